What follows belongs to an exercise in optimizing a design on an open flow for small area, a short achievable clock period and few clock cycles; a production flow would make more cautious choices. At most, simulation tests tie the RTL to the original design; equivalence was not proved. The runs stand in the order in which they began. Some may have run side by side, so a run need not build on the results above it, and the first need not be the original design. Not every run is shown, and edits may drop behaviour that the tests do not exercise. No functional check of the RTL was part of runs 2 to 6, 8 to 11, 14 to 19, 26, 34 and 35. Power is estimated from default activity; no workload was simulated.

==> design/flow/config.mk <==
export PLATFORM = sky130hd
export DESIGN_NAME = matmul
export DESIGN_NICKNAME = matmul
export VERILOG_FILES = /design/flow/design.v
export SDC_FILE = /design/flow/constraint.sdc
export NUM_CORES = 4
export LEC_CHECK = 0
export CAP_MARGIN = 20
export CORE_MARGIN = 2
export CORE_UTILIZATION = 40
export PLACE_DENSITY = 0.6
export SLEW_MARGIN = 20
==> design/flow/constraint.sdc <==
create_clock -name core_clock -period 10.0 [get_ports {clk}]
set_input_delay 2.0000 -clock core_clock [delete_from_list [all_inputs] [get_ports {clk}]]
set_output_delay 2.0000 -clock core_clock [all_outputs]
set_load 0.01 [all_outputs]
==> design/flow/design.v <==
module matmul 
#(
    parameter DIM_BITS = 16,
    parameter MEM_AW = 16,
    parameter MEM_DW = 32,
    parameter PREC = 16)
(
    input [MEM_AW-1:0] aBASE,
    input [DIM_BITS-1:0] aCOLS,
    input [DIM_BITS-1:0] aROWS,
    input [DIM_BITS-1:0] aSTRIDE,
    input [MEM_AW-1:0] bBASE,
    input [DIM_BITS-1:0] bCOLS,
    input [DIM_BITS-1:0] bSTRIDE,
    input [MEM_AW-1:0] cBASE,
    input [DIM_BITS-1:0] cSTRIDE,
    input clk,
    input go,
    input [MEM_DW-1:0] mem_rdata,
    input rst_n,
    output reg [MEM_AW-1:0] mem_addr,
    output reg mem_req,
    output reg [MEM_DW-1:0] mem_wdata,
    output reg mem_write,
    output reg ret
);
localparam SM_MATMUL_FSM_S0=0;
localparam SM_MATMUL_FSM_S1=1;
localparam SM_MATMUL_FSM_S2=2;
localparam SM_MATMUL_FSM_S3=3;
localparam SM_MATMUL_FSM_S4=4;
localparam SM_MATMUL_FSM_S5=5;
localparam SM_MATMUL_FSM_S6=6;
localparam SM_MATMUL_FSM_S7=7;
localparam SM_MATMUL_FSM_S8=8;
localparam SM_MATMUL_FSM_S9=9;
localparam SM_MATMUL_FSM_S10=10;
localparam SM_MATMUL_FSM_S11=11;
reg [PREC-1:0] a;
reg [MEM_AW-1:0] a_i0;
reg [MEM_AW-1:0] a_ik;
reg [MEM_DW-1:0] acc;
reg [MEM_AW-1:0] b_0j;
reg [MEM_AW-1:0] b_kj;
reg [MEM_AW-1:0] c_i0;
reg [MEM_AW-1:0] c_ij;
reg [DIM_BITS-1:0] i;
reg [DIM_BITS-1:0] j;
reg [DIM_BITS-1:0] k;
reg [3:0] matmul_fsm_state;
always @(posedge clk or negedge rst_n) begin : matmul_fsm_clocked
    if (~rst_n) begin
        a <= 0;
        a_i0 <= 0;
        a_ik <= 0;
        acc <= 0;
        b_0j <= 0;
        b_kj <= 0;
        c_i0 <= 0;
        c_ij <= 0;
        i <= 0;
        j <= 0;
        k <= 0;
        matmul_fsm_state <= SM_MATMUL_FSM_S0;
        mem_addr <= 0;
        mem_req <= 0;
        mem_wdata <= 0;
        mem_write <= 0;
        ret <= 0;
    end
    else begin
        case (matmul_fsm_state)
            SM_MATMUL_FSM_S0 : begin
                ret <= 0;
                matmul_fsm_state <= SM_MATMUL_FSM_S1;
            end
            SM_MATMUL_FSM_S1 : begin
                if (~go) begin
                end
                else begin
                    a_i0 <= aBASE;
                    c_i0 <= cBASE;
                    i <= 0;
                    matmul_fsm_state <= SM_MATMUL_FSM_S2;
                end
            end
            SM_MATMUL_FSM_S2 : begin
                if (aROWS != i) begin
                    b_0j <= bBASE;
                    c_ij <= c_i0;
                    j <= 0;
                    matmul_fsm_state <= SM_MATMUL_FSM_S3;
                end
                else begin
                    ret <= 1;
                    matmul_fsm_state <= SM_MATMUL_FSM_S11;
                end
            end
            SM_MATMUL_FSM_S3 : begin
                if (bCOLS != j) begin
                    a_ik <= a_i0;
                    b_kj <= b_0j;
                    acc <= 0;
                    k <= 0;
                    matmul_fsm_state <= SM_MATMUL_FSM_S4;
                end
                else begin
                    a_i0 <= a_i0 + aSTRIDE;
                    c_i0 <= c_i0 + cSTRIDE;
                    i <= i + 1;
                    matmul_fsm_state <= SM_MATMUL_FSM_S2;
                end
            end
            SM_MATMUL_FSM_S4 : begin
                mem_addr <= a_ik;
                mem_write <= 0;
                mem_req <= 1;
                a_ik <= a_ik + 1;
                matmul_fsm_state <= SM_MATMUL_FSM_S5;
            end
            SM_MATMUL_FSM_S5 : begin
                mem_addr <= b_kj;
                mem_write <= 0;
                mem_req <= 1;
                b_kj <= b_kj + bSTRIDE;
                if (aCOLS != k) begin
                    matmul_fsm_state <= SM_MATMUL_FSM_S6;
                end
                else begin
                    mem_req <= 0;
                    matmul_fsm_state <= SM_MATMUL_FSM_S9;
                end
            end
            SM_MATMUL_FSM_S6 : begin
                k <= k + 1;
                matmul_fsm_state <= SM_MATMUL_FSM_S7;
            end
            SM_MATMUL_FSM_S7 : begin
                mem_addr <= a_ik;
                mem_write <= 0;
                mem_req <= 1;
                a_ik <= a_ik + 1;
                a <= mem_rdata[PREC-1:0];
                matmul_fsm_state <= SM_MATMUL_FSM_S8;
            end
            SM_MATMUL_FSM_S8 : begin
                mem_addr <= b_kj;
                mem_write <= 0;
                mem_req <= 1;
                b_kj <= b_kj + bSTRIDE;
                acc <= acc + a[PREC-1:0] * mem_rdata[PREC-1:0];
                if (aCOLS != k) begin
                    matmul_fsm_state <= SM_MATMUL_FSM_S6;
                end
                else begin
                    mem_req <= 0;
                    matmul_fsm_state <= SM_MATMUL_FSM_S9;
                end
            end
            SM_MATMUL_FSM_S9 : begin
                mem_wdata <= acc;
                mem_addr <= c_ij;
                mem_write <= 1;
                mem_req <= 1;
                b_0j <= b_0j + 1;
                c_ij <= c_ij + 1;
                j <= j + 1;
                matmul_fsm_state <= SM_MATMUL_FSM_S10;
            end
            SM_MATMUL_FSM_S10 : begin
                mem_req <= 0;
                if (bCOLS != j) begin
                    a_ik <= a_i0;
                    b_kj <= b_0j;
                    acc <= 0;
                    k <= 0;
                    matmul_fsm_state <= SM_MATMUL_FSM_S4;
                end
                else begin
                    a_i0 <= a_i0 + aSTRIDE;
                    c_i0 <= c_i0 + cSTRIDE;
                    i <= i + 1;
                    matmul_fsm_state <= SM_MATMUL_FSM_S2;
                end
            end
            SM_MATMUL_FSM_S11 : begin
                matmul_fsm_state <= SM_MATMUL_FSM_S0;
            end
        endcase
    end
end
endmodule
==> design/flow/run.sh <==
#!/bin/bash
# synth_recipe.tcl (not shown) runs the flow's synth.tcl, then flattens the netlist and writes it again
# the make line also repeats each setting of config.mk as NAME=value (left out here)
make -C /OpenROAD-flow-scripts/flow DESIGN_CONFIG=/design/flow/config.mk WORK_HOME=/design/flow/orfs CLKGATE_MAP_FILE= SYNTH_SCRIPT=/design/flow/synth_recipe.tcl finish
==> results of run 1 <==
[routing by layer]
layer,up-vias,part of all wire
met1,9675,0.44
li1,9253,-
met3,105,0.058
met5,-,0.00020
met4,2,0.031
met2,528,0.47
[registers in the layout, indices dropped and copies added (netlist names)]
register / cells
mem_wdata: 32
mem_addr: 16
i: 16
ret: 1
mem_req: 1
mem_write: 1
k: 16
a: 16
b_0j: 16
a_ik: 16
c_ij: 16
c_i0: 16
matmul_fsm_state: 4
b_kj: 16
a_i0: 16
j: 16
acc: 32
[worst max-delay path: stages]
cell and delay, ps:
clkdlybuf4s50_1 830, and2_1 400, fa_1 540, inv_1 50
fa_1 450, fa_1 520, inv_1 60, fa_1 460
fa_1 520, inv_1 50, fa_1 480, inv_1 40
ha_1 340, a21oi_1 360, o21ai_0 130, a31oi_1 240
o21ai_0 140, o41ai_1 730, o211ai_1 240, xnor2_1 200
o22ai_1 100
[cell type report]
class                   count  area (µm²)  area share
diodes                      5        12.5    0.000458
flip-flops and latches    247        6180       0.226
well taps                 765         957      0.0350
clock buffers              40         860      0.0314
inverters                 378        1420      0.0519
repair buffers            232        2280      0.0834
multi-input cells        1993       15400       0.565
clock inverters            13         189     0.00691
[cells by family (layout without fill, tap and decap cells)]
family	Yosys count	after routing	synth area share
simple gates	948	948	0.188
compound gates	512	512	0.134
buf+inv	492	663	0.0796
fa+ha+maj	378	378	0.274
flops	247	247	0.263
xor+xnor	129	129	0.0485
mux	26	26	0.0120
other cells	0	5	0
[metrics by stage]
stage	setup slack [ps]	std cells	area, µm²	hold slack, ps
2_1_floorplan	2420	2732	23500	449
3_3_place_gp	1090	3615	26300	462
4_1_cts	1690	3668	27300	477
6_report	1540	3673	27300	474
3_5_place_dp	1100	3615	26300	463
5_1_grt	1370	3672	27300	498
[worst max-delay path by stage]
stage / slack [ps] / to / start
3_3_place_gp: 1090 / acc[30] / mem_rdata[1]
5_1_grt: 1370 / acc[30] / mem_rdata[1]
2_1_floorplan: 2420 / acc[30] / mem_rdata[9]
4_1_cts: 1690 / acc[30] / mem_rdata[10]
3_5_place_dp: 1100 / acc[30] / mem_rdata[10]
6_report: 1540 / acc[30] / mem_rdata[4]
[Yosys cell counts (all sizes together) (57+ instances only)]
master,n
nand2,419
inv,378
dfrtp,247
fa,228
nor2,172
o21ai,162
ha,150
and2,130
a21oi,129
clkbuf,104
xor2,66
xnor2,63
nand3,57
==> results.json, run 1 <==
{
  "worst_ep_required_time_ps": 10450,
  "clockBufferDepth": 3,
  "synth_top_cell_area_share": 0.263,
  "gp_routability_congestion": 0.893,
  "postCtsHoldBufs": 0,
  "skew_ps": 14.6,
  "slew_violations": 0,
  "nFillCells": 5656,
  "drcViolationCount": 0,
  "crit_fanout": 17,
  "fin_util": 0.473,
  "worstPathArrival_ps": 8910,
  "chipHeight_um": 246,
  "hold_path.class": "reg -> reg",
  "nNetsFinal": 3440,
  "top_usage_layer": "met2",
  "r2r_cells": 21,
  "synth_seq_cells": 247,
  "worst_pin_slew_ps": 1110,
  "drt_iter0_drc": 1039,
  "rows": 88,
  "syn_inst": 2732,
  "synth_cell_types": 71,
  "postCtsSetupRepairBufs": 0,
  "holdCritStartpoint": "mem_wdata[16]",
  "dr_total_vias": 19600,
  "io_buffers": 213,
  "crit_type": "in -> reg",
  "setup_tns_ps": 0,
  "reg2reg_to": "acc[30]",
  "synthesis.area_mm2": 0.0235,
  "postRouteAntennaNets": 0,
  "gr-usage-met3": 0.0383,
  "ff2ff_setup_slack_ps": 3110,
  "hold_viol": 0,
  "slew_headroom": 0.253,
  "worstHoldPathCells": 2,
  "drive_above_1_share": 0.0382,
  "numCtsBuffers": 31,
  "fin_crit_ps": 8460,
  "antenna_found_initial": 6,
  "grt_first_pass_wirelength_um": 106000,
  "overflow": 0,
  "clock-sinks": 247,
  "syn_nets": 3289,
  "timing.fmax_mhz": 118,
  "dr.pass1.iters": 7,
  "die_w_um": 246,
  "synth_enable_flop_cells": 0,
  "rsz0062_at_grt": "no",
  "die-area_mm2": 0.0606,
  "wl_per_cell_um": 17.6,
  "fin_crit_sh": 0.846,
  "grt_start_max_net_pins": 84,
  "vias_per_cell": 5.33,
  "timing.rr.start": "a[6]",
  "min_to": "mem_wdata[16]",
  "netlist.top_cell.by_area": "dfrtp_1",
  "mostFrequentLayoutCell": "nand2_1",
  "syn_area_per_cell_um2": 8.59,
  "synthTopCellsByArea": "dfrtp_1 (26%), fa_1 (19%), ha_1 (8.0%), nand2_1 (6.7%), inv_1 (6.0%)",
  "cts_tree": "yes",
  "cts.htree.levels": 1,
  "io_pins": 230,
  "post_cts_resized": 0,
  "grt_use_met1": 0.290,
  "drt_wl_total_um": 64500,
  "grt_util_met2": 0.360,
  "finalSetupViolations": 0,
  "syn2layout_area_growth_pct": 16.5,
  "cp-end-kind": "flip-flop",
  "clk_pin_slew_ps": 60,
  "maxCapViolations": 0,
  "coreArea_mm2": 0.0578,
  "yosysSeqAreaShare": 0.263,
  "grt_pass1_vias": 20200,
  "clk_latency_ps": 600,
  "synthFlopType": "dfrtp_1",
  "status": "complete, no violations",
  "grt_use_total": 0.218,
  "start_util": 0.406,
  "async_reset_ff_frac": 1.00,
  "place_hpwl_um": 49200,
  "startpoint_type": "input port",
  "final_cell_mix": "nand2_1 (419), inv_1 (378), dfrtp_1 (247)",
  "cts-root-buf": "clkbuf_16",
  "ys.warnings.count": 1
}
Testbench counts, summed over its fixed seeds: cycles 149,008.
Power of run 1 is left out: the tool's default activity adds up to more than one toggle a clock period on the data nets, which glitch-free logic cannot reach.
==> run 2: changes to the inputs <==
==> design/flow/design.v (replaced) <==
module matmul
#(
    parameter DIM_BITS = 16,
    parameter MEM_AW = 16,
    parameter MEM_DW = 32,
    parameter PREC = 16)
(
    input [MEM_AW-1:0] aBASE,
    input [DIM_BITS-1:0] aCOLS,
    input [DIM_BITS-1:0] aROWS,
    input [DIM_BITS-1:0] aSTRIDE,
    input [MEM_AW-1:0] bBASE,
    input [DIM_BITS-1:0] bCOLS,
    input [DIM_BITS-1:0] bSTRIDE,
    input [MEM_AW-1:0] cBASE,
    input [DIM_BITS-1:0] cSTRIDE,
    input clk,
    input go,
    input [MEM_DW-1:0] mem_rdata,
    input rst_n,
    output reg [MEM_AW-1:0] mem_addr,
    output reg mem_req,
    output [MEM_DW-1:0] mem_wdata,
    output reg mem_write,
    output reg ret
);
localparam S_IDLE = 2'd0;
localparam S_RD   = 2'd1;
localparam S_GAP  = 2'd2;
localparam S_WR   = 2'd3;
localparam K_A0 = 2'd0;
localparam K_B0 = 2'd1;
localparam K_B1 = 2'd2;
localparam K_A1 = 2'd3;
reg [1:0] st;
reg [1:0] ph;           
reg       gcnt;         
reg       kfirst;       
reg       wpend;        
reg       zero;         
reg       shortk;       
reg       w_r1, w_c1;   
reg       w_nrow;       
reg       w_done;       
reg [15:0] krem, jrem, irem;
reg [15:0] a_row, a_ptr, b_col, b_ptr, c_row, c_ptr;
reg       q_v, d1_v, d2_v;
reg       q_f, d1_f, d2_f;
reg [1:0] q_k, d1_k, d2_k;
reg [15:0] ha0, ha1, hb0, hb1;
reg m_v, m_f, m_x, m_y, pend;
reg [31:0] prod;
reg p_v, p_f;
reg [31:0] acc0, acc1, acc2, acc3;
assign mem_wdata = acc3;
wire klast = (krem[15:1] == 15'd0);
wire jlast = (jrem[15:2] == 14'd0) && (jrem[1:0] != 2'd3);
wire ilast = (irem[15:2] == 14'd0) && (irem[1:0] != 2'd3);
wire [15:0] a_step2 = {aSTRIDE[14:0], 1'b0};
wire [15:0] c_step2 = {cSTRIDE[14:0], 1'b0};
always @(posedge clk or negedge rst_n) begin
    if (~rst_n) begin
        st <= S_IDLE;
        mem_req <= 1'b0;
        ret <= 1'b0;
        q_v <= 1'b0;
        d1_v <= 1'b0;
        d2_v <= 1'b0;
        m_v <= 1'b0;
        pend <= 1'b0;
        p_v <= 1'b0;
    end
    else begin
        q_v <= 1'b0;
        mem_req <= 1'b0;
        ret <= 1'b0;
        case (st)
            S_IDLE: begin
                if (go) begin
                    if (aROWS == 16'd0 || bCOLS == 16'd0) begin
                        st <= S_WR;
                        ph <= 2'd3;
                        w_r1 <= 1'b1;
                        w_c1 <= 1'b1;
                        w_done <= 1'b1;
                    end
                    else begin
                        st <= S_RD;
                        ph <= 2'd0;
                    end
                end
            end
            S_RD: begin
                mem_req <= 1'b1;
                mem_write <= 1'b0;
                q_v <= 1'b1;
                q_f <= kfirst;
                q_k <= ph;
                case (ph)
                    2'd0: begin
                        mem_addr <= a_ptr;
                        ph <= 2'd1;
                    end
                    2'd1: begin
                        mem_addr <= b_ptr;
                        ph <= 2'd2;
                        if (wpend) begin
                            st <= S_WR;
                            ph <= 2'd0;
                            wpend <= 1'b0;
                        end
                    end
                    2'd2: begin
                        mem_addr <= b_ptr + 16'd1;
                        ph <= 2'd3;
                    end
                    2'd3: begin
                        mem_addr <= a_ptr + aSTRIDE;
                        ph <= 2'd0;
                        if (!klast) begin
                            krem <= krem - 16'd1;
                            kfirst <= 1'b0;
                            a_ptr <= a_ptr + 16'd1;
                            b_ptr <= b_ptr + bSTRIDE;
                        end
                        else begin
                            kfirst <= 1'b1;
                            krem <= aCOLS;
                            w_r1 <= (irem[15:1] == 15'd0);
                            w_c1 <= (jrem[15:1] == 15'd0);
                            w_nrow <= jlast;
                            w_done <= jlast & ilast;
                            if (!jlast) begin
                                a_ptr <= a_row;
                                b_col <= b_col + 16'd2;
                                b_ptr <= b_col + 16'd2;
                                jrem <= jrem - 16'd2;
                            end
                            else begin
                                a_row <= a_row + a_step2;
                                a_ptr <= a_row + a_step2;
                                b_col <= bBASE;
                                b_ptr <= bBASE;
                                jrem <= bCOLS;
                                irem <= irem - 16'd2;
                            end
                            if ((jlast & ilast) | shortk) begin
                                st <= S_GAP;
                                gcnt <= 1'b0;
                            end
                            else begin
                                wpend <= 1'b1;
                            end
                        end
                    end
                endcase
            end
            S_GAP: begin
                gcnt <= 1'b1;
                if (gcnt) begin
                    st <= S_WR;
                    ph <= 2'd0;
                end
            end
            S_WR: begin
                mem_write <= 1'b1;
                case (ph)
                    2'd0: begin
                        mem_addr <= c_ptr;
                        mem_req <= 1'b1;
                        ph <= 2'd1;
                    end
                    2'd1: begin
                        mem_addr <= c_ptr + 16'd1;
                        mem_req <= ~w_c1;
                        ph <= 2'd2;
                    end
                    2'd2: begin
                        mem_addr <= c_ptr + cSTRIDE;
                        mem_req <= ~w_r1;
                        ph <= 2'd3;
                    end
                    2'd3: begin
                        mem_addr <= mem_addr + 16'd1;
                        mem_req <= ~w_r1 & ~w_c1;
                        if (w_nrow) begin
                            c_row <= c_row + c_step2;
                            c_ptr <= c_row + c_step2;
                        end
                        else begin
                            c_ptr <= c_ptr + 16'd2;
                        end
                        if (w_done) begin
                            st <= S_IDLE;
                            ret <= 1'b1;
                        end
                        else begin
                            st <= S_RD;
                            ph <= shortk ? 2'd0 : 2'd2;
                        end
                    end
                endcase
            end
        endcase
        d1_v <= q_v;
        d2_v <= d1_v;
        m_v <= 1'b0;
        pend <= 1'b0;
        if (pend) begin
            m_v <= 1'b1;
            m_x <= 1'b1;
            m_y <= 1'b1;
        end
        else if (d2_v && d2_k != K_A0) begin
            m_v <= 1'b1;
            m_f <= d2_f;
            m_x <= (d2_k == K_A1);
            m_y <= (d2_k == K_B1);
            pend <= (d2_k == K_A1);
        end
        p_v <= m_v;
    end
end
always @(posedge clk) begin
    if (st == S_IDLE && go) begin
        krem <= aCOLS;
        jrem <= bCOLS;
        irem <= aROWS;
        a_row <= aBASE;
        a_ptr <= aBASE;
        b_col <= bBASE;
        b_ptr <= bBASE;
        c_row <= cBASE;
        c_ptr <= cBASE;
        kfirst <= 1'b1;
        wpend <= 1'b0;
        zero <= (aCOLS == 16'd0);
        shortk <= (aCOLS[15:1] == 15'd0);
    end
end
always @(posedge clk) begin
    d1_f <= q_f;
    d1_k <= q_k;
    d2_f <= d1_f;
    d2_k <= d1_k;
    if (d2_v) begin
        case (d2_k)
            K_A0: ha0 <= mem_rdata[15:0];
            K_B0: hb0 <= mem_rdata[15:0];
            K_B1: hb1 <= mem_rdata[15:0];
            K_A1: ha1 <= mem_rdata[15:0];
        endcase
    end
    p_f <= m_f;
    if (m_v)
        prod <= (zero ? 16'd0 : (m_x ? ha1 : ha0)) * (m_y ? hb1 : hb0);
    if (p_v) begin
        acc3 <= (p_f ? 32'd0 : acc0) + prod;
        acc2 <= acc3;
        acc1 <= acc2;
        acc0 <= acc1;
    end
end
endmodule
==> run 2 against run 1 <==
The run now fails in synthesis (1_2_yosys).
==> results.json, run 2 <==
{
  "status": "aborted with a tool error",
  "ys.warnings.count": 1,
  "stop_error": "ERROR: Assert `count_id(cell->name) == 0' failed in kernel/rtlil.cc:2970.",
  "haltStage": "synthesis (1_2_yosys)"
}
==> run 3: changes to the inputs <==
==> design/flow/design.v (replaced) <==
module matmul
#(
    parameter DIM_BITS = 16,
    parameter MEM_AW = 16,
    parameter MEM_DW = 32,
    parameter PREC = 16)
(
    input [MEM_AW-1:0] aBASE,
    input [DIM_BITS-1:0] aCOLS,
    input [DIM_BITS-1:0] aROWS,
    input [DIM_BITS-1:0] aSTRIDE,
    input [MEM_AW-1:0] bBASE,
    input [DIM_BITS-1:0] bCOLS,
    input [DIM_BITS-1:0] bSTRIDE,
    input [MEM_AW-1:0] cBASE,
    input [DIM_BITS-1:0] cSTRIDE,
    input clk,
    input go,
    input [MEM_DW-1:0] mem_rdata,
    input rst_n,
    output reg [MEM_AW-1:0] mem_addr,
    output reg mem_req,
    output [MEM_DW-1:0] mem_wdata,
    output reg mem_write,
    output reg ret
);
localparam S_IDLE = 2'd0;
localparam S_RD   = 2'd1;
localparam S_GAP  = 2'd2;
localparam S_WR   = 2'd3;
localparam K_A0 = 2'd0;
localparam K_B0 = 2'd1;
localparam K_B1 = 2'd2;
localparam K_A1 = 2'd3;
reg [1:0] st;
reg [1:0] ph;           
reg       gcnt;         
reg       kfirst;       
reg       wpend;        
reg       zero;         
reg       shortk;       
reg       w_r1, w_c1;   
reg       w_nrow;       
reg       w_done;       
reg [15:0] krem, jrem, irem;
reg [15:0] a_row, a_ptr, b_col, b_ptr, c_row, c_ptr;
reg       q_v, d1_v, d2_v;
reg       q_f, d1_f, d2_f;
reg [1:0] q_k, d1_k, d2_k;
reg [15:0] ha0, ha1, hb0, hb1;
reg m_v, m_f, m_x, m_y, pend;
reg [31:0] prod;
reg p_v, p_f;
reg [31:0] acc0, acc1, acc2, acc3;
assign mem_wdata = acc3;
wire klast = (krem[15:1] == 15'd0);
wire jlast = (jrem[15:2] == 14'd0) && (jrem[1:0] != 2'd3);
wire ilast = (irem[15:2] == 14'd0) && (irem[1:0] != 2'd3);
wire [15:0] a_step2 = {aSTRIDE[14:0], 1'b0};
wire [15:0] c_step2 = {cSTRIDE[14:0], 1'b0};
reg [1:0]  st_n, ph_n, q_k_n;
reg        mem_req_n, ret_n, q_v_n, q_f_n, mem_write_n;
reg        gcnt_n, kfirst_n, wpend_n, zero_n, shortk_n;
reg        w_r1_n, w_c1_n, w_nrow_n, w_done_n;
reg [15:0] mem_addr_n, krem_n, jrem_n, irem_n;
reg [15:0] a_row_n, a_ptr_n, b_col_n, b_ptr_n, c_row_n, c_ptr_n;
always @* begin
    st_n = st;
    ph_n = ph;
    gcnt_n = gcnt;
    kfirst_n = kfirst;
    wpend_n = wpend;
    zero_n = zero;
    shortk_n = shortk;
    w_r1_n = w_r1;
    w_c1_n = w_c1;
    w_nrow_n = w_nrow;
    w_done_n = w_done;
    krem_n = krem;
    jrem_n = jrem;
    irem_n = irem;
    a_row_n = a_row;
    a_ptr_n = a_ptr;
    b_col_n = b_col;
    b_ptr_n = b_ptr;
    c_row_n = c_row;
    c_ptr_n = c_ptr;
    mem_addr_n = mem_addr;
    mem_write_n = mem_write;
    mem_req_n = 1'b0;
    ret_n = 1'b0;
    q_v_n = 1'b0;
    q_f_n = kfirst;
    q_k_n = ph;
    case (st)
        S_IDLE: begin
            if (go) begin
                krem_n = aCOLS;
                jrem_n = bCOLS;
                irem_n = aROWS;
                a_row_n = aBASE;
                a_ptr_n = aBASE;
                b_col_n = bBASE;
                b_ptr_n = bBASE;
                c_row_n = cBASE;
                c_ptr_n = cBASE;
                kfirst_n = 1'b1;
                wpend_n = 1'b0;
                zero_n = (aCOLS == 16'd0);
                shortk_n = (aCOLS[15:1] == 15'd0);
                if (aROWS == 16'd0 || bCOLS == 16'd0) begin
                    st_n = S_WR;
                    ph_n = 2'd3;
                    w_r1_n = 1'b1;
                    w_c1_n = 1'b1;
                    w_done_n = 1'b1;
                end
                else begin
                    st_n = S_RD;
                    ph_n = 2'd0;
                end
            end
        end
        S_RD: begin
            mem_req_n = 1'b1;
            mem_write_n = 1'b0;
            q_v_n = 1'b1;
            case (ph)
                2'd0: begin
                    mem_addr_n = a_ptr;
                    ph_n = 2'd1;
                end
                2'd1: begin
                    mem_addr_n = b_ptr;
                    ph_n = 2'd2;
                    if (wpend) begin
                        st_n = S_WR;
                        ph_n = 2'd0;
                        wpend_n = 1'b0;
                    end
                end
                2'd2: begin
                    mem_addr_n = b_ptr + 16'd1;
                    ph_n = 2'd3;
                end
                2'd3: begin
                    mem_addr_n = a_ptr + aSTRIDE;
                    ph_n = 2'd0;
                    if (!klast) begin
                        krem_n = krem - 16'd1;
                        kfirst_n = 1'b0;
                        a_ptr_n = a_ptr + 16'd1;
                        b_ptr_n = b_ptr + bSTRIDE;
                    end
                    else begin
                        kfirst_n = 1'b1;
                        krem_n = aCOLS;
                        w_r1_n = (irem[15:1] == 15'd0);
                        w_c1_n = (jrem[15:1] == 15'd0);
                        w_nrow_n = jlast;
                        w_done_n = jlast & ilast;
                        if (!jlast) begin
                            a_ptr_n = a_row;
                            b_col_n = b_col + 16'd2;
                            b_ptr_n = b_col + 16'd2;
                            jrem_n = jrem - 16'd2;
                        end
                        else begin
                            a_row_n = a_row + a_step2;
                            a_ptr_n = a_row + a_step2;
                            b_col_n = bBASE;
                            b_ptr_n = bBASE;
                            jrem_n = bCOLS;
                            irem_n = irem - 16'd2;
                        end
                        if ((jlast & ilast) | shortk) begin
                            st_n = S_GAP;
                            gcnt_n = 1'b0;
                        end
                        else begin
                            wpend_n = 1'b1;
                        end
                    end
                end
            endcase
        end
        S_GAP: begin
            gcnt_n = 1'b1;
            if (gcnt) begin
                st_n = S_WR;
                ph_n = 2'd0;
            end
        end
        S_WR: begin
            mem_write_n = 1'b1;
            case (ph)
                2'd0: begin
                    mem_addr_n = c_ptr;
                    mem_req_n = 1'b1;
                    ph_n = 2'd1;
                end
                2'd1: begin
                    mem_addr_n = c_ptr + 16'd1;
                    mem_req_n = ~w_c1;
                    ph_n = 2'd2;
                end
                2'd2: begin
                    mem_addr_n = c_ptr + cSTRIDE;
                    mem_req_n = ~w_r1;
                    ph_n = 2'd3;
                end
                2'd3: begin
                    mem_addr_n = mem_addr + 16'd1;
                    mem_req_n = ~w_r1 & ~w_c1;
                    if (w_nrow) begin
                        c_row_n = c_row + c_step2;
                        c_ptr_n = c_row + c_step2;
                    end
                    else begin
                        c_ptr_n = c_ptr + 16'd2;
                    end
                    if (w_done) begin
                        st_n = S_IDLE;
                        ret_n = 1'b1;
                    end
                    else begin
                        st_n = S_RD;
                        ph_n = shortk ? 2'd0 : 2'd2;
                    end
                end
            endcase
        end
    endcase
end
always @(posedge clk or negedge rst_n) begin
    if (~rst_n) begin
        st <= S_IDLE;
        mem_req <= 1'b0;
        ret <= 1'b0;
        q_v <= 1'b0;
        d1_v <= 1'b0;
        d2_v <= 1'b0;
        m_v <= 1'b0;
        pend <= 1'b0;
        p_v <= 1'b0;
    end
    else begin
        st <= st_n;
        mem_req <= mem_req_n;
        ret <= ret_n;
        q_v <= q_v_n;
        d1_v <= q_v;
        d2_v <= d1_v;
        m_v <= pend | (d2_v && d2_k != K_A0);
        pend <= ~pend & d2_v & (d2_k == K_A1);
        p_v <= m_v;
    end
end
always @(posedge clk) begin
    ph <= ph_n;
    gcnt <= gcnt_n;
    kfirst <= kfirst_n;
    wpend <= wpend_n;
    zero <= zero_n;
    shortk <= shortk_n;
    w_r1 <= w_r1_n;
    w_c1 <= w_c1_n;
    w_nrow <= w_nrow_n;
    w_done <= w_done_n;
    krem <= krem_n;
    jrem <= jrem_n;
    irem <= irem_n;
    a_row <= a_row_n;
    a_ptr <= a_ptr_n;
    b_col <= b_col_n;
    b_ptr <= b_ptr_n;
    c_row <= c_row_n;
    c_ptr <= c_ptr_n;
    mem_addr <= mem_addr_n;
    mem_write <= mem_write_n;
    q_f <= q_f_n;
    q_k <= q_k_n;
    if (!pend) begin
        m_f <= d2_f;
        m_x <= (d2_k == K_A1);
        m_y <= (d2_k == K_B1);
    end
    else begin
        m_x <= 1'b1;
        m_y <= 1'b1;
    end
end
always @(posedge clk) begin
    d1_f <= q_f;
    d1_k <= q_k;
    d2_f <= d1_f;
    d2_k <= d1_k;
    if (d2_v) begin
        case (d2_k)
            K_A0: ha0 <= mem_rdata[15:0];
            K_B0: hb0 <= mem_rdata[15:0];
            K_B1: hb1 <= mem_rdata[15:0];
            K_A1: ha1 <= mem_rdata[15:0];
        endcase
    end
    p_f <= m_f;
    if (m_v)
        prod <= (zero ? 16'd0 : (m_x ? ha1 : ha0)) * (m_y ? hb1 : hb0);
    if (p_v) begin
        acc3 <= (p_f ? 32'd0 : acc0) + prod;
        acc2 <= acc3;
        acc1 <= acc2;
        acc0 <= acc1;
    end
end
endmodule
==> run 3 against run 2 <==
Now clean on timing, DRC and antenna.
==> results.json, run 3 <==
{
  "status": "complete, no violations",
  "grt_start_max_net_pins": 77,
  "grt_first_pass_wirelength_um": 132000,
  "crit_buf_inv": 3,
  "startpoint_type": "flip-flop",
  "fin_crit_ps": 7970,
  "io_pins": 230,
  "crit_top_cell": "fa_1",
  "cp-end-kind": "flip-flop",
  "nFillCells": 7629,
  "synth_enable_flop_cells": 397,
  "netlist.top_cell.by_area": "edfxtp_1",
  "drt_iter0_drc": 1401,
  "mostFrequentLayoutCell": "edfxtp_1",
  "cp_top_family": "adder cells",
  "hold_path.class": "reg -> reg",
  "numCtsBuffers": 50,
  "overflow": 0,
  "yosysSeqAreaShare": 0.385,
  "skew_ps": 54.7,
  "r2r_cells": 21,
  "rows": 104,
  "syn_inst": 3149,
  "nNetsFinal": 3941,
  "synthFlopType": "edfxtp_1",
  "worstPathArrival_ps": 8310,
  "place_hpwl_um": 62900,
  "dr_total_vias": 23700,
  "crit_fanout": 16,
  "drt_wl_total_um": 82600,
  "drive_above_1_share": 0.0665,
  "start_util": 0.402,
  "die_w_um": 288,
  "cts.htree.levels": 2,
  "gp_routability_congestion": 0.884,
  "grt_pass1_vias": 24100,
  "antenna_found_initial": 5,
  "final_cell_mix": "edfxtp_1 (397), nand2_1 (350), nor2_1 (305)",
  "hold_viol": 0,
  "cts_tree": "yes",
  "post_cts_resized": 0,
  "finalSetupViolations": 0,
  "synthesis.area_mm2": 0.0322,
  "drcViolationCount": 0,
  "syn_nets": 3749,
  "slew_headroom": 0.239,
  "slew_violations": 0,
  "yosysMostFrequentCell": "edfxtp_1",
  "synth_cell_types": 94,
  "timing.fmax_mhz": 125,
  "coreArea_mm2": 0.0802,
  "netlist_top_cells_count": "edfxtp_1 (397), nand2_1 (350), nor2_1 (305)",
  "postCtsSetupRepairBufs": 0,
  "vias_per_cell": 5.33,
  "rsz0062_at_grt": "no",
  "syn_area_per_cell_um2": 10.2,
  "dr.pass1.iters": 5,
  "io_buffers": 213,
  "die-area_mm2": 0.0829,
  "syn2layout_area_growth_pct": 16.1,
  "chipHeight_um": 288,
  "worst_ep_required_time_ps": 10340,
  "setup_tns_ps": 0,
  "synth_top_cell_area_share": 0.370,
  "clk_latency_ps": 640,
  "postCtsHoldBufs": 0,
  "synthTopCellsByArea": "edfxtp_1 (37%), fa_1 (12%), ha_1 (8.6%), nand2_1 (4.1%), nor2_1 (3.6%)",
  "path_depth": 21,
  "fin_crit_sh": 0.797,
  "slowest_stage": "dfxtp_1",
  "crit_type": "reg -> reg",
  "ys.warnings.count": 1,
  "clk_pin_slew_ps": 60,
  "synth_seq_cells": 419,
  "maxCapViolations": 0,
  "postRouteAntennaNets": 0,
  "grt_use_total": 0.202,
  "max_stage_delay_ps": 1010,
  "clockBufferDepth": 3,
  "async_reset_ff_frac": 0.0239,
  "worstHoldPathCells": 0,
  "cts-root-buf": "clkbuf_16",
  "worst_pin_slew_ps": 1140,
  "wl_per_cell_um": 18.6,
  "clock-sinks": 419,
  "crit_chain": "mux2i_1 > nor2_1 > nand2_1 > fa_1 > fa_1 > fa_1 > inv_1 > fa_1 > fa_1 > inv_1 > fa_1 > inv_1 > ha_1 > a21oi_1 > nor3b_1 > o311ai_0 > o2111ai_1 > nand2_1 > o21ai_1 > a221oi_1 > xnor2_1"
}
-- run 3: through the flow --
step | cells | setup slack (ps) | utilization | area, µm² | hold slack, ps
final | 4446 | 2030 | 0.467 | 37400 | 325
after global routing | 4443 | 1270 | 0.467 | 37400 | 332
after CTS | 4443 | 1950 | 0.467 | 37400 | 326
after detailed placement | 4349 | 2030 | 0.443 | 35500 | 312
after global placement | 4349 | 2030 | 0.443 | 35500 | 310
after floorplan | 3149 | 3140 | - | 32200 | 310
-- run 3: metal layers --
metal  routed length [µm]  part of all wire  vias up  global-route usage
met4                 2480             0.030        4              0.0619
li1                     -                 -    11500                   -
met3                 5370             0.065      136              0.0397
met1                34700              0.42    11500               0.254
met5                   24           0.00029        -                   0
met2                40000              0.48      598               0.349
-- run 3: path summary, 6_finish.rpt --
kind | from | endpoint | slack (ps)
max in group asynchronous | rst_n | p_v | 7470
min | d1_k[1] | d2_k[1] | 330
min reg2reg | d1_k[1] | d2_k[1] | 330
min in group asynchronous | rst_n | q_v | 1860
max | m_x | prod[31] | 2030
max reg2reg | m_x | prod[31] | 2030
-- run 3: area by class of cell --
| cell class | instances | area [µm²] | area share |
|---|---|---|---|
| multi-input cells | 2336 | 18400 | 0.491 |
| repair buffers | 242 | 2350 | 0.0628 |
| clock buffers | 60 | 1380 | 0.0370 |
| clock inverters | 34 | 470 | 0.0126 |
| flip-flops and latches | 419 | 12400 | 0.332 |
| diodes | 3 | 7.51 | 0.000201 |
| well taps | 1060 | 1330 | 0.0355 |
| inverters | 292 | 1100 | 0.0294 |
-- run 3: logic make-up (layout without fill, tap and decap cells) --
group	after synthesis	count (layout)	share of synthesized area
compound gates	582	582	0.119
fa+ha+maj	421	421	0.210
buf+inv	394	628	0.0468
simple gates	1035	1035	0.149
mux	91	91	0.0342
xor+xnor	207	207	0.0563
flops	419	419	0.385
other cells	0	3	0
-- run 3: worst reg2reg max path, stage by stage, from the launching register on --
cell and delay [ps]:
dfxtp_1 1010, mux2i_1 330, nor2_1 810, nand2_1 180, fa_1 550, fa_1 520
fa_1 540, inv_1 70, fa_1 480, fa_1 490, inv_1 50, fa_1 470
inv_1 40, ha_1 330, a21oi_1 200, nor3b_1 100, o311ai_0 450, o2111ai_1 260
nand2_1 170, o21ai_1 170, a221oi_1 350, xnor2_1 110
Power of run 3 is left out for the same reason.
==> run 4: changes to the inputs <==
--- a/design/flow/design.v
+++ b/design/flow/design.v
@@ -51,5 +51,5 @@
 reg m_v, m_f, m_x, m_y, pend;
 reg [31:0] prod;
-reg p_v, p_f;
+reg p_f;
 reg [31:0] acc0, acc1, acc2, acc3;
 assign mem_wdata = acc3;
@@ -243,5 +243,4 @@
         m_v <= 1'b0;
         pend <= 1'b0;
-        p_v <= 1'b0;
     end
     else begin
@@ -254,5 +253,4 @@
         m_v <= pend | (d2_v && d2_k != K_A0);
         pend <= ~pend & d2_v & (d2_k == K_A1);
-        p_v <= m_v;
     end
 end
@@ -304,13 +302,10 @@
         endcase
     end
-    p_f <= m_f;
-    if (m_v)
-        prod <= (zero ? 16'd0 : (m_x ? ha1 : ha0)) * (m_y ? hb1 : hb0);
-    if (p_v) begin
-        acc3 <= (p_f ? 32'd0 : acc0) + prod;
-        acc2 <= acc3;
-        acc1 <= acc2;
-        acc0 <= acc1;
-    end
+    p_f <= m_v & m_f;
+    prod <= ((m_v & ~zero) ? (m_x ? ha1 : ha0) : 16'd0) * (m_y ? hb1 : hb0);
+    acc3 <= (p_f ? 32'd0 : acc0) + prod;
+    acc2 <= acc3;
+    acc1 <= acc2;
+    acc0 <= acc1;
 end
 endmodule
--- a/design/flow/config.mk
+++ b/design/flow/config.mk
@@ -6,7 +6,9 @@
 export NUM_CORES = 4
 export LEC_CHECK = 0
+export ABC_CLOCK_PERIOD_IN_PS = 3000
 export CAP_MARGIN = 20
 export CORE_MARGIN = 2
 export CORE_UTILIZATION = 40
 export PLACE_DENSITY = 0.6
+export SETUP_SLACK_MARGIN = 5
 export SLEW_MARGIN = 20
==> run 4 against run 3 <==
Hold slack worse by 3.2 ps. Non-clock buffer count increased by 117. Fmax up 31%. Worst setup slack improved by 1900 ps. Register-to-register slack better by 1900 ps. Cell count fell by 1.3%. Critical path type unchanged.
==> results.json, run 4 <==
{
  "status": "complete, no violations",
  "synth_seq_cells": 418,
  "ys.warnings.count": 1,
  "hold_path.class": "reg -> reg",
  "worst_ep_required_time_ps": 10510,
  "finalPower_mw": 12.5,
  "yosysSeqAreaShare": 0.358,
  "cp_top_family": "adder cells",
  "crit_type": "reg -> reg",
  "synth_cell_types": 84,
  "setup_tns_ps": 0,
  "postCtsHoldBufs": 0,
  "die-area_mm2": 0.0776,
  "power.density_mw_per_mm2": 336,
  "cts.htree.levels": 2,
  "slew_headroom": 0.325,
  "cts-root-buf": "clkbuf_16",
  "place_hpwl_um": 60500,
  "place_ws_ps": 2840,
  "crit_fanout": 5,
  "gr-usage-met3": 0.0347,
  "overflow": 0,
  "synthesis.area_mm2": 0.0302,
  "netlist.top_cell.by_area": "edfxtp_1",
  "slew_violations": 0,
  "syn2layout_area_growth_pct": 22.9,
  "start_util": 0.404,
  "fin_crit_sh": 0.610,
  "crit_chain": "buf_12 > mux2_4 > and2_4 > buf_4 > nand2_1 > fa_1 > inv_1 > fa_1 > fa_2 > fa_1 > fa_1 > inv_1 > fa_1 > inv_2 > ha_4 > a21oi_2 > o21ai_1 > a21o_1 > nor3_4 > nor3_4 > or3_4 > a31oi_4 > xnor2_1",
  "netlist_top_cells_count": "nand2_1 (346), nor2_1 (303), inv_1 (271)",
  "antenna_found_initial": 2,
  "max_stage_delay_ps": 590,
  "clk_pin_slew_ps": 60,
  "crit_top_cell": "fa_1",
  "finalNonFillerCells": 4390,
  "grt_use_met1": 0.254,
  "wl_per_cell_um": 18.8,
  "ff_latch_area_mm2": 0.0108,
  "worstPathArrival_ps": 6610,
  "synthTopCellsByArea": "edfxtp_1 (24%), fa_1 (13%), dfxtp_1 (11%), ha_1 (9.2%), nand2_1 (4.3%)",
  "placed_cells": 4179,
  "grt_first_pass_wirelength_um": 130000,
  "hold_viol": 0,
  "die_w_um": 279,
  "drcViolationCount": 0,
  "nNetsFinal": 3981,
  "cts_tree": "yes",
  "io_buffers": 213,
  "grt_pass1_vias": 24200,
  "grt_util_met2": 0.385,
  "synth_enable_flop_cells": 237,
  "final_cell_mix": "nand2_1 (321), nor2_1 (283), inv_1 (265)",
  "clk_latency_ps": 590,
  "ff2ff_setup_slack_ps": 3900,
  "postRouteAntennaNets": 0,
  "multiInputGateArea_mm2": 0.0189,
  "fin_ws_ps": 3900,
  "dr_total_vias": 23300,
  "drt_iter0_drc": 1457,
  "maxCapViolations": 0,
  "leakage_nw": 15.5,
  "syn_inst": 3077,
  "rows": 100,
  "clockBufferDepth": 3,
  "slowest_stage": "fa_2",
  "grt_start_max_net_pins": 65,
  "coreArea_mm2": 0.0746,
  "startpoint_type": "flip-flop",
  "clock-sinks": 418,
  "fin_crit_ps": 6100,
  "syn_area_per_cell_um2": 9.80,
  "io_pins": 230,
  "chipHeight_um": 279,
  "async_reset_ff_frac": 0.0215,
  "ir_drop_mv": 0.240,
  "drt_wl_total_um": 82500,
  "synthFlopType": "edfxtp_1",
  "synth_top_cell_area_share": 0.236,
  "dr.pass1.iters": 8,
  "nFillCells": 6857,
  "mostFrequentLayoutCell": "nand2_1",
  "timing.fmax_mhz": 164,
  "cp-end-kind": "flip-flop",
  "drive_above_1_share": 0.137,
  "top_usage_layer": "met2",
  "grt_use_total": 0.214,
  "rsz0062_at_grt": "yes",
  "finalSetupViolations": 0,
  "yosysMostFrequentCell": "nand2_1",
  "numCtsBuffers": 47,
  "worst_pin_slew_ps": 1010,
  "skew_ps": 17.8,
  "gp_routability_congestion": 0.890,
  "vias_per_cell": 5.31,
  "crit_buf_inv": 5,
  "syn_nets": 3677
}
[run 4: changes by cell type after synthesis, moves of 15 or more]
cell	before	now
or2_2	24	7
edfxtp_1	397	237
a21o_1	61	46
inv_1	288	271
xnor2_1	122	137
mux2i_1	47	32
a21oi_1	149	164
dfxtp_1	12	172
[run 4: area by class of cell]
type	instances	area share
multi-input cells	2281	0.510
clock inverters	24	0.00624
repair buffers	359	0.0958
clock buffers	63	0.0361
inverters	274	0.0281
diodes	2	0.000135
flip-flops and latches	418	0.291
well taps	969	0.0327
[run 4: power breakdown]
group / total (mW) / switching [mW] / internal [mW]
registers: 3.53 / 0.597 / 2.94
clock network: 1.76 / 0.739 / 1.02
logic: 7.18 / 3.99 / 3.20
total: 12.5 / 5.32 / 7.15
[run 4: logic make-up after synthesis]
kind of cell	count (synthesis)	share of synthesized area
xor gates and xnor gates	223	0.0648
adders and majority gates	421	0.224
muxes	94	0.0405
DFF	418	0.358
AOI/OAI and AO/OA	560	0.116
buffers and inverters	379	0.0490
and+or+nand+nor	982	0.148
[run 4: final timing paths]
check                      cells after the start       end     start
max                                           23  prod[25]       m_x
min                                            0  acc0[12]  acc1[12]
max reg2reg                                   23  prod[25]       m_x
min reg2reg                                    0  acc0[12]  acc1[12]
max in group asynchronous                      1   mem_req     rst_n
min in group asynchronous                      1      pend     rst_n
[run 4: through the flow]
step / hold WS, ps / utilization / area (µm²)
3_3_place_gp: 310 / 0.450 / 33500
6_report: 322 / 0.497 / 37100
5_1_grt: 326 / 0.497 / 37100
3_5_place_dp: 312 / 0.450 / 33500
2_1_floorplan: 310 / - / 30500
4_1_cts: 324 / 0.493 / 36800
[run 4: timing repair]
action / 4_1_cts / 5_1_grt
gates resized for setup: 167 / 36
setup buffers: 98 / 17
pin swaps: 54 / 27
cloned: 7 / 0
endpoints found under the setup margin: 26 / 24
[run 4: metal layers]
layer  share of wire  up-vias  routed length [µm]
li1                -    11200                   -
met1            0.40    11300               32900
met2            0.51      612               41900
met3           0.054      176                4470
met4           0.039        0                3230
met5               0        -                   0
==> run 5: changes to the inputs <==
--- a/design/flow/design.v
+++ b/design/flow/design.v
@@ -50,5 +50,12 @@
 reg [15:0] ha0, ha1, hb0, hb1;
 reg m_v, m_f, m_x, m_y, pend;
-reg [31:0] prod;
+reg [31:0] ps, pc;       
+wire [31:0] ms, mc;
+wire [15:0] mx = (m_v & ~zero) ? (m_x ? ha1 : ha0) : 16'd0;
+wire [15:0] my = m_y ? hb1 : hb0;
+matmul_csmul u_mul (.x(mx), .y(my), .s(ms), .c(mc));
+wire [31:0] acc_a = p_f ? 32'd0 : acc0;
+wire [31:0] acc_s = acc_a ^ ps ^ pc;
+wire [31:0] acc_c = ((acc_a & ps) | (acc_a & pc) | (ps & pc));
 reg p_f;
 reg [31:0] acc0, acc1, acc2, acc3;
@@ -303,6 +310,7 @@
     end
     p_f <= m_v & m_f;
-    prod <= ((m_v & ~zero) ? (m_x ? ha1 : ha0) : 16'd0) * (m_y ? hb1 : hb0);
-    acc3 <= (p_f ? 32'd0 : acc0) + prod;
+    ps <= ms;
+    pc <= mc;
+    acc3 <= acc_s + {acc_c[30:0], 1'b0};
     acc2 <= acc3;
     acc1 <= acc2;
@@ -310,2 +318,528 @@
 end
 endmodule
+module matmul_csmul (
+    input [15:0] x,
+    input [15:0] y,
+    output [31:0] s,
+    output [31:0] c
+);
+wire one0 = y[0] ^ 1'b0;
+wire two0 = (y[1] & ~y[0] & ~1'b0) | (~y[1] & y[0] & 1'b0);
+wire neg0 = y[1];
+wire pp0_0 = ((one0 & x[0]) | (two0 & 1'b0)) ^ neg0;
+wire pp0_1 = ((one0 & x[1]) | (two0 & x[0])) ^ neg0;
+wire pp0_2 = ((one0 & x[2]) | (two0 & x[1])) ^ neg0;
+wire pp0_3 = ((one0 & x[3]) | (two0 & x[2])) ^ neg0;
+wire pp0_4 = ((one0 & x[4]) | (two0 & x[3])) ^ neg0;
+wire pp0_5 = ((one0 & x[5]) | (two0 & x[4])) ^ neg0;
+wire pp0_6 = ((one0 & x[6]) | (two0 & x[5])) ^ neg0;
+wire pp0_7 = ((one0 & x[7]) | (two0 & x[6])) ^ neg0;
+wire pp0_8 = ((one0 & x[8]) | (two0 & x[7])) ^ neg0;
+wire pp0_9 = ((one0 & x[9]) | (two0 & x[8])) ^ neg0;
+wire pp0_10 = ((one0 & x[10]) | (two0 & x[9])) ^ neg0;
+wire pp0_11 = ((one0 & x[11]) | (two0 & x[10])) ^ neg0;
+wire pp0_12 = ((one0 & x[12]) | (two0 & x[11])) ^ neg0;
+wire pp0_13 = ((one0 & x[13]) | (two0 & x[12])) ^ neg0;
+wire pp0_14 = ((one0 & x[14]) | (two0 & x[13])) ^ neg0;
+wire pp0_15 = ((one0 & x[15]) | (two0 & x[14])) ^ neg0;
+wire pp0_16 = ((one0 & 1'b0) | (two0 & x[15])) ^ neg0;
+wire nn0 = ~neg0;
+wire one1 = y[2] ^ y[1];
+wire two1 = (y[3] & ~y[2] & ~y[1]) | (~y[3] & y[2] & y[1]);
+wire neg1 = y[3];
+wire pp1_0 = ((one1 & x[0]) | (two1 & 1'b0)) ^ neg1;
+wire pp1_1 = ((one1 & x[1]) | (two1 & x[0])) ^ neg1;
+wire pp1_2 = ((one1 & x[2]) | (two1 & x[1])) ^ neg1;
+wire pp1_3 = ((one1 & x[3]) | (two1 & x[2])) ^ neg1;
+wire pp1_4 = ((one1 & x[4]) | (two1 & x[3])) ^ neg1;
+wire pp1_5 = ((one1 & x[5]) | (two1 & x[4])) ^ neg1;
+wire pp1_6 = ((one1 & x[6]) | (two1 & x[5])) ^ neg1;
+wire pp1_7 = ((one1 & x[7]) | (two1 & x[6])) ^ neg1;
+wire pp1_8 = ((one1 & x[8]) | (two1 & x[7])) ^ neg1;
+wire pp1_9 = ((one1 & x[9]) | (two1 & x[8])) ^ neg1;
+wire pp1_10 = ((one1 & x[10]) | (two1 & x[9])) ^ neg1;
+wire pp1_11 = ((one1 & x[11]) | (two1 & x[10])) ^ neg1;
+wire pp1_12 = ((one1 & x[12]) | (two1 & x[11])) ^ neg1;
+wire pp1_13 = ((one1 & x[13]) | (two1 & x[12])) ^ neg1;
+wire pp1_14 = ((one1 & x[14]) | (two1 & x[13])) ^ neg1;
+wire pp1_15 = ((one1 & x[15]) | (two1 & x[14])) ^ neg1;
+wire pp1_16 = ((one1 & 1'b0) | (two1 & x[15])) ^ neg1;
+wire nn1 = ~neg1;
+wire one2 = y[4] ^ y[3];
+wire two2 = (y[5] & ~y[4] & ~y[3]) | (~y[5] & y[4] & y[3]);
+wire neg2 = y[5];
+wire pp2_0 = ((one2 & x[0]) | (two2 & 1'b0)) ^ neg2;
+wire pp2_1 = ((one2 & x[1]) | (two2 & x[0])) ^ neg2;
+wire pp2_2 = ((one2 & x[2]) | (two2 & x[1])) ^ neg2;
+wire pp2_3 = ((one2 & x[3]) | (two2 & x[2])) ^ neg2;
+wire pp2_4 = ((one2 & x[4]) | (two2 & x[3])) ^ neg2;
+wire pp2_5 = ((one2 & x[5]) | (two2 & x[4])) ^ neg2;
+wire pp2_6 = ((one2 & x[6]) | (two2 & x[5])) ^ neg2;
+wire pp2_7 = ((one2 & x[7]) | (two2 & x[6])) ^ neg2;
+wire pp2_8 = ((one2 & x[8]) | (two2 & x[7])) ^ neg2;
+wire pp2_9 = ((one2 & x[9]) | (two2 & x[8])) ^ neg2;
+wire pp2_10 = ((one2 & x[10]) | (two2 & x[9])) ^ neg2;
+wire pp2_11 = ((one2 & x[11]) | (two2 & x[10])) ^ neg2;
+wire pp2_12 = ((one2 & x[12]) | (two2 & x[11])) ^ neg2;
+wire pp2_13 = ((one2 & x[13]) | (two2 & x[12])) ^ neg2;
+wire pp2_14 = ((one2 & x[14]) | (two2 & x[13])) ^ neg2;
+wire pp2_15 = ((one2 & x[15]) | (two2 & x[14])) ^ neg2;
+wire pp2_16 = ((one2 & 1'b0) | (two2 & x[15])) ^ neg2;
+wire nn2 = ~neg2;
+wire one3 = y[6] ^ y[5];
+wire two3 = (y[7] & ~y[6] & ~y[5]) | (~y[7] & y[6] & y[5]);
+wire neg3 = y[7];
+wire pp3_0 = ((one3 & x[0]) | (two3 & 1'b0)) ^ neg3;
+wire pp3_1 = ((one3 & x[1]) | (two3 & x[0])) ^ neg3;
+wire pp3_2 = ((one3 & x[2]) | (two3 & x[1])) ^ neg3;
+wire pp3_3 = ((one3 & x[3]) | (two3 & x[2])) ^ neg3;
+wire pp3_4 = ((one3 & x[4]) | (two3 & x[3])) ^ neg3;
+wire pp3_5 = ((one3 & x[5]) | (two3 & x[4])) ^ neg3;
+wire pp3_6 = ((one3 & x[6]) | (two3 & x[5])) ^ neg3;
+wire pp3_7 = ((one3 & x[7]) | (two3 & x[6])) ^ neg3;
+wire pp3_8 = ((one3 & x[8]) | (two3 & x[7])) ^ neg3;
+wire pp3_9 = ((one3 & x[9]) | (two3 & x[8])) ^ neg3;
+wire pp3_10 = ((one3 & x[10]) | (two3 & x[9])) ^ neg3;
+wire pp3_11 = ((one3 & x[11]) | (two3 & x[10])) ^ neg3;
+wire pp3_12 = ((one3 & x[12]) | (two3 & x[11])) ^ neg3;
+wire pp3_13 = ((one3 & x[13]) | (two3 & x[12])) ^ neg3;
+wire pp3_14 = ((one3 & x[14]) | (two3 & x[13])) ^ neg3;
+wire pp3_15 = ((one3 & x[15]) | (two3 & x[14])) ^ neg3;
+wire pp3_16 = ((one3 & 1'b0) | (two3 & x[15])) ^ neg3;
+wire nn3 = ~neg3;
+wire one4 = y[8] ^ y[7];
+wire two4 = (y[9] & ~y[8] & ~y[7]) | (~y[9] & y[8] & y[7]);
+wire neg4 = y[9];
+wire pp4_0 = ((one4 & x[0]) | (two4 & 1'b0)) ^ neg4;
+wire pp4_1 = ((one4 & x[1]) | (two4 & x[0])) ^ neg4;
+wire pp4_2 = ((one4 & x[2]) | (two4 & x[1])) ^ neg4;
+wire pp4_3 = ((one4 & x[3]) | (two4 & x[2])) ^ neg4;
+wire pp4_4 = ((one4 & x[4]) | (two4 & x[3])) ^ neg4;
+wire pp4_5 = ((one4 & x[5]) | (two4 & x[4])) ^ neg4;
+wire pp4_6 = ((one4 & x[6]) | (two4 & x[5])) ^ neg4;
+wire pp4_7 = ((one4 & x[7]) | (two4 & x[6])) ^ neg4;
+wire pp4_8 = ((one4 & x[8]) | (two4 & x[7])) ^ neg4;
+wire pp4_9 = ((one4 & x[9]) | (two4 & x[8])) ^ neg4;
+wire pp4_10 = ((one4 & x[10]) | (two4 & x[9])) ^ neg4;
+wire pp4_11 = ((one4 & x[11]) | (two4 & x[10])) ^ neg4;
+wire pp4_12 = ((one4 & x[12]) | (two4 & x[11])) ^ neg4;
+wire pp4_13 = ((one4 & x[13]) | (two4 & x[12])) ^ neg4;
+wire pp4_14 = ((one4 & x[14]) | (two4 & x[13])) ^ neg4;
+wire pp4_15 = ((one4 & x[15]) | (two4 & x[14])) ^ neg4;
+wire pp4_16 = ((one4 & 1'b0) | (two4 & x[15])) ^ neg4;
+wire nn4 = ~neg4;
+wire one5 = y[10] ^ y[9];
+wire two5 = (y[11] & ~y[10] & ~y[9]) | (~y[11] & y[10] & y[9]);
+wire neg5 = y[11];
+wire pp5_0 = ((one5 & x[0]) | (two5 & 1'b0)) ^ neg5;
+wire pp5_1 = ((one5 & x[1]) | (two5 & x[0])) ^ neg5;
+wire pp5_2 = ((one5 & x[2]) | (two5 & x[1])) ^ neg5;
+wire pp5_3 = ((one5 & x[3]) | (two5 & x[2])) ^ neg5;
+wire pp5_4 = ((one5 & x[4]) | (two5 & x[3])) ^ neg5;
+wire pp5_5 = ((one5 & x[5]) | (two5 & x[4])) ^ neg5;
+wire pp5_6 = ((one5 & x[6]) | (two5 & x[5])) ^ neg5;
+wire pp5_7 = ((one5 & x[7]) | (two5 & x[6])) ^ neg5;
+wire pp5_8 = ((one5 & x[8]) | (two5 & x[7])) ^ neg5;
+wire pp5_9 = ((one5 & x[9]) | (two5 & x[8])) ^ neg5;
+wire pp5_10 = ((one5 & x[10]) | (two5 & x[9])) ^ neg5;
+wire pp5_11 = ((one5 & x[11]) | (two5 & x[10])) ^ neg5;
+wire pp5_12 = ((one5 & x[12]) | (two5 & x[11])) ^ neg5;
+wire pp5_13 = ((one5 & x[13]) | (two5 & x[12])) ^ neg5;
+wire pp5_14 = ((one5 & x[14]) | (two5 & x[13])) ^ neg5;
+wire pp5_15 = ((one5 & x[15]) | (two5 & x[14])) ^ neg5;
+wire pp5_16 = ((one5 & 1'b0) | (two5 & x[15])) ^ neg5;
+wire nn5 = ~neg5;
+wire one6 = y[12] ^ y[11];
+wire two6 = (y[13] & ~y[12] & ~y[11]) | (~y[13] & y[12] & y[11]);
+wire neg6 = y[13];
+wire pp6_0 = ((one6 & x[0]) | (two6 & 1'b0)) ^ neg6;
+wire pp6_1 = ((one6 & x[1]) | (two6 & x[0])) ^ neg6;
+wire pp6_2 = ((one6 & x[2]) | (two6 & x[1])) ^ neg6;
+wire pp6_3 = ((one6 & x[3]) | (two6 & x[2])) ^ neg6;
+wire pp6_4 = ((one6 & x[4]) | (two6 & x[3])) ^ neg6;
+wire pp6_5 = ((one6 & x[5]) | (two6 & x[4])) ^ neg6;
+wire pp6_6 = ((one6 & x[6]) | (two6 & x[5])) ^ neg6;
+wire pp6_7 = ((one6 & x[7]) | (two6 & x[6])) ^ neg6;
+wire pp6_8 = ((one6 & x[8]) | (two6 & x[7])) ^ neg6;
+wire pp6_9 = ((one6 & x[9]) | (two6 & x[8])) ^ neg6;
+wire pp6_10 = ((one6 & x[10]) | (two6 & x[9])) ^ neg6;
+wire pp6_11 = ((one6 & x[11]) | (two6 & x[10])) ^ neg6;
+wire pp6_12 = ((one6 & x[12]) | (two6 & x[11])) ^ neg6;
+wire pp6_13 = ((one6 & x[13]) | (two6 & x[12])) ^ neg6;
+wire pp6_14 = ((one6 & x[14]) | (two6 & x[13])) ^ neg6;
+wire pp6_15 = ((one6 & x[15]) | (two6 & x[14])) ^ neg6;
+wire pp6_16 = ((one6 & 1'b0) | (two6 & x[15])) ^ neg6;
+wire nn6 = ~neg6;
+wire one7 = y[14] ^ y[13];
+wire two7 = (y[15] & ~y[14] & ~y[13]) | (~y[15] & y[14] & y[13]);
+wire neg7 = y[15];
+wire pp7_0 = ((one7 & x[0]) | (two7 & 1'b0)) ^ neg7;
+wire pp7_1 = ((one7 & x[1]) | (two7 & x[0])) ^ neg7;
+wire pp7_2 = ((one7 & x[2]) | (two7 & x[1])) ^ neg7;
+wire pp7_3 = ((one7 & x[3]) | (two7 & x[2])) ^ neg7;
+wire pp7_4 = ((one7 & x[4]) | (two7 & x[3])) ^ neg7;
+wire pp7_5 = ((one7 & x[5]) | (two7 & x[4])) ^ neg7;
+wire pp7_6 = ((one7 & x[6]) | (two7 & x[5])) ^ neg7;
+wire pp7_7 = ((one7 & x[7]) | (two7 & x[6])) ^ neg7;
+wire pp7_8 = ((one7 & x[8]) | (two7 & x[7])) ^ neg7;
+wire pp7_9 = ((one7 & x[9]) | (two7 & x[8])) ^ neg7;
+wire pp7_10 = ((one7 & x[10]) | (two7 & x[9])) ^ neg7;
+wire pp7_11 = ((one7 & x[11]) | (two7 & x[10])) ^ neg7;
+wire pp7_12 = ((one7 & x[12]) | (two7 & x[11])) ^ neg7;
+wire pp7_13 = ((one7 & x[13]) | (two7 & x[12])) ^ neg7;
+wire pp7_14 = ((one7 & x[14]) | (two7 & x[13])) ^ neg7;
+wire pp7_15 = ((one7 & x[15]) | (two7 & x[14])) ^ neg7;
+wire pp7_16 = ((one7 & 1'b0) | (two7 & x[15])) ^ neg7;
+wire nn7 = ~neg7;
+wire one8 = 1'b0 ^ y[15];
+wire two8 = (1'b0 & ~1'b0 & ~y[15]) | (~1'b0 & 1'b0 & y[15]);
+wire neg8 = 1'b0;
+wire pp8_0 = ((one8 & x[0]) | (two8 & 1'b0)) ^ neg8;
+wire pp8_1 = ((one8 & x[1]) | (two8 & x[0])) ^ neg8;
+wire pp8_2 = ((one8 & x[2]) | (two8 & x[1])) ^ neg8;
+wire pp8_3 = ((one8 & x[3]) | (two8 & x[2])) ^ neg8;
+wire pp8_4 = ((one8 & x[4]) | (two8 & x[3])) ^ neg8;
+wire pp8_5 = ((one8 & x[5]) | (two8 & x[4])) ^ neg8;
+wire pp8_6 = ((one8 & x[6]) | (two8 & x[5])) ^ neg8;
+wire pp8_7 = ((one8 & x[7]) | (two8 & x[6])) ^ neg8;
+wire pp8_8 = ((one8 & x[8]) | (two8 & x[7])) ^ neg8;
+wire pp8_9 = ((one8 & x[9]) | (two8 & x[8])) ^ neg8;
+wire pp8_10 = ((one8 & x[10]) | (two8 & x[9])) ^ neg8;
+wire pp8_11 = ((one8 & x[11]) | (two8 & x[10])) ^ neg8;
+wire pp8_12 = ((one8 & x[12]) | (two8 & x[11])) ^ neg8;
+wire pp8_13 = ((one8 & x[13]) | (two8 & x[12])) ^ neg8;
+wire pp8_14 = ((one8 & x[14]) | (two8 & x[13])) ^ neg8;
+wire pp8_15 = ((one8 & x[15]) | (two8 & x[14])) ^ neg8;
+wire s1 = nn0 ^ pp1_15;
+wire c2 = nn0 & pp1_15;
+wire s3 = pp1_16 ^ pp2_14;
+wire c4 = pp1_16 & pp2_14;
+wire s5 = pp0_10 ^ pp1_8;
+wire c6 = pp0_10 & pp1_8;
+wire s7 = pp0_11 ^ pp1_9;
+wire c8 = pp0_11 & pp1_9;
+wire s9 = pp0_12 ^ pp1_10 ^ pp2_8;
+wire c10 = (pp0_12 & pp1_10) | (pp0_12 & pp2_8) | (pp1_10 & pp2_8);
+wire s11 = pp3_6 ^ pp4_4;
+wire c12 = pp3_6 & pp4_4;
+wire s13 = pp0_13 ^ pp1_11 ^ pp2_9;
+wire c14 = (pp0_13 & pp1_11) | (pp0_13 & pp2_9) | (pp1_11 & pp2_9);
+wire s15 = pp3_7 ^ pp4_5;
+wire c16 = pp3_7 & pp4_5;
+wire s17 = pp0_14 ^ pp1_12 ^ pp2_10;
+wire c18 = (pp0_14 & pp1_12) | (pp0_14 & pp2_10) | (pp1_12 & pp2_10);
+wire s19 = pp3_8 ^ pp4_6 ^ pp5_4;
+wire c20 = (pp3_8 & pp4_6) | (pp3_8 & pp5_4) | (pp4_6 & pp5_4);
+wire s21 = pp6_2 ^ pp7_0;
+wire c22 = pp6_2 & pp7_0;
+wire s23 = pp0_15 ^ pp1_13 ^ pp2_11;
+wire c24 = (pp0_15 & pp1_13) | (pp0_15 & pp2_11) | (pp1_13 & pp2_11);
+wire s25 = pp3_9 ^ pp4_7 ^ pp5_5;
+wire c26 = (pp3_9 & pp4_7) | (pp3_9 & pp5_5) | (pp4_7 & pp5_5);
+wire s27 = pp6_3 ^ pp7_1;
+wire c28 = pp6_3 & pp7_1;
+wire s29 = pp0_16 ^ pp1_14 ^ pp2_12;
+wire c30 = (pp0_16 & pp1_14) | (pp0_16 & pp2_12) | (pp1_14 & pp2_12);
+wire s31 = pp3_10 ^ pp4_8 ^ pp5_6;
+wire c32 = (pp3_10 & pp4_8) | (pp3_10 & pp5_6) | (pp4_8 & pp5_6);
+wire s33 = pp6_4 ^ pp7_2 ^ pp8_0;
+wire c34 = (pp6_4 & pp7_2) | (pp6_4 & pp8_0) | (pp7_2 & pp8_0);
+wire s35 = pp2_13 ^ pp3_11 ^ pp4_9;
+wire c36 = (pp2_13 & pp3_11) | (pp2_13 & pp4_9) | (pp3_11 & pp4_9);
+wire s37 = pp5_7 ^ pp6_5 ^ pp7_3;
+wire c38 = (pp5_7 & pp6_5) | (pp5_7 & pp7_3) | (pp6_5 & pp7_3);
+wire s39 = pp8_1 ^ 1'b1 ^ s1;
+wire c40 = (pp8_1 & 1'b1) | (pp8_1 & s1) | (1'b1 & s1);
+wire s41 = pp3_12 ^ pp4_10 ^ pp5_8;
+wire c42 = (pp3_12 & pp4_10) | (pp3_12 & pp5_8) | (pp4_10 & pp5_8);
+wire s43 = pp6_6 ^ pp7_4 ^ pp8_2;
+wire c44 = (pp6_6 & pp7_4) | (pp6_6 & pp8_2) | (pp7_4 & pp8_2);
+wire s45 = 1'b1 ^ s3 ^ c2;
+wire c46 = (1'b1 & s3) | (1'b1 & c2) | (s3 & c2);
+wire s47 = nn1 ^ pp2_15 ^ pp3_13;
+wire c48 = (nn1 & pp2_15) | (nn1 & pp3_13) | (pp2_15 & pp3_13);
+wire s49 = pp4_11 ^ pp5_9 ^ pp6_7;
+wire c50 = (pp4_11 & pp5_9) | (pp4_11 & pp6_7) | (pp5_9 & pp6_7);
+wire s51 = pp7_5 ^ pp8_3 ^ c4;
+wire c52 = (pp7_5 & pp8_3) | (pp7_5 & c4) | (pp8_3 & c4);
+wire s53 = pp2_16 ^ pp3_14 ^ pp4_12;
+wire c54 = (pp2_16 & pp3_14) | (pp2_16 & pp4_12) | (pp3_14 & pp4_12);
+wire s55 = pp5_10 ^ pp6_8 ^ pp7_6;
+wire c56 = (pp5_10 & pp6_8) | (pp5_10 & pp7_6) | (pp6_8 & pp7_6);
+wire s57 = pp8_4 ^ 1'b1;
+wire c58 = pp8_4 & 1'b1;
+wire s59 = nn2 ^ pp3_15 ^ pp4_13;
+wire c60 = (nn2 & pp3_15) | (nn2 & pp4_13) | (pp3_15 & pp4_13);
+wire s61 = pp5_11 ^ pp6_9 ^ pp7_7;
+wire c62 = (pp5_11 & pp6_9) | (pp5_11 & pp7_7) | (pp6_9 & pp7_7);
+wire s63 = pp3_16 ^ pp4_14 ^ pp5_12;
+wire c64 = (pp3_16 & pp4_14) | (pp3_16 & pp5_12) | (pp4_14 & pp5_12);
+wire s65 = pp6_10 ^ pp7_8;
+wire c66 = pp6_10 & pp7_8;
+wire s67 = nn3 ^ pp4_15 ^ pp5_13;
+wire c68 = (nn3 & pp4_15) | (nn3 & pp5_13) | (pp4_15 & pp5_13);
+wire s69 = pp4_16 ^ pp5_14;
+wire c70 = pp4_16 & pp5_14;
+wire s71 = pp0_6 ^ pp1_4;
+wire c72 = pp0_6 & pp1_4;
+wire s73 = pp0_7 ^ pp1_5;
+wire c74 = pp0_7 & pp1_5;
+wire s75 = pp0_8 ^ pp1_6 ^ pp2_4;
+wire c76 = (pp0_8 & pp1_6) | (pp0_8 & pp2_4) | (pp1_6 & pp2_4);
+wire s77 = pp3_2 ^ pp4_0;
+wire c78 = pp3_2 & pp4_0;
+wire s79 = pp0_9 ^ pp1_7 ^ pp2_5;
+wire c80 = (pp0_9 & pp1_7) | (pp0_9 & pp2_5) | (pp1_7 & pp2_5);
+wire s81 = pp3_3 ^ pp4_1;
+wire c82 = pp3_3 & pp4_1;
+wire s83 = pp2_6 ^ pp3_4 ^ pp4_2;
+wire c84 = (pp2_6 & pp3_4) | (pp2_6 & pp4_2) | (pp3_4 & pp4_2);
+wire s85 = pp5_0 ^ neg5 ^ s5;
+wire c86 = (pp5_0 & neg5) | (pp5_0 & s5) | (neg5 & s5);
+wire s87 = pp2_7 ^ pp3_5 ^ pp4_3;
+wire c88 = (pp2_7 & pp3_5) | (pp2_7 & pp4_3) | (pp3_5 & pp4_3);
+wire s89 = pp5_1 ^ s7 ^ c6;
+wire c90 = (pp5_1 & s7) | (pp5_1 & c6) | (s7 & c6);
+wire s91 = pp5_2 ^ pp6_0 ^ neg6;
+wire c92 = (pp5_2 & pp6_0) | (pp5_2 & neg6) | (pp6_0 & neg6);
+wire s93 = s9 ^ s11 ^ c8;
+wire c94 = (s9 & s11) | (s9 & c8) | (s11 & c8);
+wire s95 = pp5_3 ^ pp6_1 ^ s13;
+wire c96 = (pp5_3 & pp6_1) | (pp5_3 & s13) | (pp6_1 & s13);
+wire s97 = s15 ^ c10 ^ c12;
+wire c98 = (s15 & c10) | (s15 & c12) | (c10 & c12);
+wire s99 = neg7 ^ s17 ^ s19;
+wire c100 = (neg7 & s17) | (neg7 & s19) | (s17 & s19);
+wire s101 = s21 ^ c14 ^ c16;
+wire c102 = (s21 & c14) | (s21 & c16) | (c14 & c16);
+wire s103 = s23 ^ s25 ^ s27;
+wire c104 = (s23 & s25) | (s23 & s27) | (s25 & s27);
+wire s105 = c18 ^ c20 ^ c22;
+wire c106 = (c18 & c20) | (c18 & c22) | (c20 & c22);
+wire s107 = s29 ^ s31 ^ s33;
+wire c108 = (s29 & s31) | (s29 & s33) | (s31 & s33);
+wire s109 = c24 ^ c26 ^ c28;
+wire c110 = (c24 & c26) | (c24 & c28) | (c26 & c28);
+wire s111 = s35 ^ s37 ^ s39;
+wire c112 = (s35 & s37) | (s35 & s39) | (s37 & s39);
+wire s113 = c30 ^ c32 ^ c34;
+wire c114 = (c30 & c32) | (c30 & c34) | (c32 & c34);
+wire s115 = s41 ^ s43 ^ s45;
+wire c116 = (s41 & s43) | (s41 & s45) | (s43 & s45);
+wire s117 = c36 ^ c38 ^ c40;
+wire c118 = (c36 & c38) | (c36 & c40) | (c38 & c40);
+wire s119 = s47 ^ s49 ^ s51;
+wire c120 = (s47 & s49) | (s47 & s51) | (s49 & s51);
+wire s121 = c42 ^ c44 ^ c46;
+wire c122 = (c42 & c44) | (c42 & c46) | (c44 & c46);
+wire s123 = s53 ^ s55 ^ s57;
+wire c124 = (s53 & s55) | (s53 & s57) | (s55 & s57);
+wire s125 = c48 ^ c50 ^ c52;
+wire c126 = (c48 & c50) | (c48 & c52) | (c50 & c52);
+wire s127 = pp8_5 ^ s59 ^ s61;
+wire c128 = (pp8_5 & s59) | (pp8_5 & s61) | (s59 & s61);
+wire s129 = c54 ^ c56 ^ c58;
+wire c130 = (c54 & c56) | (c54 & c58) | (c56 & c58);
+wire s131 = pp8_6 ^ 1'b1 ^ s63;
+wire c132 = (pp8_6 & 1'b1) | (pp8_6 & s63) | (1'b1 & s63);
+wire s133 = s65 ^ c60 ^ c62;
+wire c134 = (s65 & c60) | (s65 & c62) | (c60 & c62);
+wire s135 = pp6_11 ^ pp7_9 ^ pp8_7;
+wire c136 = (pp6_11 & pp7_9) | (pp6_11 & pp8_7) | (pp7_9 & pp8_7);
+wire s137 = s67 ^ c64 ^ c66;
+wire c138 = (s67 & c64) | (s67 & c66) | (c64 & c66);
+wire s139 = pp6_12 ^ pp7_10 ^ pp8_8;
+wire c140 = (pp6_12 & pp7_10) | (pp6_12 & pp8_8) | (pp7_10 & pp8_8);
+wire s141 = 1'b1 ^ s69 ^ c68;
+wire c142 = (1'b1 & s69) | (1'b1 & c68) | (s69 & c68);
+wire s143 = nn4 ^ pp5_15 ^ pp6_13;
+wire c144 = (nn4 & pp5_15) | (nn4 & pp6_13) | (pp5_15 & pp6_13);
+wire s145 = pp7_11 ^ pp8_9 ^ c70;
+wire c146 = (pp7_11 & pp8_9) | (pp7_11 & c70) | (pp8_9 & c70);
+wire s147 = pp5_16 ^ pp6_14 ^ pp7_12;
+wire c148 = (pp5_16 & pp6_14) | (pp5_16 & pp7_12) | (pp6_14 & pp7_12);
+wire s149 = pp8_10 ^ 1'b1;
+wire c150 = pp8_10 & 1'b1;
+wire s151 = nn5 ^ pp6_15 ^ pp7_13;
+wire c152 = (nn5 & pp6_15) | (nn5 & pp7_13) | (pp6_15 & pp7_13);
+wire s153 = pp6_16 ^ pp7_14;
+wire c154 = pp6_16 & pp7_14;
+wire s155 = pp0_4 ^ pp1_2;
+wire c156 = pp0_4 & pp1_2;
+wire s157 = pp0_5 ^ pp1_3;
+wire c158 = pp0_5 & pp1_3;
+wire s159 = pp2_2 ^ pp3_0 ^ neg3;
+wire c160 = (pp2_2 & pp3_0) | (pp2_2 & neg3) | (pp3_0 & neg3);
+wire s161 = pp2_3 ^ pp3_1 ^ s73;
+wire c162 = (pp2_3 & pp3_1) | (pp2_3 & s73) | (pp3_1 & s73);
+wire s163 = neg4 ^ s75 ^ s77;
+wire c164 = (neg4 & s75) | (neg4 & s77) | (s75 & s77);
+wire s165 = s79 ^ s81 ^ c76;
+wire c166 = (s79 & s81) | (s79 & c76) | (s81 & c76);
+wire s167 = s83 ^ s85 ^ c80;
+wire c168 = (s83 & s85) | (s83 & c80) | (s85 & c80);
+wire s169 = s87 ^ s89 ^ c84;
+wire c170 = (s87 & s89) | (s87 & c84) | (s89 & c84);
+wire s171 = s91 ^ s93 ^ c88;
+wire c172 = (s91 & s93) | (s91 & c88) | (s93 & c88);
+wire s173 = s95 ^ s97 ^ c92;
+wire c174 = (s95 & s97) | (s95 & c92) | (s97 & c92);
+wire s175 = s99 ^ s101 ^ c96;
+wire c176 = (s99 & s101) | (s99 & c96) | (s101 & c96);
+wire s177 = s103 ^ s105 ^ c100;
+wire c178 = (s103 & s105) | (s103 & c100) | (s105 & c100);
+wire s179 = s107 ^ s109 ^ c104;
+wire c180 = (s107 & s109) | (s107 & c104) | (s109 & c104);
+wire s181 = s111 ^ s113 ^ c108;
+wire c182 = (s111 & s113) | (s111 & c108) | (s113 & c108);
+wire s183 = s115 ^ s117 ^ c112;
+wire c184 = (s115 & s117) | (s115 & c112) | (s117 & c112);
+wire s185 = s119 ^ s121 ^ c116;
+wire c186 = (s119 & s121) | (s119 & c116) | (s121 & c116);
+wire s187 = s123 ^ s125 ^ c120;
+wire c188 = (s123 & s125) | (s123 & c120) | (s125 & c120);
+wire s189 = s127 ^ s129 ^ c124;
+wire c190 = (s127 & s129) | (s127 & c124) | (s129 & c124);
+wire s191 = s131 ^ s133 ^ c128;
+wire c192 = (s131 & s133) | (s131 & c128) | (s133 & c128);
+wire s193 = s135 ^ s137 ^ c132;
+wire c194 = (s135 & s137) | (s135 & c132) | (s137 & c132);
+wire s195 = s139 ^ s141 ^ c136;
+wire c196 = (s139 & s141) | (s139 & c136) | (s141 & c136);
+wire s197 = s143 ^ s145 ^ c140;
+wire c198 = (s143 & s145) | (s143 & c140) | (s145 & c140);
+wire s199 = s147 ^ s149 ^ c144;
+wire c200 = (s147 & s149) | (s147 & c144) | (s149 & c144);
+wire s201 = pp8_11 ^ s151 ^ c148;
+wire c202 = (pp8_11 & s151) | (pp8_11 & c148) | (s151 & c148);
+wire s203 = pp8_12 ^ 1'b1 ^ s153;
+wire c204 = (pp8_12 & 1'b1) | (pp8_12 & s153) | (1'b1 & s153);
+wire s205 = nn6 ^ pp7_15 ^ pp8_13;
+wire c206 = (nn6 & pp7_15) | (nn6 & pp8_13) | (pp7_15 & pp8_13);
+wire s207 = pp7_16 ^ pp8_14;
+wire c208 = pp7_16 & pp8_14;
+wire s209 = pp0_2 ^ pp1_0;
+wire c210 = pp0_2 & pp1_0;
+wire s211 = pp0_3 ^ pp1_1;
+wire c212 = pp0_3 & pp1_1;
+wire s213 = pp2_0 ^ neg2 ^ s155;
+wire c214 = (pp2_0 & neg2) | (pp2_0 & s155) | (neg2 & s155);
+wire s215 = pp2_1 ^ s157 ^ c156;
+wire c216 = (pp2_1 & s157) | (pp2_1 & c156) | (s157 & c156);
+wire s217 = s71 ^ s159 ^ c158;
+wire c218 = (s71 & s159) | (s71 & c158) | (s159 & c158);
+wire s219 = c72 ^ s161 ^ c160;
+wire c220 = (c72 & s161) | (c72 & c160) | (s161 & c160);
+wire s221 = c74 ^ s163 ^ c162;
+wire c222 = (c74 & s163) | (c74 & c162) | (s163 & c162);
+wire s223 = c78 ^ s165 ^ c164;
+wire c224 = (c78 & s165) | (c78 & c164) | (s165 & c164);
+wire s225 = c82 ^ s167 ^ c166;
+wire c226 = (c82 & s167) | (c82 & c166) | (s167 & c166);
+wire s227 = c86 ^ s169 ^ c168;
+wire c228 = (c86 & s169) | (c86 & c168) | (s169 & c168);
+wire s229 = c90 ^ s171 ^ c170;
+wire c230 = (c90 & s171) | (c90 & c170) | (s171 & c170);
+wire s231 = c94 ^ s173 ^ c172;
+wire c232 = (c94 & s173) | (c94 & c172) | (s173 & c172);
+wire s233 = c98 ^ s175 ^ c174;
+wire c234 = (c98 & s175) | (c98 & c174) | (s175 & c174);
+wire s235 = c102 ^ s177 ^ c176;
+wire c236 = (c102 & s177) | (c102 & c176) | (s177 & c176);
+wire s237 = c106 ^ s179 ^ c178;
+wire c238 = (c106 & s179) | (c106 & c178) | (s179 & c178);
+wire s239 = c110 ^ s181 ^ c180;
+wire c240 = (c110 & s181) | (c110 & c180) | (s181 & c180);
+wire s241 = c114 ^ s183 ^ c182;
+wire c242 = (c114 & s183) | (c114 & c182) | (s183 & c182);
+wire s243 = c118 ^ s185 ^ c184;
+wire c244 = (c118 & s185) | (c118 & c184) | (s185 & c184);
+wire s245 = c122 ^ s187 ^ c186;
+wire c246 = (c122 & s187) | (c122 & c186) | (s187 & c186);
+wire s247 = c126 ^ s189 ^ c188;
+wire c248 = (c126 & s189) | (c126 & c188) | (s189 & c188);
+wire s249 = c130 ^ s191 ^ c190;
+wire c250 = (c130 & s191) | (c130 & c190) | (s191 & c190);
+wire s251 = c134 ^ s193 ^ c192;
+wire c252 = (c134 & s193) | (c134 & c192) | (s193 & c192);
+wire s253 = c138 ^ s195 ^ c194;
+wire c254 = (c138 & s195) | (c138 & c194) | (s195 & c194);
+wire s255 = c142 ^ s197 ^ c196;
+wire c256 = (c142 & s197) | (c142 & c196) | (s197 & c196);
+wire s257 = c146 ^ s199 ^ c198;
+wire c258 = (c146 & s199) | (c146 & c198) | (s199 & c198);
+wire s259 = c150 ^ s201 ^ c200;
+wire c260 = (c150 & s201) | (c150 & c200) | (s201 & c200);
+wire s261 = c152 ^ s203 ^ c202;
+wire c262 = (c152 & s203) | (c152 & c202) | (s203 & c202);
+wire s263 = c154 ^ s205 ^ c204;
+wire c264 = (c154 & s205) | (c154 & c204) | (s205 & c204);
+wire s265 = 1'b1 ^ s207 ^ c206;
+wire c266 = (1'b1 & s207) | (1'b1 & c206) | (s207 & c206);
+wire s267 = nn7 ^ pp8_15 ^ c208;
+wire c268 = (nn7 & pp8_15) | (nn7 & c208) | (pp8_15 & c208);
+assign s[0] = pp0_0;
+assign c[0] = neg0;
+assign s[1] = pp0_1;
+assign c[1] = 1'b0;
+assign s[2] = neg1;
+assign c[2] = s209;
+assign s[3] = s211;
+assign c[3] = c210;
+assign s[4] = s213;
+assign c[4] = c212;
+assign s[5] = s215;
+assign c[5] = c214;
+assign s[6] = s217;
+assign c[6] = c216;
+assign s[7] = s219;
+assign c[7] = c218;
+assign s[8] = s221;
+assign c[8] = c220;
+assign s[9] = s223;
+assign c[9] = c222;
+assign s[10] = s225;
+assign c[10] = c224;
+assign s[11] = s227;
+assign c[11] = c226;
+assign s[12] = s229;
+assign c[12] = c228;
+assign s[13] = s231;
+assign c[13] = c230;
+assign s[14] = s233;
+assign c[14] = c232;
+assign s[15] = s235;
+assign c[15] = c234;
+assign s[16] = s237;
+assign c[16] = c236;
+assign s[17] = s239;
+assign c[17] = c238;
+assign s[18] = s241;
+assign c[18] = c240;
+assign s[19] = s243;
+assign c[19] = c242;
+assign s[20] = s245;
+assign c[20] = c244;
+assign s[21] = s247;
+assign c[21] = c246;
+assign s[22] = s249;
+assign c[22] = c248;
+assign s[23] = s251;
+assign c[23] = c250;
+assign s[24] = s253;
+assign c[24] = c252;
+assign s[25] = s255;
+assign c[25] = c254;
+assign s[26] = s257;
+assign c[26] = c256;
+assign s[27] = s259;
+assign c[27] = c258;
+assign s[28] = s261;
+assign c[28] = c260;
+assign s[29] = s263;
+assign c[29] = c262;
+assign s[30] = s265;
+assign c[30] = c264;
+assign s[31] = s267;
+assign c[31] = c266;
+endmodule
==> run 5 against run 4 <==
Wire length rose by 4.8%. Critical path depth decreased by 8. Count of clock-buffer cells in the layout is 5 higher. First-iteration DRC count up 68%. Worst setup slack better by 1300 ps. Sequential share of layout area increased by 2.9 points. Critical path type unchanged. Still clean on timing, DRC and antenna. Fmax rose by 28%. Global-route usage is 0.30 points higher. Design area decreased by 3.8%. Hold slack got worse by 15 ps.
==> results.json, run 5 <==
{
  "postRouteAntennaNets": 0,
  "postCtsHoldBufs": 0,
  "worst_ep_required_time_ps": 10460,
  "crit_start": "m_y",
  "hold_viol": 0,
  "wl_per_cell_um": 19.1,
  "place_hpwl_um": 62300,
  "drt_wl_total_um": 86400,
  "gp_routability_congestion": 0.927,
  "status": "complete, no violations",
  "die_w_um": 282,
  "die-area_mm2": 0.0795,
  "netlist.top_cell.by_area": "edfxtp_1",
  "grt_pass1_vias": 24600,
  "final_cell_mix": "a21oi_1 (293), nand2_1 (265), inv_1 (265)",
  "grt_use_met1": 0.275,
  "nNetsFinal": 3914,
  "io_pins": 230,
  "chipHeight_um": 282,
  "synthesis.area_mm2": 0.0309,
  "slew_violations": 0,
  "max_stage_delay_ps": 550,
  "cts.htree.levels": 2,
  "synth_fa_ha_area_frac": 0.145,
  "crit_fanout": 23,
  "yosysSeqAreaShare": 0.369,
  "syn_inst": 3360,
  "clockBufferDepth": 3,
  "setup_tns_ps": 0,
  "slowest_stage": "fa_1",
  "grt_first_pass_wirelength_um": 137000,
  "netlist_top_cells_count": "a21oi_1 (294), nand2_1 (275), inv_1 (268)",
  "yosys-mux-area-fraction": 0.0345,
  "ys.warnings.count": 1,
  "synth_compound_area_frac": 0.202,
  "gr-usage-met3": 0.0472,
  "start_util": 0.405,
  "syn_nets": 3817,
  "timing.fmax_mhz": 209,
  "hold_path.class": "reg -> reg",
  "mostFrequentLayoutCell": "a21oi_1",
  "rsz0062_at_grt": "no",
  "io_buffers": 213,
  "coreArea_mm2": 0.0762,
  "yosysMostFrequentCell": "a21oi_1",
  "grt_use_total": 0.217,
  "fin_crit_ps": 4780,
  "synth-xor-area-share": 0.0567,
  "cts-root-buf": "clkbuf_16",
  "syn2layout_area_growth_pct": 15.4,
  "crit_top_cell": "fa_1",
  "dr_total_vias": 25600,
  "synth_enable_flop_cells": 237,
  "timing.rr.start": "m_y",
  "crit_chain": "buf_6 > mux2i_2 > buf_4 > nand2_1 > nand2_1 > nand2_1 > o22ai_1 > a21oi_1 > fa_1 > inv_1 > fa_1 > inv_1 > fa_1 > inv_1 > fa_1",
  "antenna_found_initial": 4,
  "cp-end-kind": "flip-flop",
  "cts_tree": "yes",
  "finalSetupViolations": 0,
  "worst_pin_slew_ps": 986,
  "ff_latch_area_mm2": 0.0114,
  "post_dp_cell_area_mm2": 0.0339,
  "crit_type": "reg -> reg",
  "nFillCells": 7276,
  "clk_pin_slew_ps": 60,
  "synth_seq_cells": 449,
  "fin_util": 0.468,
  "top_usage_layer": "met2",
  "holdCritStartpoint": "acc1[31]",
  "skew_ps": 32.9,
  "fin_crit_sh": 0.478,
  "worstPathArrival_ps": 5250,
  "syn_area_per_cell_um2": 9.19,
  "finalNonFillerCells": 4532,
  "async_reset_ff_frac": 0.0200,
  "grt_start_max_net_pins": 82,
  "maxCapViolations": 0,
  "grt_util_met2": 0.363,
  "numCtsBuffers": 51,
  "placed_cells": 4428,
  "overflow": 0,
  "synth_cell_types": 87,
  "drive_above_1_share": 0.0691,
  "synth_top_family_by_area": "compound AO/OA/AOI/OAI gates",
  "startpoint_type": "flip-flop",
  "slew_headroom": 0.340,
  "clk_latency_ps": 610,
  "dr.pass1.iters": 8,
  "vias_per_cell": 5.66,
  "synthTopCellsByArea": "edfxtp_1 (23%), dfxtp_1 (13%), fa_1 (8.7%), ha_1 (5.8%), a21oi_1 (4.8%)",
  "clock-sinks": 449,
  "multiInputGateArea_mm2": 0.0178,
  "drcViolationCount": 0,
  "drt_iter0_drc": 2443,
  "rows": 101,
  "synth_top_cell_area_share": 0.230,
  "synthFlopType": "edfxtp_1",
  "design_area_mm2": 0.0357,
  "synth-simple-area-share": 0.132
}
run 5: path summary, 6_finish.rpt:
| kind | end | depth (start not counted) | slack (ps) |
|---|---|---|---|
| setup reg to reg | ps[21] | 15 | 5220 |
| setup / recovery | ps[21] | 15 | 5220 |
| hold / removal | acc0[31] | 0 | 310 |
| hold reg to reg | acc0[31] | 0 | 310 |
| min in group asynchronous | ret | 1 | 1740 |
| max in group asynchronous | d1_v | 1 | 7890 |
run 5: per-layer routing:
layer  vias to the layer above  share of wire
met5                         -        0.00045
met4                         6          0.032
met2                       940           0.47
met1                     12200           0.41
li1                      12300              -
met3                       173          0.083
run 5: area by class of cell:
type	instances	area share
multi-input combinational	2420	0.498
sequential	449	0.320
timing repair buffer	260	0.0702
clock buffer	68	0.0395
tap	1030	0.0361
inverter	273	0.0292
clock inverter	28	0.00635
timing repair inverter	2	0.000281
antenna	2	0.000140
run 5: what timing repair did:
| action | in CTS | in global routing |
|---|---|---|
| setup endpoints to repair | 27 | 24 |
| gates cloned | 1 | 1 |
| setup buffers | 0 | 3 |
| gates resized for setup | 11 | 15 |
run 5: through the flow:
step                      setup slack, ps  hold slack (ps)
after detailed placement             4300              312
after CTS                            5010              318
final                                5220              307
after global routing                 5030              327
after global placement               4330              310
after floorplan                      4780              310
run 5: worst max-delay path, delay by kind of cell, from the launching register on:
family,cells,cell delay (ps)
fa+ha+maj,4,2000
buf+inv,5,710
simple gates,3,710
mux,1,500
compound gates,2,380
flops,1,320
run 5: logic make-up (layout without fill, tap and decap cells):
family                     after synthesis  count (layout)
xor gates and xnor gates               200             200
buffers and inverters                  491             631
and+or+nand+nor                        852             852
muxes                                   85              85
AOI/OAI and AO/OA                     1005            1005
other                                    0               2
adders and majority gates              278             278
DFF                                    449             449
Power of run 5 is not shown: the default activity estimate is doubtful for this run.
==> run 6: changes to the inputs <==
==> design/flow/flow/run.sh (new file) <==
#!/bin/bash
set -euo pipefail
bash standard.sh SETUP_SLACK_MARGIN=6.5 finish > standard_make.log 2>&1
==> design/flow/standard.sh (new file) <==
#!/bin/bash
# synth_recipe.tcl (not shown) runs the flow's synth.tcl, then flattens the netlist and writes it again
# the make line also repeats each setting of config.mk as NAME=value (left out here)
make -C /OpenROAD-flow-scripts/flow DESIGN_CONFIG=/design/flow/config.mk WORK_HOME=/design/flow/orfs CLKGATE_MAP_FILE= SYNTH_SCRIPT=/design/flow/synth_recipe.tcl "${@:-finish}"
--- a/design/flow/config.mk
+++ b/design/flow/config.mk
@@ -11,4 +11,3 @@
 export CORE_UTILIZATION = 40
 export PLACE_DENSITY = 0.6
-export SETUP_SLACK_MARGIN = 5
 export SLEW_MARGIN = 20
removed: design/flow/run.sh
==> run 6 against run 5 <==
Worst setup slack improved by 800 ps. Critical path depth increased by 2. Via count increased by 8.0%. Synthesized area unchanged. Wire length increased by 14%. Sequential share of layout area decreased by 4.2 points. Utilization increased by 7.1 points. First-iteration DRC count increased by 26%. Synthesized cell count unchanged. Fmax increased by 20%. Count of clock-buffer cells in the layout decreased by 2. Non-clock buffer count increased by 231. Largest cell class unchanged.
==> results.json, run 6 <==
{
  "cts_tree": "yes",
  "synthTopCellsByArea": "edfxtp_1 (23%), dfxtp_1 (13%), fa_1 (8.7%), ha_1 (5.8%), a21oi_1 (4.8%)",
  "maxCapViolations": 0,
  "worst_ep_required_time_ps": 10560,
  "crit_type": "reg -> reg",
  "setup_tns_ps": 0,
  "timing.fmax_mhz": 251,
  "grt_pass1_vias": 26400,
  "syn_inst": 3360,
  "grt_start_max_net_pins": 83,
  "final_cell_mix": "inv_1 (245), nand2_1 (243), a21oi_1 (242)",
  "async_reset_ff_frac": 0.0200,
  "worstPathArrival_ps": 4530,
  "hold_viol": 0,
  "gp_routability_congestion": 0.919,
  "skew_ps": 29.8,
  "place_hpwl_um": 63000,
  "start_util": 0.405,
  "postRouteAntennaNets": 0,
  "status": "complete, no violations",
  "wl_per_cell_um": 20.6,
  "startpoint_type": "flip-flop",
  "clock-sinks": 449,
  "postCtsHoldBufs": 0,
  "synth_cell_types": 87,
  "drt_iter0_drc": 3067,
  "max_stage_delay_ps": 500,
  "netlist_top_cells_count": "a21oi_1 (294), nand2_1 (275), inv_1 (268)",
  "clk_latency_ps": 610,
  "fin_crit_sh": 0.398,
  "synth_enable_flop_cells": 237,
  "nFillCells": 6762,
  "synthesis.area_mm2": 0.0309,
  "mostFrequentLayoutCell": "inv_1",
  "die_w_um": 282,
  "synth_top_cell_area_share": 0.230,
  "place_ws_ps": 4600,
  "rsz0062_at_grt": "yes",
  "cts-root-buf": "clkbuf_16",
  "drcViolationCount": 0,
  "clk_pin_slew_ps": 60,
  "crit_top_cell": "buf_6",
  "yosysMostFrequentCell": "a21oi_1",
  "io_pins": 230,
  "crit_fanout": 6,
  "drt_wl_total_um": 98500,
  "grt_use_total": 0.239,
  "chipHeight_um": 282,
  "die-area_mm2": 0.0795,
  "ff2ff_setup_slack_ps": 6020,
  "synth_seq_cells": 449,
  "worst_pin_slew_ps": 919,
  "syn2layout_area_growth_pct": 33.0,
  "ys.warnings.count": 1,
  "coreArea_mm2": 0.0762,
  "hold_path.class": "reg -> reg",
  "dr_total_vias": 27700,
  "grt_first_pass_wirelength_um": 150000,
  "overflow": 0,
  "nNetsFinal": 4164,
  "slew_violations": 0,
  "yosysSeqAreaShare": 0.369,
  "synthFlopType": "edfxtp_1",
  "syn_nets": 3817,
  "numCtsBuffers": 52,
  "syn_area_per_cell_um2": 9.19,
  "slowest_stage": "fa_2",
  "crit_chain": "buf_12 > mux2i_4 > buf_8 > clkinvlp_4 > buf_6 > nand2_8 > buf_4 > buf_6 > buf_6 > o221ai_2 > a21oi_2 > fa_2 > inv_2 > fa_1 > fa_1 > inv_1 > fa_2",
  "cp-end-kind": "flip-flop",
  "rows": 101,
  "fin_crit_ps": 3980,
  "slew_headroom": 0.387,
  "dr.pass1.iters": 8,
  "cts.htree.levels": 2,
  "netlist.top_cell.by_area": "edfxtp_1",
  "antenna_found_initial": 9,
  "clockBufferDepth": 3,
  "finalSetupViolations": 0,
  "vias_per_cell": 5.79,
  "fin_ws_ps": 6020,
  "drive_above_1_share": 0.232,
  "cp_top_family": "adder cells",
  "io_buffers": 213,
  "crit_buf_inv": 9
}
run 6: what timing repair did:
action                                  in CTS  in global routing
gates cloned                                26                  6
buffers inserted                           148                 81
pin swaps                                  130                101
resized for setup                          478                180
endpoints found under the setup margin     259                158
run 6: layout make-up:
cell class / instances / area (µm²) / area share
Clock inverter: 31 / 329 / 0.00801
Timing Repair Buffer: 491 / 4900 / 0.119
Antenna cell: 3 / 7.51 / 0.000183
Multi-Input combinational cell: 2433 / 20600 / 0.501
Inverter: 273 / 1130 / 0.0275
Timing Repair inverter: 7 / 68.8 / 0.00168
Sequential cell: 449 / 11400 / 0.278
Tap cell: 1030 / 1290 / 0.0314
Clock buffer: 66 / 1370 / 0.0335
run 6: worst paths after layout:
kind / start / cells past startpoint / end
max: m_y / 17 / ps[12]
max in group asynchronous: rst_n / 1 / m_v
max reg2reg: m_y / 17 / ps[12]
min in group asynchronous: rst_n / 1 / mem_req
min reg2reg: acc2[17] / 0 / acc1[17]
min: acc2[17] / 0 / acc1[17]
run 6: cell families (layout without fill, tap and decap cells):
logic type / after synthesis / count (layout) / synth area share
flip-flops: 449 / 449 / 0.369
XOR/XNOR: 200 / 200 / 0.0567
AND/OR/NAND/NOR: 852 / 857 / 0.132
adder cells (fa/ha/maj): 278 / 278 / 0.145
AO/OA/AOI/OAI: 1005 / 1005 / 0.202
buffers and inverters: 491 / 868 / 0.0606
other: 0 / 3 / 0
multiplexers: 85 / 93 / 0.0345
run 6: metrics by stage:
stage,cells,hold WS (ps),instance area [µm²],utilization
after floorplan,3360,310,32100,-
after global placement,4422,311,34700,0.455
after detailed placement,4422,312,34700,0.455
after CTS,4693,312,39600,0.520
after global routing,4781,318,41100,0.539
final,4783,309,41100,0.539
run 6: per-layer routing:
layer,GRT usage,vias to the layer above,share of wire
met4,0.0818,8,0.039
met2,0.401,1360,0.47
met3,0.0488,339,0.090
met5,0,-,0.00050
met1,0.307,13100,0.40
li1,-,12900,-
Power of run 6 is not shown: the default activity estimate is doubtful for this run.
==> run 7: changes to the inputs <==
--- a/design/flow/design.v
+++ b/design/flow/design.v
@@ -48,11 +48,10 @@
 reg       q_f, d1_f, d2_f;
 reg [1:0] q_k, d1_k, d2_k;
-reg [15:0] ha0, ha1, hb0, hb1;
-reg m_v, m_f, m_x, m_y, pend;
+reg [15:0] ha0, hb0, hb1;
+reg [15:0] xr, yr;
+reg m_v, m_f, pend;
 reg [31:0] ps, pc;       
 wire [31:0] ms, mc;
-wire [15:0] mx = (m_v & ~zero) ? (m_x ? ha1 : ha0) : 16'd0;
-wire [15:0] my = m_y ? hb1 : hb0;
-matmul_csmul u_mul (.x(mx), .y(my), .s(ms), .c(mc));
+matmul_csmul u_mul (.x(xr), .y(yr), .s(ms), .c(mc));
 wire [31:0] acc_a = p_f ? 32'd0 : acc0;
 wire [31:0] acc_s = acc_a ^ ps ^ pc;
@@ -61,4 +60,8 @@
 reg [31:0] acc0, acc1, acc2, acc3;
 assign mem_wdata = acc3;
+wire arr_a0 = d2_v & (d2_k == K_A0);
+wire arr_b0 = d2_v & (d2_k == K_B0);
+wire arr_b1 = d2_v & (d2_k == K_B1);
+wire arr_a1 = d2_v & (d2_k == K_A1);
 wire klast = (krem[15:1] == 15'd0);
 wire jlast = (jrem[15:2] == 14'd0) && (jrem[1:0] != 2'd3);
@@ -286,13 +289,6 @@
     q_f <= q_f_n;
     q_k <= q_k_n;
-    if (!pend) begin
+    if (!pend)
         m_f <= d2_f;
-        m_x <= (d2_k == K_A1);
-        m_y <= (d2_k == K_B1);
-    end
-    else begin
-        m_x <= 1'b1;
-        m_y <= 1'b1;
-    end
 end
 always @(posedge clk) begin
@@ -301,12 +297,21 @@
     d2_f <= d1_f;
     d2_k <= d1_k;
-    if (d2_v) begin
-        case (d2_k)
-            K_A0: ha0 <= mem_rdata[15:0];
-            K_B0: hb0 <= mem_rdata[15:0];
-            K_B1: hb1 <= mem_rdata[15:0];
-            K_A1: ha1 <= mem_rdata[15:0];
-        endcase
-    end
+    if (arr_a0) ha0 <= mem_rdata[15:0];
+    if (arr_b0) hb0 <= mem_rdata[15:0];
+    if (arr_b1) hb1 <= mem_rdata[15:0];
+    if (zero)
+        xr <= 16'd0;
+    else if (arr_b0 | arr_b1)
+        xr <= ha0;
+    else if (arr_a1)
+        xr <= mem_rdata[15:0];
+    else if (!pend)
+        xr <= 16'd0;
+    if (arr_a1)
+        yr <= hb0;
+    else if (pend)
+        yr <= hb1;
+    else
+        yr <= mem_rdata[15:0];
     p_f <= m_v & m_f;
     ps <= ms;
==> design/flow/run.sh (new file) <==
#!/bin/bash
# synth_recipe.tcl (not shown) runs the flow's synth.tcl, then flattens the netlist and writes it again
# the make line also repeats each setting of config.mk as NAME=value (left out here)
make -C /OpenROAD-flow-scripts/flow DESIGN_CONFIG=/design/flow/config.mk WORK_HOME=/design/flow/orfs CLKGATE_MAP_FILE= SYNTH_SCRIPT=/design/flow/synth_recipe.tcl finish
--- a/design/flow/config.mk
+++ b/design/flow/config.mk
@@ -11,3 +11,4 @@
 export CORE_UTILIZATION = 40
 export PLACE_DENSITY = 0.6
+export SETUP_SLACK_MARGIN = 5
 export SLEW_MARGIN = 20
removed: design/flow/flow/run.sh
removed: design/flow/standard.sh
==> run 7 against run 6 <==
Critical path type unchanged. Still clean. Cell count fell by 6.3%. Design area fell by 14%. Die area fell by 1.3%. Synthesized area fell by 1.3%. Via count fell by 12%. Flip-flop and latch count rose by 14. Synthesized cell count fell by 0.57%.
==> results.json, run 7 <==
{
  "syn2layout_area_growth_pct": 16.1,
  "mostFrequentLayoutCell": "nand2_1",
  "crit_type": "reg -> reg",
  "overflow": 0,
  "drt_iter0_drc": 1675,
  "chipHeight_um": 280,
  "ff_latch_area_mm2": 0.0115,
  "io_buffers": 213,
  "holdCritStartpoint": "acc1[31]",
  "grt_use_total": 0.208,
  "syn_nets": 3800,
  "crit_chain": "and2_0 > nand2_1 > a21oi_1 > nor2_1 > a221oi_1 > fa_1 > inv_1 > fa_1 > fa_1 > inv_1 > fa_1",
  "fin_crit_sh": 0.460,
  "io_pins": 230,
  "finalSetupViolations": 0,
  "maxCapViolations": 0,
  "slowest_stage": "dfxtp_1",
  "postCtsSetupRepairBufs": 0,
  "finalNonFillerCells": 4481,
  "cp-end-kind": "flip-flop",
  "fin_crit_ps": 4600,
  "hold_path.class": "reg -> reg",
  "cts_tree": "yes",
  "status": "complete, no violations",
  "clock-sinks": 463,
  "netlist_top_cells_count": "nand2_1 (439), inv_1 (274), a21oi_1 (261)",
  "worst_pin_slew_ps": 1000,
  "post_cts_resized": 0,
  "antenna_found_initial": 2,
  "ff2ff_setup_slack_ps": 5400,
  "skew_ps": 35.2,
  "crit_fanout": 25,
  "crit_top_cell": "fa_1",
  "final_cell_mix": "nand2_1 (438), inv_1 (273), a21oi_1 (260)",
  "dr.pass1.iters": 6,
  "drt_wl_total_um": 82000,
  "synth_cell_types": 92,
  "syn_inst": 3341,
  "placed_cells": 4378,
  "rows": 101,
  "reg2reg_to": "ps[17]",
  "dr_total_vias": 24300,
  "crit_start": "yr[5]",
  "wl_per_cell_um": 18.3,
  "crit_buf_inv": 2,
  "netlist.top_cell.by_area": "edfxtp_1",
  "postRouteAntennaNets": 0,
  "worstPathArrival_ps": 5090,
  "grt_first_pass_wirelength_um": 130000,
  "timing.rr.start": "yr[5]",
  "drive_above_1_share": 0.0625,
  "postCtsHoldBufs": 0,
  "rsz0062_at_grt": "no",
  "synth_top_cell_area_share": 0.218,
  "yosysSeqAreaShare": 0.378,
  "hold_viol": 0,
  "die_w_um": 280,
  "max_stage_delay_ps": 930,
  "ys.warnings.count": 1,
  "clk_latency_ps": 630,
  "antenna_cells": 0,
  "slew_headroom": 0.331,
  "syn_area_per_cell_um2": 9.12,
  "nNetsFinal": 3916,
  "min_to": "acc0[31]",
  "drcViolationCount": 0,
  "worst_ep_required_time_ps": 10490,
  "coreArea_mm2": 0.0757,
  "nFillCells": 7177,
  "synthFlopType": "dfxtp_1",
  "numCtsBuffers": 54,
  "worstHoldPathCells": 0,
  "grt_start_max_net_pins": 83,
  "timing.fmax_mhz": 217,
  "path_depth": 11,
  "synthesis.area_mm2": 0.0305,
  "setup_tns_ps": 0,
  "synthTopCellsByArea": "edfxtp_1 (22%), dfxtp_1 (15%), fa_1 (9.0%), ha_1 (5.9%), nand2_1 (5.4%)",
  "multiInputGateArea_mm2": 0.0172,
  "synth_enable_flop_cells": 221,
  "clk_pin_slew_ps": 60,
  "die-area_mm2": 0.0784,
  "r2r_cells": 11,
  "yosysMostFrequentCell": "nand2_1",
  "vias_per_cell": 5.42,
  "async_reset_ff_frac": 0.0194,
  "slew_violations": 0,
  "cp_top_family": "adder cells",
  "place_hpwl_um": 59400,
  "cts.htree.levels": 2,
  "gp_routability_congestion": 0.896,
  "synth_seq_cells": 463,
  "grt_pass1_vias": 23500,
  "start_util": 0.403,
  "cts-root-buf": "clkbuf_16",
  "startpoint_type": "flip-flop",
  "clockBufferDepth": 3
}
-- run 7: worst reg2reg max path: stages, from the launching register on --
cell	delay, ps
dfxtp_1	930
and2_0	810
nand2_1	120
a21oi_1	160
nor2_1	50
a221oi_1	350
fa_1	490
inv_1	100
fa_1	430
fa_1	550
inv_1	50
fa_1	430
-- run 7: layout make-up --
type	count	share of cell area
Multi-Input combinational cell	2399	0.486
Sequential cell	463	0.326
Timing Repair Buffer	262	0.0710
Clock buffer	66	0.0430
Tap cell	978	0.0346
Inverter	277	0.0295
Clock inverter	36	0.0109
-- run 7: metrics by stage --
stage          instance area (µm²)  setup slack (ps)  utilization  hold WS (ps)
3_5_place_dp                 33500              4820        0.442           312
6_report                     35400              5400        0.468           324
5_1_grt                      35400              5070        0.468           330
3_3_place_gp                 33500              4830        0.442           311
4_1_cts                      35400              5360        0.467           325
2_1_floorplan                30500              4670            -           310
-- run 7: worst max path at each step --
stage                         to
global route              ps[19]
floorplan              a_row[10]
finish                    ps[17]
global placement    mem_addr[14]
CTS                       ps[17]
detailed placement  mem_addr[12]
-- run 7: kinds of logic after synthesis --
logic type               Yosys count  synth area share
XOR/XNOR                         220            0.0632
adder cells (fa/ha/maj)          280             0.149
buffers and inverters            479            0.0597
AND/OR/NAND/NOR                 1007             0.152
AO/OA/AOI/OAI                    830             0.173
flip-flops                       463             0.378
multiplexers                      62            0.0257
-- run 7: layer usage --
metal / routed length (µm) / vias to the layer above / GRT usage
met5: 20 / - / 0
met4: 2250 / 4 / 0.0617
met1: 35300 / 11500 / 0.272
met2: 39300 / 776 / 0.354
met3: 5090 / 117 / 0.0322
li1: - / 11900 / -
Testbench counts for the RTL of run 7, summed over its fixed seeds: cycles 52,372.
Power of run 7 is not shown: the default activity estimate is doubtful for this run.
==> run 8: changes to the inputs <==
--- a/design/flow/design.v
+++ b/design/flow/design.v
@@ -48,10 +48,18 @@
 reg       q_f, d1_f, d2_f;
 reg [1:0] q_k, d1_k, d2_k;
+wire arr_a0 = d2_v & (d2_k == K_A0);
+wire arr_b0 = d2_v & (d2_k == K_B0);
+wire arr_b1 = d2_v & (d2_k == K_B1);
+wire arr_a1 = d2_v & (d2_k == K_A1);
 reg [15:0] ha0, hb0, hb1;
-reg [15:0] xr, yr;
+reg [15:0] xr;
+reg [8:0] y_one, y_two, y_neg;    
+wire [15:0] ysrc = arr_a1 ? hb0 : pend ? hb1 : mem_rdata[15:0];
+wire [8:0] ysrc_one, ysrc_two, ysrc_neg;
+matmul_booth_enc u_enc (.y(ysrc), .one(ysrc_one), .two(ysrc_two), .neg(ysrc_neg));
 reg m_v, m_f, pend;
 reg [31:0] ps, pc;       
 wire [31:0] ms, mc;
-matmul_csmul u_mul (.x(xr), .y(yr), .s(ms), .c(mc));
+matmul_csmul u_mul (.x(xr), .yone(y_one), .ytwo(y_two), .yneg(y_neg), .s(ms), .c(mc));
 wire [31:0] acc_a = p_f ? 32'd0 : acc0;
 wire [31:0] acc_s = acc_a ^ ps ^ pc;
@@ -60,8 +68,4 @@
 reg [31:0] acc0, acc1, acc2, acc3;
 assign mem_wdata = acc3;
-wire arr_a0 = d2_v & (d2_k == K_A0);
-wire arr_b0 = d2_v & (d2_k == K_B0);
-wire arr_b1 = d2_v & (d2_k == K_B1);
-wire arr_a1 = d2_v & (d2_k == K_A1);
 wire klast = (krem[15:1] == 15'd0);
 wire jlast = (jrem[15:2] == 14'd0) && (jrem[1:0] != 2'd3);
@@ -308,10 +312,7 @@
     else if (!pend)
         xr <= 16'd0;
-    if (arr_a1)
-        yr <= hb0;
-    else if (pend)
-        yr <= hb1;
-    else
-        yr <= mem_rdata[15:0];
+    y_one <= ysrc_one;
+    y_two <= ysrc_two;
+    y_neg <= ysrc_neg;
     p_f <= m_v & m_f;
     ps <= ms;
@@ -323,13 +324,49 @@
 end
 endmodule
+module matmul_booth_enc (
+    input [15:0] y,
+    output [8:0] one,
+    output [8:0] two,
+    output [8:0] neg
+);
+assign one[0] = y[0] ^ 1'b0;
+assign two[0] = (y[1] & ~y[0] & ~1'b0) | (~y[1] & y[0] & 1'b0);
+assign neg[0] = y[1];
+assign one[1] = y[2] ^ y[1];
+assign two[1] = (y[3] & ~y[2] & ~y[1]) | (~y[3] & y[2] & y[1]);
+assign neg[1] = y[3];
+assign one[2] = y[4] ^ y[3];
+assign two[2] = (y[5] & ~y[4] & ~y[3]) | (~y[5] & y[4] & y[3]);
+assign neg[2] = y[5];
+assign one[3] = y[6] ^ y[5];
+assign two[3] = (y[7] & ~y[6] & ~y[5]) | (~y[7] & y[6] & y[5]);
+assign neg[3] = y[7];
+assign one[4] = y[8] ^ y[7];
+assign two[4] = (y[9] & ~y[8] & ~y[7]) | (~y[9] & y[8] & y[7]);
+assign neg[4] = y[9];
+assign one[5] = y[10] ^ y[9];
+assign two[5] = (y[11] & ~y[10] & ~y[9]) | (~y[11] & y[10] & y[9]);
+assign neg[5] = y[11];
+assign one[6] = y[12] ^ y[11];
+assign two[6] = (y[13] & ~y[12] & ~y[11]) | (~y[13] & y[12] & y[11]);
+assign neg[6] = y[13];
+assign one[7] = y[14] ^ y[13];
+assign two[7] = (y[15] & ~y[14] & ~y[13]) | (~y[15] & y[14] & y[13]);
+assign neg[7] = y[15];
+assign one[8] = 1'b0 ^ y[15];
+assign two[8] = (1'b0 & ~1'b0 & ~y[15]) | (~1'b0 & 1'b0 & y[15]);
+assign neg[8] = 1'b0;
+endmodule
 module matmul_csmul (
     input [15:0] x,
-    input [15:0] y,
+    input [8:0] yone,
+    input [8:0] ytwo,
+    input [8:0] yneg,
     output [31:0] s,
     output [31:0] c
 );
-wire one0 = y[0] ^ 1'b0;
-wire two0 = (y[1] & ~y[0] & ~1'b0) | (~y[1] & y[0] & 1'b0);
-wire neg0 = y[1];
+wire one0 = yone[0];
+wire two0 = ytwo[0];
+wire neg0 = yneg[0];
 wire pp0_0 = ((one0 & x[0]) | (two0 & 1'b0)) ^ neg0;
 wire pp0_1 = ((one0 & x[1]) | (two0 & x[0])) ^ neg0;
@@ -350,7 +387,7 @@
 wire pp0_16 = ((one0 & 1'b0) | (two0 & x[15])) ^ neg0;
 wire nn0 = ~neg0;
-wire one1 = y[2] ^ y[1];
-wire two1 = (y[3] & ~y[2] & ~y[1]) | (~y[3] & y[2] & y[1]);
-wire neg1 = y[3];
+wire one1 = yone[1];
+wire two1 = ytwo[1];
+wire neg1 = yneg[1];
 wire pp1_0 = ((one1 & x[0]) | (two1 & 1'b0)) ^ neg1;
 wire pp1_1 = ((one1 & x[1]) | (two1 & x[0])) ^ neg1;
@@ -371,7 +408,7 @@
 wire pp1_16 = ((one1 & 1'b0) | (two1 & x[15])) ^ neg1;
 wire nn1 = ~neg1;
-wire one2 = y[4] ^ y[3];
-wire two2 = (y[5] & ~y[4] & ~y[3]) | (~y[5] & y[4] & y[3]);
-wire neg2 = y[5];
+wire one2 = yone[2];
+wire two2 = ytwo[2];
+wire neg2 = yneg[2];
 wire pp2_0 = ((one2 & x[0]) | (two2 & 1'b0)) ^ neg2;
 wire pp2_1 = ((one2 & x[1]) | (two2 & x[0])) ^ neg2;
@@ -392,7 +429,7 @@
 wire pp2_16 = ((one2 & 1'b0) | (two2 & x[15])) ^ neg2;
 wire nn2 = ~neg2;
-wire one3 = y[6] ^ y[5];
-wire two3 = (y[7] & ~y[6] & ~y[5]) | (~y[7] & y[6] & y[5]);
-wire neg3 = y[7];
+wire one3 = yone[3];
+wire two3 = ytwo[3];
+wire neg3 = yneg[3];
 wire pp3_0 = ((one3 & x[0]) | (two3 & 1'b0)) ^ neg3;
 wire pp3_1 = ((one3 & x[1]) | (two3 & x[0])) ^ neg3;
@@ -413,7 +450,7 @@
 wire pp3_16 = ((one3 & 1'b0) | (two3 & x[15])) ^ neg3;
 wire nn3 = ~neg3;
-wire one4 = y[8] ^ y[7];
-wire two4 = (y[9] & ~y[8] & ~y[7]) | (~y[9] & y[8] & y[7]);
-wire neg4 = y[9];
+wire one4 = yone[4];
+wire two4 = ytwo[4];
+wire neg4 = yneg[4];
 wire pp4_0 = ((one4 & x[0]) | (two4 & 1'b0)) ^ neg4;
 wire pp4_1 = ((one4 & x[1]) | (two4 & x[0])) ^ neg4;
@@ -434,7 +471,7 @@
 wire pp4_16 = ((one4 & 1'b0) | (two4 & x[15])) ^ neg4;
 wire nn4 = ~neg4;
-wire one5 = y[10] ^ y[9];
-wire two5 = (y[11] & ~y[10] & ~y[9]) | (~y[11] & y[10] & y[9]);
-wire neg5 = y[11];
+wire one5 = yone[5];
+wire two5 = ytwo[5];
+wire neg5 = yneg[5];
 wire pp5_0 = ((one5 & x[0]) | (two5 & 1'b0)) ^ neg5;
 wire pp5_1 = ((one5 & x[1]) | (two5 & x[0])) ^ neg5;
@@ -455,7 +492,7 @@
 wire pp5_16 = ((one5 & 1'b0) | (two5 & x[15])) ^ neg5;
 wire nn5 = ~neg5;
-wire one6 = y[12] ^ y[11];
-wire two6 = (y[13] & ~y[12] & ~y[11]) | (~y[13] & y[12] & y[11]);
-wire neg6 = y[13];
+wire one6 = yone[6];
+wire two6 = ytwo[6];
+wire neg6 = yneg[6];
 wire pp6_0 = ((one6 & x[0]) | (two6 & 1'b0)) ^ neg6;
 wire pp6_1 = ((one6 & x[1]) | (two6 & x[0])) ^ neg6;
@@ -476,7 +513,7 @@
 wire pp6_16 = ((one6 & 1'b0) | (two6 & x[15])) ^ neg6;
 wire nn6 = ~neg6;
-wire one7 = y[14] ^ y[13];
-wire two7 = (y[15] & ~y[14] & ~y[13]) | (~y[15] & y[14] & y[13]);
-wire neg7 = y[15];
+wire one7 = yone[7];
+wire two7 = ytwo[7];
+wire neg7 = yneg[7];
 wire pp7_0 = ((one7 & x[0]) | (two7 & 1'b0)) ^ neg7;
 wire pp7_1 = ((one7 & x[1]) | (two7 & x[0])) ^ neg7;
@@ -497,7 +534,7 @@
 wire pp7_16 = ((one7 & 1'b0) | (two7 & x[15])) ^ neg7;
 wire nn7 = ~neg7;
-wire one8 = 1'b0 ^ y[15];
-wire two8 = (1'b0 & ~1'b0 & ~y[15]) | (~1'b0 & 1'b0 & y[15]);
-wire neg8 = 1'b0;
+wire one8 = yone[8];
+wire two8 = ytwo[8];
+wire neg8 = yneg[8];
 wire pp8_0 = ((one8 & x[0]) | (two8 & 1'b0)) ^ neg8;
 wire pp8_1 = ((one8 & x[1]) | (two8 & x[0])) ^ neg8;
@@ -516,272 +553,268 @@
 wire pp8_14 = ((one8 & x[14]) | (two8 & x[13])) ^ neg8;
 wire pp8_15 = ((one8 & x[15]) | (two8 & x[14])) ^ neg8;
-wire s1 = nn0 ^ pp1_15;
-wire c2 = nn0 & pp1_15;
-wire s3 = pp1_16 ^ pp2_14;
-wire c4 = pp1_16 & pp2_14;
-wire s5 = pp0_10 ^ pp1_8;
-wire c6 = pp0_10 & pp1_8;
-wire s7 = pp0_11 ^ pp1_9;
-wire c8 = pp0_11 & pp1_9;
-wire s9 = pp0_12 ^ pp1_10 ^ pp2_8;
-wire c10 = (pp0_12 & pp1_10) | (pp0_12 & pp2_8) | (pp1_10 & pp2_8);
-wire s11 = pp3_6 ^ pp4_4;
-wire c12 = pp3_6 & pp4_4;
-wire s13 = pp0_13 ^ pp1_11 ^ pp2_9;
-wire c14 = (pp0_13 & pp1_11) | (pp0_13 & pp2_9) | (pp1_11 & pp2_9);
-wire s15 = pp3_7 ^ pp4_5;
-wire c16 = pp3_7 & pp4_5;
-wire s17 = pp0_14 ^ pp1_12 ^ pp2_10;
-wire c18 = (pp0_14 & pp1_12) | (pp0_14 & pp2_10) | (pp1_12 & pp2_10);
-wire s19 = pp3_8 ^ pp4_6 ^ pp5_4;
-wire c20 = (pp3_8 & pp4_6) | (pp3_8 & pp5_4) | (pp4_6 & pp5_4);
-wire s21 = pp6_2 ^ pp7_0;
-wire c22 = pp6_2 & pp7_0;
-wire s23 = pp0_15 ^ pp1_13 ^ pp2_11;
-wire c24 = (pp0_15 & pp1_13) | (pp0_15 & pp2_11) | (pp1_13 & pp2_11);
-wire s25 = pp3_9 ^ pp4_7 ^ pp5_5;
-wire c26 = (pp3_9 & pp4_7) | (pp3_9 & pp5_5) | (pp4_7 & pp5_5);
-wire s27 = pp6_3 ^ pp7_1;
-wire c28 = pp6_3 & pp7_1;
-wire s29 = pp0_16 ^ pp1_14 ^ pp2_12;
-wire c30 = (pp0_16 & pp1_14) | (pp0_16 & pp2_12) | (pp1_14 & pp2_12);
-wire s31 = pp3_10 ^ pp4_8 ^ pp5_6;
-wire c32 = (pp3_10 & pp4_8) | (pp3_10 & pp5_6) | (pp4_8 & pp5_6);
-wire s33 = pp6_4 ^ pp7_2 ^ pp8_0;
-wire c34 = (pp6_4 & pp7_2) | (pp6_4 & pp8_0) | (pp7_2 & pp8_0);
-wire s35 = pp2_13 ^ pp3_11 ^ pp4_9;
-wire c36 = (pp2_13 & pp3_11) | (pp2_13 & pp4_9) | (pp3_11 & pp4_9);
-wire s37 = pp5_7 ^ pp6_5 ^ pp7_3;
-wire c38 = (pp5_7 & pp6_5) | (pp5_7 & pp7_3) | (pp6_5 & pp7_3);
-wire s39 = pp8_1 ^ 1'b1 ^ s1;
-wire c40 = (pp8_1 & 1'b1) | (pp8_1 & s1) | (1'b1 & s1);
-wire s41 = pp3_12 ^ pp4_10 ^ pp5_8;
-wire c42 = (pp3_12 & pp4_10) | (pp3_12 & pp5_8) | (pp4_10 & pp5_8);
-wire s43 = pp6_6 ^ pp7_4 ^ pp8_2;
-wire c44 = (pp6_6 & pp7_4) | (pp6_6 & pp8_2) | (pp7_4 & pp8_2);
-wire s45 = 1'b1 ^ s3 ^ c2;
-wire c46 = (1'b1 & s3) | (1'b1 & c2) | (s3 & c2);
-wire s47 = nn1 ^ pp2_15 ^ pp3_13;
-wire c48 = (nn1 & pp2_15) | (nn1 & pp3_13) | (pp2_15 & pp3_13);
-wire s49 = pp4_11 ^ pp5_9 ^ pp6_7;
-wire c50 = (pp4_11 & pp5_9) | (pp4_11 & pp6_7) | (pp5_9 & pp6_7);
-wire s51 = pp7_5 ^ pp8_3 ^ c4;
-wire c52 = (pp7_5 & pp8_3) | (pp7_5 & c4) | (pp8_3 & c4);
-wire s53 = pp2_16 ^ pp3_14 ^ pp4_12;
-wire c54 = (pp2_16 & pp3_14) | (pp2_16 & pp4_12) | (pp3_14 & pp4_12);
-wire s55 = pp5_10 ^ pp6_8 ^ pp7_6;
-wire c56 = (pp5_10 & pp6_8) | (pp5_10 & pp7_6) | (pp6_8 & pp7_6);
-wire s57 = pp8_4 ^ 1'b1;
-wire c58 = pp8_4 & 1'b1;
-wire s59 = nn2 ^ pp3_15 ^ pp4_13;
-wire c60 = (nn2 & pp3_15) | (nn2 & pp4_13) | (pp3_15 & pp4_13);
-wire s61 = pp5_11 ^ pp6_9 ^ pp7_7;
-wire c62 = (pp5_11 & pp6_9) | (pp5_11 & pp7_7) | (pp6_9 & pp7_7);
-wire s63 = pp3_16 ^ pp4_14 ^ pp5_12;
-wire c64 = (pp3_16 & pp4_14) | (pp3_16 & pp5_12) | (pp4_14 & pp5_12);
-wire s65 = pp6_10 ^ pp7_8;
-wire c66 = pp6_10 & pp7_8;
-wire s67 = nn3 ^ pp4_15 ^ pp5_13;
-wire c68 = (nn3 & pp4_15) | (nn3 & pp5_13) | (pp4_15 & pp5_13);
-wire s69 = pp4_16 ^ pp5_14;
-wire c70 = pp4_16 & pp5_14;
-wire s71 = pp0_6 ^ pp1_4;
-wire c72 = pp0_6 & pp1_4;
-wire s73 = pp0_7 ^ pp1_5;
-wire c74 = pp0_7 & pp1_5;
-wire s75 = pp0_8 ^ pp1_6 ^ pp2_4;
-wire c76 = (pp0_8 & pp1_6) | (pp0_8 & pp2_4) | (pp1_6 & pp2_4);
-wire s77 = pp3_2 ^ pp4_0;
-wire c78 = pp3_2 & pp4_0;
-wire s79 = pp0_9 ^ pp1_7 ^ pp2_5;
-wire c80 = (pp0_9 & pp1_7) | (pp0_9 & pp2_5) | (pp1_7 & pp2_5);
-wire s81 = pp3_3 ^ pp4_1;
-wire c82 = pp3_3 & pp4_1;
-wire s83 = pp2_6 ^ pp3_4 ^ pp4_2;
-wire c84 = (pp2_6 & pp3_4) | (pp2_6 & pp4_2) | (pp3_4 & pp4_2);
-wire s85 = pp5_0 ^ neg5 ^ s5;
-wire c86 = (pp5_0 & neg5) | (pp5_0 & s5) | (neg5 & s5);
-wire s87 = pp2_7 ^ pp3_5 ^ pp4_3;
-wire c88 = (pp2_7 & pp3_5) | (pp2_7 & pp4_3) | (pp3_5 & pp4_3);
-wire s89 = pp5_1 ^ s7 ^ c6;
-wire c90 = (pp5_1 & s7) | (pp5_1 & c6) | (s7 & c6);
-wire s91 = pp5_2 ^ pp6_0 ^ neg6;
-wire c92 = (pp5_2 & pp6_0) | (pp5_2 & neg6) | (pp6_0 & neg6);
-wire s93 = s9 ^ s11 ^ c8;
-wire c94 = (s9 & s11) | (s9 & c8) | (s11 & c8);
-wire s95 = pp5_3 ^ pp6_1 ^ s13;
-wire c96 = (pp5_3 & pp6_1) | (pp5_3 & s13) | (pp6_1 & s13);
-wire s97 = s15 ^ c10 ^ c12;
-wire c98 = (s15 & c10) | (s15 & c12) | (c10 & c12);
-wire s99 = neg7 ^ s17 ^ s19;
-wire c100 = (neg7 & s17) | (neg7 & s19) | (s17 & s19);
-wire s101 = s21 ^ c14 ^ c16;
-wire c102 = (s21 & c14) | (s21 & c16) | (c14 & c16);
-wire s103 = s23 ^ s25 ^ s27;
-wire c104 = (s23 & s25) | (s23 & s27) | (s25 & s27);
-wire s105 = c18 ^ c20 ^ c22;
-wire c106 = (c18 & c20) | (c18 & c22) | (c20 & c22);
-wire s107 = s29 ^ s31 ^ s33;
-wire c108 = (s29 & s31) | (s29 & s33) | (s31 & s33);
-wire s109 = c24 ^ c26 ^ c28;
-wire c110 = (c24 & c26) | (c24 & c28) | (c26 & c28);
-wire s111 = s35 ^ s37 ^ s39;
-wire c112 = (s35 & s37) | (s35 & s39) | (s37 & s39);
-wire s113 = c30 ^ c32 ^ c34;
-wire c114 = (c30 & c32) | (c30 & c34) | (c32 & c34);
-wire s115 = s41 ^ s43 ^ s45;
-wire c116 = (s41 & s43) | (s41 & s45) | (s43 & s45);
-wire s117 = c36 ^ c38 ^ c40;
-wire c118 = (c36 & c38) | (c36 & c40) | (c38 & c40);
-wire s119 = s47 ^ s49 ^ s51;
-wire c120 = (s47 & s49) | (s47 & s51) | (s49 & s51);
-wire s121 = c42 ^ c44 ^ c46;
-wire c122 = (c42 & c44) | (c42 & c46) | (c44 & c46);
-wire s123 = s53 ^ s55 ^ s57;
-wire c124 = (s53 & s55) | (s53 & s57) | (s55 & s57);
-wire s125 = c48 ^ c50 ^ c52;
-wire c126 = (c48 & c50) | (c48 & c52) | (c50 & c52);
-wire s127 = pp8_5 ^ s59 ^ s61;
-wire c128 = (pp8_5 & s59) | (pp8_5 & s61) | (s59 & s61);
-wire s129 = c54 ^ c56 ^ c58;
-wire c130 = (c54 & c56) | (c54 & c58) | (c56 & c58);
-wire s131 = pp8_6 ^ 1'b1 ^ s63;
-wire c132 = (pp8_6 & 1'b1) | (pp8_6 & s63) | (1'b1 & s63);
-wire s133 = s65 ^ c60 ^ c62;
-wire c134 = (s65 & c60) | (s65 & c62) | (c60 & c62);
-wire s135 = pp6_11 ^ pp7_9 ^ pp8_7;
-wire c136 = (pp6_11 & pp7_9) | (pp6_11 & pp8_7) | (pp7_9 & pp8_7);
-wire s137 = s67 ^ c64 ^ c66;
-wire c138 = (s67 & c64) | (s67 & c66) | (c64 & c66);
-wire s139 = pp6_12 ^ pp7_10 ^ pp8_8;
-wire c140 = (pp6_12 & pp7_10) | (pp6_12 & pp8_8) | (pp7_10 & pp8_8);
-wire s141 = 1'b1 ^ s69 ^ c68;
-wire c142 = (1'b1 & s69) | (1'b1 & c68) | (s69 & c68);
-wire s143 = nn4 ^ pp5_15 ^ pp6_13;
-wire c144 = (nn4 & pp5_15) | (nn4 & pp6_13) | (pp5_15 & pp6_13);
-wire s145 = pp7_11 ^ pp8_9 ^ c70;
-wire c146 = (pp7_11 & pp8_9) | (pp7_11 & c70) | (pp8_9 & c70);
-wire s147 = pp5_16 ^ pp6_14 ^ pp7_12;
-wire c148 = (pp5_16 & pp6_14) | (pp5_16 & pp7_12) | (pp6_14 & pp7_12);
-wire s149 = pp8_10 ^ 1'b1;
-wire c150 = pp8_10 & 1'b1;
-wire s151 = nn5 ^ pp6_15 ^ pp7_13;
-wire c152 = (nn5 & pp6_15) | (nn5 & pp7_13) | (pp6_15 & pp7_13);
-wire s153 = pp6_16 ^ pp7_14;
-wire c154 = pp6_16 & pp7_14;
-wire s155 = pp0_4 ^ pp1_2;
-wire c156 = pp0_4 & pp1_2;
-wire s157 = pp0_5 ^ pp1_3;
-wire c158 = pp0_5 & pp1_3;
-wire s159 = pp2_2 ^ pp3_0 ^ neg3;
-wire c160 = (pp2_2 & pp3_0) | (pp2_2 & neg3) | (pp3_0 & neg3);
-wire s161 = pp2_3 ^ pp3_1 ^ s73;
-wire c162 = (pp2_3 & pp3_1) | (pp2_3 & s73) | (pp3_1 & s73);
-wire s163 = neg4 ^ s75 ^ s77;
-wire c164 = (neg4 & s75) | (neg4 & s77) | (s75 & s77);
-wire s165 = s79 ^ s81 ^ c76;
-wire c166 = (s79 & s81) | (s79 & c76) | (s81 & c76);
-wire s167 = s83 ^ s85 ^ c80;
-wire c168 = (s83 & s85) | (s83 & c80) | (s85 & c80);
-wire s169 = s87 ^ s89 ^ c84;
-wire c170 = (s87 & s89) | (s87 & c84) | (s89 & c84);
-wire s171 = s91 ^ s93 ^ c88;
-wire c172 = (s91 & s93) | (s91 & c88) | (s93 & c88);
-wire s173 = s95 ^ s97 ^ c92;
-wire c174 = (s95 & s97) | (s95 & c92) | (s97 & c92);
-wire s175 = s99 ^ s101 ^ c96;
-wire c176 = (s99 & s101) | (s99 & c96) | (s101 & c96);
-wire s177 = s103 ^ s105 ^ c100;
-wire c178 = (s103 & s105) | (s103 & c100) | (s105 & c100);
-wire s179 = s107 ^ s109 ^ c104;
-wire c180 = (s107 & s109) | (s107 & c104) | (s109 & c104);
-wire s181 = s111 ^ s113 ^ c108;
-wire c182 = (s111 & s113) | (s111 & c108) | (s113 & c108);
-wire s183 = s115 ^ s117 ^ c112;
-wire c184 = (s115 & s117) | (s115 & c112) | (s117 & c112);
-wire s185 = s119 ^ s121 ^ c116;
-wire c186 = (s119 & s121) | (s119 & c116) | (s121 & c116);
-wire s187 = s123 ^ s125 ^ c120;
-wire c188 = (s123 & s125) | (s123 & c120) | (s125 & c120);
-wire s189 = s127 ^ s129 ^ c124;
-wire c190 = (s127 & s129) | (s127 & c124) | (s129 & c124);
-wire s191 = s131 ^ s133 ^ c128;
-wire c192 = (s131 & s133) | (s131 & c128) | (s133 & c128);
-wire s193 = s135 ^ s137 ^ c132;
-wire c194 = (s135 & s137) | (s135 & c132) | (s137 & c132);
-wire s195 = s139 ^ s141 ^ c136;
-wire c196 = (s139 & s141) | (s139 & c136) | (s141 & c136);
-wire s197 = s143 ^ s145 ^ c140;
-wire c198 = (s143 & s145) | (s143 & c140) | (s145 & c140);
-wire s199 = s147 ^ s149 ^ c144;
-wire c200 = (s147 & s149) | (s147 & c144) | (s149 & c144);
-wire s201 = pp8_11 ^ s151 ^ c148;
-wire c202 = (pp8_11 & s151) | (pp8_11 & c148) | (s151 & c148);
-wire s203 = pp8_12 ^ 1'b1 ^ s153;
-wire c204 = (pp8_12 & 1'b1) | (pp8_12 & s153) | (1'b1 & s153);
-wire s205 = nn6 ^ pp7_15 ^ pp8_13;
-wire c206 = (nn6 & pp7_15) | (nn6 & pp8_13) | (pp7_15 & pp8_13);
-wire s207 = pp7_16 ^ pp8_14;
-wire c208 = pp7_16 & pp8_14;
-wire s209 = pp0_2 ^ pp1_0;
-wire c210 = pp0_2 & pp1_0;
-wire s211 = pp0_3 ^ pp1_1;
-wire c212 = pp0_3 & pp1_1;
-wire s213 = pp2_0 ^ neg2 ^ s155;
-wire c214 = (pp2_0 & neg2) | (pp2_0 & s155) | (neg2 & s155);
-wire s215 = pp2_1 ^ s157 ^ c156;
-wire c216 = (pp2_1 & s157) | (pp2_1 & c156) | (s157 & c156);
-wire s217 = s71 ^ s159 ^ c158;
-wire c218 = (s71 & s159) | (s71 & c158) | (s159 & c158);
-wire s219 = c72 ^ s161 ^ c160;
-wire c220 = (c72 & s161) | (c72 & c160) | (s161 & c160);
-wire s221 = c74 ^ s163 ^ c162;
-wire c222 = (c74 & s163) | (c74 & c162) | (s163 & c162);
-wire s223 = c78 ^ s165 ^ c164;
-wire c224 = (c78 & s165) | (c78 & c164) | (s165 & c164);
-wire s225 = c82 ^ s167 ^ c166;
-wire c226 = (c82 & s167) | (c82 & c166) | (s167 & c166);
-wire s227 = c86 ^ s169 ^ c168;
-wire c228 = (c86 & s169) | (c86 & c168) | (s169 & c168);
-wire s229 = c90 ^ s171 ^ c170;
-wire c230 = (c90 & s171) | (c90 & c170) | (s171 & c170);
-wire s231 = c94 ^ s173 ^ c172;
-wire c232 = (c94 & s173) | (c94 & c172) | (s173 & c172);
-wire s233 = c98 ^ s175 ^ c174;
-wire c234 = (c98 & s175) | (c98 & c174) | (s175 & c174);
-wire s235 = c102 ^ s177 ^ c176;
-wire c236 = (c102 & s177) | (c102 & c176) | (s177 & c176);
-wire s237 = c106 ^ s179 ^ c178;
-wire c238 = (c106 & s179) | (c106 & c178) | (s179 & c178);
-wire s239 = c110 ^ s181 ^ c180;
-wire c240 = (c110 & s181) | (c110 & c180) | (s181 & c180);
-wire s241 = c114 ^ s183 ^ c182;
-wire c242 = (c114 & s183) | (c114 & c182) | (s183 & c182);
-wire s243 = c118 ^ s185 ^ c184;
-wire c244 = (c118 & s185) | (c118 & c184) | (s185 & c184);
-wire s245 = c122 ^ s187 ^ c186;
-wire c246 = (c122 & s187) | (c122 & c186) | (s187 & c186);
-wire s247 = c126 ^ s189 ^ c188;
-wire c248 = (c126 & s189) | (c126 & c188) | (s189 & c188);
-wire s249 = c130 ^ s191 ^ c190;
-wire c250 = (c130 & s191) | (c130 & c190) | (s191 & c190);
-wire s251 = c134 ^ s193 ^ c192;
-wire c252 = (c134 & s193) | (c134 & c192) | (s193 & c192);
-wire s253 = c138 ^ s195 ^ c194;
-wire c254 = (c138 & s195) | (c138 & c194) | (s195 & c194);
-wire s255 = c142 ^ s197 ^ c196;
-wire c256 = (c142 & s197) | (c142 & c196) | (s197 & c196);
-wire s257 = c146 ^ s199 ^ c198;
-wire c258 = (c146 & s199) | (c146 & c198) | (s199 & c198);
+wire s1 = pp0_10 ^ pp1_8;
+wire c2 = pp0_10 & pp1_8;
+wire s3 = pp0_11 ^ pp1_9;
+wire c4 = pp0_11 & pp1_9;
+wire s5 = pp0_12 ^ pp1_10 ^ pp2_8;
+wire c6 = (pp0_12 & pp1_10) | (pp0_12 & pp2_8) | (pp1_10 & pp2_8);
+wire s7 = pp3_6 ^ pp4_4;
+wire c8 = pp3_6 & pp4_4;
+wire s9 = pp0_13 ^ pp1_11 ^ pp2_9;
+wire c10 = (pp0_13 & pp1_11) | (pp0_13 & pp2_9) | (pp1_11 & pp2_9);
+wire s11 = pp3_7 ^ pp4_5;
+wire c12 = pp3_7 & pp4_5;
+wire s13 = pp0_14 ^ pp1_12 ^ pp2_10;
+wire c14 = (pp0_14 & pp1_12) | (pp0_14 & pp2_10) | (pp1_12 & pp2_10);
+wire s15 = pp3_8 ^ pp4_6 ^ pp5_4;
+wire c16 = (pp3_8 & pp4_6) | (pp3_8 & pp5_4) | (pp4_6 & pp5_4);
+wire s17 = pp6_2 ^ pp7_0;
+wire c18 = pp6_2 & pp7_0;
+wire s19 = pp0_15 ^ pp1_13 ^ pp2_11;
+wire c20 = (pp0_15 & pp1_13) | (pp0_15 & pp2_11) | (pp1_13 & pp2_11);
+wire s21 = pp3_9 ^ pp4_7 ^ pp5_5;
+wire c22 = (pp3_9 & pp4_7) | (pp3_9 & pp5_5) | (pp4_7 & pp5_5);
+wire s23 = pp6_3 ^ pp7_1;
+wire c24 = pp6_3 & pp7_1;
+wire s25 = pp0_16 ^ pp1_14 ^ pp2_12;
+wire c26 = (pp0_16 & pp1_14) | (pp0_16 & pp2_12) | (pp1_14 & pp2_12);
+wire s27 = pp3_10 ^ pp4_8 ^ pp5_6;
+wire c28 = (pp3_10 & pp4_8) | (pp3_10 & pp5_6) | (pp4_8 & pp5_6);
+wire s29 = pp6_4 ^ pp7_2 ^ pp8_0;
+wire c30 = (pp6_4 & pp7_2) | (pp6_4 & pp8_0) | (pp7_2 & pp8_0);
+wire s31 = neg0 ^ pp1_15 ^ pp2_13;
+wire c32 = (neg0 & pp1_15) | (neg0 & pp2_13) | (pp1_15 & pp2_13);
+wire s33 = pp3_11 ^ pp4_9 ^ pp5_7;
+wire c34 = (pp3_11 & pp4_9) | (pp3_11 & pp5_7) | (pp4_9 & pp5_7);
+wire s35 = pp6_5 ^ pp7_3 ^ pp8_1;
+wire c36 = (pp6_5 & pp7_3) | (pp6_5 & pp8_1) | (pp7_3 & pp8_1);
+wire s37 = neg0 ^ pp1_16 ^ pp2_14;
+wire c38 = (neg0 & pp1_16) | (neg0 & pp2_14) | (pp1_16 & pp2_14);
+wire s39 = pp3_12 ^ pp4_10 ^ pp5_8;
+wire c40 = (pp3_12 & pp4_10) | (pp3_12 & pp5_8) | (pp4_10 & pp5_8);
+wire s41 = pp6_6 ^ pp7_4 ^ pp8_2;
+wire c42 = (pp6_6 & pp7_4) | (pp6_6 & pp8_2) | (pp7_4 & pp8_2);
+wire s43 = nn0 ^ nn1 ^ pp2_15;
+wire c44 = (nn0 & nn1) | (nn0 & pp2_15) | (nn1 & pp2_15);
+wire s45 = pp3_13 ^ pp4_11 ^ pp5_9;
+wire c46 = (pp3_13 & pp4_11) | (pp3_13 & pp5_9) | (pp4_11 & pp5_9);
+wire s47 = pp6_7 ^ pp7_5 ^ pp8_3;
+wire c48 = (pp6_7 & pp7_5) | (pp6_7 & pp8_3) | (pp7_5 & pp8_3);
+wire s49 = pp2_16 ^ pp3_14 ^ pp4_12;
+wire c50 = (pp2_16 & pp3_14) | (pp2_16 & pp4_12) | (pp3_14 & pp4_12);
+wire s51 = pp5_10 ^ pp6_8 ^ pp7_6;
+wire c52 = (pp5_10 & pp6_8) | (pp5_10 & pp7_6) | (pp6_8 & pp7_6);
+wire s53 = pp8_4 ^ 1'b1;
+wire c54 = pp8_4 & 1'b1;
+wire s55 = nn2 ^ pp3_15 ^ pp4_13;
+wire c56 = (nn2 & pp3_15) | (nn2 & pp4_13) | (pp3_15 & pp4_13);
+wire s57 = pp5_11 ^ pp6_9 ^ pp7_7;
+wire c58 = (pp5_11 & pp6_9) | (pp5_11 & pp7_7) | (pp6_9 & pp7_7);
+wire s59 = pp3_16 ^ pp4_14 ^ pp5_12;
+wire c60 = (pp3_16 & pp4_14) | (pp3_16 & pp5_12) | (pp4_14 & pp5_12);
+wire s61 = pp6_10 ^ pp7_8;
+wire c62 = pp6_10 & pp7_8;
+wire s63 = nn3 ^ pp4_15 ^ pp5_13;
+wire c64 = (nn3 & pp4_15) | (nn3 & pp5_13) | (pp4_15 & pp5_13);
+wire s65 = pp4_16 ^ pp5_14;
+wire c66 = pp4_16 & pp5_14;
+wire s67 = pp0_6 ^ pp1_4;
+wire c68 = pp0_6 & pp1_4;
+wire s69 = pp0_7 ^ pp1_5;
+wire c70 = pp0_7 & pp1_5;
+wire s71 = pp0_8 ^ pp1_6 ^ pp2_4;
+wire c72 = (pp0_8 & pp1_6) | (pp0_8 & pp2_4) | (pp1_6 & pp2_4);
+wire s73 = pp3_2 ^ pp4_0;
+wire c74 = pp3_2 & pp4_0;
+wire s75 = pp0_9 ^ pp1_7 ^ pp2_5;
+wire c76 = (pp0_9 & pp1_7) | (pp0_9 & pp2_5) | (pp1_7 & pp2_5);
+wire s77 = pp3_3 ^ pp4_1;
+wire c78 = pp3_3 & pp4_1;
+wire s79 = pp2_6 ^ pp3_4 ^ pp4_2;
+wire c80 = (pp2_6 & pp3_4) | (pp2_6 & pp4_2) | (pp3_4 & pp4_2);
+wire s81 = pp5_0 ^ neg5 ^ s1;
+wire c82 = (pp5_0 & neg5) | (pp5_0 & s1) | (neg5 & s1);
+wire s83 = pp2_7 ^ pp3_5 ^ pp4_3;
+wire c84 = (pp2_7 & pp3_5) | (pp2_7 & pp4_3) | (pp3_5 & pp4_3);
+wire s85 = pp5_1 ^ s3 ^ c2;
+wire c86 = (pp5_1 & s3) | (pp5_1 & c2) | (s3 & c2);
+wire s87 = pp5_2 ^ pp6_0 ^ neg6;
+wire c88 = (pp5_2 & pp6_0) | (pp5_2 & neg6) | (pp6_0 & neg6);
+wire s89 = s5 ^ s7 ^ c4;
+wire c90 = (s5 & s7) | (s5 & c4) | (s7 & c4);
+wire s91 = pp5_3 ^ pp6_1 ^ s9;
+wire c92 = (pp5_3 & pp6_1) | (pp5_3 & s9) | (pp6_1 & s9);
+wire s93 = s11 ^ c6 ^ c8;
+wire c94 = (s11 & c6) | (s11 & c8) | (c6 & c8);
+wire s95 = neg7 ^ s13 ^ s15;
+wire c96 = (neg7 & s13) | (neg7 & s15) | (s13 & s15);
+wire s97 = s17 ^ c10 ^ c12;
+wire c98 = (s17 & c10) | (s17 & c12) | (c10 & c12);
+wire s99 = s19 ^ s21 ^ s23;
+wire c100 = (s19 & s21) | (s19 & s23) | (s21 & s23);
+wire s101 = c14 ^ c16 ^ c18;
+wire c102 = (c14 & c16) | (c14 & c18) | (c16 & c18);
+wire s103 = s25 ^ s27 ^ s29;
+wire c104 = (s25 & s27) | (s25 & s29) | (s27 & s29);
+wire s105 = c20 ^ c22 ^ c24;
+wire c106 = (c20 & c22) | (c20 & c24) | (c22 & c24);
+wire s107 = s31 ^ s33 ^ s35;
+wire c108 = (s31 & s33) | (s31 & s35) | (s33 & s35);
+wire s109 = c26 ^ c28 ^ c30;
+wire c110 = (c26 & c28) | (c26 & c30) | (c28 & c30);
+wire s111 = s37 ^ s39 ^ s41;
+wire c112 = (s37 & s39) | (s37 & s41) | (s39 & s41);
+wire s113 = c32 ^ c34 ^ c36;
+wire c114 = (c32 & c34) | (c32 & c36) | (c34 & c36);
+wire s115 = s43 ^ s45 ^ s47;
+wire c116 = (s43 & s45) | (s43 & s47) | (s45 & s47);
+wire s117 = c38 ^ c40 ^ c42;
+wire c118 = (c38 & c40) | (c38 & c42) | (c40 & c42);
+wire s119 = s49 ^ s51 ^ s53;
+wire c120 = (s49 & s51) | (s49 & s53) | (s51 & s53);
+wire s121 = c44 ^ c46 ^ c48;
+wire c122 = (c44 & c46) | (c44 & c48) | (c46 & c48);
+wire s123 = pp8_5 ^ s55 ^ s57;
+wire c124 = (pp8_5 & s55) | (pp8_5 & s57) | (s55 & s57);
+wire s125 = c50 ^ c52 ^ c54;
+wire c126 = (c50 & c52) | (c50 & c54) | (c52 & c54);
+wire s127 = pp8_6 ^ 1'b1 ^ s59;
+wire c128 = (pp8_6 & 1'b1) | (pp8_6 & s59) | (1'b1 & s59);
+wire s129 = s61 ^ c56 ^ c58;
+wire c130 = (s61 & c56) | (s61 & c58) | (c56 & c58);
+wire s131 = pp6_11 ^ pp7_9 ^ pp8_7;
+wire c132 = (pp6_11 & pp7_9) | (pp6_11 & pp8_7) | (pp7_9 & pp8_7);
+wire s133 = s63 ^ c60 ^ c62;
+wire c134 = (s63 & c60) | (s63 & c62) | (c60 & c62);
+wire s135 = pp6_12 ^ pp7_10 ^ pp8_8;
+wire c136 = (pp6_12 & pp7_10) | (pp6_12 & pp8_8) | (pp7_10 & pp8_8);
+wire s137 = 1'b1 ^ s65 ^ c64;
+wire c138 = (1'b1 & s65) | (1'b1 & c64) | (s65 & c64);
+wire s139 = nn4 ^ pp5_15 ^ pp6_13;
+wire c140 = (nn4 & pp5_15) | (nn4 & pp6_13) | (pp5_15 & pp6_13);
+wire s141 = pp7_11 ^ pp8_9 ^ c66;
+wire c142 = (pp7_11 & pp8_9) | (pp7_11 & c66) | (pp8_9 & c66);
+wire s143 = pp5_16 ^ pp6_14 ^ pp7_12;
+wire c144 = (pp5_16 & pp6_14) | (pp5_16 & pp7_12) | (pp6_14 & pp7_12);
+wire s145 = pp8_10 ^ 1'b1;
+wire c146 = pp8_10 & 1'b1;
+wire s147 = nn5 ^ pp6_15 ^ pp7_13;
+wire c148 = (nn5 & pp6_15) | (nn5 & pp7_13) | (pp6_15 & pp7_13);
+wire s149 = pp6_16 ^ pp7_14;
+wire c150 = pp6_16 & pp7_14;
+wire s151 = pp0_4 ^ pp1_2;
+wire c152 = pp0_4 & pp1_2;
+wire s153 = pp0_5 ^ pp1_3;
+wire c154 = pp0_5 & pp1_3;
+wire s155 = pp2_2 ^ pp3_0 ^ neg3;
+wire c156 = (pp2_2 & pp3_0) | (pp2_2 & neg3) | (pp3_0 & neg3);
+wire s157 = pp2_3 ^ pp3_1 ^ s69;
+wire c158 = (pp2_3 & pp3_1) | (pp2_3 & s69) | (pp3_1 & s69);
+wire s159 = neg4 ^ s71 ^ s73;
+wire c160 = (neg4 & s71) | (neg4 & s73) | (s71 & s73);
+wire s161 = s75 ^ s77 ^ c72;
+wire c162 = (s75 & s77) | (s75 & c72) | (s77 & c72);
+wire s163 = s79 ^ s81 ^ c76;
+wire c164 = (s79 & s81) | (s79 & c76) | (s81 & c76);
+wire s165 = s83 ^ s85 ^ c80;
+wire c166 = (s83 & s85) | (s83 & c80) | (s85 & c80);
+wire s167 = s87 ^ s89 ^ c84;
+wire c168 = (s87 & s89) | (s87 & c84) | (s89 & c84);
+wire s169 = s91 ^ s93 ^ c88;
+wire c170 = (s91 & s93) | (s91 & c88) | (s93 & c88);
+wire s171 = s95 ^ s97 ^ c92;
+wire c172 = (s95 & s97) | (s95 & c92) | (s97 & c92);
+wire s173 = s99 ^ s101 ^ c96;
+wire c174 = (s99 & s101) | (s99 & c96) | (s101 & c96);
+wire s175 = s103 ^ s105 ^ c100;
+wire c176 = (s103 & s105) | (s103 & c100) | (s105 & c100);
+wire s177 = s107 ^ s109 ^ c104;
+wire c178 = (s107 & s109) | (s107 & c104) | (s109 & c104);
+wire s179 = s111 ^ s113 ^ c108;
+wire c180 = (s111 & s113) | (s111 & c108) | (s113 & c108);
+wire s181 = s115 ^ s117 ^ c112;
+wire c182 = (s115 & s117) | (s115 & c112) | (s117 & c112);
+wire s183 = s119 ^ s121 ^ c116;
+wire c184 = (s119 & s121) | (s119 & c116) | (s121 & c116);
+wire s185 = s123 ^ s125 ^ c120;
+wire c186 = (s123 & s125) | (s123 & c120) | (s125 & c120);
+wire s187 = s127 ^ s129 ^ c124;
+wire c188 = (s127 & s129) | (s127 & c124) | (s129 & c124);
+wire s189 = s131 ^ s133 ^ c128;
+wire c190 = (s131 & s133) | (s131 & c128) | (s133 & c128);
+wire s191 = s135 ^ s137 ^ c132;
+wire c192 = (s135 & s137) | (s135 & c132) | (s137 & c132);
+wire s193 = s139 ^ s141 ^ c136;
+wire c194 = (s139 & s141) | (s139 & c136) | (s141 & c136);
+wire s195 = s143 ^ s145 ^ c140;
+wire c196 = (s143 & s145) | (s143 & c140) | (s145 & c140);
+wire s197 = pp8_11 ^ s147 ^ c144;
+wire c198 = (pp8_11 & s147) | (pp8_11 & c144) | (s147 & c144);
+wire s199 = pp8_12 ^ 1'b1 ^ s149;
+wire c200 = (pp8_12 & 1'b1) | (pp8_12 & s149) | (1'b1 & s149);
+wire s201 = nn6 ^ pp7_15 ^ pp8_13;
+wire c202 = (nn6 & pp7_15) | (nn6 & pp8_13) | (pp7_15 & pp8_13);
+wire s203 = pp7_16 ^ pp8_14;
+wire c204 = pp7_16 & pp8_14;
+wire s205 = pp0_2 ^ pp1_0;
+wire c206 = pp0_2 & pp1_0;
+wire s207 = pp0_3 ^ pp1_1;
+wire c208 = pp0_3 & pp1_1;
+wire s209 = pp2_0 ^ neg2 ^ s151;
+wire c210 = (pp2_0 & neg2) | (pp2_0 & s151) | (neg2 & s151);
+wire s211 = pp2_1 ^ s153 ^ c152;
+wire c212 = (pp2_1 & s153) | (pp2_1 & c152) | (s153 & c152);
+wire s213 = s67 ^ s155 ^ c154;
+wire c214 = (s67 & s155) | (s67 & c154) | (s155 & c154);
+wire s215 = c68 ^ s157 ^ c156;
+wire c216 = (c68 & s157) | (c68 & c156) | (s157 & c156);
+wire s217 = c70 ^ s159 ^ c158;
+wire c218 = (c70 & s159) | (c70 & c158) | (s159 & c158);
+wire s219 = c74 ^ s161 ^ c160;
+wire c220 = (c74 & s161) | (c74 & c160) | (s161 & c160);
+wire s221 = c78 ^ s163 ^ c162;
+wire c222 = (c78 & s163) | (c78 & c162) | (s163 & c162);
+wire s223 = c82 ^ s165 ^ c164;
+wire c224 = (c82 & s165) | (c82 & c164) | (s165 & c164);
+wire s225 = c86 ^ s167 ^ c166;
+wire c226 = (c86 & s167) | (c86 & c166) | (s167 & c166);
+wire s227 = c90 ^ s169 ^ c168;
+wire c228 = (c90 & s169) | (c90 & c168) | (s169 & c168);
+wire s229 = c94 ^ s171 ^ c170;
+wire c230 = (c94 & s171) | (c94 & c170) | (s171 & c170);
+wire s231 = c98 ^ s173 ^ c172;
+wire c232 = (c98 & s173) | (c98 & c172) | (s173 & c172);
+wire s233 = c102 ^ s175 ^ c174;
+wire c234 = (c102 & s175) | (c102 & c174) | (s175 & c174);
+wire s235 = c106 ^ s177 ^ c176;
+wire c236 = (c106 & s177) | (c106 & c176) | (s177 & c176);
+wire s237 = c110 ^ s179 ^ c178;
+wire c238 = (c110 & s179) | (c110 & c178) | (s179 & c178);
+wire s239 = c114 ^ s181 ^ c180;
+wire c240 = (c114 & s181) | (c114 & c180) | (s181 & c180);
+wire s241 = c118 ^ s183 ^ c182;
+wire c242 = (c118 & s183) | (c118 & c182) | (s183 & c182);
+wire s243 = c122 ^ s185 ^ c184;
+wire c244 = (c122 & s185) | (c122 & c184) | (s185 & c184);
+wire s245 = c126 ^ s187 ^ c186;
+wire c246 = (c126 & s187) | (c126 & c186) | (s187 & c186);
+wire s247 = c130 ^ s189 ^ c188;
+wire c248 = (c130 & s189) | (c130 & c188) | (s189 & c188);
+wire s249 = c134 ^ s191 ^ c190;
+wire c250 = (c134 & s191) | (c134 & c190) | (s191 & c190);
+wire s251 = c138 ^ s193 ^ c192;
+wire c252 = (c138 & s193) | (c138 & c192) | (s193 & c192);
+wire s253 = c142 ^ s195 ^ c194;
+wire c254 = (c142 & s195) | (c142 & c194) | (s195 & c194);
+wire s255 = c146 ^ s197 ^ c196;
+wire c256 = (c146 & s197) | (c146 & c196) | (s197 & c196);
+wire s257 = c148 ^ s199 ^ c198;
+wire c258 = (c148 & s199) | (c148 & c198) | (s199 & c198);
 wire s259 = c150 ^ s201 ^ c200;
 wire c260 = (c150 & s201) | (c150 & c200) | (s201 & c200);
-wire s261 = c152 ^ s203 ^ c202;
-wire c262 = (c152 & s203) | (c152 & c202) | (s203 & c202);
-wire s263 = c154 ^ s205 ^ c204;
-wire c264 = (c154 & s205) | (c154 & c204) | (s205 & c204);
-wire s265 = 1'b1 ^ s207 ^ c206;
-wire c266 = (1'b1 & s207) | (1'b1 & c206) | (s207 & c206);
-wire s267 = nn7 ^ pp8_15 ^ c208;
-wire c268 = (nn7 & pp8_15) | (nn7 & c208) | (pp8_15 & c208);
+wire s261 = 1'b1 ^ s203 ^ c202;
+wire c262 = (1'b1 & s203) | (1'b1 & c202) | (s203 & c202);
+wire s263 = nn7 ^ pp8_15 ^ c204;
+wire c264 = (nn7 & pp8_15) | (nn7 & c204) | (pp8_15 & c204);
 assign s[0] = pp0_0;
 assign c[0] = neg0;
@@ -789,62 +822,62 @@
 assign c[1] = 1'b0;
 assign s[2] = neg1;
-assign c[2] = s209;
-assign s[3] = s211;
-assign c[3] = c210;
-assign s[4] = s213;
-assign c[4] = c212;
-assign s[5] = s215;
-assign c[5] = c214;
-assign s[6] = s217;
-assign c[6] = c216;
-assign s[7] = s219;
-assign c[7] = c218;
-assign s[8] = s221;
-assign c[8] = c220;
-assign s[9] = s223;
-assign c[9] = c222;
-assign s[10] = s225;
-assign c[10] = c224;
-assign s[11] = s227;
-assign c[11] = c226;
-assign s[12] = s229;
-assign c[12] = c228;
-assign s[13] = s231;
-assign c[13] = c230;
-assign s[14] = s233;
-assign c[14] = c232;
-assign s[15] = s235;
-assign c[15] = c234;
-assign s[16] = s237;
-assign c[16] = c236;
-assign s[17] = s239;
-assign c[17] = c238;
-assign s[18] = s241;
-assign c[18] = c240;
-assign s[19] = s243;
-assign c[19] = c242;
-assign s[20] = s245;
-assign c[20] = c244;
-assign s[21] = s247;
-assign c[21] = c246;
-assign s[22] = s249;
-assign c[22] = c248;
-assign s[23] = s251;
-assign c[23] = c250;
-assign s[24] = s253;
-assign c[24] = c252;
-assign s[25] = s255;
-assign c[25] = c254;
-assign s[26] = s257;
-assign c[26] = c256;
-assign s[27] = s259;
-assign c[27] = c258;
-assign s[28] = s261;
-assign c[28] = c260;
-assign s[29] = s263;
-assign c[29] = c262;
-assign s[30] = s265;
-assign c[30] = c264;
-assign s[31] = s267;
-assign c[31] = c266;
+assign c[2] = s205;
+assign s[3] = s207;
+assign c[3] = c206;
+assign s[4] = s209;
+assign c[4] = c208;
+assign s[5] = s211;
+assign c[5] = c210;
+assign s[6] = s213;
+assign c[6] = c212;
+assign s[7] = s215;
+assign c[7] = c214;
+assign s[8] = s217;
+assign c[8] = c216;
+assign s[9] = s219;
+assign c[9] = c218;
+assign s[10] = s221;
+assign c[10] = c220;
+assign s[11] = s223;
+assign c[11] = c222;
+assign s[12] = s225;
+assign c[12] = c224;
+assign s[13] = s227;
+assign c[13] = c226;
+assign s[14] = s229;
+assign c[14] = c228;
+assign s[15] = s231;
+assign c[15] = c230;
+assign s[16] = s233;
+assign c[16] = c232;
+assign s[17] = s235;
+assign c[17] = c234;
+assign s[18] = s237;
+assign c[18] = c236;
+assign s[19] = s239;
+assign c[19] = c238;
+assign s[20] = s241;
+assign c[20] = c240;
+assign s[21] = s243;
+assign c[21] = c242;
+assign s[22] = s245;
+assign c[22] = c244;
+assign s[23] = s247;
+assign c[23] = c246;
+assign s[24] = s249;
+assign c[24] = c248;
+assign s[25] = s251;
+assign c[25] = c250;
+assign s[26] = s253;
+assign c[26] = c252;
+assign s[27] = s255;
+assign c[27] = c254;
+assign s[28] = s257;
+assign c[28] = c256;
+assign s[29] = s259;
+assign c[29] = c258;
+assign s[30] = s261;
+assign c[30] = c260;
+assign s[31] = s263;
+assign c[31] = c262;
 endmodule
==> run 8 against run 7 <==
Still clean on timing, DRC and antenna. Via count is 10% lower. Design area shrank 4.1%. Non-clock buffer count fell by 21. Die area decreased by 4.6%. Flip-flop and latch count is 8 higher. Synthesized area shrank 4.7%. Sequential share of layout area rose by 1.9 points. Wire length is 8.2% lower. Worst setup slack lost 100 ps. Hold slack lost 9.7 ps. Cell count is 9.7% lower. Largest cell class unchanged. Highest routed layer unchanged.
==> results.json, run 8 <==
{
  "fin_ws_ps": 5300,
  "drcViolationCount": 0,
  "synth_top_cell_area_share": 0.228,
  "grt_util_met2": 0.350,
  "mostFrequentLayoutCell": "inv_1",
  "grt_use_total": 0.200,
  "hold_path.class": "reg -> reg",
  "io_pins": 230,
  "skew_ps": 31.8,
  "gp_routability_congestion": 0.875,
  "postCtsSetupRepairBufs": 0,
  "finalSetupViolations": 0,
  "hold_ws_ps": 314,
  "syn_area_per_cell_um2": 9.99,
  "fin_crit_sh": 0.470,
  "grt_first_pass_wirelength_um": 120000,
  "start_util": 0.405,
  "overflow": 0,
  "io_buffers": 213,
  "hold_viol": 0,
  "yosysSeqAreaShare": 0.402,
  "synth_enable_flop_cells": 221,
  "synth_seq_cells": 471,
  "synthTopCellsByArea": "edfxtp_1 (23%), dfxtp_1 (17%), fa_1 (9.6%), xnor2_1 (7.4%), ha_1 (5.9%)",
  "postCtsHoldBufs": 0,
  "cts-root-buf": "clkbuf_16",
  "cp-end-kind": "flip-flop",
  "slew_headroom": 0.253,
  "worst_pin_slew_ps": 1110,
  "slew_violations": 0,
  "drive_above_1_share": 0.0566,
  "min_to": "acc0[28]",
  "gr-usage-met3": 0.0316,
  "worst_ep_required_time_ps": 10360,
  "grt_pass1_vias": 22100,
  "drt_wl_total_um": 75300,
  "synthFlopType": "dfxtp_1",
  "drt_iter0_drc": 1551,
  "timing.fmax_mhz": 213,
  "top_usage_layer": "met2",
  "timing.rr.start": "p_f",
  "crit_fanout": 4,
  "crit_type": "in -> reg",
  "dr_total_vias": 21800,
  "clk_pin_slew_ps": 60,
  "worstPathArrival_ps": 5060,
  "place_hpwl_um": 55800,
  "cts_tree": "yes",
  "netlist.top_cell.by_area": "edfxtp_1",
  "grt_use_met1": 0.252,
  "die-area_mm2": 0.0748,
  "wl_per_cell_um": 18.6,
  "cts.htree.levels": 2,
  "maxCapViolations": 0,
  "antenna_found_initial": 9,
  "postRouteAntennaNets": 0,
  "worstHoldPathCells": 0,
  "numCtsBuffers": 53,
  "startpoint_type": "input port",
  "synthesis.area_mm2": 0.0291,
  "r2r_cells": 15,
  "grt_start_max_net_pins": 86,
  "place_ws_ps": 4680,
  "reg2reg_to": "acc3[29]",
  "coreArea_mm2": 0.0717,
  "rows": 98,
  "yosysMostFrequentCell": "inv_1",
  "synth_cell_types": 87,
  "holdCritStartpoint": "acc1[28]",
  "chipHeight_um": 274,
  "rsz0062_at_grt": "no",
  "finalNonFillerCells": 4045,
  "clock-sinks": 471,
  "die_w_um": 274,
  "syn_nets": 3366,
  "vias_per_cell": 5.39,
  "ys.warnings.count": 1,
  "netlist_top_cells_count": "inv_1 (249), xnor2_1 (244), dfxtp_1 (241)",
  "nNetsFinal": 3503,
  "placed_cells": 3942,
  "post_cts_resized": 0,
  "async_reset_ff_frac": 0.0191,
  "setup_tns_ps": 0,
  "clockBufferDepth": 3,
  "final_cell_mix": "inv_1 (248), xnor2_1 (244), dfxtp_1 (241)",
  "status": "complete, no violations",
  "dr.pass1.iters": 5,
  "syn2layout_area_growth_pct": 16.9,
  "ff2ff_setup_slack_ps": 5930,
  "syn_inst": 2910,
  "fin_crit_ps": 4700,
  "clk_latency_ps": 640
}
## run 8: layout make-up
class | count | area [µm²]
inverters | 254 | 953
clock buffers | 79 | 1610
fillers | 6637 | 37800
multi-input cells | 2026 | 15900
diodes | 4 | 10.0
flip-flops and latches | 471 | 11700
well taps | 950 | 1190
repair buffers | 241 | 2340
clock inverters | 20 | 314
## run 8: critical path: stages
cell and delay, ps:
clkdlybuf4s50_1 650, ha_1 240, inv_1 60, fa_1 410
nor2b_1 270, o31a_1 280, o2111ai_1 180, nand3_1 170
a41oi_1 180, xnor2_1 200, a21boi_1 110, nor3_1 190
o22ai_1 110
## run 8: how the worst max path moves through the flow
stage | from | endpoint | slack [ps] | depth (start not counted)
floorplan | go | a_row[10] | 5120 | 5
global placement | aSTRIDE[1] | mem_addr[11] | 4700 | 11
detailed placement | aSTRIDE[1] | mem_addr[11] | 4680 | 11
CTS | aSTRIDE[1] | mem_addr[11] | 5350 | 11
global route | aSTRIDE[1] | a_row[15] | 5140 | 12
finish | aSTRIDE[0] | a_ptr[15] | 5300 | 13
## run 8: through the flow
step | utilization | area (µm²)
floorplan | - | 29100
global placement | 0.446 | 32000
detailed placement | 0.446 | 32000
CTS | 0.473 | 33900
global route | 0.473 | 33900
finish | 0.473 | 34000
## run 8: layer usage
| metal | vias to the layer above | routed length, µm | part of all wire |
|---|---|---|---|
| met1 | 10700 | 31500 | 0.42 |
| met3 | 135 | 4410 | 0.059 |
| met2 | 629 | 37300 | 0.50 |
| li1 | 10400 | - | - |
| met5 | - | 76 | 0.0010 |
| met4 | 12 | 1980 | 0.026 |
## run 8: cell families after synthesis
family,Yosys count,share of synthesized area
XOR/XNOR,335,0.101
AND/OR/NAND/NOR,700,0.115
AO/OA/AOI/OAI,664,0.151
flip-flops,471,0.402
buffers and inverters,413,0.0537
multiplexers,50,0.0222
adder cells (fa/ha/maj),277,0.155
Power of run 8 is not shown: the default activity estimate is doubtful for this run.
==> run 9: changes to the inputs <==
--- a/design/flow/design.v
+++ b/design/flow/design.v
@@ -25,13 +25,14 @@
     output reg ret
 );
-localparam S_IDLE = 2'd0;
-localparam S_RD   = 2'd1;
-localparam S_GAP  = 2'd2;
-localparam S_WR   = 2'd3;
+localparam S_IDLE = 3'd0;
+localparam S_RD   = 3'd1;
+localparam S_GAP  = 3'd2;
+localparam S_WR   = 3'd3;
+localparam S_INIT = 3'd4;
 localparam K_A0 = 2'd0;
 localparam K_B0 = 2'd1;
 localparam K_B1 = 2'd2;
 localparam K_A1 = 2'd3;
-reg [1:0] st;
+reg [2:0] st;
 reg [1:0] ph;           
 reg       gcnt;         
@@ -45,4 +46,6 @@
 reg [15:0] krem, jrem, irem;
 reg [15:0] a_row, a_ptr, b_col, b_ptr, c_row, c_ptr;
+reg [15:0] a_s, b_s, c_s;   
+reg        klast, jlast, ilast, r1, c1;   
 reg       q_v, d1_v, d2_v;
 reg       q_f, d1_f, d2_f;
@@ -68,10 +71,8 @@
 reg [31:0] acc0, acc1, acc2, acc3;
 assign mem_wdata = acc3;
-wire klast = (krem[15:1] == 15'd0);
-wire jlast = (jrem[15:2] == 14'd0) && (jrem[1:0] != 2'd3);
-wire ilast = (irem[15:2] == 14'd0) && (irem[1:0] != 2'd3);
-wire [15:0] a_step2 = {aSTRIDE[14:0], 1'b0};
-wire [15:0] c_step2 = {cSTRIDE[14:0], 1'b0};
-reg [1:0]  st_n, ph_n, q_k_n;
+wire [15:0] a_step2 = {a_s[14:0], 1'b0};
+wire [15:0] c_step2 = {c_s[14:0], 1'b0};
+reg [2:0]  st_n;
+reg [1:0]  ph_n, q_k_n;
 reg        mem_req_n, ret_n, q_v_n, q_f_n, mem_write_n;
 reg        gcnt_n, kfirst_n, wpend_n, zero_n, shortk_n;
@@ -109,29 +110,37 @@
     case (st)
         S_IDLE: begin
-            if (go) begin
-                krem_n = aCOLS;
-                jrem_n = bCOLS;
-                irem_n = aROWS;
-                a_row_n = aBASE;
-                a_ptr_n = aBASE;
-                b_col_n = bBASE;
-                b_ptr_n = bBASE;
-                c_row_n = cBASE;
-                c_ptr_n = cBASE;
-                kfirst_n = 1'b1;
-                wpend_n = 1'b0;
-                zero_n = (aCOLS == 16'd0);
-                shortk_n = (aCOLS[15:1] == 15'd0);
-                if (aROWS == 16'd0 || bCOLS == 16'd0) begin
-                    st_n = S_WR;
-                    ph_n = 2'd3;
-                    w_r1_n = 1'b1;
-                    w_c1_n = 1'b1;
-                    w_done_n = 1'b1;
-                end
-                else begin
-                    st_n = S_RD;
-                    ph_n = 2'd0;
-                end
+            if (go)
+                st_n = S_INIT;
+        end
+        S_INIT: begin
+            krem_n = aCOLS;
+            jrem_n = bCOLS;
+            irem_n = aROWS;
+            a_row_n = aBASE;
+            a_ptr_n = aBASE;
+            b_col_n = bBASE;
+            b_ptr_n = bBASE;
+            c_row_n = cBASE;
+            c_ptr_n = cBASE;
+            kfirst_n = 1'b1;
+            wpend_n = 1'b0;
+            zero_n = (aCOLS == 16'd0);
+            shortk_n = (aCOLS[15:1] == 15'd0);
+            if (aROWS == 16'd0 || bCOLS == 16'd0) begin
+                st_n = S_WR;
+                ph_n = 2'd3;
+                w_r1_n = 1'b1;
+                w_c1_n = 1'b1;
+                w_done_n = 1'b1;
+            end
+            else begin
+                st_n = S_RD;
+                ph_n = 2'd1;
+                mem_addr_n = aBASE;
+                mem_req_n = 1'b1;
+                mem_write_n = 1'b0;
+                q_v_n = 1'b1;
+                q_f_n = 1'b1;
+                q_k_n = K_A0;
             end
         end
@@ -159,5 +168,5 @@
                 end
                 2'd3: begin
-                    mem_addr_n = a_ptr + aSTRIDE;
+                    mem_addr_n = a_ptr + a_s;
                     ph_n = 2'd0;
                     if (!klast) begin
@@ -165,11 +174,11 @@
                         kfirst_n = 1'b0;
                         a_ptr_n = a_ptr + 16'd1;
-                        b_ptr_n = b_ptr + bSTRIDE;
+                        b_ptr_n = b_ptr + b_s;
                     end
                     else begin
                         kfirst_n = 1'b1;
                         krem_n = aCOLS;
-                        w_r1_n = (irem[15:1] == 15'd0);
-                        w_c1_n = (jrem[15:1] == 15'd0);
+                        w_r1_n = r1;
+                        w_c1_n = c1;
                         w_nrow_n = jlast;
                         w_done_n = jlast & ilast;
@@ -220,5 +229,5 @@
                 end
                 2'd2: begin
-                    mem_addr_n = c_ptr + cSTRIDE;
+                    mem_addr_n = c_ptr + c_s;
                     mem_req_n = ~w_r1;
                     ph_n = 2'd3;
@@ -270,4 +279,14 @@
 end
 always @(posedge clk) begin
+    if (st == S_INIT) begin
+        a_s <= aSTRIDE;
+        b_s <= bSTRIDE;
+        c_s <= cSTRIDE;
+    end
+    klast <= (krem[15:1] == 15'd0);
+    jlast <= (jrem[15:2] == 14'd0) && (jrem[1:0] != 2'd3);
+    ilast <= (irem[15:2] == 14'd0) && (irem[1:0] != 2'd3);
+    r1 <= (irem[15:1] == 15'd0);
+    c1 <= (jrem[15:1] == 15'd0);
     ph <= ph_n;
     gcnt <= gcnt_n;
==> run 9 against run 8 <==
Critical endpoint is now acc3[31]. Sequential share of layout area rose by 2.2 points. Synthesized cell count increased by 6.9%. Hold slack improved by 1.2 ps. Worst setup slack better by 340 ps. Cell count grew 7.1%. Global-route usage down 0.081 points. Still clean on timing, DRC and antenna. Critical path type is now reg -> reg. Register-to-register slack lost 290 ps. Synthesized area increased by 7.5%.
==> results.json, run 9 <==
{
  "synth_compound_area_frac": 0.144,
  "syn_area_per_cell_um2": 10.0,
  "io_pins": 230,
  "drcViolationCount": 0,
  "synth-simple-area-share": 0.122,
  "post_cts_resized": 0,
  "fin_crit_sh": 0.436,
  "crit_type": "reg -> reg",
  "netlist.top_cell.by_area": "edfxtp_1",
  "hold_ws_ps": 315,
  "yosys-mux-area-fraction": 0.0230,
  "slew_violations": 0,
  "coreArea_mm2": 0.0773,
  "synth_top_cell_area_share": 0.259,
  "vias_per_cell": 5.35,
  "syn_nets": 3563,
  "antenna_found_initial": 6,
  "synthFlopType": "edfxtp_1",
  "worst_pin_slew_ps": 1120,
  "crit_fanout": 21,
  "maxCapViolations": 0,
  "multiInputGateArea_mm2": 0.0163,
  "hold_viol": 0,
  "drt_iter0_drc": 1679,
  "synth_fa_ha_area_frac": 0.143,
  "dr.pass1.iters": 9,
  "cp-end-kind": "flip-flop",
  "gp_routability_congestion": 0.876,
  "cts-root-buf": "clkbuf_16",
  "leakage_nw": 14.2,
  "hold_path.class": "reg -> reg",
  "synth_top_family_by_area": "compound AO/OA/AOI/OAI gates",
  "die_w_um": 283,
  "timing.fmax_mhz": 229,
  "setup_tns_ps": 0,
  "numCtsBuffers": 59,
  "netlist_top_cells_count": "inv_1 (275), edfxtp_1 (269), nand2_1 (251)",
  "cts_tree": "yes",
  "postRouteAntennaNets": 0,
  "power.density_mw_per_mm2": 220,
  "nFillCells": 7361,
  "wl_per_cell_um": 18.6,
  "grt_pass1_vias": 23200,
  "ff_latch_area_mm2": 0.0133,
  "clockBufferDepth": 3,
  "synthesis.area_mm2": 0.0312,
  "ff2ff_setup_slack_ps": 5640,
  "synth_enable_flop_cells": 269,
  "drt_wl_total_um": 80500,
  "postCtsHoldBufs": 0,
  "syn2layout_area_growth_pct": 16.0,
  "synthTopCellsByArea": "edfxtp_1 (26%), dfxtp_1 (16%), fa_1 (8.9%), xnor2_1 (6.5%), ha_1 (5.4%)",
  "syn_inst": 3111,
  "ys.warnings.count": 1,
  "place_hpwl_um": 57900,
  "io_buffers": 213,
  "drive_above_1_share": 0.0550,
  "final_cell_mix": "inv_1 (273), edfxtp_1 (269), nand2_1 (250)",
  "fin_crit_ps": 4360,
  "skew_ps": 25.3,
  "ir_drop_mv": 0.163,
  "synth_seq_cells": 525,
  "dr_total_vias": 23200,
  "yosysSeqAreaShare": 0.424,
  "grt_use_total": 0.199,
  "grt_start_max_net_pins": 60,
  "grt_first_pass_wirelength_um": 128000,
  "worst_ep_required_time_ps": 10570,
  "rows": 102,
  "fin_util": 0.468,
  "async_reset_ff_frac": 0.0190,
  "startpoint_type": "flip-flop",
  "postCtsSetupRepairBufs": 0,
  "synth_cell_types": 91,
  "start_util": 0.404,
  "overflow": 0,
  "clock-sinks": 525,
  "nNetsFinal": 3691,
  "clk_pin_slew_ps": 60,
  "finalPower_mw": 7.97,
  "mostFrequentLayoutCell": "inv_1",
  "slew_headroom": 0.252,
  "clk_latency_ps": 640,
  "rsz0062_at_grt": "no",
  "finalSetupViolations": 0,
  "synth-xor-area-share": 0.0886,
  "cts.htree.levels": 2,
  "status": "complete, no violations",
  "die-area_mm2": 0.0803,
  "yosysMostFrequentCell": "inv_1",
  "chipHeight_um": 283,
  "worstPathArrival_ps": 4930
}
==> run 9: changes by cell type after synthesis, sizes merged, moves of 12 or more <==
cell / previous run / this run
a21o: 58 / 41
nor2b: 33 / 17
edfxtp: 221 / 269
nand2: 219 / 251
mux2i: 24 / 39
nor3: 34 / 55
xnor2: 244 / 232
nand4: 10 / 25
o21ai: 152 / 169
nand3: 49 / 76
inv: 251 / 278
==> run 9: metrics by stage <==
stage | std cells | cell area, µm² | worst slack (ps)
4_1_cts | 4330 | 36200 | 5610
2_1_floorplan | 3111 | 31200 | 6070
3_3_place_gp | 4218 | 34200 | 5400
3_5_place_dp | 4218 | 34200 | 5340
6_report | 4333 | 36200 | 5640
5_1_grt | 4331 | 36200 | 5420
==> run 9: final cells by class <==
type | count | share of cell area
Sequential cell | 525 | 0.366
Clock buffer | 93 | 0.0501
Inverter | 280 | 0.0290
Timing Repair Buffer | 244 | 0.0653
Antenna cell | 3 | 0.000207
Clock inverter | 19 | 0.00456
Tap cell | 1040 | 0.0359
Multi-Input combinational cell | 2129 | 0.449
==> run 9: metal layers <==
layer,GRT usage,vias up,routed length (µm)
met3,0.0339,129,4790
met2,0.344,655,39200
met4,0.0620,6,2310
li1,-,11200,-
met5,0,-,32
met1,0.254,11200,34100
==> run 9: worst paths after layout <==
check | depth (start not counted) | startpoint | endpoint
max in group asynchronous | 1 | rst_n | m_v
max | 13 | p_f | acc3[31]
min | 0 | acc1[1] | acc0[1]
min reg2reg | 0 | acc1[1] | acc0[1]
min in group asynchronous | 1 | rst_n | ret
max reg2reg | 13 | p_f | acc3[31]
==> run 9: kinds of logic after synthesis <==
logic type      count (synthesis)
flops                         525
simple gates                  793
compound gates                684
buf+inv                       457
fa+ha+maj                     273
mux                            63
xor+xnor                      316
==> run 9: critical path, cell delays in order, from the launching register on <==
cell     delay, ps
dfxtp_1        720
buf_4          370
nor2b_1         90
fa_1           370
ha_1           230
fa_1           480
a21o_1         210
a31oi_1        250
o21ai_1        160
a21o_1         280
a21oi_2        300
a41oi_2        250
or4_1          460
nand3_1        120
==> run 9: report_power, final <==
part	leakage (nW)	internal, mW	switching, mW
combinational	8.53	1.34	1.62
sequential	4.66	2.66	0.142
clock	0.986	1.30	0.906
==> run 10: changes to the inputs <==
==> design/flow/flow/run.sh (new file) <==
#!/bin/bash
# The standard layout, with two changes to how it is made (the SDC and its
# 10 ns clock are unchanged): port buffers use the small buf_1 cell instead of
# the default delay buffer, and repair_timing aims for a larger setup margin.
set -euo pipefail
bash standard.sh 'BUFFER_PORTS_ARGS=-buffer_cell sky130_fd_sc_hd__buf_1' SETUP_SLACK_MARGIN=5 finish > standard_make.log 2>&1
==> design/flow/standard.sh (new file) <==
#!/bin/bash
# synth_recipe.tcl (not shown) runs the flow's synth.tcl, then flattens the netlist and writes it again
# the make line also repeats each setting of config.mk as NAME=value (left out here)
make -C /OpenROAD-flow-scripts/flow DESIGN_CONFIG=/design/flow/config.mk WORK_HOME=/design/flow/orfs CLKGATE_MAP_FILE= SYNTH_SCRIPT=/design/flow/synth_recipe.tcl "${@:-finish}"
--- a/design/flow/config.mk
+++ b/design/flow/config.mk
@@ -11,4 +11,3 @@
 export CORE_UTILIZATION = 40
 export PLACE_DENSITY = 0.6
-export SETUP_SLACK_MARGIN = 5
 export SLEW_MARGIN = 20
removed: design/flow/run.sh
==> run 10 against run 9 <==
Count of clock-buffer cells in the layout fell by 21. Critical path depth is the same. Design area fell by 3.6%. Critical endpoint is now acc3[24]. Clock power up 3%. Combinational power decreased by 4%. Sequential share of layout area grew 1.4 points. Power is 0.68% lower. Synthesized cell count unchanged. Still clean on timing, DRC and antenna.
==> results.json, run 10 <==
{
  "status": "complete, no violations",
  "vias_per_cell": 5.36,
  "timing.rr.start": "p_f",
  "netlist_top_cells_count": "inv_1 (275), edfxtp_1 (269), nand2_1 (251)",
  "final_cell_mix": "inv_1 (273), edfxtp_1 (269), nand2_1 (250)",
  "synthesis.area_mm2": 0.0312,
  "crit_type": "reg -> reg",
  "grt_use_met1": 0.248,
  "hold_viol": 0,
  "maxCapViolations": 0,
  "clock-sinks": 525,
  "place_hpwl_um": 57000,
  "drcViolationCount": 0,
  "worstPathArrival_ps": 4790,
  "fin_crit_sh": 0.428,
  "slew_headroom": 0.269,
  "ff_latch_area_mm2": 0.0133,
  "drive_above_1_share": 0.0542,
  "dr.pass1.iters": 6,
  "cts.htree.levels": 2,
  "synth_enable_flop_cells": 269,
  "clk_latency_ps": 620,
  "finalSetupViolations": 0,
  "syn_nets": 3563,
  "slew_violations": 0,
  "cts-root-buf": "clkbuf_16",
  "rsz0062_at_grt": "no",
  "crit_fanout": 21,
  "synth_cell_types": 91,
  "startpoint_type": "flip-flop",
  "syn_inst": 3111,
  "antenna_found_initial": 7,
  "start_util": 0.404,
  "synthFlopType": "edfxtp_1",
  "yosysMostFrequentCell": "inv_1",
  "io_buffers": 213,
  "nNetsFinal": 3687,
  "ir_drop_mv": 0.157,
  "async_reset_ff_frac": 0.0190,
  "setup_tns_ps": 0,
  "mostFrequentLayoutCell": "inv_1",
  "worst_ep_required_time_ps": 10510,
  "fin_crit_ps": 4280,
  "grt_first_pass_wirelength_um": 125000,
  "drt_wl_total_um": 79100,
  "grt_use_total": 0.194,
  "gp_routability_congestion": 0.893,
  "timing.fmax_mhz": 234,
  "leakage_nw": 13.6,
  "postRouteAntennaNets": 0,
  "hold_path.class": "reg -> reg",
  "grt_start_max_net_pins": 82,
  "wl_per_cell_um": 18.3,
  "fin_util": 0.452,
  "coreArea_mm2": 0.0773,
  "synthTopCellsByArea": "edfxtp_1 (26%), dfxtp_1 (16%), fa_1 (8.9%), xnor2_1 (6.5%), ha_1 (5.4%)",
  "rows": 102,
  "numCtsBuffers": 58,
  "synth_top_cell_area_share": 0.259,
  "synth_seq_cells": 525,
  "multiInputGateArea_mm2": 0.0163,
  "ys.warnings.count": 1,
  "yosysSeqAreaShare": 0.424,
  "die_w_um": 283,
  "clk_pin_slew_ps": 60,
  "reg2reg_to": "acc3[24]",
  "holdCritStartpoint": "d1_f",
  "grt_pass1_vias": 22800,
  "ff2ff_setup_slack_ps": 5720,
  "clockBufferDepth": 3,
  "netlist.top_cell.by_area": "edfxtp_1",
  "power.density_mw_per_mm2": 227,
  "die-area_mm2": 0.0803,
  "worstHoldPathCells": 0,
  "overflow": 0,
  "syn2layout_area_growth_pct": 11.8,
  "cp-end-kind": "flip-flop",
  "postCtsHoldBufs": 0,
  "min_to": "d2_f",
  "io_pins": 230,
  "skew_ps": 13.3,
  "top_usage_layer": "met2",
  "postCtsSetupRepairBufs": 0,
  "syn_area_per_cell_um2": 10.0,
  "r2r_cells": 13,
  "worst_pin_slew_ps": 1100,
  "gr-usage-met3": 0.0301,
  "cts_tree": "yes",
  "chipHeight_um": 283,
  "post_cts_resized": 0,
  "dr_total_vias": 23200,
  "grt_util_met2": 0.336,
  "drt_iter0_drc": 1429,
  "nFillCells": 7592
}
## run 10: cell count changes in the layout (fill, tap and decap cells not counted), sizes merged
cell           before  now
diode               3    1
clkdlybuf4s50     213    0
buf                31  241
clkinvlp            1    2
clkbuf             93   72
inv               282  285
clkinv             14   23
bufinv              2    8
## run 10: layout make-up
class,count,share of cell area
Clock buffer,72,0.0459
Clock inverter,38,0.0124
Inverter,280,0.0301
Antenna cell,1,0.0000716
Tap cell,1040,0.0373
Multi-Input combinational cell,2129,0.466
Timing Repair Buffer,241,0.0289
Sequential cell,525,0.379
## run 10: cell families after synthesis
family,Yosys count,share of synthesized area
adder cells (fa/ha/maj),273,0.143
XOR/XNOR,316,0.0886
multiplexers,63,0.0230
AND/OR/NAND/NOR,793,0.122
AO/OA/AOI/OAI,684,0.144
buffers and inverters,457,0.0559
flip-flops,525,0.424
## run 10: through the flow
stage	std cells	setup slack, ps	total power, mW	cell area, µm²	hold WS [ps]
after floorplan	3111	6070	5.04	31200	310
after global placement	4215	5700	5.69	32900	310
after detailed placement	4215	5700	5.73	32900	312
after CTS	4325	5660	8.03	34900	320
after global routing	4326	5390	8.57	34900	322
final	4326	5720	7.92	34900	319
## run 10: critical path, cell delays in order, from the launching register on
cell,delay (ps)
dfxtp_1,700
buf_4,360
nand2b_1,150
fa_1,410
inv_1,70
ha_1,250
nand3_1,100
o211ai_1,320
a22oi_1,230
o32ai_2,580
a21boi_1,270
o311ai_1,430
a21oi_1,140
xnor2_1,130
## run 10: worst max-delay path by stage
stage | start | end | slack [ps] | cells after the start
floorplan | st[0] | a_ptr[0] | 6070 | 6
global placement | p_f | acc3[31] | 5700 | 13
detailed placement | p_f | acc3[31] | 5700 | 13
CTS | p_f | acc3[31] | 5660 | 13
global route | p_f | acc3[30] | 5390 | 13
finish | p_f | acc3[24] | 5720 | 13
## run 10: power breakdown
| part | total, mW | switching, mW | leakage (nW) | internal, mW |
|---|---|---|---|---|
| logic | 2.85 | 1.61 | 7.94 | 1.24 |
| registers | 2.81 | 0.147 | 4.66 | 2.66 |
| clock network | 2.26 | 0.910 | 1.00 | 1.35 |
| total | 7.92 | 2.67 | 13.6 | 5.25 |
## run 10: per-layer routing
metal / vias to the layer above / part of all wire
met4: 10 / 0.029
met2: 655 / 0.48
li1: 11200 / -
met5: - / 0.00069
met3: 129 / 0.059
met1: 11200 / 0.43
==> run 11: changes to the inputs <==
==> design/flow/flow/run.sh (replaced) <==
#!/bin/bash
# The standard layout, with two changes to how it is made (the SDC and its
# 10 ns clock are unchanged): port buffers use the small buf_1 cell instead of
# the default delay buffer, and repair_timing aims for a larger setup margin.
set -euo pipefail
bash standard.sh 'BUFFER_PORTS_ARGS=-buffer_cell sky130_fd_sc_hd__buf_1' SETUP_SLACK_MARGIN=6 finish > standard_make.log 2>&1
==> run 11 against run 10 <==
Still clean on timing, DRC and antenna. Combinational power rose by 1%. Sequential share of layout area about the same. Global-route usage is the same. Non-clock buffer count unchanged. Clock power about the same. Synthesized area stayed put. Largest cell class unchanged. Largest power group unchanged.
==> results.json, run 11 <==
{
  "crit_fanout": 69,
  "synthFlopType": "edfxtp_1",
  "cp-end-kind": "flip-flop",
  "synth-xor-area-share": 0.0886,
  "crit_type": "reg -> reg",
  "yosys-mux-area-fraction": 0.0230,
  "dr.pass1.iters": 5,
  "place_hpwl_um": 57000,
  "synthesis.area_mm2": 0.0312,
  "ff_latch_area_mm2": 0.0133,
  "grt_use_total": 0.194,
  "hold_ws_ps": 320,
  "netlist_top_cells_count": "inv_1 (275), edfxtp_1 (269), nand2_1 (251)",
  "startpoint_type": "flip-flop",
  "worst_pin_slew_ps": 1100,
  "maxCapViolations": 0,
  "io_pins": 230,
  "worst_ep_required_time_ps": 10330,
  "drt_wl_total_um": 79200,
  "gp_routability_congestion": 0.893,
  "clk_pin_slew_ps": 60,
  "mostFrequentLayoutCell": "inv_1",
  "status": "complete, no violations",
  "postCtsHoldBufs": 0,
  "synth_enable_flop_cells": 269,
  "syn_area_per_cell_um2": 10.0,
  "clock-sinks": 525,
  "grt_pass1_vias": 22800,
  "synth_top_cell_area_share": 0.259,
  "slew_violations": 0,
  "antenna_found_initial": 7,
  "grt_start_max_net_pins": 82,
  "nNetsFinal": 3687,
  "ys.warnings.count": 1,
  "wl_per_cell_um": 18.3,
  "synth_cell_types": 91,
  "power.density_mw_per_mm2": 227,
  "holdCritStartpoint": "d1_f",
  "syn_inst": 3111,
  "nFillCells": 7587,
  "die-area_mm2": 0.0803,
  "worstPathArrival_ps": 4110,
  "synth-simple-area-share": 0.122,
  "ir_drop_mv": 0.155,
  "yosysMostFrequentCell": "inv_1",
  "vias_per_cell": 5.34,
  "syn2layout_area_growth_pct": 11.9,
  "dr_total_vias": 23100,
  "fin_crit_sh": 0.378,
  "fin_crit_ps": 3780,
  "overflow": 0,
  "synth_fa_ha_area_frac": 0.143,
  "skew_ps": 13.0,
  "coreArea_mm2": 0.0773,
  "slowest_stage": "nand2_1",
  "chipHeight_um": 283,
  "finalSetupViolations": 0,
  "synthTopCellsByArea": "edfxtp_1 (26%), dfxtp_1 (16%), fa_1 (8.9%), xnor2_1 (6.5%), ha_1 (5.4%)",
  "rsz0062_at_grt": "no",
  "slew_headroom": 0.265,
  "numCtsBuffers": 58,
  "die_w_um": 283,
  "cts-root-buf": "clkbuf_16",
  "netlist.top_cell.by_area": "edfxtp_1",
  "multiInputGateArea_mm2": 0.0163,
  "drive_above_1_share": 0.0554,
  "setup_tns_ps": 0,
  "synth_seq_cells": 525,
  "leakage_nw": 13.6,
  "crit_start": "ph[1]",
  "synth_compound_area_frac": 0.144,
  "syn_nets": 3563,
  "drt_iter0_drc": 1368,
  "io_buffers": 213,
  "max_stage_delay_ps": 670,
  "cp_top_family": "simple AND/OR/NAND/NOR gates",
  "yosysSeqAreaShare": 0.424,
  "crit_buf_inv": 1,
  "clockBufferDepth": 3,
  "hold_path.class": "reg -> reg",
  "fin_util": 0.452,
  "async_reset_ff_frac": 0.0190,
  "cts.htree.levels": 2,
  "grt_first_pass_wirelength_um": 125000,
  "timing.rr.start": "ph[1]",
  "postRouteAntennaNets": 0,
  "hold_viol": 0,
  "crit_chain": "buf_4 > nand2_1 > and3_4 > o21a_1 > and2_4 > xor2_1 > mux4_2 > o311ai_1 > o211ai_1",
  "final_cell_mix": "inv_1 (273), edfxtp_1 (269), nand2_1 (250)",
  "timing.fmax_mhz": 265,
  "drcViolationCount": 0,
  "start_util": 0.404,
  "rows": 102,
  "synth_top_family_by_area": "compound AO/OA/AOI/OAI gates",
  "cts_tree": "yes",
  "clk_latency_ps": 620
}
-- run 11: layer usage --
layer  track usage  part of all wire
met4        0.0631             0.029
met5             0           0.00069
met2         0.336              0.49
met1         0.248              0.43
met3        0.0301             0.056
-- run 11: worst paths after layout --
| check | to | slack [ps] | cells after the start |
|---|---|---|---|
| worst min-delay path | d2_f | 320 | 0 |
| worst max register to register | mem_addr[9] | 6220 | 9 |
| min in group asynchronous | ret | 1420 | 1 |
| worst min register to register | d2_f | 320 | 0 |
| max in group asynchronous | st[1] | 8090 | 1 |
| worst max-delay path | mem_addr[9] | 6220 | 9 |
-- run 11: repair_timing --
| action | CTS | global route |
|---|---|---|
| resized for setup | 3 | 6 |
| setup endpoints to repair | 8 | 9 |
| setup buffers | 0 | 0 |
| hold endpoints to repair | 0 | 0 |
-- run 11: final cells by class --
type	count	share of cell area
multi-input cells	2129	0.466
flip-flops and latches	525	0.379
clock buffers	72	0.0458
well taps	1040	0.0372
inverters	280	0.0302
repair buffers	241	0.0291
clock inverters	38	0.0124
diodes	1	0.0000716
-- run 11: logic make-up after synthesis --
kind of cell	after synthesis
flops	525
fa+ha+maj	273
compound gates	684
simple gates	793
xor+xnor	316
mux	63
buf+inv	457
-- run 11: power by group --
group	leakage (nW)	switching [mW]	internal (mW)
sequential	4.66	0.147	2.66
clock	1.00	0.911	1.35
combinational	7.94	1.64	1.25
total	13.6	2.69	5.26
-- run 11: metrics by stage --
stage               instance area [µm²]  power [mW]  setup WS (ps)  cells
floorplan                         31200        5.04           6070   3111
global placement                  32900        5.69           5700   4215
detailed placement                32900        5.73           5700   4215
CTS                               34900        8.06           5910   4325
global route                      35000        8.60           6010   4326
finish                            35000        7.95           6220   4326
==> run 12: changes to the inputs <==
--- a/design/flow/design.v
+++ b/design/flow/design.v
@@ -65,8 +65,6 @@
 wire [31:0] ms, mc;
 matmul_csmul u_mul (.x(xr), .yone(y_one), .ytwo(y_two), .yneg(y_neg), .s(ms), .c(mc));
-wire [31:0] acc_a = p_f ? 32'd0 : acc0;
-wire [31:0] acc_s = acc_a ^ ps ^ pc;
-wire [31:0] acc_c = ((acc_a & ps) | (acc_a & pc) | (ps & pc));
-reg p_f;
+wire [31:0] acc_s = acc0 ^ ps ^ pc;
+wire [31:0] acc_c = ((acc0 & ps) | (acc0 & pc) | (ps & pc));
 reg [31:0] acc0, acc1, acc2, acc3;
 assign mem_wdata = acc3;
@@ -101,6 +99,6 @@
     c_row_n = c_row;
     c_ptr_n = c_ptr;
-    mem_addr_n = mem_addr;
-    mem_write_n = mem_write;
+    mem_addr_n = a_ptr;
+    mem_write_n = 1'b1;
     mem_req_n = 1'b0;
     ret_n = 1'b0;
@@ -334,5 +332,4 @@
     y_two <= ysrc_two;
     y_neg <= ysrc_neg;
-    p_f <= m_v & m_f;
     ps <= ms;
     pc <= mc;
@@ -340,5 +337,5 @@
     acc2 <= acc3;
     acc1 <= acc2;
-    acc0 <= acc1;
+    acc0 <= (m_v & m_f) ? 32'd0 : acc1;
 end
 endmodule
==> design/flow/flow/run.sh (replaced) <==
#!/bin/bash
# The standard layout, with two changes to how it is made (the SDC and its
# 10 ns clock are unchanged): port buffers use the small buf_1 cell instead of
# the default delay buffer, and repair_timing aims for a larger setup margin.
set -euo pipefail
bash standard.sh 'BUFFER_PORTS_ARGS=-buffer_cell sky130_fd_sc_hd__buf_1' SETUP_SLACK_MARGIN=6.5 finish > standard_make.log 2>&1
==> run 12 against run 11 <==
Still clean on timing, DRC and antenna. Worst setup slack improved by 250 ps. Fmax grew 7.0%. Design area shrank 1.5%. Flip-flop and latch count decreased by 1. Sequential share of layout area increased by 0.14 points. Via count fell by 4.5%.
==> results.json, run 12 <==
{
  "maxCapViolations": 0,
  "postRouteAntennaNets": 0,
  "hold_viol": 0,
  "yosysSeqAreaShare": 0.430,
  "finalSetupViolations": 0,
  "crit_fanout": 5,
  "cts-root-buf": "clkbuf_16",
  "worst_ep_required_time_ps": 10570,
  "gp_routability_congestion": 0.862,
  "startpoint_type": "flip-flop",
  "clk_latency_ps": 660,
  "overflow": 0,
  "dr_total_vias": 22100,
  "syn_nets": 3410,
  "synthTopCellsByArea": "edfxtp_1 (25%), dfxtp_1 (17%), fa_1 (9.2%), xnor2_1 (6.6%), ha_1 (5.5%)",
  "yosysMostFrequentCell": "dfxtp_1",
  "netlist.top_cell.by_area": "edfxtp_1",
  "rsz0062_at_grt": "yes",
  "skew_ps": 28.6,
  "place_hpwl_um": 55300,
  "crit_type": "reg -> reg",
  "wl_per_cell_um": 18.5,
  "cts.htree.levels": 2,
  "cp-end-kind": "flip-flop",
  "synth_seq_cells": 524,
  "clock-sinks": 524,
  "start_util": 0.402,
  "drcViolationCount": 0,
  "final_cell_mix": "nand2_1 (252), edfxtp_1 (252), dfxtp_1 (230)",
  "clockBufferDepth": 3,
  "setup_tns_ps": 0,
  "rows": 101,
  "drt_wl_total_um": 76500,
  "slew_violations": 0,
  "grt_use_total": 0.193,
  "grt_pass1_vias": 21400,
  "worstPathArrival_ps": 4100,
  "drt_iter0_drc": 1518,
  "clk_pin_slew_ps": 70,
  "grt_start_max_net_pins": 84,
  "synth_enable_flop_cells": 252,
  "synthFlopType": "dfxtp_1",
  "grt_first_pass_wirelength_um": 120000,
  "timing.fmax_mhz": 283,
  "io_buffers": 213,
  "status": "complete, no violations",
  "fin_crit_ps": 3530,
  "die_w_um": 280,
  "io_pins": 230,
  "die-area_mm2": 0.0781,
  "async_reset_ff_frac": 0.0191,
  "chipHeight_um": 280,
  "cts_tree": "yes",
  "slew_headroom": 0.296,
  "vias_per_cell": 5.33,
  "drive_above_1_share": 0.0814,
  "synthesis.area_mm2": 0.0304,
  "worst_pin_slew_ps": 1050,
  "netlist_top_cells_count": "dfxtp_1 (262), nand2_1 (257), edfxtp_1 (252)",
  "dr.pass1.iters": 7,
  "nNetsFinal": 3556,
  "hold_path.class": "reg -> reg",
  "syn2layout_area_growth_pct": 13.4,
  "coreArea_mm2": 0.0756,
  "syn_inst": 2958,
  "fin_crit_sh": 0.353,
  "synth_cell_types": 91,
  "numCtsBuffers": 61,
  "antenna_found_initial": 14,
  "syn_area_per_cell_um2": 10.3,
  "synth_top_cell_area_share": 0.249,
  "ys.warnings.count": 1
}
run 12: cell types whose count changed after synthesis, moves of 16 or more:
cell      change
inv_1       -105
nand2b_1     -27
o21ai_0      +26
and2_1       +24
o21ai_1      -23
a21o_1       -19
edfxtp_1     -17
nor2_1       +17
dfxtp_1      +16
nand3_1      -16
run 12: final cells by class:
cell class,instances,area (µm²)
clock buffers,71,1630
well taps,978,1220
multi-input cells,2093,16100
diodes,6,15.0
flip-flops and latches,524,13100
repair buffers,250,1080
inverters,174,663
fillers,7190,41100
clock inverters,45,597
run 12: kinds of logic (layout without fill, tap and decap cells):
group           count (synthesis)  in the layout  share of synthesized area
compound gates                663            663                      0.143
xor+xnor                      325            325                     0.0937
fa+ha+maj                     273            273                      0.147
buf+inv                       342            540                     0.0429
flops                         524            524                      0.430
mux                            63             63                     0.0237
other cells                     0              6                          0
simple gates                  768            769                      0.120
run 12: final timing paths:
check                      startpoint        to  slack, ps  cells past startpoint
max                             ps[4]  acc3[19]       6470                     17
min                           acc2[5]   acc1[5]        320                      0
max reg2reg                     ps[4]  acc3[19]       6470                     17
min reg2reg                   acc2[5]   acc1[5]        320                      0
max in group asynchronous       rst_n      d2_v       7900                      1
min in group asynchronous       rst_n     st[0]       1480                      1
run 12: metal layers:
layer	part of all wire	up-vias	GRT usage
li1	-	10700	-
met1	0.43	10600	0.245
met2	0.49	592	0.332
met3	0.056	136	0.0330
met4	0.030	14	0.0627
met5	0.0013	-	0
run 12: what timing repair did:
| item | CTS | global route |
|---|---|---|
| buffers inserted | 13 | 1 |
| hold buffers | 0 | 0 |
| gates cloned | 0 | 1 |
| hold endpoints to repair | 0 | 0 |
| setup endpoints to repair | 38 | 34 |
| resized for setup | 23 | 31 |
| pin swaps | 3 | 6 |
run 12: worst max-delay path, cell delays in order (launching register included):
cell,delay [ps]
dfxtp_1,310
fa_1,600
ha_4,240
o211ai_1,280
a21oi_4,60
a211oi_4,360
o211ai_1,220
buf_4,180
buf_4,120
buf_4,120
buf_4,120
buf_4,120
buf_4,120
buf_4,120
buf_4,120
buf_4,130
a21oi_2,120
xnor2_1,130
run 12: metrics by stage:
stage          cell area [µm²]  setup WS [ps]  cells  utilization  hold slack, ps
6_report                 34400           6470   4141        0.456             318
5_1_grt                  34400           6340   4139        0.456             324
4_1_cts                  34300           6470   4133        0.454             317
3_5_place_dp             31900           5880   4004        0.423             312
3_3_place_gp             31900           5900   4004        0.423             311
2_1_floorplan            30400           6510   2958            -             310
Testbench counts for the RTL of run 12, summed over its fixed seeds: cycles 52,372.
Power of run 12 is not shown: the default activity estimate is doubtful for this run.
==> run 13: changes to the inputs <==
==> design/flow/flow/run.sh (replaced) <==
#!/bin/bash
# The standard layout, with two changes to how it is made (the SDC and its
# 10 ns clock are unchanged): port buffers use the small buf_1 cell instead of
# the default delay buffer, and repair_timing aims for a larger setup margin.
set -euo pipefail
bash standard.sh 'BUFFER_PORTS_ARGS=-buffer_cell sky130_fd_sc_hd__buf_1' SETUP_SLACK_MARGIN=7 finish > standard_make.log 2>&1
==> run 13 against run 12 <==
Die area unchanged. First-iteration DRC count increased by 15%. Count of clock-buffer cells in the layout increased by 7. Hold slack got worse by 33 ps. Utilization increased by 3.5 points. Critical path depth decreased by 16. Design area increased by 7.6%. Clock skew increased by 32 ps. Flip-flop and latch count unchanged. Register-to-register slack improved by 450 ps. Highest routed layer unchanged.
==> results.json, run 13 <==
{
  "start_util": 0.402,
  "synth_cell_types": 91,
  "rsz0062_at_grt": "yes",
  "coreArea_mm2": 0.0756,
  "synth_top_cell_area_share": 0.249,
  "slew_headroom": 0.278,
  "netlist.top_cell.by_area": "edfxtp_1",
  "synth-xor-area-share": 0.0937,
  "synth_top_family_by_area": "adder cells",
  "clockBufferDepth": 3,
  "hold_viol": 0,
  "netlist_top_cells_count": "dfxtp_1 (262), nand2_1 (257), edfxtp_1 (252)",
  "ff2ff_setup_slack_ps": 6920,
  "die_w_um": 280,
  "crit_chain": "clkbuf_2",
  "async_reset_ff_frac": 0.0191,
  "worstHoldPathCells": 0,
  "startpoint_type": "flip-flop",
  "grt_first_pass_wirelength_um": 124000,
  "timing.fmax_mhz": 311,
  "clk_pin_slew_ps": 60,
  "cp_top_family": "flip-flops",
  "syn_nets": 3410,
  "finalSetupViolations": 0,
  "crit_fanout": 1,
  "worstPathArrival_ps": 1220,
  "place_hpwl_um": 54800,
  "grt_use_total": 0.199,
  "drt_wl_total_um": 79500,
  "synthesis.area_mm2": 0.0304,
  "slew_violations": 0,
  "r2r_cells": 10,
  "setup_tns_ps": 0,
  "synth_fa_ha_area_frac": 0.147,
  "max_stage_delay_ps": 410,
  "synth_enable_flop_cells": 252,
  "clk_latency_ps": 670,
  "numCtsBuffers": 59,
  "ys.warnings.count": 1,
  "yosys-mux-area-fraction": 0.0237,
  "yosysSeqAreaShare": 0.430,
  "synth-simple-area-share": 0.120,
  "drive_above_1_share": 0.201,
  "syn_inst": 2958,
  "postCtsHoldBufs": 0,
  "hold_ws_ps": 285,
  "io_pins": 230,
  "cts_tree": "yes",
  "dr.pass1.iters": 10,
  "fin_crit_ps": 3220,
  "fin_crit_sh": 0.322,
  "path_depth": 1,
  "mostFrequentLayoutCell": "edfxtp_1",
  "status": "complete, no violations",
  "slowest_stage": "dfrtp_1",
  "gp_routability_congestion": 0.845,
  "cts.htree.levels": 2,
  "vias_per_cell": 5.32,
  "hold_path.class": "reg -> reg",
  "die-area_mm2": 0.0781,
  "grt_pass1_vias": 22200,
  "synth_compound_area_frac": 0.143,
  "nNetsFinal": 3668,
  "worst_pin_slew_ps": 1080,
  "drt_iter0_drc": 1746,
  "syn_area_per_cell_um2": 10.3,
  "fin_util": 0.490,
  "syn2layout_area_growth_pct": 22.0,
  "io_buffers": 213,
  "chipHeight_um": 280,
  "cp-end-kind": "output port",
  "cts-root-buf": "clkbuf_16",
  "clock-sinks": 524,
  "synthFlopType": "dfxtp_1",
  "wl_per_cell_um": 18.7,
  "maxCapViolations": 0,
  "drcViolationCount": 0,
  "postRouteAntennaNets": 0,
  "worst_ep_required_time_ps": 8000,
  "skew_ps": 60.9,
  "antenna_found_initial": 9,
  "overflow": 0,
  "crit_type": "reg -> out",
  "dr_total_vias": 22600,
  "final_cell_mix": "edfxtp_1 (252), nand2_1 (250), xnor2_1 (208)",
  "synth_seq_cells": 524,
  "synthTopCellsByArea": "edfxtp_1 (25%), dfxtp_1 (17%), fa_1 (9.2%), xnor2_1 (6.6%), ha_1 (5.5%)",
  "grt_start_max_net_pins": 84,
  "rows": 101,
  "yosysMostFrequentCell": "dfxtp_1",
  "crit_buf_inv": 1
}
## run 13: logic make-up after synthesis
kind of cell	after synthesis
flip-flops	524
adder cells (fa/ha/maj)	273
multiplexers	63
AND/OR/NAND/NOR	768
buffers and inverters	342
AO/OA/AOI/OAI	663
XOR/XNOR	325
## run 13: path summary, 6_finish.rpt
| path | startpoint | endpoint |
|---|---|---|
| max in group asynchronous | rst_n | m_v |
| min in group asynchronous | rst_n | mem_req |
| min | q_k[1] | d1_k[1] |
| max | ret | ret |
| max reg2reg | xr[11] | ps[21] |
| min reg2reg | q_k[1] | d1_k[1] |
## run 13: what timing repair did
action | CTS | global route
gates resized for setup | 341 | 136
setup buffers | 83 | 43
pin swaps | 51 | 98
endpoints found under the setup margin | 158 | 140
cloned | 1 | 1
## run 13: metrics by stage
step,cells,setup slack (ps),area (µm²)
after global placement,4005,5880,32300
after global routing,4249,6760,37100
after CTS,4201,6760,36200
after floorplan,2958,6640,31300
after detailed placement,4005,5890,32300
final,4250,6780,37100
## run 13: cell type report
| cell class | instances | area [µm²] |
|---|---|---|
| Timing Repair Buffer | 363 | 2560 |
| Antenna cell | 5 | 12.5 |
| Sequential cell | 524 | 13300 |
| Tap cell | 978 | 1220 |
| Inverter | 174 | 684 |
| Clock buffer | 78 | 1740 |
| Clock inverter | 34 | 400 |
| Multi-Input combinational cell | 2093 | 17100 |
| Timing Repair inverter | 1 | 5.00 |
| Fill cell | 6936 | 38500 |
## run 13: per-layer routing
layer	GRT usage	wire, µm
met1	0.265	34800
met2	0.336	38200
met3	0.0289	4340
met4	0.0609	2140
met5	0	28
Power of run 13 is not shown: the default activity estimate is doubtful for this run.
==> run 14: changes to the inputs <==
--- a/design/flow/design.v
+++ b/design/flow/design.v
@@ -48,4 +48,5 @@
 reg [15:0] a_s, b_s, c_s;   
 reg        klast, jlast, ilast, r1, c1;   
+reg        bend;         
 reg       q_v, d1_v, d2_v;
 reg       q_f, d1_f, d2_f;
@@ -168,5 +169,5 @@
                     mem_addr_n = a_ptr + a_s;
                     ph_n = 2'd0;
-                    if (!klast) begin
+                    if (!bend) begin
                         krem_n = krem - 16'd1;
                         kfirst_n = 1'b0;
@@ -283,4 +284,5 @@
     end
     klast <= (krem[15:1] == 15'd0);
+    bend <= (st == S_RD) && (ph == 2'd2) && klast;
     jlast <= (jrem[15:2] == 14'd0) && (jrem[1:0] != 2'd3);
     ilast <= (irem[15:2] == 14'd0) && (irem[1:0] != 2'd3);
==> run 14 against run 13 <==
Clock skew shrank 15 ps. Hold slack gained 32 ps. Fmax shrank 4.4%. Register-to-register slack lost 100 ps. Die area grew 1.2%. Highest routed layer unchanged.
==> results.json, run 14 <==
{
  "drcViolationCount": 0,
  "ys.warnings.count": 1,
  "place_ws_ps": 5700,
  "worstHoldPathCells": 0,
  "fin_crit_sh": 0.336,
  "status": "complete, no violations",
  "drt_iter0_drc": 1670,
  "clockBufferDepth": 3,
  "chipHeight_um": 281,
  "netlist_top_cells_count": "dfxtp_1 (263), edfxtp_1 (252), nand2_1 (248)",
  "hold_path.class": "reg -> reg",
  "drt_wl_total_um": 85700,
  "final_cell_mix": "edfxtp_1 (252), nand2_1 (242), xnor2_1 (195)",
  "slew_violations": 0,
  "cp-end-kind": "flip-flop",
  "maxCapViolations": 0,
  "mostFrequentLayoutCell": "edfxtp_1",
  "fin_ws_ps": 6640,
  "nNetsFinal": 3729,
  "cts.htree.levels": 2,
  "syn_nets": 3462,
  "reg2reg_to": "mem_addr[15]",
  "netlist.top_cell.by_area": "edfxtp_1",
  "wl_per_cell_um": 19.7,
  "clk_latency_ps": 660,
  "synth_enable_flop_cells": 252,
  "numCtsBuffers": 59,
  "skew_ps": 46.3,
  "drive_above_1_share": 0.192,
  "synthesis.area_mm2": 0.0307,
  "dr.pass1.iters": 6,
  "min_to": "acc1[16]",
  "vias_per_cell": 5.44,
  "synthTopCellsByArea": "edfxtp_1 (25%), dfxtp_1 (17%), fa_1 (9.0%), xnor2_1 (6.1%), ha_1 (5.5%)",
  "async_reset_ff_frac": 0.0190,
  "overflow": 0,
  "yosysMostFrequentCell": "dfxtp_1",
  "timing.rr.start": "st[1]",
  "gp_routability_congestion": 0.914,
  "synth_seq_cells": 525,
  "antenna_found_initial": 11,
  "slew_headroom": 0.271,
  "worst_ep_required_time_ps": 10490,
  "coreArea_mm2": 0.0761,
  "syn2layout_area_growth_pct": 21.8,
  "grt_pass1_vias": 23900,
  "post_dp_cell_area_mm2": 0.0327,
  "postRouteAntennaNets": 0,
  "worst_pin_slew_ps": 1090,
  "grt_first_pass_wirelength_um": 133000,
  "setup_tns_ps": 0,
  "io_pins": 230,
  "rows": 101,
  "io_buffers": 213,
  "dr_total_vias": 23700,
  "grt_start_max_net_pins": 78,
  "crit_type": "in -> reg",
  "grt_use_total": 0.214,
  "worstPathArrival_ps": 3850,
  "syn_inst": 3010,
  "cts-root-buf": "clkbuf_16",
  "die_w_um": 281,
  "clk_pin_slew_ps": 60,
  "place_hpwl_um": 57600,
  "synth_top_cell_area_share": 0.246,
  "clock-sinks": 525,
  "r2r_cells": 10,
  "holdCritStartpoint": "acc2[16]",
  "timing.fmax_mhz": 297,
  "ff2ff_setup_slack_ps": 6820,
  "synth_cell_types": 86,
  "fin_util": 0.492,
  "rsz0062_at_grt": "yes",
  "syn_area_per_cell_um2": 10.2,
  "fin_crit_ps": 3360,
  "startpoint_type": "input port",
  "cts_tree": "yes",
  "start_util": 0.404,
  "yosysSeqAreaShare": 0.425,
  "crit_fanout": 4,
  "die-area_mm2": 0.0791,
  "design_area_mm2": 0.0375,
  "finalSetupViolations": 0,
  "synthFlopType": "dfxtp_1",
  "hold_viol": 0
}
## run 14: cell type report
type                       instances  area, µm²
timing repair inverter             1       5.00
antenna                            4       10.0
clock buffer                      82       1660
multi-input combinational       2136      17400
sequential                       525      13300
fill                            6958      38600
tap                             1030       1290
inverter                         174        686
clock inverter                    30        383
timing repair buffer             380       2720
## run 14: repair_timing
item,4_1_cts,5_1_grt
pin swaps,75,83
hold buffers,0,0
buffers inserted,96,41
setup endpoints to repair,118,116
gates resized for setup,369,101
gates cloned,0,2
## run 14: through the flow
| stage | instances | hold WS [ps] |
|---|---|---|
| final | 4362 | 317 |
| after global routing | 4358 | 324 |
| after CTS | 4315 | 318 |
| after detailed placement | 4107 | 312 |
| after global placement | 4107 | 310 |
| after floorplan | 3010 | 310 |
## run 14: worst max-delay path by stage
stage	end	slack, ps	cells past startpoint	start
floorplan	mem_addr[15]	6370	8	bCOLS[6]
global placement	mem_addr[15]	5730	9	bCOLS[14]
detailed placement	mem_addr[15]	5700	9	bCOLS[5]
CTS	mem_addr[15]	6650	9	bCOLS[6]
global route	mem_addr[15]	6570	9	bCOLS[6]
finish	mem_addr[15]	6640	9	bCOLS[6]
## run 14: critical path: stages
cell and delay (ps):
buf_6 100, nor4_4 260, nand4_1 240, nand2_4 200, nor2_4 70, a32o_2 270, or4_1 470, o21ai_1 140
o22ai_1 100
## run 14: cell families after synthesis
kind of cell               count (synthesis)  synth area share
DFF                                      525             0.425
muxes                                     61            0.0223
and+or+nand+nor                          802             0.127
adders and majority gates                273             0.145
AOI/OAI and AO/OA                        690             0.148
buffers and inverters                    350            0.0437
xor gates and xnor gates                 309            0.0880
## run 14: metal layers
layer	wire [µm]	GRT usage	vias up
met3	5230	0.0370	219
met2	42500	0.378	703
met5	88	0	-
li1	-	-	11300
met1	34400	0.256	11500
met4	3550	0.0873	14
Power of run 14 is not shown: the default activity estimate is doubtful for this run.
==> run 15: changes to the inputs <==
--- a/design/flow/design.v
+++ b/design/flow/design.v
@@ -46,5 +46,4 @@
 reg [15:0] krem, jrem, irem;
 reg [15:0] a_row, a_ptr, b_col, b_ptr, c_row, c_ptr;
-reg [15:0] a_s, b_s, c_s;   
 reg        klast, jlast, ilast, r1, c1;   
 reg        bend;         
@@ -70,6 +69,6 @@
 reg [31:0] acc0, acc1, acc2, acc3;
 assign mem_wdata = acc3;
-wire [15:0] a_step2 = {a_s[14:0], 1'b0};
-wire [15:0] c_step2 = {c_s[14:0], 1'b0};
+wire [15:0] a_step2 = {aSTRIDE[14:0], 1'b0};
+wire [15:0] c_step2 = {cSTRIDE[14:0], 1'b0};
 reg [2:0]  st_n;
 reg [1:0]  ph_n, q_k_n;
@@ -167,5 +166,5 @@
                 end
                 2'd3: begin
-                    mem_addr_n = a_ptr + a_s;
+                    mem_addr_n = a_ptr + aSTRIDE;
                     ph_n = 2'd0;
                     if (!bend) begin
@@ -173,5 +172,5 @@
                         kfirst_n = 1'b0;
                         a_ptr_n = a_ptr + 16'd1;
-                        b_ptr_n = b_ptr + b_s;
+                        b_ptr_n = b_ptr + bSTRIDE;
                     end
                     else begin
@@ -228,5 +227,5 @@
                 end
                 2'd2: begin
-                    mem_addr_n = c_ptr + c_s;
+                    mem_addr_n = c_ptr + cSTRIDE;
                     mem_req_n = ~w_r1;
                     ph_n = 2'd3;
@@ -278,9 +277,4 @@
 end
 always @(posedge clk) begin
-    if (st == S_INIT) begin
-        a_s <= aSTRIDE;
-        b_s <= bSTRIDE;
-        c_s <= cSTRIDE;
-    end
     klast <= (krem[15:1] == 15'd0);
     bend <= (st == S_RD) && (ph == 2'd2) && klast;
==> run 15 against run 14 <==
Synthesized area down 5.7%. Register-to-register slack worse by 390 ps. Hold slack worse by 31 ps. First-iteration DRC count down 0.42%. Wire length down 1.4%. Non-clock buffer count up 77. Sequential share of layout area down 3.7 points. Critical endpoint is now a_ptr[15]. Utilization up 2.8 points. Fmax down 11%. Count of clock-buffer cells in the layout down 5. Via count down 0.94%. Clock skew up 27 ps.
==> results.json, run 15 <==
{
  "cts_tree": "yes",
  "ir_drop_mv": 0.227,
  "drcViolationCount": 0,
  "clk_pin_slew_ps": 60,
  "final_cell_mix": "nand2_1 (280), edfxtp_1 (204), xnor2_1 (202)",
  "synth_cell_types": 79,
  "syn_area_per_cell_um2": 9.82,
  "io_pins": 230,
  "clk_latency_ps": 660,
  "wl_per_cell_um": 19.7,
  "synthesis.area_mm2": 0.0290,
  "power.density_mw_per_mm2": 223,
  "setup_tns_ps": 0,
  "yosysMostFrequentCell": "nand2_1",
  "dr.pass1.iters": 9,
  "ff2ff_setup_slack_ps": 6430,
  "cts-root-buf": "clkbuf_16",
  "io_buffers": 213,
  "synth_seq_cells": 477,
  "post_dp_cell_area_mm2": 0.0314,
  "synthFlopType": "dfxtp_1",
  "maxCapViolations": 0,
  "worstHoldPathCells": 0,
  "drive_above_1_share": 0.258,
  "crit_start": "aSTRIDE[5]",
  "grt_start_max_net_pins": 63,
  "syn2layout_area_growth_pct": 28.4,
  "drt_wl_total_um": 84500,
  "chipHeight_um": 273,
  "r2r_cells": 11,
  "worst_pin_slew_ps": 1050,
  "syn_nets": 3405,
  "numCtsBuffers": 55,
  "synth_enable_flop_cells": 204,
  "postRouteAntennaNets": 0,
  "die_w_um": 273,
  "slew_headroom": 0.302,
  "timing.rr.start": "ps[3]",
  "coreArea_mm2": 0.0716,
  "overflow": 0,
  "crit_fanout": 5,
  "async_reset_ff_frac": 0.0210,
  "grt_pass1_vias": 24000,
  "finalSetupViolations": 0,
  "rows": 98,
  "nFillCells": 6338,
  "drt_iter0_drc": 1663,
  "antenna_found_initial": 4,
  "leakage_nw": 14.2,
  "worstPathArrival_ps": 4160,
  "netlist_top_cells_count": "nand2_1 (294), dfxtp_1 (263), xnor2_1 (230)",
  "ys.warnings.count": 1,
  "worst_ep_required_time_ps": 10390,
  "synthTopCellsByArea": "edfxtp_1 (21%), dfxtp_1 (18%), fa_1 (9.6%), xnor2_1 (6.9%), ha_1 (5.8%)",
  "dr_total_vias": 23500,
  "finalPower_mw": 8.31,
  "nNetsFinal": 3751,
  "hold_viol": 0,
  "reg2reg_to": "acc3[29]",
  "yosysSeqAreaShare": 0.401,
  "design_area_mm2": 0.0373,
  "holdCritStartpoint": "acc2[31]",
  "die-area_mm2": 0.0747,
  "syn_inst": 2953,
  "clock-sinks": 477,
  "slew_violations": 0,
  "crit_type": "in -> reg",
  "timing.fmax_mhz": 265,
  "synth_top_cell_area_share": 0.211,
  "grt_use_total": 0.220,
  "cp-end-kind": "flip-flop",
  "cts.htree.levels": 2,
  "skew_ps": 73.4,
  "hold_ws_ps": 286,
  "netlist.top_cell.by_area": "edfxtp_1",
  "rsz0062_at_grt": "yes",
  "gp_routability_congestion": 0.902,
  "fin_crit_ps": 3780,
  "vias_per_cell": 5.46,
  "clockBufferDepth": 3,
  "place_hpwl_um": 58100,
  "grt_first_pass_wirelength_um": 131000,
  "start_util": 0.405,
  "mostFrequentLayoutCell": "nand2_1",
  "fin_crit_sh": 0.378,
  "min_to": "acc1[31]",
  "startpoint_type": "input port",
  "hold_path.class": "reg -> reg",
  "status": "complete, no violations"
}
[run 15: cell count changes in the layout (fill, tap and decap cells not counted), sizes merged, moves of 13 or more]
cell and delta:
xnor2 +15, nor2 +13, buf +74, nand2 +46, edfxtp -48, o21ai +35, nand4 -15, a31oi -13
[run 15: repair_timing]
action / 4_1_cts / 5_1_grt
resized for setup: 481 / 140
setup buffers: 167 / 50
endpoints found under the setup margin: 205 / 226
hold buffers: 0 / 0
pin swaps: 192 / 144
[run 15: final cells by class]
cell class / instances / area, µm² / area share
clock inverters: 27 / 427 / 0.0115
repair buffers: 457 / 3460 / 0.0929
diodes: 3 / 7.51 / 0.000202
inverters: 170 / 662 / 0.0178
well taps: 950 / 1190 / 0.0319
clock buffers: 77 / 1600 / 0.0430
multi-input cells: 2138 / 18100 / 0.485
flip-flops and latches: 477 / 11800 / 0.318
[run 15: cell families (layout without fill, tap and decap cells)]
group,after synthesis,in the layout,synth area share
DFF,477,477,0.401
muxes,55,55,0.0206
and+or+nand+nor,799,799,0.127
AOI/OAI and AO/OA,689,689,0.156
buffers and inverters,338,731,0.0438
other,0,3,0
adders and majority gates,273,273,0.154
xor gates and xnor gates,322,322,0.0972
[run 15: worst max-delay path by stage]
stage	endpoint	slack, ps	cells past startpoint
after floorplan	a_ptr[12]	5840	10
after global placement	a_ptr[12]	5240	11
after detailed placement	a_ptr[14]	5120	10
after CTS	mem_addr[10]	6180	12
after global routing	a_ptr[15]	6170	13
final	a_ptr[15]	6220	10
[run 15: power by group]
part	internal (mW)	switching [mW]	total, mW
clock network	1.34	0.869	2.21
registers	2.46	0.187	2.65
logic	1.67	1.79	3.46
[run 15: layer usage]
metal | part of all wire | GRT usage
met1 | 0.42 | 0.274
met2 | 0.49 | 0.383
met3 | 0.057 | 0.0367
met4 | 0.033 | 0.0810
met5 | 0 | 0
[run 15: per-stage QoR]
| stage | std cells | worst slack, ps | utilization |
|---|---|---|---|
| final | 4299 | 6220 | 0.520 |
| after global placement | 3975 | 5240 | 0.439 |
| after floorplan | 2953 | 5840 | - |
| after CTS | 4246 | 6180 | 0.507 |
| after detailed placement | 3975 | 5120 | 0.439 |
| after global routing | 4299 | 6170 | 0.520 |
[run 15: critical path: stages]
cell      delay [ps]
buf_1            140
ha_1             320
or3_1            360
o211ai_1         310
nand3_2          150
a31o_4           250
a21oi_4          140
xnor2_2          160
mux2i_1          230
o22ai_1           90
==> run 16: changes to the inputs <==
--- a/design/flow/design.v
+++ b/design/flow/design.v
@@ -40,4 +40,5 @@
 reg       wpend;        
 reg       zero;         
+reg       empty;        
 reg       shortk;       
 reg       w_r1, w_c1;   
@@ -74,7 +75,9 @@
 reg [1:0]  ph_n, q_k_n;
 reg        mem_req_n, ret_n, q_v_n, q_f_n, mem_write_n;
-reg        gcnt_n, kfirst_n, wpend_n, zero_n, shortk_n;
+reg        gcnt_n, kfirst_n, wpend_n, zero_n, shortk_n, empty_n;
 reg        w_r1_n, w_c1_n, w_nrow_n, w_done_n;
 reg [15:0] mem_addr_n, krem_n, jrem_n, irem_n;
+reg [15:0] abase, aoff;
+reg        acin, ajunk;
 reg [15:0] a_row_n, a_ptr_n, b_col_n, b_ptr_n, c_row_n, c_ptr_n;
 always @* begin
@@ -86,4 +89,5 @@
     zero_n = zero;
     shortk_n = shortk;
+    empty_n = empty;
     w_r1_n = w_r1;
     w_c1_n = w_c1;
@@ -99,5 +103,7 @@
     c_row_n = c_row;
     c_ptr_n = c_ptr;
-    mem_addr_n = a_ptr;
+    abase = a_ptr;
+    aoff = 16'd0;
+    acin = 1'b0;
     mem_write_n = 1'b1;
     mem_req_n = 1'b0;
@@ -108,4 +114,7 @@
     case (st)
         S_IDLE: begin
+            zero_n = (aCOLS == 16'd0);
+            shortk_n = (aCOLS[15:1] == 15'd0);
+            empty_n = (aROWS == 16'd0) || (bCOLS == 16'd0);
             if (go)
                 st_n = S_INIT;
@@ -123,7 +132,9 @@
             kfirst_n = 1'b1;
             wpend_n = 1'b0;
-            zero_n = (aCOLS == 16'd0);
-            shortk_n = (aCOLS[15:1] == 15'd0);
-            if (aROWS == 16'd0 || bCOLS == 16'd0) begin
+            abase = aBASE;
+            mem_write_n = 1'b0;
+            q_f_n = 1'b1;
+            q_k_n = K_A0;
+            if (empty) begin
                 st_n = S_WR;
                 ph_n = 2'd3;
@@ -135,10 +146,6 @@
                 st_n = S_RD;
                 ph_n = 2'd1;
-                mem_addr_n = aBASE;
                 mem_req_n = 1'b1;
-                mem_write_n = 1'b0;
                 q_v_n = 1'b1;
-                q_f_n = 1'b1;
-                q_k_n = K_A0;
             end
         end
@@ -149,9 +156,9 @@
             case (ph)
                 2'd0: begin
-                    mem_addr_n = a_ptr;
+                    abase = a_ptr;
                     ph_n = 2'd1;
                 end
                 2'd1: begin
-                    mem_addr_n = b_ptr;
+                    abase = b_ptr;
                     ph_n = 2'd2;
                     if (wpend) begin
@@ -162,9 +169,11 @@
                 end
                 2'd2: begin
-                    mem_addr_n = b_ptr + 16'd1;
+                    abase = b_ptr;
+                    acin = 1'b1;
                     ph_n = 2'd3;
                 end
                 2'd3: begin
-                    mem_addr_n = a_ptr + aSTRIDE;
+                    abase = a_ptr;
+                    aoff = aSTRIDE;
                     ph_n = 2'd0;
                     if (!bend) begin
@@ -217,20 +226,23 @@
             case (ph)
                 2'd0: begin
-                    mem_addr_n = c_ptr;
+                    abase = c_ptr;
                     mem_req_n = 1'b1;
                     ph_n = 2'd1;
                 end
                 2'd1: begin
-                    mem_addr_n = c_ptr + 16'd1;
+                    abase = c_ptr;
+                    acin = 1'b1;
                     mem_req_n = ~w_c1;
                     ph_n = 2'd2;
                 end
                 2'd2: begin
-                    mem_addr_n = c_ptr + cSTRIDE;
+                    abase = c_ptr;
+                    aoff = cSTRIDE;
                     mem_req_n = ~w_r1;
                     ph_n = 2'd3;
                 end
                 2'd3: begin
-                    mem_addr_n = mem_addr + 16'd1;
+                    abase = mem_addr;
+                    acin = 1'b1;
                     mem_req_n = ~w_r1 & ~w_c1;
                     if (w_nrow) begin
@@ -253,4 +265,5 @@
         end
     endcase
+    {mem_addr_n, ajunk} = {abase, 1'b1} + {aoff, acin};
 end
 always @(posedge clk or negedge rst_n) begin
@@ -289,4 +302,5 @@
     zero <= zero_n;
     shortk <= shortk_n;
+    empty <= empty_n;
     w_r1 <= w_r1_n;
     w_c1 <= w_c1_n;
==> run 16 against run 15 <==
Hold slack better by 27 ps. Worst setup slack worse by 120 ps. Cell count is 8.9% lower. Utilization barely moved. Fmax shrank 3.1%. Critical path depth grew 4. Count of clock-buffer cells in the layout is 4 higher. Flip-flop and latch count increased by 1.
==> results.json, run 16 <==
{
  "status": "complete, no violations",
  "crit_fanout": 2,
  "maxCapViolations": 0,
  "hold_path.class": "reg -> reg",
  "startpoint_type": "input port",
  "rsz0062_at_grt": "yes",
  "clockBufferDepth": 3,
  "grt_start_max_net_pins": 55,
  "coreArea_mm2": 0.0674,
  "crit_type": "in -> reg",
  "multiInputGateArea_mm2": 0.0161,
  "vias_per_cell": 5.42,
  "nFillCells": 5922,
  "syn_inst": 2647,
  "skew_ps": 22.1,
  "finalSetupViolations": 0,
  "dr_total_vias": 21200,
  "slew_violations": 0,
  "grt_first_pass_wirelength_um": 119000,
  "worst_pin_slew_ps": 1090,
  "ff_latch_area_mm2": 0.0119,
  "clk_latency_ps": 630,
  "cts.htree.levels": 2,
  "worst_ep_required_time_ps": 10550,
  "clk_pin_slew_ps": 60,
  "synthFlopType": "dfxtp_1",
  "drcViolationCount": 0,
  "syn2layout_area_growth_pct": 28.4,
  "hold_viol": 0,
  "postRouteAntennaNets": 0,
  "antenna_found_initial": 9,
  "die_w_um": 265,
  "netlist.top_cell.by_area": "edfxtp_1",
  "holdCritStartpoint": "q_k[1]",
  "synth_enable_flop_cells": 205,
  "overflow": 0,
  "wl_per_cell_um": 19.5,
  "worstPathArrival_ps": 4450,
  "mostFrequentLayoutCell": "nand2_1",
  "nNetsFinal": 3437,
  "fin_crit_sh": 0.390,
  "fin_crit_ps": 3900,
  "synthTopCellsByArea": "edfxtp_1 (23%), dfxtp_1 (19%), fa_1 (10%), xnor2_1 (7.1%), ha_1 (5.7%)",
  "synth_seq_cells": 478,
  "io_buffers": 213,
  "timing.fmax_mhz": 257,
  "clock-sinks": 478,
  "chipHeight_um": 265,
  "drt_wl_total_um": 76500,
  "io_pins": 230,
  "yosysMostFrequentCell": "dfxtp_1",
  "synth_top_cell_area_share": 0.225,
  "rows": 95,
  "setup_tns_ps": 0,
  "syn_area_per_cell_um2": 10.3,
  "drive_above_1_share": 0.263,
  "numCtsBuffers": 54,
  "place_hpwl_um": 51000,
  "synth_cell_types": 85,
  "final_cell_mix": "nand2_1 (222), edfxtp_1 (205), xnor2_1 (197)",
  "die-area_mm2": 0.0704,
  "start_util": 0.405,
  "gp_routability_congestion": 0.902,
  "drt_iter0_drc": 1580,
  "async_reset_ff_frac": 0.0209,
  "crit_start": "aBASE[0]",
  "yosysSeqAreaShare": 0.427,
  "syn_nets": 3088,
  "grt_use_total": 0.213,
  "cp-end-kind": "flip-flop",
  "timing.rr.start": "st[1]",
  "synthesis.area_mm2": 0.0273,
  "cts_tree": "yes",
  "ys.warnings.count": 1,
  "grt_pass1_vias": 21900,
  "netlist_top_cells_count": "dfxtp_1 (263), nand2_1 (234), xnor2_1 (221)",
  "cts-root-buf": "clkbuf_16",
  "dr.pass1.iters": 5,
  "slew_headroom": 0.272
}
==> run 16: routing by layer <==
layer	wire, µm	GRT usage	share of wire	up-vias
met1	30000	0.251	0.39	10400
met2	38600	0.375	0.50	674
met5	81	0	0.0011	-
met4	3320	0.102	0.043	14
met3	4480	0.0375	0.059	200
li1	-	-	-	9942
==> run 16: cell families (layout without fill, tap and decap cells) <==
| group | after synthesis | count (layout) | synth area share |
|---|---|---|---|
| compound gates | 591 | 591 | 0.144 |
| xor+xnor | 298 | 298 | 0.0955 |
| fa+ha+maj | 262 | 262 | 0.158 |
| buf+inv | 310 | 703 | 0.0437 |
| flops | 478 | 478 | 0.427 |
| mux | 51 | 51 | 0.0192 |
| other cells | 0 | 2 | 0 |
| simple gates | 657 | 658 | 0.112 |
==> run 16: final timing paths <==
| path | end | slack, ps | cells past startpoint |
|---|---|---|---|
| worst max-delay path | mem_addr[15] | 6100 | 14 |
| worst min-delay path | d1_k[1] | 310 | 0 |
| worst max register to register | mem_addr[15] | 6210 | 17 |
| worst min register to register | d1_k[1] | 310 | 0 |
| max in group asynchronous | st[2] | 8220 | 1 |
| min in group asynchronous | m_v | 1350 | 1 |
==> run 16: per-stage QoR <==
stage | utilization | instances | hold WS (ps) | cell area [µm²] | setup WS, ps
floorplan | - | 2647 | 310 | 28500 | 5680
global placement | 0.436 | 3601 | 312 | 29400 | 5250
detailed placement | 0.436 | 3601 | 312 | 29400 | 5240
CTS | 0.504 | 3856 | 303 | 34000 | 6120
global route | 0.520 | 3915 | 324 | 35100 | 6000
finish | 0.520 | 3916 | 313 | 35100 | 6100
==> run 16: what timing repair did <==
item	in CTS	in global routing
endpoints found under the setup margin	301	163
buffers inserted	153	57
pin swaps	141	139
endpoints found under the hold margin	0	0
gates cloned	1	0
hold buffers	0	0
gates resized for setup	410	155
==> run 16: final cells by class <==
type,instances,area share
Timing Repair Buffer,447,0.0994
Multi-Input combinational cell,1860,0.459
Inverter,155,0.0175
Clock inverter,20,0.00742
Clock buffer,81,0.0476
Tap cell,873,0.0311
Antenna cell,2,0.000143
Sequential cell,478,0.338
==> run 16: critical path: stages <==
cell	delay, ps
buf_6	100
nand2_4	40
o21ai_2	40
a221o_1	340
fa_2	380
a21o_1	200
a21oi_2	160
nor2b_1	60
o21a_1	210
o41ai_4	280
o211ai_1	160
a31o_1	220
a21oi_2	130
xnor2_1	120
Power of run 16 is not shown: the default activity estimate is doubtful for this run.
==> run 17: changes to the inputs <==
--- a/design/flow/design.v
+++ b/design/flow/design.v
@@ -47,4 +47,5 @@
 reg [15:0] krem, jrem, irem;
 reg [15:0] a_row, a_ptr, b_col, b_ptr, c_row, c_ptr;
+reg [15:0] a_s, b_s, c_s;   
 reg        klast, jlast, ilast, r1, c1;   
 reg        bend;         
@@ -70,6 +71,6 @@
 reg [31:0] acc0, acc1, acc2, acc3;
 assign mem_wdata = acc3;
-wire [15:0] a_step2 = {aSTRIDE[14:0], 1'b0};
-wire [15:0] c_step2 = {cSTRIDE[14:0], 1'b0};
+wire [15:0] a_step2 = {a_s[14:0], 1'b0};
+wire [15:0] c_step2 = {c_s[14:0], 1'b0};
 reg [2:0]  st_n;
 reg [1:0]  ph_n, q_k_n;
@@ -175,5 +176,5 @@
                 2'd3: begin
                     abase = a_ptr;
-                    aoff = aSTRIDE;
+                    aoff = a_s;
                     ph_n = 2'd0;
                     if (!bend) begin
@@ -181,5 +182,5 @@
                         kfirst_n = 1'b0;
                         a_ptr_n = a_ptr + 16'd1;
-                        b_ptr_n = b_ptr + bSTRIDE;
+                        b_ptr_n = b_ptr + b_s;
                     end
                     else begin
@@ -238,5 +239,5 @@
                 2'd2: begin
                     abase = c_ptr;
-                    aoff = cSTRIDE;
+                    aoff = c_s;
                     mem_req_n = ~w_r1;
                     ph_n = 2'd3;
@@ -290,4 +291,9 @@
 end
 always @(posedge clk) begin
+    if (st == S_INIT) begin
+        a_s <= aSTRIDE;
+        b_s <= bSTRIDE;
+        c_s <= cSTRIDE;
+    end
     klast <= (krem[15:1] == 15'd0);
     bend <= (st == S_RD) && (ph == 2'd2) && klast;
==> run 17 against run 16 <==
Critical path depth shrank 3. Highest routed layer unchanged. Cell count increased by 5.1%. Global-route usage up 0.63 points. Still clean. Critical path type unchanged. Register-to-register slack gained 390 ps. Fmax is 12% higher. Count of clock-buffer cells in the layout increased by 2.
==> results.json, run 17 <==
{
  "drt_wl_total_um": 84700,
  "die_w_um": 275,
  "netlist.top_cell.by_area": "edfxtp_1",
  "synth_top_cell_area_share": 0.258,
  "numCtsBuffers": 60,
  "vias_per_cell": 5.49,
  "dr.pass1.iters": 10,
  "r2r_cells": 13,
  "grt_start_max_net_pins": 71,
  "max_stage_delay_ps": 390,
  "clock-sinks": 526,
  "leakage_nw": 13.9,
  "crit_chain": "buf_8 > a222oi_1 > nand2_2 > fa_2 > a21o_1 > a21oi_4 > o21ai_4 > nand3_2 > o21a_1 > o21bai_1 > xor2_1",
  "drt_iter0_drc": 2082,
  "rows": 99,
  "clockBufferDepth": 3,
  "yosysMostFrequentCell": "nand2_1",
  "setup_tns_ps": 0,
  "swShare": 0.360,
  "worst_pin_slew_ps": 1090,
  "clk_latency_ps": 650,
  "cts_tree": "yes",
  "synthesis.area_mm2": 0.0294,
  "overflow": 0,
  "syn_inst": 2807,
  "gp_routability_congestion": 0.908,
  "worstPathArrival_ps": 4030,
  "ir_drop_mv": 0.262,
  "ff2ff_setup_slack_ps": 6600,
  "grt_first_pass_wirelength_um": 129000,
  "fin_crit_ps": 3490,
  "die-area_mm2": 0.0757,
  "start_util": 0.404,
  "ys.warnings.count": 1,
  "drive_above_1_share": 0.219,
  "place_hpwl_um": 57300,
  "drcViolationCount": 0,
  "grt_pass1_vias": 22900,
  "holdCritStartpoint": "acc2[31]",
  "synthFlopType": "dfxtp_1",
  "postRouteAntennaNets": 0,
  "fin_crit_sh": 0.349,
  "syn_nets": 3248,
  "p_seq_frac": 0.322,
  "cts.htree.levels": 2,
  "chipHeight_um": 275,
  "wl_per_cell_um": 20.6,
  "nNetsFinal": 3543,
  "min_to": "acc1[31]",
  "p_int_mw": 5.65,
  "crit_fanout": 3,
  "coreArea_mm2": 0.0728,
  "hold_path.class": "reg -> reg",
  "crit_type": "in -> reg",
  "worst_ep_required_time_ps": 10530,
  "netlist_top_cells_count": "nand2_1 (282), dfxtp_1 (263), edfxtp_1 (253)",
  "io_buffers": 213,
  "finalSetupViolations": 0,
  "syn_area_per_cell_um2": 10.5,
  "slew_headroom": 0.270,
  "clk_pin_slew_ps": 70,
  "wl_met2_um": 42800,
  "yosysSeqAreaShare": 0.446,
  "cp-end-kind": "flip-flop",
  "timing.rr.start": "st[2]",
  "async_reset_ff_frac": 0.0190,
  "power.density_mw_per_mm2": 242,
  "slowest_stage": "fa_2",
  "startpoint_type": "input port",
  "maxCapViolations": 0,
  "synth_seq_cells": 526,
  "switching_power_mw": 3.18,
  "synth_cell_types": 81,
  "rsz0062_at_grt": "yes",
  "synthTopCellsByArea": "edfxtp_1 (26%), dfxtp_1 (18%), fa_1 (9.4%), xnor2_1 (6.2%), ha_1 (5.3%)",
  "syn2layout_area_growth_pct": 23.8,
  "cts-root-buf": "clkbuf_16",
  "wl_met3_um": 5050,
  "reg2reg_to": "mem_addr[11]",
  "dr_total_vias": 22600,
  "io_pins": 230,
  "drt-met1-wl_um": 32900,
  "place_ws_ps": 5490,
  "synth_enable_flop_cells": 253,
  "timing.fmax_mhz": 286,
  "worstHoldPathCells": 0,
  "pwr-share-comb": 0.416,
  "antenna_found_initial": 7,
  "final_cell_mix": "nand2_1 (277), edfxtp_1 (253), xnor2_1 (179)",
  "finalPower_mw": 8.83,
  "skew_ps": 45.1,
  "clkPwrFrac": 0.262,
  "fin_ws_ps": 6510,
  "hold_viol": 0,
  "highest_layer": "met5",
  "status": "complete, no violations",
  "mostFrequentLayoutCell": "nand2_1",
  "grt_use_total": 0.219,
  "slew_violations": 0
}
-- run 17: cell count changes after synthesis, moves of 8 or more --
cell / change
a211oi_1: +8
a21oi_1: -8
a221o_1: -13
a222oi_1: +15
clkbuf_1: +9
edfxtp_1: +48
mux2_2: +14
mux2i_1: -14
nand2_1: +48
nand4_1: +11
o21ai_0: +37
o21ai_1: -17
xnor2_1: -14
xor2_1: +10
-- run 17: how the worst max path moves through the flow --
stage / end / from
2_1_floorplan: mem_addr[10] / aBASE[4]
3_3_place_gp: mem_addr[15] / st[1]
3_5_place_dp: mem_addr[15] / st[1]
4_1_cts: mem_addr[12] / aBASE[0]
5_1_grt: mem_addr[6] / aBASE[0]
6_report: mem_addr[11] / aBASE[0]
-- run 17: area by class of cell --
cell class	instances	area (µm²)
Fill cell	6498	36400
Timing Repair inverter	1	5.00
Clock buffer	83	1650
Clock inverter	31	430
Multi-Input combinational cell	1950	16100
Antenna cell	3	7.51
Inverter	164	648
Timing Repair Buffer	399	3030
Sequential cell	526	13300
Tap cell	959	1200
-- run 17: worst max-delay path: cells and delay by family --
family,cells,cell delay (ps)
buffers and inverters,1,110
AOI/OAI and AO/OA,6,1110
and+or+nand+nor,2,280
adders and majority gates,1,390
xor gates and xnor gates,1,140
-- run 17: power by group through the flow --
stage          sequential, mW  clock [mW]  combinational [mW]
2_1_floorplan            2.82           0                2.35
3_3_place_gp             2.90           0                3.04
3_5_place_dp             2.89           0                3.06
4_1_cts                  2.85        2.36                3.44
5_1_grt                  2.88        2.45                4.15
6_report                 2.84        2.31                3.67
-- run 17: kinds of logic after synthesis --
family,count (synthesis),share of synthesized area
fa+ha+maj,262,0.147
xor+xnor,295,0.0883
mux,51,0.0184
simple gates,711,0.114
compound gates,631,0.143
buf+inv,331,0.0429
flops,526,0.446
-- run 17: metal layers --
metal,vias to the layer above,GRT usage
met3,237,0.0357
met4,10,0.0997
li1,10500,-
met5,-,0
met1,11100,0.259
met2,807,0.390
-- run 17: stage by stage --
step	std cells	hold WS, ps	util	instance area [µm²]
4_1_cts	4078	288	0.490	35700
3_3_place_gp	3835	311	0.430	31300
3_5_place_dp	3835	312	0.430	31300
5_1_grt	4114	293	0.500	36400
6_report	4116	284	0.500	36400
2_1_floorplan	2807	310	-	30300
-- run 17: timing repair --
action                     CTS  global route
hold buffers                 0             0
setup buffers              128            35
pin swaps                  106           105
gates resized for setup    369           115
setup endpoints to repair  213           152
cloned                       1             0
==> run 18: changes to the inputs <==
--- a/design/flow/design.v
+++ b/design/flow/design.v
@@ -25,14 +25,13 @@
     output reg ret
 );
-localparam S_IDLE = 3'd0;
-localparam S_RD   = 3'd1;
-localparam S_GAP  = 3'd2;
-localparam S_WR   = 3'd3;
-localparam S_INIT = 3'd4;
+localparam S_IDLE = 2'd0;
+localparam S_RD   = 2'd1;
+localparam S_GAP  = 2'd2;
+localparam S_WR   = 2'd3;
 localparam K_A0 = 2'd0;
 localparam K_B0 = 2'd1;
 localparam K_B1 = 2'd2;
 localparam K_A1 = 2'd3;
-reg [2:0] st;
+reg [1:0] st;
 reg [1:0] ph;           
 reg       gcnt;         
@@ -40,5 +39,4 @@
 reg       wpend;        
 reg       zero;         
-reg       empty;        
 reg       shortk;       
 reg       w_r1, w_c1;   
@@ -73,8 +71,8 @@
 wire [15:0] a_step2 = {a_s[14:0], 1'b0};
 wire [15:0] c_step2 = {c_s[14:0], 1'b0};
-reg [2:0]  st_n;
+reg [1:0]  st_n;
 reg [1:0]  ph_n, q_k_n;
 reg        mem_req_n, ret_n, q_v_n, q_f_n, mem_write_n;
-reg        gcnt_n, kfirst_n, wpend_n, zero_n, shortk_n, empty_n;
+reg        gcnt_n, kfirst_n, wpend_n, zero_n, shortk_n;
 reg        w_r1_n, w_c1_n, w_nrow_n, w_done_n;
 reg [15:0] mem_addr_n, krem_n, jrem_n, irem_n;
@@ -90,5 +88,4 @@
     zero_n = zero;
     shortk_n = shortk;
-    empty_n = empty;
     w_r1_n = w_r1;
     w_c1_n = w_c1;
@@ -117,9 +114,4 @@
             zero_n = (aCOLS == 16'd0);
             shortk_n = (aCOLS[15:1] == 15'd0);
-            empty_n = (aROWS == 16'd0) || (bCOLS == 16'd0);
-            if (go)
-                st_n = S_INIT;
-        end
-        S_INIT: begin
             krem_n = aCOLS;
             jrem_n = bCOLS;
@@ -133,20 +125,16 @@
             kfirst_n = 1'b1;
             wpend_n = 1'b0;
-            abase = aBASE;
-            mem_write_n = 1'b0;
-            q_f_n = 1'b1;
-            q_k_n = K_A0;
-            if (empty) begin
-                st_n = S_WR;
-                ph_n = 2'd3;
-                w_r1_n = 1'b1;
-                w_c1_n = 1'b1;
-                w_done_n = 1'b1;
-            end
-            else begin
-                st_n = S_RD;
-                ph_n = 2'd1;
-                mem_req_n = 1'b1;
-                q_v_n = 1'b1;
+            w_r1_n = 1'b1;
+            w_c1_n = 1'b1;
+            w_done_n = 1'b1;
+            if (go) begin
+                if ((aROWS == 16'd0) || (bCOLS == 16'd0)) begin
+                    st_n = S_WR;
+                    ph_n = 2'd3;
+                end
+                else begin
+                    st_n = S_RD;
+                    ph_n = 2'd0;
+                end
             end
         end
@@ -291,5 +279,5 @@
 end
 always @(posedge clk) begin
-    if (st == S_INIT) begin
+    if (st == S_IDLE) begin
         a_s <= aSTRIDE;
         b_s <= bSTRIDE;
@@ -308,5 +296,4 @@
     zero <= zero_n;
     shortk <= shortk_n;
-    empty <= empty_n;
     w_r1 <= w_r1_n;
     w_c1 <= w_c1_n;
==> run 18 against run 17 <==
Cell count down 2.0%. Flip-flop and latch count down 2. Non-clock buffer count down 12. Utilization down 0.46 points. Synthesized area down 0.68%. Register-to-register slack better by 310 ps. Sequential share of layout area up 0.29 points. Critical endpoint is now mem_req. Highest routed layer unchanged.
==> results.json, run 18 <==
{
  "worstPathArrival_ps": 1190,
  "drt_iter0_drc": 1513,
  "drcViolationCount": 0,
  "synth-xor-area-share": 0.0885,
  "crit_buf_inv": 1,
  "place_hpwl_um": 55100,
  "clockBufferDepth": 3,
  "synth_fa_ha_area_frac": 0.150,
  "finalNonFillerCells": 4033,
  "hold_viol": 0,
  "die-area_mm2": 0.0752,
  "grt_first_pass_wirelength_um": 125000,
  "crit_chain": "clkbuf_2",
  "cp_top_family": "flip-flops",
  "ff2ff_setup_slack_ps": 6910,
  "fin_crit_ps": 3190,
  "final_cell_mix": "edfxtp_1 (252), xnor2_1 (199), nand2_1 (194)",
  "async_reset_ff_frac": 0.0172,
  "synth-simple-area-share": 0.105,
  "slew_violations": 0,
  "cts_tree": "yes",
  "grt_start_max_net_pins": 78,
  "crit_fanout": 1,
  "overflow": 0,
  "vias_per_cell": 5.49,
  "yosysSeqAreaShare": 0.447,
  "synth_seq_cells": 524,
  "synth_top_cell_area_share": 0.259,
  "worst_ep_required_time_ps": 8000,
  "rows": 99,
  "syn_area_per_cell_um2": 10.7,
  "crit_type": "reg -> out",
  "path_depth": 1,
  "finalSetupViolations": 0,
  "coreArea_mm2": 0.0726,
  "gp_routability_congestion": 0.896,
  "slew_headroom": 0.221,
  "timing.fmax_mhz": 314,
  "r2r_cells": 9,
  "grt_pass1_vias": 22600,
  "synthesis.area_mm2": 0.0292,
  "netlist.top_cell.by_area": "edfxtp_1",
  "syn_nets": 3181,
  "synthFlopType": "dfxtp_1",
  "cts.htree.levels": 2,
  "wl_per_cell_um": 20.2,
  "yosysMostFrequentCell": "dfxtp_1",
  "skew_ps": 36.9,
  "dr.pass1.iters": 6,
  "worstHoldPathCells": 0,
  "syn2layout_area_growth_pct": 23.1,
  "synth_top_family_by_area": "adder cells",
  "synthTopCellsByArea": "edfxtp_1 (26%), dfxtp_1 (18%), fa_1 (9.5%), xnor2_1 (6.8%), ha_1 (5.5%)",
  "synth_enable_flop_cells": 252,
  "clk_latency_ps": 650,
  "netlist_top_cells_count": "dfxtp_1 (263), edfxtp_1 (252), xnor2_1 (227)",
  "clock-sinks": 524,
  "die_w_um": 274,
  "postRouteAntennaNets": 0,
  "mostFrequentLayoutCell": "edfxtp_1",
  "worst_pin_slew_ps": 1160,
  "drive_above_1_share": 0.216,
  "io_buffers": 213,
  "yosys-mux-area-fraction": 0.0260,
  "dr_total_vias": 22100,
  "chipHeight_um": 274,
  "antenna_found_initial": 7,
  "placed_cells": 3771,
  "max_stage_delay_ps": 400,
  "io_pins": 230,
  "clk_pin_slew_ps": 70,
  "grt_use_total": 0.212,
  "fin_crit_sh": 0.319,
  "numCtsBuffers": 58,
  "setup_tns_ps": 0,
  "synth_compound_area_frac": 0.143,
  "rsz0062_at_grt": "yes",
  "hold_ws_ps": 299,
  "status": "complete, no violations",
  "ys.warnings.count": 1,
  "start_util": 0.402,
  "syn_inst": 2735,
  "cts-root-buf": "clkbuf_16",
  "drt_wl_total_um": 81500,
  "nNetsFinal": 3468,
  "synth_cell_types": 78,
  "startpoint_type": "flip-flop",
  "hold_path.class": "reg -> reg",
  "slowest_stage": "dfrtp_1",
  "cp-end-kind": "output port",
  "maxCapViolations": 0
}
[run 18: cells by family after synthesis]
| kind of cell | Yosys count |
|---|---|
| flip-flops | 524 |
| adder cells (fa/ha/maj) | 267 |
| AO/OA/AOI/OAI | 629 |
| XOR/XNOR | 295 |
| AND/OR/NAND/NOR | 631 |
| buffers and inverters | 317 |
| multiplexers | 72 |
[run 18: layout make-up]
type	instances	area [µm²]
Sequential cell	524	13300
Clock inverter	25	213
Fill cell	6509	36600
Multi-Input combinational cell	1894	16100
Timing Repair Buffer	387	2870
Antenna cell	2	5.00
Inverter	157	619
Tap cell	959	1200
Clock buffer	85	1710
[run 18: path summary, 6_finish.rpt]
check,from,to
setup / recovery,mem_req,mem_req
max in group asynchronous,rst_n,d1_v
setup reg to reg,y_two[5],ps[14]
min in group asynchronous,rst_n,ret
hold / removal,q_f,d1_f
hold reg to reg,q_f,d1_f
[run 18: stage by stage]
stage / area, µm² / util / worst slack, ps
floorplan: 29900 / - / 6930
global placement: 31000 / 0.427 / 6150
detailed placement: 31000 / 0.427 / 6100
CTS: 35100 / 0.484 / 6770
global route: 36000 / 0.495 / 6780
finish: 36000 / 0.495 / 6810
[run 18: per-layer routing]
| layer | share of wire | vias to the layer above | GRT usage |
|---|---|---|---|
| li1 | - | 10300 | - |
| met5 | 0.00070 | - | 0 |
| met1 | 0.40 | 10900 | 0.256 |
| met3 | 0.059 | 205 | 0.0333 |
| met4 | 0.040 | 8 | 0.0874 |
| met2 | 0.50 | 763 | 0.374 |
[run 18: what timing repair did]
| item | CTS | global route |
|---|---|---|
| cloned | 3 | 0 |
| endpoints found under the setup margin | 239 | 129 |
| pin swaps | 92 | 116 |
| setup buffers | 115 | 32 |
| hold buffers | 0 | 0 |
| gates resized for setup | 369 | 127 |
Power of run 18 is not shown: the default activity estimate is doubtful for this run.
==> run 19: changes to the inputs <==
--- a/design/flow/config.mk
+++ b/design/flow/config.mk
@@ -9,5 +9,5 @@
 export CAP_MARGIN = 20
 export CORE_MARGIN = 2
-export CORE_UTILIZATION = 40
-export PLACE_DENSITY = 0.6
+export CORE_UTILIZATION = 55
+export PLACE_DENSITY = 0.7
 export SLEW_MARGIN = 20
==> run 19 against run 18 <==
Utilization up 18 points. Highest routed layer unchanged. Cell count down 6.1%. Flip-flop and latch count unchanged. Die area down 27%. Synthesized area unchanged. Register-to-register slack worse by 70 ps. Clock skew up 2.3 ps. Fmax up 0.78%. Wire length down 0.95%.
==> results.json, run 19 <==
{
  "finalSetupViolations": 0,
  "setup_tns_ps": 0,
  "startpoint_type": "flip-flop",
  "yosysMostFrequentCell": "dfxtp_1",
  "slew_violations": 0,
  "yosysSeqAreaShare": 0.447,
  "grt_start_max_net_pins": 60,
  "nNetsFinal": 3494,
  "start_util": 0.556,
  "dr.pass1.iters": 6,
  "synthTopCellsByArea": "edfxtp_1 (26%), dfxtp_1 (18%), fa_1 (9.5%), xnor2_1 (6.8%), ha_1 (5.5%)",
  "io_buffers": 213,
  "die-area_mm2": 0.0550,
  "chipHeight_um": 234,
  "cts.htree.levels": 2,
  "place_hpwl_um": 52300,
  "postRouteAntennaNets": 0,
  "fin_crit_sh": 0.316,
  "crit_chain": "buf_4 > a22oi_2 > xnor2_1 > fa_1 > fa_2 > fa_1 > inv_2 > fa_2",
  "slew_headroom": 0.283,
  "wl_per_cell_um": 21.3,
  "slowest_stage": "fa_1",
  "antenna_found_initial": 5,
  "rsz0062_at_grt": "yes",
  "final_cell_mix": "edfxtp_1 (252), xnor2_1 (205), nand2_1 (195)",
  "maxCapViolations": 0,
  "clk_pin_slew_ps": 60,
  "io_pins": 230,
  "vias_per_cell": 5.97,
  "async_reset_ff_frac": 0.0172,
  "fin_ws_ps": 6840,
  "numCtsBuffers": 56,
  "postCtsHoldBufs": 0,
  "clk_latency_ps": 660,
  "rows": 84,
  "die_w_um": 234,
  "crit_fanout": 8,
  "netlist.top_cell.by_area": "edfxtp_1",
  "clockBufferDepth": 3,
  "dr_total_vias": 22600,
  "drive_above_1_share": 0.218,
  "hold_ws_ps": 324,
  "gp_routability_congestion": 0.942,
  "synthFlopType": "dfxtp_1",
  "skew_ps": 39.2,
  "synthesis.area_mm2": 0.0292,
  "synth_seq_cells": 524,
  "clock-sinks": 524,
  "drcViolationCount": 0,
  "cp-end-kind": "flip-flop",
  "synth_top_cell_area_share": 0.259,
  "fin_crit_ps": 3160,
  "grt_use_total": 0.287,
  "status": "complete, no violations",
  "grt_pass1_vias": 23000,
  "coreArea_mm2": 0.0526,
  "hold_viol": 0,
  "syn2layout_area_growth_pct": 22.4,
  "overflow": 0,
  "netlist_top_cells_count": "dfxtp_1 (263), edfxtp_1 (252), xnor2_1 (227)",
  "drt_wl_total_um": 80700,
  "cts_tree": "yes",
  "drt_iter0_drc": 1919,
  "grt_first_pass_wirelength_um": 122000,
  "synth_enable_flop_cells": 252,
  "place_ws_ps": 6050,
  "hold_path.class": "reg -> reg",
  "ys.warnings.count": 1,
  "syn_nets": 3181,
  "syn_area_per_cell_um2": 10.7,
  "mostFrequentLayoutCell": "edfxtp_1",
  "syn_inst": 2735,
  "worst_ep_required_time_ps": 10570,
  "max_stage_delay_ps": 610,
  "cts-root-buf": "clkbuf_16",
  "timing.fmax_mhz": 316,
  "worstPathArrival_ps": 3730,
  "crit_type": "reg -> reg",
  "worst_pin_slew_ps": 1080,
  "synth_cell_types": 78
}
## run 19: cell counts after synthesis
Identical to the previous run, type by type.
## run 19: worst max-delay path: cells and delay by family (launching register included)
kind | cells | cell delay [ps]
AO/OA/AOI/OAI | 1 | 220
XOR/XNOR | 1 | 160
adder cells (fa/ha/maj) | 4 | 2080
buffers and inverters | 2 | 200
flip-flops | 1 | 410
## run 19: repair_timing
item,in CTS,in global routing
setup buffers,144,33
setup endpoints to repair,211,149
gates cloned,2,0
pin swaps,96,99
resized for setup,340,131
## run 19: path summary, 6_finish.rpt
| kind | from | end | slack, ps | cells after the start |
|---|---|---|---|---|
| setup / recovery | xr[7] | ps[19] | 6840 | 8 |
| hold / removal | acc2[31] | acc1[31] | 320 | 0 |
| setup reg to reg | xr[7] | ps[19] | 6840 | 8 |
| hold reg to reg | acc2[31] | acc1[31] | 320 | 0 |
| max in group asynchronous | rst_n | st[0] | 8280 | 1 |
| min in group asynchronous | rst_n | pend | 1310 | 1 |
## run 19: stage by stage
step           cell area (µm²)  utilization  std cells
3_3_place_gp             30600        0.583       3499
5_1_grt                  35700        0.680       3787
2_1_floorplan            29900            -       2735
6_report                 35800        0.680       3788
4_1_cts                  34900        0.665       3751
3_5_place_dp             30600        0.583       3499
## run 19: kinds of logic (layout without fill, tap and decap cells)
group           after synthesis  after routing  synth area share
simple gates                631            632             0.105
flops                       524            524             0.447
fa+ha+maj                   267            267             0.150
mux                          72             72            0.0260
buf+inv                     317            677            0.0408
compound gates              629            629             0.143
other cells                   0              4                 0
xor+xnor                    295            295            0.0885
## run 19: routing by layer
layer	part of all wire	global-route usage
met5	0.00036	0
met4	0.062	0.166
met3	0.065	0.0469
met2	0.50	0.502
met1	0.37	0.332
## run 19: layout make-up
cell class | instances | area [µm²]
fillers | 3831 | 16800
multi-input cells | 1895 | 16000
clock buffers | 70 | 1550
clock inverters | 36 | 505
inverters | 157 | 623
repair buffers | 414 | 2980
flip-flops and latches | 524 | 13300
diodes | 4 | 10.0
well taps | 688 | 861
Power of run 19 is not shown: the default activity estimate is doubtful for this run.
==> run 20: changes to the inputs <==
--- a/design/flow/design.v
+++ b/design/flow/design.v
@@ -55,8 +55,12 @@
 wire arr_b1 = d2_v & (d2_k == K_B1);
 wire arr_a1 = d2_v & (d2_k == K_A1);
-reg [15:0] ha0, hb0, hb1;
+reg [15:0] rd1;           
+reg [15:0] hb0;
 reg [15:0] xr;
 reg [8:0] y_one, y_two, y_neg;    
-wire [15:0] ysrc = arr_a1 ? hb0 : pend ? hb1 : mem_rdata[15:0];
+wire [15:0] ysrc = zero ? 16'd0 :
+                   (arr_b0 | arr_b1) ? mem_rdata[15:0] :
+                   arr_a1 ? rd1 :
+                   pend ? hb0 : 16'd0;
 wire [8:0] ysrc_one, ysrc_two, ysrc_neg;
 matmul_booth_enc u_enc (.y(ysrc), .one(ysrc_one), .two(ysrc_two), .neg(ysrc_neg));
@@ -228,11 +232,12 @@
                     abase = c_ptr;
                     aoff = c_s;
-                    mem_req_n = ~w_r1;
+                    acin = 1'b1;
+                    mem_req_n = ~w_r1 & ~w_c1;
                     ph_n = 2'd3;
                 end
                 2'd3: begin
-                    abase = mem_addr;
-                    acin = 1'b1;
-                    mem_req_n = ~w_r1 & ~w_c1;
+                    abase = c_ptr;
+                    aoff = c_s;
+                    mem_req_n = ~w_r1;
                     if (w_nrow) begin
                         c_row_n = c_row + c_step2;
@@ -321,15 +326,10 @@
     d2_f <= d1_f;
     d2_k <= d1_k;
-    if (arr_a0) ha0 <= mem_rdata[15:0];
+    rd1 <= mem_rdata[15:0];
     if (arr_b0) hb0 <= mem_rdata[15:0];
-    if (arr_b1) hb1 <= mem_rdata[15:0];
-    if (zero)
-        xr <= 16'd0;
-    else if (arr_b0 | arr_b1)
-        xr <= ha0;
+    if (arr_b0)
+        xr <= rd1;
     else if (arr_a1)
         xr <= mem_rdata[15:0];
-    else if (!pend)
-        xr <= 16'd0;
     y_one <= ysrc_one;
     y_two <= ysrc_two;
--- a/design/flow/config.mk
+++ b/design/flow/config.mk
@@ -9,5 +9,7 @@
 export CAP_MARGIN = 20
 export CORE_MARGIN = 2
-export CORE_UTILIZATION = 55
-export PLACE_DENSITY = 0.7
+export CORE_UTILIZATION = 40
+export CTS_CLUSTER_DIAMETER = 60
+export CTS_CLUSTER_SIZE = 25
+export PLACE_DENSITY = 0.6
 export SLEW_MARGIN = 20
==> run 20 against run 19 <==
Utilization fell by 19 points. Wire length fell by 2.0%. Sequential share of layout area fell by 0.60 points. Synthesized area fell by 2.0%. Worst setup slack got worse by 75 ps. Via count fell by 4.5%. Cell count rose by 5.3%.
==> results.json, run 20 <==
{
  "status": "complete, no violations",
  "numCtsBuffers": 48,
  "cp_top_family": "adder cells",
  "place_hpwl_um": 55300,
  "reg2reg_to": "ps[21]",
  "startpoint_type": "flip-flop",
  "fin_crit_ps": 3240,
  "path_depth": 11,
  "rows": 98,
  "worst_ep_required_time_ps": 10560,
  "postRouteAntennaNets": 0,
  "dr_total_vias": 21600,
  "crit_fanout": 6,
  "yosysMostFrequentCell": "dfxtp_1",
  "grt_use_total": 0.210,
  "synthFlopType": "dfxtp_1",
  "grt_use_met1": 0.266,
  "die-area_mm2": 0.0737,
  "gp_routability_congestion": 0.875,
  "final_cell_mix": "nand2_1 (237), edfxtp_1 (236), dfxtp_1 (204)",
  "crit_chain": "buf_12 > buf_8 > a22oi_2 > xnor2_2 > fa_2 > inv_2 > fa_1 > inv_2 > fa_2 > inv_2 > fa_2",
  "cts-root-buf": "clkbuf_16",
  "nFillCells": 6480,
  "syn_inst": 2732,
  "cp-end-kind": "flip-flop",
  "syn_area_per_cell_um2": 10.5,
  "grt_first_pass_wirelength_um": 123000,
  "yosysSeqAreaShare": 0.440,
  "synth_enable_flop_cells": 236,
  "antenna_found_initial": 15,
  "crit_buf_inv": 5,
  "async_reset_ff_frac": 0.0177,
  "rsz0062_at_grt": "yes",
  "ys.warnings.count": 1,
  "clockBufferDepth": 3,
  "synth_seq_cells": 508,
  "max_stage_delay_ps": 530,
  "overflow": 0,
  "wl_per_cell_um": 19.8,
  "clock-sinks": 508,
  "coreArea_mm2": 0.0711,
  "maxCapViolations": 0,
  "io_buffers": 213,
  "place_ws_ps": 5760,
  "nNetsFinal": 3441,
  "grt_pass1_vias": 21700,
  "top_usage_layer": "met2",
  "clk_latency_ps": 630,
  "vias_per_cell": 5.42,
  "dr.pass1.iters": 5,
  "fin_ws_ps": 6760,
  "finalNonFillerCells": 3989,
  "grt_start_max_net_pins": 77,
  "finalSetupViolations": 0,
  "cts.htree.levels": 2,
  "synth_top_cell_area_share": 0.248,
  "syn_nets": 3178,
  "ff2ff_setup_slack_ps": 6760,
  "clk_pin_slew_ps": 80,
  "power.density_mw_per_mm2": 214,
  "fin_crit_sh": 0.324,
  "setup_tns_ps": 0,
  "gr-usage-met3": 0.0380,
  "crit_type": "reg -> reg",
  "slowest_stage": "fa_2",
  "slew_headroom": 0.337,
  "ir_drop_mv": 0.209,
  "finalPower_mw": 7.45,
  "min_to": "acc1[2]",
  "netlist.top_cell.by_area": "edfxtp_1",
  "hold_path.class": "reg -> reg",
  "synth_cell_types": 80,
  "fin_util": 0.489,
  "timing.fmax_mhz": 309,
  "multiInputGateArea_mm2": 0.0159,
  "worst_pin_slew_ps": 993,
  "io_pins": 230,
  "die_w_um": 271,
  "drcViolationCount": 0,
  "hold_viol": 0,
  "drive_above_1_share": 0.201,
  "drt_iter0_drc": 1644,
  "worstPathArrival_ps": 3790,
  "grt_util_met2": 0.354,
  "mostFrequentLayoutCell": "nand2_1",
  "skew_ps": 33.7,
  "syn2layout_area_growth_pct": 21.6,
  "r2r_cells": 11,
  "holdCritStartpoint": "acc2[2]",
  "ff_latch_area_mm2": 0.0127,
  "timing.rr.start": "xr[13]",
  "slew_violations": 0,
  "chipHeight_um": 271,
  "synthTopCellsByArea": "edfxtp_1 (25%), dfxtp_1 (18%), fa_1 (9.7%), xnor2_1 (6.6%), ha_1 (5.6%)",
  "drt_wl_total_um": 79100,
  "worstHoldPathCells": 0,
  "cts_tree": "yes",
  "start_util": 0.402,
  "placed_cells": 3748,
  "synthesis.area_mm2": 0.0286,
  "netlist_top_cells_count": "dfxtp_1 (263), nand2_1 (243), edfxtp_1 (236)",
  "leakage_nw": 13.4
}
run 20: final cells by class:
class / count / share of cell area
multi-input combinational: 1908 / 0.456
clock inverter: 37 / 0.0134
inverter: 154 / 0.0176
tap: 950 / 0.0342
antenna: 4 / 0.000288
clock buffer: 53 / 0.0363
sequential: 508 / 0.365
timing repair inverter: 1 / 0.000144
timing repair buffer: 374 / 0.0774
run 20: how the worst max path moves through the flow:
| stage | from | end |
|---|---|---|
| floorplan | st[1] | mem_addr[11] |
| global placement | st[1] | mem_addr[11] |
| detailed placement | st[1] | mem_addr[11] |
| CTS | xr[13] | ps[21] |
| global route | xr[12] | ps[23] |
| finish | xr[13] | ps[21] |
run 20: what timing repair did:
| action | 4_1_cts | 5_1_grt |
|---|---|---|
| setup endpoints to repair | 314 | 127 |
| gates cloned | 2 | 2 |
| resized for setup | 279 | 101 |
| hold buffers | 0 | 0 |
| setup buffers | 104 | 39 |
| pin swaps | 75 | 76 |
run 20: per-layer routing:
layer	up-vias	part of all wire
li1	10200	-
met1	10600	0.41
met2	673	0.49
met3	169	0.064
met4	20	0.035
met5	-	0.0017
run 20: worst register-to-register path, stage by stage, from the launching register on:
cell	delay [ps]
edfxtp_1	420
buf_12	160
buf_8	130
a22oi_2	190
xnor2_2	100
fa_2	530
inv_2	50
fa_1	490
inv_2	40
fa_2	520
inv_2	40
fa_2	500
run 20: stage by stage:
step                      hold WS (ps)  cell area (µm²)
final                              326            34800
after global routing               334            34800
after CTS                          330            34000
after detailed placement           312            30400
after global placement             312            30400
after floorplan                    310            29300
run 20: power by group:
part | switching, mW | leakage (nW) | internal [mW]
Clock | 0.966 | 0.847 | 1.03
Combinational | 1.53 | 8.06 | 1.28
Sequential | 0.163 | 4.49 | 2.48
Total | 2.66 | 13.4 | 4.79
run 20: cell families (layout without fill, tap and decap cells):
kind of cell | count (synthesis) | in the layout | synth area share
adder cells (fa/ha/maj) | 267 | 267 | 0.153
flip-flops | 508 | 508 | 0.440
multiplexers | 51 | 51 | 0.0188
buffers and inverters | 316 | 619 | 0.0423
XOR/XNOR | 297 | 297 | 0.0909
other | 0 | 4 | 0
AND/OR/NAND/NOR | 674 | 674 | 0.110
AO/OA/AOI/OAI | 619 | 619 | 0.145
Testbench counts for the RTL of run 20, summed over its fixed seeds: cycles 52,372.
==> run 21: changes to the inputs <==
--- a/design/flow/config.mk
+++ b/design/flow/config.mk
@@ -10,6 +10,4 @@
 export CORE_MARGIN = 2
 export CORE_UTILIZATION = 40
-export CTS_CLUSTER_DIAMETER = 60
-export CTS_CLUSTER_SIZE = 25
 export PLACE_DENSITY = 0.6
 export SLEW_MARGIN = 20
==> run 21 against run 20 <==
Register-to-register slack barely moved. Clock power rose by 18%. Highest routed layer unchanged. Sequential share of layout area fell by 0.39 points. First-iteration DRC count fell by 5.5%. Design area rose by 1.0%. Flip-flop and latch count did not move. Via count rose by 0.58%. Count of clock-buffer cells in the layout rose by 27. Cell count rose by 0.40%. Clock skew rose by 15 ps. Synthesized area did not move. Synthesized cell count did not move.
==> results.json, run 21 <==
{
  "status": "complete, no violations",
  "max_stage_delay_ps": 530,
  "async_reset_ff_frac": 0.0177,
  "syn2layout_area_growth_pct": 22.8,
  "nNetsFinal": 3446,
  "clock-sinks": 508,
  "crit_fanout": 6,
  "cts-root-buf": "clkbuf_16",
  "worst_pin_slew_ps": 991,
  "wl_met3_um": 5110,
  "io_pins": 230,
  "wl_per_cell_um": 19.8,
  "synth-simple-area-share": 0.110,
  "grt_pass1_vias": 21800,
  "slowest_stage": "fa_2",
  "synth_compound_area_frac": 0.145,
  "postCtsHoldBufs": 0,
  "synth_enable_flop_cells": 236,
  "cp-end-kind": "flip-flop",
  "synth_cell_types": 80,
  "mostFrequentLayoutCell": "nand2_1",
  "hold_viol": 0,
  "crit_type": "reg -> reg",
  "grt_start_max_net_pins": 77,
  "syn_nets": 3178,
  "vias_per_cell": 5.43,
  "gp_routability_congestion": 0.875,
  "maxCapViolations": 0,
  "fin_util": 0.494,
  "fin_crit_sh": 0.323,
  "die_w_um": 271,
  "grt_use_total": 0.211,
  "slew_violations": 0,
  "drt_wl_total_um": 79300,
  "chipHeight_um": 271,
  "clockBufferDepth": 3,
  "coreArea_mm2": 0.0711,
  "synth_seq_cells": 508,
  "finalSetupViolations": 0,
  "drt_iter0_drc": 1554,
  "clk_pin_slew_ps": 60,
  "die-area_mm2": 0.0737,
  "place_hpwl_um": 55300,
  "dr_total_vias": 21700,
  "netlist.top_cell.by_area": "edfxtp_1",
  "drcViolationCount": 0,
  "fin_crit_ps": 3230,
  "rsz0062_at_grt": "yes",
  "setup_tns_ps": 0,
  "wl_met2_um": 38600,
  "worst_ep_required_time_ps": 10580,
  "worstPathArrival_ps": 3810,
  "syn_inst": 2732,
  "final_cell_mix": "nand2_1 (237), edfxtp_1 (236), dfxtp_1 (204)",
  "synth_top_family_by_area": "adder cells",
  "syn_area_per_cell_um2": 10.5,
  "power.density_mw_per_mm2": 221,
  "startpoint_type": "flip-flop",
  "postRouteAntennaNets": 0,
  "io_buffers": 213,
  "synthFlopType": "dfxtp_1",
  "synthTopCellsByArea": "edfxtp_1 (25%), dfxtp_1 (18%), fa_1 (9.7%), xnor2_1 (6.6%), ha_1 (5.6%)",
  "synth_top_cell_area_share": 0.248,
  "leakage_nw": 13.5,
  "timing.fmax_mhz": 309,
  "clk_latency_ps": 660,
  "start_util": 0.402,
  "ir_drop_mv": 0.211,
  "finalPower_mw": 7.77,
  "overflow": 0,
  "synthesis.area_mm2": 0.0286,
  "highest_layer": "met5",
  "grt_first_pass_wirelength_um": 123000,
  "yosysSeqAreaShare": 0.440,
  "synth_fa_ha_area_frac": 0.153,
  "crit_chain": "buf_12 > buf_8 > a22oi_2 > xnor2_2 > fa_2 > inv_2 > fa_1 > inv_2 > fa_2 > inv_2 > fa_2",
  "skew_ps": 48.9,
  "antenna_found_initial": 14,
  "netlist_top_cells_count": "dfxtp_1 (263), nand2_1 (243), edfxtp_1 (236)",
  "finalNonFillerCells": 4005,
  "cts.htree.levels": 2,
  "numCtsBuffers": 58,
  "yosys-mux-area-fraction": 0.0188,
  "yosysMostFrequentCell": "dfxtp_1",
  "ys.warnings.count": 1,
  "rows": 98,
  "dr.pass1.iters": 5,
  "synth-xor-area-share": 0.0909,
  "slew_headroom": 0.338,
  "cts_tree": "yes",
  "placed_cells": 3748,
  "drive_above_1_share": 0.205,
  "drt-met1-wl_um": 32600,
  "hold_path.class": "reg -> reg"
}
## run 21: worst paths after layout
| kind | from | to | slack [ps] | cells past startpoint |
|---|---|---|---|---|
| max in group asynchronous | rst_n | st[0] | 8260 | 1 |
| max reg2reg | xr[13] | ps[21] | 6770 | 11 |
| max | xr[13] | ps[21] | 6770 | 11 |
| min | acc2[27] | acc1[27] | 320 | 0 |
| min reg2reg | acc2[27] | acc1[27] | 320 | 0 |
| min in group asynchronous | rst_n | st[1] | 1320 | 1 |
## run 21: per-layer routing
| layer | global-route usage | vias to the layer above |
|---|---|---|
| met5 | 0 | - |
| met1 | 0.264 | 10700 |
| met2 | 0.357 | 672 |
| li1 | - | 10200 |
| met3 | 0.0418 | 189 |
| met4 | 0.0844 | 18 |
## run 21: power breakdown
group / switching (mW) / total, mW / internal, mW
clock: 0.908 / 2.35 / 1.44
combinational: 1.53 / 2.78 / 1.25
sequential: 0.162 / 2.64 / 2.48
total: 2.60 / 7.77 / 5.18
## run 21: worst max-delay path, delay by kind of cell, from the launching register on
kind,cells,cell delay (ps)
adders and majority gates,4,2040
DFF,1,410
AOI/OAI and AO/OA,1,190
buffers and inverters,5,410
xor gates and xnor gates,1,100
## run 21: logic make-up (layout without fill, tap and decap cells)
group / after synthesis / in the layout
compound gates: 619 / 619
xor+xnor: 297 / 297
fa+ha+maj: 267 / 267
buf+inv: 316 / 634
flops: 508 / 508
mux: 51 / 51
other cells: 0 / 5
simple gates: 674 / 674
## run 21: layout make-up
cell class,count,area (µm²)
Timing Repair Buffer,369,2650
Tap cell,950,1190
Clock buffer,80,1720
Fill cell,6469,36000
Antenna cell,5,12.5
Clock inverter,30,413
Sequential cell,508,12700
Timing Repair inverter,1,5.00
Multi-Input combinational cell,1908,15900
Inverter,154,609
## run 21: what timing repair did
action / in CTS / in global routing
endpoints found under the setup margin: 313 / 109
pin swaps: 73 / 61
gates resized for setup: 267 / 111
gates cloned: 2 / 2
buffers inserted: 98 / 40
## run 21: per-stage QoR
stage	area [µm²]	hold WS, ps	setup slack, ps
3_3_place_gp	30400	312	5850
6_report	35100	317	6770
4_1_cts	34300	320	6750
5_1_grt	35100	330	6690
2_1_floorplan	29300	310	6810
3_5_place_dp	30400	312	5760
==> run 22: changes to the inputs <==
--- a/design/flow/config.mk
+++ b/design/flow/config.mk
@@ -10,4 +10,7 @@
 export CORE_MARGIN = 2
 export CORE_UTILIZATION = 40
+export CTS_CLUSTER_DIAMETER = 60
+export CTS_CLUSTER_SIZE = 25
 export PLACE_DENSITY = 0.6
 export SLEW_MARGIN = 20
+export TNS_END_PERCENT = 0
==> run 22 against run 21 <==
Sequential share of layout area up 1.9 points. Non-clock buffer count decreased by 49. Critical endpoint is now mem_addr[11]. Still clean on timing, DRC and antenna. Flip-flop and latch count unchanged. Global-route usage fell by 0.79 points.
==> results.json, run 22 <==
{
  "status": "complete, no violations",
  "die-area_mm2": 0.0737,
  "coreArea_mm2": 0.0711,
  "netlist_top_cells_count": "dfxtp_1 (263), nand2_1 (243), edfxtp_1 (236)",
  "chipHeight_um": 271,
  "postRouteAntennaNets": 0,
  "io_buffers": 213,
  "synth_top_cell_area_share": 0.248,
  "drt_iter0_drc": 1688,
  "ff2ff_setup_slack_ps": 6660,
  "yosysMostFrequentCell": "dfxtp_1",
  "slew_violations": 0,
  "async_reset_ff_frac": 0.0177,
  "hold_path.class": "reg -> reg",
  "finalPower_mw": 7.03,
  "cts-root-buf": "clkbuf_16",
  "synth_fa_ha_area_frac": 0.153,
  "netlist.top_cell.by_area": "edfxtp_1",
  "clk_latency_ps": 640,
  "cts.htree.levels": 2,
  "numCtsBuffers": 48,
  "path_depth": 13,
  "mostFrequentLayoutCell": "dfxtp_1",
  "clock-sinks": 508,
  "crit_start": "ph[1]",
  "dr.pass1.iters": 6,
  "final_cell_mix": "dfxtp_1 (242), nand2_1 (241), edfxtp_1 (236)",
  "io_pins": 230,
  "crit_top_cell": "a21oi_2",
  "slowest_stage": "edfxtp_1",
  "p_int_mw": 4.48,
  "fin_ws_ps": 6660,
  "leakage_nw": 12.8,
  "slew_headroom": 0.343,
  "crit_fanout": 6,
  "antenna_found_initial": 13,
  "rows": 98,
  "overflow": 0,
  "synth_cell_types": 80,
  "pwr-share-comb": 0.340,
  "dr_total_vias": 21600,
  "ir_drop_mv": 0.214,
  "place_ws_ps": 5490,
  "max_stage_delay_ps": 500,
  "synthesis.area_mm2": 0.0286,
  "synth_compound_area_frac": 0.145,
  "die_w_um": 271,
  "hold_viol": 0,
  "worstHoldPathCells": 0,
  "r2r_cells": 13,
  "synthTopCellsByArea": "edfxtp_1 (25%), dfxtp_1 (18%), fa_1 (9.7%), xnor2_1 (6.6%), ha_1 (5.6%)",
  "synthFlopType": "dfxtp_1",
  "clk_pin_slew_ps": 90,
  "skew_ps": 43.9,
  "cp-end-kind": "flip-flop",
  "grt_pass1_vias": 21300,
  "synth_enable_flop_cells": 236,
  "yosys-mux-area-fraction": 0.0188,
  "wl_per_cell_um": 19.6,
  "fin_crit_sh": 0.334,
  "vias_per_cell": 5.48,
  "grt_first_pass_wirelength_um": 119000,
  "ys.warnings.count": 1,
  "setup_tns_ps": 0,
  "wl_met3_um": 5310,
  "p_seq_frac": 0.371,
  "power.density_mw_per_mm2": 212,
  "synth_top_family_by_area": "adder cells",
  "yosysSeqAreaShare": 0.440,
  "timing.rr.start": "ph[1]",
  "cts_tree": "yes",
  "syn_inst": 2732,
  "syn_nets": 3178,
  "cp_top_family": "compound AO/OA/AOI/OAI gates",
  "wl_met2_um": 37500,
  "synth_seq_cells": 508,
  "synth-simple-area-share": 0.110,
  "worst_ep_required_time_ps": 10490,
  "drive_above_1_share": 0.108,
  "swShare": 0.362,
  "clockBufferDepth": 3,
  "clkPwrFrac": 0.289,
  "cp-endpoint": "mem_addr[11]",
  "nNetsFinal": 3386,
  "worstPathArrival_ps": 3820,
  "switching_power_mw": 2.55,
  "fin_crit_ps": 3340,
  "crit_type": "reg -> reg",
  "drcViolationCount": 0,
  "reg2reg_to": "mem_addr[11]",
  "syn_area_per_cell_um2": 10.5,
  "place_hpwl_um": 55300,
  "postCtsHoldBufs": 0,
  "timing.fmax_mhz": 300,
  "syn2layout_area_growth_pct": 16.1,
  "highest_layer": "met5",
  "grt_use_total": 0.203,
  "drt-met1-wl_um": 31600,
  "startpoint_type": "flip-flop",
  "synth-xor-area-share": 0.0909,
  "start_util": 0.402,
  "worst_pin_slew_ps": 984,
  "crit_buf_inv": 2,
  "crit_chain": "buf_6 > clkinvlp_4 > ha_4 > mux2i_2 > a21oi_2 > ha_1 > a21oi_2 > o21ai_2 > a211oi_2 > nor2_2 > o41ai_4 > o21ai_1 > xor2_1",
  "maxCapViolations": 0,
  "drt_wl_total_um": 77000,
  "gp_routability_congestion": 0.901,
  "rsz0062_at_grt": "yes",
  "grt_start_max_net_pins": 61,
  "finalSetupViolations": 0
}
run 22: cell counts after synthesis:
No cell type changed its count.
run 22: layout make-up:
class	instances	area [µm²]
diodes	6	15.0
clock buffers	52	1250
clock inverters	37	539
fillers	6677	37900
inverters	154	606
multi-input cells	1908	15100
flip-flops and latches	508	12600
well taps	950	1190
repair buffers	320	1880
run 22: timing repair:
| action | in CTS | in global routing |
|---|---|---|
| gates cloned | 0 | 3 |
| endpoints found under the setup margin | 291 | 201 |
| pin swaps | 6 | 46 |
| setup buffers | 50 | 38 |
| resized for setup | 42 | 67 |
run 22: worst min path at each step:
stage / startpoint / endpoint
6_report: acc2[2] / acc1[2]
5_1_grt: acc2[2] / acc1[2]
4_1_cts: acc2[2] / acc1[2]
3_5_place_dp: acc2[19] / acc1[19]
3_3_place_gp: acc2[26] / acc1[26]
2_1_floorplan: acc2[0] / acc1[0]
run 22: kinds of logic (layout without fill, tap and decap cells):
family	Yosys count	count (layout)
adder cells (fa/ha/maj)	267	267
AND/OR/NAND/NOR	674	674
other	0	6
multiplexers	51	51
XOR/XNOR	297	297
AO/OA/AOI/OAI	619	619
buffers and inverters	316	563
flip-flops	508	508
run 22: routing by layer:
layer	vias to the layer above	GRT usage
met5	-	0
met4	12	0.0745
met3	145	0.0337
met2	803	0.347
met1	10500	0.258
li1	10100	-
run 22: worst reg2reg max path, delay by kind of cell, from the launching register on:
family          cells  cell delay (ps)
compound gates      6             1220
fa+ha+maj           2              700
flops               1              500
buf+inv             2              250
mux                 1              250
xor+xnor            1              150
simple gates        1              110
run 22: power by group through the flow:
stage | Combinational [mW] | Sequential [mW] | Clock (mW)
2_1_floorplan | 1.77 | 2.63 | 0
3_3_place_gp | 2.32 | 2.67 | 0
3_5_place_dp | 2.35 | 2.67 | 0
4_1_cts | 2.40 | 2.62 | 2.09
5_1_grt | 2.75 | 2.64 | 2.16
6_report | 2.39 | 2.61 | 2.03
run 22: stage by stage:
step           hold slack [ps]   util  instance area [µm²]  instances
4_1_cts                    328  0.457                32500       3887
2_1_floorplan              310      -                28600       2732
5_1_grt                    328  0.467                33200       3933
6_report                   320  0.467                33200       3935
3_5_place_dp               312  0.424                30100       3748
3_3_place_gp               312  0.424                30100       3748
==> run 23: changes to the inputs <==
==> design/flow/flow/run.sh (replaced) <==
#!/bin/bash
# The standard layout, with two changes to how it is made (the SDC and its
# 10 ns clock are unchanged): port buffers use the small buf_1 cell instead of
# the default delay buffer, and repair_timing aims for a larger setup margin.
set -euo pipefail
bash standard.sh 'BUFFER_PORTS_ARGS=-buffer_cell sky130_fd_sc_hd__buf_1' SETUP_SLACK_MARGIN=6.8 finish > standard_make.log 2>&1
--- a/design/flow/config.mk
+++ b/design/flow/config.mk
@@ -14,3 +14,2 @@
 export PLACE_DENSITY = 0.6
 export SLEW_MARGIN = 20
-export TNS_END_PERCENT = 0
==> run 23 against run 22 <==
Synthesized cell count stayed put. Wire length is 1.5% higher. Non-clock buffer count is 5 higher. Hold slack better by 5.4 ps. Via count hardly changed. Critical path depth is 12 lower. Clock skew is 1.0 ps lower. Utilization is 0.40 points higher. Sequential share of layout area is 0.25 points lower. Fmax is 2.3% higher. Critical path type is now reg -> out. Largest cell class unchanged. Largest power group unchanged.
==> results.json, run 23 <==
{
  "rows": 98,
  "finalSetupViolations": 0,
  "ir_drop_mv": 0.176,
  "design_area_mm2": 0.0335,
  "post_dp_cell_area_mm2": 0.0301,
  "p_seq_frac": 0.365,
  "holdCritStartpoint": "acc2[5]",
  "chipHeight_um": 271,
  "synth_top_cell_area_share": 0.248,
  "synth_seq_cells": 508,
  "dr.pass1.iters": 6,
  "switching_power_mw": 2.57,
  "slew_violations": 0,
  "slew_headroom": 0.313,
  "swShare": 0.360,
  "drt_iter0_drc": 1660,
  "clk_latency_ps": 640,
  "dr_total_vias": 21500,
  "drcViolationCount": 0,
  "worst_ep_required_time_ps": 8000,
  "syn2layout_area_growth_pct": 17.1,
  "synthTopCellsByArea": "edfxtp_1 (25%), dfxtp_1 (18%), fa_1 (9.7%), xnor2_1 (6.6%), ha_1 (5.6%)",
  "synth_enable_flop_cells": 236,
  "hold_ws_ps": 325,
  "numCtsBuffers": 49,
  "worstPathArrival_ps": 1270,
  "cp_top_family": "flip-flops",
  "io_buffers": 213,
  "overflow": 0,
  "crit_chain": "buf_2",
  "antenna_found_initial": 9,
  "clk_pin_slew_ps": 80,
  "clock-sinks": 508,
  "cts-root-buf": "clkbuf_16",
  "placed_cells": 3750,
  "fin_crit_ps": 3270,
  "fin_util": 0.471,
  "crit_buf_inv": 1,
  "worst_pin_slew_ps": 1030,
  "grt_first_pass_wirelength_um": 121000,
  "cts_tree": "yes",
  "drive_above_1_share": 0.124,
  "grt_start_max_net_pins": 56,
  "synth_cell_types": 80,
  "maxCapViolations": 0,
  "max_stage_delay_ps": 450,
  "synthFlopType": "dfxtp_1",
  "die-area_mm2": 0.0737,
  "final_cell_mix": "dfxtp_1 (242), nand2_1 (241), edfxtp_1 (236)",
  "synthesis.area_mm2": 0.0286,
  "cp-end-kind": "output port",
  "status": "complete, no violations",
  "syn_nets": 3178,
  "crit_type": "reg -> out",
  "die_w_um": 271,
  "slowest_stage": "dfrtp_1",
  "clkPwrFrac": 0.290,
  "crit_fanout": 1,
  "finalPower_mw": 7.15,
  "timing.rr.start": "xr[12]",
  "min_to": "acc1[5]",
  "mostFrequentLayoutCell": "dfxtp_1",
  "coreArea_mm2": 0.0711,
  "nNetsFinal": 3392,
  "yosysSeqAreaShare": 0.440,
  "rsz0062_at_grt": "yes",
  "grt_pass1_vias": 21700,
  "wl_per_cell_um": 19.9,
  "hold_viol": 0,
  "vias_per_cell": 5.47,
  "r2r_cells": 9,
  "hold_path.class": "reg -> reg",
  "syn_area_per_cell_um2": 10.5,
  "finalNonFillerCells": 3939,
  "fin_crit_sh": 0.327,
  "place_hpwl_um": 56100,
  "leakage_nw": 13.0,
  "timing.fmax_mhz": 306,
  "gp_routability_congestion": 0.906,
  "postRouteAntennaNets": 0,
  "io_pins": 230,
  "startpoint_type": "flip-flop",
  "postCtsHoldBufs": 0,
  "power.density_mw_per_mm2": 213,
  "worstHoldPathCells": 0,
  "syn_inst": 2732,
  "setup_tns_ps": 0,
  "place_ws_ps": 5200,
  "yosysMostFrequentCell": "dfxtp_1",
  "start_util": 0.402,
  "netlist.top_cell.by_area": "edfxtp_1",
  "drt_wl_total_um": 78200,
  "grt_use_total": 0.208,
  "ys.warnings.count": 1,
  "async_reset_ff_frac": 0.0177,
  "skew_ps": 42.9,
  "ff2ff_setup_slack_ps": 6780,
  "clockBufferDepth": 3,
  "cts.htree.levels": 2,
  "pwr-share-comb": 0.345,
  "netlist_top_cells_count": "dfxtp_1 (263), nand2_1 (243), edfxtp_1 (236)",
  "p_int_mw": 4.57,
  "fin_ws_ps": 6730,
  "reg2reg_to": "ps[18]"
}
run 23: cell families (layout without fill, tap and decap cells):
logic type,Yosys count,in the layout,synth area share
simple gates,674,674,0.110
mux,51,51,0.0188
compound gates,619,619,0.145
flops,508,508,0.440
xor+xnor,297,297,0.0909
buf+inv,316,571,0.0423
fa+ha+maj,267,267,0.153
other cells,0,2,0
run 23: final cells by class:
class / count / area, µm²
diodes: 2 / 5.00
clock buffers: 55 / 1340
clock inverters: 37 / 500
fillers: 6581 / 37600
inverters: 154 / 606
multi-input cells: 1908 / 15300
flip-flops and latches: 508 / 12600
well taps: 950 / 1190
repair buffers: 325 / 1930
run 23: worst max-delay path by stage:
| stage | startpoint | end | slack (ps) | cells after the start |
|---|---|---|---|---|
| 3_5_place_dp | st[1] | mem_addr[11] | 5200 | 14 |
| 3_3_place_gp | st[1] | mem_addr[11] | 5230 | 14 |
| 2_1_floorplan | st[1] | mem_addr[11] | 6790 | 14 |
| 4_1_cts | mem_req | mem_req | 6720 | 1 |
| 5_1_grt | xr[12] | ps[21] | 6660 | 10 |
| 6_report | mem_req | mem_req | 6730 | 1 |
run 23: what timing repair did:
action                     4_1_cts  5_1_grt
buffers inserted                79       14
resized for setup               86       90
setup endpoints to repair      228       62
gates cloned                     2        0
pin swaps                       22       37
run 23: layer usage:
layer  wire length (µm)  track usage
met1              32300        0.265
met2              38000        0.353
met3               5110       0.0356
met4               2730       0.0797
met5                 93            0
run 23: power by group through the flow:
stage,Sequential [mW],Clock [mW],Combinational (mW)
after floorplan,2.63,0,1.78
after global placement,2.67,0,2.33
after detailed placement,2.68,0,2.37
after CTS,2.61,2.13,2.44
after global routing,2.65,2.20,2.81
final,2.61,2.07,2.46
==> run 24: changes to the inputs <==
==> design/flow/flow/run.sh (replaced) <==
#!/bin/bash
# The standard layout, with two changes to how it is made (the SDC and its
# 10 ns clock are unchanged): port buffers use the small buf_1 cell instead of
# the default delay buffer, and repair_timing aims for a larger setup margin.
set -euo pipefail
bash standard.sh 'BUFFER_PORTS_ARGS=-buffer_cell sky130_fd_sc_hd__buf_1' SETUP_SLACK_MARGIN=6.6 finish > standard_make.log 2>&1
==> run 24 against run 23 <==
Flip-flop and latch count is the same. Clock skew grew 2.1 ps. Sequential share of layout area rose by 0.81 points. Critical path type is now reg -> reg. Critical endpoint is now mem_addr[9]. Highest routed layer unchanged.
==> results.json, run 24 <==
{
  "status": "complete, no violations",
  "crit_type": "reg -> reg",
  "synth_cell_types": 80,
  "slew_violations": 0,
  "cp_top_family": "compound AO/OA/AOI/OAI gates",
  "io_buffers": 213,
  "die-area_mm2": 0.0737,
  "start_util": 0.402,
  "fin_crit_ps": 3270,
  "crit_fanout": 6,
  "async_reset_ff_frac": 0.0177,
  "grt_use_met1": 0.255,
  "grt_first_pass_wirelength_um": 118000,
  "power.density_mw_per_mm2": 213,
  "synthTopCellsByArea": "edfxtp_1 (25%), dfxtp_1 (18%), fa_1 (9.7%), xnor2_1 (6.6%), ha_1 (5.6%)",
  "grt_util_met2": 0.346,
  "slowest_stage": "edfxtp_1",
  "cts_tree": "yes",
  "yosys-mux-area-fraction": 0.0188,
  "hold_path.class": "reg -> reg",
  "antenna_found_initial": 11,
  "clockBufferDepth": 3,
  "place_ws_ps": 5890,
  "yosysSeqAreaShare": 0.440,
  "numCtsBuffers": 47,
  "cts.htree.levels": 2,
  "drt_iter0_drc": 1609,
  "grt_pass1_vias": 21200,
  "syn2layout_area_growth_pct": 14.4,
  "synth_seq_cells": 508,
  "dr_total_vias": 21100,
  "timing.fmax_mhz": 306,
  "leakage_nw": 12.6,
  "netlist_top_cells_count": "dfxtp_1 (263), nand2_1 (243), edfxtp_1 (236)",
  "grt_start_max_net_pins": 90,
  "synth_top_cell_area_share": 0.248,
  "cts-root-buf": "clkbuf_16",
  "hold_viol": 0,
  "worst_pin_slew_ps": 1020,
  "netlist.top_cell.by_area": "edfxtp_1",
  "syn_inst": 2732,
  "nNetsFinal": 3356,
  "holdCritStartpoint": "acc2[24]",
  "synth_compound_area_frac": 0.145,
  "worstPathArrival_ps": 3830,
  "syn_nets": 3178,
  "finalSetupViolations": 0,
  "crit_buf_inv": 3,
  "synth_enable_flop_cells": 236,
  "maxCapViolations": 0,
  "grt_use_total": 0.201,
  "slew_headroom": 0.319,
  "place_hpwl_um": 55300,
  "syn_area_per_cell_um2": 10.5,
  "dr.pass1.iters": 6,
  "cp-end-kind": "flip-flop",
  "crit_top_cell": "buf_4",
  "nFillCells": 6692,
  "ff_latch_area_mm2": 0.0126,
  "top_usage_layer": "met2",
  "rsz0062_at_grt": "yes",
  "overflow": 0,
  "synth_top_family_by_area": "adder cells",
  "gp_routability_congestion": 0.897,
  "gr-usage-met3": 0.0348,
  "yosysMostFrequentCell": "dfxtp_1",
  "startpoint_type": "flip-flop",
  "synth-simple-area-share": 0.110,
  "mostFrequentLayoutCell": "nand2_1",
  "io_pins": 230,
  "clk_latency_ps": 620,
  "vias_per_cell": 5.41,
  "drcViolationCount": 0,
  "ir_drop_mv": 0.228,
  "postRouteAntennaNets": 0,
  "drt_wl_total_um": 75200,
  "crit_start": "ph[0]",
  "die_w_um": 271,
  "ys.warnings.count": 1,
  "worst_ep_required_time_ps": 10560,
  "synthFlopType": "dfxtp_1",
  "rows": 98,
  "setup_tns_ps": 0,
  "fin_crit_sh": 0.327,
  "wl_per_cell_um": 19.3,
  "timing.rr.start": "ph[0]",
  "max_stage_delay_ps": 480,
  "synth-xor-area-share": 0.0909,
  "clock-sinks": 508,
  "drive_above_1_share": 0.0899,
  "synthesis.area_mm2": 0.0286,
  "coreArea_mm2": 0.0711,
  "clk_pin_slew_ps": 80,
  "synth_fa_ha_area_frac": 0.153,
  "crit_chain": "inv_2 > ha_2 > o21a_4 > a22o_4 > fa_2 > a21oi_4 > o21ai_1 > a211oi_2 > nor2_2 > o41ai_2 > buf_4 > buf_4 > xnor2_1",
  "final_cell_mix": "nand2_1 (243), dfxtp_1 (241), edfxtp_1 (236)",
  "chipHeight_um": 271,
  "skew_ps": 45.1,
  "multiInputGateArea_mm2": 0.0150,
  "fin_ws_ps": 6730
}
-- run 24: cell count changes in the layout (fill, tap and decap cells not counted), sizes merged --
| cell | delta |
|---|---|
| clkinv | -3 |
| diode | +4 |
| clkinvlp | +4 |
| clkbuf | -16 |
| bufinv | +2 |
| bufbuf | -2 |
| buf | -23 |
-- run 24: worst reg2reg max path, stage by stage, from the launching register on --
cell and delay [ps]:
edfxtp_1 480, inv_2 120, ha_2 260, o21a_4 250, a22o_4 280, fa_2 420, a21oi_4 170, o21ai_1 120
a211oi_2 340, nor2_2 80, o41ai_2 330, buf_4 180, buf_4 90, xnor2_1 90
-- run 24: cell families (layout without fill, tap and decap cells) --
kind of cell	Yosys count	in the layout
mux	51	51
xor+xnor	297	297
other cells	0	6
fa+ha+maj	267	267
compound gates	619	619
flops	508	508
simple gates	674	674
buf+inv	316	533
-- run 24: metrics by stage --
step	power (mW)	cell area [µm²]	std cells	utilization	hold WS, ps
2_1_floorplan	4.40	28600	2732	-	310
3_3_place_gp	4.99	30100	3747	0.423	311
3_5_place_dp	5.02	30100	3747	0.423	312
4_1_cts	7.07	32400	3879	0.455	325
5_1_grt	7.53	32700	3903	0.460	325
6_report	6.99	32700	3905	0.460	321
-- run 24: worst paths after layout --
| path | endpoint | slack [ps] | cells past startpoint |
|---|---|---|---|
| worst max-delay path | mem_addr[9] | 6730 | 13 |
| worst min-delay path | acc1[24] | 320 | 0 |
| worst max register to register | mem_addr[9] | 6730 | 13 |
| worst min register to register | acc1[24] | 320 | 0 |
| max in group asynchronous | pend | 8200 | 1 |
| min in group asynchronous | st[1] | 1370 | 1 |
-- run 24: layout make-up --
type / count / area share
clock buffers: 48 / 0.0360
inverters: 154 / 0.0185
repair buffers: 291 / 0.0482
well taps: 950 / 0.0363
flip-flops and latches: 508 / 0.385
diodes: 6 / 0.000459
clock inverters: 40 / 0.0172
multi-input cells: 1908 / 0.458
-- run 24: routing by layer --
layer  vias up  share of wire
met4        14          0.033
met5         -         0.0013
met1     10300           0.42
met2       625           0.49
li1      10000              -
met3       159          0.060
-- run 24: report_power, final --
group / internal, mW / leakage (nW) / switching [mW]
clock network: 1.01 / 0.837 / 0.995
logic: 1.00 / 7.25 / 1.37
registers: 2.47 / 4.48 / 0.147
total: 4.48 / 12.6 / 2.51
-- run 24: repair_timing --
item	in CTS	in global routing
pin swaps	3	11
setup buffers	44	19
hold buffers	0	0
endpoints found under the hold margin	0	0
gates resized for setup	37	32
setup endpoints to repair	183	106
==> run 25: changes to the inputs <==
==> design/flow/flow/run.sh (replaced) <==
#!/bin/bash
# The standard layout, with two changes to how it is made (the SDC and its
# 10 ns clock are unchanged): port buffers use the small buf_1 cell instead of
# the default delay buffer, and repair_timing aims for a larger setup margin.
set -euo pipefail
bash standard.sh 'BUFFER_PORTS_ARGS=-buffer_cell sky130_fd_sc_hd__buf_1' SETUP_SLACK_MARGIN=6.8 finish > standard_make.log 2>&1
--- a/design/flow/config.mk
+++ b/design/flow/config.mk
@@ -10,4 +10,5 @@
 export CORE_MARGIN = 2
 export CORE_UTILIZATION = 40
+export CTS_BUF_LIST = sky130_fd_sc_hd__clkbuf_4 sky130_fd_sc_hd__clkbuf_8 sky130_fd_sc_hd__clkbuf_16
 export CTS_CLUSTER_DIAMETER = 60
 export CTS_CLUSTER_SIZE = 25
==> run 25 against run 24 <==
Sequential share of layout area down 0.82 points. First-iteration DRC count up 3.2%. Clock skew down 1.9 ps. Sequential power about the same. Power up 2.4%. Via count up 1.8%. Critical endpoint is now mem_req. Highest routed layer unchanged.
==> results.json, run 25 <==
{
  "status": "complete, no violations",
  "clk_latency_ps": 640,
  "finalSetupViolations": 0,
  "slew_violations": 0,
  "slew_headroom": 0.309,
  "synthesis.area_mm2": 0.0286,
  "drcViolationCount": 0,
  "io_buffers": 213,
  "numCtsBuffers": 49,
  "grt_first_pass_wirelength_um": 121000,
  "r2r_cells": 9,
  "dr.pass1.iters": 6,
  "async_reset_ff_frac": 0.0177,
  "chipHeight_um": 271,
  "timing.fmax_mhz": 306,
  "die_w_um": 271,
  "drt_wl_total_um": 78200,
  "ff_latch_area_mm2": 0.0126,
  "synth_top_family_by_area": "adder cells",
  "multiInputGateArea_mm2": 0.0153,
  "finalNonFillerCells": 3939,
  "ff2ff_setup_slack_ps": 6780,
  "cp_top_family": "flip-flops",
  "gp_routability_congestion": 0.906,
  "vias_per_cell": 5.46,
  "worst_ep_required_time_ps": 8000,
  "mostFrequentLayoutCell": "dfxtp_1",
  "syn_nets": 3178,
  "hold_viol": 0,
  "crit_type": "reg -> out",
  "hold_path.class": "reg -> reg",
  "synth_seq_cells": 508,
  "syn_area_per_cell_um2": 10.5,
  "rsz0062_at_grt": "yes",
  "synth_fa_ha_area_frac": 0.153,
  "crit_fanout": 1,
  "skew_ps": 43.1,
  "cts-root-buf": "clkbuf_16",
  "slowest_stage": "dfrtp_1",
  "min_to": "acc1[5]",
  "nFillCells": 6579,
  "cts.htree.levels": 2,
  "wl_per_cell_um": 19.9,
  "cts_tree": "yes",
  "synth-simple-area-share": 0.110,
  "synth-xor-area-share": 0.0909,
  "crit_start": "mem_req",
  "rows": 98,
  "postRouteAntennaNets": 0,
  "nNetsFinal": 3392,
  "fin_crit_sh": 0.326,
  "drive_above_1_share": 0.124,
  "setup_tns_ps": 0,
  "fin_crit_ps": 3260,
  "reg2reg_to": "ps[18]",
  "ys.warnings.count": 1,
  "timing.rr.start": "xr[12]",
  "postCtsHoldBufs": 0,
  "max_stage_delay_ps": 450,
  "netlist.top_cell.by_area": "edfxtp_1",
  "coreArea_mm2": 0.0711,
  "synth_enable_flop_cells": 236,
  "synthTopCellsByArea": "edfxtp_1 (25%), dfxtp_1 (18%), fa_1 (9.7%), xnor2_1 (6.6%), ha_1 (5.6%)",
  "crit_chain": "buf_2",
  "synth_top_cell_area_share": 0.248,
  "leakage_nw": 13.0,
  "grt_start_max_net_pins": 56,
  "holdCritStartpoint": "acc2[5]",
  "cp-end-kind": "output port",
  "antenna_found_initial": 9,
  "syn_inst": 2732,
  "yosys-mux-area-fraction": 0.0188,
  "crit_buf_inv": 1,
  "synth_cell_types": 80,
  "clockBufferDepth": 3,
  "grt_pass1_vias": 21700,
  "overflow": 0,
  "fin_util": 0.471,
  "maxCapViolations": 0,
  "power.density_mw_per_mm2": 213,
  "final_cell_mix": "dfxtp_1 (242), nand2_1 (241), edfxtp_1 (236)",
  "drt_iter0_drc": 1660,
  "worst_pin_slew_ps": 1030,
  "grt_use_total": 0.208,
  "netlist_top_cells_count": "dfxtp_1 (263), nand2_1 (243), edfxtp_1 (236)",
  "io_pins": 230,
  "worstPathArrival_ps": 1260,
  "place_hpwl_um": 56100,
  "placed_cells": 3750,
  "ir_drop_mv": 0.176,
  "yosysMostFrequentCell": "dfxtp_1",
  "startpoint_type": "flip-flop",
  "die-area_mm2": 0.0737,
  "clock-sinks": 508,
  "syn2layout_area_growth_pct": 17.2,
  "synth_compound_area_frac": 0.145,
  "dr_total_vias": 21500,
  "yosysSeqAreaShare": 0.440,
  "post_dp_cell_area_mm2": 0.0301,
  "synthFlopType": "dfxtp_1",
  "worstHoldPathCells": 0,
  "design_area_mm2": 0.0335,
  "clk_pin_slew_ps": 80,
  "start_util": 0.402
}
## run 25: cell types whose count changed in the layout (fill, tap and decap cells not counted), sizes merged
cell and change:
buf +23, clkinvlp -4, diode -4, clkinv +3, bufbuf +2, clkbuf +16
bufinv -2
## run 25: final cells by class
cell class,count,area share
multi-input cells,1908,0.456
flip-flops and latches,508,0.377
repair buffers,325,0.0575
clock buffers,55,0.0402
well taps,950,0.0355
inverters,154,0.0181
clock inverters,37,0.0149
diodes,2,0.000149
## run 25: worst max-delay path by stage
stage / to / slack (ps) / depth (start not counted)
3_5_place_dp: mem_addr[11] / 5200 / 14
3_3_place_gp: mem_addr[11] / 5230 / 14
2_1_floorplan: mem_addr[11] / 6790 / 14
6_report: mem_req / 6740 / 1
4_1_cts: mem_req / 6720 / 1
5_1_grt: ps[21] / 6660 / 10
## run 25: power breakdown
group	leakage [nW]	internal (mW)	total [mW]	switching (mW)
Combinational	7.58	1.05	2.47	1.42
Clock	0.904	1.06	2.08	1.01
Sequential	4.49	2.46	2.61	0.147
Total	13.0	4.58	7.15	2.58
## run 25: routing by layer
layer / vias to the layer above / global-route usage / wire length, µm
met4: 14 / 0.0797 / 2700
met3: 171 / 0.0356 / 4990
met1: 10500 / 0.265 / 32400
li1: 10100 / - / -
met5: - / 0 / 93
met2: 704 / 0.353 / 38000
## run 25: kinds of logic after synthesis
logic type | Yosys count
simple gates | 674
compound gates | 619
flops | 508
buf+inv | 316
xor+xnor | 297
fa+ha+maj | 267
mux | 51
## run 25: stage by stage
step / power (mW) / setup slack, ps / hold slack [ps]
after detailed placement: 5.04 / 5200 / 312
after floorplan: 4.41 / 6790 / 310
final: 7.15 / 6740 / 325
after global placement: 5.00 / 5230 / 312
after global routing: 7.66 / 6660 / 335
after CTS: 7.18 / 6720 / 329
## run 25: what timing repair did
action                     CTS  global route
buffers inserted            79            14
pin swaps                   22            37
gates resized for setup     86            90
cloned                       2             0
setup endpoints to repair  228            62
==> run 26: changes to the inputs <==
--- a/design/flow/design.v
+++ b/design/flow/design.v
@@ -45,5 +45,4 @@
 reg [15:0] krem, jrem, irem;
 reg [15:0] a_row, a_ptr, b_col, b_ptr, c_row, c_ptr;
-reg [15:0] a_s, b_s, c_s;   
 reg        klast, jlast, ilast, r1, c1;   
 reg        bend;         
@@ -73,6 +72,6 @@
 reg [31:0] acc0, acc1, acc2, acc3;
 assign mem_wdata = acc3;
-wire [15:0] a_step2 = {a_s[14:0], 1'b0};
-wire [15:0] c_step2 = {c_s[14:0], 1'b0};
+wire [15:0] a_step2 = {aSTRIDE[14:0], 1'b0};
+wire [15:0] c_step2 = {cSTRIDE[14:0], 1'b0};
 reg [1:0]  st_n;
 reg [1:0]  ph_n, q_k_n;
@@ -168,5 +167,5 @@
                 2'd3: begin
                     abase = a_ptr;
-                    aoff = a_s;
+                    aoff = aSTRIDE;
                     ph_n = 2'd0;
                     if (!bend) begin
@@ -174,5 +173,5 @@
                         kfirst_n = 1'b0;
                         a_ptr_n = a_ptr + 16'd1;
-                        b_ptr_n = b_ptr + b_s;
+                        b_ptr_n = b_ptr + bSTRIDE;
                     end
                     else begin
@@ -231,5 +230,5 @@
                 2'd2: begin
                     abase = c_ptr;
-                    aoff = c_s;
+                    aoff = cSTRIDE;
                     acin = 1'b1;
                     mem_req_n = ~w_r1 & ~w_c1;
@@ -238,5 +237,5 @@
                 2'd3: begin
                     abase = c_ptr;
-                    aoff = c_s;
+                    aoff = cSTRIDE;
                     mem_req_n = ~w_r1;
                     if (w_nrow) begin
@@ -284,9 +283,4 @@
 end
 always @(posedge clk) begin
-    if (st == S_IDLE) begin
-        a_s <= aSTRIDE;
-        b_s <= bSTRIDE;
-        c_s <= cSTRIDE;
-    end
     klast <= (krem[15:1] == 15'd0);
     bend <= (st == S_RD) && (ph == 2'd2) && klast;
--- a/design/flow/config.mk
+++ b/design/flow/config.mk
@@ -10,5 +10,4 @@
 export CORE_MARGIN = 2
 export CORE_UTILIZATION = 40
-export CTS_BUF_LIST = sky130_fd_sc_hd__clkbuf_4 sky130_fd_sc_hd__clkbuf_8 sky130_fd_sc_hd__clkbuf_16
 export CTS_CLUSTER_DIAMETER = 60
 export CTS_CLUSTER_SIZE = 25
==> run 26 against run 25 <==
Still clean on timing, DRC and antenna. Synthesized cell count decreased by 2.7%. Design area down 1.8%. Utilization is 2.7 points higher. Non-clock buffer count up 58. First-iteration DRC count decreased by 9.8%. Fmax is 12% lower.
==> results.json, run 26 <==
{
  "status": "complete, no violations",
  "max_stage_delay_ps": 340,
  "grt_pass1_vias": 21500,
  "slew_violations": 0,
  "crit_chain": "buf_8 > ha_4 > inv_2 > fa_2 > nor2b_2 > o21ai_2 > a21boi_2 > o221a_4 > o221ai_4 > a31oi_4 > xnor2_2 > mux2_4",
  "crit_buf_inv": 2,
  "synth_cell_types": 73,
  "io_buffers": 213,
  "synthTopCellsByArea": "edfxtp_1 (21%), dfxtp_1 (20%), fa_1 (10%), xnor2_1 (7.0%), ha_1 (6.0%)",
  "die-area_mm2": 0.0692,
  "nFillCells": 6024,
  "holdCritStartpoint": "d1_k[0]",
  "slowest_stage": "fa_2",
  "synth_enable_flop_cells": 188,
  "crit_fanout": 4,
  "vias_per_cell": 5.48,
  "grt_start_max_net_pins": 93,
  "netlist.top_cell.by_area": "edfxtp_1",
  "dr_total_vias": 21000,
  "syn2layout_area_growth_pct": 22.6,
  "syn_area_per_cell_um2": 10.1,
  "fin_crit_sh": 0.372,
  "chipHeight_um": 263,
  "start_util": 0.406,
  "maxCapViolations": 0,
  "gr-usage-met3": 0.0348,
  "clk_pin_slew_ps": 90,
  "yosysMostFrequentCell": "dfxtp_1",
  "hold_ws_ps": 307,
  "synthFlopType": "dfxtp_1",
  "clockBufferDepth": 3,
  "postCtsHoldBufs": 0,
  "worstHoldPathCells": 0,
  "grt_use_met1": 0.257,
  "cp_top_family": "compound AO/OA/AOI/OAI gates",
  "wl_per_cell_um": 19.6,
  "gp_routability_congestion": 0.902,
  "final_cell_mix": "nand2_1 (257), dfxtp_1 (240), xnor2_1 (192)",
  "worst_ep_required_time_ps": 10340,
  "r2r_cells": 16,
  "postRouteAntennaNets": 0,
  "drt_wl_total_um": 75300,
  "synth_top_cell_area_share": 0.210,
  "ff_latch_area_mm2": 0.0112,
  "startpoint_type": "input port",
  "drt_iter0_drc": 1498,
  "syn_inst": 2658,
  "worst_pin_slew_ps": 1030,
  "synthesis.area_mm2": 0.0268,
  "place_ws_ps": 5090,
  "clk_latency_ps": 610,
  "syn_nets": 3104,
  "io_pins": 230,
  "synth_seq_cells": 460,
  "skew_ps": 47.1,
  "cp-end-kind": "flip-flop",
  "rsz0062_at_grt": "yes",
  "timing.fmax_mhz": 269,
  "slew_headroom": 0.312,
  "async_reset_ff_frac": 0.0196,
  "die_w_um": 263,
  "grt_use_total": 0.212,
  "drive_above_1_share": 0.192,
  "nNetsFinal": 3380,
  "grt_first_pass_wirelength_um": 118000,
  "dr.pass1.iters": 5,
  "drcViolationCount": 0,
  "cts.htree.levels": 2,
  "reg2reg_to": "mem_addr[5]",
  "yosysSeqAreaShare": 0.415,
  "antenna_found_initial": 3,
  "finalSetupViolations": 0,
  "grt_util_met2": 0.375,
  "mostFrequentLayoutCell": "nand2_1",
  "fin_ws_ps": 6280,
  "coreArea_mm2": 0.0661,
  "clock-sinks": 460,
  "ff2ff_setup_slack_ps": 6500,
  "cts-root-buf": "clkbuf_16",
  "hold_path.class": "reg -> reg",
  "ys.warnings.count": 1,
  "rows": 94,
  "min_to": "d2_k[0]",
  "worstPathArrival_ps": 4060,
  "top_usage_layer": "met2",
  "timing.rr.start": "st[1]",
  "fin_crit_ps": 3720,
  "place_hpwl_um": 52900,
  "cts_tree": "yes",
  "overflow": 0,
  "netlist_top_cells_count": "dfxtp_1 (263), nand2_1 (260), xnor2_1 (214)",
  "crit_type": "in -> reg",
  "hold_viol": 0,
  "multiInputGateArea_mm2": 0.0160,
  "setup_tns_ps": 0,
  "numCtsBuffers": 41
}
==> run 26: cell count changes in the layout (fill, tap and decap cells not counted), moves of 17 or more <==
cell      previous run  this run
a21o_1              51        31
a21oi_2              3        26
buf_4               84       117
buf_6               13        43
edfxtp_1           236       188
fa_1               136       113
fa_2                 2        25
ha_1               118        92
ha_4                 4        29
inv_1              139       110
o21ai_0            109        88
o21ai_1              5        23
xnor2_1            209       192
xnor2_2              5        22
==> run 26: timing repair <==
action | in CTS | in global routing
pin swaps | 144 | 131
buffers inserted | 117 | 36
resized for setup | 225 | 140
setup endpoints to repair | 237 | 115
cloned | 4 | 1
==> run 26: cell families (layout without fill, tap and decap cells) <==
group,count (synthesis),after routing,share of synthesized area
buffers and inverters,294,603,0.0413
XOR/XNOR,298,298,0.0972
other,0,1,0
adder cells (fa/ha/maj),267,267,0.163
AND/OR/NAND/NOR,693,693,0.120
multiplexers,36,36,0.0139
flip-flops,460,460,0.415
AO/OA/AOI/OAI,610,610,0.150
==> run 26: through the flow <==
stage / util / area [µm²] / std cells
global placement: 0.435 / 28700 / 3597
detailed placement: 0.435 / 28700 / 3597
global route: 0.498 / 32900 / 3831
floorplan: - / 27400 / 2658
CTS: 0.485 / 32100 / 3794
finish: 0.498 / 32900 / 3832
==> run 26: routing by layer <==
| metal | up-vias | part of all wire |
|---|---|---|
| li1 | 9868 | - |
| met1 | 10300 | 0.40 |
| met2 | 655 | 0.50 |
| met3 | 160 | 0.058 |
| met4 | 6 | 0.039 |
| met5 | - | 0.00049 |
==> run 26: final cells by class <==
class,instances,share of cell area
multi-input cells,1904,0.487
flip-flops and latches,460,0.340
repair buffers,383,0.0779
clock buffers,48,0.0342
well taps,864,0.0328
inverters,142,0.0169
clock inverters,28,0.00992
repair inverters,2,0.000304
diodes,1,0.0000760
==> run 26: how the worst max path moves through the flow <==
| stage | from | endpoint | slack [ps] | cells past startpoint |
|---|---|---|---|---|
| detailed placement | st[0] | mem_addr[15] | 5090 | 14 |
| floorplan | cSTRIDE[0] | c_row[15] | 5930 | 11 |
| finish | cSTRIDE[0] | c_row[15] | 6280 | 12 |
| CTS | cSTRIDE[0] | c_row[15] | 6330 | 12 |
| global route | aSTRIDE[0] | a_ptr[15] | 6210 | 12 |
| global placement | st[0] | mem_addr[15] | 5120 | 14 |
Power of run 26 is not shown: default switching activity piles up to over one toggle a cycle in this logic, so the estimate is an artifact.
==> run 27: changes to the inputs <==
--- a/design/flow/design.v
+++ b/design/flow/design.v
@@ -45,4 +45,5 @@
 reg [15:0] krem, jrem, irem;
 reg [15:0] a_row, a_ptr, b_col, b_ptr, c_row, c_ptr;
+reg [15:0] a_s, b_s, c_s;   
 reg        klast, jlast, ilast, r1, c1;   
 reg        bend;         
@@ -72,6 +73,6 @@
 reg [31:0] acc0, acc1, acc2, acc3;
 assign mem_wdata = acc3;
-wire [15:0] a_step2 = {aSTRIDE[14:0], 1'b0};
-wire [15:0] c_step2 = {cSTRIDE[14:0], 1'b0};
+wire [15:0] a_step2 = {a_s[14:0], 1'b0};
+wire [15:0] c_step2 = {c_s[14:0], 1'b0};
 reg [1:0]  st_n;
 reg [1:0]  ph_n, q_k_n;
@@ -167,5 +168,5 @@
                 2'd3: begin
                     abase = a_ptr;
-                    aoff = aSTRIDE;
+                    aoff = a_s;
                     ph_n = 2'd0;
                     if (!bend) begin
@@ -173,5 +174,5 @@
                         kfirst_n = 1'b0;
                         a_ptr_n = a_ptr + 16'd1;
-                        b_ptr_n = b_ptr + bSTRIDE;
+                        b_ptr_n = b_ptr + b_s;
                     end
                     else begin
@@ -230,5 +231,5 @@
                 2'd2: begin
                     abase = c_ptr;
-                    aoff = cSTRIDE;
+                    aoff = c_s;
                     acin = 1'b1;
                     mem_req_n = ~w_r1 & ~w_c1;
@@ -237,5 +238,5 @@
                 2'd3: begin
                     abase = c_ptr;
-                    aoff = cSTRIDE;
+                    aoff = c_s;
                     mem_req_n = ~w_r1;
                     if (w_nrow) begin
@@ -283,4 +284,9 @@
 end
 always @(posedge clk) begin
+    if (st == S_IDLE) begin
+        a_s <= aSTRIDE;
+        b_s <= bSTRIDE;
+        c_s <= cSTRIDE;
+    end
     klast <= (krem[15:1] == 15'd0);
     bend <= (st == S_RD) && (ph == 2'd2) && klast;
--- a/design/flow/config.mk
+++ b/design/flow/config.mk
@@ -10,4 +10,5 @@
 export CORE_MARGIN = 2
 export CORE_UTILIZATION = 40
+export CTS_BUF_LIST = sky130_fd_sc_hd__clkbuf_8
 export CTS_CLUSTER_DIAMETER = 60
 export CTS_CLUSTER_SIZE = 25
==> run 27 against run 26 <==
Still clean. Count of clock-buffer cells in the layout is 3 higher. Wire length is 5.0% higher. Utilization is 2.5 points lower. Clock skew is 1.2 ps lower.
==> results.json, run 27 <==
{
  "rows": 98,
  "finalPower_mw": 6.79,
  "syn_nets": 3178,
  "wl_per_cell_um": 20.0,
  "rsz0062_at_grt": "yes",
  "grt_start_max_net_pins": 56,
  "leakage_nw": 13.0,
  "synth_top_cell_area_share": 0.248,
  "die_w_um": 271,
  "ys.warnings.count": 1,
  "syn_inst": 2732,
  "synthesis.area_mm2": 0.0286,
  "crit_chain": "buf_2",
  "vias_per_cell": 5.46,
  "skew_ps": 45.8,
  "worst_pin_slew_ps": 1030,
  "fin_crit_sh": 0.336,
  "synth_cell_types": 80,
  "numCtsBuffers": 49,
  "grt_use_total": 0.208,
  "slew_headroom": 0.309,
  "status": "complete, no violations",
  "syn_area_per_cell_um2": 10.5,
  "drive_above_1_share": 0.164,
  "finalSetupViolations": 0,
  "start_util": 0.402,
  "crit_buf_inv": 1,
  "netlist.top_cell.by_area": "edfxtp_1",
  "timing.fmax_mhz": 298,
  "mostFrequentLayoutCell": "nand2_1",
  "place_hpwl_um": 56100,
  "holdCritStartpoint": "acc2[5]",
  "netlist_top_cells_count": "dfxtp_1 (263), nand2_1 (243), edfxtp_1 (236)",
  "coreArea_mm2": 0.0711,
  "grt_first_pass_wirelength_um": 121000,
  "clock-sinks": 508,
  "hold_ws_ps": 330,
  "syn2layout_area_growth_pct": 17.5,
  "fin_util": 0.473,
  "design_area_mm2": 0.0336,
  "io_pins": 230,
  "dr.pass1.iters": 6,
  "startpoint_type": "flip-flop",
  "grt_pass1_vias": 21800,
  "cts.htree.levels": 2,
  "slew_violations": 0,
  "ir_drop_mv": 0.187,
  "maxCapViolations": 0,
  "dr_total_vias": 21600,
  "antenna_found_initial": 9,
  "cp_top_family": "flip-flops",
  "drt_wl_total_um": 79000,
  "post_dp_cell_area_mm2": 0.0301,
  "yosysSeqAreaShare": 0.440,
  "nNetsFinal": 3408,
  "hold_viol": 0,
  "nFillCells": 6542,
  "postRouteAntennaNets": 0,
  "yosysMostFrequentCell": "dfxtp_1",
  "crit_start": "mem_req",
  "drcViolationCount": 0,
  "hold_path.class": "reg -> reg",
  "chipHeight_um": 271,
  "io_buffers": 213,
  "final_cell_mix": "nand2_1 (241), edfxtp_1 (236), xnor2_1 (201), dfxtp_1 (201), buf_1 (162)",
  "clk_pin_slew_ps": 110,
  "synthFlopType": "dfxtp_1",
  "fin_crit_ps": 3360,
  "crit_type": "reg -> out",
  "slowest_stage": "dfrtp_1",
  "gp_routability_congestion": 0.906,
  "clk_latency_ps": 720,
  "worst_ep_required_time_ps": 8000,
  "synthTopCellsByArea": "edfxtp_1 (25%), dfxtp_1 (18%), fa_1 (9.7%), xnor2_1 (6.6%), ha_1 (5.6%)",
  "power.density_mw_per_mm2": 202,
  "timing.rr.start": "xr[12]",
  "cp-end-kind": "output port",
  "cts-root-buf": "clkbuf_8",
  "crit_fanout": 1,
  "async_reset_ff_frac": 0.0177,
  "setup_tns_ps": 0,
  "die-area_mm2": 0.0737,
  "synth_seq_cells": 508,
  "overflow": 0,
  "clockBufferDepth": 3,
  "max_stage_delay_ps": 460,
  "worstPathArrival_ps": 1360,
  "cts_tree": "yes",
  "synth_enable_flop_cells": 236,
  "postCtsHoldBufs": 0,
  "drt_iter0_drc": 1715
}
## run 27: cell count changes in the layout (fill, tap and decap cells not counted), sizes merged, moves of 11 or more
cell | previous run | this run
edfxtp | 188 | 236
buf | 379 | 338
inv | 145 | 170
a21o | 32 | 51
nand2 | 260 | 243
a21oi | 146 | 135
mux2 | 11 | 22
o21ai | 128 | 117
## run 27: final cells by class
class / count / area, µm² / area share
antenna: 3 / 7.51 / 0.000223
multi-input combinational: 1908 / 15500 / 0.460
timing repair buffer: 341 / 2380 / 0.0708
inverter: 154 / 607 / 0.0180
tap: 950 / 1190 / 0.0353
clock inverter: 41 / 578 / 0.0172
clock buffer: 51 / 702 / 0.0209
sequential: 508 / 12700 / 0.378
## run 27: timing repair
action,CTS,global route
pin swaps,42,76
buffers inserted,80,27
endpoints found under the hold margin,0,0
resized for setup,228,109
endpoints found under the setup margin,269,89
cloned,3,1
## run 27: final timing paths
| path | endpoint | slack (ps) | depth (start not counted) |
|---|---|---|---|
| worst min register to register | acc1[5] | 330 | 0 |
| min in group asynchronous | ret | 1200 | 1 |
| worst max-delay path | mem_req | 6640 | 1 |
| worst min-delay path | acc1[5] | 330 | 0 |
| max in group asynchronous | st[0] | 8430 | 1 |
| worst max register to register | ps[15] | 6740 | 10 |
## run 27: metal layers
layer  up-vias  track usage  share of wire
met1     10500        0.263           0.41
li1      10100            -              -
met5         -            0        0.00094
met3       195       0.0365          0.068
met4        12       0.0800          0.035
met2       759        0.356           0.49
## run 27: metrics by stage
step / worst slack, ps / cells
floorplan: 6790 / 2732
global placement: 5230 / 3749
detailed placement: 5200 / 3750
CTS: 6600 / 3925
global route: 6620 / 3955
finish: 6640 / 3956
## run 27: power breakdown
part           total, mW  internal [mW]  switching, mW
Combinational       2.56           1.13           1.42
Sequential          2.64           2.48          0.159
Clock               1.60          0.653          0.944
## run 27: logic make-up after synthesis
logic type	count (synthesis)	share of synthesized area
adders and majority gates	267	0.153
AOI/OAI and AO/OA	619	0.145
muxes	51	0.0188
and+or+nand+nor	674	0.110
DFF	508	0.440
buffers and inverters	316	0.0423
xor gates and xnor gates	297	0.0909
Testbench counts for the RTL of run 27, summed over its fixed seeds: cycles 52,372.
==> run 28: changes to the inputs <==
--- a/design/flow/config.mk
+++ b/design/flow/config.mk
@@ -10,7 +10,6 @@
 export CORE_MARGIN = 2
 export CORE_UTILIZATION = 40
-export CTS_BUF_LIST = sky130_fd_sc_hd__clkbuf_8
-export CTS_CLUSTER_DIAMETER = 60
-export CTS_CLUSTER_SIZE = 25
+export CTS_CLUSTER_DIAMETER = 70
+export CTS_CLUSTER_SIZE = 35
 export PLACE_DENSITY = 0.6
 export SLEW_MARGIN = 20
==> run 28 against run 27 <==
Fmax grew 2.1%. Power grew 2.7%. Count of clock-buffer cells in the layout fell by 10. Cell count fell by 0.66%. Utilization decreased by 0.26 points. Wire length decreased by 0.77%. Sequential share of layout area is essentially flat. Clock power up 16%. First-iteration DRC count fell by 19%. Critical endpoint is now ps[15]. Largest cell class unchanged. Largest power group unchanged. Highest routed layer unchanged.
==> results.json, run 28 <==
{
  "vias_per_cell": 5.46,
  "power.density_mw_per_mm2": 209,
  "grt_pass1_vias": 21700,
  "finalSetupViolations": 0,
  "cts.htree.levels": 2,
  "coreArea_mm2": 0.0711,
  "yosysSeqAreaShare": 0.440,
  "postCtsHoldBufs": 0,
  "overflow": 0,
  "synth_seq_cells": 508,
  "fin_util": 0.470,
  "hold_path.class": "reg -> reg",
  "fin_crit_ps": 3290,
  "worst_ep_required_time_ps": 10550,
  "status": "complete, no violations",
  "leakage_nw": 12.9,
  "start_util": 0.402,
  "nNetsFinal": 3393,
  "synthFlopType": "dfxtp_1",
  "syn2layout_area_growth_pct": 16.9,
  "cp-end-kind": "flip-flop",
  "dr.pass1.iters": 7,
  "hold_ws_ps": 321,
  "clk_pin_slew_ps": 110,
  "skew_ps": 40.0,
  "crit_type": "reg -> reg",
  "cts_tree": "yes",
  "gp_routability_congestion": 0.906,
  "io_pins": 230,
  "wl_per_cell_um": 19.9,
  "numCtsBuffers": 40,
  "setup_tns_ps": 0,
  "clockBufferDepth": 3,
  "nFillCells": 6582,
  "grt_first_pass_wirelength_um": 121000,
  "worstPathArrival_ps": 3840,
  "placed_cells": 3750,
  "mostFrequentLayoutCell": "dfxtp_1",
  "syn_area_per_cell_um2": 10.5,
  "async_reset_ff_frac": 0.0177,
  "clock-sinks": 508,
  "netlist_top_cells_count": "dfxtp_1 (263), nand2_1 (243), edfxtp_1 (236)",
  "drt_wl_total_um": 78400,
  "crit_chain": "buf_4 > buf_6 > a22oi_2 > xnor2_1 > fa_2 > inv_2 > fa_1 > fa_1 > inv_2 > fa_2",
  "die-area_mm2": 0.0737,
  "final_cell_mix": "dfxtp_1 (241), nand2_1 (240), edfxtp_1 (236)",
  "chipHeight_um": 271,
  "place_hpwl_um": 56100,
  "netlist.top_cell.by_area": "edfxtp_1",
  "synthTopCellsByArea": "edfxtp_1 (25%), dfxtp_1 (18%), fa_1 (9.7%), xnor2_1 (6.6%), ha_1 (5.6%)",
  "die_w_um": 271,
  "drive_above_1_share": 0.134,
  "syn_inst": 2732,
  "hold_viol": 0,
  "grt_start_max_net_pins": 56,
  "synth_cell_types": 80,
  "slew_violations": 0,
  "finalNonFillerCells": 3930,
  "timing.fmax_mhz": 304,
  "clk_latency_ps": 610,
  "dr_total_vias": 21500,
  "slowest_stage": "fa_2",
  "synthesis.area_mm2": 0.0286,
  "drt_iter0_drc": 1395,
  "synth_top_cell_area_share": 0.248,
  "slew_headroom": 0.303,
  "syn_nets": 3178,
  "cts-root-buf": "clkbuf_16",
  "synth_enable_flop_cells": 236,
  "crit_fanout": 5,
  "max_stage_delay_ps": 540,
  "ir_drop_mv": 0.195,
  "worst_pin_slew_ps": 1040,
  "fin_crit_sh": 0.329,
  "drcViolationCount": 0,
  "rows": 98,
  "post_dp_cell_area_mm2": 0.0301,
  "ys.warnings.count": 1,
  "startpoint_type": "flip-flop",
  "yosysMostFrequentCell": "dfxtp_1",
  "design_area_mm2": 0.0334,
  "io_buffers": 213,
  "maxCapViolations": 0,
  "rsz0062_at_grt": "yes",
  "grt_use_total": 0.209,
  "postRouteAntennaNets": 0,
  "antenna_found_initial": 9
}
run 28: repair_timing:
action                     CTS  global route
gates cloned                 3             0
setup buffers               84            18
resized for setup          110           106
pin swaps                   55            71
setup endpoints to repair  230            79
hold endpoints to repair     0             0
run 28: cell families after synthesis:
| logic type | after synthesis | share of synthesized area |
|---|---|---|
| flip-flops | 508 | 0.440 |
| AO/OA/AOI/OAI | 619 | 0.145 |
| adder cells (fa/ha/maj) | 267 | 0.153 |
| multiplexers | 51 | 0.0188 |
| buffers and inverters | 316 | 0.0423 |
| AND/OR/NAND/NOR | 674 | 0.110 |
| XOR/XNOR | 297 | 0.0909 |
run 28: area by class of cell:
cell class / instances / area (µm²) / area share
multi-input cells: 1908 / 15500 / 0.462
flip-flops and latches: 508 / 12600 / 0.378
repair buffers: 335 / 2010 / 0.0601
well taps: 950 / 1190 / 0.0355
clock buffers: 41 / 1010 / 0.0303
inverters: 154 / 604 / 0.0181
clock inverters: 32 / 526 / 0.0157
diodes: 2 / 5.00 / 0.000150
run 28: final timing paths:
kind / from / to / slack (ps) / cells past startpoint
min in group asynchronous: rst_n / st[1] / 1300 / 1
max: xr[10] / ps[15] / 6710 / 10
min reg2reg: d1_k[0] / d2_k[0] / 320 / 0
max in group asynchronous: rst_n / mem_req / 8370 / 1
max reg2reg: xr[10] / ps[15] / 6710 / 10
min: d1_k[0] / d2_k[0] / 320 / 0
run 28: worst max-delay path: cells and delay by family (launching register included):
kind	cells	cell delay (ps)
XOR/XNOR	1	110
buffers and inverters	4	410
flip-flops	1	500
AO/OA/AOI/OAI	1	190
adder cells (fa/ha/maj)	4	2010
run 28: stage by stage:
stage	power [mW]	setup WS (ps)
after global placement	5.00	5230
final	6.97	6710
after floorplan	4.41	6790
after detailed placement	5.04	5200
after global routing	7.47	6640
after CTS	6.97	6740
run 28: report_power, final:
part           switching, mW  internal (mW)
clock network          0.965          0.880
logic                   1.44           1.07
registers              0.150           2.46
run 28: routing by layer:
layer	global-route usage	vias to the layer above	share of wire
met3	0.0360	165	0.066
met4	0.0762	14	0.036
met1	0.263	10500	0.41
met2	0.360	692	0.49
met5	0	-	0.0012
li1	-	10100	-
==> run 29: changes to the inputs <==
==> design/flow/config.mk (replaced) <==
export PLATFORM = sky130hd
export DESIGN_NAME = matmul
export DESIGN_NICKNAME = matmul
export VERILOG_FILES = /design/flow/design.v
export SDC_FILE = /design/flow/constraint.sdc
export NUM_CORES = 4
export LEC_CHECK = 0
export ABC_AREA = 1
export CAP_MARGIN = 20
export CORE_MARGIN = 2
export CORE_UTILIZATION = 40
export CTS_CLUSTER_DIAMETER = 60
export CTS_CLUSTER_SIZE = 25
export PLACE_DENSITY = 0.6
export SLEW_MARGIN = 20
==> run 29 against run 28 <==
Largest power group unchanged. Wire length up 13%. Die area increased by 5.3%. Synthesized area grew 5.4%. Sequential share of layout area shrank 2.2 points. Combinational power rose by 2%. Non-clock buffer count is 10 higher. Design area rose by 6.0%. Worst setup slack got worse by 110 ps.
==> results.json, run 29 <==
{
  "status": "complete, no violations",
  "synth_seq_cells": 508,
  "grt_start_max_net_pins": 71,
  "synth_enable_flop_cells": 236,
  "timing.rr.start": "xr[8]",
  "antenna_found_initial": 1,
  "synthesis.area_mm2": 0.0302,
  "leakage_nw": 15.8,
  "cp-end-kind": "flip-flop",
  "fin_crit_sh": 0.339,
  "dr.pass1.iters": 8,
  "max_stage_delay_ps": 550,
  "worst_pin_slew_ps": 839,
  "syn_inst": 3486,
  "final_cell_mix": "nand2_1 (715), inv_1 (471), nor2_1 (255)",
  "crit_top_cell": "fa_1",
  "place_hpwl_um": 64700,
  "postCtsHoldBufs": 0,
  "ys.warnings.count": 1,
  "finalSetupViolations": 0,
  "clk_latency_ps": 630,
  "r2r_cells": 11,
  "synth_top_cell_area_share": 0.235,
  "slew_violations": 0,
  "die_w_um": 279,
  "grt_pass1_vias": 24100,
  "fin_ws_ps": 6610,
  "maxCapViolations": 0,
  "grt_use_total": 0.224,
  "io_buffers": 213,
  "skew_ps": 43.6,
  "netlist.top_cell.by_area": "edfxtp_1",
  "rows": 100,
  "postRouteAntennaNets": 0,
  "synth_cell_types": 61,
  "die-area_mm2": 0.0776,
  "synthTopCellsByArea": "edfxtp_1 (23%), dfxtp_1 (17%), fa_1 (9.2%), nand2_1 (8.9%), inv_1 (6.4%)",
  "nNetsFinal": 4234,
  "async_reset_ff_frac": 0.0177,
  "overflow": 0,
  "chipHeight_um": 279,
  "cts-root-buf": "clkbuf_16",
  "startpoint_type": "flip-flop",
  "worst_ep_required_time_ps": 10540,
  "wl_per_cell_um": 18.4,
  "worstHoldPathCells": 0,
  "reg2reg_to": "ps[12]",
  "place_ws_ps": 5750,
  "fin_crit_ps": 3390,
  "ff2ff_setup_slack_ps": 6610,
  "yosysSeqAreaShare": 0.417,
  "cts.htree.levels": 2,
  "ff_latch_area_mm2": 0.0126,
  "crit_buf_inv": 5,
  "mostFrequentLayoutCell": "nand2_1",
  "drt_wl_total_um": 88400,
  "start_util": 0.404,
  "drcViolationCount": 0,
  "coreArea_mm2": 0.0746,
  "grt_first_pass_wirelength_um": 135000,
  "multiInputGateArea_mm2": 0.0156,
  "crit_chain": "buf_6 > clkinvlp_4 > buf_6 > o22ai_2 > xor2_1 > fa_1 > fa_1 > inv_2 > fa_1 > inv_2 > fa_2",
  "worstPathArrival_ps": 3930,
  "clock-sinks": 508,
  "slowest_stage": "fa_1",
  "syn_area_per_cell_um2": 8.65,
  "synthFlopType": "dfxtp_1",
  "syn_nets": 3932,
  "hold_viol": 0,
  "drive_above_1_share": 0.123,
  "holdCritStartpoint": "acc2[16]",
  "numCtsBuffers": 46,
  "yosysMostFrequentCell": "nand2_1",
  "cp_top_family": "adder cells",
  "hold_path.class": "reg -> reg",
  "syn2layout_area_growth_pct": 17.5,
  "vias_per_cell": 5.17,
  "rsz0062_at_grt": "yes",
  "gp_routability_congestion": 0.952,
  "clk_pin_slew_ps": 80,
  "power.density_mw_per_mm2": 201,
  "nFillCells": 7250,
  "cts_tree": "yes",
  "dr_total_vias": 24800,
  "timing.fmax_mhz": 295,
  "slew_headroom": 0.440,
  "crit_fanout": 6,
  "netlist_top_cells_count": "nand2_1 (718), inv_1 (515), dfxtp_1 (263)",
  "min_to": "acc1[16]",
  "clockBufferDepth": 3,
  "setup_tns_ps": 0,
  "ir_drop_mv": 0.128,
  "drt_iter0_drc": 2049,
  "crit_type": "reg -> reg",
  "io_pins": 230
}
==> run 29: routing by layer <==
metal | vias up | track usage | part of all wire
met2 | 856 | 0.377 | 0.47
met4 | 0 | 0.0862 | 0.038
met3 | 194 | 0.0391 | 0.067
li1 | 12000 | - | -
met1 | 11700 | 0.288 | 0.42
met5 | - | 0 | 0
==> run 29: how the worst max path moves through the flow <==
stage                     startpoint      endpoint  slack [ps]  cells past startpoint
after floorplan                xr[6]        ps[14]        6800                     11
after global placement         st[1]  mem_addr[13]        5780                     17
after detailed placement       st[1]     a_row[14]        5750                     10
after CTS                     xr[13]        ps[23]        6660                     10
after global routing          xr[10]        ps[14]        6520                     10
final                          xr[8]        ps[12]        6610                     11
==> run 29: repair_timing <==
item	CTS	global route
setup endpoints to repair	167	44
gates cloned	11	3
buffers inserted	71	46
pin swaps	34	20
gates resized for setup	125	80
==> run 29: cell families after synthesis <==
logic type	after synthesis	share of synthesized area
adders and majority gates	267	0.145
AOI/OAI and AO/OA	510	0.103
buffers and inverters	640	0.0824
and+or+nand+nor	1336	0.187
DFF	508	0.417
xor gates and xnor gates	215	0.0624
muxes	10	0.00336
==> run 29: through the flow <==
step | power, mW | util | instances | instance area (µm²) | hold WS [ps]
after floorplan | 4.35 | - | 3486 | 30200 | 310
after global placement | 5.09 | 0.427 | 4578 | 31800 | 310
after detailed placement | 5.12 | 0.427 | 4578 | 31800 | 312
after CTS | 7.18 | 0.465 | 4744 | 34700 | 320
after global routing | 7.70 | 0.475 | 4793 | 35400 | 326
final | 7.12 | 0.475 | 4795 | 35400 | 322
==> run 29: cell type report <==
class,instances,area share
inverter,537,0.0611
timing repair buffer,345,0.0582
multi-input combinational,2339,0.440
timing repair inverter,11,0.00226
sequential,508,0.356
clock buffer,50,0.0338
antenna,2,0.000141
tap,969,0.0342
clock inverter,34,0.0142
==> run 29: power by group <==
group	leakage [nW]	internal (mW)	switching, mW
clock network	0.825	0.984	0.986
registers	4.48	2.46	0.142
logic	10.5	0.960	1.59
==> run 30: changes to the inputs <==
--- a/design/flow/config.mk
+++ b/design/flow/config.mk
@@ -6,5 +6,5 @@
 export NUM_CORES = 4
 export LEC_CHECK = 0
-export ABC_AREA = 1
+export ABC_CLOCK_PERIOD_IN_PS = 4000
 export CAP_MARGIN = 20
 export CORE_MARGIN = 2
==> run 30 against run 29 <==
Still clean on timing, DRC and antenna. Flip-flop and latch count did not move. Die area fell by 5.1%. Design area is 5.4% lower. Via count decreased by 13%. Clock skew fell by 0.72 ps. Synthesized area is 5.1% lower. Wire length decreased by 12%. Critical path depth is 10 lower. Fmax increased by 4.0%. Combinational power fell by 4%. Global-route usage fell by 1.6 points. Critical endpoint is now mem_req. Highest routed layer is now met5.
==> results.json, run 30 <==
{
  "nFillCells": 6581,
  "skew_ps": 42.9,
  "antenna_found_initial": 9,
  "die-area_mm2": 0.0737,
  "cts.htree.levels": 2,
  "drt_wl_total_um": 78200,
  "hold_path.class": "reg -> reg",
  "yosysSeqAreaShare": 0.440,
  "maxCapViolations": 0,
  "async_reset_ff_frac": 0.0177,
  "hold_viol": 0,
  "dr.pass1.iters": 6,
  "synthFlopType": "dfxtp_1",
  "yosysMostFrequentCell": "dfxtp_1",
  "crit_fanout": 1,
  "place_hpwl_um": 56100,
  "grt_util_met2": 0.353,
  "die_w_um": 271,
  "grt_use_met1": 0.265,
  "placed_cells": 3750,
  "ys.warnings.count": 1,
  "top_usage_layer": "met2",
  "crit_buf_inv": 1,
  "grt_start_max_net_pins": 56,
  "synth_seq_cells": 508,
  "fin_util": 0.471,
  "cts_tree": "yes",
  "netlist_top_cells_count": "dfxtp_1 (263), nand2_1 (243), edfxtp_1 (236)",
  "power.density_mw_per_mm2": 213,
  "drive_above_1_share": 0.124,
  "final_cell_mix": "dfxtp_1 (242), nand2_1 (241), edfxtp_1 (236)",
  "grt_first_pass_wirelength_um": 121000,
  "leakage_nw": 13.0,
  "wl_per_cell_um": 19.9,
  "cp_top_family": "flip-flops",
  "cts-root-buf": "clkbuf_16",
  "chipHeight_um": 271,
  "postRouteAntennaNets": 0,
  "io_pins": 230,
  "syn2layout_area_growth_pct": 17.1,
  "rows": 98,
  "synth_cell_types": 80,
  "worstPathArrival_ps": 1270,
  "nNetsFinal": 3392,
  "start_util": 0.402,
  "status": "complete, no violations",
  "switching_power_mw": 2.57,
  "cp-end-kind": "output port",
  "coreArea_mm2": 0.0711,
  "ir_drop_mv": 0.176,
  "postCtsHoldBufs": 0,
  "syn_area_per_cell_um2": 10.5,
  "rsz0062_at_grt": "yes",
  "gr-usage-met3": 0.0356,
  "drcViolationCount": 0,
  "fin_crit_ps": 3270,
  "worst_ep_required_time_ps": 8000,
  "pwr-share-comb": 0.345,
  "clkPwrFrac": 0.290,
  "fin_crit_sh": 0.327,
  "syn_inst": 2732,
  "swShare": 0.360,
  "p_int_mw": 4.57,
  "finalSetupViolations": 0,
  "syn_nets": 3178,
  "finalNonFillerCells": 3939,
  "p_seq_frac": 0.365,
  "synth_enable_flop_cells": 236,
  "synthesis.area_mm2": 0.0286,
  "slew_headroom": 0.313,
  "overflow": 0,
  "setup_tns_ps": 0,
  "worst_pin_slew_ps": 1030,
  "clockBufferDepth": 3,
  "dr_total_vias": 21500,
  "numCtsBuffers": 49,
  "grt_use_total": 0.208,
  "grt_pass1_vias": 21700,
  "gp_routability_congestion": 0.906,
  "crit_type": "reg -> out",
  "clock-sinks": 508,
  "clk_latency_ps": 640,
  "max_stage_delay_ps": 450,
  "netlist.top_cell.by_area": "edfxtp_1",
  "synthTopCellsByArea": "edfxtp_1 (25%), dfxtp_1 (18%), fa_1 (9.7%), xnor2_1 (6.6%), ha_1 (5.6%)",
  "timing.fmax_mhz": 306,
  "synth_top_cell_area_share": 0.248,
  "vias_per_cell": 5.47,
  "crit_chain": "buf_2",
  "io_buffers": 213,
  "slew_violations": 0,
  "slowest_stage": "dfrtp_1",
  "drt_iter0_drc": 1660,
  "startpoint_type": "flip-flop",
  "mostFrequentLayoutCell": "dfxtp_1",
  "clk_pin_slew_ps": 80
}
-- run 30: path summary, 6_finish.rpt --
| kind | end | from | slack (ps) | cells past startpoint |
|---|---|---|---|---|
| setup / recovery | mem_req | mem_req | 6730 | 1 |
| hold / removal | acc1[5] | acc2[5] | 330 | 0 |
| setup reg to reg | ps[18] | xr[12] | 6780 | 9 |
| hold reg to reg | acc1[5] | acc2[5] | 330 | 0 |
| max in group asynchronous | st[0] | rst_n | 8360 | 1 |
| min in group asynchronous | ret | rst_n | 1290 | 1 |
-- run 30: power groups by stage --
stage,Sequential [mW],Clock (mW),Combinational (mW)
after floorplan,2.63,0,1.78
after global placement,2.67,0,2.33
after detailed placement,2.68,0,2.37
after CTS,2.61,2.13,2.44
after global routing,2.65,2.20,2.81
final,2.61,2.07,2.46
-- run 30: repair_timing --
item                                    4_1_cts  5_1_grt
resized for setup                            86       90
pin swaps                                    22       37
gates cloned                                  2        0
endpoints found under the setup margin      228       62
endpoints found under the hold margin         0        0
buffers inserted                             79       14
-- run 30: layout make-up --
cell class | count | area [µm²] | share of cell area
clock buffers | 55 | 1340 | 0.0401
inverters | 154 | 606 | 0.0181
multi-input cells | 1908 | 15300 | 0.457
repair buffers | 325 | 1930 | 0.0575
clock inverters | 37 | 500 | 0.0149
flip-flops and latches | 508 | 12600 | 0.377
well taps | 950 | 1190 | 0.0355
diodes | 2 | 5.00 | 0.000149
-- run 30: metrics by stage --
stage | worst slack, ps | total power [mW] | hold WS, ps | area, µm²
global route | 6660 | 7.66 | 335 | 33500
CTS | 6720 | 7.18 | 329 | 33000
global placement | 5230 | 5.00 | 312 | 30100
finish | 6730 | 7.15 | 325 | 33500
floorplan | 6790 | 4.41 | 310 | 28700
detailed placement | 5200 | 5.04 | 312 | 30100
-- run 30: layer usage --
| metal | vias to the layer above | share of wire |
|---|---|---|
| met5 | - | 0.0012 |
| met3 | 174 | 0.065 |
| met4 | 14 | 0.035 |
| li1 | 10100 | - |
| met2 | 725 | 0.49 |
| met1 | 10500 | 0.41 |
-- run 30: kinds of logic after synthesis --
logic type / Yosys count / synth area share
AOI/OAI and AO/OA: 619 / 0.145
buffers and inverters: 316 / 0.0423
muxes: 51 / 0.0188
DFF: 508 / 0.440
and+or+nand+nor: 674 / 0.110
xor gates and xnor gates: 297 / 0.0909
adders and majority gates: 267 / 0.153
==> run 31: changes to the inputs <==
--- a/design/flow/config.mk
+++ b/design/flow/config.mk
@@ -6,5 +6,5 @@
 export NUM_CORES = 4
 export LEC_CHECK = 0
-export ABC_CLOCK_PERIOD_IN_PS = 4000
+export ABC_CLOCK_PERIOD_IN_PS = 2500
 export CAP_MARGIN = 20
 export CORE_MARGIN = 2
==> run 31 against run 30 <==
Design area stayed put. Largest cell class unchanged. Die area unchanged. Synthesized area did not move. Sequential share of layout area is the same. Clock skew stayed put. Still clean on timing, DRC and antenna. Flip-flop and latch count unchanged. Wire length is the same.
==> results.json, run 31 <==
{
  "slew_headroom": 0.313,
  "slew_violations": 0,
  "die-area_mm2": 0.0737,
  "status": "complete, no violations",
  "mostFrequentLayoutCell": "dfxtp_1",
  "synth_top_cell_area_share": 0.248,
  "ff2ff_setup_slack_ps": 6780,
  "drt_iter0_drc": 1660,
  "reg2reg_to": "ps[18]",
  "synthTopCellsByArea": "edfxtp_1 (25%), dfxtp_1 (18%), fa_1 (9.7%), xnor2_1 (6.6%), ha_1 (5.6%)",
  "async_reset_ff_frac": 0.0177,
  "max_stage_delay_ps": 450,
  "io_buffers": 213,
  "overflow": 0,
  "cts.htree.levels": 2,
  "yosysMostFrequentCell": "dfxtp_1",
  "cp_top_family": "flip-flops",
  "yosysSeqAreaShare": 0.440,
  "place_hpwl_um": 56100,
  "finalSetupViolations": 0,
  "grt_use_total": 0.208,
  "start_util": 0.402,
  "io_pins": 230,
  "worst_pin_slew_ps": 1030,
  "dr.pass1.iters": 6,
  "hold_viol": 0,
  "ys.warnings.count": 1,
  "synth_cell_types": 80,
  "finalPower_mw": 7.15,
  "slowest_stage": "dfrtp_1",
  "clock-sinks": 508,
  "synthFlopType": "dfxtp_1",
  "crit_buf_inv": 1,
  "grt_start_max_net_pins": 56,
  "syn2layout_area_growth_pct": 17.1,
  "hold_path.class": "reg -> reg",
  "timing.rr.start": "xr[12]",
  "timing.fmax_mhz": 306,
  "worst_ep_required_time_ps": 8000,
  "final_cell_mix": "dfxtp_1 (242), nand2_1 (241), edfxtp_1 (236)",
  "power.density_mw_per_mm2": 213,
  "grt_first_pass_wirelength_um": 121000,
  "skew_ps": 42.9,
  "nNetsFinal": 3392,
  "drt_wl_total_um": 78200,
  "wl_per_cell_um": 19.9,
  "syn_nets": 3178,
  "fin_crit_sh": 0.327,
  "r2r_cells": 9,
  "synthesis.area_mm2": 0.0286,
  "clockBufferDepth": 3,
  "crit_type": "reg -> out",
  "antenna_found_initial": 9,
  "place_ws_ps": 5200,
  "maxCapViolations": 0,
  "syn_area_per_cell_um2": 10.5,
  "numCtsBuffers": 49,
  "rows": 98,
  "min_to": "acc1[5]",
  "clk_latency_ps": 640,
  "postRouteAntennaNets": 0,
  "syn_inst": 2732,
  "dr_total_vias": 21500,
  "synth_seq_cells": 508,
  "crit_fanout": 1,
  "drive_above_1_share": 0.124,
  "holdCritStartpoint": "acc2[5]",
  "finalNonFillerCells": 3939,
  "chipHeight_um": 271,
  "cp-end-kind": "output port",
  "placed_cells": 3750,
  "cts-root-buf": "clkbuf_16",
  "ir_drop_mv": 0.176,
  "leakage_nw": 13.0,
  "fin_ws_ps": 6730,
  "clk_pin_slew_ps": 80,
  "rsz0062_at_grt": "yes",
  "drcViolationCount": 0,
  "gp_routability_congestion": 0.906,
  "worstHoldPathCells": 0,
  "cts_tree": "yes",
  "startpoint_type": "flip-flop",
  "die_w_um": 271,
  "vias_per_cell": 5.47,
  "netlist.top_cell.by_area": "edfxtp_1",
  "crit_chain": "buf_2",
  "netlist_top_cells_count": "dfxtp_1 (263), nand2_1 (243), edfxtp_1 (236)",
  "coreArea_mm2": 0.0711,
  "grt_pass1_vias": 21700,
  "fin_crit_ps": 3270,
  "synth_enable_flop_cells": 236,
  "setup_tns_ps": 0,
  "worstPathArrival_ps": 1270
}
==> run 31: cells by family (layout without fill, tap and decap cells) <==
kind of cell | after synthesis | after routing | share of synthesized area
XOR/XNOR | 297 | 297 | 0.0909
multiplexers | 51 | 51 | 0.0188
AND/OR/NAND/NOR | 674 | 674 | 0.110
buffers and inverters | 316 | 571 | 0.0423
other | 0 | 2 | 0
AO/OA/AOI/OAI | 619 | 619 | 0.145
adder cells (fa/ha/maj) | 267 | 267 | 0.153
flip-flops | 508 | 508 | 0.440
==> run 31: area by class of cell <==
cell class / instances / area, µm²
Antenna cell: 2 / 5.00
Clock buffer: 55 / 1340
Clock inverter: 37 / 500
Fill cell: 6581 / 37600
Inverter: 154 / 606
Multi-Input combinational cell: 1908 / 15300
Sequential cell: 508 / 12600
Tap cell: 950 / 1190
Timing Repair Buffer: 325 / 1930
==> run 31: worst max-delay path by stage <==
stage / from / end / slack (ps) / depth (start not counted)
6_report: mem_req / mem_req / 6730 / 1
5_1_grt: xr[12] / ps[21] / 6660 / 10
4_1_cts: mem_req / mem_req / 6720 / 1
3_5_place_dp: st[1] / mem_addr[11] / 5200 / 14
3_3_place_gp: st[1] / mem_addr[11] / 5230 / 14
2_1_floorplan: st[1] / mem_addr[11] / 6790 / 14
==> run 31: per-stage QoR <==
| step | area (µm²) | hold slack (ps) | util |
|---|---|---|---|
| after detailed placement | 30100 | 312 | 0.424 |
| after floorplan | 28700 | 310 | - |
| after global routing | 33500 | 335 | 0.471 |
| after CTS | 33000 | 329 | 0.464 |
| after global placement | 30100 | 312 | 0.424 |
| final | 33500 | 325 | 0.471 |
==> run 31: timing repair <==
action | CTS | global route
resized for setup | 86 | 90
gates cloned | 2 | 0
endpoints found under the setup margin | 228 | 62
setup buffers | 79 | 14
pin swaps | 22 | 37
hold buffers | 0 | 0
hold endpoints to repair | 0 | 0
==> run 31: report_power, final <==
| group | switching [mW] | internal (mW) | leakage, nW |
|---|---|---|---|
| logic | 1.41 | 1.05 | 7.58 |
| clock network | 1.01 | 1.06 | 0.901 |
| registers | 0.147 | 2.46 | 4.49 |
| total | 2.57 | 4.57 | 13.0 |
==> run 31: metal layers <==
layer  vias to the layer above  wire (µm)  track usage  share of wire
met1                     10500      32300        0.265           0.41
li1                      10100          -            -              -
met2                       725      38000        0.353           0.49
met5                         -         93            0         0.0012
met3                       174       5110       0.0356          0.065
met4                        14       2730       0.0797          0.035
==> run 32: changes to the inputs <==
==> design/flow/flow/run.sh (replaced) <==
#!/bin/bash
# The standard layout, with two changes to how it is made (the SDC and its
# 10 ns clock are unchanged): port buffers use the small buf_1 cell instead of
# the default delay buffer, and repair_timing aims for a larger setup margin.
set -euo pipefail
bash standard.sh 'BUFFER_PORTS_ARGS=-buffer_cell sky130_fd_sc_hd__buf_1' SETUP_SLACK_MARGIN=6.7 finish > standard_make.log 2>&1
--- a/design/flow/config.mk
+++ b/design/flow/config.mk
@@ -6,5 +6,5 @@
 export NUM_CORES = 4
 export LEC_CHECK = 0
-export ABC_CLOCK_PERIOD_IN_PS = 2500
+export ABC_CLOCK_PERIOD_IN_PS = 3000
 export CAP_MARGIN = 20
 export CORE_MARGIN = 2
==> run 32 against run 31 <==
Via count down 1.6%. Clock power decreased by 2%. Synthesized cell count stayed put. Combinational power down 3%. Fmax grew 1.1%. Synthesized area unchanged. Die area unchanged. First-iteration DRC count decreased by 3.4%. Wire length shrank 2.4%. Largest power group unchanged. Highest routed layer unchanged.
==> results.json, run 32 <==
{
  "synth_top_family_by_area": "adder cells",
  "maxCapViolations": 0,
  "clock-sinks": 508,
  "rows": 98,
  "chipHeight_um": 271,
  "place_hpwl_um": 55300,
  "syn_area_per_cell_um2": 10.5,
  "netlist_top_cells_count": "dfxtp_1 (263), nand2_1 (243), edfxtp_1 (236)",
  "top_usage_layer": "met2",
  "synth_enable_flop_cells": 236,
  "design_area_mm2": 0.0329,
  "grt_use_met1": 0.258,
  "syn_nets": 3178,
  "crit_fanout": 12,
  "worst_ep_required_time_ps": 10500,
  "hold_ws_ps": 325,
  "post_dp_cell_area_mm2": 0.0301,
  "final_cell_mix": "nand2_1 (243), dfxtp_1 (241), edfxtp_1 (236)",
  "yosysSeqAreaShare": 0.440,
  "leakage_nw": 12.7,
  "synth_top_cell_area_share": 0.248,
  "drt_wl_total_um": 76400,
  "dr.pass1.iters": 5,
  "ff2ff_setup_slack_ps": 6770,
  "grt_first_pass_wirelength_um": 119000,
  "worstPathArrival_ps": 3730,
  "start_util": 0.402,
  "mostFrequentLayoutCell": "nand2_1",
  "postRouteAntennaNets": 0,
  "io_buffers": 213,
  "max_stage_delay_ps": 550,
  "clockBufferDepth": 3,
  "nNetsFinal": 3373,
  "synthesis.area_mm2": 0.0286,
  "grt_util_met2": 0.347,
  "drive_above_1_share": 0.101,
  "gr-usage-met3": 0.0381,
  "status": "complete, no violations",
  "io_pins": 230,
  "synth-xor-area-share": 0.0909,
  "wl_per_cell_um": 19.5,
  "cp-end-kind": "flip-flop",
  "fin_crit_ps": 3230,
  "crit_buf_inv": 3,
  "reg2reg_to": "ps[20]",
  "syn_inst": 2732,
  "slew_headroom": 0.340,
  "finalSetupViolations": 0,
  "rsz0062_at_grt": "yes",
  "die_w_um": 271,
  "timing.fmax_mhz": 310,
  "timing.rr.start": "xr[13]",
  "synth_seq_cells": 508,
  "clk_latency_ps": 640,
  "drcViolationCount": 0,
  "slew_violations": 0,
  "cts.htree.levels": 2,
  "r2r_cells": 9,
  "postCtsHoldBufs": 0,
  "synth_compound_area_frac": 0.145,
  "power.density_mw_per_mm2": 213,
  "coreArea_mm2": 0.0711,
  "startpoint_type": "flip-flop",
  "netlist.top_cell.by_area": "edfxtp_1",
  "cts-root-buf": "clkbuf_16",
  "slowest_stage": "fa_1",
  "fin_crit_sh": 0.323,
  "worst_pin_slew_ps": 990,
  "grt_use_total": 0.204,
  "ir_drop_mv": 0.194,
  "synthFlopType": "dfxtp_1",
  "hold_path.class": "reg -> reg",
  "vias_per_cell": 5.41,
  "antenna_found_initial": 12,
  "clk_pin_slew_ps": 80,
  "synth_cell_types": 80,
  "finalNonFillerCells": 3922,
  "nFillCells": 6718,
  "cp_top_family": "adder cells",
  "syn2layout_area_growth_pct": 15.1,
  "synthTopCellsByArea": "edfxtp_1 (25%), dfxtp_1 (18%), fa_1 (9.7%), xnor2_1 (6.6%), ha_1 (5.6%)",
  "synth-simple-area-share": 0.110,
  "yosys-mux-area-fraction": 0.0188,
  "ys.warnings.count": 1,
  "crit_type": "reg -> reg",
  "drt_iter0_drc": 1603,
  "overflow": 0,
  "cp-endpoint": "ps[20]",
  "crit_start": "xr[13]",
  "setup_tns_ps": 0,
  "grt_start_max_net_pins": 91,
  "crit_top_cell": "fa_1",
  "skew_ps": 41.3,
  "path_depth": 9,
  "async_reset_ff_frac": 0.0177,
  "synth_fa_ha_area_frac": 0.153,
  "yosysMostFrequentCell": "dfxtp_1",
  "crit_chain": "buf_12 > a22oi_1 > xnor2_1 > fa_1 > inv_1 > fa_1 > fa_1 > inv_1 > fa_1",
  "gp_routability_congestion": 0.892,
  "cts_tree": "yes",
  "die-area_mm2": 0.0737,
  "dr_total_vias": 21200,
  "hold_viol": 0,
  "placed_cells": 3747,
  "grt_pass1_vias": 21400,
  "numCtsBuffers": 50
}
run 32: what timing repair did:
item / in CTS / in global routing
setup buffers: 56 / 20
resized for setup: 51 / 47
gates cloned: 0 / 1
setup endpoints to repair: 218 / 79
pin swaps: 6 / 23
run 32: worst min-delay path by stage:
| stage | from | endpoint | slack (ps) | cells past startpoint |
|---|---|---|---|---|
| final | acc2[5] | acc1[5] | 330 | 0 |
| after floorplan | acc2[0] | acc1[0] | 310 | 0 |
| after CTS | acc2[24] | acc1[24] | 330 | 0 |
| after detailed placement | acc2[24] | acc1[24] | 310 | 0 |
| after global routing | acc2[24] | acc1[24] | 330 | 0 |
| after global placement | acc2[27] | acc1[27] | 310 | 0 |
run 32: metal layers:
layer / share of wire / routed length, µm
met5: 0.0015 / 115
met4: 0.034 / 2610
met3: 0.066 / 5040
met2: 0.49 / 37100
met1: 0.41 / 31500
run 32: logic make-up after synthesis:
family,count (synthesis)
simple gates,674
compound gates,619
flops,508
buf+inv,316
xor+xnor,297
fa+ha+maj,267
mux,51
run 32: where the power goes:
group | total (mW) | switching, mW | internal, mW
combinational | 2.39 | 1.38 | 1.01
clock | 2.03 | 0.996 | 1.03
sequential | 2.61 | 0.147 | 2.47
total | 7.03 | 2.52 | 4.51
run 32: cell type report:
type                       count  area [µm²]  share of cell area
timing repair buffer         304        1650              0.0500
tap                          950        1190              0.0361
antenna                        3        7.51            0.000228
clock buffer                  55        1310              0.0398
timing repair inverter         1        5.00            0.000152
multi-input combinational   1908       15100               0.457
inverter                     154         608              0.0185
sequential                   508       12600               0.383
clock inverter                39         478              0.0145
run 32: metrics by stage:
step | utilization | total power [mW] | setup slack [ps]
2_1_floorplan | - | 4.40 | 6700
3_3_place_gp | 0.423 | 4.99 | 5850
3_5_place_dp | 0.423 | 5.02 | 5740
4_1_cts | 0.458 | 7.10 | 6670
5_1_grt | 0.463 | 7.55 | 6660
6_report | 0.463 | 7.03 | 6770
run 32: worst register-to-register path, delay by kind of cell (launching register included):
family	cells	cell delay [ps]
flops	1	430
xor+xnor	1	120
compound gates	1	230
buf+inv	3	300
fa+ha+maj	4	2010
==> run 33: changes to the inputs <==
==> design/flow/flow/run.sh (replaced) <==
#!/bin/bash
# The standard layout, with two changes to how it is made (the SDC and its
# 10 ns clock are unchanged): port buffers use the small buf_1 cell instead of
# the default delay buffer, and repair_timing aims for a larger setup margin.
set -euo pipefail
bash standard.sh 'BUFFER_PORTS_ARGS=-buffer_cell sky130_fd_sc_hd__buf_1' SETUP_SLACK_MARGIN=6.8 finish > standard_make.log 2>&1
--- a/design/flow/config.mk
+++ b/design/flow/config.mk
@@ -12,4 +12,4 @@
 export CTS_CLUSTER_DIAMETER = 60
 export CTS_CLUSTER_SIZE = 25
-export PLACE_DENSITY = 0.6
+export PLACE_DENSITY = 0.7
 export SLEW_MARGIN = 20
==> run 33 against run 32 <==
Largest cell class unchanged. Hold slack worse by 2.4 ps. Synthesized area did not move. Design area decreased by 0.20%. First-iteration DRC count is 16% higher. Utilization fell by 0.091 points. Combinational power is essentially flat.
==> results.json, run 33 <==
{
  "status": "complete, no violations",
  "gp_routability_congestion": 0.881,
  "drcViolationCount": 0,
  "synth_seq_cells": 508,
  "placed_cells": 3749,
  "grt_first_pass_wirelength_um": 114000,
  "synth_cell_types": 80,
  "nFillCells": 6535,
  "timing.rr.start": "y_two[3]",
  "antenna_found_initial": 9,
  "syn_inst": 2732,
  "vias_per_cell": 5.40,
  "min_to": "acc1[28]",
  "chipHeight_um": 271,
  "fin_crit_sh": 0.323,
  "cts.htree.levels": 2,
  "overflow": 0,
  "p_seq_frac": 0.384,
  "worst_pin_slew_ps": 1040,
  "netlist.top_cell.by_area": "edfxtp_1",
  "p_int_mw": 4.39,
  "reg2reg_to": "ps[21]",
  "syn_nets": 3178,
  "async_reset_ff_frac": 0.0177,
  "numCtsBuffers": 41,
  "r2r_cells": 9,
  "final_cell_mix": "nand2_1 (243), dfxtp_1 (241), edfxtp_1 (236)",
  "io_buffers": 213,
  "slew_violations": 0,
  "swShare": 0.354,
  "max_stage_delay_ps": 590,
  "rsz0062_at_grt": "yes",
  "maxCapViolations": 0,
  "dr_total_vias": 21200,
  "synthFlopType": "dfxtp_1",
  "skew_ps": 28.7,
  "dr.pass1.iters": 6,
  "synthesis.area_mm2": 0.0286,
  "postCtsHoldBufs": 0,
  "power.density_mw_per_mm2": 207,
  "io_pins": 230,
  "syn2layout_area_growth_pct": 14.9,
  "clkPwrFrac": 0.262,
  "cts-root-buf": "clkbuf_16",
  "setup_tns_ps": 0,
  "cts_tree": "yes",
  "netlist_top_cells_count": "dfxtp_1 (263), nand2_1 (243), edfxtp_1 (236)",
  "worstPathArrival_ps": 3700,
  "synth_top_cell_area_share": 0.248,
  "pwr-share-comb": 0.354,
  "synthTopCellsByArea": "edfxtp_1 (25%), dfxtp_1 (18%), fa_1 (9.7%), xnor2_1 (6.6%), ha_1 (5.6%)",
  "coreArea_mm2": 0.0711,
  "ir_drop_mv": 0.183,
  "finalPower_mw": 6.79,
  "drt_wl_total_um": 73700,
  "worstHoldPathCells": 0,
  "holdCritStartpoint": "acc2[28]",
  "yosysSeqAreaShare": 0.440,
  "slowest_stage": "dfxtp_2",
  "die_w_um": 271,
  "place_hpwl_um": 53200,
  "slew_headroom": 0.305,
  "fin_crit_ps": 3230,
  "mostFrequentLayoutCell": "nand2_1",
  "leakage_nw": 12.7,
  "finalNonFillerCells": 3922,
  "grt_pass1_vias": 20300,
  "crit_chain": "a22oi_2 > xnor2_1 > fa_1 > inv_1 > fa_1 > inv_1 > fa_1 > inv_1 > fa_1",
  "clock-sinks": 508,
  "clockBufferDepth": 3,
  "fin_util": 0.462,
  "wl_per_cell_um": 18.8,
  "synth_enable_flop_cells": 236,
  "ys.warnings.count": 1,
  "postRouteAntennaNets": 0,
  "finalSetupViolations": 0,
  "grt_start_max_net_pins": 62,
  "clk_latency_ps": 600,
  "ff2ff_setup_slack_ps": 6770,
  "drt_iter0_drc": 1862,
  "timing.fmax_mhz": 309,
  "clk_pin_slew_ps": 90,
  "die-area_mm2": 0.0737,
  "hold_path.class": "reg -> reg",
  "switching_power_mw": 2.40,
  "cp-end-kind": "flip-flop",
  "syn_area_per_cell_um2": 10.5,
  "hold_ws_ps": 323,
  "worst_ep_required_time_ps": 10470,
  "startpoint_type": "flip-flop",
  "nNetsFinal": 3383,
  "crit_top_cell": "fa_1",
  "crit_type": "reg -> reg",
  "crit_fanout": 16,
  "hold_viol": 0,
  "yosysMostFrequentCell": "dfxtp_1",
  "start_util": 0.402,
  "rows": 98,
  "drive_above_1_share": 0.107,
  "grt_use_total": 0.195
}
[run 33: cell counts after synthesis]
Identical to the previous run, type by type.
[run 33: worst max path at each step]
stage / from / to
floorplan: st[1] / mem_addr[11]
global placement: st[1] / b_ptr[14]
detailed placement: st[1] / b_ptr[10]
CTS: y_neg[3] / ps[21]
global route: xr[10] / ps[15]
finish: y_two[3] / ps[21]
[run 33: critical path, delay by kind of cell, from the launching register on]
kind                       cells  cell delay, ps
DFF                            1             590
adders and majority gates      4            2040
buffers and inverters          3             160
xor gates and xnor gates       1             170
AOI/OAI and AO/OA              1             140
[run 33: what timing repair did]
| action | CTS | global route |
|---|---|---|
| setup buffers | 65 | 29 |
| resized for setup | 63 | 53 |
| cloned | 1 | 0 |
| setup endpoints to repair | 172 | 97 |
| hold endpoints to repair | 0 | 0 |
| pin swaps | 14 | 41 |
[run 33: power by group through the flow]
stage	logic, mW	clock network (mW)	registers (mW)
6_report	2.40	1.78	2.61
5_1_grt	2.76	1.90	2.64
4_1_cts	2.39	1.82	2.61
3_5_place_dp	2.33	0	2.67
3_3_place_gp	2.28	0	2.67
2_1_floorplan	1.78	0	2.63
[run 33: logic make-up (layout without fill, tap and decap cells)]
logic type	Yosys count	after routing	share of synthesized area
compound gates	619	619	0.145
fa+ha+maj	267	267	0.153
buf+inv	316	554	0.0423
mux	51	51	0.0188
xor+xnor	297	297	0.0909
simple gates	674	674	0.110
other cells	0	2	0
flops	508	508	0.440
[run 33: layer usage]
metal	routed length, µm	part of all wire	global-route usage	up-vias
met5	86	0.0012	0	-
met4	2680	0.036	0.0645	14
met3	5380	0.073	0.0340	173
met1	29500	0.40	0.246	10100
met2	36100	0.49	0.339	849
li1	-	-	-	10100
[run 33: layout make-up]
type / count / area (µm²) / share of cell area
diodes: 2 / 5.00 / 0.000152
clock buffers: 49 / 1130 / 0.0344
clock inverters: 27 / 367 / 0.0112
inverters: 154 / 599 / 0.0182
multi-input cells: 1908 / 15200 / 0.462
flip-flops and latches: 508 / 12600 / 0.384
well taps: 950 / 1190 / 0.0362
repair buffers: 323 / 1790 / 0.0543
repair inverters: 1 / 5.00 / 0.000152
[run 33: per-stage QoR]
stage | instance area (µm²) | setup WS, ps
after floorplan | 28700 | 6790
after global placement | 30100 | 5780
after detailed placement | 30100 | 5730
after CTS | 32400 | 6690
after global routing | 32900 | 6680
final | 32900 | 6770
==> run 34: changes to the inputs <==
--- a/design/flow/design.v
+++ b/design/flow/design.v
@@ -44,5 +44,6 @@
 reg       w_done;       
 reg [15:0] krem, jrem, irem;
-reg [15:0] a_row, a_ptr, b_col, b_ptr, c_row, c_ptr;
+reg [15:0] a_row, a_ptr, b_col, b_ptr, c_ptr;
+reg        dir;          
 reg [15:0] a_s, b_s, c_s;   
 reg        klast, jlast, ilast, r1, c1;   
@@ -83,5 +84,6 @@
 reg [15:0] abase, aoff;
 reg        acin, ajunk;
-reg [15:0] a_row_n, a_ptr_n, b_col_n, b_ptr_n, c_row_n, c_ptr_n;
+reg [15:0] a_row_n, a_ptr_n, b_col_n, b_ptr_n, c_ptr_n;
+reg        dir_n;
 always @* begin
     st_n = st;
@@ -103,5 +105,5 @@
     b_col_n = b_col;
     b_ptr_n = b_ptr;
-    c_row_n = c_row;
+    dir_n = dir;
     c_ptr_n = c_ptr;
     abase = a_ptr;
@@ -125,5 +127,5 @@
             b_col_n = bBASE;
             b_ptr_n = bBASE;
-            c_row_n = cBASE;
+            dir_n = 1'b0;
             c_ptr_n = cBASE;
             kfirst_n = 1'b1;
@@ -185,15 +187,14 @@
                         if (!jlast) begin
                             a_ptr_n = a_row;
-                            b_col_n = b_col + 16'd2;
-                            b_ptr_n = b_col + 16'd2;
-                            jrem_n = jrem - 16'd2;
+                            b_col_n = b_col + (dir ? 16'hfffe : 16'd2);
+                            b_ptr_n = b_col + (dir ? 16'hfffe : 16'd2);
+                            jrem_n = jrem + (dir ? 16'd2 : 16'hfffe);
                         end
                         else begin
                             a_row_n = a_row + a_step2;
                             a_ptr_n = a_row + a_step2;
-                            b_col_n = bBASE;
-                            b_ptr_n = bBASE;
-                            jrem_n = bCOLS;
+                            b_ptr_n = b_col;
                             irem_n = irem - 16'd2;
+                            dir_n = ~dir;
                         end
                         if ((jlast & ilast) | shortk) begin
@@ -240,11 +241,5 @@
                     aoff = c_s;
                     mem_req_n = ~w_r1;
-                    if (w_nrow) begin
-                        c_row_n = c_row + c_step2;
-                        c_ptr_n = c_row + c_step2;
-                    end
-                    else begin
-                        c_ptr_n = c_ptr + 16'd2;
-                    end
+                    c_ptr_n = c_ptr + (w_nrow ? c_step2 : dir ? 16'hfffe : 16'd2);
                     if (w_done) begin
                         st_n = S_IDLE;
@@ -291,5 +286,5 @@
     klast <= (krem[15:1] == 15'd0);
     bend <= (st == S_RD) && (ph == 2'd2) && klast;
-    jlast <= (jrem[15:2] == 14'd0) && (jrem[1:0] != 2'd3);
+    jlast <= dir ? (jrem == bCOLS) : ((jrem[15:2] == 14'd0) && (jrem[1:0] != 2'd3));
     ilast <= (irem[15:2] == 14'd0) && (irem[1:0] != 2'd3);
     r1 <= (irem[15:1] == 15'd0);
@@ -312,5 +307,5 @@
     b_col <= b_col_n;
     b_ptr <= b_ptr_n;
-    c_row <= c_row_n;
+    dir <= dir_n;
     c_ptr <= c_ptr_n;
     mem_addr <= mem_addr_n;
==> design/flow/flow/run.sh (replaced) <==
#!/bin/bash
# The standard layout, with two changes to how it is made (the SDC and its
# 10 ns clock are unchanged): port buffers use the small buf_1 cell instead of
# the default delay buffer, and repair_timing aims for a larger setup margin.
set -euo pipefail
bash standard.sh 'BUFFER_PORTS_ARGS=-buffer_cell sky130_fd_sc_hd__buf_1' SETUP_SLACK_MARGIN=6.7 finish > standard_make.log 2>&1
--- a/design/flow/config.mk
+++ b/design/flow/config.mk
@@ -12,4 +12,4 @@
 export CTS_CLUSTER_DIAMETER = 60
 export CTS_CLUSTER_SIZE = 25
-export PLACE_DENSITY = 0.7
+export PLACE_DENSITY = 0.6
 export SLEW_MARGIN = 20
==> run 34 against run 33 <==
Count of clock-buffer cells in the layout shrank 1. Flip-flop and latch count shrank 15. Synthesized cell count grew 0.66%. Die area increased by 0.12%. Global-route usage grew 0.20 points. Still clean. Cell count grew 1.0%. Worst setup slack worse by 69 ps. Synthesized area increased by 0.12%. Hold slack improved by 5.6 ps. Design area rose by 2.0%. First-iteration DRC count decreased by 18%.
==> results.json, run 34 <==
{
  "synth-simple-area-share": 0.110,
  "drt-met1-wl_um": 31600,
  "cts_tree": "yes",
  "startpoint_type": "flip-flop",
  "setup_tns_ps": 0,
  "cts-root-buf": "clkbuf_16",
  "grt_start_max_net_pins": 80,
  "hold_viol": 0,
  "drive_above_1_share": 0.121,
  "wl_per_cell_um": 18.9,
  "wl_met2_um": 36800,
  "io_buffers": 213,
  "dr_total_vias": 21300,
  "clockBufferDepth": 3,
  "synth-xor-area-share": 0.0911,
  "coreArea_mm2": 0.0712,
  "worst_pin_slew_ps": 1000,
  "highest_layer": "met4",
  "worstPathArrival_ps": 3840,
  "syn_nets": 3221,
  "finalSetupViolations": 0,
  "skew_ps": 55.6,
  "start_util": 0.402,
  "mostFrequentLayoutCell": "nand2_1",
  "synth_top_family_by_area": "adder cells",
  "clk_pin_slew_ps": 80,
  "drt_iter0_drc": 1536,
  "die_w_um": 272,
  "synth_enable_flop_cells": 221,
  "synthTopCellsByArea": "edfxtp_1 (23%), dfxtp_1 (18%), fa_1 (9.8%), xnor2_1 (7.0%), ha_1 (6.6%)",
  "rsz0062_at_grt": "yes",
  "fin_crit_ps": 3300,
  "numCtsBuffers": 44,
  "slew_headroom": 0.330,
  "maxCapViolations": 0,
  "antenna_found_initial": 8,
  "gp_routability_congestion": 0.918,
  "io_pins": 230,
  "worst_ep_required_time_ps": 10530,
  "syn_area_per_cell_um2": 10.4,
  "syn2layout_area_growth_pct": 17.1,
  "place_hpwl_um": 53300,
  "drcViolationCount": 0,
  "synth_compound_area_frac": 0.149,
  "yosys-mux-area-fraction": 0.0227,
  "chipHeight_um": 272,
  "grt_first_pass_wirelength_um": 116000,
  "fin_crit_sh": 0.330,
  "cp-end-kind": "flip-flop",
  "synthFlopType": "dfxtp_1",
  "netlist.top_cell.by_area": "edfxtp_1",
  "rows": 98,
  "yosysMostFrequentCell": "dfxtp_1",
  "netlist_top_cells_count": "dfxtp_1 (263), nand2_1 (247), xnor2_1 (228)",
  "nFillCells": 6476,
  "clk_latency_ps": 610,
  "ff2ff_setup_slack_ps": 6700,
  "synth_top_cell_area_share": 0.232,
  "vias_per_cell": 5.38,
  "yosysSeqAreaShare": 0.423,
  "postRouteAntennaNets": 0,
  "synthesis.area_mm2": 0.0286,
  "crit_type": "reg -> reg",
  "dr.pass1.iters": 6,
  "slew_violations": 0,
  "nNetsFinal": 3440,
  "status": "complete, no violations",
  "crit_fanout": 4,
  "grt_pass1_vias": 21300,
  "grt_use_total": 0.197,
  "wl_met3_um": 4440,
  "synth_fa_ha_area_frac": 0.164,
  "synth_seq_cells": 493,
  "syn_inst": 2750,
  "hold_path.class": "reg -> reg",
  "ys.warnings.count": 1,
  "die-area_mm2": 0.0738,
  "async_reset_ff_frac": 0.0183,
  "cts.htree.levels": 2,
  "timing.fmax_mhz": 303,
  "drt_wl_total_um": 75000,
  "overflow": 0,
  "final_cell_mix": "nand2_1 (246), dfxtp_1 (241), xnor2_1 (222)",
  "clock-sinks": 493,
  "synth_cell_types": 80
}
run 34: cell types whose count changed after synthesis, sizes merged, moves of 9 or more:
cell | before | now
xor2 | 83 | 70
xnor2 | 214 | 228
mux2 | 22 | 31
ha | 129 | 152
nand4 | 23 | 10
a21oi | 135 | 153
buf | 25 | 15
a21o | 51 | 39
o21ai | 117 | 101
nand3 | 65 | 53
edfxtp | 236 | 221
run 34: metal layers:
metal  vias to the layer above  track usage
li1                      10200            -
met4                         0       0.0603
met2                       654        0.343
met1                     10400        0.254
met5                         -            0
met3                       126       0.0273
run 34: metrics by stage:
step                instance area (µm²)  utilization  hold slack (ps)  setup slack, ps  std cells
floorplan                         28800            -              310             6700       2750
global placement                  30300        0.425              311             5550       3782
detailed placement                30300        0.425              312             5500       3782
CTS                               32900        0.462              329             6650       3933
global route                      33500        0.471              335             6510       3959
finish                            33500        0.471              328             6700       3962
run 34: worst paths after layout:
kind | start | depth (start not counted) | to
min reg2reg | acc2[23] | 0 | acc1[23]
min in group asynchronous | rst_n | 1 | st[1]
max | ph[0] | 15 | mem_addr[15]
min | acc2[23] | 0 | acc1[23]
max reg2reg | ph[0] | 15 | mem_addr[15]
max in group asynchronous | rst_n | 1 | st[0]
run 34: final cells by class:
| class | instances | area, µm² | area share |
|---|---|---|---|
| Antenna cell | 7 | 17.5 | 0.000522 |
| Clock buffer | 48 | 1180 | 0.0352 |
| Clock inverter | 34 | 432 | 0.0129 |
| Inverter | 153 | 612 | 0.0182 |
| Multi-Input combinational cell | 1955 | 15900 | 0.474 |
| Sequential cell | 493 | 12200 | 0.363 |
| Tap cell | 950 | 1190 | 0.0354 |
| Timing Repair Buffer | 322 | 2040 | 0.0608 |
run 34: cells by family (layout without fill, tap and decap cells):
logic type,after synthesis,in the layout
AO/OA/AOI/OAI,624,624
XOR/XNOR,298,298
adder cells (fa/ha/maj),292,292
buffers and inverters,302,557
flip-flops,493,493
multiplexers,61,61
other,0,7
AND/OR/NAND/NOR,680,680
run 34: timing repair:
item | 4_1_cts | 5_1_grt
gates resized for setup | 63 | 78
gates cloned | 4 | 2
pin swaps | 11 | 45
setup buffers | 65 | 19
hold buffers | 0 | 0
endpoints found under the setup margin | 103 | 30
run 34: worst max-delay path, stage by stage (launching register included):
cell and delay (ps):
edfxtp_1 440, buf_6 160, inv_4 80, ha_4 230, buf_12 140, nand2_1 80
o21ai_2 90, fa_2 430, a21oi_4 150, o21ai_2 90, o41a_1 350, a41o_1 240
o41ai_4 310, o2111ai_1 150, a21oi_1 170, xnor2_1 130
Power of run 34 is not shown: default switching activity piles up to over one toggle a cycle in this logic, so the estimate is an artifact.
==> run 35: changes to the inputs <==
--- a/design/flow/config.mk
+++ b/design/flow/config.mk
@@ -12,4 +12,4 @@
 export CTS_CLUSTER_DIAMETER = 60
 export CTS_CLUSTER_SIZE = 25
-export PLACE_DENSITY = 0.6
+export PLACE_DENSITY = 0.7
 export SLEW_MARGIN = 20
==> run 35 against run 34 <==
Still clean. Sequential share of layout area up 0.49 points. Clock skew decreased by 5.6 ps. Fmax is 4.1% lower. Critical path type unchanged. Critical endpoint unchanged. Highest routed layer is now met5.
==> results.json, run 35 <==
{
  "synth_cell_types": 80,
  "status": "complete, no violations",
  "dr.pass1.iters": 5,
  "rsz0062_at_grt": "yes",
  "postRouteAntennaNets": 0,
  "grt_first_pass_wirelength_um": 115000,
  "worst_pin_slew_ps": 1020,
  "netlist_top_cells_count": "dfxtp_1 (263), nand2_1 (247), xnor2_1 (228)",
  "syn_inst": 2750,
  "slew_violations": 0,
  "cts_tree": "yes",
  "nNetsFinal": 3425,
  "syn2layout_area_growth_pct": 15.7,
  "nFillCells": 6517,
  "clock-sinks": 493,
  "rows": 98,
  "worst_ep_required_time_ps": 10540,
  "max_stage_delay_ps": 450,
  "cp_top_family": "compound AO/OA/AOI/OAI gates",
  "yosysMostFrequentCell": "dfxtp_1",
  "syn_nets": 3221,
  "io_pins": 230,
  "antenna_cells": 0,
  "synth_seq_cells": 493,
  "vias_per_cell": 5.42,
  "hold_path.class": "reg -> reg",
  "fin_crit_sh": 0.344,
  "synthesis.area_mm2": 0.0286,
  "clk_latency_ps": 610,
  "crit_fanout": 8,
  "cts.htree.levels": 2,
  "start_util": 0.402,
  "setup_tns_ps": 0,
  "numCtsBuffers": 44,
  "yosysSeqAreaShare": 0.423,
  "synth_enable_flop_cells": 221,
  "grt_pass1_vias": 21200,
  "startpoint_type": "flip-flop",
  "finalSetupViolations": 0,
  "drcViolationCount": 0,
  "async_reset_ff_frac": 0.0183,
  "slowest_stage": "edfxtp_1",
  "synthTopCellsByArea": "edfxtp_1 (23%), dfxtp_1 (18%), fa_1 (9.8%), xnor2_1 (7.0%), ha_1 (6.6%)",
  "ff_latch_area_mm2": 0.0122,
  "die-area_mm2": 0.0738,
  "synthFlopType": "dfxtp_1",
  "crit_type": "reg -> reg",
  "cp-end-kind": "flip-flop",
  "netlist.top_cell.by_area": "edfxtp_1",
  "drt_iter0_drc": 1549,
  "place_hpwl_um": 51700,
  "clockBufferDepth": 3,
  "clk_pin_slew_ps": 80,
  "gp_routability_congestion": 0.893,
  "worstPathArrival_ps": 3980,
  "hold_viol": 0,
  "hold_ws_ps": 317,
  "slew_headroom": 0.315,
  "final_cell_mix": "nand2_1 (246), dfxtp_1 (239), xnor2_1 (221), edfxtp_1 (221), buf_1 (213)",
  "ys.warnings.count": 1,
  "crit_chain": "ha_2 > nor2_4 > nor3_4 > buf_6 > a22o_4 > fa_2 > a21oi_4 > o21ai_2 > o41a_1 > a41o_1 > o41ai_4 > o2111ai_1 > a21oi_1 > xnor2_1",
  "crit_buf_inv": 1,
  "chipHeight_um": 272,
  "overflow": 0,
  "skew_ps": 50.0,
  "timing.fmax_mhz": 291,
  "cts-root-buf": "clkbuf_16",
  "maxCapViolations": 0,
  "dr_total_vias": 21400,
  "drt_wl_total_um": 73600,
  "wl_per_cell_um": 18.7,
  "grt_start_max_net_pins": 97,
  "multiInputGateArea_mm2": 0.0158,
  "io_buffers": 213,
  "fin_crit_ps": 3440,
  "drive_above_1_share": 0.114,
  "synth_top_cell_area_share": 0.232,
  "die_w_um": 272,
  "antenna_found_initial": 4,
  "syn_area_per_cell_um2": 10.4,
  "mostFrequentLayoutCell": "nand2_1",
  "grt_use_total": 0.196,
  "coreArea_mm2": 0.0712
}
-- run 35: kinds of logic (layout without fill, tap and decap cells) --
family          Yosys count  after routing  synth area share
compound gates          624            624             0.149
xor+xnor                298            298            0.0911
fa+ha+maj               292            292             0.164
buf+inv                 302            541            0.0397
flops                   493            493             0.423
mux                      61             61            0.0227
simple gates            680            680             0.110
-- run 35: final timing paths --
| kind | from | endpoint | slack (ps) | cells past startpoint |
|---|---|---|---|---|
| worst max-delay path | ph[0] | mem_addr[15] | 6560 | 14 |
| worst min-delay path | acc3[15] | acc2[15] | 320 | 0 |
| worst max register to register | ph[0] | mem_addr[15] | 6560 | 14 |
| worst min register to register | acc3[15] | acc2[15] | 320 | 0 |
| max in group asynchronous | rst_n | st[1] | 8220 | 1 |
| min in group asynchronous | rst_n | ret | 1370 | 1 |
-- run 35: layout make-up --
type / count / area share
multi-input combinational: 1955 / 0.477
clock buffer: 49 / 0.0354
sequential: 493 / 0.368
tap: 950 / 0.0359
inverter: 153 / 0.0184
clock inverter: 32 / 0.0128
timing repair buffer: 307 / 0.0521
-- run 35: timing repair --
action                     in CTS  in global routing
hold buffers                    0                  0
setup buffers                  66                 13
pin swaps                      17                 34
setup endpoints to repair      83                 36
gates cloned                    2                  0
resized for setup              63                 60
-- run 35: metal layers --
metal  wire [µm]  vias up  GRT usage
met5          55        -          0
met4        2560        8     0.0749
met3        4420      154     0.0320
met2       37100      694      0.352
met1       29500    10400      0.236
li1            -    10100          -
-- run 35: metrics by stage --
stage,util,area (µm²),worst slack (ps),cells
final,0.465,33100,6560,3939
after global routing,0.465,33100,6450,3939
after CTS,0.460,32800,6580,3926
after detailed placement,0.425,30300,5560,3777
after global placement,0.425,30300,5600,3777
after floorplan,-,28800,6700,2750
Power of run 35 is left out for the same reason.
==> run 36: changes to the inputs <==
--- a/design/flow/design.v
+++ b/design/flow/design.v
@@ -44,6 +44,5 @@
 reg       w_done;       
 reg [15:0] krem, jrem, irem;
-reg [15:0] a_row, a_ptr, b_col, b_ptr, c_ptr;
-reg        dir;          
+reg [15:0] a_row, a_ptr, b_col, b_ptr, c_row, c_ptr;
 reg [15:0] a_s, b_s, c_s;   
 reg        klast, jlast, ilast, r1, c1;   
@@ -52,8 +51,10 @@
 reg       q_f, d1_f, d2_f;
 reg [1:0] q_k, d1_k, d2_k;
-wire arr_a0 = d2_v & (d2_k == K_A0);
 wire arr_b0 = d2_v & (d2_k == K_B0);
 wire arr_b1 = d2_v & (d2_k == K_B1);
 wire arr_a1 = d2_v & (d2_k == K_A1);
+reg m_v, m_f, pend;
+reg [31:0] acc0, acc1, acc2, acc3;
+assign mem_wdata = acc3;
 reg [15:0] rd1;           
 reg [15:0] hb0;
@@ -66,5 +67,4 @@
 wire [8:0] ysrc_one, ysrc_two, ysrc_neg;
 matmul_booth_enc u_enc (.y(ysrc), .one(ysrc_one), .two(ysrc_two), .neg(ysrc_neg));
-reg m_v, m_f, pend;
 reg [31:0] ps, pc;       
 wire [31:0] ms, mc;
@@ -72,6 +72,4 @@
 wire [31:0] acc_s = acc0 ^ ps ^ pc;
 wire [31:0] acc_c = ((acc0 & ps) | (acc0 & pc) | (ps & pc));
-reg [31:0] acc0, acc1, acc2, acc3;
-assign mem_wdata = acc3;
 wire [15:0] a_step2 = {a_s[14:0], 1'b0};
 wire [15:0] c_step2 = {c_s[14:0], 1'b0};
@@ -82,8 +80,7 @@
 reg        w_r1_n, w_c1_n, w_nrow_n, w_done_n;
 reg [15:0] mem_addr_n, krem_n, jrem_n, irem_n;
-reg [15:0] abase, aoff;
-reg        acin, ajunk;
-reg [15:0] a_row_n, a_ptr_n, b_col_n, b_ptr_n, c_ptr_n;
-reg        dir_n;
+reg [15:0] addr_base, addr_off;
+reg        addr_cin, addr_junk;
+reg [15:0] a_row_n, a_ptr_n, b_col_n, b_ptr_n, c_row_n, c_ptr_n;
 always @* begin
     st_n = st;
@@ -105,9 +102,9 @@
     b_col_n = b_col;
     b_ptr_n = b_ptr;
-    dir_n = dir;
+    c_row_n = c_row;
     c_ptr_n = c_ptr;
-    abase = a_ptr;
-    aoff = 16'd0;
-    acin = 1'b0;
+    addr_base = a_ptr;
+    addr_off = 16'd0;
+    addr_cin = 1'b0;
     mem_write_n = 1'b1;
     mem_req_n = 1'b0;
@@ -127,5 +124,5 @@
             b_col_n = bBASE;
             b_ptr_n = bBASE;
-            dir_n = 1'b0;
+            c_row_n = cBASE;
             c_ptr_n = cBASE;
             kfirst_n = 1'b1;
@@ -151,9 +148,9 @@
             case (ph)
                 2'd0: begin
-                    abase = a_ptr;
+                    addr_base = a_ptr;
                     ph_n = 2'd1;
                 end
                 2'd1: begin
-                    abase = b_ptr;
+                    addr_base = b_ptr;
                     ph_n = 2'd2;
                     if (wpend) begin
@@ -164,11 +161,11 @@
                 end
                 2'd2: begin
-                    abase = b_ptr;
-                    acin = 1'b1;
+                    addr_base = b_ptr;
+                    addr_cin = 1'b1;
                     ph_n = 2'd3;
                 end
                 2'd3: begin
-                    abase = a_ptr;
-                    aoff = a_s;
+                    addr_base = a_ptr;
+                    addr_off = a_s;
                     ph_n = 2'd0;
                     if (!bend) begin
@@ -187,14 +184,15 @@
                         if (!jlast) begin
                             a_ptr_n = a_row;
-                            b_col_n = b_col + (dir ? 16'hfffe : 16'd2);
-                            b_ptr_n = b_col + (dir ? 16'hfffe : 16'd2);
-                            jrem_n = jrem + (dir ? 16'd2 : 16'hfffe);
+                            b_col_n = b_col + 16'd2;
+                            b_ptr_n = b_col + 16'd2;
+                            jrem_n = jrem - 16'd2;
                         end
                         else begin
                             a_row_n = a_row + a_step2;
                             a_ptr_n = a_row + a_step2;
-                            b_ptr_n = b_col;
+                            b_col_n = bBASE;
+                            b_ptr_n = bBASE;
+                            jrem_n = bCOLS;
                             irem_n = irem - 16'd2;
-                            dir_n = ~dir;
                         end
                         if ((jlast & ilast) | shortk) begin
@@ -220,26 +218,32 @@
             case (ph)
                 2'd0: begin
-                    abase = c_ptr;
+                    addr_base = c_ptr;
                     mem_req_n = 1'b1;
                     ph_n = 2'd1;
                 end
                 2'd1: begin
-                    abase = c_ptr;
-                    acin = 1'b1;
+                    addr_base = c_ptr;
+                    addr_cin = 1'b1;
                     mem_req_n = ~w_c1;
                     ph_n = 2'd2;
                 end
                 2'd2: begin
-                    abase = c_ptr;
-                    aoff = c_s;
-                    acin = 1'b1;
+                    addr_base = c_ptr;
+                    addr_off = c_s;
+                    addr_cin = 1'b1;
                     mem_req_n = ~w_r1 & ~w_c1;
                     ph_n = 2'd3;
                 end
                 2'd3: begin
-                    abase = c_ptr;
-                    aoff = c_s;
+                    addr_base = c_ptr;
+                    addr_off = c_s;
                     mem_req_n = ~w_r1;
-                    c_ptr_n = c_ptr + (w_nrow ? c_step2 : dir ? 16'hfffe : 16'd2);
+                    if (w_nrow) begin
+                        c_row_n = c_row + c_step2;
+                        c_ptr_n = c_row + c_step2;
+                    end
+                    else begin
+                        c_ptr_n = c_ptr + 16'd2;
+                    end
                     if (w_done) begin
                         st_n = S_IDLE;
@@ -254,5 +258,5 @@
         end
     endcase
-    {mem_addr_n, ajunk} = {abase, 1'b1} + {aoff, acin};
+    {mem_addr_n, addr_junk} = {addr_base, 1'b1} + {addr_off, addr_cin};
 end
 always @(posedge clk or negedge rst_n) begin
@@ -286,5 +290,5 @@
     klast <= (krem[15:1] == 15'd0);
     bend <= (st == S_RD) && (ph == 2'd2) && klast;
-    jlast <= dir ? (jrem == bCOLS) : ((jrem[15:2] == 14'd0) && (jrem[1:0] != 2'd3));
+    jlast <= (jrem[15:2] == 14'd0) && (jrem[1:0] != 2'd3);
     ilast <= (irem[15:2] == 14'd0) && (irem[1:0] != 2'd3);
     r1 <= (irem[15:1] == 15'd0);
@@ -307,5 +311,5 @@
     b_col <= b_col_n;
     b_ptr <= b_ptr_n;
-    dir <= dir_n;
+    c_row <= c_row_n;
     c_ptr <= c_ptr_n;
     mem_addr <= mem_addr_n;
==> design/flow/flow/run.sh (replaced) <==
#!/bin/bash
# The standard layout, with two changes to how it is made (the SDC and its
# 10 ns clock are unchanged): port buffers use the small buf_1 cell instead of
# the default delay buffer, and repair_timing aims for a larger setup margin.
set -euo pipefail
bash standard.sh 'BUFFER_PORTS_ARGS=-buffer_cell sky130_fd_sc_hd__buf_1' SETUP_SLACK_MARGIN=6.8 finish > standard_make.log 2>&1
--- a/design/flow/config.mk
+++ b/design/flow/config.mk
@@ -12,4 +12,4 @@
 export CTS_CLUSTER_DIAMETER = 60
 export CTS_CLUSTER_SIZE = 25
-export PLACE_DENSITY = 0.7
+export PLACE_DENSITY = 0.6
 export SLEW_MARGIN = 20
==> run 36 against run 35 <==
Wire length grew 5.5%. Utilization grew 0.46 points. Fmax rose by 6.5%.
==> results.json, run 36 <==
{
  "status": "complete, no violations",
  "grt_first_pass_wirelength_um": 120000,
  "grt_start_max_net_pins": 60,
  "synth_enable_flop_cells": 236,
  "synth_seq_cells": 508,
  "slew_violations": 0,
  "synth_top_family_by_area": "adder cells",
  "cp-end-kind": "flip-flop",
  "rsz0062_at_grt": "yes",
  "netlist_top_cells_count": "dfxtp_1 (263), nand2_1 (243), edfxtp_1 (236)",
  "startpoint_type": "flip-flop",
  "worst_ep_required_time_ps": 10480,
  "syn_nets": 3178,
  "worstPathArrival_ps": 3710,
  "clockBufferDepth": 3,
  "start_util": 0.402,
  "fin_crit_sh": 0.323,
  "place_hpwl_um": 56000,
  "hold_path.class": "reg -> reg",
  "ys.warnings.count": 1,
  "syn_area_per_cell_um2": 10.5,
  "setup_tns_ps": 0,
  "vias_per_cell": 5.45,
  "syn2layout_area_growth_pct": 16.8,
  "clk_pin_slew_ps": 80,
  "crit_type": "reg -> reg",
  "clk_latency_ps": 630,
  "postRouteAntennaNets": 0,
  "yosysMostFrequentCell": "dfxtp_1",
  "fin_crit_ps": 3230,
  "cts_tree": "yes",
  "slew_headroom": 0.312,
  "cts-root-buf": "clkbuf_16",
  "holdCritStartpoint": "acc2[0]",
  "postCtsHoldBufs": 0,
  "rows": 98,
  "drive_above_1_share": 0.124,
  "chipHeight_um": 271,
  "drt_iter0_drc": 1663,
  "synth_cell_types": 80,
  "finalSetupViolations": 0,
  "io_buffers": 213,
  "fin_util": 0.470,
  "power.density_mw_per_mm2": 214,
  "synth-simple-area-share": 0.110,
  "synth-xor-area-share": 0.0909,
  "hold_viol": 0,
  "leakage_nw": 12.8,
  "grt_use_total": 0.206,
  "crit_fanout": 6,
  "synth_fa_ha_area_frac": 0.153,
  "io_pins": 230,
  "maxCapViolations": 0,
  "skew_ps": 37.0,
  "ir_drop_mv": 0.216,
  "hold_ws_ps": 322,
  "overflow": 0,
  "synthTopCellsByArea": "edfxtp_1 (25%), dfxtp_1 (18%), fa_1 (9.7%), xnor2_1 (6.6%), ha_1 (5.6%)",
  "die-area_mm2": 0.0737,
  "netlist.top_cell.by_area": "edfxtp_1",
  "cts.htree.levels": 2,
  "synth_compound_area_frac": 0.145,
  "coreArea_mm2": 0.0711,
  "die_w_um": 271,
  "timing.rr.start": "ph[1]",
  "clock-sinks": 508,
  "worst_pin_slew_ps": 1030,
  "synthesis.area_mm2": 0.0286,
  "async_reset_ff_frac": 0.0177,
  "timing.fmax_mhz": 309,
  "gp_routability_congestion": 0.905,
  "crit_start": "ph[1]",
  "nNetsFinal": 3385,
  "wl_per_cell_um": 19.8,
  "dr_total_vias": 21400,
  "final_cell_mix": "nand2_1 (242), dfxtp_1 (242), edfxtp_1 (236)",
  "dr.pass1.iters": 6,
  "yosysSeqAreaShare": 0.440,
  "drcViolationCount": 0,
  "syn_inst": 2732,
  "numCtsBuffers": 47,
  "yosys-mux-area-fraction": 0.0188,
  "drt_wl_total_um": 77600,
  "synth_top_cell_area_share": 0.248,
  "grt_pass1_vias": 21400,
  "fin_ws_ps": 6770,
  "synthFlopType": "dfxtp_1",
  "place_ws_ps": 5640,
  "antenna_cells": 0,
  "antenna_found_initial": 10
}
## run 36: changes by cell type in the layout (fill, tap and decap cells not counted), sizes merged, moves of 14 or more
cell,change
edfxtp,+15
o21ai,+16
xnor2,-14
a21oi,-18
ha,-23
## run 36: cells by family after synthesis
family,count (synthesis)
AND/OR/NAND/NOR,674
AO/OA/AOI/OAI,619
flip-flops,508
buffers and inverters,316
XOR/XNOR,297
adder cells (fa/ha/maj),267
multiplexers,51
## run 36: final cells by class
type                    instances  area, µm²
clock buffers                  49       1210
clock inverters                39        587
fillers                      6668      37700
inverters                     154        606
multi-input cells            1908      15400
flip-flops and latches        508      12600
well taps                     950       1190
repair buffers                319       1820
repair inverters                1       5.00
## run 36: what timing repair did
item                                    in CTS  in global routing
endpoints found under the setup margin     242                 91
gates cloned                                 1                  0
gates resized for setup                     77                 92
pin swaps                                   17                 73
buffers inserted                            70                 19
## run 36: critical path: stages (launching register included)
cell and delay [ps]:
edfxtp_1 560, inv_2 90, ha_4 340, mux2i_2 240
a21oi_2 100, fa_2 410, a21oi_4 170, o21ai_2 90
a211oi_2 340, nor2_2 90, o41ai_2 220, buf_4 190
o21ai_1 90, xor2_1 160
## run 36: metrics by stage
step                power, mW  area (µm²)  instances
floorplan                4.40       28700       2732
global placement         5.00       30100       3748
detailed placement       5.03       30100       3749
CTS                      7.15       32800       3908
global route             7.65       33400       3928
finish                   7.14       33400       3928
## run 36: layer usage
metal | share of wire | wire [µm] | track usage
met1 | 0.42 | 32900 | 0.270
met2 | 0.48 | 37100 | 0.344
met3 | 0.063 | 4920 | 0.0358
met4 | 0.033 | 2550 | 0.0722
met5 | 0.0015 | 116 | 0
## run 36: worst paths after layout
check / slack, ps / to / cells past startpoint
worst max-delay path: 6770 / mem_addr[11] / 13
worst min-delay path: 320 / acc1[0] / 0
worst max register to register: 6770 / mem_addr[11] / 13
worst min register to register: 320 / acc1[0] / 0
max in group asynchronous: 8330 / d2_v / 1
min in group asynchronous: 1320 / st[1] / 1
## run 36: power breakdown
group	leakage [nW]	internal, mW	switching, mW
sequential	4.48	2.46	0.141
clock	0.873	1.05	0.989
combinational	7.48	1.06	1.43
total	12.8	4.58	2.56
Testbench counts for the RTL of run 36, summed over its fixed seeds: cycles 52,372.

## port drivers added, routing unchanged
How much do the figures lean on ideal ports? The routed layouts below were timed once more, with nothing changed but the port constraints. Step 1 assumes that a clkbuf_16 drives the clock port and a buf_2 every other input. Step 2 also shifts input and output timing later by t, the mid clock arrival at the registers, as if the neighbouring blocks saw the same clock. Three values: ideal ports, drivers, drivers and shift; two values: the first two.
| run | shift t [ns] | slack for setup (ns) | slew at the worst register clock pin (ns) |
|---|---|---|---|
| run 1 | 0.645 | 1.541 / 1.575 / 0.929 | 0.06 / 0.06 |
| run 3 | 0.678 | 2.031 / 2.031 / 2.031 | 0.07 / 0.07 |
| run 4 | 0.651 | 3.899 / 3.899 / 3.899 | 0.06 / 0.06 |
| run 5 | 0.668 | 5.220 / 5.220 / 4.584 | 0.06 / 0.06 |
| run 6 | 0.671 | 6.022 / 6.022 / 5.492 | 0.07 / 0.07 |
| run 7 | 0.678 | 5.400 / 5.400 / 4.777 | 0.06 / 0.06 |
| run 8 | 0.686 | 5.298 / 5.333 / 4.647 | 0.07 / 0.07 |
| run 9 | 0.689 | 5.643 / 5.643 / 5.419 | 0.07 / 0.07 |
| run 10 | 0.673 | 5.723 / 5.723 / 5.723 | 0.07 / 0.07 |
| run 11 | 0.675 | 6.224 / 6.224 / 5.886 | 0.07 / 0.07 |
| run 12 | 0.704 | 6.470 / 6.470 / 5.992 | 0.07 / 0.07 |
| run 13 | 0.700 | 6.784 / 6.722 / 6.295 | 0.07 / 0.07 |
| run 14 | 0.708 | 6.635 / 6.673 / 5.966 | 0.07 / 0.07 |
| run 15 | 0.690 | 6.224 / 6.254 / 5.564 | 0.07 / 0.07 |
| run 16 | 0.682 | 6.102 / 6.123 / 5.441 | 0.06 / 0.06 |
| run 17 | 0.697 | 6.507 / 6.533 / 5.837 | 0.07 / 0.07 |
| run 18 | 0.686 | 6.815 / 6.758 / 6.487 | 0.07 / 0.07 |
| run 19 | 0.701 | 6.839 / 6.813 / 6.619 | 0.07 / 0.07 |
| run 20 | 0.676 | 6.764 / 6.751 / 6.451 | 0.09 / 0.09 |
| run 21 | 0.692 | 6.766 / 6.724 / 6.505 | 0.07 / 0.07 |
| run 22 | 0.679 | 6.661 / 6.661 / 6.452 | 0.09 / 0.09 |
| run 23 | 0.676 | 6.735 / 6.676 / 6.492 | 0.08 / 0.08 |
| run 24 | 0.666 | 6.729 / 6.729 / 6.458 | 0.09 / 0.09 |
| run 25 | 0.675 | 6.737 / 6.678 / 6.494 | 0.08 / 0.08 |
| run 26 | 0.649 | 6.276 / 6.286 / 5.637 | 0.09 / 0.09 |
| run 27 | 0.752 | 6.640 / 6.587 / 6.480 | 0.12 / 0.12 |
| run 28 | 0.653 | 6.711 / 6.704 / 6.466 | 0.11 / 0.11 |
| run 29 | 0.673 | 6.606 / 6.606 / 6.606 | 0.09 / 0.09 |
| run 30 | 0.676 | 6.735 / 6.676 / 6.492 | 0.08 / 0.08 |
| run 31 | 0.676 | 6.735 / 6.676 / 6.492 | 0.08 / 0.08 |
| run 32 | 0.677 | 6.771 / 6.752 / 6.446 | 0.08 / 0.08 |
| run 33 | 0.645 | 6.767 / 6.767 / 6.480 | 0.09 / 0.09 |
| run 34 | 0.648 | 6.698 / 6.677 / 6.624 | 0.09 / 0.09 |
| run 35 | 0.644 | 6.558 / 6.558 / 6.558 | 0.09 / 0.09 |
| run 36 | 0.666 | 6.769 / 6.715 / 6.696 | 0.09 / 0.09 |
After both steps every run listed still meets setup and hold. For run 17, which loses most, drivers alone change the setup slack by +0.026 ns; drivers and shift together by -0.670 ns.
